Context: an optimization exercise on an open-source flow, tuned for small area, a short achievable clock period and few clock cycles. The choices shown serve that exercise and are no tape-out recipe. At most, simulation tests tie the RTL to the original design; equivalence was not proved. Runs are listed by start time; runs that overlapped did not see each other's results, and the first one shown may already differ from the original design. The series may have gaps, and a smaller design here may also do less where the tests do not look. No functional check of the RTL was part of runs 2, 3 and 5. Power figures rest on the tool's default switching activity, not on a simulated workload.

--- design.v ---
`timescale 1ns / 1ps
module alu #(parameter DATA_WIDTH = 32)
(
    input  [DATA_WIDTH-1 : 0] a_i,
    input  [DATA_WIDTH-1 : 0] b_i,              
    input  [ 2 : 0]           operation_sel_i,
    input                     shift_sel_i,      
    output [DATA_WIDTH-1 : 0] alu_result_o
);
wire [DATA_WIDTH-1 : 0] ones;
wire [DATA_WIDTH-1 : 0] result_add, result_sll, result_slt, result_sltu;
wire [DATA_WIDTH-1 : 0] result_xor, result_sr, result_or, result_and;
wire operation_add, operation_sll, operation_slt, operation_sltu;
wire operation_xor, operation_sr, operation_or, operation_and;
assign result_add = a_i + b_i;                                     
assign result_sll = a_i << b_i[4:0];                               
assign result_slt = ($signed(a_i) < $signed(b_i)) ? 1 : 0;         
assign result_sltu = (a_i < b_i) ? 1 : 0;                          
assign result_xor = a_i ^ b_i;                                     
assign result_sr = shift_sel_i? ($signed(a_i) >>> b_i[4:0]) : ($signed(a_i) >> b_i[4:0]);  
assign result_or = a_i | b_i;                                      
assign result_and = a_i & b_i;                                     
assign operation_add  = (operation_sel_i == 3'b000);
assign operation_sll  = (operation_sel_i == 3'b001);
assign operation_slt  = (operation_sel_i == 3'b010);
assign operation_sltu = (operation_sel_i == 3'b011);
assign operation_xor  = (operation_sel_i == 3'b100);
assign operation_sr   = (operation_sel_i == 3'b101);
assign operation_or   = (operation_sel_i == 3'b110);
assign operation_and  = (operation_sel_i == 3'b111);
assign alu_result_o =
       (    {DATA_WIDTH{operation_add }} & result_add  )
       | (  {DATA_WIDTH{operation_sll }} & result_sll  )
       | (  {DATA_WIDTH{operation_slt }} & result_slt  )
       | (  {DATA_WIDTH{operation_sltu}} & result_sltu )
       | (  {DATA_WIDTH{operation_xor }} & result_xor  )
       | (  {DATA_WIDTH{operation_sr  }} & result_sr   )
       | (  {DATA_WIDTH{operation_or  }} & result_or   )
       | (  {DATA_WIDTH{operation_and }} & result_and  );
endmodule  
`timescale 1ns / 1ps
module bcu#(parameter DATA_WIDTH = 32)
(
    input  [DATA_WIDTH-1 : 0] a_i,
    input  [DATA_WIDTH-1 : 0] b_i,
    input  [2 : 0]            operation_sel_i,
    output                    compare_result_o
);
wire signed [DATA_WIDTH-1 : 0] signed_a = a_i;
wire signed [DATA_WIDTH-1 : 0] signed_b = b_i;
wire result_beq  = (a_i == b_i) ? 1 : 0;
wire result_bne  = (a_i != b_i) ? 1 : 0;
wire result_blt  = (signed_a < signed_b) ? 1 : 0;
wire result_bge  = (signed_a >= signed_b) ? 1 : 0;
wire result_bltu = (a_i < b_i) ? 1 : 0;
wire result_bgeu = (a_i >= b_i) ? 1 : 0;
wire operation_beq = (operation_sel_i == 3'b000);
wire operation_bne = (operation_sel_i == 3'b001);
wire operation_blt = (operation_sel_i == 3'b100);
wire operation_bge = (operation_sel_i == 3'b101);
wire operation_bltu = (operation_sel_i == 3'b110);
wire operation_bgeu = (operation_sel_i == 3'b111);
assign compare_result_o =
       (operation_beq & result_beq )
       | (operation_bne & result_bne )
       | (operation_blt & result_blt )
       | (operation_bge & result_bge )
       | (operation_bltu & result_bltu)
       | (operation_bgeu & result_bgeu);
endmodule  
`timescale 1ns / 1ps 
module bpu #( parameter ENTRY_NUM = 24, ADDR_WIDTH = 5, DATA_WIDTH = 32 )
(
    input                       clk_i,
    input                       rst_i,
    input                       stall_i,
    input  [DATA_WIDTH - 1 : 0] pc_IF_i,
    input                       is_cond_branch_i,
    input  [DATA_WIDTH - 1 : 0] pc_EXE_i,
    input                       branch_taken_i,
    input  [DATA_WIDTH-1 : 0]   branch_target_addr_i,
    input                       cond_branch_misprediction_i,
    output                      cond_branch_hit_o,
    output                      cond_branch_result_o,
    output [DATA_WIDTH-1 : 0]   cond_branch_target_addr_o
);
wire we;
wire [DATA_WIDTH - 1 : 0] data_out;
wire [ENTRY_NUM - 1  : 0] addr_hit_IF, addr_hit_EXE;
reg  [ADDR_WIDTH - 1 : 0] read_addr, update_addr;
reg  [ADDR_WIDTH - 1 : 0] write_addr;
reg  [DATA_WIDTH - 1 : 0] cond_branch_pc_table[ENTRY_NUM - 1 : 0];
reg  [1: 0]               prediction_table[ENTRY_NUM - 1 : 0];
assign we = ~stall_i & is_cond_branch_i & ~|addr_hit_EXE;  
genvar i;
generate
    for (i = 0; i < ENTRY_NUM; i = i + 1)
    begin
        assign addr_hit_IF[i] = (cond_branch_pc_table[i] == pc_IF_i);
        assign addr_hit_EXE[i] = (cond_branch_pc_table[i] == pc_EXE_i);
    end
endgenerate
always @(posedge clk_i)
begin
    if (rst_i)
    begin
        write_addr <= 0;
    end
    else if (stall_i)
    begin
        write_addr <= write_addr;
    end
    else if (we)
    begin
        write_addr <= (write_addr == (ENTRY_NUM - 1)) ? 0 : write_addr + 1;
    end
end
always @( * )
begin
    case (addr_hit_IF)
        32'h0000_0002: read_addr <= 1 ;
        32'h0000_0004: read_addr <= 2 ;
        32'h0000_0008: read_addr <= 3 ;
        32'h0000_0010: read_addr <= 4 ;
        32'h0000_0020: read_addr <= 5 ;
        32'h0000_0040: read_addr <= 6 ;
        32'h0000_0080: read_addr <= 7 ;
        32'h0000_0100: read_addr <= 8 ;
        32'h0000_0200: read_addr <= 9 ;
        32'h0000_0400: read_addr <= 10;
        32'h0000_0800: read_addr <= 11;
        32'h0000_1000: read_addr <= 12;
        32'h0000_2000: read_addr <= 13;
        32'h0000_4000: read_addr <= 14;
        32'h0000_8000: read_addr <= 15;
        32'h0001_0000: read_addr <= 16;
        32'h0002_0000: read_addr <= 17;
        32'h0004_0000: read_addr <= 18;
        32'h0008_0000: read_addr <= 19;
        32'h0010_0000: read_addr <= 20;
        32'h0020_0000: read_addr <= 21;
        32'h0040_0000: read_addr <= 22;
        32'h0080_0000: read_addr <= 23;
        32'h0100_0000: read_addr <= 24;
        32'h0200_0000: read_addr <= 25;
        32'h0400_0000: read_addr <= 26;
        32'h0800_0000: read_addr <= 27;
        32'h1000_0000: read_addr <= 28;
        32'h2000_0000: read_addr <= 29;
        32'h4000_0000: read_addr <= 30;
        32'h8000_0000: read_addr <= 31;
        default:       read_addr <= 0;   
    endcase
end
always @( * )
begin
    case (addr_hit_EXE)
        32'h0000_0002: update_addr <= 1 ;
        32'h0000_0004: update_addr <= 2 ;
        32'h0000_0008: update_addr <= 3 ;
        32'h0000_0010: update_addr <= 4 ;
        32'h0000_0020: update_addr <= 5 ;
        32'h0000_0040: update_addr <= 6 ;
        32'h0000_0080: update_addr <= 7 ;
        32'h0000_0100: update_addr <= 8 ;
        32'h0000_0200: update_addr <= 9 ;
        32'h0000_0400: update_addr <= 10;
        32'h0000_0800: update_addr <= 11;
        32'h0000_1000: update_addr <= 12;
        32'h0000_2000: update_addr <= 13;
        32'h0000_4000: update_addr <= 14;
        32'h0000_8000: update_addr <= 15;
        32'h0001_0000: update_addr <= 16;
        32'h0002_0000: update_addr <= 17;
        32'h0004_0000: update_addr <= 18;
        32'h0008_0000: update_addr <= 19;
        32'h0010_0000: update_addr <= 20;
        32'h0020_0000: update_addr <= 21;
        32'h0040_0000: update_addr <= 22;
        32'h0080_0000: update_addr <= 23;
        32'h0100_0000: update_addr <= 24;
        32'h0200_0000: update_addr <= 25;
        32'h0400_0000: update_addr <= 26;
        32'h0800_0000: update_addr <= 27;
        32'h1000_0000: update_addr <= 28;
        32'h2000_0000: update_addr <= 29;
        32'h4000_0000: update_addr <= 30;
        32'h8000_0000: update_addr <= 31;
        default:       update_addr <= 0;   
    endcase
end
integer idx;
always @(posedge clk_i)
begin
    if (rst_i)
    begin
        for (idx = 0; idx < ENTRY_NUM; idx = idx + 1)
            cond_branch_pc_table[idx] <= 0;
    end
    else if (stall_i)
    begin
        for (idx = 0; idx < ENTRY_NUM; idx = idx + 1)
            cond_branch_pc_table[idx] <= cond_branch_pc_table[idx];
    end
    else if (we)
    begin
        cond_branch_pc_table[write_addr] <= pc_EXE_i;
    end
end
always @(posedge clk_i)
begin
    if (rst_i)
    begin
        for (idx = 0; idx < ENTRY_NUM; idx = idx + 1)
            prediction_table[idx] <= 2'b0;
    end
    else if (stall_i)
    begin
        for (idx = 0; idx < ENTRY_NUM; idx = idx + 1)
            prediction_table[idx] <= prediction_table[idx];
    end
    else
    begin
        if (we)
        begin
            prediction_table[write_addr] <= {branch_taken_i, branch_taken_i};
        end
        else if (cond_branch_misprediction_i)
        begin
            case (prediction_table[update_addr])
                2'b00:   
                    if (branch_taken_i)
                        prediction_table[update_addr] <= 2'b01;
                    else
                        prediction_table[update_addr] <= 2'b00;
                2'b01:   
                    if (branch_taken_i)
                        prediction_table[update_addr] <= 2'b11;
                    else
                        prediction_table[update_addr] <= 2'b00;
                2'b10:   
                    if (branch_taken_i)
                        prediction_table[update_addr] <= 2'b11;
                    else
                        prediction_table[update_addr] <= 2'b00;
                2'b11:   
                    if (branch_taken_i)
                        prediction_table[update_addr] <= 2'b11;
                    else
                        prediction_table[update_addr] <= 2'b10;
            endcase
        end
    end
end
distri_ram #(.ENTRY_NUM(ENTRY_NUM), .ADDR_WIDTH(ADDR_WIDTH), .DATA_WIDTH(DATA_WIDTH))
           BPU_distri_ram_0(
               .clk_i(clk_i),
               .we_i(we),
               .write_addr_i(write_addr),
               .read_addr_i(read_addr),
               .branch_target_addr_i(branch_target_addr_i),
               .data_o(data_out)
           );
assign cond_branch_hit_o = ( | addr_hit_IF) & ( | pc_IF_i);
assign cond_branch_result_o = ( | prediction_table[read_addr][1]);
assign cond_branch_target_addr_o = {32{( | addr_hit_IF)}} & data_out;
endmodule    
`timescale 1ns / 1ps
module distri_ram
#(parameter ENTRY_NUM = 24, ADDR_WIDTH = 5, DATA_WIDTH = 32)
(
    input  clk_i,
    input  we_i,
    input  [DATA_WIDTH - 1: 0] branch_target_addr_i,
    input  [ADDR_WIDTH - 1: 0] write_addr_i,
    input  [ADDR_WIDTH - 1: 0] read_addr_i,
    output [DATA_WIDTH - 1: 0] data_o
);
reg [DATA_WIDTH - 1: 0] history_table [ENTRY_NUM - 1: 0];
assign data_o = history_table[read_addr_i];
always @(posedge clk_i)
begin
    if (we_i)
    begin
        history_table[write_addr_i] <= branch_target_addr_i;
    end
end
endmodule  
`timescale 1ns / 1ps
module uncond_BHT #( parameter ENTRY_NUM = 24, ADDR_WIDTH = 5, DATA_WIDTH = 32 )
(
    input                     clk_i,
    input                     rst_i,
    input                     stall_i,
    input  [DATA_WIDTH-1 : 0] pc_IF_i,
    input                     is_uncond_branch_i,
    input  [DATA_WIDTH-1 : 0] pc_EXE_i,
    input  [DATA_WIDTH-1 : 0] branch_target_addr_i,
    output                    uncond_branch_hit_o,
    output [DATA_WIDTH-1 : 0] uncond_branch_target_addr_o
);
reg  [DATA_WIDTH-1 : 0] uncond_branch_pc_table[ENTRY_NUM - 1: 0];
wire                    we;
wire [DATA_WIDTH-1 : 0] data_o;
wire [ENTRY_NUM-1  : 0] addr_hit_IF;
wire [ENTRY_NUM-1  : 0] addr_hit_EXE;
reg  [ADDR_WIDTH-1 : 0] read_addr;
reg  [ADDR_WIDTH-1 : 0] write_addr;
assign we = is_uncond_branch_i & ~|addr_hit_EXE;
genvar i;
generate
    for (i = 0; i < ENTRY_NUM; i = i + 1)
    begin
        assign addr_hit_IF[i] = (uncond_branch_pc_table[i] == pc_IF_i);
        assign addr_hit_EXE[i] = (uncond_branch_pc_table[i] == pc_EXE_i);
    end
endgenerate
always @( * )
begin
    case (addr_hit_IF)
        32'h0000_0002: read_addr <= 1 ;
        32'h0000_0004: read_addr <= 2 ;
        32'h0000_0008: read_addr <= 3 ;
        32'h0000_0010: read_addr <= 4 ;
        32'h0000_0020: read_addr <= 5 ;
        32'h0000_0040: read_addr <= 6 ;
        32'h0000_0080: read_addr <= 7 ;
        32'h0000_0100: read_addr <= 8 ;
        32'h0000_0200: read_addr <= 9 ;
        32'h0000_0400: read_addr <= 10;
        32'h0000_0800: read_addr <= 11;
        32'h0000_1000: read_addr <= 12;
        32'h0000_2000: read_addr <= 13;
        32'h0000_4000: read_addr <= 14;
        32'h0000_8000: read_addr <= 15;
        32'h0001_0000: read_addr <= 16;
        32'h0002_0000: read_addr <= 17;
        32'h0004_0000: read_addr <= 18;
        32'h0008_0000: read_addr <= 19;
        32'h0010_0000: read_addr <= 20;
        32'h0020_0000: read_addr <= 21;
        32'h0040_0000: read_addr <= 22;
        32'h0080_0000: read_addr <= 23;
        32'h0100_0000: read_addr <= 24;
        32'h0200_0000: read_addr <= 25;
        32'h0400_0000: read_addr <= 26;
        32'h0800_0000: read_addr <= 27;
        32'h1000_0000: read_addr <= 28;
        32'h2000_0000: read_addr <= 29;
        32'h4000_0000: read_addr <= 30;
        32'h8000_0000: read_addr <= 31;
        default:       read_addr <= 0;   
    endcase
end
always @(posedge clk_i)
begin
    if (rst_i)
    begin
        write_addr <= 0;
    end
    else if (stall_i)
    begin
        write_addr <= write_addr;
    end
    else if (we)
    begin
        write_addr <= (write_addr == (ENTRY_NUM - 1)) ? 0 : write_addr + 1;
    end
end
integer idx;
always @(posedge clk_i)
begin
    if (rst_i)
    begin
        for (idx = 0; idx < ENTRY_NUM; idx = idx + 1)
            uncond_branch_pc_table[idx] <= 0;
    end
    else if (stall_i)
    begin
        for (idx = 0; idx < ENTRY_NUM; idx = idx + 1)
            uncond_branch_pc_table[idx] <= uncond_branch_pc_table[idx];
    end
    else if (we)
    begin
        uncond_branch_pc_table[write_addr] <= pc_EXE_i;
    end
end
distri_ram #(.ENTRY_NUM(ENTRY_NUM), .ADDR_WIDTH(ADDR_WIDTH), .DATA_WIDTH(DATA_WIDTH))
uncond_BHT_distri_ram_0(
    .clk_i(clk_i),
    .we_i(we),
    .write_addr_i(write_addr),
    .read_addr_i(read_addr),
    .branch_target_addr_i(branch_target_addr_i),
    .data_o(data_o)
);
assign uncond_branch_hit_o = ( | addr_hit_IF) & ( | pc_IF_i);
assign uncond_branch_target_addr_o = {32{( | addr_hit_IF)}} & data_o;
endmodule  
`timescale 1ns / 1ps 
module csr_file #(parameter HART_ID = 0, ADDR_WIDTH = 32, DATA_WIDTH = 32)
(
    input  wire                    clk_i,
    input  wire                    rst_i,
    input wire                     stall_i,
    input  wire [11: 0]            csr_rd_addr_i,
    output wire [DATA_WIDTH-1 : 0] csr_data_o,
    input  wire                    csr_we_i,
    input  wire [11: 0]            csr_we_addr_i,
    input  wire [DATA_WIDTH-1 : 0] csr_we_data_i,
    output wire                    irq_taken_o,
    output wire [ADDR_WIDTH-1 : 0] PC_handler_o,
    input  wire [ADDR_WIDTH-1 : 0] nxt_unwb_PC_i,
    input  wire                    sys_jump_i,
    input  wire [ 1: 0]            sys_jump_csr_addr_i,
    output wire                    sys_jump_o,
    output wire [DATA_WIDTH-1 : 0] sys_jump_csr_data_o,
    output wire [ 1: 0]            privilege_lvl_o,
    output wire                    tvm_o,
    output wire                    mmu_enable_o,
    output wire [ 1: 0]            ld_st_privilege_lvl_o,
    output wire [21: 0]            root_ppn_o,
    output wire [ 8: 0]            asid_o,
    output wire                    mxr_o,
    output wire                    sum_o,
    input wire                     exp_vld_i,
    input wire                     exp_isinterrupt_i,
    input wire [ 3: 0]             exp_cause_i,
    input wire [31: 0]             exp_tval_i,
    output wire [ 3: 0]            mstatus_ie_o,  
    output wire [31: 0]            mie_o,
    input  wire [31: 0]            mip_update_i
);
reg  [DATA_WIDTH-1 : 0] mstatus_r;
reg  [DATA_WIDTH-1 : 0] mie_r;
reg  [DATA_WIDTH-1 : 0] mip_r;
reg  [DATA_WIDTH-1 : 0] mtvec_r;
reg  [DATA_WIDTH-1 : 0] mscratch_r;
reg  [DATA_WIDTH-1 : 0] mepc_r;
reg  [DATA_WIDTH-1 : 0] mcause_r, mcause_d;
reg  [DATA_WIDTH-1 : 0] mtval_r;   
reg  [DATA_WIDTH-1 : 0] medeleg_r;   
reg  [DATA_WIDTH-1 : 0] mideleg_r;   
reg  [63           : 0] mcycle_r;
wire [DATA_WIDTH-1 : 0] mvendorid = 0;   
wire [DATA_WIDTH-1 : 0] marchid   = 0;
wire [DATA_WIDTH-1 : 0] mimpid    = 0;
wire [DATA_WIDTH-1 : 0] mhartid   = HART_ID;
wire [DATA_WIDTH-1 : 0] sstatus;
wire [DATA_WIDTH-1 : 0] sip;
wire [DATA_WIDTH-1 : 0] sie;
reg  [DATA_WIDTH-1 : 0] satp_r;
reg  [DATA_WIDTH-1 : 0] stvec_r;
reg  [DATA_WIDTH-1 : 0] sscratch_r;
reg  [DATA_WIDTH-1 : 0] sepc_r;
reg  [DATA_WIDTH-1 : 0] scause_r, scause_d;
reg  [DATA_WIDTH-1 : 0] stval_r;   
reg  [DATA_WIDTH-1 : 0] sedeleg_r;   
reg  [DATA_WIDTH-1 : 0] sideleg_r;   
reg  [63           : 0] cycle_r;
reg  [1            : 0] privilege_lvl_r;
wire [DATA_WIDTH-1 : 0] mtvec_base;
wire [DATA_WIDTH-1 : 0] stvec_base;
wire is_mret = (sys_jump_csr_addr_i == 2'b11);
wire is_sret = (sys_jump_csr_addr_i == 2'b01);
wire is_uret = (sys_jump_csr_addr_i == 2'b00);  
reg  [DATA_WIDTH-1 : 0] csr_data;
reg          trap_to_M;
reg          irq_taken;
reg  [31: 0] PC_handler;
reg stall_delay;
always@(posedge clk_i)
begin
    stall_delay <= stall_i;
end
always @(posedge clk_i)
begin
    if (rst_i)
    begin
        mstatus_r <= {19'b0, 2'b11, 7'b0, 1'b1, 3'b0}; 
    end
    else if(stall_delay)
    begin
        mstatus_r <= mstatus_r;
    end
    else if (irq_taken)
    begin
        if(trap_to_M)
        begin
            mstatus_r <= {mstatus_r[31:13], privilege_lvl_r, mstatus_r[10:8], mstatus_r[3], mstatus_r[6:4], 1'b0, mstatus_r[2:0]}; 
        end
        else
        begin
            mstatus_r <= {mstatus_r[31:9], privilege_lvl_r[0], mstatus_r[7:6], mstatus_r[1], mstatus_r[4:2], 1'b0, mstatus_r[0]}; 
        end
    end
    else if (sys_jump_i)
    begin
        if(is_mret)
        begin
            mstatus_r <= {mstatus_r[31:8], 1'b1, mstatus_r[6:4], mstatus_r[7], mstatus_r[2:0]}; 
        end
        else if(is_sret)
        begin
            mstatus_r <= {mstatus_r[31:6], 1'b1,mstatus_r[4:2], mstatus_r[5],mstatus_r[0]}; 
        end
    end
    else if (csr_we_i)
    begin
        if(csr_we_addr_i == 12'h300)
        begin
            mstatus_r <= csr_we_data_i;
        end
        else if(csr_we_addr_i == 12'h100)
        begin
            mstatus_r <= {csr_we_data_i[31], mstatus_r[30:20], csr_we_data_i[19:18], mstatus_r[17], csr_we_data_i[16:13], mstatus_r[12:9], csr_we_data_i[8], mstatus_r[7:6], csr_we_data_i[5:4], mstatus_r[3:2], csr_we_data_i[1:0]};
        end
    end
end
always @(posedge clk_i)
begin
    if (rst_i)
    begin
        mie_r <= 32'b0;
    end
    else if (csr_we_i && csr_we_addr_i == 12'h304)
    begin
        mie_r <= csr_we_data_i;
    end
end
always @(posedge clk_i)
begin
    if (rst_i)
    begin
        mip_r <= 32'b0;
    end
    else if (csr_we_i && csr_we_addr_i == 12'h304)
    begin
        mip_r <= {22'b0, csr_we_data_i[9:8], 2'b0, csr_we_data_i[5:4], 2'b0, csr_we_data_i[1:0]};
    end
    else
    begin
        mip_r <= mip_update_i;
    end
end
assign mtvec_base = {mtvec_r[DATA_WIDTH-1 : 2], 2'b00};
always @(posedge clk_i)
begin
    if (rst_i)
    begin
        mtvec_r <= 32'h0;  
    end
    else if (csr_we_i && csr_we_addr_i == 12'h305)
    begin
        mtvec_r <= csr_we_data_i;
    end
end
always @(posedge clk_i)
begin
    if (rst_i)
    begin
        mscratch_r <= 32'b0;
    end
    else if (csr_we_i && csr_we_addr_i == 12'h340)
    begin
        mscratch_r <= csr_we_data_i;
    end
end
always @(posedge clk_i)
begin
    if (rst_i)
    begin
        mepc_r <= 32'b0;
    end
    else if (irq_taken && trap_to_M)
    begin
        mepc_r <= nxt_unwb_PC_i;
    end
    else if (csr_we_i && csr_we_addr_i == 12'h341)
    begin
        mepc_r <= csr_we_data_i;
    end
end
always @(posedge clk_i)
begin
    if (rst_i)
    begin
        mcause_r <= 32'b0;
    end
    else if (irq_taken)
    begin
        mcause_r <= mcause_d;
    end
    else if (csr_we_i && csr_we_addr_i == 12'h342)
    begin
        mcause_r <= csr_we_data_i;
    end
end
always @(*)
begin
    mcause_d = mcause_r;
    if(irq_taken && trap_to_M)
    begin
        mcause_d = {exp_isinterrupt_i, 27'b0, exp_cause_i};     
    end
end
always @(posedge clk_i)
begin
    if (rst_i)
    begin
        mtval_r <= 32'b0;
    end
    else if(exp_vld_i && !exp_isinterrupt_i && trap_to_M)
    begin
        if( (exp_cause_i >= 'd0  && exp_cause_i <= 'd1)  ||
            (exp_cause_i >= 'd4  && exp_cause_i <= 'd7)  ||
            (exp_cause_i >= 'd12 && exp_cause_i <= 'd13) ||
            (exp_cause_i == 'd15))
        begin
            mtval_r <= exp_tval_i;
        end
    end
    else if (csr_we_i && csr_we_addr_i == 12'h343)
    begin
        mtval_r <= csr_we_data_i;
    end
end
always @(posedge clk_i)
begin
    if (rst_i)
    begin
        medeleg_r <= 32'b0;
    end
    else if (csr_we_i && csr_we_addr_i == 12'h302)
    begin
        medeleg_r <= csr_we_data_i;
    end
end
always @(posedge clk_i)
begin
    if (rst_i)
    begin
        mideleg_r <= 32'b0;
    end
    else if (csr_we_i && csr_we_addr_i == 12'h303)
    begin
        mideleg_r <= csr_we_data_i;
    end
end
always @(posedge clk_i)
begin
    if (rst_i)
    begin
        mcycle_r    <= 64'b0;
    end
    else if (csr_we_i)
    begin
        case (csr_we_addr_i)
            12'hB00 :
                mcycle_r[31 : 0] <= csr_we_data_i;
            12'hB80 :
                mcycle_r[63: 32] <= csr_we_data_i;
            12'hC00 :
                mcycle_r[31 : 0] <= csr_we_data_i;
            12'hC00 :
                mcycle_r[63: 32] <= csr_we_data_i;
        endcase
    end
    else
    begin
        mcycle_r <= mcycle_r + 1;
    end
end
assign sstatus = {mstatus_r[31], 11'b0, mstatus_r[19:18], 1'b0, mstatus_r[16:13], 4'b0, mstatus_r[ 8], 2'b0, mstatus_r[ 5: 4], 2'b0, mstatus_r[ 1: 0]};
assign sip = {20'b0, mip_r[9:8], 2'b0, mip_r[5:4], 2'b0, mip_r[1:0]};
assign sie = {20'b0, mie_r[9:8], 2'b0, mie_r[5:4], 2'b0, mie_r[1:0]};
always @(posedge clk_i)
begin
    if (rst_i)
    begin
        satp_r <= 32'b0;
    end
    else if (csr_we_i && csr_we_addr_i == 12'h180)
    begin
        satp_r <= csr_we_data_i;
    end
end
assign stvec_base = {stvec_r[DATA_WIDTH-1 : 2], 2'b00};
always @(posedge clk_i)
begin
    if (rst_i)
    begin
        stvec_r <= 32'h0;  
    end
    else if (csr_we_i && csr_we_addr_i == 12'h105)
    begin
        stvec_r <= csr_we_data_i;
    end
end
always @(posedge clk_i)
begin
    if (rst_i)
    begin
        sscratch_r <= 32'b0;
    end
    else if (csr_we_i && csr_we_addr_i == 12'h140)
    begin
        sscratch_r <= csr_we_data_i;
    end
end
always @(posedge clk_i)
begin
    if (rst_i)
    begin
        sepc_r <= 32'b0;
    end
    else if (irq_taken && !trap_to_M)
    begin
        sepc_r <= nxt_unwb_PC_i;
    end
    else if (csr_we_i && csr_we_addr_i == 12'h141)
    begin
        sepc_r <= csr_we_data_i;
    end
end
always @(posedge clk_i)
begin
    if (rst_i)
    begin
        scause_r <= 32'b0;
    end
    else if (irq_taken)
    begin
        scause_r <= scause_d;
    end
    else if (csr_we_i && csr_we_addr_i == 12'h142)
    begin
        scause_r <= csr_we_data_i;
    end
end
always @(*)
begin
    scause_d = scause_r;
    if(irq_taken && !trap_to_M)
    begin
        scause_d = {exp_isinterrupt_i, 27'b0, exp_cause_i};
    end
end
always @(posedge clk_i)
begin
    if (rst_i)
    begin
        stval_r <= 32'b0;
    end
    else if(exp_vld_i && !exp_isinterrupt_i && !trap_to_M)
    begin
        if( (exp_cause_i >= 'd0  && exp_cause_i <= 'd1)  ||
            (exp_cause_i >= 'd4  && exp_cause_i <= 'd7)  ||
            (exp_cause_i >= 'd12 && exp_cause_i <= 'd13) ||
            (exp_cause_i == 'd15))
        begin
            stval_r <= exp_tval_i;
        end
    end
    else if (csr_we_i && csr_we_addr_i == 12'h143)
    begin
        stval_r <= csr_we_data_i;
    end
end
always @(posedge clk_i)
begin
    if (rst_i)
    begin
        sedeleg_r <= 32'b0;
    end
    else if (csr_we_i && csr_we_addr_i == 12'h102)
    begin
        sedeleg_r <= csr_we_data_i;
    end
end
always @(posedge clk_i)
begin
    if (rst_i)
    begin
        sideleg_r <= 32'b0;
    end
    else if (csr_we_i && csr_we_addr_i == 12'h103)
    begin
        sideleg_r <= csr_we_data_i;
    end
end
always @(posedge clk_i)
begin
    if (rst_i)
    begin
        cycle_r <= 64'b0;
    end
    else
    begin
        cycle_r <= cycle_r + 1;
    end
end
always @( * )
begin
    case (csr_rd_addr_i)
        12'h300:
            csr_data = mstatus_r;
        12'h304:
            csr_data = mie_r;
        12'h344:
            csr_data = mip_r;
        12'h305:
            csr_data = mtvec_r;
        12'h340:
            csr_data = mscratch_r;
        12'h341:
            csr_data = mepc_r;
        12'h342:
            csr_data = mcause_r;
        12'h343:       
            csr_data = mtval_r;
        12'hB00:
            csr_data = mcycle_r[31 : 0];
        12'hB80:
            csr_data = mcycle_r[63: 32];
        12'hF11:
            csr_data = mvendorid;
        12'hF12:
            csr_data = marchid;
        12'hF13:
            csr_data = mimpid;
        12'hF14:
            csr_data = mhartid;
        12'h302:
            csr_data = medeleg_r;
        12'h303:
            csr_data = mideleg_r;
        12'h100:
            csr_data = sstatus;
        12'h304:
            csr_data = sie;
        12'h144:
            csr_data = sip;
        12'h180:
            csr_data = satp_r;
        12'h105:
            csr_data = stvec_r;
        12'h140:
            csr_data = sscratch_r;
        12'h141:
            csr_data = sepc_r;
        12'h142:
            csr_data = scause_r;
        12'h143:
            csr_data = stval_r;
        12'h102:
            csr_data = sedeleg_r;
        12'h103:
            csr_data = sideleg_r;
        12'hC00:                        
            csr_data = mcycle_r[31 : 0];   
        12'hC00:                       
            csr_data = mcycle_r[63: 32];   
        default :
            csr_data = 0;
    endcase
end
always@(*) begin
    irq_taken         = 0;
    trap_to_M         = 1;
    if(exp_vld_i)
    begin
        irq_taken = 1;
        if(exp_isinterrupt_i)
        begin
            trap_to_M = (privilege_lvl_r == 2'b11)?1:~mideleg_r[exp_cause_i];
        end
        else
        begin
            trap_to_M = (privilege_lvl_r == 2'b11)?1:~medeleg_r[exp_cause_i];
        end
    end
end
always@(*)
begin
    if(trap_to_M)
    begin
        if(mtvec_r[1: 0] == 2'b00 || !mcause_d[31])
        begin
            PC_handler = mtvec_base;
        end
        else
        begin
            PC_handler = mtvec_base + (mcause_d[30: 0] << 2);
        end
    end
    else
    begin
        if(mtvec_r[1: 0] == 2'b00)
        begin
            PC_handler = stvec_base;
        end
        else
        begin
            PC_handler = stvec_base + (scause_d[30: 0] << 2);
        end
    end
end
always @(posedge clk_i)
begin
    if (rst_i)
    begin 
        privilege_lvl_r <= 2'b11; 
    end
    else
    begin
        if(is_mret)
        begin
            privilege_lvl_r <= mstatus_r[12:11];  
        end
        else if(is_sret)
        begin
            privilege_lvl_r <= {1'b0, mstatus_r[8]};  
        end
        else if(irq_taken)
        begin
            privilege_lvl_r <= (trap_to_M)?2'b11:2'b01;
        end
    end
end
assign csr_data_o          = csr_data;
assign sys_jump_o          = sys_jump_i;
assign sys_jump_csr_data_o = is_mret ? mepc_r :
                             is_sret ? sepc_r :
                             32'b0;
assign irq_taken_o  = irq_taken;
assign PC_handler_o = PC_handler;
assign privilege_lvl_o       = privilege_lvl_r;
assign tvm_o                 = mstatus_r[20]; 
assign mmu_enable_o          = satp_r[31] && privilege_lvl_r != 2'b11; 
assign root_ppn_o            = satp_r[21: 0];
assign asid_o                = satp_r[30:22];
assign ld_st_privilege_lvl_o = (mstatus_r[17])? mstatus_r[12:11] : privilege_lvl_r; 
assign mxr_o                 = mstatus_r[19];
assign sum_o                 = mstatus_r[18];
assign mie_o                 = mie_r;
assign mstatus_ie_o          = mstatus_r[3:0];
endmodule    
`timescale 1ns / 1ps
module decode #(parameter DATA_WIDTH = 32)
(
    input                     clk_i,
    input                     rst_i,
    input                     stall_i,
    input                     flush_i,
    input [DATA_WIDTH-1 : 0]  pc_i,
    input                     pc_vld_i,
    input [DATA_WIDTH-1 : 0]  instruction_i,
    input                     instr_valid_i,
    input                     cond_branch_hit_ID_i,
    input                     cond_branch_result_ID_i,
    input                     uncond_branch_hit_ID_i,
    input  [DATA_WIDTH-1 : 0] rs1_data_i,
    input  [DATA_WIDTH-1 : 0] rs2_data_i,
    output [4: 0]             rs1_addr_o,
    output [4: 0]             rs2_addr_o,
    output                    illegal_instr_o,
    output reg [DATA_WIDTH-1 : 0] pc_o,
    output reg [DATA_WIDTH-1 : 0] imm_o,
    output reg [1: 0]             inputA_sel_o,
    output reg [1: 0]             inputB_sel_o,
    output reg [2: 0]             operation_sel_o,
    output reg                    mem_load_ext_sel_o,
    output reg                    alu_muldiv_sel_o,
    output reg                    shift_sel_o,
    output reg                    is_branch_o,
    output reg                    is_jal_o,
    output reg                    is_jalr_o,
    output reg                    cond_branch_hit_EXE_o,
    output reg                    cond_branch_result_EXE_o,
    output reg                    uncond_branch_hit_EXE_o,
    output reg                    is_csr_instr_o,
    output reg [4: 0]             csr_imm_o,
    output reg                    instr_pc_valid_o,
    output wire [11: 0]            csr_addr_o,
    input  wire [DATA_WIDTH-1 : 0] csr_data_i,
    output reg                    regfile_we_o,
    output reg [2: 0]             regfile_input_sel_o,
    output reg                    mem_we_o,
    output reg                    mem_re_o,
    output reg [1: 0]             mem_input_sel_o,
    output reg [4: 0]             rd_addr_o,
    output reg [4: 0]             rs1_addr2fwd_o,
    output reg [4: 0]             rs2_addr2fwd_o,
    output reg [DATA_WIDTH-1 : 0] rs1_data2fwd_o,
    output reg [DATA_WIDTH-1 : 0] rs2_data2fwd_o,
    output reg [11 :0]            csr_addr2fwd_o,
    output reg [DATA_WIDTH-1 : 0] csr_data2fwd_o,
    input  wire                    tvm_i,
    input  wire [ 1: 0]            privilege_lvl_i,
    output reg                     sys_jump_o,
    output reg  [ 1: 0]            sys_jump_csr_addr_o,
    output reg                     sfence_o,
    output reg                     sfence_type_o, 
    input  wire                    exp_vld_i,
    input  wire [ 3: 0]            exp_cause_i,
    input  wire [31: 0]            exp_tval_i,
    output reg                     exp_vld_o,
    output reg  [ 3: 0]            exp_cause_o,
    output reg  [31: 0]            exp_tval_o
);
wire [DATA_WIDTH-1 : 0] imm;
wire [4: 0]             rd_addr;
wire                    mem_we;
wire                    mem_re;
wire                    regfile_we;
reg  [1: 0]             inputA_sel;
reg  [1: 0]             inputB_sel;
reg  [2: 0]             regfile_input_sel;
wire [2: 0]             operation_sel;
wire [1: 0]             mem_input_sel;
wire                    mem_load_ext_sel;  
wire                    alu_muldiv_sel;    
wire                    shift_sel;         
wire                    is_branch;
wire                    is_jal;
wire                    is_jalr;
wire                    is_csr_instr;
wire [4: 0]             csr_imm;
wire [DATA_WIDTH-1 : 0] rv32_instr = instruction_i;
wire [ 6 : 0]           opcode = rv32_instr[6: 0];
wire [ 4 : 0]           rv32_shamt = rv32_instr[24: 20];
wire [ 2 : 0]           rv32_funct3 = rv32_instr[14: 12];
wire [ 6 : 0]           rv32_funct7 = rv32_instr[DATA_WIDTH-1 : 25];
wire [DATA_WIDTH-1 : 0] immI, immS, immB, immU, immJ;
assign immI = { {21{rv32_instr[31]}}, rv32_instr[30: 25],
                 rv32_instr[24: 21], rv32_instr[20] };
assign immS = { {21{rv32_instr[31]}}, rv32_instr[30: 25], rv32_instr[11: 7] };
assign immB = { {20{rv32_instr[31]}}, rv32_instr[7],
                 rv32_instr[30: 25], rv32_instr[11: 8], 1'b0 };
assign immU = { rv32_instr[31: 12], 12'b0 };
assign immJ = { {12{rv32_instr[31]}}, rv32_instr[19: 12],
                rv32_instr[20], rv32_instr[30: 25], rv32_instr[24: 21], 1'b0 };
wire opcode_1_0_11 = (opcode[1: 0] == 2'b11);  
wire opcode_4_2_000 = (opcode[4: 2] == 3'b000);
wire opcode_4_2_001 = (opcode[4: 2] == 3'b001);
wire opcode_4_2_010 = (opcode[4: 2] == 3'b010);
wire opcode_4_2_011 = (opcode[4: 2] == 3'b011);
wire opcode_4_2_100 = (opcode[4: 2] == 3'b100);
wire opcode_4_2_101 = (opcode[4: 2] == 3'b101);
wire opcode_4_2_110 = (opcode[4: 2] == 3'b110);
wire opcode_4_2_111 = (opcode[4: 2] == 3'b111);
wire opcode_6_5_00 = (opcode[6: 5] == 2'b00);
wire opcode_6_5_01 = (opcode[6: 5] == 2'b01);
wire opcode_6_5_10 = (opcode[6: 5] == 2'b10);
wire opcode_6_5_11 = (opcode[6: 5] == 2'b11);
wire rv32_funct3_000 = (rv32_funct3 == 3'b000);
wire rv32_funct3_001 = (rv32_funct3 == 3'b001);
wire rv32_funct3_010 = (rv32_funct3 == 3'b010);
wire rv32_funct3_011 = (rv32_funct3 == 3'b011);
wire rv32_funct3_100 = (rv32_funct3 == 3'b100);
wire rv32_funct3_101 = (rv32_funct3 == 3'b101);
wire rv32_funct3_110 = (rv32_funct3 == 3'b110);
wire rv32_funct3_111 = (rv32_funct3 == 3'b111);
wire rv32_funct7_0000000 = (rv32_funct7 == 7'b0000000);
wire rv32_funct7_0100000 = (rv32_funct7 == 7'b0100000);
wire rv32_funct7_0000001 = (rv32_funct7 == 7'b0000001);
wire rv32_funct7_0000101 = (rv32_funct7 == 7'b0000101);
wire rv32_funct7_0001001 = (rv32_funct7 == 7'b0001001);
wire rv32_funct7_0001101 = (rv32_funct7 == 7'b0001101);
wire rv32_funct7_0010101 = (rv32_funct7 == 7'b0010101);
wire rv32_funct7_0100001 = (rv32_funct7 == 7'b0100001);
wire rv32_funct7_0010001 = (rv32_funct7 == 7'b0010001);
wire rv32_funct7_0101101 = (rv32_funct7 == 7'b0101101);
wire rv32_funct7_1111111 = (rv32_funct7 == 7'b1111111);
wire rv32_funct7_0000100 = (rv32_funct7 == 7'b0000100);
wire rv32_funct7_0001000 = (rv32_funct7 == 7'b0001000);
wire rv32_funct7_0001100 = (rv32_funct7 == 7'b0001100);
wire rv32_funct7_0101100 = (rv32_funct7 == 7'b0101100);
wire rv32_funct7_0010000 = (rv32_funct7 == 7'b0010000);
wire rv32_funct7_0010100 = (rv32_funct7 == 7'b0010100);
wire rv32_funct7_1100000 = (rv32_funct7 == 7'b1100000);
wire rv32_funct7_1110000 = (rv32_funct7 == 7'b1110000);
wire rv32_funct7_1010000 = (rv32_funct7 == 7'b1010000);
wire rv32_funct7_1101000 = (rv32_funct7 == 7'b1101000);
wire rv32_funct7_1111000 = (rv32_funct7 == 7'b1111000);
wire rv32_funct7_1010001 = (rv32_funct7 == 7'b1010001);
wire rv32_funct7_1110001 = (rv32_funct7 == 7'b1110001);
wire rv32_funct7_1100001 = (rv32_funct7 == 7'b1100001);
wire rv32_funct7_1101001 = (rv32_funct7 == 7'b1101001);
wire rv32_op = opcode_6_5_01 & opcode_4_2_100;       
wire rv32_op_imm = opcode_6_5_00 & opcode_4_2_100;   
wire rv32_jal = opcode_6_5_11 & opcode_4_2_011;      
wire rv32_jalr = opcode_6_5_11 & opcode_4_2_001;     
wire rv32_load = opcode_6_5_00 & opcode_4_2_000 & opcode_1_0_11;     
wire rv32_store = opcode_6_5_01 & opcode_4_2_000 & opcode_1_0_11;    
wire rv32_branch = opcode_6_5_11 & opcode_4_2_000;   
wire rv32_lui = opcode_6_5_01 & opcode_4_2_101;      
wire rv32_auipc = opcode_6_5_00 & opcode_4_2_101;    
wire rv32_miscmem = opcode_6_5_00 & opcode_4_2_011;  
wire rv32_system = opcode_6_5_11 & opcode_4_2_100;   
wire rv32_amo = opcode_6_5_01 & opcode_4_2_011;      
wire rv32m = rv32_op & rv32_funct7_0000001;   
wire rv32_imm_seli = rv32_op_imm | rv32_jalr | rv32_load;
wire rv32_imm_sels = rv32_store;
wire rv32_imm_selb = rv32_branch;
wire rv32_imm_selu = rv32_lui | rv32_auipc;
wire rv32_imm_selj = rv32_jal;
wire rv32_sub = rv32_op & rv32_funct3_000 & rv32_funct7_0100000;
wire rv32_beq = rv32_branch & rv32_funct3_000;
wire rv32_bne = rv32_branch & rv32_funct3_001;
wire rv32_blt = rv32_branch & rv32_funct3_100;
wire rv32_bgt = rv32_branch & rv32_funct3_101;
wire rv32_bltu = rv32_branch & rv32_funct3_110;
wire rv32_bgtu = rv32_branch & rv32_funct3_111;
wire rv32_fence = rv32_miscmem & rv32_funct3_000;
wire rv32_fence_i = rv32_miscmem & rv32_funct3_001;
wire rv32_csrrw = rv32_system & rv32_funct3_001;
wire rv32_csrrs = rv32_system & rv32_funct3_010;
wire rv32_csrrc = rv32_system & rv32_funct3_011;
wire rv32_csrrwi = rv32_system & rv32_funct3_101;
wire rv32_csrrsi = rv32_system & rv32_funct3_110;
wire rv32_csrrci = rv32_system & rv32_funct3_111;
wire rv32_csr = rv32_system & (~rv32_funct3_000);
wire rv32_sys_op = rv32_system & rv32_funct3_000;
wire rv32_ecall = rv32_sys_op & (rv32_instr[31: 20] == 12'b0000_0000_0000);
wire rv32_ebreak = rv32_sys_op & (rv32_instr[31: 20] == 12'b0000_0000_0001);
wire rv32_mret = rv32_sys_op & (rv32_instr[31: 20] == 12'b0011_0000_0010);
wire rv32_sret = rv32_sys_op & (rv32_instr[31: 20] == 12'b0001_0000_0010);
wire rv32_lb = rv32_load & rv32_funct3_000;
wire rv32_lh = rv32_load & rv32_funct3_001;
wire rv32_lw = rv32_load & rv32_funct3_010;
wire rv32_lbu = rv32_load & rv32_funct3_100;
wire rv32_lhu = rv32_load & rv32_funct3_101;
wire rv32_sb = rv32_store & rv32_funct3_000;
wire rv32_sh = rv32_store & rv32_funct3_001;
wire rv32_sw = rv32_store & rv32_funct3_010;
wire rv32_sfence_vma = rv32_funct7_0001001 && rv32_funct3_000 && opcode_6_5_11 && opcode_4_2_100 && opcode_1_0_11;
wire rv32_sfence_type = (rs1_addr_o != 0);
wire         exp_vld   = rv32_ecall;
wire [ 3: 0] exp_cause = (privilege_lvl_i == 2'b11)?'d11:
                         (privilege_lvl_i == 2'b01)?'d9 :'d8;
wire [31: 0] exp_tval  = 0;
assign imm =
       ({32{rv32_imm_seli}} & immI)
       | ({32{rv32_imm_sels}} & immS)
       | ({32{rv32_imm_selb}} & immB)
       | ({32{rv32_imm_selu}} & immU)
       | ({32{rv32_imm_selj}} & immJ)
       ;
assign regfile_we = rv32_lui | rv32_auipc | rv32_load | rv32_op_imm |
                    rv32_op | rv32_csr | rv32_amo | rv32_jal | rv32_jalr;
assign mem_re = rv32_load | rv32_amo;  
assign mem_we = rv32_store;
assign is_jal = rv32_jal;
assign is_jalr = rv32_jalr;
assign is_branch = rv32_branch;
assign rd_addr = rv32_instr[11: 7];
assign rs1_addr_o = rv32_instr[19: 15];
assign rs2_addr_o = rv32_instr[24: 20];
assign csr_addr_o = rv32_instr[31: 20];
assign mem_input_sel = rv32_funct3[1: 0];          
assign mem_load_ext_sel = rv32_funct3[2];          
assign alu_muldiv_sel = rv32m;                     
assign operation_sel = (rv32_lui | rv32_auipc) ?   
       3'b000 : rv32_funct3;                       
assign shift_sel = rv32_funct7_0100000;            
assign is_csr_instr = rv32_csr;
assign csr_imm = rv32_instr[19: 15];
always @(*)
begin
    if (rv32_auipc | rv32_jal | rv32_branch)
        inputA_sel = 1;  
    else if (rv32_lui | rv32_store)
        inputA_sel = 0;  
    else
        inputA_sel = 2;  
end
always @(*)
begin
    if (rv32_sub)
        inputB_sel = 2;  
    else if (rv32_store | rv32_op | rv32_amo)
        inputB_sel = 1;  
    else
        inputB_sel = 0;  
end
always @(*)
begin
    if (rv32_lb | rv32_lbu)
        regfile_input_sel = 0;  
    else if (rv32_lh | rv32_lhu)
        regfile_input_sel = 1;  
    else if (rv32_lw)
        regfile_input_sel = 2;  
    else if (is_jal | is_jalr)
        regfile_input_sel = 3;  
    else if (rv32_csr)
        regfile_input_sel = 5;  
    else
        regfile_input_sel = 4;  
end
wire         sys_jump          = rv32_mret | rv32_sret;  
wire [ 1: 0] sys_jump_csr_addr = ( {2{rv32_mret}} & 2'b11) |
                                 ( {2{rv32_sret}} & 2'b01) ;
assign illegal_instr_o =      
       rv32_fence
       | rv32_fence_i
       | rv32_ebreak;
always @(posedge clk_i)
begin
    if (rst_i)
    begin
        pc_o <= 0;
        rs1_data2fwd_o <= 0;
        rs2_data2fwd_o <= 0;
        imm_o <= 0;
        inputA_sel_o <= 2;
        inputB_sel_o <= 0;
        operation_sel_o <= 0;
        mem_load_ext_sel_o  <= 0;
        mem_input_sel_o <= 0;
        alu_muldiv_sel_o <= 0;
        shift_sel_o <= 0;
        is_branch_o <= 0;
        is_jal_o <= 0;
        is_jalr_o <= 0;
        regfile_we_o <= 1;
        regfile_input_sel_o <= 4;
        mem_we_o <= 0;
        mem_re_o <= 0;
        mem_input_sel_o <= 0;
        rd_addr_o <= 0;
        rs1_addr2fwd_o <= 0;
        rs2_addr2fwd_o <= 0;
        is_csr_instr_o <= 0;
        csr_imm_o <= 0;
        instr_pc_valid_o <= 0;
        cond_branch_hit_EXE_o <= 0;
        cond_branch_result_EXE_o <= 0;
        uncond_branch_hit_EXE_o <= 0;
        sfence_o <= 0;
        sfence_type_o <= 0;
        sys_jump_o <= 0;
        sys_jump_csr_addr_o <= 0;
        exp_vld_o   <= 0;
        exp_cause_o <= 0;
        exp_tval_o <= 0;
        csr_data2fwd_o <= 0;
        csr_addr2fwd_o <= 0;
    end
    else if (stall_i)
    begin
        pc_o <= pc_o;
        rs1_data2fwd_o <= rs1_data2fwd_o;
        rs2_data2fwd_o <= rs2_data2fwd_o;
        imm_o <= imm_o;
        inputA_sel_o <= inputA_sel_o;
        inputB_sel_o <= inputB_sel_o;
        operation_sel_o <= operation_sel_o;
        mem_load_ext_sel_o <= mem_load_ext_sel_o;
        mem_input_sel_o <= mem_input_sel_o;
        alu_muldiv_sel_o <= alu_muldiv_sel_o;
        shift_sel_o <= shift_sel_o;
        is_branch_o <= is_branch_o;
        is_jal_o <= is_jal_o;
        is_jalr_o <= is_jalr_o;
        regfile_we_o <= regfile_we_o;
        regfile_input_sel_o <= regfile_input_sel_o;
        mem_we_o <= mem_we_o;
        mem_re_o <= mem_re_o;
        mem_input_sel_o <= mem_input_sel_o;
        rd_addr_o <= rd_addr_o;
        rs1_addr2fwd_o <= rs1_addr2fwd_o;
        rs2_addr2fwd_o <= rs2_addr2fwd_o;
        is_csr_instr_o <= is_csr_instr_o;
        csr_imm_o <= csr_imm_o;
        instr_pc_valid_o <= instr_pc_valid_o;
        cond_branch_hit_EXE_o <= cond_branch_hit_EXE_o;
        cond_branch_result_EXE_o <= cond_branch_result_EXE_o;
        uncond_branch_hit_EXE_o <= uncond_branch_hit_EXE_o;
        sfence_o <= sfence_o;
        sfence_type_o <= sfence_type_o;
        sys_jump_o <= sys_jump_o;
        sys_jump_csr_addr_o <= sys_jump_csr_addr_o;
        exp_vld_o   <= exp_vld_o;
        exp_cause_o <= exp_cause_o;
        exp_tval_o <= exp_tval_o;
        csr_data2fwd_o <= csr_data2fwd_o;
        csr_addr2fwd_o <= csr_addr2fwd_o;
    end
    else if (flush_i)
    begin  
        pc_o <= pc_i;
        rs1_data2fwd_o <= 0;
        rs2_data2fwd_o <= 0;
        imm_o <= 0;
        inputA_sel_o <= 2;
        inputB_sel_o <= 0;
        operation_sel_o <= 0;
        mem_load_ext_sel_o <= 0;
        mem_input_sel_o <= 0;
        alu_muldiv_sel_o <= 0;
        shift_sel_o <= 0;
        is_branch_o <= 0;
        is_jal_o <= 0;
        is_jalr_o <= 0;
        regfile_we_o <= 1;
        regfile_input_sel_o <= 4;
        mem_we_o <= 0;
        mem_re_o <= 0;
        mem_input_sel_o <= 0;
        rd_addr_o <= 0;
        rs1_addr2fwd_o <= 0;
        rs2_addr2fwd_o <= 0;
        is_csr_instr_o <= 0;
        csr_imm_o <= 0;
        instr_pc_valid_o <= 0;
        cond_branch_hit_EXE_o <= 0;
        cond_branch_result_EXE_o <= 0;
        uncond_branch_hit_EXE_o <= 0;
        sfence_o <= 0;
        sfence_type_o <= 0;
        sys_jump_o <= 0;
        sys_jump_csr_addr_o <= 0;
        exp_vld_o   <= 0;
        exp_cause_o <= 0;
        exp_tval_o <= 0;
        csr_data2fwd_o <= 0;
        csr_addr2fwd_o <= 0;
    end
    else if(exp_vld)
    begin
        pc_o <= pc_i;
        rs1_data2fwd_o <= 0;
        rs2_data2fwd_o <= 0;
        imm_o <= 0;
        inputA_sel_o <= 2;
        inputB_sel_o <= 0;
        operation_sel_o <= 0;
        mem_load_ext_sel_o <= 0;
        mem_input_sel_o <= 0;
        alu_muldiv_sel_o <= 0;
        shift_sel_o <= 0;
        is_branch_o <= 0;
        is_jal_o <= 0;
        is_jalr_o <= 0;
        regfile_we_o <= 1;
        regfile_input_sel_o <= 4;
        mem_we_o <= 0;
        mem_re_o <= 0;
        mem_input_sel_o <= 0;
        rd_addr_o <= 0;
        rs1_addr2fwd_o <= 0;
        rs2_addr2fwd_o <= 0;
        is_csr_instr_o <= 0;
        csr_imm_o <= 0;
        instr_pc_valid_o <= 1;
        cond_branch_hit_EXE_o <= 0;
        cond_branch_result_EXE_o <= 0;
        uncond_branch_hit_EXE_o <= 0;
        sfence_o <= 0;
        sfence_type_o <= 0;
        sys_jump_o <= 0;
        sys_jump_csr_addr_o <= 0;
        exp_vld_o   <= exp_vld;
        exp_cause_o <= exp_cause;
        exp_tval_o <= exp_tval;
        csr_data2fwd_o <= 0;
        csr_addr2fwd_o <= 0;
    end
    else
    begin
        pc_o <= pc_i;
        rs1_data2fwd_o <= rs1_data_i;
        rs2_data2fwd_o <= rs2_data_i;
        imm_o <= imm;
        inputA_sel_o <= inputA_sel;
        inputB_sel_o <= inputB_sel;
        operation_sel_o <= operation_sel;
        mem_load_ext_sel_o <= mem_load_ext_sel;
        mem_input_sel_o <= mem_input_sel;
        alu_muldiv_sel_o <= alu_muldiv_sel;
        shift_sel_o <= shift_sel;
        is_branch_o <= is_branch;
        is_jal_o <= is_jal;
        is_jalr_o <= is_jalr;
        regfile_we_o <= regfile_we;
        regfile_input_sel_o <= regfile_input_sel;
        mem_we_o <= mem_we;
        mem_re_o <= mem_re;
        mem_input_sel_o <= mem_input_sel;
        rd_addr_o <= rd_addr;
        rs1_addr2fwd_o <= rs1_addr_o;
        rs2_addr2fwd_o <= rs2_addr_o;
        is_csr_instr_o <= is_csr_instr;
        csr_imm_o <= csr_imm;
        instr_pc_valid_o <= pc_vld_i;
        cond_branch_hit_EXE_o <= cond_branch_hit_ID_i;
        cond_branch_result_EXE_o <= cond_branch_result_ID_i;
        uncond_branch_hit_EXE_o <= uncond_branch_hit_ID_i;
        sfence_o <= rv32_sfence_vma;
        sfence_type_o <= rv32_sfence_type;
        sys_jump_o <= sys_jump;
        sys_jump_csr_addr_o <= sys_jump_csr_addr;
        exp_vld_o   <= exp_vld_i;
        exp_cause_o <= exp_cause_i;
        exp_tval_o <= exp_tval_i;
        csr_data2fwd_o <= csr_data_i;
        csr_addr2fwd_o <= csr_addr_o;
    end
end
endmodule    
`timescale 1ns / 1ps
module execute #(parameter DATA_WIDTH = 32)
(
    input  wire                    clk_i,
    input  wire                    rst_i,
    input  wire                    flush_i,
    input  wire [DATA_WIDTH-1 : 0] pc_i,
    input  wire                    stall_i,
    input  wire [DATA_WIDTH-1 : 0] imm_i,
    input  wire [ 1: 0]            inputA_sel_i,
    input  wire [ 1: 0]            inputB_sel_i,
    input  wire [ 2: 0]            operation_sel_i,
    input  wire                    alu_muldiv_sel_i,
    input  wire                    shift_sel_i,
    input  wire                    is_branch_i,
    input  wire                    is_jal_i,
    input  wire                    is_jalr_i,
    input  wire                    cond_branch_hit_EXE_i,
    input  wire                    cond_branch_result_EXE_i,
    input  wire                    regfile_we_i,
    input  wire [2: 0]             regfile_input_sel_i,
    input  wire                    mem_we_i,
    input  wire                    mem_re_i,
    input  wire [1: 0]             mem_input_sel_i,
    input  wire                    mem_load_ext_sel_i,
    input  wire [4: 0]             rd_addr_i,
    input  wire [4: 0]             csr_imm_i,
    input  wire                    csr_we_i,
    input  wire [11: 0]            csr_we_addr_i,
    input  wire [DATA_WIDTH-1 : 0] rs1_data_i,
    input  wire [DATA_WIDTH-1 : 0] rs2_data_i,
    input  wire [DATA_WIDTH-1 : 0] csr_data_i,
    output wire [DATA_WIDTH-1 : 0] pc_o,
    output wire [DATA_WIDTH-1 : 0] branch_target_addr_o,
    output wire                    branch_taken_o,
    output wire                    cond_branch_misprediction_o,
    output wire                    stall_from_exe_o,
    output reg                     mem_we_o,
    output reg                     mem_re_o,
    output reg  [DATA_WIDTH-1 : 0] rs2_data_o,
    output reg  [DATA_WIDTH-1 : 0] mem_addr_o,
    output reg  [1: 0]             mem_input_sel_o,
    output reg  [2: 0]             regfile_input_sel_o,
    output reg                     regfile_we_o,
    output reg  [4: 0]             rd_addr_o,
    output reg  [DATA_WIDTH-1 : 0] p_data_o,
    output reg                     csr_we_o,
    output reg  [11: 0]            csr_we_addr_o,
    output reg  [DATA_WIDTH-1 : 0] csr_we_data_o,
    output reg                     mem_load_ext_sel_o,
    input  wire                    sys_jump_i,
    input  wire [ 1: 0]            sys_jump_csr_addr_i,
    output reg                     sys_jump_o,
    output reg  [ 1: 0]            sys_jump_csr_addr_o,
    input  wire                    sfence_i,
    output reg                     sfence_o,
    input  wire                    sfence_type_i,
    output reg                     sfence_type_o, 
    output reg [DATA_WIDTH-1 : 0]  rs1_data_o,
    input  wire                    exp_vld_i,
    input  wire [ 3: 0]            exp_cause_i,
    input  wire [31: 0]            exp_tval_i,
    input  wire                    instruction_pc_vld_i,
    output reg                     exp_vld_o,
    output reg  [ 3: 0]            exp_cause_o,
    output reg  [31: 0]            exp_tval_o,
    output reg  [31: 0]            instruction_pc_o,
    output reg                     instruction_pc_vld_o
);
reg  [DATA_WIDTH-1 : 0]           inputA, inputB;
wire [DATA_WIDTH-1 : 0]           alu_result;
wire [DATA_WIDTH-1 : 0]           muldiv_result;
wire                              compare_result, stall_from_muldiv, muldiv_ready;
wire [DATA_WIDTH-1 : 0]           result;
wire [DATA_WIDTH-1 : 0]           mem_addr;
always @(*)
begin
    case (inputA_sel_i)
        3'd0: inputA = 0;
        3'd1: inputA = pc_i;
        3'd2: inputA = rs1_data_i;
        default: inputA = 0;
    endcase
end
always @(*)
begin
    case (inputB_sel_i)
        3'd0: inputB = imm_i;
        3'd1: inputB = rs2_data_i;
        3'd2: inputB = ~rs2_data_i + 1'b1;
        default: inputB = 0;
    endcase
end
wire [2: 0] alu_operation = (is_branch_i | is_jal_i | is_jalr_i)? 3'b000 : operation_sel_i;
wire [2: 0] muldiv_operation = operation_sel_i;
wire muldiv_req = alu_muldiv_sel_i & !muldiv_ready;
wire [2: 0] branch_operation = operation_sel_i;
alu ALU(
    .a_i(inputA),
    .b_i(inputB),
    .operation_sel_i(alu_operation),
    .shift_sel_i(shift_sel_i),
    .alu_result_o(alu_result)
);
muldiv MulDiv(
    .clk_i(clk_i),
    .rst_i(rst_i),
    .stall_i(stall_i),
    .a_i(inputA),
    .b_i(inputB),
    .req_i(muldiv_req),
    .operation_sel_i(muldiv_operation),
    .muldiv_result_o(muldiv_result),
    .ready_o(muldiv_ready)
);
bcu BCU(
    .a_i(rs1_data_i),
    .b_i(rs2_data_i),
    .operation_sel_i(branch_operation),
    .compare_result_o(compare_result)
);
assign mem_addr = rs1_data_i + imm_i;          
assign branch_target_addr_o = alu_result;  
assign pc_o = pc_i + 'd4;                    
assign branch_taken_o = (is_branch_i & compare_result) | is_jal_i | is_jalr_i;
assign cond_branch_misprediction_o = cond_branch_hit_EXE_i &
                                    (cond_branch_result_EXE_i ^ branch_taken_o);
assign result = alu_muldiv_sel_i ? muldiv_result : alu_result;
assign stall_from_exe_o = alu_muldiv_sel_i & !muldiv_ready;
wire [DATA_WIDTH-1 : 0] csr_inputA = csr_data_i;
wire [DATA_WIDTH-1 : 0] csr_inputB = operation_sel_i[2] ? {27'b0, csr_imm_i} : rs1_data_i;
reg  [DATA_WIDTH-1 : 0] csr_update_data;
always @( * )
begin
    case (operation_sel_i[1: 0])
        2'b01:
            csr_update_data = csr_inputB;
        2'b10:
            csr_update_data = csr_inputA | csr_inputB;
        2'b11:
            csr_update_data = csr_inputA & ~csr_inputB;
        default:
            csr_update_data = csr_inputA;
    endcase
end
always @(posedge clk_i)
begin
    if (rst_i)
    begin
        mem_we_o            <= 0;
        mem_re_o            <= 0;
        rs2_data_o          <= 0;
        mem_addr_o          <= 0;
        mem_input_sel_o     <= 0;
        mem_load_ext_sel_o  <= 0;
        regfile_input_sel_o <= 0;
        regfile_we_o        <= 0;
        rd_addr_o           <= 0;
        sys_jump_o          <= 0;
        sys_jump_csr_addr_o <= 0;
        exp_vld_o           <= 0;
        exp_cause_o         <= 0;
        exp_tval_o          <= 0;
        instruction_pc_o    <= 0;
        instruction_pc_vld_o<= 0;
        csr_we_o            <= 0;
        csr_we_addr_o       <= 0;
        csr_we_data_o       <= 0;
        sfence_o            <= 0;
        sfence_type_o       <= 0;
        rs1_data_o          <= 0;
    end
    else if (stall_i)
    begin
        mem_we_o            <= mem_we_o;
        mem_re_o            <= mem_re_o;
        rs2_data_o          <= rs2_data_o;
        mem_addr_o          <= mem_addr_o;
        mem_input_sel_o     <= mem_input_sel_o;
        mem_load_ext_sel_o  <= mem_load_ext_sel_o;
        regfile_input_sel_o <= regfile_input_sel_o;
        regfile_we_o        <= regfile_we_o;
        rd_addr_o           <= rd_addr_o;
        sys_jump_o          <= sys_jump_o;
        sys_jump_csr_addr_o <= sys_jump_csr_addr_o;
        exp_vld_o           <= exp_vld_o;
        exp_cause_o         <= exp_cause_o;
        exp_tval_o          <= exp_tval_o;
        instruction_pc_o    <= instruction_pc_o;
        instruction_pc_vld_o<= instruction_pc_vld_o;
        csr_we_o            <= csr_we_o;
        csr_we_addr_o       <= csr_we_addr_o;
        csr_we_data_o       <= csr_we_data_o;
        sfence_o            <= sfence_o;
        sfence_type_o       <= sfence_type_o;
        rs1_data_o          <= rs1_data_o;
    end
    else if(flush_i)
    begin
        mem_we_o            <= 0;
        mem_re_o            <= 0;
        rs2_data_o          <= 0;
        mem_addr_o          <= 0;
        mem_input_sel_o     <= 0;
        mem_load_ext_sel_o  <= 0;
        regfile_input_sel_o <= 0;
        regfile_we_o        <= 0;
        rd_addr_o           <= 0;
        sys_jump_o          <= 0;
        sys_jump_csr_addr_o <= 0;
        exp_vld_o           <= 0;
        exp_cause_o         <= 0;
        exp_tval_o          <= 0;
        instruction_pc_o    <= 0;
        instruction_pc_vld_o<= 0;
        csr_we_o            <= 0;
        csr_we_addr_o       <= 0;
        csr_we_data_o       <= 0;
        sfence_o            <= 0;
        sfence_type_o       <= 0;
        rs1_data_o          <= 0;
    end
    else
    begin
        mem_we_o            <= mem_we_i ;
        mem_re_o            <= mem_re_i;
        rs2_data_o          <= rs2_data_i;
        mem_addr_o          <= mem_addr;
        mem_input_sel_o     <= mem_input_sel_i;
        mem_load_ext_sel_o  <= mem_load_ext_sel_i;
        regfile_input_sel_o <= regfile_input_sel_i;
        regfile_we_o        <= regfile_we_i;
        rd_addr_o           <= rd_addr_i;
        sys_jump_o          <= sys_jump_i;
        sys_jump_csr_addr_o <= sys_jump_csr_addr_i;
        exp_vld_o           <= exp_vld_i;
        exp_cause_o         <= exp_cause_i;
        exp_tval_o          <= exp_tval_i;
        instruction_pc_o    <= pc_i;
        instruction_pc_vld_o<= instruction_pc_vld_i;
        csr_we_o            <= csr_we_i;
        csr_we_addr_o       <= csr_we_addr_i;
        csr_we_data_o       <= csr_update_data;
        sfence_o            <= sfence_i;
        sfence_type_o       <= sfence_type_i;
        rs1_data_o          <= rs1_data_i;
    end
end
always @(posedge clk_i)
begin
    if (rst_i)
    begin
        p_data_o <= 0;   
    end
    else if (stall_i)
    begin
        p_data_o <= p_data_o;
    end
    else
    begin
        case (regfile_input_sel_i)
            3'b011: p_data_o <= pc_o;
            3'b100: p_data_o <= result;
            3'b101: p_data_o <= csr_data_i;
            default: p_data_o <= 0;
        endcase
    end
end
endmodule    
`timescale 1ns / 1ps
module fetch #( parameter DATA_WIDTH = 32 )
(
    input                         clk_i,
    input                         rst_i,
    input                         stall_i,
    input                         flush_i,
    input  [DATA_WIDTH-1 : 0]     instruction_i,
    input  [DATA_WIDTH-1 : 0]     pc_i,
    input                         cond_branch_hit_IF_i,
    input                         cond_branch_result_IF_i,
    input                         uncond_branch_hit_IF_i,
    output reg [DATA_WIDTH-1 : 0] instruction_o,
    output reg [DATA_WIDTH-1 : 0] pc_o,
    output reg                    pc_vld_o,
    output reg                    instr_valid_o,
    output reg                    cond_branch_hit_ID_o,
    output reg                    cond_branch_result_ID_o,
    output reg                    uncond_branch_hit_ID_o,
    input  wire                    exp_from_mmu_vld_i,
    input  wire [ 3: 0]            exp_from_mmu_cause_i,
    input  wire [31: 0]            exp_from_mmu_tval_i,
    output reg                     exp_vld_o,
    output reg  [ 3: 0]            exp_cause_o,
    output reg  [31: 0]            exp_tval_o
);
reg [DATA_WIDTH-1 : 0] instruction_tcm;
reg [DATA_WIDTH-1 : 0] instruction_dram;
reg stall_delay;
reg flush_delay;
reg [31: 0] instruction_delay;
always @(posedge clk_i)
begin
    if (rst_i)
        instruction_o <= 32'h00000013;
    else if (stall_i)
        instruction_o <= instruction_o;
    else if (flush_i)
        instruction_o <= 32'h00000013;
    else
        instruction_o <= instruction_i;
end
always @(posedge clk_i)
begin
    if (rst_i)
    begin
        pc_o <= 32'h00000000;
        pc_vld_o <= 0;
        instr_valid_o <= 0;
        cond_branch_hit_ID_o <= 0;
        cond_branch_result_ID_o <= 0;
        uncond_branch_hit_ID_o <= 0;
        exp_vld_o <= 0;
        exp_cause_o <= 0;
        exp_tval_o <= 0;
    end
    else if (stall_i)
    begin
        pc_o <= pc_o;
        pc_vld_o <= pc_vld_o;
        instr_valid_o <= instr_valid_o;
        cond_branch_hit_ID_o <= cond_branch_hit_ID_o;
        cond_branch_result_ID_o <= cond_branch_result_ID_o;
        uncond_branch_hit_ID_o <= uncond_branch_hit_ID_o;
        exp_vld_o <= exp_vld_o;
        exp_cause_o <= exp_cause_o;
        exp_tval_o <= exp_tval_o;
    end
    else if (flush_i)
    begin
        pc_o <= pc_i;
        pc_vld_o <= 0;
        instr_valid_o <= 0;
        cond_branch_hit_ID_o <= 0;
        cond_branch_result_ID_o <= 0;
        uncond_branch_hit_ID_o <= 0;
        exp_vld_o <= 0;
        exp_cause_o <= 0;
        exp_tval_o <= 0;
    end
    else if(exp_from_mmu_vld_i)
    begin
        pc_o <= pc_i;
        pc_vld_o <= 1;
        instr_valid_o <= 0;  
        cond_branch_hit_ID_o <= 0;
        cond_branch_result_ID_o <= 0;
        uncond_branch_hit_ID_o <= 0;
        exp_vld_o <= exp_from_mmu_vld_i;
        exp_cause_o <= exp_from_mmu_cause_i;
        exp_tval_o <= exp_from_mmu_tval_i;
    end
    else
    begin
        pc_o <= pc_i;
        pc_vld_o <= 1;
        instr_valid_o <= 1;  
        cond_branch_hit_ID_o <= cond_branch_hit_IF_i;
        cond_branch_result_ID_o <= cond_branch_result_IF_i;
        uncond_branch_hit_ID_o <= uncond_branch_hit_IF_i;
        exp_vld_o <= exp_from_mmu_vld_i;
        exp_cause_o <= exp_from_mmu_cause_i;
        exp_tval_o <= exp_from_mmu_tval_i;
    end
end
endmodule
`timescale 1ns / 1ps
module forwarding_unit #( parameter DATA_WIDTH = 32 )
(
    input wire  [ 4: 0]            rs1_addr_i,
    input wire  [ 4: 0]            rs2_addr_i,
    input wire  [11: 0]            csr_addr_i,
    input wire  [DATA_WIDTH-1 : 0] rs1_data_i,
    input wire  [DATA_WIDTH-1 : 0] rs2_data_i,
    input wire  [DATA_WIDTH-1 : 0] csr_data_i,
    input wire  [4: 0]             rd_addr_EXE_MEM_i,
    input wire                     regfile_we_EXE_MEM_i,
    input wire  [2: 0]             regfile_input_sel_EXE_MEM_i,
    input wire  [DATA_WIDTH-1 : 0] p_data_EXE_MEM_i,
    input wire  [11: 0]            csr_addr_EXE_MEM_i,
    input wire                     csr_we_EXE_MEM_i,
    input wire  [DATA_WIDTH-1 : 0] csr_data_EXE_MEM_i,
    input wire  [4: 0]             rd_addr_MEM_WB_i,
    input wire                     regfile_we_MEM_WB_i,
    input wire  [DATA_WIDTH-1 : 0] rd_data_MEM_WB_i,
    input wire  [11: 0]            csr_addr_MEM_WB_i,
    input wire                     csr_we_MEM_WB_i,
    input wire  [DATA_WIDTH-1 : 0] csr_data_MEM_WB_i,
    output wire [DATA_WIDTH-1 : 0] rs1_fwd_o,
    output wire [DATA_WIDTH-1 : 0] rs2_fwd_o,
    output wire [DATA_WIDTH-1 : 0] csr_fwd_o
);
wire is_rs1_rd_EXE_MEM_same, is_rs2_rd_EXE_MEM_same, is_csr_addr_EXE_MEM_same;
wire is_rs1_rd_MEM_WB_same, is_rs2_rd_MEM_WB_same, is_csr_addr_MEM_WB_same;
wire is_rd_EXE_MEM_not_zero, is_rd_MEM_WB_not_zero;
wire rs1_EXE_MEM_fwd, rs2_EXE_MEM_fwd, csr_EXE_MEM_fwd;
wire rs1_MEM_WB_fwd, rs2_MEM_WB_fwd, csr_MEM_WB_fwd;
wire [DATA_WIDTH-1 : 0] correct_rs1_data, correct_rs2_data, correct_csr_data;
wire [DATA_WIDTH-1 : 0] correct_fwd_src2;
wire [DATA_WIDTH-1 : 0] correct_fwd_src1;
assign is_rs1_rd_EXE_MEM_same = (rs1_addr_i == rd_addr_EXE_MEM_i);
assign is_rs2_rd_EXE_MEM_same = (rs2_addr_i == rd_addr_EXE_MEM_i);
assign is_csr_addr_EXE_MEM_same = (csr_addr_i == csr_addr_EXE_MEM_i);
assign is_rs1_rd_MEM_WB_same = (rs1_addr_i == rd_addr_MEM_WB_i);
assign is_rs2_rd_MEM_WB_same = (rs2_addr_i == rd_addr_MEM_WB_i);
assign is_csr_addr_MEM_WB_same = (csr_addr_i == csr_addr_MEM_WB_i);
assign is_rd_EXE_MEM_not_zero = ( | rd_addr_EXE_MEM_i);
assign is_rd_MEM_WB_not_zero = ( | rd_addr_MEM_WB_i);
assign rs1_EXE_MEM_fwd = regfile_we_EXE_MEM_i & is_rs1_rd_EXE_MEM_same & is_rd_EXE_MEM_not_zero;
assign rs2_EXE_MEM_fwd = regfile_we_EXE_MEM_i & is_rs2_rd_EXE_MEM_same & is_rd_EXE_MEM_not_zero;
assign csr_EXE_MEM_fwd = csr_we_EXE_MEM_i & is_csr_addr_EXE_MEM_same;
assign rs1_MEM_WB_fwd = regfile_we_MEM_WB_i & is_rs1_rd_MEM_WB_same & is_rd_MEM_WB_not_zero;
assign rs2_MEM_WB_fwd = regfile_we_MEM_WB_i & is_rs2_rd_MEM_WB_same & is_rd_MEM_WB_not_zero;
assign csr_MEM_WB_fwd = csr_we_MEM_WB_i & is_csr_addr_MEM_WB_same;
assign correct_fwd_src2 = rd_data_MEM_WB_i;
assign correct_fwd_src1 = p_data_EXE_MEM_i;     
assign correct_rs1_data =
       rs1_EXE_MEM_fwd ? correct_fwd_src1
       : rs1_MEM_WB_fwd ? correct_fwd_src2
       : rs1_data_i;
assign correct_rs2_data =
       rs2_EXE_MEM_fwd ? correct_fwd_src1
       : rs2_MEM_WB_fwd ? correct_fwd_src2
       : rs2_data_i;
assign correct_csr_data =
       csr_EXE_MEM_fwd ? csr_data_EXE_MEM_i
       : csr_MEM_WB_fwd ? csr_data_MEM_WB_i
       : csr_data_i;
assign rs1_fwd_o = correct_rs1_data;
assign rs2_fwd_o = correct_rs2_data;
assign csr_fwd_o = correct_csr_data;
endmodule    
`timescale 1ns / 1ps
module memory_access #( parameter DATA_WIDTH = 32 )
(
    input  wire                     clk_i,
    input  wire                     rst_i,
    input  wire                    stall_i,
    input  wire                    flush_i,
    output wire                     stall_for_data_fetch_o,
    input  wire [DATA_WIDTH-1 : 0]  unaligned_data_i,        
    input  wire [31: 0]             mem_addr_i,
    input  wire [1 : 0]             mem_input_sel_i,
    input  wire                     exe_we_i,
    input  wire                     exe_re_i,
    output wire [DATA_WIDTH-1 : 0]   data_o,            
    output wire [3: 0]               byte_write_sel_o,
    output wire                      req_vld_o,    
    output wire [DATA_WIDTH-1 : 0]   req_vaddr_o,       
    output wire                      req_rw_o,     
    input  wire                     d_rtrn_vld_i,
    input  wire [DATA_WIDTH-1 : 0]  d_rtrn_data_i,
    input  wire                     sys_jump_i,
    input  wire [ 1: 0]             sys_jump_csr_addr_i,
    output wire                     sys_jump_o,
    output wire [ 1: 0]             sys_jump_csr_addr_o,  
    input  wire                     exp_vld_i,
    input  wire [3 : 0]             exp_cause_i,
    input  wire [31: 0]             exp_tval_i,
    input  wire [31: 0]             instruction_pc_i,
    input  wire                     instruction_pc_vld_i,
    input  wire                     exp_from_mmu_vld_i,
    input  wire [3 : 0]             exp_from_mmu_cause_i,
    input  wire [31: 0]             exp_from_mmu_tval_i,
    output wire                     exp_vld_o,
    output wire                     exp_isinterrupt_o,
    output wire [3 : 0]             exp_cause_o,
    output wire [31: 0]             exp_tval_o,
    output wire [31: 0]             instruction_pc_o,
    output wire                     instruction_pc_vld_o,
    input  wire                    regfile_we_i,
    input  wire [4 : 0]            rd_addr_i,
    input  wire [2 : 0]            regfile_input_sel_i,
    input  wire                    mem_load_ext_sel_i,
    input  wire [1 : 0]            mem_addr_alignment_i,
    input  wire [DATA_WIDTH-1 : 0] p_data_i,
    input  wire                    csr_we_i,
    input  wire [11: 0]            csr_we_addr_i,
    input  wire [DATA_WIDTH-1 : 0] csr_we_data_i,
    input  wire                    sfence_i,
    input  wire                    sfence_type_i,  
    input  wire [DATA_WIDTH-1 : 0] rs1_data_i,  
    input  wire [DATA_WIDTH-1 : 0] rs2_data_i,
    output wire                    sfence_o,
    output wire                    sfence_type_o,  
    output wire [DATA_WIDTH-1 : 0] rs1_data_o,  
    output wire [DATA_WIDTH-1 : 0] rs2_data_o,
    output wire [2: 0]             regfile_input_sel_o,
    output wire                    regfile_we_o,
    output wire [4: 0]             rd_addr_o,
    output wire                    mem_load_ext_sel_o,
    output wire [1: 0]             mem_addr_alignment_o,
    output wire [DATA_WIDTH-1 : 0] p_data_o,
    output wire                    csr_we_o,
    output wire [31: 0]            csr_we_addr_o,
    output wire [31: 0]            csr_we_data_o,
    output wire [DATA_WIDTH-1 : 0] mem_data_o,
    output wire [31: 0]            mip_update_o,
    input  wire                    m_ext_irq_i,  
    input  wire                    m_tmr_irq_i,  
    input  wire                    m_sft_irq_i,  
    input  wire                    s_ext_irq_i,  
    input  wire                    s_tmr_irq_i,  
    input  wire                    s_sft_irq_i,  
    input  wire                    u_ext_irq_i,  
    input  wire                    u_tmr_irq_i,  
    input  wire                    u_sft_irq_i,  
    input  wire [ 3: 0]            mstatus_ie_i,  
    input  wire [31: 0]            mie_i
);
localparam d_IDLE = 0, d_WAIT = 1;
reg                     dS, dS_nxt;
reg  [DATA_WIDTH-1 : 0] data;            
reg  [3: 0]             byte_write_sel;
reg          memory_alignment_exception;
reg          exp_vld;
reg          exp_isinterrupt;
reg  [3 : 0] exp_cause;
reg  [31: 0] exp_tval;
reg                     req_done;
reg                     buffer_exp_vld;
reg [3 : 0]             buffer_exp_cause;
reg [31: 0]             buffer_exp_tval;
reg [DATA_WIDTH-1 : 0]  buffer_data;
reg [2: 0]             regfile_input_sel_r;
reg                    regfile_we_r;
reg [4: 0]             rd_addr_r;
reg                    mem_load_ext_sel_r;
reg [1: 0]             mem_addr_alignment_r;
reg [DATA_WIDTH-1 : 0] p_data_r;
reg                    exp_vld_r;
reg [ 3: 0]            exp_cause_r;
reg [31: 0]            exp_tval_r;
reg                    sys_jump_r;
reg [ 1: 0]            sys_jump_csr_addr_r;
reg [31: 0]            instruction_pc_r;
reg                    instruction_pc_vld_r;
reg                    csr_we_r;
reg [31: 0]            csr_we_addr_r;
reg [31: 0]            csr_we_data_r;
reg [DATA_WIDTH-1 : 0] mem_data_r;
reg [31: 0]            mip_update_r;
reg                    exp_isinterrupt_r;
always @(posedge clk_i)
begin
    if (rst_i)
        dS <= d_IDLE;
    else
        dS <= dS_nxt;
end
always @(*)
begin
    case (dS)
        d_IDLE:
            if ((exe_re_i || exe_we_i) && !memory_alignment_exception && !flush_i && !req_done)
                dS_nxt = d_WAIT;
            else
                dS_nxt = d_IDLE;
        d_WAIT:
            if (d_rtrn_vld_i || exp_from_mmu_vld_i)
                dS_nxt = d_IDLE;
            else
                dS_nxt = d_WAIT;
    endcase
end
always@(posedge clk_i)
begin
    if(rst_i)
    begin
        req_done         <= 'd0;
        buffer_exp_vld   <= 'd0;
        buffer_exp_cause <= 'd0;
        buffer_exp_tval  <= 'd0;
        buffer_data      <= 'd0;
    end
    else if(dS == d_WAIT && (d_rtrn_vld_i || exp_from_mmu_vld_i) && stall_i && !stall_for_data_fetch_o)
    begin
        req_done         <= 'd1;
        buffer_exp_vld   <= exp_from_mmu_vld_i;
        buffer_exp_cause <= exp_from_mmu_cause_i;
        buffer_exp_tval  <= exp_from_mmu_tval_i;
        buffer_data      <= d_rtrn_data_i;
    end
    else if(stall_i)
    begin
        req_done         <= req_done;
        buffer_exp_vld   <= buffer_exp_vld;
        buffer_exp_cause <= buffer_exp_cause;
        buffer_exp_tval  <= buffer_exp_tval;
        buffer_data      <= buffer_data;
    end
    else
    begin
        req_done         <= 'd0;
        buffer_exp_vld   <= 'd0;
        buffer_exp_cause <= 'd0;
        buffer_exp_tval  <= 'd0;
        buffer_data      <= 'd0;
    end
end
always@(*)
begin
    if(m_ext_irq_i && mstatus_ie_i[3] && mie_i[11])
    begin
        exp_vld         = 1'b1;
        exp_isinterrupt = 1'b1;
        exp_cause       = 'd11;
        exp_tval        = 'd0;
    end
    else if(m_tmr_irq_i && mstatus_ie_i[3] && mie_i[7])
    begin
        exp_vld         = 1'b1;
        exp_isinterrupt = 1'b1;
        exp_cause       = 'd7;
        exp_tval        = 'd0;
    end
    else if(m_sft_irq_i && mstatus_ie_i[3] && mie_i[3])
    begin
        exp_vld         = 1'b1;
        exp_isinterrupt = 1'b1;
        exp_cause       = 'd3;
        exp_tval        = 'd0;
    end
    else if(s_ext_irq_i && mstatus_ie_i[1] && mie_i[9])
    begin
        exp_vld         = 1'b1;
        exp_isinterrupt = 1'b1;
        exp_cause       = 'd9;
        exp_tval        = 'd0;
    end
    else if(s_tmr_irq_i && mstatus_ie_i[1] && mie_i[5])
    begin
        exp_vld         = 1'b1;
        exp_isinterrupt = 1'b1;
        exp_cause       = 'd5;
        exp_tval        = 'd0;
    end
    else if(s_sft_irq_i && mstatus_ie_i[1] && mie_i[1])
    begin
        exp_vld         = 1'b1;
        exp_isinterrupt = 1'b1;
        exp_cause       = 'd1;
        exp_tval        = 'd0;
    end
     else if(u_ext_irq_i && mstatus_ie_i[0] && mie_i[8])
    begin
        exp_vld         = 1'b1;
        exp_isinterrupt = 1'b1;
        exp_cause       = 'd8;
        exp_tval        = 'd0;
    end
    else if(u_tmr_irq_i && mstatus_ie_i[0] && mie_i[4])
    begin
        exp_vld         = 1'b1;
        exp_isinterrupt = 1'b1;
        exp_cause       = 'd4;
        exp_tval        = 'd0;
    end
    else if(u_sft_irq_i && mstatus_ie_i[0] && mie_i[0])
    begin
        exp_vld         = 1'b1;
        exp_isinterrupt = 1'b1;
        exp_cause       = 'd0;
        exp_tval        = 'd0;
    end
    else if(memory_alignment_exception && (exe_we_i || exe_re_i))
    begin
        exp_vld         = 1'b1;
        exp_isinterrupt = 1'b0;
        exp_cause       = 'd11;
        exp_tval        = 'd0;
    end
    else if(exp_from_mmu_vld_i)
    begin
        exp_vld         = 1'b1;
        exp_isinterrupt = 1'b0;
        exp_cause       = exp_from_mmu_cause_i;
        exp_tval        = exp_from_mmu_tval_i;
    end
    else if(req_done)
    begin
        exp_vld         = buffer_exp_vld;
        exp_isinterrupt = 1'b0;
        exp_cause       = buffer_exp_cause;
        exp_tval        = buffer_exp_tval;
    end
    else
    begin
        exp_vld         = exp_vld_i;
        exp_isinterrupt = 1'b0;
        exp_cause       = exp_cause_i;
        exp_tval        = exp_tval_i;
    end
end
always @(*)
begin
    case (mem_addr_i[1:0])
        2'b00:
        begin
            case (mem_input_sel_i)
                2'b00:
                begin    
                    data = {24'b0, unaligned_data_i[7: 0]};
                    byte_write_sel = 4'b0001;
                    memory_alignment_exception = 0;
                end
                2'b01:
                begin    
                    data = {16'b0, unaligned_data_i[15: 0]};
                    byte_write_sel = 4'b0011;
                    memory_alignment_exception = 0;
                end
                2'b10:
                begin    
                    data = unaligned_data_i;
                    byte_write_sel = 4'b1111;
                    memory_alignment_exception = 0;
                end
                default:
                begin
                    data = 0;
                    byte_write_sel = 4'b0000;
                    memory_alignment_exception = 1;
                end
            endcase
        end
        2'b01:
        begin
            case (mem_input_sel_i)
                2'b00:
                begin    
                    data = {16'b0, unaligned_data_i[7: 0], 8'b0};
                    byte_write_sel = 4'b0010;
                    memory_alignment_exception = 0;
                end
                default:
                begin
                    data = 0;
                    byte_write_sel = 4'b0000;
                    memory_alignment_exception = 1;
                end
            endcase
        end
        2'b10:
        begin
            case (mem_input_sel_i)
                2'b00:
                begin
                    data = {8'b0, unaligned_data_i[7: 0], 16'b0};
                    byte_write_sel = 4'b0100;
                    memory_alignment_exception = 0;
                end
                2'b01:
                begin
                    data = {unaligned_data_i[15: 0], 16'b0};
                    byte_write_sel = 4'b1100;
                    memory_alignment_exception = 0;
                end
                default:
                begin
                    data = 0;
                    byte_write_sel = 4'b0000;
                    memory_alignment_exception = 1;
                end
            endcase
        end
        2'b11:
        begin
            case (mem_input_sel_i)
                2'b00:
                begin
                    data = {unaligned_data_i[7: 0], 24'b0};
                    byte_write_sel = 4'b1000;
                    memory_alignment_exception = 0;
                end
                default:
                begin
                    data = 0;
                    byte_write_sel = 4'b0000;
                    memory_alignment_exception = 1;
                end
            endcase
        end
        default:
        begin
            data = 0;
            byte_write_sel = 4'b0000;
            memory_alignment_exception = 0;
        end
    endcase
end
always @(posedge clk_i)
begin
    if (rst_i)
    begin
        regfile_we_r         <= 0;
        rd_addr_r            <= 0;
        regfile_input_sel_r  <= 4;
        mem_load_ext_sel_r   <= 0;
        mem_addr_alignment_r <= 0;
        p_data_r             <= 0;
        csr_we_r             <= 0;
        csr_we_addr_r        <= 0;
        csr_we_data_r        <= 0;
        sys_jump_r           <= 0;
        sys_jump_csr_addr_r  <= 0;
        exp_vld_r            <= 0;
        exp_cause_r          <= 0;
        exp_tval_r           <= 0;
        instruction_pc_r     <= 0;
        instruction_pc_vld_r <= 0;
        mem_data_r           <= 32'b0;
        exp_isinterrupt_r    <= 0;
    end
    else if (stall_i)
    begin
        regfile_we_r         <= regfile_we_r;
        rd_addr_r            <= rd_addr_r;
        regfile_input_sel_r  <= regfile_input_sel_r;
        mem_load_ext_sel_r   <= mem_load_ext_sel_r;
        mem_addr_alignment_r <= mem_addr_alignment_r;
        p_data_r             <= p_data_r;
        csr_we_r             <= csr_we_r;
        csr_we_addr_r        <= csr_we_addr_r;
        csr_we_data_r        <= csr_we_data_r;
        sys_jump_r           <= sys_jump_r;
        sys_jump_csr_addr_r  <= sys_jump_csr_addr_r;
        exp_vld_r            <= exp_vld_r;
        exp_cause_r          <= exp_cause_r;
        exp_tval_r           <= exp_tval_r;
        instruction_pc_r     <= instruction_pc_r;
        instruction_pc_vld_r <= instruction_pc_vld_r;
        mem_data_r           <= mem_data_r;
        exp_isinterrupt_r    <= exp_isinterrupt_r;
    end
    else if(flush_i)
    begin
        regfile_we_r         <= 0;
        rd_addr_r            <= 0;
        regfile_input_sel_r  <= 4;
        mem_load_ext_sel_r   <= 0;
        mem_addr_alignment_r <= 0;
        p_data_r             <= 0;
        csr_we_r             <= 0;
        csr_we_addr_r        <= 0;
        csr_we_data_r        <= 0;
        sys_jump_r           <= 0;
        sys_jump_csr_addr_r  <= 0;
        exp_vld_r            <= 0;
        exp_cause_r          <= 0;
        exp_tval_r           <= 0;
        instruction_pc_r     <= 0;
        instruction_pc_vld_r <= 0;
        mem_data_r           <= 32'b0;
        exp_isinterrupt_r    <= 0;
    end
    else if(exp_vld)
    begin
        regfile_we_r         <= 0;
        rd_addr_r            <= 0;
        regfile_input_sel_r  <= 4;
        mem_load_ext_sel_r   <= 0;
        mem_addr_alignment_r <= 0;
        p_data_r             <= 0;
        csr_we_r             <= 0;
        csr_we_addr_r        <= 0;
        csr_we_data_r        <= 0;
        sys_jump_r           <= 0;
        sys_jump_csr_addr_r  <= 0;
        exp_vld_r            <= exp_vld;
        exp_cause_r          <= exp_cause;
        exp_tval_r           <= exp_tval;
        instruction_pc_r     <= instruction_pc_i;
        instruction_pc_vld_r <= instruction_pc_vld_i;
        mem_data_r           <= 32'b0;
        exp_isinterrupt_r    <= exp_isinterrupt;
    end
    else
    begin
        regfile_we_r         <= regfile_we_i;
        rd_addr_r            <= rd_addr_i;
        regfile_input_sel_r  <= regfile_input_sel_i;
        mem_load_ext_sel_r   <= mem_load_ext_sel_i;
        mem_addr_alignment_r <= mem_addr_alignment_i;
        p_data_r             <= p_data_i;
        csr_we_r             <= csr_we_i;
        csr_we_addr_r        <= csr_we_addr_i;
        csr_we_data_r        <= csr_we_data_i;
        sys_jump_r           <= sys_jump_i;
        sys_jump_csr_addr_r  <= sys_jump_csr_addr_i;
        exp_vld_r            <= exp_vld;
        exp_cause_r          <= exp_cause;
        exp_tval_r           <= exp_tval;
        instruction_pc_r     <= instruction_pc_i;
        instruction_pc_vld_r <= instruction_pc_vld_i;
        mem_data_r           <= (req_done)?buffer_data:d_rtrn_data_i;
        exp_isinterrupt_r    <= exp_isinterrupt;
    end
end
always@(posedge clk_i)
begin
    if(rst_i)
    begin
        mip_update_r <= 0;
    end
    else
    begin
        mip_update_r <= {20'b0, {m_ext_irq_i, 1'b0, s_ext_irq_i, u_ext_irq_i}, 
                                {m_tmr_irq_i, 1'b0, s_tmr_irq_i, u_tmr_irq_i}, 
                                {m_sft_irq_i, 1'b0, s_sft_irq_i, u_sft_irq_i}} & mie_i;
    end
end
assign req_vld_o              = (dS == d_IDLE) && ((exe_re_i || exe_we_i) && !memory_alignment_exception && !flush_i && !req_done);      
assign req_vaddr_o            = mem_addr_i;
assign req_rw_o               = exe_we_i;
assign data_o                 = data;
assign byte_write_sel_o       = byte_write_sel;
assign stall_for_data_fetch_o = (dS_nxt == d_WAIT);
assign regfile_input_sel_o  = regfile_input_sel_r;
assign regfile_we_o         = regfile_we_r;
assign rd_addr_o            = rd_addr_r;
assign mem_load_ext_sel_o   = mem_load_ext_sel_r;
assign mem_addr_alignment_o = mem_addr_alignment_r;
assign p_data_o             = p_data_r;
assign exp_vld_o            = exp_vld_r;
assign exp_cause_o          = exp_cause_r;
assign exp_tval_o           = exp_tval_r;
assign sys_jump_o           = sys_jump_r;
assign sys_jump_csr_addr_o  = sys_jump_csr_addr_r;
assign instruction_pc_o     = instruction_pc_r;
assign instruction_pc_vld_o = instruction_pc_vld_r;
assign csr_we_o             = csr_we_r;
assign csr_we_addr_o        = csr_we_addr_r;
assign csr_we_data_o        = csr_we_data_r;
assign mem_data_o           = mem_data_r;
assign mip_update_o         = mip_update_r;
assign exp_isinterrupt_o    = exp_isinterrupt_r;
assign sfence_o             = sfence_i;
assign sfence_type_o        = sfence_type_i;
assign rs1_data_o           = rs1_data_i;
assign rs2_data_o           = rs2_data_i;
endmodule    
`timescale 1 ns / 1 ps
module tlb # (
    parameter TLB_ENTRIES = 4
)(
    input wire          clk_i,
    input wire          rst_i,
    input wire          flush_i,
    input  wire         flush_type_i,
    input  wire [31: 0] fulsh_vaddr_i,
    input  wire [31: 0] fulsh_asid_i,
    input wire          enable_i,
    input wire [ 8: 0]  asid_i,
    input wire          update_vld_i,
    input wire [19: 0]  update_tag_i,
    input wire [31: 0]  update_content_i,
    input wire          update_content_is_4MB_i,
    input  wire [31: 0] vaddr_i,
    output wire         hit_o,
    output wire [31: 0] paddr_o,
    output wire [31: 0] content_o
);
integer i;
genvar  g;
reg  [ 9: 0] tag_vpn_1_r      [0 : TLB_ENTRIES - 1];
reg  [ 9: 0] tag_vpn_0_r      [0 : TLB_ENTRIES - 1];
reg  [31: 0] content_r        [0 : TLB_ENTRIES - 1];
wire [11: 0] content_ppn_1    [0 : TLB_ENTRIES - 1];
wire [ 9: 0] content_ppn_0    [0 : TLB_ENTRIES - 1];
wire [ 1: 0] content_rsw      [0 : TLB_ENTRIES - 1];
wire         content_D        [0 : TLB_ENTRIES - 1];
wire         content_A        [0 : TLB_ENTRIES - 1];
wire         content_G        [0 : TLB_ENTRIES - 1];
wire         content_U        [0 : TLB_ENTRIES - 1];
wire         content_X        [0 : TLB_ENTRIES - 1];
wire         content_W        [0 : TLB_ENTRIES - 1];
wire         content_R        [0 : TLB_ENTRIES - 1];
wire         content_V        [0 : TLB_ENTRIES - 1];        
reg          content_is_4MB_r [0 : TLB_ENTRIES - 1];
reg          content_valid_r  [0 : TLB_ENTRIES - 1];
reg [ 8: 0]  content_asid_r   [0 : TLB_ENTRIES - 1];
wire [ 9: 0] vaddr_i_vpn_1;
wire [ 9: 0] vaddr_i_vpn_0;
reg [0 : TLB_ENTRIES - 1] tlb_sel;
reg [33: 0]               tlb_paddr [0 : TLB_ENTRIES - 1];
reg [$clog2(TLB_ENTRIES) - 1 : 0] FIFO_cnt_r;
assign vaddr_i_vpn_1 = vaddr_i[31:22];
assign vaddr_i_vpn_0 = vaddr_i[21:12];
always@(*) begin
    for(i = 0; i < TLB_ENTRIES; i = i + 1) begin
        if(content_valid_r[i] && (tag_vpn_1_r[i] == vaddr_i_vpn_1)) begin
            if(content_is_4MB_r[i]) begin
                tlb_sel[i]   = 'b1;
                tlb_paddr[i] = {content_ppn_1[i], vaddr_i[21:0]};
            end else begin
                if(tag_vpn_0_r[i] == vaddr_i_vpn_0) begin
                    tlb_sel[i]   = 'b1;
                    tlb_paddr[i] = {content_ppn_1[i], content_ppn_0[i], vaddr_i[11:0]};
                end else begin
                    tlb_sel[i]   = 'b0;
                    tlb_paddr[i] = 'd0;
                end
            end    
        end else begin
            tlb_sel[i]   = 'b0;
            tlb_paddr[i] = 'd0;
        end
    end
end
always@(posedge clk_i) begin
    if(rst_i) begin
        for(i = 0; i < TLB_ENTRIES; i = i +1) begin
            content_valid_r[i]    <= 'b0;
        end
    end else if(flush_i) begin
        for(i = 0; i < TLB_ENTRIES; i = i +1) begin
            if(flush_type_i) begin
                if((content_is_4MB_r[i] && fulsh_vaddr_i[31:22] == {tag_vpn_1_r[i]}) || (fulsh_vaddr_i[31:12] == {tag_vpn_1_r[i],tag_vpn_0_r[i]})) begin
                    if(!fulsh_asid_i) begin
                        content_valid_r[i]    <= (content_asid_r[i] == fulsh_asid_i[8:0])?content_G[i]:content_valid_r[i];
                    end else begin
                        content_valid_r[i]    <= 0;
                    end
                end
            end else begin
                if(!fulsh_asid_i) begin
                    content_valid_r[i]    <= (content_asid_r[i] == fulsh_asid_i[8:0])?content_G[i]:content_valid_r[i];
                end else begin
                    content_valid_r[i]    <= 0;
                end
            end
        end
    end else if(update_vld_i) begin
        content_valid_r[FIFO_cnt_r] <= 'b1;
    end
end
always@(posedge clk_i) begin
    if(update_vld_i) begin
        content_asid_r[FIFO_cnt_r] <= asid_i;
    end
end
always@(posedge clk_i) begin
    if(update_vld_i) begin
        content_r[FIFO_cnt_r] <= update_content_i;
    end
end
generate
    for(g = 0; g < TLB_ENTRIES ; g = g + 1) 
    begin : content_gen
        assign content_ppn_1[g] = content_r[g][31:20];
        assign content_ppn_0[g] = content_r[g][19:10];
        assign content_rsw[g]   = content_r[g][ 9: 8];
        assign content_D[g]     = content_r[g][7];
        assign content_A[g]     = content_r[g][6];
        assign content_G[g]     = content_r[g][5];
        assign content_U[g]     = content_r[g][4];
        assign content_X[g]     = content_r[g][3];
        assign content_W[g]     = content_r[g][2];
        assign content_R[g]     = content_r[g][1];
        assign content_V[g]     = content_r[g][0];
    end
endgenerate
always@(posedge clk_i) begin
    if(update_vld_i) begin
        content_is_4MB_r[FIFO_cnt_r] <= update_content_is_4MB_i;
    end
end
always@(posedge clk_i) begin
    if(rst_i) begin
        for(i = 0; i < TLB_ENTRIES; i = i +1) begin
            tag_vpn_1_r[i] <= 'd0;
            tag_vpn_0_r[i] <= 'd0;
        end
    end else if(update_vld_i) begin
        tag_vpn_1_r[FIFO_cnt_r] <= update_tag_i[19:10];
        tag_vpn_0_r[FIFO_cnt_r] <= update_tag_i[ 9: 0];
    end
end
always @(posedge clk_i) begin
    if (rst_i) begin
        FIFO_cnt_r <= 'd0;
    end else if (update_vld_i) begin
        FIFO_cnt_r <= FIFO_cnt_r + 'd1;
    end
end
assign hit_o = (|tlb_sel);
generate
    for(g = 0; g < TLB_ENTRIES ; g = g + 1) 
    begin : paddr_o_gen
        wire [33:0] paddr_temp;
        if(g == 0)
            assign paddr_temp = {(34){tlb_sel[g]}} & tlb_paddr[g];
        else
            assign paddr_temp = paddr_o_gen[g-1].paddr_temp | ( {(34){tlb_sel[g]}} & tlb_paddr[g] );
    end
    assign paddr_o = paddr_o_gen[TLB_ENTRIES-1].paddr_temp[31:0];
endgenerate
generate
    for(g = 0; g < TLB_ENTRIES ; g = g + 1) 
    begin : content_o_gen
        wire [31:0] content_temp;
        if(g == 0)
            assign content_temp = {(32){tlb_sel[g]}} & content_r[g];
        else
            assign content_temp = content_o_gen[g-1].content_temp | ( {(32){tlb_sel[g]}} & content_r[g] );
    end
    assign content_o = content_o_gen[TLB_ENTRIES-1].content_temp;
endgenerate
endmodule
`timescale 1 ns / 1 ps
module ptw (
    input  wire         clk_i,
    input  wire         rst_i,
    input  wire         flush_i,
    input  wire         itlb_miss_i,
    input  wire [31: 0] i_vaddr_i,
    output wire         itlb_update_vld_o,
    output wire [31: 0] itlb_update_content_o,
    output wire         itlb_update_content_is_4MB_o,
    input  wire         dtlb_miss_i,
    input  wire [31: 0] d_vaddr_i,
    output wire         dtlb_update_vld_o,
    output wire [31: 0] dtlb_update_content_o,
    output wire         dtlb_update_content_is_4MB_o,
    output wire         req_vld_o,          
    output wire         req_rw_o,           
    output wire [3 : 0] req_byte_enable_o,  
    output wire [31: 0] req_addr_o,         
    input  wire         rtrn_vld_i,        
    input  wire [31: 0] rtrn_data_i,       
    input  wire [21: 0] root_ppn_i,
    input  wire [ 8: 0] asid_i,
    input  wire [ 1: 0] privilege_lvl_i,
    output wire         i_exp_vld_o,
    output wire         d_exp_vld_o
);
parameter [1:0] Idle    = 0,
                Look_up = 1,
                Update  = 2;
reg [ 1: 0] S, S_nxt;
reg         work_for_itlb_r;
reg [33: 0] req_addr_r;
reg         pte_lvl_r;
wire [ 9 : 0] d_vaddr_i_vpn_1, d_vaddr_i_vpn_0;
wire [ 9 : 0] i_vaddr_i_vpn_1, i_vaddr_i_vpn_0;
wire [11: 0] rtrn_data_ppn_1;
wire [ 9: 0] rtrn_data_ppn_0;
wire [ 1: 0] rtrn_data_rsw;
wire         rtrn_data_D;
wire         rtrn_data_A;
wire         rtrn_data_G;
wire         rtrn_data_U;
wire         rtrn_data_X;
wire         rtrn_data_W;
wire         rtrn_data_R;
wire         rtrn_data_V;
reg  [31: 0] rtrn_data_r;
reg          content_is_4MB_r;
reg         exception_vld;
assign i_vaddr_i_vpn_1 = i_vaddr_i[31:22];
assign i_vaddr_i_vpn_0 = i_vaddr_i[21:12];
assign d_vaddr_i_vpn_1 = d_vaddr_i[31:22];
assign d_vaddr_i_vpn_0 = d_vaddr_i[21:12];
assign rtrn_data_ppn_1      = rtrn_data_i[31:20];
assign rtrn_data_ppn_0      = rtrn_data_i[19:10];
assign rtrn_data_rsw        = rtrn_data_i[ 9: 8];
assign rtrn_data_D          = rtrn_data_i[7];
assign rtrn_data_A          = rtrn_data_i[6];
assign rtrn_data_G          = rtrn_data_i[5];
assign rtrn_data_U          = rtrn_data_i[4];
assign rtrn_data_X          = rtrn_data_i[3];
assign rtrn_data_W          = rtrn_data_i[2];
assign rtrn_data_R          = rtrn_data_i[1];
assign rtrn_data_V          = rtrn_data_i[0];
assign req_vld_o         = (S == Look_up);
assign req_rw_o          = 'b0;  
assign req_byte_enable_o = 'b1111;
assign req_addr_o        = req_addr_r[31:0];
always@(posedge clk_i) begin
    if(rst_i) begin
        S <= 'd0;
    end else begin
        S <= S_nxt;
    end
end
always @(*) begin
    case(S)
        Idle:
            if(itlb_miss_i || dtlb_miss_i) begin
                S_nxt = Look_up;
            end else begin
                S_nxt = Idle;
            end
        Look_up:
            if(rtrn_vld_i) begin
                if(!rtrn_data_V || 
                    (rtrn_data_W && !rtrn_data_R)) begin
                        S_nxt = Idle;
                end else begin
                    if(rtrn_data_X || rtrn_data_R) begin
                        S_nxt = Update;
                    end else begin
                        if(!pte_lvl_r) begin
                            S_nxt = Look_up;
                        end else begin
                            S_nxt = Idle;
                        end 
                    end
                end
            end else begin
                S_nxt = Look_up;
            end 
        Update:
            S_nxt = Idle;
        default:
            S_nxt = Idle;
    endcase
end
always@(posedge clk_i) begin
    if(S == Idle) begin
        if(itlb_miss_i) begin
            work_for_itlb_r <= 1'b1;  
        end else begin
            work_for_itlb_r <= 1'b0;  
        end
    end
end
always@(posedge clk_i) begin
    if(S == Idle) begin
        if(itlb_miss_i) begin
            req_addr_r <= {root_ppn_i, i_vaddr_i_vpn_1, 2'b0};  
        end else begin
            req_addr_r <= {root_ppn_i, d_vaddr_i_vpn_1, 2'b0};  
        end
    end else if(S == Look_up) begin
        if(rtrn_vld_i) begin
            if(rtrn_data_V
            && !(rtrn_data_W && !rtrn_data_R)  
            && !(rtrn_data_X || rtrn_data_R)  
            && (!pte_lvl_r)) begin  
                if(work_for_itlb_r)
                    req_addr_r <= {rtrn_data_i[31:10], i_vaddr_i_vpn_0, 2'b0};
                else
                    req_addr_r <= {rtrn_data_i[31:10], d_vaddr_i_vpn_0, 2'b0};
            end
        end
    end
end
always@(posedge clk_i) begin
    if(rtrn_vld_i) begin
        if(rtrn_data_V 
        && !(rtrn_data_W && !rtrn_data_R) 
        && (rtrn_data_X || rtrn_data_R)) begin  
            if(!pte_lvl_r) begin
                content_is_4MB_r <= 1'b1;
            end else begin
                content_is_4MB_r <= 1'b0;
            end
        end
    end
end
always@(posedge clk_i) begin
    rtrn_data_r <= rtrn_data_i;
end
always@(posedge clk_i) begin
    if(S == Idle) begin
        pte_lvl_r <= 'b0;
    end else if(S == Look_up && rtrn_vld_i) begin
        pte_lvl_r <= 'b1;
    end
end
assign itlb_update_vld_o     = (S == Update) && work_for_itlb_r;
assign itlb_update_content_o        = rtrn_data_r;
assign itlb_update_content_is_4MB_o = content_is_4MB_r;
assign dtlb_update_vld_o     = (S == Update) && ~work_for_itlb_r;
assign dtlb_update_content_o        = rtrn_data_r;
assign dtlb_update_content_is_4MB_o = content_is_4MB_r;
assign i_exp_vld_o   = exception_vld & work_for_itlb_r;
assign d_exp_vld_o   = exception_vld & (~work_for_itlb_r);
always@(posedge clk_i) begin
    if(rst_i) begin
        exception_vld <= 0;
    end else if(S == Look_up) begin
        if(rtrn_vld_i) begin
            if(~rtrn_data_V || 
                (rtrn_data_W && ~rtrn_data_R)) begin
                    exception_vld <= 1;
            end else begin
                if(rtrn_data_X || rtrn_data_R) begin
                    exception_vld <= 0;
                end else begin
                    if(!pte_lvl_r) begin
                        exception_vld <= 0;
                    end else begin
                        exception_vld <= 1;
                    end 
                end
            end
        end
    end else begin
        exception_vld <= 0;
    end
end
endmodule
`timescale 1 ns / 1 ps
module mmu_arb #(
) (
    input  wire         clk_i,
    input  wire         rst_i,
    input  wire         flush_i,
    input  wire         d_req_vld_i,          
    input  wire [31: 0] d_req_paddr_i,        
    input  wire [31: 0] d_req_data_i,
    input  wire         d_req_rw_i,           
    input  wire [ 3: 0] d_req_byte_enable_i,
    output wire         d_rtrn_vld_o,
    output wire [31: 0] d_rtrn_data_o,
    input  wire         ptw_req_vld_i,          
    input  wire [31: 0] ptw_req_paddr_i,        
    input  wire [31: 0] ptw_req_data_i,
    input  wire         ptw_req_rw_i,           
    input  wire [ 3: 0] ptw_req_byte_enable_i,
    output wire         ptw_rtrn_vld_o,
    output wire [31: 0] ptw_rtrn_data_o,
    output wire         d_req_vld_o,          
    output wire         d_strobe_o,
    output wire [31: 0] d_req_paddr_o,        
    output wire [31: 0] d_req_data_o,
    output wire         d_req_rw_o,           
    output wire [ 3: 0] d_req_byte_enable_o,
    input  wire         d_rtrn_vld_i,
    input  wire [31: 0] d_rtrn_data_i
);
    wire [ 1: 0] req_masked;
    wire [ 1: 0] mask_higher_pri_reqs;
    wire [ 1: 0] grant_masked;
    wire [ 1: 0] unmask_higher_pri_reqs;
    wire [ 1: 0] grant_unmasked;
    wire         no_req_masked;
    wire [ 1: 0] grant;  
    reg  [ 1: 0] pointer_reg, pointer_update_reg;
    reg          wait_for_dcache;
    assign req_masked = {ptw_req_vld_i, d_req_vld_i} & pointer_reg;
    assign mask_higher_pri_reqs[1] = mask_higher_pri_reqs[0] | req_masked[0];
    assign mask_higher_pri_reqs[0] = 1'b0;
    assign grant_masked[ 1: 0] = req_masked[ 1: 0] & ~mask_higher_pri_reqs[ 1: 0];
    assign unmask_higher_pri_reqs[1] = unmask_higher_pri_reqs[0] | d_req_vld_i;
    assign unmask_higher_pri_reqs[0] = 1'b0;
    assign grant_unmasked[ 1: 0] = {ptw_req_vld_i, d_req_vld_i} & ~unmask_higher_pri_reqs[ 1: 0];
    assign no_req_masked = ~(|req_masked);
    assign grant = ({2{no_req_masked}} & grant_unmasked) | grant_masked;
    always @ (posedge clk_i) begin
        if (rst_i) begin
            pointer_update_reg <= 2'b11;
        end else begin
            if (|req_masked) begin  
                pointer_update_reg <= mask_higher_pri_reqs;
            end else begin
                if (d_req_vld_i || ptw_req_vld_i) begin  
                    pointer_update_reg <= unmask_higher_pri_reqs;
                end else begin
                    pointer_update_reg <= pointer_update_reg ;
                end
            end
        end
    end
    always @ (posedge clk_i) begin
        if(rst_i) begin
            pointer_reg <= 2'b11;
        end else begin
            if(d_rtrn_vld_i) begin
                pointer_reg <= pointer_update_reg;
            end
        end 
    end
    reg [31: 0] req_paddr;
    always@(posedge clk_i) begin
        if(rst_i) begin
            req_paddr <= 0;
        end else if(grant[0]) begin
            req_paddr <= d_req_paddr_i;
        end else if(grant[1]) begin
            req_paddr <= ptw_req_paddr_i;
        end
    end 
    reg [31: 0] req_data;
    always@(posedge clk_i) begin
        if(rst_i) begin
            req_data <= 0;
        end else if(grant[0]) begin
            req_data <= d_req_data_i;
        end else if(grant[1]) begin
            req_data <= ptw_req_data_i;
        end
    end 
    reg req_rw;
    always@(posedge clk_i) begin
        if(rst_i) begin
            req_rw <= 0;
        end else if(grant[0]) begin
            req_rw <= d_req_rw_i;
        end else if(grant[1]) begin
            req_rw <= ptw_req_rw_i;
        end
    end 
    reg [3:0] req_byte_enable;
    always@(posedge clk_i) begin
        if(rst_i) begin
            req_byte_enable <= 0;
        end else if(grant[0]) begin
            req_byte_enable <= d_req_byte_enable_i;
        end else if(grant[1]) begin
            req_byte_enable <= ptw_req_byte_enable_i;
        end
    end 
    reg [1:0] req_vld;
    always@(posedge clk_i) begin
        if(rst_i) begin
            req_vld <= 2'b00;
        end else if(d_rtrn_vld_i) begin
            req_vld <= 2'b00;
        end else if(grant[0]) begin
            req_vld <= 2'b01;
        end else if(grant[1]) begin
            req_vld <= 2'b10;
        end else begin
            req_vld <= 2'b00;
        end
    end
    assign d_req_vld_o         = (grant[0] & ~req_vld[0])         |  (grant[1] & ~ req_vld[1]);     
    assign d_req_paddr_o       = (grant[0])?d_req_paddr_i         :((grant[1])?ptw_req_paddr_i:req_paddr);  
    assign d_req_data_o        = (grant[0])?d_req_data_i          :((grant[1])?ptw_req_data_i:req_data);
    assign d_req_rw_o          = (grant[0])?d_req_rw_i            :((grant[1])?ptw_req_rw_i:req_rw);       
    assign d_req_byte_enable_o = (grant[0])?d_req_byte_enable_i   :((grant[1])?ptw_req_byte_enable_i:req_byte_enable);
    assign d_rtrn_vld_o        = pointer_update_reg[1]       & d_rtrn_vld_i;
    assign d_rtrn_data_o       = {32{pointer_update_reg[1]}} & d_rtrn_data_i;
    assign ptw_rtrn_vld_o      = ~pointer_update_reg[1]       & d_rtrn_vld_i;
    assign ptw_rtrn_data_o     = {32{~pointer_update_reg[1]}} & d_rtrn_data_i;
endmodule
`timescale 1 ns / 1 ps
module mmu #(
    parameter INSTR_TLB_ENTRIES     = 4,
    parameter DATA_TLB_ENTRIES      = 4,
    parameter ASID_WIDTH            = 9
) (
    input  wire         clk_i,
    input  wire         rst_i,
    input  wire         flush_i,
    input  wire         flush_type_i,
    input  wire [31: 0] fulsh_vaddr_i,
    input  wire [31: 0] fulsh_asid_i,
    input  wire         enable_i,
    input  wire [21: 0] root_ppn_i,
    input  wire [ 8: 0] asid_i,
    input  wire [ 1: 0] privilege_lvl_i,
    input  wire [ 1: 0] ld_st_privilege_lvl_i,
    input  wire         mxr_i,
    input  wire         sum_i,
    input  wire         i_req_vld_i,          
    input  wire [31: 0] i_req_vaddr_i,        
    output wire         i_req_vld_o,          
    output wire [31: 0] i_req_paddr_o,         
    input  wire         d_req_vld_i,          
    input  wire [31: 0] d_req_vaddr_i,        
    input  wire [31: 0] d_req_data_i,
    input  wire         d_req_rw_i,           
    input  wire [ 3: 0] d_req_byte_enable_i,
    output wire         d_req_vld_o,
    output wire [31: 0] d_req_paddr_o,
    output wire [31: 0] d_req_data_o,
    output wire         d_req_rw_o,           
    output wire [ 3: 0] d_req_byte_enable_o,
    input  wire         i_rtrn_vld_i,
    input  wire [31: 0] i_rtrn_data_i,
    output wire         i_rtrn_vld_o,
    output wire [31: 0] i_rtrn_data_o,
    output wire [31: 0] i_rtrn_vaddr_o,
    input  wire         d_rtrn_vld_i,
    input  wire [31: 0] d_rtrn_data_i,
    output wire         d_rtrn_vld_o,
    output wire [31: 0] d_rtrn_data_o,
    output wire         i_exp_vld_o,
    output wire [ 3: 0] i_exp_cause_o,
    output wire [31: 0] i_exp_tval_o,
    output wire         d_exp_vld_o,
    output wire [ 3: 0] d_exp_cause_o,
    output wire [31: 0] d_exp_tval_o
);
    reg          itlb_req_vld_r;
    reg  [31: 0] itlb_paddr_r;
    reg  [31: 0] itlb_vaddr_r;
    reg          itlb_content_U_r;
    reg          itlb_content_R_r;
    reg          itlb_content_X_r;
    reg          pmp_i_exp_vld;
    reg  [ 3: 0] i_exp_cause;
    reg  [31: 0] i_exp_tval;
    wire         hit_itlb;
    wire [31: 0] paddr_itlb;
    wire [31: 0] itlb_content;
    reg          dtlb_req_vld_r;
    reg  [31: 0] dtlb_paddr_r;
    reg          dtlb_content_U_r;
    reg          dtlb_content_R_r;
    reg          dtlb_content_W_r;
    reg          dtlb_content_D_r;
    reg          dtlb_content_X_r;
    reg          pmp_d_exp_vld;
    reg  [ 3: 0] d_exp_cause;
    reg  [31: 0] d_exp_tval;
    wire         hit_dtlb;
    wire [31: 0] paddr_dtlb;        
    wire [31: 0] dtlb_content;
    wire         itlb_miss_vld = (enable_i && !hit_itlb && i_req_vld_i);
    wire         update_vld_ptw2itlb;
    wire [31: 0] update_content_ptw2itlb;
    wire         update_content_is_4MB_ptw2itlb;
    wire         dtlb_miss_vld = (enable_i && !hit_dtlb && d_req_vld_i);
    wire         update_vld_ptw2dtlb;
    wire [31: 0] update_content_ptw2dtlb;
    wire         update_content_is_4MB_ptw2dtlb;
    wire         req_vld_d2arb;   
    wire [31: 0] req_paddr_d2arb;
    wire [31: 0] req_data_d2arb;
    wire         req_rw_d2arb;
    wire [ 3: 0] req_byte_enable_d2arb;
    wire         req_vld_ptw2arb;
    wire         req_rw_ptw2arb;
    wire [ 3: 0] req_byte_enable_ptw2arb;
    wire [31: 0] req_addr_ptw2arb;
    wire         rtrn_vld_arb2ptw;
    wire         ptw_i_exp_vld;
    wire         ptw_d_exp_vld;
    wire [31: 0] rtrn_data_arb2ptw;
    always@(posedge clk_i) begin
        if(rst_i) begin
            itlb_req_vld_r   <= 0;
            itlb_paddr_r     <= 0;
            itlb_vaddr_r     <= 0;
            itlb_content_U_r <= 0;
            itlb_content_R_r <= 0;
            itlb_content_X_r <= 0;
        end if(enable_i && hit_itlb && i_req_vld_i && !flush_i) begin
            itlb_req_vld_r   <= 1;
            itlb_paddr_r     <= paddr_itlb;
            itlb_vaddr_r     <= i_req_vaddr_i;
            itlb_content_U_r <= itlb_content[4];
            itlb_content_R_r <= itlb_content[1];
            itlb_content_X_r <= itlb_content[3];
        end else if(i_rtrn_vld_i || i_exp_vld_o) begin
            itlb_req_vld_r   <= 0;
            itlb_paddr_r     <= 0;
            itlb_vaddr_r     <= 0;
            itlb_content_U_r <= 0;
            itlb_content_R_r <= 0;
            itlb_content_X_r <= 0;
        end
    end
    always@(*) begin
        if(itlb_req_vld_r && 
            ((!itlb_content_X_r && !itlb_content_R_r)  || 
             (privilege_lvl_i == 'd0 && !itlb_content_U_r) || 
             (privilege_lvl_i == 'd1 &&  itlb_content_U_r)) ) begin
            pmp_i_exp_vld   = 1'b1;
        end else begin
            pmp_i_exp_vld   = 1'b0;
        end
    end
    always@(*) begin
        i_exp_cause = 'd12;
        i_exp_tval  = i_req_vaddr_i;
    end
    reg update_dtlb_done;
    always@(posedge clk_i) begin
        if(rst_i) begin
            update_dtlb_done <= 0;
        end else begin
            update_dtlb_done <= update_vld_ptw2dtlb;
        end
    end
    always@(posedge clk_i) begin
        if(rst_i) begin
            dtlb_req_vld_r   <= 0;
            dtlb_paddr_r     <= 0;
            dtlb_content_U_r <= 0;
            dtlb_content_R_r <= 0;
            dtlb_content_W_r <= 0;
            dtlb_content_D_r <= 0;
            dtlb_content_X_r <= 0;
        end if(enable_i && hit_dtlb && (d_req_vld_i || update_dtlb_done)) begin
            dtlb_req_vld_r   <= 1;
            dtlb_paddr_r     <= paddr_dtlb;
            dtlb_content_U_r <= dtlb_content[4];
            dtlb_content_R_r <= dtlb_content[1];
            dtlb_content_W_r <= dtlb_content[2];
            dtlb_content_D_r <= dtlb_content[7];
            dtlb_content_X_r <= dtlb_content[3];
        end else if(d_rtrn_vld_o || d_exp_vld_o) begin
            dtlb_req_vld_r   <= 0;
            dtlb_paddr_r     <= 0;
            dtlb_content_U_r <= 0;
            dtlb_content_R_r <= 0;
            dtlb_content_W_r <= 0;
            dtlb_content_D_r <= 0;
            dtlb_content_X_r <= 0;
        end
    end
    always@(*) begin
        if(dtlb_req_vld_r && 
            ((!mxr_i && !dtlb_content_R_r) ||
             (mxr_i  && !dtlb_content_R_r && !dtlb_content_X_r) ||
             (d_req_rw_i && (!dtlb_content_W_r || !dtlb_content_D_r)) ||
             (              ld_st_privilege_lvl_i == 0   && !dtlb_content_U_r) || 
             (sum_i == 0 && ld_st_privilege_lvl_i == 'd1 && dtlb_content_U_r)) ) begin
                pmp_d_exp_vld   = 1'b1;
        end else begin
            pmp_d_exp_vld   = 1'b0;
        end
    end
    always@(*) begin
        d_exp_tval = d_req_vaddr_i;
        if(d_req_rw_i) begin
            d_exp_cause = 'd15;
        end else begin
            d_exp_cause = 'd13;
        end
    end
    assign req_vld_d2arb           = (enable_i)?(!d_exp_vld_o && dtlb_req_vld_r):d_req_vld_i;
    assign req_paddr_d2arb         = (enable_i)?dtlb_paddr_r                    :d_req_vaddr_i;
    assign req_data_d2arb          = d_req_data_i;
    assign req_rw_d2arb            = d_req_rw_i;
    assign req_byte_enable_d2arb   = d_req_byte_enable_i;
    assign i_req_vld_o   = (enable_i)?(!i_exp_vld_o && !i_rtrn_vld_o && itlb_req_vld_r):i_req_vld_i;
    assign i_req_paddr_o = (enable_i)?itlb_paddr_r                    :i_req_vaddr_i;
    assign i_rtrn_vld_o   = i_rtrn_vld_i;
    assign i_rtrn_data_o  = i_rtrn_data_i;
    assign i_rtrn_vaddr_o = (enable_i && !ptw_i_exp_vld)?itlb_vaddr_r                    :i_req_vaddr_i;
    assign i_exp_vld_o   = pmp_i_exp_vld || ptw_i_exp_vld;
    assign i_exp_cause_o = i_exp_cause;
    assign i_exp_tval_o  = i_exp_tval; 
    assign d_exp_vld_o   = pmp_d_exp_vld || ptw_d_exp_vld;
    assign d_exp_cause_o = d_exp_cause;
    assign d_exp_tval_o  = d_exp_tval; 
    tlb #(
    ) itlb (
        .clk_i(clk_i),
        .rst_i(rst_i),
        .flush_i(flush_i),
        .flush_type_i(flush_type_i),
        .fulsh_vaddr_i(fulsh_vaddr_i),
        .fulsh_asid_i(fulsh_asid_i),
        .enable_i(enable_i),
        .asid_i(asid_i),
        .update_vld_i(update_vld_ptw2itlb),
        .update_tag_i(i_req_vaddr_i[31:12]),
        .update_content_i(update_content_ptw2itlb),
        .update_content_is_4MB_i(update_content_is_4MB_ptw2itlb),
        .vaddr_i(i_req_vaddr_i),
        .hit_o(hit_itlb),
        .paddr_o(paddr_itlb),
        .content_o(itlb_content)
    );
    tlb #(
    ) dtlb (
        .clk_i(clk_i),
        .rst_i(rst_i),
        .flush_i(flush_i),
        .flush_type_i(flush_type_i),
        .fulsh_vaddr_i(fulsh_vaddr_i),
        .fulsh_asid_i(fulsh_asid_i),
        .enable_i(enable_i),
        .asid_i(asid_i),
        .update_vld_i(update_vld_ptw2dtlb),
        .update_tag_i(d_req_vaddr_i[31:12]),
        .update_content_i(update_content_ptw2dtlb),
        .update_content_is_4MB_i(update_content_is_4MB_ptw2dtlb),
        .vaddr_i(d_req_vaddr_i),
        .hit_o(hit_dtlb),
        .paddr_o(paddr_dtlb),
        .content_o(dtlb_content)
    );
    ptw #(
    ) Ptw (
        .clk_i(clk_i),
        .rst_i(rst_i),
        .flush_i(flush_i),
        .itlb_miss_i(itlb_miss_vld),
        .i_vaddr_i(i_req_vaddr_i),
        .itlb_update_vld_o(update_vld_ptw2itlb),
        .itlb_update_content_o(update_content_ptw2itlb),
        .itlb_update_content_is_4MB_o(update_content_is_4MB_ptw2itlb),
        .dtlb_miss_i(dtlb_miss_vld),
        .d_vaddr_i(d_req_vaddr_i),
        .dtlb_update_vld_o(update_vld_ptw2dtlb),
        .dtlb_update_content_o(update_content_ptw2dtlb),
        .dtlb_update_content_is_4MB_o(update_content_is_4MB_ptw2dtlb),
        .req_vld_o(req_vld_ptw2arb),        
        .req_addr_o(req_addr_ptw2arb),      
        .req_rw_o(req_rw_ptw2arb),          
        .req_byte_enable_o(req_byte_enable_ptw2arb),
        .rtrn_vld_i(rtrn_vld_arb2ptw),
        .rtrn_data_i(rtrn_data_arb2ptw),
        .root_ppn_i(root_ppn_i),
        .asid_i(asid_i),
        .privilege_lvl_i(privilege_lvl_i),
        .i_exp_vld_o(ptw_i_exp_vld),
        .d_exp_vld_o(ptw_d_exp_vld)
    );
    mmu_arb #(
    ) MMU_arb (
        .clk_i(clk_i),
        .rst_i(rst_i),
        .flush_i(flush_i),
        .d_req_vld_i(req_vld_d2arb),   
        .d_req_paddr_i(req_paddr_d2arb),    
        .d_req_data_i(req_data_d2arb),
        .d_req_rw_i(req_rw_d2arb),       
        .d_req_byte_enable_i(req_byte_enable_d2arb),
        .d_rtrn_vld_o(d_rtrn_vld_o),
        .d_rtrn_data_o(d_rtrn_data_o),
        .ptw_req_vld_i(req_vld_ptw2arb),    
        .ptw_req_paddr_i(req_addr_ptw2arb),    
        .ptw_req_data_i('d0),
        .ptw_req_rw_i(req_rw_ptw2arb),      
        .ptw_req_byte_enable_i(req_byte_enable_ptw2arb),
        .ptw_rtrn_vld_o(rtrn_vld_arb2ptw),
        .ptw_rtrn_data_o(rtrn_data_arb2ptw),
        .d_req_vld_o(d_req_vld_o),    
        .d_req_paddr_o(d_req_paddr_o),       
        .d_req_data_o(d_req_data_o),
        .d_req_rw_o(d_req_rw_o),      
        .d_req_byte_enable_o(d_req_byte_enable_o),
        .d_rtrn_vld_i(d_rtrn_vld_i),
        .d_rtrn_data_i(d_rtrn_data_i)
    );
endmodule
`timescale 1ns / 1ps
module muldiv#(parameter DATA_WIDTH = 32)
(
    input                         clk_i,
    input                         rst_i,
    input                         stall_i,
    input  [DATA_WIDTH-1 : 0]     a_i,
    input  [DATA_WIDTH-1 : 0]     b_i,
    input                         req_i,
    input  [ 2 : 0]               operation_sel_i,
    output reg [DATA_WIDTH-1 : 0] muldiv_result_o,
    output reg                    ready_o
);
function [DATA_WIDTH-1 : 0] twos;
    input [DATA_WIDTH-1 : 0] num;
    twos = ~num + 1'b1;
endfunction
function [DATA_WIDTH-1 : 0] abs;
    input [DATA_WIDTH-1 : 0] num;
    abs = num[DATA_WIDTH-1] ? twos(num) : num;
endfunction
wire operation_mul, operation_mulh, operation_mulhsu, operation_mulhu,
     operation_div, operation_divu, operation_rem, operation_remu;
assign operation_mul = (operation_sel_i == 3'b000);
assign operation_mulh = (operation_sel_i == 3'b001);
assign operation_mulhsu = (operation_sel_i == 3'b010);
assign operation_mulhu = (operation_sel_i == 3'b011);
assign operation_div = (operation_sel_i == 3'b100);
assign operation_divu = (operation_sel_i == 3'b101);
assign operation_rem = (operation_sel_i == 3'b110);
assign operation_remu = (operation_sel_i == 3'b111);
wire is_divider, is_a_zero, is_b_zero,
     is_a_neg, is_b_neg, signed_adjust, mul_overflow;
assign is_divider = operation_sel_i[2];
assign is_a_zero = (a_i == 32'b0);
assign is_b_zero = (b_i == 32'b0);
assign is_a_neg  = a_i[31] & (operation_mulh | operation_mulhsu | operation_div | operation_rem);
assign is_b_neg  = b_i[31] & (operation_mulh | operation_div | operation_rem);
assign signed_adjust = is_a_neg ^ is_b_neg;
assign mul_overflow   = (is_a_neg & (a_i[30: 0] == 31'b0));
wire [DATA_WIDTH-1 : 0] op_a, op_b;
assign op_a = ( | is_a_neg) ? abs(a_i) : a_i;
assign op_b = ( | is_b_neg) ? abs(b_i) : b_i;
wire                    is_calc_done;
reg  [DATA_WIDTH-1 : 0] reg32;
reg  [DATA_WIDTH*2 : 0] result;        
reg  [ 5 : 0]           cnt;
assign is_calc_done = ~|cnt;
wire [DATA_WIDTH-1 : 0] mull, mulh, quotient, remainder;
assign mull = result[31: 0];
assign mulh = result[63: 32];
assign quotient = result[31: 0];
assign remainder = result[64: 33];
localparam S_IDLE    = 2'b00,
           S_CALC    = 2'b01,
           S_SIGN_ADJUST = 2'b10,
           S_DONE    = 2'b11;
reg [1 : 0] S, S_nxt;
always @(posedge clk_i)
begin
    if (rst_i)
        S <= S_IDLE;
    else
        S <= S_nxt;
end
always @( * )
begin
    case (S)
        S_IDLE:
            S_nxt = ( | req_i) ?
            (is_a_zero | is_b_zero) ? S_DONE : S_CALC
                : S_IDLE;
        S_CALC:
            S_nxt = ( | is_calc_done) ? S_SIGN_ADJUST : S_CALC;
        S_SIGN_ADJUST:
            S_nxt = S_DONE;
        S_DONE:
            if(stall_i)
                S_nxt = S_DONE;
            else
                S_nxt = S_IDLE;
        default:
            S_nxt = S_IDLE;
    endcase
end
wire mul_add = ( | result[0]);
wire div_sub = (result[63: 32] >= reg32);
wire [32 : 0] adder_opa, adder_opb;
assign adder_opa = is_divider ? twos(reg32) : reg32;
assign adder_opb = result[63: 32];
wire [32 : 0] adder_tmp = adder_opa + adder_opb;
wire [64 : 0] result_tmp = {adder_tmp, result[31: 0]};
always @(posedge clk_i)
begin
    if ( (S == S_IDLE) & req_i)
    begin
        if ( | is_divider)
        begin                    
            if (is_b_zero)
            begin                    
                result[64: 33] <= a_i;
                result[32]  <= 1'b0;
                result[31: 0] <= {32{1'b1}};
            end
            else
            begin
                cnt <= 'd32;
                reg32 <= op_b;
                result <= {1'b0, 32'b0, op_a};   
            end
        end
        else
        begin                                
            if (is_a_zero | is_b_zero)
            begin
                result <= 65'b0;
            end
            else
            begin
                cnt <= 'd31;
                reg32 <= op_a;
                result <= {1'b0, 32'b0, op_b};   
            end
        end
    end
    else if (S == S_CALC)
    begin
        cnt <= cnt - 'd1;
        if ( | is_divider)
        begin
            result <= ( | div_sub) ? {result_tmp[63 : 0], 1'b1} : {result[63 : 0], 1'b0};        
        end
        else
        begin
            result <= ( | mul_add) ? {1'b0, result_tmp[64 : 1]} : {1'b0, result[64 : 1]};        
        end
    end
    else if (S == S_SIGN_ADJUST)
    begin
        if ( | is_divider)
        begin
            result[64: 33] <= ( | is_a_neg) ? twos(remainder) : remainder;
            result[31: 0] <= ( | signed_adjust) ? twos(quotient) : quotient;
        end
        else
        begin
            result <= (operation_mulh | operation_mulhu) ? ( | signed_adjust) ? -result : result
       : ( | operation_mulhsu) ? ( | is_a_neg) ? -result : result
       : result;
        end
    end
end
always @(posedge clk_i)
begin
    if (S == S_DONE)
        ready_o <= 1;
    else
        ready_o <= 0;
end
always @(posedge clk_i)
begin
    if (S == S_DONE)
        muldiv_result_o <= ( {32{operation_mul}} & mull)
                      | ( {32{operation_mulh | operation_mulhsu | operation_mulhu}} & mulh)
                      | ( {32{operation_div | operation_divu}} & quotient)
                      | ( {32{operation_rem | operation_remu}} & remainder)
                      ;
    else
        muldiv_result_o <= muldiv_result_o;
end
endmodule    
`timescale 1ns / 1ps
module pipeline_control(
    input [4: 0] rs1_addr_i,
    input [4: 0] rs2_addr_i,
    input        illegal_instr_i,
    input [4: 0] rd_addr_DEC_EXE_i,
    input        is_load_instr_DEC_EXE_i,
    input        cond_branch_hit_EXE_i,
    input        uncond_branch_hit_EXE_i,
    input        branch_taken_i,
    input        cond_branch_misprediction_i,
    input        sys_jump_i,
    output       flush2fet_o,
    output       flush2dec_o,
    output       flush2exe_o,
    output       flush2mem_o,
    output       stall_from_hazard_o,
    input wire                    sfence_i,
    input wire                    sfence_type_i,  
    input wire [31: 0]            rs1_data_i,  
    input wire [31: 0]            rs2_data_i,
    output wire                    tlb_fulsh_o,
    output wire                    tlb_flush_type_o,
    output wire [31: 0]            tlb_fulsh_vaddr_o,
    output wire [31: 0]            tlb_fulsh_asid_o
);
wire is_rs1_rd_DEC_EXE_same;
wire is_rs2_rd_DEC_EXE_same;
wire is_load_use;
wire branch_flush;
assign is_rs1_rd_DEC_EXE_same = (rs1_addr_i == rd_addr_DEC_EXE_i);
assign is_rs2_rd_DEC_EXE_same = (rs2_addr_i == rd_addr_DEC_EXE_i);
assign is_load_use = (is_rs1_rd_DEC_EXE_same | is_rs2_rd_DEC_EXE_same) & is_load_instr_DEC_EXE_i;
assign branch_flush = (branch_taken_i & !uncond_branch_hit_EXE_i & !cond_branch_hit_EXE_i) | cond_branch_misprediction_i;
assign flush2fet_o = branch_flush | sys_jump_i | sfence_i;
assign flush2dec_o = branch_flush | is_load_use | illegal_instr_i | sys_jump_i | sfence_i;
assign flush2exe_o = sys_jump_i | sfence_i;
assign flush2mem_o = sys_jump_i;
assign stall_from_hazard_o = is_load_use;
assign tlb_fulsh_o       = sfence_i;
assign tlb_flush_type_o  = sfence_type_i;
assign tlb_fulsh_vaddr_o = rs1_data_i;
assign tlb_fulsh_asid_o  = rs2_data_i;
endmodule    
`timescale 1ns / 1ps 
module program_counter #( parameter ADDR_WIDTH = 32, DATA_WIDTH = 32 )
(
    input                     clk_i,
    input                     rst_i,
    input  [ADDR_WIDTH-1 : 0] init_pc_addr_i,
    input                     irq_taken_i,
    input  [ADDR_WIDTH-1 : 0] PC_handler_i,
    input                     stall_i,
    input                     cond_branch_hit_IF_i,
    input                     cond_branch_result_IF_i,
    input  [ADDR_WIDTH-1 : 0] cond_branch_target_addr_i,
    input                     uncond_branch_hit_IF_i,
    input  [ADDR_WIDTH-1 : 0] uncond_branch_target_addr_i,
    input                     sys_jump_i,
    input  [ADDR_WIDTH-1 : 0] sys_jump_csr_data_i,
    input                     cond_branch_hit_EXE_i,
    input                     cond_branch_result_EXE_i,
    input                     uncond_branch_hit_EXE_i,
    input                     cond_branch_misprediction_i,
    input                     branch_taken_i,
    input  [ADDR_WIDTH-1 : 0] branch_target_addr_i,
    input  [ADDR_WIDTH-1 : 0] branch_restore_addr_i,   
    output [ADDR_WIDTH-1 : 0] pc_o,
    input wire         sfence_i,
    input wire [31: 0] dec_pc2exe_i
);
reg  [ADDR_WIDTH-1 : 0] pc_r;
wire                    rv32 = 1;
wire [ 2 : 0]           pc_offset = rv32 ? 4 : 2;
wire [ADDR_WIDTH-1 : 0] pc_increment;
assign pc_increment = pc_r + pc_offset;
reg irq_taken_hold;
reg [31: 0] PC_handler_hold;
always@(posedge clk_i)
begin
    if(rst_i)
    begin
        irq_taken_hold <= 0;
        PC_handler_hold <= 0;
    end
    else if (stall_i)
    begin
        if(!irq_taken_hold)
        begin
            irq_taken_hold <= irq_taken_i;
            PC_handler_hold <= PC_handler_i;
        end
        else
        begin
            irq_taken_hold <= irq_taken_hold;
            PC_handler_hold <= PC_handler_hold;
        end
    end
    else
    begin
        irq_taken_hold <= 0;
        PC_handler_hold <= 0;
    end
end
always @(posedge clk_i)
begin
    if (rst_i)
        pc_r <= init_pc_addr_i;
    else if (stall_i)
        pc_r <= pc_r;
    else if(irq_taken_hold)
        pc_r <= PC_handler_hold;
    else if (irq_taken_i)
        pc_r <= PC_handler_i;
    else if(sfence_i)
        pc_r <= dec_pc2exe_i;
    else
        if (branch_taken_i & !uncond_branch_hit_EXE_i & !cond_branch_hit_EXE_i)
            pc_r <= branch_target_addr_i;
        else if (cond_branch_misprediction_i)
            pc_r <= cond_branch_result_EXE_i ? branch_restore_addr_i : branch_target_addr_i;
        else if (sys_jump_i)
            pc_r <= sys_jump_csr_data_i;
        else if (uncond_branch_hit_IF_i)
            pc_r <= uncond_branch_target_addr_i;
        else if (cond_branch_hit_IF_i & cond_branch_result_IF_i)
            pc_r <= cond_branch_target_addr_i;
        else
            pc_r <= pc_increment;
end
assign pc_o = pc_r;
endmodule    
`timescale 1ns / 1ps
module regfile #( parameter stack_pointer_addr = 32'h0000_4000, DATA_WIDTH = 32 )
(
    input                       clk_i,
    input                       rst_i,
    input  [4: 0]               rs1_addr_i,
    input  [4: 0]               rs2_addr_i,
    input                       regfile_we_i,
    input  [4: 0]               rd_addr_i,
    input  [DATA_WIDTH - 1 : 0] rd_data_i,
    output [DATA_WIDTH - 1 : 0] rs1_data_o,
    output [DATA_WIDTH - 1 : 0] rs2_data_o
);
wire we = regfile_we_i & ( | rd_addr_i);  
reg [31 : 0] rf [0 : 31];
assign rs1_data_o = (we & (rs1_addr_i == rd_addr_i)) ? rd_data_i : rf[rs1_addr_i];
assign rs2_data_o = (we & (rs2_addr_i == rd_addr_i)) ? rd_data_i : rf[rs2_addr_i];
integer i;
always @(posedge clk_i)
begin
    if (rst_i)
    begin
        rf[0 ] <= 32'b0;
        rf[1 ] <= stack_pointer_addr;
        rf[2 ] <= stack_pointer_addr;
        rf[3 ] <= 32'b0;
        rf[4 ] <= 32'b0;
        rf[5 ] <= 32'b0;
        rf[6 ] <= 32'b0;
        rf[7 ] <= 32'b0;
        rf[8 ] <= 32'b0;
        rf[9 ] <= 32'b0;
        rf[10] <= 32'b0;
        rf[11] <= 32'b0;
        rf[12] <= 32'b0;
        rf[13] <= 32'b0;
        rf[14] <= 32'b0;
        rf[15] <= 32'b0;
        rf[16] <= 32'b0;
        rf[17] <= 32'b0;
        rf[18] <= 32'b0;
        rf[19] <= 32'b0;
        rf[20] <= 32'b0;
        rf[21] <= 32'b0;
        rf[22] <= 32'b0;
        rf[23] <= 32'b0;
        rf[24] <= 32'b0;
        rf[25] <= 32'b0;
        rf[26] <= 32'b0;
        rf[27] <= 32'b0;
        rf[28] <= 32'b0;
        rf[29] <= 32'b0;
        rf[30] <= 32'b0;
        rf[31] <= 32'b0;
    end
    else
    begin
        if (we)
        begin
            rf[rd_addr_i] <= rd_data_i;
        end
    end
end
endmodule    
`timescale 1ns / 1ps
module writeback #( parameter DATA_WIDTH = 32 )
(
    input  wire                    clk_i,
    input  wire                    rst_i,
    output wire                    csr_we_o,
    output wire [11: 0]            csr_we_addr_o,
    output wire [DATA_WIDTH-1 : 0] csr_we_data_o,
    output wire                    rd_we_o,
    output wire [4 : 0]            rd_addr_o,
    output wire [DATA_WIDTH-1 : 0] rd_data_o,
    input  wire                    sys_jump_i,
    input  wire [ 1: 0]            sys_jump_csr_addr_i,
    output wire                    sys_jump_o,
    output wire [ 1: 0]            sys_jump_csr_addr_o,
    input  wire                    exp_vld_i,
    input  wire                    exp_isinterrupt_i,
    input  wire [3 : 0]            exp_cause_i,
    input  wire [31: 0]            exp_tval_i,
    input  wire [31: 0]            instruction_pc_i,
    input  wire                    instruction_pc_vld_i,
    output wire                    exp_vld_o,
    output wire                    exp_isinterrupt_o,
    output wire [3 : 0]            exp_cause_o,
    output wire [31: 0]            exp_tval_o,
    output wire [31: 0]            instruction_pc_o,
    output wire                    instruction_pc_vld_o,
    output wire [31: 0]            mip_update_o,
    input wire [2: 0]              regfile_input_sel_i,
    input  wire                    regfile_we_i,
    input  wire [4: 0]             rd_addr_i,
    input  wire                    mem_load_ext_sel_i,
    input  wire [1: 0]             mem_addr_alignment_i,
    input  wire [DATA_WIDTH-1 : 0] p_data_i,
    input  wire                    csr_we_i,
    input  wire [31: 0]            csr_we_addr_i,
    input  wire [31: 0]            csr_we_data_i,
    input  wire [DATA_WIDTH-1 : 0] mem_data_i,
    input  wire [31: 0]            mip_update_i
);
reg [31 : 0] aligned_data, rd_data;
always @(*)
begin
    case (mem_addr_alignment_i)
        2'b00:   aligned_data = mem_data_i;
        2'b01:   aligned_data = {mem_data_i[7: 0], mem_data_i[31: 8]};
        2'b10:   aligned_data = {mem_data_i[15: 0], mem_data_i[31: 16]};
        2'b11:   aligned_data = {mem_data_i[23: 0], mem_data_i[31: 24]};
        default: aligned_data = mem_data_i;
    endcase
end
always @(*)
begin
    case (regfile_input_sel_i)
        3'b000:  rd_data = mem_load_ext_sel_i ?
                          {24'b0, aligned_data[7 : 0]} :
                          {{24{aligned_data[7]}}, aligned_data[7 : 0]};    
        3'b001:  rd_data = mem_load_ext_sel_i ?
                          {16'b0, aligned_data[15 : 0]} :
                          {{16{aligned_data[15]}}, aligned_data[15 : 0]};  
        3'b010:  rd_data = aligned_data;                                    
        default: rd_data = p_data_i;                                       
    endcase
end
assign rd_we_o              = regfile_we_i;
assign rd_addr_o            = rd_addr_i;
assign rd_data_o            = rd_data;
assign sys_jump_o           = sys_jump_i;
assign sys_jump_csr_addr_o  = sys_jump_csr_addr_i;
assign csr_we_o             = csr_we_i;
assign csr_we_addr_o        = csr_we_addr_i;
assign csr_we_data_o        = csr_we_data_i;
assign exp_vld_o            = exp_vld_i;
assign exp_cause_o          = exp_cause_i;
assign exp_tval_o           = exp_tval_i;
assign instruction_pc_o     = instruction_pc_i;
assign instruction_pc_vld_o = instruction_pc_vld_i;
assign mip_update_o         = mip_update_i;
assign exp_isinterrupt_o    = exp_isinterrupt_i;
endmodule  
`timescale 1ns / 1ps
module core_top #(
    parameter ADDR_WIDTH        = 32,
    parameter DATA_WIDTH        = 32,
    parameter HART_ID           = 0,
    parameter COND_ENTRY_NUM    = 8,
    parameter COND_DATA_WIDTH   = 32,
    parameter UNCOND_ENTRY_NUM  = 8,
    parameter UNCOND_DATA_WIDTH = 32
)
(
    input                       clk_i,
    input                       rst_i,
    input                       stall_i,
    input  [ADDR_WIDTH-1 : 0]   init_pc_addr_i,
    input  [DATA_WIDTH-1 : 0]   instruction_i,
    input                       instruction_ready_i,
    output [ADDR_WIDTH-1 : 0]   instruction_addr_o,
    output                      instruction_req_o,
    input  [DATA_WIDTH-1 : 0]   data_read_i,
    input                       data_ready_i,
    output [DATA_WIDTH-1 : 0]   data_write_o,
    output [ADDR_WIDTH-1 : 0]   data_addr_o,
    output                      data_rw_o,       
    output [DATA_WIDTH/8-1 : 0] data_byte_enable_o,
    output                      data_req_o,
    input                       ext_irq_i,
    input                       tmr_irq_i,
    input                       sft_irq_i
);
wire                    sys_jump;
wire [11 : 0]           sys_jump_csr_addr;
wire [DATA_WIDTH-1 : 0] sys_jump_csr_data;
wire flush2fet, flush2dec;
wire flush2exe, flush2mem_wb;
wire pc_vld_fet2dec;
wire stall_from_hazard;
wire [DATA_WIDTH-1 : 0] rs1_fwd, rs2_fwd;
wire [ADDR_WIDTH-1 : 0] pc;
wire [DATA_WIDTH-1 : 0] fet_instr2dec, fet_pc2dec;
wire                    fet_valid2dec;
wire [DATA_WIDTH-1 : 0] rs1_data2dec, rs2_data2dec;
wire [ 4 : 0]           dec_rs1_addr, dec_rs2_addr;
wire                    dec_illegal_instr;
wire [DATA_WIDTH-1 : 0] dec_pc2exe, dec_imm2exe,
                        dec_rs1_data2fwd, dec_rs2_data2fwd;
wire                    dec_regfile_we2exe, dec_we2exe, dec_re2exe,
                        dec_load_ext_sel2exe, instruction_pc_vld_dec2exe;
wire [ 4 : 0]           dec_rd_addr2exe, dec_rs1_addr2fwd, dec_rs2_addr2fwd,
                        dec_csr_imm2csr;
wire [ 1 : 0]           dec_inA_sel2exe, dec_inB_sel2exe, dec_input_sel2exe;
wire [ 2 : 0]           dec_regfile_sel2exe, dec_operation_sel2exe;
wire [11 : 0]           dec_csr_addr2csr;
wire                    alu_muldiv_sel2exe, shift_sel2exe, is_branch2exe,
                        is_jal2exe, is_jalr2exe;
wire                    exe_branch_taken;
wire                    stall_from_exe;
wire [DATA_WIDTH-1 : 0] exe_pc2pc, exe_branch_target_addr;
wire                    exe_we, exe_re;
wire                    exe_regfile_we2mem_wb, exe_load_ext_sel2mem_wb;
wire [DATA_WIDTH-1 : 0] exe_rs2_data2mem, exe_addr2mem, exe_p_data;
wire [ 4 : 0]           exe_rd_addr2mem_wb;
wire [ 1 : 0]           exe_input_sel2mem;
wire [ 2 : 0]           exe_regfile_input_sel2mem_wb;
wire [DATA_WIDTH-1 : 0] data2mem_wb;
wire [ 3 : 0]           byte_write_sel;
wire                    memory_alignment_exception;
wire [DATA_WIDTH-1 : 0] rd_data2wb;
wire                    rd_we2wb;
wire [ 4 : 0]           rd_addr2wb;
localparam COND_ADDR_WIDTH   = $clog2(COND_ENTRY_NUM),
           UNCOND_ADDR_WIDTH = $clog2(UNCOND_ENTRY_NUM);
wire                    cond_branch_hit_IF, cond_branch_hit_ID,
                        cond_branch_hit_EXE,
                        cond_branch_result_IF, cond_branch_result_ID,
                        cond_branch_result_EXE,
                        uncond_branch_hit_IF, uncond_branch_hit_ID,
                        uncond_branch_hit_EXE,
                        cond_branch_misprediction;
wire [DATA_WIDTH-1 : 0] cond_branch_target_addr, uncond_branch_target_addr;
wire irq_taken;
wire [DATA_WIDTH-1 : 0] PC_handler;
wire [ 1: 0] priv_lvl;
wire [11: 0]            csr_addr_dec2fwd;
wire [DATA_WIDTH-1 : 0] csr_data_dec2fwd;
wire [DATA_WIDTH-1 : 0] csr_fwd;
wire [3 : 0] mstatus_ie_csr2mem;
wire [31: 0] mie_csr2mem;
wire         mmu_enable_csr2mmu;
wire [21: 0] root_ppn_csr2mmu;
wire [ 8: 0] asid_csr2mmu;
wire [ 1: 0] ld_st_privilege_lvl_csr2mmu;
wire         mxr_csr2mmu;
wire         sum_csr2mmu;
wire         i_req_vld_fet2mmu;
wire [31: 0] i_req_vaddr_fet2mmu;
wire         i_rtrn_vld_mmu2fet;
wire [31: 0] i_rtrn_data_mmu2fet;
wire [31: 0] i_rtrn_vaddr_mmu2fet;
wire         i_exp_vld_mmu2fet;
wire [ 3: 0] i_exp_cause_mmu2fet;
wire [31: 0] i_exp_tval_mmu2fet;
wire         d_req_vld_mem2mmu;        
wire [31: 0] d_req_vaddr_mem2mmu;      
wire [31: 0] d_req_data_mem2mmu;
wire         d_req_rw_mem2mmu;         
wire [ 3: 0] d_req_byte_enable_mem2mmu;
wire         d_rtrn_vld_mmu2mem;
wire         d_exp_vld_mmu2mem;
wire [ 3: 0] d_exp_cause_mmu2mem;
wire [31: 0] d_exp_tval_mmu2mem;
wire         exp_vld_fet2dec;
wire [ 3: 0] exp_cause_fet2dec;
wire [31: 0] exp_tval_fet2dec;
wire         csr_we_dec2exe;
wire         sys_jump_dec2exe;
wire [ 1: 0] sys_jump_csr_addr_dec2exe;
wire         exp_vld_dec2exe;
wire [ 3: 0] exp_cause_dec2exe;
wire [31: 0] exp_tval_dec2exe;
wire          sfence_dec2exe;
wire          sfence_type_dec2exe;
wire         sys_jump_exe2mem;
wire [ 1: 0] sys_jump_csr_addr_exe2mem;
wire         exp_vld_exe2mem;
wire [ 3: 0] exp_cause_exe2mem;
wire [31: 0] exp_tval_exe2mem;
wire [31: 0] instruction_pc_exe2mem;
wire         instruction_pc_vld_exe2mem;
wire         csr_we_exe2mem_wb;
wire [31: 0] csr_we_addr_exe2mem_wb;
wire [31: 0] csr_we_data_exe2mem_wb;
wire          sfence_exe2mem;
wire          sfence_type_exe2mem;
wire [31: 0]  rs1_data_exe2mem;
wire         sys_jump_mem2mem_wb;
wire [ 1: 0] sys_jump_csr_addr_mem2mem_wb;
wire [31: 0] d_rtrn_data_mmu2mem_wb;
wire         exp_vld_mem2mem_wb;
wire         exp_isinterrupt_mem2wb;
wire [ 3: 0] exp_cause_mem2mem_wb;
wire [31: 0] exp_tval_mem2mem_wb;
wire [31: 0] instruction_pc_mem2mem_wb;
wire         instruction_pc_vld_mem2wb;
wire         sys_jump_mem_wb2csr;
wire [ 1: 0] sys_jump_csr_addr_mem_wb2csr;
wire         exp_vld_mem_wb2csr;
wire         exp_isinterrupt_wb2csr;
wire [ 3: 0] exp_cause_mem_wb2csr;
wire [31: 0] exp_tval_mem_wb2csr;
wire [31: 0] instruction_pc_mem_wb2csr;
wire         instruction_pc_vld_wb2csr;
wire         csr_we_mem_wb2csr;
wire [31: 0] csr_we_addr_mem_wb2csr;
wire [31: 0] csr_we_data_mem_wb2csr;
wire [31: 0] mip_update_wb2csr;
wire         tvm_csr2dec;
wire [31: 0]  csr_data2dec;
wire          flush2mmu;
wire          flush_type2mmu;
wire [31: 0]  fulsh_vaddr2mmu;
wire [31: 0]  fulsh_asid2mmu;
wire          sfence_mem2cont;
wire          sfence_type_mem2cont;
wire [31: 0]  rs1_data_mem2cont;
wire [31: 0]  rs2_data_mem2cont;
localparam i_IDLE = 0, i_NEXT = 1, i_WAIT = 2;
reg[ 1: 0] iS, iS_nxt, dS, dS_nxt;
wire stall_pipeline, stall_for_instr_fetch, stall_for_data_fetch;
assign stall_for_instr_fetch = (iS_nxt == i_WAIT) || (iS == i_IDLE);
 always @(posedge clk_i)
 begin
     if (rst_i)
         iS <= i_IDLE;
     else
         iS <= iS_nxt;
 end
 always @(*)
 begin
     case (iS)
        i_IDLE:
            iS_nxt = i_NEXT;
        i_NEXT:  
            if (i_rtrn_vld_mmu2fet || i_exp_vld_mmu2fet || flush2mmu)
                iS_nxt = i_NEXT;
            else
                iS_nxt = i_WAIT;
        i_WAIT:
            if (i_rtrn_vld_mmu2fet || i_exp_vld_mmu2fet)
                iS_nxt = i_NEXT;  
            else
                iS_nxt = i_WAIT;
        default:
            iS_nxt = i_IDLE;
     endcase
 end
assign i_req_vld_fet2mmu   = (iS == i_NEXT)||(iS == i_WAIT && (!i_rtrn_vld_mmu2fet && !i_exp_vld_mmu2fet));
assign i_req_vaddr_fet2mmu = pc;
pipeline_control Pipeline_Control(
    .rs1_addr_i(dec_rs1_addr),
    .rs2_addr_i(dec_rs2_addr),
    .illegal_instr_i(dec_illegal_instr),
    .rd_addr_DEC_EXE_i(dec_rd_addr2exe),
    .is_load_instr_DEC_EXE_i(dec_re2exe),
    .cond_branch_hit_EXE_i(cond_branch_hit_EXE),
    .uncond_branch_hit_EXE_i(uncond_branch_hit_EXE),
    .branch_taken_i(exe_branch_taken),
    .cond_branch_misprediction_i(cond_branch_misprediction),
    .sys_jump_i(sys_jump),
    .flush2fet_o(flush2fet),
    .flush2dec_o(flush2dec),
    .flush2exe_o(flush2exe),
    .flush2mem_o(flush2mem_wb),
    .stall_from_hazard_o(stall_from_hazard),
    .sfence_i(sfence_mem2cont),
    .sfence_type_i(sfence_type_mem2cont),  
    .rs1_data_i(rs1_data_mem2cont),  
    .rs2_data_i(rs2_data_mem2cont),
    .tlb_fulsh_o(flush2mmu),
    .tlb_flush_type_o(flush_type2mmu),
    .tlb_fulsh_vaddr_o(fulsh_vaddr2mmu),
    .tlb_fulsh_asid_o(fulsh_asid2mmu)
);
forwarding_unit Forwarding_Unit(
    .rs1_addr_i(dec_rs1_addr2fwd),
    .rs2_addr_i(dec_rs2_addr2fwd),
    .csr_addr_i(csr_addr_dec2fwd),
    .rs1_data_i(dec_rs1_data2fwd),
    .rs2_data_i(dec_rs2_data2fwd),
    .csr_data_i(csr_data_dec2fwd),
    .regfile_we_EXE_MEM_i(exe_regfile_we2mem_wb),
    .rd_addr_EXE_MEM_i(exe_rd_addr2mem_wb),
    .regfile_input_sel_EXE_MEM_i(exe_regfile_input_sel2mem_wb),
    .p_data_EXE_MEM_i(exe_p_data),
    .csr_addr_EXE_MEM_i(csr_we_addr_exe2mem_wb),
    .csr_we_EXE_MEM_i(csr_we_exe2mem_wb),
    .csr_data_EXE_MEM_i(csr_we_data_exe2mem_wb),
    .regfile_we_MEM_WB_i(rd_we2wb),
    .rd_addr_MEM_WB_i(rd_addr2wb),
    .rd_data_MEM_WB_i(rd_data2wb),
    .csr_addr_MEM_WB_i(csr_we_addr_mem_wb2csr),
    .csr_we_MEM_WB_i(csr_we_mem_wb2csr),
    .csr_data_MEM_WB_i(csr_we_data_mem_wb2csr),
    .rs1_fwd_o(rs1_fwd),
    .rs2_fwd_o(rs2_fwd),
    .csr_fwd_o(csr_fwd)
);
bpu #(
    .ENTRY_NUM(COND_ENTRY_NUM),
    .ADDR_WIDTH(COND_ADDR_WIDTH),
    .DATA_WIDTH(COND_DATA_WIDTH)
)
Branch_Prediction_Unit(
    .clk_i(clk_i),
    .rst_i(rst_i),
    .stall_i(stall_for_instr_fetch | stall_for_data_fetch | stall_from_exe),
    .pc_IF_i(pc),
    .is_cond_branch_i(is_branch2exe),
    .pc_EXE_i(dec_pc2exe),
    .branch_taken_i(exe_branch_taken),
    .branch_target_addr_i(exe_branch_target_addr),
    .cond_branch_misprediction_i(cond_branch_misprediction),
    .cond_branch_hit_o(cond_branch_hit_IF),
    .cond_branch_result_o(cond_branch_result_IF),
    .cond_branch_target_addr_o(cond_branch_target_addr)
);
uncond_BHT #(
    .ENTRY_NUM(UNCOND_ENTRY_NUM),
    .ADDR_WIDTH(UNCOND_ADDR_WIDTH),
    .DATA_WIDTH(UNCOND_DATA_WIDTH)
)
JAL_BHT(
    .clk_i(clk_i),
    .rst_i(rst_i),
    .stall_i(stall_for_instr_fetch | stall_for_data_fetch | stall_from_exe),
    .pc_IF_i(pc),
    .is_uncond_branch_i(is_jal2exe),
    .pc_EXE_i(dec_pc2exe),
    .branch_target_addr_i(exe_branch_target_addr),
    .uncond_branch_hit_o(uncond_branch_hit_IF),
    .uncond_branch_target_addr_o(uncond_branch_target_addr)
);
regfile Register_File(
    .clk_i(clk_i),
    .rst_i(rst_i),
    .rs1_addr_i(dec_rs1_addr),
    .rs2_addr_i(dec_rs2_addr),
    .regfile_we_i(rd_we2wb),
    .rd_addr_i(rd_addr2wb),
    .rd_data_i(rd_data2wb),
    .rs1_data_o(rs1_data2dec),
    .rs2_data_o(rs2_data2dec)
);
program_counter Program_Counter(
    .clk_i(clk_i),
    .rst_i(rst_i),
    .init_pc_addr_i(init_pc_addr_i),
    .irq_taken_i(irq_taken),
    .PC_handler_i(PC_handler),
    .stall_i((stall_for_instr_fetch | stall_for_data_fetch | stall_from_exe) || stall_from_hazard),
    .cond_branch_hit_IF_i(cond_branch_hit_IF),
    .cond_branch_result_IF_i(cond_branch_result_IF),
    .cond_branch_target_addr_i(cond_branch_target_addr),
    .uncond_branch_hit_IF_i(uncond_branch_hit_IF),
    .uncond_branch_target_addr_i(uncond_branch_target_addr),
    .sys_jump_i(sys_jump),
    .sys_jump_csr_data_i(sys_jump_csr_data),
    .cond_branch_hit_EXE_i(cond_branch_hit_EXE),
    .cond_branch_result_EXE_i(cond_branch_result_EXE),
    .uncond_branch_hit_EXE_i(uncond_branch_hit_EXE),
    .cond_branch_misprediction_i(cond_branch_misprediction),
    .branch_taken_i(exe_branch_taken),
    .branch_target_addr_i(exe_branch_target_addr),
    .branch_restore_addr_i(exe_pc2pc),
    .pc_o(pc),
    .sfence_i(flush2mmu),
    .dec_pc2exe_i(dec_pc2exe)
);
fetch Fetch(
    .clk_i(clk_i),
    .rst_i(rst_i),
    .stall_i((stall_for_instr_fetch | stall_for_data_fetch | stall_from_exe) || stall_from_hazard),
    .flush_i(flush2fet || irq_taken),
    .cond_branch_hit_IF_i(cond_branch_hit_IF),
    .cond_branch_result_IF_i(cond_branch_result_IF),
    .uncond_branch_hit_IF_i(uncond_branch_hit_IF),
    .instruction_i(i_rtrn_data_mmu2fet),
    .pc_i(i_rtrn_vaddr_mmu2fet),
    .instruction_o(fet_instr2dec),
    .cond_branch_hit_ID_o(cond_branch_hit_ID),
    .cond_branch_result_ID_o(cond_branch_result_ID),
    .uncond_branch_hit_ID_o(uncond_branch_hit_ID),
    .pc_o(fet_pc2dec),
    .instr_valid_o(fet_valid2dec),
    .pc_vld_o(pc_vld_fet2dec),
    .exp_from_mmu_vld_i(i_exp_vld_mmu2fet),
    .exp_from_mmu_cause_i(i_exp_cause_mmu2fet),
    .exp_from_mmu_tval_i(i_exp_tval_mmu2fet),
    .exp_vld_o(exp_vld_fet2dec),
    .exp_cause_o(exp_cause_fet2dec),
    .exp_tval_o(exp_tval_fet2dec)
);
decode Decode(
    .clk_i(clk_i),
    .rst_i(rst_i),
    .stall_i(stall_for_instr_fetch | stall_for_data_fetch | stall_from_exe),
    .flush_i(flush2dec || irq_taken),
    .pc_i(fet_pc2dec),
    .pc_vld_i(pc_vld_fet2dec),
    .instruction_i(fet_instr2dec),
    .instr_valid_i(fet_valid2dec),
    .cond_branch_hit_ID_i(cond_branch_hit_ID),
    .cond_branch_result_ID_i(cond_branch_result_ID),
    .uncond_branch_hit_ID_i(uncond_branch_hit_ID),
    .rs1_data_i(rs1_data2dec),
    .rs2_data_i(rs2_data2dec),
    .rs1_addr_o(dec_rs1_addr),
    .rs2_addr_o(dec_rs2_addr),
    .illegal_instr_o(dec_illegal_instr),
    .pc_o(dec_pc2exe),
    .imm_o(dec_imm2exe),
    .inputA_sel_o(dec_inA_sel2exe),
    .inputB_sel_o(dec_inB_sel2exe),
    .operation_sel_o(dec_operation_sel2exe),
    .alu_muldiv_sel_o(alu_muldiv_sel2exe),
    .shift_sel_o(shift_sel2exe),
    .cond_branch_hit_EXE_o(cond_branch_hit_EXE),
    .cond_branch_result_EXE_o(cond_branch_result_EXE),
    .is_jalr_o(is_jalr2exe),
    .is_csr_instr_o(csr_we_dec2exe),
    .csr_imm_o(dec_csr_imm2csr),
    .instr_pc_valid_o(instruction_pc_vld_dec2exe),
    .is_branch_o(is_branch2exe),
    .is_jal_o(is_jal2exe),
    .csr_addr_o(dec_csr_addr2csr),
    .csr_data_i(csr_data2dec),
    .regfile_we_o(dec_regfile_we2exe),
    .regfile_input_sel_o(dec_regfile_sel2exe),
    .mem_we_o(dec_we2exe),
    .mem_re_o(dec_re2exe),
    .mem_input_sel_o(dec_input_sel2exe),
    .mem_load_ext_sel_o(dec_load_ext_sel2exe),
    .uncond_branch_hit_EXE_o(uncond_branch_hit_EXE),
    .rd_addr_o(dec_rd_addr2exe),
    .rs1_addr2fwd_o(dec_rs1_addr2fwd),
    .rs2_addr2fwd_o(dec_rs2_addr2fwd),
    .rs1_data2fwd_o(dec_rs1_data2fwd),
    .rs2_data2fwd_o(dec_rs2_data2fwd),
    .csr_addr2fwd_o(csr_addr_dec2fwd),
    .csr_data2fwd_o(csr_data_dec2fwd),
    .tvm_i(tvm_csr2dec),
    .privilege_lvl_i(priv_lvl),
    .sys_jump_o(sys_jump_dec2exe),
    .sys_jump_csr_addr_o(sys_jump_csr_addr_dec2exe),
    .sfence_o(sfence_dec2exe),
    .sfence_type_o(sfence_type_dec2exe), 
    .exp_vld_i(exp_vld_fet2dec),
    .exp_cause_i(exp_cause_fet2dec),
    .exp_tval_i(exp_tval_fet2dec),
    .exp_vld_o(exp_vld_dec2exe),
    .exp_cause_o(exp_cause_dec2exe),
    .exp_tval_o(exp_tval_dec2exe)
);
execute Execute(
    .clk_i(clk_i),
    .rst_i(rst_i),
    .flush_i(flush2exe || irq_taken),
    .pc_i(dec_pc2exe),
    .stall_i(stall_for_instr_fetch | stall_for_data_fetch | stall_from_exe),
    .imm_i(dec_imm2exe),
    .inputA_sel_i(dec_inA_sel2exe),
    .inputB_sel_i(dec_inB_sel2exe),
    .operation_sel_i(dec_operation_sel2exe),
    .alu_muldiv_sel_i(alu_muldiv_sel2exe),
    .shift_sel_i(shift_sel2exe),
    .is_branch_i(is_branch2exe),
    .is_jal_i(is_jal2exe),
    .is_jalr_i(is_jalr2exe),
    .cond_branch_hit_EXE_i(cond_branch_hit_EXE),
    .cond_branch_result_EXE_i(cond_branch_result_EXE),
    .regfile_we_i(dec_regfile_we2exe),
    .regfile_input_sel_i(dec_regfile_sel2exe),
    .mem_we_i(dec_we2exe),
    .mem_re_i(dec_re2exe),
    .mem_input_sel_i(dec_input_sel2exe),
    .mem_load_ext_sel_i(dec_load_ext_sel2exe),
    .rd_addr_i(dec_rd_addr2exe),
    .csr_imm_i(dec_csr_imm2csr),
    .csr_we_i(csr_we_dec2exe),
    .csr_we_addr_i(csr_addr_dec2fwd),
    .rs1_data_i(rs1_fwd),
    .rs2_data_i(rs2_fwd),
    .csr_data_i(csr_fwd),
    .pc_o(exe_pc2pc),
    .branch_target_addr_o(exe_branch_target_addr),
    .branch_taken_o(exe_branch_taken),
    .cond_branch_misprediction_o(cond_branch_misprediction),
    .stall_from_exe_o(stall_from_exe),
    .mem_we_o(exe_we),
    .mem_re_o(exe_re),
    .rs2_data_o(exe_rs2_data2mem),
    .mem_addr_o(exe_addr2mem),
    .mem_input_sel_o(exe_input_sel2mem),
    .regfile_we_o(exe_regfile_we2mem_wb),
    .regfile_input_sel_o(exe_regfile_input_sel2mem_wb),
    .rd_addr_o(exe_rd_addr2mem_wb),
    .p_data_o(exe_p_data),
    .csr_we_o(csr_we_exe2mem_wb),
    .csr_we_addr_o(csr_we_addr_exe2mem_wb),
    .csr_we_data_o(csr_we_data_exe2mem_wb),
    .mem_load_ext_sel_o(exe_load_ext_sel2mem_wb),
    .sys_jump_i(sys_jump_dec2exe),
    .sys_jump_csr_addr_i(sys_jump_csr_addr_dec2exe),
    .sys_jump_o(sys_jump_exe2mem),
    .sys_jump_csr_addr_o(sys_jump_csr_addr_exe2mem),
    .sfence_i(sfence_dec2exe),
    .sfence_o(sfence_exe2mem),
    .sfence_type_i(sfence_type_dec2exe),
    .sfence_type_o(sfence_type_exe2mem), 
    .rs1_data_o(rs1_data_exe2mem),
    .exp_vld_i(exp_vld_dec2exe),
    .exp_cause_i(exp_cause_dec2exe),
    .exp_tval_i(exp_tval_dec2exe),
    .instruction_pc_vld_i(instruction_pc_vld_dec2exe),
    .exp_vld_o(exp_vld_exe2mem),
    .exp_cause_o(exp_cause_exe2mem),
    .exp_tval_o(exp_tval_exe2mem),
    .instruction_pc_o(instruction_pc_exe2mem),
    .instruction_pc_vld_o(instruction_pc_vld_exe2mem)
);
wire                     req_done_mem2wb;        
wire                     buffer_exp_vld_mem2wb;  
wire [3 : 0]             buffer_exp_cause_mem2wb;
wire [31: 0]             buffer_exp_tval_mem2wb; 
wire [DATA_WIDTH-1 : 0]  buffer_data_mem2wb;
wire [2: 0]             regfile_input_sel_mem2wb;
wire                    regfile_we_mem2wb;
wire [4: 0]             rd_addr_mem2wb;
wire                    mem_load_ext_sel_mem2wb;
wire [1: 0]             mem_addr_alignment_mem2wb;
wire [DATA_WIDTH-1 : 0] p_data_mem2wb;
wire                    exp_vld_mem2wb;
wire [ 3: 0]            exp_cause_mem2wb;
wire [31: 0]            exp_tval_mem2wb;
wire                    sys_jump_mem2wb;
wire [ 1: 0]            sys_jump_csr_addr_mem2wb;
wire [31: 0]            instruction_pc_mem2wb;
wire                    csr_we_mem2wb;
wire [31: 0]            csr_we_addr_mem2wb;
wire [31: 0]            csr_we_data_mem2wb;
wire [DATA_WIDTH-1 : 0] mem_data_mem2wb;
wire [31: 0]            mip_update_mem2wb;
memory_access Memory_Access(
    .clk_i(clk_i),
    .rst_i(rst_i),
    .stall_i(stall_for_instr_fetch | stall_for_data_fetch | stall_from_exe),
    .flush_i(flush2mem_wb || irq_taken),
    .stall_for_data_fetch_o(stall_for_data_fetch),
    .unaligned_data_i(exe_rs2_data2mem),       
    .mem_addr_i(exe_addr2mem),
    .mem_input_sel_i(exe_input_sel2mem),
    .exe_we_i(exe_we),
    .exe_re_i(exe_re),
    .data_o(d_req_data_mem2mmu),                         
    .byte_write_sel_o(d_req_byte_enable_mem2mmu),
    .req_vld_o(d_req_vld_mem2mmu),    
    .req_vaddr_o(d_req_vaddr_mem2mmu),       
    .req_rw_o(d_req_rw_mem2mmu),     
    .d_rtrn_vld_i(d_rtrn_vld_mmu2mem),
    .d_rtrn_data_i(d_rtrn_data_mmu2mem_wb),
    .sys_jump_i(sys_jump_exe2mem),
    .sys_jump_csr_addr_i(sys_jump_csr_addr_exe2mem),
    .sys_jump_o(sys_jump_mem2mem_wb),
    .sys_jump_csr_addr_o(sys_jump_csr_addr_mem2mem_wb),
    .exp_vld_i(exp_vld_exe2mem),
    .exp_cause_i(exp_cause_exe2mem),
    .exp_tval_i(exp_tval_exe2mem),
    .instruction_pc_i(instruction_pc_exe2mem),
    .instruction_pc_vld_i(instruction_pc_vld_exe2mem),
    .exp_from_mmu_vld_i(d_exp_vld_mmu2mem),
    .exp_from_mmu_cause_i(d_exp_cause_mmu2mem),
    .exp_from_mmu_tval_i(d_exp_tval_mmu2mem),
    .exp_vld_o(exp_vld_mem2mem_wb),
    .exp_isinterrupt_o(exp_isinterrupt_mem2wb),
    .exp_cause_o(exp_cause_mem2mem_wb),
    .exp_tval_o(exp_tval_mem2mem_wb),
    .instruction_pc_o(instruction_pc_mem2mem_wb),
    .instruction_pc_vld_o(instruction_pc_vld_mem2wb),
    .regfile_we_i(exe_regfile_we2mem_wb),
    .rd_addr_i(exe_rd_addr2mem_wb),
    .regfile_input_sel_i(exe_regfile_input_sel2mem_wb),
    .mem_load_ext_sel_i(exe_load_ext_sel2mem_wb),
    .mem_addr_alignment_i(exe_addr2mem[1: 0]),
    .p_data_i(exe_p_data),
    .csr_we_i(csr_we_exe2mem_wb),
    .csr_we_addr_i(csr_we_addr_exe2mem_wb),
    .csr_we_data_i(csr_we_data_exe2mem_wb),
    .sfence_i(sfence_exe2mem),
    .sfence_type_i(sfence_type_exe2mem),  
    .rs1_data_i(rs1_data_exe2mem),  
    .rs2_data_i(exe_rs2_data2mem),
    .sfence_o(sfence_mem2cont),
    .sfence_type_o(sfence_type_mem2cont),  
    .rs1_data_o(rs1_data_mem2cont),  
    .rs2_data_o(rs2_data_mem2cont),
    .regfile_input_sel_o(regfile_input_sel_mem2wb),
    .regfile_we_o(regfile_we_mem2wb),
    .rd_addr_o(rd_addr_mem2wb),
    .mem_load_ext_sel_o(mem_load_ext_sel_mem2wb),
    .mem_addr_alignment_o(mem_addr_alignment_mem2wb),
    .p_data_o(p_data_mem2wb),
    .csr_we_o(csr_we_mem2wb),
    .csr_we_addr_o(csr_we_addr_mem2wb),
    .csr_we_data_o(csr_we_data_mem2wb),
    .mem_data_o(mem_data_mem2wb),
    .mip_update_o(mip_update_mem2wb),
    .m_ext_irq_i(ext_irq_i),  
    .m_tmr_irq_i(tmr_irq_i),  
    .m_sft_irq_i(sft_irq_i),  
    .s_ext_irq_i(),  
    .s_tmr_irq_i(),  
    .s_sft_irq_i(),  
    .u_ext_irq_i(),  
    .u_tmr_irq_i(),  
    .u_sft_irq_i(),  
    .mstatus_ie_i(mstatus_ie_csr2mem),  
    .mie_i(mie_csr2mem)
);
writeback Writeback(
    .clk_i(clk_i),
    .rst_i(rst_i),
    .rd_we_o(rd_we2wb),
    .rd_addr_o(rd_addr2wb),
    .rd_data_o(rd_data2wb),
    .sys_jump_i(sys_jump_mem2mem_wb),
    .sys_jump_csr_addr_i(sys_jump_csr_addr_mem2mem_wb),
    .sys_jump_o(sys_jump_mem_wb2csr),
    .sys_jump_csr_addr_o(sys_jump_csr_addr_mem_wb2csr),  
    .exp_vld_i(exp_vld_mem2mem_wb),
    .exp_isinterrupt_i(exp_isinterrupt_mem2wb),
    .exp_cause_i(exp_cause_mem2mem_wb),
    .exp_tval_i(exp_tval_mem2mem_wb),
    .instruction_pc_i(instruction_pc_mem2mem_wb),
    .instruction_pc_vld_i(instruction_pc_vld_mem2wb),
    .csr_we_o(csr_we_mem_wb2csr),
    .csr_we_addr_o(csr_we_addr_mem_wb2csr),
    .csr_we_data_o(csr_we_data_mem_wb2csr),
    .exp_vld_o(exp_vld_mem_wb2csr),
    .exp_isinterrupt_o(exp_isinterrupt_wb2csr),
    .exp_cause_o(exp_cause_mem_wb2csr),
    .exp_tval_o(exp_tval_mem_wb2csr),
    .instruction_pc_o(instruction_pc_mem_wb2csr),
    .instruction_pc_vld_o(instruction_pc_vld_wb2csr),
    .mip_update_o(mip_update_wb2csr),
    .regfile_input_sel_i(regfile_input_sel_mem2wb),
    .regfile_we_i(regfile_we_mem2wb),
    .rd_addr_i(rd_addr_mem2wb),
    .mem_load_ext_sel_i(mem_load_ext_sel_mem2wb),
    .mem_addr_alignment_i(mem_addr_alignment_mem2wb),
    .p_data_i(p_data_mem2wb),
    .csr_we_i(csr_we_mem2wb),
    .csr_we_addr_i(csr_we_addr_mem2wb),
    .csr_we_data_i(csr_we_data_mem2wb),
    .mem_data_i(mem_data_mem2wb),
    .mip_update_i(mip_update_mem2wb)
);
reg [31: 0] nxt_unwb_PC;
always@(*) begin
    if(instruction_pc_vld_wb2csr)
        nxt_unwb_PC = instruction_pc_mem_wb2csr;
    else if(instruction_pc_vld_mem2wb)
        nxt_unwb_PC = instruction_pc_mem2mem_wb;
    else if(instruction_pc_vld_exe2mem)
        nxt_unwb_PC = instruction_pc_exe2mem;
    else if(instruction_pc_vld_dec2exe)
        nxt_unwb_PC = dec_pc2exe;
    else if(fet_valid2dec)
        nxt_unwb_PC = fet_pc2dec;
    else
        nxt_unwb_PC = i_rtrn_vaddr_mmu2fet;
end
csr_file #( .HART_ID(HART_ID) )
CSR(
    .clk_i(clk_i),
    .rst_i(rst_i),
    .stall_i(stall_for_instr_fetch | stall_for_data_fetch | stall_from_exe),
    .csr_rd_addr_i(dec_csr_addr2csr),
    .csr_data_o(csr_data2dec),
    .csr_we_i(csr_we_mem_wb2csr),
    .csr_we_addr_i(csr_we_addr_mem_wb2csr),
    .csr_we_data_i(csr_we_data_mem_wb2csr),
    .irq_taken_o(irq_taken),
    .PC_handler_o(PC_handler),
    .nxt_unwb_PC_i(nxt_unwb_PC),
    .sys_jump_i(sys_jump_mem_wb2csr),
    .sys_jump_csr_addr_i(sys_jump_csr_addr_mem_wb2csr),
    .sys_jump_o(sys_jump),
    .sys_jump_csr_data_o(sys_jump_csr_data),
    .privilege_lvl_o(priv_lvl),
    .tvm_o(tvm_csr2dec),
    .mmu_enable_o(mmu_enable_csr2mmu),
    .ld_st_privilege_lvl_o(ld_st_privilege_lvl_csr2mmu),
    .root_ppn_o(root_ppn_csr2mmu),
    .asid_o(asid_csr2mmu),
    .mxr_o(mxr_csr2mmu),
    .sum_o(sum_csr2mmu),
    .exp_vld_i(exp_vld_mem_wb2csr),
    .exp_isinterrupt_i(exp_isinterrupt_wb2csr),
    .exp_cause_i(exp_cause_mem_wb2csr),
    .exp_tval_i(exp_tval_mem_wb2csr),
    .mstatus_ie_o(mstatus_ie_csr2mem),  
    .mie_o(mie_csr2mem),
    .mip_update_i(mip_update_wb2csr)
);
mmu #(
    .INSTR_TLB_ENTRIES(16),
    .DATA_TLB_ENTRIES(16),
    .ASID_WIDTH(1)
) MMU (
    .clk_i(clk_i),
    .rst_i(rst_i),
    .flush_i(flush2mmu),
    .flush_type_i(flush_type2mmu),
    .fulsh_vaddr_i(fulsh_vaddr2mmu),
    .fulsh_asid_i(fulsh_asid2mmu),
    .enable_i(mmu_enable_csr2mmu),
    .root_ppn_i(root_ppn_csr2mmu),
    .asid_i(asid_csr2mmu),
    .privilege_lvl_i(priv_lvl),
    .ld_st_privilege_lvl_i(ld_st_privilege_lvl_csr2mmu),
    .mxr_i(mxr_csr2mmu),
    .sum_i(sum_csr2mmu),
    .i_req_vld_i(i_req_vld_fet2mmu),          
    .i_req_vaddr_i(i_req_vaddr_fet2mmu),      
    .i_req_vld_o(instruction_req_o),            
    .i_req_paddr_o(instruction_addr_o),         
    .d_req_vld_i(d_req_vld_mem2mmu),          
    .d_req_vaddr_i(d_req_vaddr_mem2mmu),        
    .d_req_data_i(d_req_data_mem2mmu),
    .d_req_rw_i(d_req_rw_mem2mmu),           
    .d_req_byte_enable_i(d_req_byte_enable_mem2mmu),
    .d_req_vld_o(data_req_o),
    .d_req_paddr_o(data_addr_o),
    .d_req_data_o(data_write_o),
    .d_req_rw_o(data_rw_o),           
    .d_req_byte_enable_o(data_byte_enable_o),    
    .i_rtrn_vld_i(instruction_ready_i),
    .i_rtrn_data_i(instruction_i),
    .i_rtrn_vld_o(i_rtrn_vld_mmu2fet),
    .i_rtrn_vaddr_o(i_rtrn_vaddr_mmu2fet),
    .i_rtrn_data_o(i_rtrn_data_mmu2fet),
    .d_rtrn_vld_i(data_ready_i),
    .d_rtrn_data_i(data_read_i),
    .d_rtrn_vld_o(d_rtrn_vld_mmu2mem),
    .d_rtrn_data_o(d_rtrn_data_mmu2mem_wb),
    .i_exp_vld_o(i_exp_vld_mmu2fet),
    .i_exp_cause_o(i_exp_cause_mmu2fet),
    .i_exp_tval_o(i_exp_tval_mmu2fet),
    .d_exp_vld_o(d_exp_vld_mmu2mem),
    .d_exp_cause_o(d_exp_cause_mmu2mem),
    .d_exp_tval_o(d_exp_tval_mmu2mem)
);
endmodule  
--- run.sh ---
#!/bin/bash
# synth_recipe.tcl (not shown) runs the flow's synth.tcl, then flattens the netlist and writes it again
# the make line also repeats each setting of config.mk as NAME=value (left out here)
make -C /OpenROAD-flow-scripts/flow DESIGN_CONFIG=/design/flow/config.mk WORK_HOME=/design/flow/orfs CLKGATE_MAP_FILE= SYNTH_SCRIPT=/design/flow/synth_recipe.tcl finish
--- config.mk ---
export PLATFORM = sky130hd
export DESIGN_NAME = core_top
export DESIGN_NICKNAME = core_top
export VERILOG_FILES = /design/flow/design.v
export SDC_FILE = /design/flow/constraint.sdc
export NUM_CORES = 8
export LEC_CHECK = 0
export CAP_MARGIN = 20
export CORE_MARGIN = 2
export CORE_UTILIZATION = 40
export SLEW_MARGIN = 20
--- constraint.sdc ---
create_clock -name core_clock -period 20.0 [get_ports {clk_i}]
set_input_delay 4.0000 -clock core_clock [delete_from_list [all_inputs] [get_ports {clk_i}]]
set_output_delay 4.0000 -clock core_clock [all_outputs]
set_load 0.01 [all_outputs]
==> parameters.txt, run 1 <==
Parameter                              Value

Cells and area
  Share of post-route cells with drive strength above 1 ... 12.8%
  Final net count ... 22200
  Final design area excluding fillers ... 264000 um^2
  Final core utilization ... 44.8%
  Layout-stage area growth over the synthesis result ... 11.8%
  Number of flip-flops in the largest register ... 1024
  Area taken by multi-input logic gates ... 111000 um^2
  Area taken by flip-flops and latches ... 118000 um^2
  Largest register by flop count ... Register_File.rf
  Layout fillers ... 54600

Yosys
  EDFF count, synth ... 2806
  Share of synthesized flip-flops with an asynchronous set or reset ... 0%
  Avg Inst Size Synth ... 10.6 um^2
  Unique masters post-synth ... 102
  YS warnings ... 30
  Fraction of the yosys area taken by sequential cells ... 49.7%
  Cell count after synthesis ... 22300
  Biggest area contributors in the synthesized netlist ... sky130_fd_sc_hd__edfxtp_1 36%, sky130_fd_sc_hd__dfxtp_1 14%, sky130_fd_sc_hd__mux4_2 6.5%
  Most frequent cell after synthesis ... sky130_fd_sc_hd__edfxtp_1
  Post-synth top area cell ... sky130_fd_sc_hd__edfxtp_1
  Post-synthesis cell area ... 236000 um^2
  Predominant post-synthesis flop cell ... sky130_fd_sc_hd__edfxtp_1
  Post-synthesis sequential element count ... 4462
  Most numerous cell types in the synthesized netlist ... 2806 x sky130_fd_sc_hd__edfxtp_1, 2474 x sky130_fd_sc_hd__nand2_1, 1977 x sky130_fd_sc_hd__nor2_1
  Proportion of netlist area held by the largest area contributor ... 35.7%

Worst setup path
  Crit path required time ... 20.98 ns
  Largest stage delay on the critical path ... 0.97 ns
  Maximum fanout count along the critical path ... 75
  Type of element launching the critical path ... flop
  Cell with the largest stage delay on the worst path ... sky130_fd_sc_hd__and3_4
  Reg-to-reg critical path startpoint ... Memory_Access.rd_addr_r[2]
  Kind of critical path ... reg2reg
  CP Data Arrival Time ... 12.09 ns
  Worst setup EP type ... flop
  Worst setup startpoint ... Memory_Access.rd_addr_r[2]
  Cell chain of the critical path ... nor3_2 -> a211oi_2 -> buf_4 -> and2_1 -> nand2_1 -> o221ai_1 -> clkinv_1 -> ha_1 -> nand4_1 -> nor2_1 -> a21oi_1 -> o211ai_1 -> a21oi_1 -> o311ai_0 -> mux2i_1 -> o21ai_0 -> o21ai_1 -> and4_4 -> and3_4 -> buf_4 -> a32o_1

Min path
  Start point of the worst min-delay path ... Memory_Access.mip_update_r[11]
  Tightest Hold Check Type ... reg2reg

Detailed routing
  Antenna-violating nets left ... 0
  Average wire per cell in the routed design ... 35.5 um
  Number of vias per cell ... 6.45
  DRC violations left ... 0
  DR iter-0 viols ... 30900
  Routed wire length ... 1070 mm
  DRT Pass-1 Iters ... 14
  Via Count ... 194000

Clock network
  Post_cts resized ... 0
  CTS sink count ... 4462
  Clock slew seen by the registers of the worst setup and hold paths ... 0.06 ns
  Clock latency reported for the late side of the worst-skew pair ... 1.13 ns
  Number of buffers inserted to repair setup after CTS ... 0
  Number of CTS-inserted buffers ... 477
  Depth of the CTS H-tree ... 5
  Clock tree from TritonCTS ... yes
  Deepest clock path buffer count ... 4
  Clk Tree Root Cell ... sky130_fd_sc_hd__clkbuf_16
  Hold Buf Count CTS ... 0

Floorplanning
  Row count ... 282
  Initial Util ... 40.1%
  Y dimension of the die ... 772 um
  Total Die Area ... 597000 um^2
  Floorplan die width ... 772 um
  Core Box Area ... 589000 um^2
  I/O Pins ... 207

Global route
  Wire length of the first global-routing pass ... 1450 mm
  Overall fraction of global-route tracks in use ... 34.4%
  Maximum number of pins on one net before global-route repair ... 159
  Vias in the first global route ... 178000
  Number of antenna violations at the first check in global routing ... 112
  Grt ovf ... 0

Place
  Count of buffers from port buffering ... 205
  HPWL after detailed placement ... 724 mm
  Weighted congestion reported at the end of routability-driven placement ... 1.07
  Placed inst area ... 248000 um^2

Timing
  Number of hold-slack violations in the final timing report ... 0
  Top achievable clock speed ... 90.0 MHz
  RSZ-0062 raised after global routing ... false
  Share of the clock period used by the worst path after layout ... 55.5%
  Final clock skew ... 0.0908 ns
  Normalized max-slew margin ... 4.89%
  Fin Setup TNS ... 0 ns
  Worst-margin pin slew ... 1.42 ns
  Count of final setup violators ... 0
  Time the worst path needs with I/O delays and setup ... 11.11 ns
  Max-slew violation count ... 0

Flow run
  Max-cap violation count ... 0

Power and ir drop
  Switching part of the total ... 27.0%
  Share of total power in combinational logic ... 11.0%
  Total power per unit cell area ... 82.7 nW/um^2
  Maximum resistive drop on vdd ... 0.0821 mV
  Seq pwr share ... 46.6%
  Net switching component of the power ... 5900 uW
  P_leak ... 0.0922 uW
  Cell internal pwr ... 16000 uW
  Clock Power Share ... 42.4%

Status
  Outcome ... complete, no violations
==> through the flow <==
| stage | hold WS, ns | setup slack, ns | power [uW] | instances |
|---|---|---|---|---|
| floorplan | 0.422 | 9.96 | 11600 | 22300 |
| global placement | 0.434 | 9.60 | 12700 | 29100 |
| detailed placement | 0.441 | 9.59 | 12700 | 29100 |
| CTS | 0.444 | 9.47 | 21700 | 30000 |
| global route | 0.457 | 8.89 | 22200 | 30000 |
| finish | 0.441 | 8.89 | 21900 | 30100 |
==> layer usage <==
layer / global-route usage, % / routed length (um)
met2: 49.9 / 446000
met5: 0.0563 / 327
met1: 43.3 / 386000
met4: 27.5 / 106000
met3: 9.18 / 130000
==> cell type report <==
cell class,count,area share (%)
clock inverter,249,1.03
antenna,76,0.0720
timing repair buffer,983,3.05
tap,7810,3.70
clock buffer,646,5.06
multi-input combinational,15500,42.2
inverter,289,0.415
sequential,4462,44.5
==> final timing paths <==
| path | end | depth (start not counted) | slack (ns) |
|---|---|---|---|
| max | Decode.rs1_data2fwd_o[24] | 21 | 8.89 |
| min | CSR.mip_r[11] | 1 | 0.44 |
| max reg2reg | Decode.rs1_data2fwd_o[24] | 21 | 8.89 |
| min reg2reg | CSR.mip_r[11] | 1 | 0.44 |
==> placed cells by master, fill, tap and decap left out, types with 91 or more instances in the layout <==
cell and instances:
sky130_fd_sc_hd__mux2_2 210, sky130_fd_sc_hd__o31ai_1 98, sky130_fd_sc_hd__a21o_1 91, sky130_fd_sc_hd__a22oi_1 319, sky130_fd_sc_hd__a31oi_1 113, sky130_fd_sc_hd__edfxtp_1 2806, sky130_fd_sc_hd__o22ai_1 133, sky130_fd_sc_hd__o21ai_0 774
sky130_fd_sc_hd__a22o_1 481, sky130_fd_sc_hd__o211ai_1 102, sky130_fd_sc_hd__ha_1 316, sky130_fd_sc_hd__and2_1 685, sky130_fd_sc_hd__and3_1 303, sky130_fd_sc_hd__xnor2_1 820, sky130_fd_sc_hd__nor2_1 1925, sky130_fd_sc_hd__buf_4 761
sky130_fd_sc_hd__nand4_1 283, sky130_fd_sc_hd__clkbuf_1 102, sky130_fd_sc_hd__nand3_1 350, sky130_fd_sc_hd__nor2b_1 182, sky130_fd_sc_hd__a21oi_1 1146, sky130_fd_sc_hd__nor3_1 183, sky130_fd_sc_hd__dfxtp_1 1589, sky130_fd_sc_hd__mux2i_1 854
sky130_fd_sc_hd__clkdlybuf4s50_1 204, sky130_fd_sc_hd__nand2_1 2399, sky130_fd_sc_hd__clkinv_2 94, sky130_fd_sc_hd__a221oi_1 96, sky130_fd_sc_hd__inv_1 270, sky130_fd_sc_hd__xor2_1 1053, sky130_fd_sc_hd__a211oi_1 361, sky130_fd_sc_hd__nor4_1 318
sky130_fd_sc_hd__mux4_2 686, sky130_fd_sc_hd__clkbuf_16 487
==> power groups by stage <==
stage	registers (uW)	clock network (uW)	logic [uW]
after floorplan	10300	0	1330
after global placement	10400	0	2300
after detailed placement	10400	0	2310
after CTS	10200	9250	2320
after global routing	10200	9600	2450
final	10200	9260	2410
==> critical path, delay by kind of cell (launching register included) <==
family | cells | cell delay (ns)
buffers and inverters | 3 | 1.76
muxes | 1 | 0.96
adders and majority gates | 1 | 0.48
AOI/OAI and AO/OA | 9 | 3.78
DFF | 1 | 0.69
and+or+nand+nor | 7 | 3.08
==> logic make-up (layout without fill, tap and decap cells) <==
| logic type | Yosys count | in the layout | synth area share, % |
|---|---|---|---|
| DFF | 4462 | 4462 | 49.7 |
| xor gates and xnor gates | 1877 | 1877 | 6.96 |
| and+or+nand+nor | 7110 | 7110 | 14.0 |
| AOI/OAI and AO/OA | 4443 | 4443 | 12.7 |
| other | 1 | 108 | 0.00159 |
| buffers and inverters | 2327 | 2167 | 3.74 |
| muxes | 1759 | 1759 | 11.2 |
| adders and majority gates | 322 | 322 | 1.72 |
Testbench counts, summed over its fixed seeds: cycles 84,421.
==> run 2, diff against run 1 <==
--- a/design.v
+++ b/design.v
@@ -2407,5 +2407,6 @@
 reg [0 : TLB_ENTRIES - 1] tlb_sel;
 reg [33: 0]               tlb_paddr [0 : TLB_ENTRIES - 1];
-reg [$clog2(TLB_ENTRIES) - 1 : 0] FIFO_cnt_r;
+localparam IW = (TLB_ENTRIES > 1) ? $clog2(TLB_ENTRIES) : 1;
+reg [IW - 1 : 0] FIFO_cnt_r;
 assign vaddr_i_vpn_1 = vaddr_i[31:22];
 assign vaddr_i_vpn_0 = vaddr_i[21:12];
@@ -2504,5 +2505,5 @@
         FIFO_cnt_r <= 'd0;
     end else if (update_vld_i) begin
-        FIFO_cnt_r <= FIFO_cnt_r + 'd1;
+        FIFO_cnt_r <= (FIFO_cnt_r == TLB_ENTRIES - 1) ? 'd0 : FIFO_cnt_r + 'd1;
     end
 end
@@ -3066,4 +3067,5 @@
     assign d_exp_tval_o  = d_exp_tval; 
     tlb #(
+        .TLB_ENTRIES(1)
     ) itlb (
         .clk_i(clk_i),
@@ -3085,4 +3087,5 @@
     );
     tlb #(
+        .TLB_ENTRIES(1)
     ) dtlb (
         .clk_i(clk_i),
@@ -3171,49 +3174,50 @@
     output reg                    ready_o
 );
-function [DATA_WIDTH-1 : 0] twos;
-    input [DATA_WIDTH-1 : 0] num;
-    twos = ~num + 1'b1;
-endfunction
-function [DATA_WIDTH-1 : 0] abs;
-    input [DATA_WIDTH-1 : 0] num;
-    abs = num[DATA_WIDTH-1] ? twos(num) : num;
+localparam S_IDLE  = 2'b00,
+           S_CALC  = 2'b01,
+           S_SETUP = 2'b10,
+           S_DONE  = 2'b11;
+reg [1 : 0] S;
+wire op_div    = operation_sel_i[2];
+wire signed_a  = (operation_sel_i == 3'b001) | (operation_sel_i == 3'b010) |
+                 (operation_sel_i == 3'b100) | (operation_sel_i == 3'b110);
+wire signed_b  = (operation_sel_i == 3'b001) |
+                 (operation_sel_i == 3'b100) | (operation_sel_i == 3'b110);
+wire neg_a     = a_i[31] & signed_a;
+wire neg_b     = b_i[31] & signed_b;
+wire a_zero    = (a_i == 32'b0);
+wire b_zero    = (b_i == 32'b0);
+wire [31:0] abs_a = neg_a ? (~a_i + 32'd1) : a_i;
+wire [31:0] abs_b = neg_b ? (~b_i + 32'd1) : b_i;
+reg  [2:0]  op_r;
+reg         neg_a_r, neg_b_r;
+reg  [32:0] X;
+reg  [31:0] Y;
+reg  [32:0] Z;
+reg  [3:0]  cnt;               
+wire [39:0] pp   = Z[31:0] * Y[7:0];
+wire [39:0] msum = {8'b0, X[31:0]} + pp;
+function [5:0] clz32;
+    input [31:0] v;
+    integer k;
+    begin
+        clz32 = 6'd32;
+        for (k = 0; k < 32; k = k + 1)
+            if (v[k]) clz32 = 6'd31 - k;
+    end
 endfunction
-wire operation_mul, operation_mulh, operation_mulhsu, operation_mulhu,
-     operation_div, operation_divu, operation_rem, operation_remu;
-assign operation_mul = (operation_sel_i == 3'b000);
-assign operation_mulh = (operation_sel_i == 3'b001);
-assign operation_mulhsu = (operation_sel_i == 3'b010);
-assign operation_mulhu = (operation_sel_i == 3'b011);
-assign operation_div = (operation_sel_i == 3'b100);
-assign operation_divu = (operation_sel_i == 3'b101);
-assign operation_rem = (operation_sel_i == 3'b110);
-assign operation_remu = (operation_sel_i == 3'b111);
-wire is_divider, is_a_zero, is_b_zero,
-     is_a_neg, is_b_neg, signed_adjust, mul_overflow;
-assign is_divider = operation_sel_i[2];
-assign is_a_zero = (a_i == 32'b0);
-assign is_b_zero = (b_i == 32'b0);
-assign is_a_neg  = a_i[31] & (operation_mulh | operation_mulhsu | operation_div | operation_rem);
-assign is_b_neg  = b_i[31] & (operation_mulh | operation_div | operation_rem);
-assign signed_adjust = is_a_neg ^ is_b_neg;
-assign mul_overflow   = (is_a_neg & (a_i[30: 0] == 31'b0));
-wire [DATA_WIDTH-1 : 0] op_a, op_b;
-assign op_a = ( | is_a_neg) ? abs(a_i) : a_i;
-assign op_b = ( | is_b_neg) ? abs(b_i) : b_i;
-wire                    is_calc_done;
-reg  [DATA_WIDTH-1 : 0] reg32;
-reg  [DATA_WIDTH*2 : 0] result;        
-reg  [ 5 : 0]           cnt;
-assign is_calc_done = ~|cnt;
-wire [DATA_WIDTH-1 : 0] mull, mulh, quotient, remainder;
-assign mull = result[31: 0];
-assign mulh = result[63: 32];
-assign quotient = result[31: 0];
-assign remainder = result[64: 33];
-localparam S_IDLE    = 2'b00,
-           S_CALC    = 2'b01,
-           S_SIGN_ADJUST = 2'b10,
-           S_DONE    = 2'b11;
-reg [1 : 0] S, S_nxt;
+wire [5:0]  clz_a   = clz32(X[31:0]);
+wire [5:0]  clz_b   = clz32(Z[31:0]);
+wire        a_lt_b  = (X[31:0] < Z[31:0]);
+wire [4:0]  sh      = clz_b[4:0] - clz_a[4:0];    
+wire [4:0]  sh_even = sh | 5'd1;
+wire [32:0] d_init  = {1'b0, Z[31:0]} << (sh + {4'b0, ~sh[0]});
+wire [33:0] t1   = {1'b0, X} - {1'b0, Z};
+wire        q1   = ~t1[33];
+wire [32:0] r1   = q1 ? t1[32:0] : X;
+wire [32:0] d1   = {1'b0, Z[32:1]};
+wire [33:0] t2   = {1'b0, r1} - {1'b0, d1};
+wire        q2   = ~t2[33];
+wire [32:0] r2   = q2 ? t2[32:0] : r1;
 always @(posedge clk_i)
 begin
@@ -3221,110 +3225,71 @@
         S <= S_IDLE;
     else
-        S <= S_nxt;
+        case (S)
+            S_IDLE:  if (req_i) S <= (a_zero | b_zero) ? S_DONE : (op_div ? S_SETUP : S_CALC);
+            S_SETUP: S <= a_lt_b ? S_DONE : S_CALC;
+            S_CALC:  if (cnt == 4'd0) S <= S_DONE;
+            S_DONE:  if (!stall_i) S <= S_IDLE;
+        endcase
 end
-always @( * )
+always @(posedge clk_i)
 begin
     case (S)
         S_IDLE:
-            S_nxt = ( | req_i) ?
-            (is_a_zero | is_b_zero) ? S_DONE : S_CALC
-                : S_IDLE;
-        S_CALC:
-            S_nxt = ( | is_calc_done) ? S_SIGN_ADJUST : S_CALC;
-        S_SIGN_ADJUST:
-            S_nxt = S_DONE;
-        S_DONE:
-            if(stall_i)
-                S_nxt = S_DONE;
-            else
-                S_nxt = S_IDLE;
-        default:
-            S_nxt = S_IDLE;
-    endcase
-end
-wire mul_add = ( | result[0]);
-wire div_sub = (result[63: 32] >= reg32);
-wire [32 : 0] adder_opa, adder_opb;
-assign adder_opa = is_divider ? twos(reg32) : reg32;
-assign adder_opb = result[63: 32];
-wire [32 : 0] adder_tmp = adder_opa + adder_opb;
-wire [64 : 0] result_tmp = {adder_tmp, result[31: 0]};
-always @(posedge clk_i)
-begin
-    if ( (S == S_IDLE) & req_i)
-    begin
-        if ( | is_divider)
-        begin                    
-            if (is_b_zero)
-            begin                    
-                result[64: 33] <= a_i;
-                result[32]  <= 1'b0;
-                result[31: 0] <= {32{1'b1}};
-            end
-            else
-            begin
-                cnt <= 'd32;
-                reg32 <= op_b;
-                result <= {1'b0, 32'b0, op_a};   
-            end
-        end
-        else
-        begin                                
-            if (is_a_zero | is_b_zero)
-            begin
-                result <= 65'b0;
+            if (req_i) begin
+                op_r    <= operation_sel_i;
+                neg_a_r <= neg_a & ~b_zero;
+                neg_b_r <= neg_b & ~b_zero;
+                cnt     <= 4'd3;
+                if (a_zero | b_zero) begin
+                    X <= {1'b0, (b_zero & op_div) ? a_i : 32'b0};
+                    Y <= (b_zero & op_div) ? 32'hFFFF_FFFF : 32'b0;
+                end else if (op_div) begin
+                    X <= {1'b0, abs_a};
+                    Y <= 32'b0;
+                    Z <= {1'b0, abs_b};
+                end else begin
+                    X <= 33'b0;
+                    Y <= abs_b;
+                    Z <= {1'b0, abs_a};
+                end
             end
-            else
-            begin
-                cnt <= 'd31;
-                reg32 <= op_a;
-                result <= {1'b0, 32'b0, op_b};   
+        S_SETUP: begin
+            Z   <= d_init;
+            cnt <= sh_even[4:1];
+        end
+        S_CALC: begin
+            cnt <= cnt - 4'd1;
+            if (op_r[2]) begin
+                X <= r2;
+                Z <= {2'b0, Z[32:2]};
+                Y <= {Y[29:0], q1, q2};
+            end else begin
+                X <= {1'b0, msum[39:8]};
+                Y <= {msum[7:0], Y[31:8]};
             end
         end
-    end
-    else if (S == S_CALC)
-    begin
-        cnt <= cnt - 'd1;
-        if ( | is_divider)
-        begin
-            result <= ( | div_sub) ? {result_tmp[63 : 0], 1'b1} : {result[63 : 0], 1'b0};        
-        end
-        else
-        begin
-            result <= ( | mul_add) ? {1'b0, result_tmp[64 : 1]} : {1'b0, result[64 : 1]};        
-        end
-    end
-    else if (S == S_SIGN_ADJUST)
-    begin
-        if ( | is_divider)
-        begin
-            result[64: 33] <= ( | is_a_neg) ? twos(remainder) : remainder;
-            result[31: 0] <= ( | signed_adjust) ? twos(quotient) : quotient;
-        end
-        else
-        begin
-            result <= (operation_mulh | operation_mulhu) ? ( | signed_adjust) ? -result : result
-       : ( | operation_mulhsu) ? ( | is_a_neg) ? -result : result
-       : result;
-        end
-    end
+        default: ;
+    endcase
 end
-always @(posedge clk_i)
+wire        y_zero = (Y == 32'b0);
+wire [31:0] x_neg  = ~X[31:0] + {31'b0, (op_r[2] | y_zero)};
+wire [31:0] y_neg  = ~Y + 32'd1;
+wire        neg_ab = neg_a_r ^ neg_b_r;
+always @(*)
 begin
-    if (S == S_DONE)
-        ready_o <= 1;
-    else
-        ready_o <= 0;
+    case (op_r)
+        3'b000:         muldiv_result_o = Y;
+        3'b001, 3'b010,
+        3'b011:         muldiv_result_o = neg_ab ? x_neg : X[31:0];
+        3'b100, 3'b101: muldiv_result_o = neg_ab ? y_neg : Y;
+        default:        muldiv_result_o = neg_a_r ? x_neg : X[31:0];
+    endcase
 end
 always @(posedge clk_i)
 begin
     if (S == S_DONE)
-        muldiv_result_o <= ( {32{operation_mul}} & mull)
-                      | ( {32{operation_mulh | operation_mulhsu | operation_mulhu}} & mulh)
-                      | ( {32{operation_div | operation_divu}} & quotient)
-                      | ( {32{operation_rem | operation_remu}} & remainder)
-                      ;
+        ready_o <= 1;
     else
-        muldiv_result_o <= muldiv_result_o;
+        ready_o <= 0;
 end
 endmodule    
@@ -3475,53 +3440,22 @@
 );
 wire we = regfile_we_i & ( | rd_addr_i);  
-reg [31 : 0] rf [0 : 31];
-assign rs1_data_o = (we & (rs1_addr_i == rd_addr_i)) ? rd_data_i : rf[rs1_addr_i];
-assign rs2_data_o = (we & (rs2_addr_i == rd_addr_i)) ? rd_data_i : rf[rs2_addr_i];
-integer i;
-always @(posedge clk_i)
-begin
-    if (rst_i)
-    begin
-        rf[0 ] <= 32'b0;
-        rf[1 ] <= stack_pointer_addr;
-        rf[2 ] <= stack_pointer_addr;
-        rf[3 ] <= 32'b0;
-        rf[4 ] <= 32'b0;
-        rf[5 ] <= 32'b0;
-        rf[6 ] <= 32'b0;
-        rf[7 ] <= 32'b0;
-        rf[8 ] <= 32'b0;
-        rf[9 ] <= 32'b0;
-        rf[10] <= 32'b0;
-        rf[11] <= 32'b0;
-        rf[12] <= 32'b0;
-        rf[13] <= 32'b0;
-        rf[14] <= 32'b0;
-        rf[15] <= 32'b0;
-        rf[16] <= 32'b0;
-        rf[17] <= 32'b0;
-        rf[18] <= 32'b0;
-        rf[19] <= 32'b0;
-        rf[20] <= 32'b0;
-        rf[21] <= 32'b0;
-        rf[22] <= 32'b0;
-        rf[23] <= 32'b0;
-        rf[24] <= 32'b0;
-        rf[25] <= 32'b0;
-        rf[26] <= 32'b0;
-        rf[27] <= 32'b0;
-        rf[28] <= 32'b0;
-        rf[29] <= 32'b0;
-        rf[30] <= 32'b0;
-        rf[31] <= 32'b0;
-    end
-    else
-    begin
-        if (we)
+reg  [31 : 0] rf [1 : 31];
+wire [31 : 0] wd_zero = rst_i ? 32'b0 : rd_data_i;
+wire [31 : 0] wd_sp   = rst_i ? stack_pointer_addr : rd_data_i;
+wire [31 : 0] rf_rs1 = (rs1_addr_i == 5'd0) ? 32'b0 : rf[rs1_addr_i];
+wire [31 : 0] rf_rs2 = (rs2_addr_i == 5'd0) ? 32'b0 : rf[rs2_addr_i];
+assign rs1_data_o = (we & (rs1_addr_i == rd_addr_i)) ? rd_data_i : rf_rs1;
+assign rs2_data_o = (we & (rs2_addr_i == rd_addr_i)) ? rd_data_i : rf_rs2;
+genvar g;
+generate
+    for (g = 1; g < 32; g = g + 1)
+    begin : regs
+        always @(posedge clk_i)
         begin
-            rf[rd_addr_i] <= rd_data_i;
+            if (rst_i | (we & (rd_addr_i == g)))
+                rf[g] <= (g == 1 || g == 2) ? wd_sp : wd_zero;
         end
     end
-end
+endgenerate
 endmodule    
 `timescale 1ns / 1ps
==> run 2 against run 1 <==
  * Largest power group unchanged
  * Synthesized area fell by 6.5%
  * Global-route usage up 1.7 points
  * Flip-flop and latch count decreased by 410
  * Critical endpoint is now Decode.imm_o[17]
  * Power increased by 7.2%
  * Clock skew decreased by 0.031 ns
==> parameters.txt, run 2 <==
Parameter                              Value

Cells and area
  Top library cells by usage in the layout, fill and taps aside ... 2792 x sky130_fd_sc_hd__nand2_1, 2419 x sky130_fd_sc_hd__edfxtp_1, 1581 x sky130_fd_sc_hd__dfxtp_1, 1252 x sky130_fd_sc_hd__a21oi_1, 1108 x sky130_fd_sc_hd__nor2_1
  Layout-stage area growth over the synthesis result ... 12.1%
  Number of flip-flops in the largest register ... 992 (-3.1%)
  Leading cell type in the layout, fill and taps excluded ... sky130_fd_sc_hd__nand2_1
  Share of post-route cells with drive strength above 1 ... 9.60% (-3.2 points)
  Largest register by flop count ... Register_File.rf
  Final net count ... 22600 (+1.9%)
  Final design area excluding fillers ... 247000 um^2 (-6.3%)

Detailed routing
  Number of vias per cell ... 6.61 (+2.6%)
  Average wire per cell in the routed design ... 35.7 um (+0.58%)
  DR iter-0 viols ... 31600 (+2.5%)
  Antenna-violating nets left ... 0 (unchanged)
  Routed wire length ... 1060 mm (-0.92%)
  Via Count ... 196000 (+1.1%)
  DRT Pass-1 Iters ... 17 (+3)
  DRC violations left ... 0 (unchanged)

Worst setup path
  Crit path required time ... 20.99 ns (about the same)
  Type of element launching the critical path ... flop
  Capturing point of the worst reg2reg path ... Decode.imm_o[17]
  Endpoint of the most critical setup path ... Decode.imm_o[17]
  CP Data Arrival Time ... 12.25 ns (+0.16 ns)
  Cell chain of the critical path ... buf_4 -> mux4_2 -> a22o_1 -> a211oi_1 -> a21oi_1 -> mux2i_1 -> inv_1 -> ha_1 -> a21o_1 -> a21o_1 -> a21o_1 -> a31oi_1 -> nand2_1 -> o211a_1 -> a2111oi_2 -> buf_4 -> mux2_2 -> nand3_1 -> or4_1 -> or3_2 -> buf_4 -> nor2_1 -> a221o_1
  Minimum setup slack among reg-to-reg paths ... 8.73 ns (-0.16 ns)
  Maximum fanout count along the critical path ... 69 (-8.0%)
  Worst setup startpoint ... Memory_Access.mem_addr_alignment_r[0]
  Kind of critical path ... reg2reg
  Worst setup EP type ... flop
  Largest stage delay on the critical path ... 0.94 ns (-0.03 ns)
  Cells on worst reg2reg path ... 23 (+9.5%)
  Cell with the largest stage delay on the worst path ... sky130_fd_sc_hd__or4_1
  Reg-to-reg critical path startpoint ... Memory_Access.mem_addr_alignment_r[0]

Timing
  Number of hold-slack violations in the final timing report ... 0 (unchanged)
  Normalized max-slew margin ... 7.10% (+2.2 points)
  Fin Setup TNS ... 0 ns (unchanged)
  Time the worst path needs with I/O delays and setup ... 11.27 ns (+0.159 ns)
  Count of final setup violators ... 0 (unchanged)
  Worst-margin pin slew ... 1.38 ns (-0.0357 ns)
  Final clock skew ... 0.0600 ns (-0.0308 ns)
  Hold_ws ... 0.425 ns (-0.0156 ns)
  Max-slew violation count ... 0 (unchanged)
  RSZ-0062 raised after global routing ... false
  Top achievable clock speed ... 88.7 MHz (-1.4%)
  Share of the clock period used by the worst path after layout ... 56.3% (+0.79 points)

Yosys
  Predominant post-synthesis flop cell ... sky130_fd_sc_hd__edfxtp_1
  EDFF count, synth ... 2419 (-14%)
  Cell count after synthesis ... 22300 (+0.15%)
  YS warnings ... 63 (+110%)
  Post-synthesis cell area ... 221000 um^2 (-6.5%)
  Post-synthesis sequential element count ... 4052 (-9.2%)
  Unique masters post-synth ... 117 (+15%)
  Fraction of the yosys area taken by sequential cells ... 47.7% (-2.0 points)
  Biggest area contributors in the synthesized netlist ... sky130_fd_sc_hd__edfxtp_1 33%, sky130_fd_sc_hd__dfxtp_1 15%, sky130_fd_sc_hd__nand2_1 4.8%
  Proportion of netlist area held by the largest area contributor ... 32.9% (-2.8 points)
  Most numerous cell types in the synthesized netlist ... 2810 x sky130_fd_sc_hd__nand2_1, 2419 x sky130_fd_sc_hd__edfxtp_1, 1633 x sky130_fd_sc_hd__dfxtp_1
  Avg Inst Size Synth ... 9.89 um^2 (-6.6%)
  Post-synth top area cell ... sky130_fd_sc_hd__edfxtp_1
  Share of synthesized flip-flops with an asynchronous set or reset ... 0% (unchanged)
  Most frequent cell after synthesis ... sky130_fd_sc_hd__nand2_1

Global route
  Overall fraction of global-route tracks in use ... 36.2% (+1.7 points)
  Number of antenna violations at the first check in global routing ... 99 (-12%)
  Wire length of the first global-routing pass ... 1440 mm (-0.21%)
  Vias in the first global route ... 180000 (+1.2%)
  Grt ovf ... 0 (unchanged)
  Maximum number of pins on one net before global-route repair ... 190 (+19%)

Place
  HPWL after detailed placement ... 709 mm (-2.2%)
  Placed inst area ... 233000 um^2 (-6.0%)
  Count of buffers from port buffering ... 205 (unchanged)
  Weighted congestion reported at the end of routability-driven placement ... 1.03 (-4.2%)

Floorplanning
  Row count ... 272 (-3.5%)
  Core Box Area ... 549000 um^2 (-6.7%)
  Y dimension of the die ... 747 um (-3.3%)
  Total Die Area ... 558000 um^2 (-6.5%)
  Initial Util ... 40.2% (+0.099 points)
  Floorplan die width ... 747 um (-3.3%)
  I/O Pins ... 207 (unchanged)

Clock network
  Clock slew seen by the registers of the worst setup and hold paths ... 0.07 ns (about the same)
  CTS sink count ... 4052 (-9.2%)
  Depth of the CTS H-tree ... 5 (unchanged)
  Post_cts resized ... 0 (unchanged)
  Clock latency reported for the late side of the worst-skew pair ... 1.08 ns (-0.05 ns)
  Deepest clock path buffer count ... 4 (unchanged)
  Number of CTS-inserted buffers ... 428 (-10%)
  Number of buffers inserted to repair setup after CTS ... 0 (unchanged)
  Clk Tree Root Cell ... sky130_fd_sc_hd__clkbuf_16
  Clock tree from TritonCTS ... yes
  Hold Buf Count CTS ... 0 (unchanged)

Power and ir drop
  Total power per unit cell area ... 94.7 nW/um^2 (+14%)
  Maximum resistive drop on vdd ... 0.168 mV (+100%)
  P_leak ... 0.0888 uW (-3.7%)

Status
  Outcome ... complete, no violations

Flow run
  Max-cap violation count ... 0 (unchanged)

Min path
  Tightest Hold Check Type ... reg2reg
==> run 2: changes by cell type after synthesis, moves of 184 or more <==
cell                       before   now
sky130_fd_sc_hd__a221oi_1      97   315
sky130_fd_sc_hd__inv_1        276   523
sky130_fd_sc_hd__fa_1           5   219
sky130_fd_sc_hd__o21ai_0      796  1014
sky130_fd_sc_hd__edfxtp_1    2806  2419
sky130_fd_sc_hd__nor2_1      1977  1225
sky130_fd_sc_hd__clkbuf_1    1727  1543
sky130_fd_sc_hd__xor2_1      1055   676
sky130_fd_sc_hd__mux4_2       686    37
sky130_fd_sc_hd__a22oi_1      319   711
sky130_fd_sc_hd__nand2_1     2474  2810
==> run 2: cell families after synthesis <==
family / synth area share (%)
buffers and inverters: 4.14
muxes: 5.12
DFF: 47.7
AOI/OAI and AO/OA: 17.4
adders and majority gates: 4.10
and+or+nand+nor: 15.1
xor gates and xnor gates: 6.42
==> run 2: worst min-delay path by stage <==
stage,startpoint,end,slack (ns),cells past startpoint
floorplan,MMU.Ptw.rtrn_data_r[2],MMU.dtlb.content_r[0][2],0.39,0
CTS,MMU.Ptw.rtrn_data_r[2],MMU.dtlb.content_r[0][2],0.42,0
detailed placement,MMU.Ptw.rtrn_data_r[2],MMU.dtlb.content_r[0][2],0.39,0
global placement,MMU.Ptw.rtrn_data_r[2],MMU.dtlb.content_r[0][2],0.39,0
finish,MMU.Ptw.rtrn_data_r[2],MMU.dtlb.content_r[0][2],0.42,0
global route,MMU.Ptw.rtrn_data_r[2],MMU.dtlb.content_r[0][2],0.44,0
==> run 2: routing by layer <==
metal,wire (um),vias up,GRT usage (%)
li1,-,81100,-
met1,376000,95800,44.4
met2,436000,14800,52.5
met3,141000,4084,11.5
met4,104000,58,28.4
met5,397,-,0
==> run 2: critical path, delay by kind of cell (launching register included) <==
family | cells | cell delay (ns)
compound gates | 10 | 4.23
fa+ha+maj | 1 | 0.35
buf+inv | 4 | 1.60
flops | 1 | 0.31
mux | 3 | 1.99
simple gates | 5 | 2.66
==> run 2: report_power, final <==
group / internal [uW] / switching (uW) / total (uW) / leakage, uW
clock: 4740 / 3670 / 8410 / 0.00704
combinational: 2040 / 3640 / 5680 / 0.0443
sequential: 9070 / 278 / 9350 / 0.0376
==> run 2: area by class of cell <==
class	instances	area [um^2]
Fill cell	51900	302000
Multi-Input combinational cell	15900	108000
Sequential cell	4052	105000
Clock buffer	568	11900
Tap cell	7261	9080
Timing Repair Buffer	993	8050
Clock inverter	228	2530
Inverter	541	2040
Antenna cell	72	180
==> run 2: through the flow <==
step | std cells | power [uW] | setup slack (ns) | utilization (%)
final | 29600 | 23400 | 8.73 | 45.1
after global routing | 29600 | 24200 | 8.85 | 45.0
after CTS | 29500 | 23300 | 9.19 | 45.0
after detailed placement | 28700 | 15000 | 9.30 | 42.4
after global placement | 28700 | 15000 | 9.37 | 42.4
after floorplan | 22300 | 13200 | 10.66 | -
==> run 3, diff against run 2 <==
--- a/design.v
+++ b/design.v
@@ -1008,5 +1008,13 @@
     output reg                     exp_vld_o,
     output reg  [ 3: 0]            exp_cause_o,
-    output reg  [31: 0]            exp_tval_o
+    output reg  [31: 0]            exp_tval_o,
+    input  wire [ 4: 0]            ex_mem_rd_i,
+    input  wire [11: 0]            ex_mem_csr_addr_i,
+    output reg                     fwd_m1_rs1_o,
+    output reg                     fwd_m1_rs2_o,
+    output reg                     fwd_m2_rs1_o,
+    output reg                     fwd_m2_rs2_o,
+    output reg                     fwd_m1_csr_o,
+    output reg                     fwd_m2_csr_o
 );
 wire [DATA_WIDTH-1 : 0] imm;
@@ -1208,4 +1216,10 @@
        | rv32_fence_i
        | rv32_ebreak;
+wire fwd_m1_rs1 = (rs1_addr_o == rd_addr_o) & (|rd_addr_o);
+wire fwd_m1_rs2 = (rs2_addr_o == rd_addr_o) & (|rd_addr_o);
+wire fwd_m2_rs1 = (rs1_addr_o == ex_mem_rd_i) & (|ex_mem_rd_i);
+wire fwd_m2_rs2 = (rs2_addr_o == ex_mem_rd_i) & (|ex_mem_rd_i);
+wire fwd_m1_csr = (csr_addr_o == csr_addr2fwd_o);
+wire fwd_m2_csr = (csr_addr_o == ex_mem_csr_addr_i);
 always @(posedge clk_i)
 begin
@@ -1221,126 +1235,33 @@
         mem_load_ext_sel_o  <= 0;
         mem_input_sel_o <= 0;
-        alu_muldiv_sel_o <= 0;
         shift_sel_o <= 0;
-        is_branch_o <= 0;
-        is_jal_o <= 0;
-        is_jalr_o <= 0;
-        regfile_we_o <= 1;
-        regfile_input_sel_o <= 4;
-        mem_we_o <= 0;
-        mem_re_o <= 0;
-        mem_input_sel_o <= 0;
-        rd_addr_o <= 0;
-        rs1_addr2fwd_o <= 0;
-        rs2_addr2fwd_o <= 0;
-        is_csr_instr_o <= 0;
         csr_imm_o <= 0;
-        instr_pc_valid_o <= 0;
-        cond_branch_hit_EXE_o <= 0;
-        cond_branch_result_EXE_o <= 0;
-        uncond_branch_hit_EXE_o <= 0;
-        sfence_o <= 0;
-        sfence_type_o <= 0;
-        sys_jump_o <= 0;
-        sys_jump_csr_addr_o <= 0;
-        exp_vld_o   <= 0;
         exp_cause_o <= 0;
         exp_tval_o <= 0;
         csr_data2fwd_o <= 0;
-        csr_addr2fwd_o <= 0;
     end
-    else if (stall_i)
+    else if (!stall_i)
     begin
-        pc_o <= pc_o;
-        rs1_data2fwd_o <= rs1_data2fwd_o;
-        rs2_data2fwd_o <= rs2_data2fwd_o;
-        imm_o <= imm_o;
-        inputA_sel_o <= inputA_sel_o;
-        inputB_sel_o <= inputB_sel_o;
-        operation_sel_o <= operation_sel_o;
-        mem_load_ext_sel_o <= mem_load_ext_sel_o;
-        mem_input_sel_o <= mem_input_sel_o;
-        alu_muldiv_sel_o <= alu_muldiv_sel_o;
-        shift_sel_o <= shift_sel_o;
-        is_branch_o <= is_branch_o;
-        is_jal_o <= is_jal_o;
-        is_jalr_o <= is_jalr_o;
-        regfile_we_o <= regfile_we_o;
-        regfile_input_sel_o <= regfile_input_sel_o;
-        mem_we_o <= mem_we_o;
-        mem_re_o <= mem_re_o;
-        mem_input_sel_o <= mem_input_sel_o;
-        rd_addr_o <= rd_addr_o;
-        rs1_addr2fwd_o <= rs1_addr2fwd_o;
-        rs2_addr2fwd_o <= rs2_addr2fwd_o;
-        is_csr_instr_o <= is_csr_instr_o;
-        csr_imm_o <= csr_imm_o;
-        instr_pc_valid_o <= instr_pc_valid_o;
-        cond_branch_hit_EXE_o <= cond_branch_hit_EXE_o;
-        cond_branch_result_EXE_o <= cond_branch_result_EXE_o;
-        uncond_branch_hit_EXE_o <= uncond_branch_hit_EXE_o;
-        sfence_o <= sfence_o;
-        sfence_type_o <= sfence_type_o;
-        sys_jump_o <= sys_jump_o;
-        sys_jump_csr_addr_o <= sys_jump_csr_addr_o;
-        exp_vld_o   <= exp_vld_o;
-        exp_cause_o <= exp_cause_o;
-        exp_tval_o <= exp_tval_o;
-        csr_data2fwd_o <= csr_data2fwd_o;
-        csr_addr2fwd_o <= csr_addr2fwd_o;
-    end
-    else if (flush_i)
-    begin  
         pc_o <= pc_i;
-        rs1_data2fwd_o <= 0;
-        rs2_data2fwd_o <= 0;
-        imm_o <= 0;
-        inputA_sel_o <= 2;
-        inputB_sel_o <= 0;
-        operation_sel_o <= 0;
-        mem_load_ext_sel_o <= 0;
-        mem_input_sel_o <= 0;
-        alu_muldiv_sel_o <= 0;
-        shift_sel_o <= 0;
-        is_branch_o <= 0;
-        is_jal_o <= 0;
-        is_jalr_o <= 0;
-        regfile_we_o <= 1;
-        regfile_input_sel_o <= 4;
-        mem_we_o <= 0;
-        mem_re_o <= 0;
-        mem_input_sel_o <= 0;
-        rd_addr_o <= 0;
-        rs1_addr2fwd_o <= 0;
-        rs2_addr2fwd_o <= 0;
-        is_csr_instr_o <= 0;
-        csr_imm_o <= 0;
-        instr_pc_valid_o <= 0;
-        cond_branch_hit_EXE_o <= 0;
-        cond_branch_result_EXE_o <= 0;
-        uncond_branch_hit_EXE_o <= 0;
-        sfence_o <= 0;
-        sfence_type_o <= 0;
-        sys_jump_o <= 0;
-        sys_jump_csr_addr_o <= 0;
-        exp_vld_o   <= 0;
-        exp_cause_o <= 0;
-        exp_tval_o <= 0;
-        csr_data2fwd_o <= 0;
-        csr_addr2fwd_o <= 0;
+        rs1_data2fwd_o <= rs1_data_i;
+        rs2_data2fwd_o <= rs2_data_i;
+        imm_o <= imm;
+        inputA_sel_o <= inputA_sel;
+        inputB_sel_o <= inputB_sel;
+        operation_sel_o <= operation_sel;
+        mem_load_ext_sel_o <= mem_load_ext_sel;
+        mem_input_sel_o <= mem_input_sel;
+        shift_sel_o <= shift_sel;
+        csr_imm_o <= csr_imm;
+        exp_cause_o <= exp_vld ? exp_cause : exp_cause_i;
+        exp_tval_o <= exp_vld ? exp_tval : exp_tval_i;
+        csr_data2fwd_o <= csr_data_i;
     end
-    else if(exp_vld)
-    begin
-        pc_o <= pc_i;
-        rs1_data2fwd_o <= 0;
-        rs2_data2fwd_o <= 0;
-        imm_o <= 0;
-        inputA_sel_o <= 2;
-        inputB_sel_o <= 0;
-        operation_sel_o <= 0;
-        mem_load_ext_sel_o <= 0;
-        mem_input_sel_o <= 0;
+end
+always @(posedge clk_i)
+begin
+    if (rst_i || (!stall_i && (flush_i || exp_vld)))
+    begin  
         alu_muldiv_sel_o <= 0;
-        shift_sel_o <= 0;
         is_branch_o <= 0;
         is_jal_o <= 0;
@@ -1350,11 +1271,9 @@
         mem_we_o <= 0;
         mem_re_o <= 0;
-        mem_input_sel_o <= 0;
         rd_addr_o <= 0;
         rs1_addr2fwd_o <= 0;
         rs2_addr2fwd_o <= 0;
         is_csr_instr_o <= 0;
-        csr_imm_o <= 0;
-        instr_pc_valid_o <= 1;
+        instr_pc_valid_o <= !rst_i && !flush_i;
         cond_branch_hit_EXE_o <= 0;
         cond_branch_result_EXE_o <= 0;
@@ -1364,23 +1283,16 @@
         sys_jump_o <= 0;
         sys_jump_csr_addr_o <= 0;
-        exp_vld_o   <= exp_vld;
-        exp_cause_o <= exp_cause;
-        exp_tval_o <= exp_tval;
-        csr_data2fwd_o <= 0;
+        exp_vld_o   <= !rst_i && !flush_i;
         csr_addr2fwd_o <= 0;
+        fwd_m1_rs1_o <= 0;
+        fwd_m1_rs2_o <= 0;
+        fwd_m2_rs1_o <= 0;
+        fwd_m2_rs2_o <= 0;
+        fwd_m1_csr_o <= 0;
+        fwd_m2_csr_o <= 0;
     end
-    else
+    else if (!stall_i)
     begin
-        pc_o <= pc_i;
-        rs1_data2fwd_o <= rs1_data_i;
-        rs2_data2fwd_o <= rs2_data_i;
-        imm_o <= imm;
-        inputA_sel_o <= inputA_sel;
-        inputB_sel_o <= inputB_sel;
-        operation_sel_o <= operation_sel;
-        mem_load_ext_sel_o <= mem_load_ext_sel;
-        mem_input_sel_o <= mem_input_sel;
         alu_muldiv_sel_o <= alu_muldiv_sel;
-        shift_sel_o <= shift_sel;
         is_branch_o <= is_branch;
         is_jal_o <= is_jal;
@@ -1390,10 +1302,8 @@
         mem_we_o <= mem_we;
         mem_re_o <= mem_re;
-        mem_input_sel_o <= mem_input_sel;
         rd_addr_o <= rd_addr;
         rs1_addr2fwd_o <= rs1_addr_o;
         rs2_addr2fwd_o <= rs2_addr_o;
         is_csr_instr_o <= is_csr_instr;
-        csr_imm_o <= csr_imm;
         instr_pc_valid_o <= pc_vld_i;
         cond_branch_hit_EXE_o <= cond_branch_hit_ID_i;
@@ -1405,8 +1315,11 @@
         sys_jump_csr_addr_o <= sys_jump_csr_addr;
         exp_vld_o   <= exp_vld_i;
-        exp_cause_o <= exp_cause_i;
-        exp_tval_o <= exp_tval_i;
-        csr_data2fwd_o <= csr_data_i;
         csr_addr2fwd_o <= csr_addr_o;
+        fwd_m1_rs1_o <= fwd_m1_rs1;
+        fwd_m1_rs2_o <= fwd_m1_rs2;
+        fwd_m2_rs1_o <= fwd_m2_rs1;
+        fwd_m2_rs2_o <= fwd_m2_rs2;
+        fwd_m1_csr_o <= fwd_m1_csr;
+        fwd_m2_csr_o <= fwd_m2_csr;
     end
 end
@@ -1693,5 +1606,5 @@
     input                         cond_branch_result_IF_i,
     input                         uncond_branch_hit_IF_i,
-    output reg [DATA_WIDTH-1 : 0] instruction_o,
+    output reg [DATA_WIDTH-1 : 0] instruction_o,    
     output reg [DATA_WIDTH-1 : 0] pc_o,
     output reg                    pc_vld_o,
@@ -1712,15 +1625,20 @@
 reg flush_delay;
 reg [31: 0] instruction_delay;
+reg [DATA_WIDTH-1 : 0] instruction_r;
+reg                    instr_nop;
+always @(posedge clk_i)
+begin
+    if (!stall_i)
+        instruction_r <= instruction_i;
+end
 always @(posedge clk_i)
 begin
     if (rst_i)
-        instruction_o <= 32'h00000013;
-    else if (stall_i)
-        instruction_o <= instruction_o;
-    else if (flush_i)
-        instruction_o <= 32'h00000013;
-    else
-        instruction_o <= instruction_i;
+        instr_nop <= 1'b1;
+    else if (!stall_i)
+        instr_nop <= flush_i;
 end
+always @(*)
+    instruction_o = instr_nop ? 32'h00000013 : instruction_r;
 always @(posedge clk_i)
 begin
@@ -1728,4 +1646,18 @@
     begin
         pc_o <= 32'h00000000;
+        exp_cause_o <= 0;
+        exp_tval_o <= 0;
+    end
+    else if (!stall_i)
+    begin
+        pc_o <= pc_i;
+        exp_cause_o <= exp_from_mmu_cause_i;
+        exp_tval_o <= exp_from_mmu_tval_i;
+    end
+end
+always @(posedge clk_i)
+begin
+    if (rst_i)
+    begin
         pc_vld_o <= 0;
         instr_valid_o <= 0;
@@ -1734,10 +1666,7 @@
         uncond_branch_hit_ID_o <= 0;
         exp_vld_o <= 0;
-        exp_cause_o <= 0;
-        exp_tval_o <= 0;
     end
     else if (stall_i)
     begin
-        pc_o <= pc_o;
         pc_vld_o <= pc_vld_o;
         instr_valid_o <= instr_valid_o;
@@ -1746,10 +1675,7 @@
         uncond_branch_hit_ID_o <= uncond_branch_hit_ID_o;
         exp_vld_o <= exp_vld_o;
-        exp_cause_o <= exp_cause_o;
-        exp_tval_o <= exp_tval_o;
     end
     else if (flush_i)
     begin
-        pc_o <= pc_i;
         pc_vld_o <= 0;
         instr_valid_o <= 0;
@@ -1758,10 +1684,7 @@
         uncond_branch_hit_ID_o <= 0;
         exp_vld_o <= 0;
-        exp_cause_o <= 0;
-        exp_tval_o <= 0;
     end
     else if(exp_from_mmu_vld_i)
     begin
-        pc_o <= pc_i;
         pc_vld_o <= 1;
         instr_valid_o <= 0;  
@@ -1770,10 +1693,7 @@
         uncond_branch_hit_ID_o <= 0;
         exp_vld_o <= exp_from_mmu_vld_i;
-        exp_cause_o <= exp_from_mmu_cause_i;
-        exp_tval_o <= exp_from_mmu_tval_i;
     end
     else
     begin
-        pc_o <= pc_i;
         pc_vld_o <= 1;
         instr_valid_o <= 1;  
@@ -1782,6 +1702,4 @@
         uncond_branch_hit_ID_o <= uncond_branch_hit_IF_i;
         exp_vld_o <= exp_from_mmu_vld_i;
-        exp_cause_o <= exp_from_mmu_cause_i;
-        exp_tval_o <= exp_from_mmu_tval_i;
     end
 end
@@ -1809,4 +1727,10 @@
     input wire                     csr_we_MEM_WB_i,
     input wire  [DATA_WIDTH-1 : 0] csr_data_MEM_WB_i,
+    input wire                     fwd_m1_rs1_i,
+    input wire                     fwd_m1_rs2_i,
+    input wire                     fwd_m2_rs1_i,
+    input wire                     fwd_m2_rs2_i,
+    input wire                     fwd_m1_csr_i,
+    input wire                     fwd_m2_csr_i,
     output wire [DATA_WIDTH-1 : 0] rs1_fwd_o,
     output wire [DATA_WIDTH-1 : 0] rs2_fwd_o,
@@ -1829,10 +1753,10 @@
 assign is_rd_EXE_MEM_not_zero = ( | rd_addr_EXE_MEM_i);
 assign is_rd_MEM_WB_not_zero = ( | rd_addr_MEM_WB_i);
-assign rs1_EXE_MEM_fwd = regfile_we_EXE_MEM_i & is_rs1_rd_EXE_MEM_same & is_rd_EXE_MEM_not_zero;
-assign rs2_EXE_MEM_fwd = regfile_we_EXE_MEM_i & is_rs2_rd_EXE_MEM_same & is_rd_EXE_MEM_not_zero;
-assign csr_EXE_MEM_fwd = csr_we_EXE_MEM_i & is_csr_addr_EXE_MEM_same;
-assign rs1_MEM_WB_fwd = regfile_we_MEM_WB_i & is_rs1_rd_MEM_WB_same & is_rd_MEM_WB_not_zero;
-assign rs2_MEM_WB_fwd = regfile_we_MEM_WB_i & is_rs2_rd_MEM_WB_same & is_rd_MEM_WB_not_zero;
-assign csr_MEM_WB_fwd = csr_we_MEM_WB_i & is_csr_addr_MEM_WB_same;
+assign rs1_EXE_MEM_fwd = regfile_we_EXE_MEM_i & fwd_m1_rs1_i;
+assign rs2_EXE_MEM_fwd = regfile_we_EXE_MEM_i & fwd_m1_rs2_i;
+assign csr_EXE_MEM_fwd = csr_we_EXE_MEM_i & fwd_m1_csr_i;
+assign rs1_MEM_WB_fwd = regfile_we_MEM_WB_i & fwd_m2_rs1_i;
+assign rs2_MEM_WB_fwd = regfile_we_MEM_WB_i & fwd_m2_rs2_i;
+assign csr_MEM_WB_fwd = csr_we_MEM_WB_i & fwd_m2_csr_i;
 assign correct_fwd_src2 = rd_data_MEM_WB_i;
 assign correct_fwd_src1 = p_data_EXE_MEM_i;     
@@ -2212,4 +2136,28 @@
     endcase
 end
+wire [DATA_WIDTH-1 : 0] load_raw = (req_done)?buffer_data:d_rtrn_data_i;
+reg  [DATA_WIDTH-1 : 0] load_aligned, wb_data;
+always @(*)
+begin
+    case (mem_addr_alignment_i)
+        2'b00:   load_aligned = load_raw;
+        2'b01:   load_aligned = {load_raw[7: 0], load_raw[31: 8]};
+        2'b10:   load_aligned = {load_raw[15: 0], load_raw[31: 16]};
+        default: load_aligned = {load_raw[23: 0], load_raw[31: 24]};
+    endcase
+end
+always @(*)
+begin
+    case (regfile_input_sel_i)
+        3'b000:  wb_data = mem_load_ext_sel_i ?
+                          {24'b0, load_aligned[7 : 0]} :
+                          {{24{load_aligned[7]}}, load_aligned[7 : 0]};
+        3'b001:  wb_data = mem_load_ext_sel_i ?
+                          {16'b0, load_aligned[15 : 0]} :
+                          {{16{load_aligned[15]}}, load_aligned[15 : 0]};
+        3'b010:  wb_data = load_aligned;
+        default: wb_data = p_data_i;
+    endcase
+end
 always @(posedge clk_i)
 begin
@@ -2305,5 +2253,5 @@
         mem_load_ext_sel_r   <= mem_load_ext_sel_i;
         mem_addr_alignment_r <= mem_addr_alignment_i;
-        p_data_r             <= p_data_i;
+        p_data_r             <= wb_data;
         csr_we_r             <= csr_we_i;
         csr_we_addr_r        <= csr_we_addr_i;
@@ -2972,5 +2920,5 @@
             itlb_content_R_r <= itlb_content[1];
             itlb_content_X_r <= itlb_content[3];
-        end else if(i_rtrn_vld_i || i_exp_vld_o) begin
+        end else if(i_req_vld_o || i_exp_vld_o) begin
             itlb_req_vld_r   <= 0;
             itlb_paddr_r     <= 0;
@@ -3055,7 +3003,7 @@
     assign req_rw_d2arb            = d_req_rw_i;
     assign req_byte_enable_d2arb   = d_req_byte_enable_i;
-    assign i_req_vld_o   = (enable_i)?(!i_exp_vld_o && !i_rtrn_vld_o && itlb_req_vld_r):i_req_vld_i;
+    assign i_req_vld_o   = (enable_i)?(!i_exp_vld_o && itlb_req_vld_r):i_req_vld_i;
     assign i_req_paddr_o = (enable_i)?itlb_paddr_r                    :i_req_vaddr_i;
-    assign i_rtrn_vld_o   = i_rtrn_vld_i;
+    assign i_rtrn_vld_o   = i_req_vld_o;
     assign i_rtrn_data_o  = i_rtrn_data_i;
     assign i_rtrn_vaddr_o = (enable_i && !ptw_i_exp_vld)?itlb_vaddr_r                    :i_req_vaddr_i;
@@ -3133,4 +3081,14 @@
         .d_exp_vld_o(ptw_d_exp_vld)
     );
+    wire         arb_req_vld;
+    wire [31: 0] arb_req_paddr;
+    wire [31: 0] arb_req_data;
+    wire         arb_req_rw;
+    wire [ 3: 0] arb_req_byte_enable;
+    assign d_req_vld_o         = enable_i ? arb_req_vld         : d_req_vld_i;
+    assign d_req_paddr_o       = enable_i ? arb_req_paddr       : d_req_vaddr_i;
+    assign d_req_data_o        = enable_i ? arb_req_data        : d_req_data_i;
+    assign d_req_rw_o          = enable_i ? arb_req_rw          : d_req_rw_i;
+    assign d_req_byte_enable_o = enable_i ? arb_req_byte_enable : d_req_byte_enable_i;
     mmu_arb #(
     ) MMU_arb (
@@ -3152,9 +3110,9 @@
         .ptw_rtrn_vld_o(rtrn_vld_arb2ptw),
         .ptw_rtrn_data_o(rtrn_data_arb2ptw),
-        .d_req_vld_o(d_req_vld_o),    
-        .d_req_paddr_o(d_req_paddr_o),       
-        .d_req_data_o(d_req_data_o),
-        .d_req_rw_o(d_req_rw_o),      
-        .d_req_byte_enable_o(d_req_byte_enable_o),
+        .d_req_vld_o(arb_req_vld),
+        .d_req_paddr_o(arb_req_paddr),
+        .d_req_data_o(arb_req_data),
+        .d_req_rw_o(arb_req_rw),
+        .d_req_byte_enable_o(arb_req_byte_enable),
         .d_rtrn_vld_i(d_rtrn_vld_i),
         .d_rtrn_data_i(d_rtrn_data_i)
@@ -3225,10 +3183,5 @@
         S <= S_IDLE;
     else
-        case (S)
-            S_IDLE:  if (req_i) S <= (a_zero | b_zero) ? S_DONE : (op_div ? S_SETUP : S_CALC);
-            S_SETUP: S <= a_lt_b ? S_DONE : S_CALC;
-            S_CALC:  if (cnt == 4'd0) S <= S_DONE;
-            S_DONE:  if (!stall_i) S <= S_IDLE;
-        endcase
+        S <= S_nxt;
 end
 always @(posedge clk_i)
@@ -3286,10 +3239,21 @@
     endcase
 end
+reg [1:0] S_nxt;
+always @(*)
+begin
+    S_nxt = S;
+    case (S)
+        S_IDLE:  if (req_i) S_nxt = (a_zero | b_zero) ? S_DONE : (op_div ? S_SETUP : S_CALC);
+        S_SETUP: S_nxt = a_lt_b ? S_DONE : S_CALC;
+        S_CALC:  if (cnt == 4'd0) S_nxt = S_DONE;
+        S_DONE:  if (!stall_i) S_nxt = S_IDLE;
+    endcase
+end
 always @(posedge clk_i)
 begin
-    if (S == S_DONE)
-        ready_o <= 1;
-    else
+    if (rst_i)
         ready_o <= 0;
+    else
+        ready_o <= (S == S_DONE) | (S_nxt == S_DONE);
 end
 endmodule    
@@ -3512,14 +3476,5 @@
 always @(*)
 begin
-    case (regfile_input_sel_i)
-        3'b000:  rd_data = mem_load_ext_sel_i ?
-                          {24'b0, aligned_data[7 : 0]} :
-                          {{24{aligned_data[7]}}, aligned_data[7 : 0]};    
-        3'b001:  rd_data = mem_load_ext_sel_i ?
-                          {16'b0, aligned_data[15 : 0]} :
-                          {{16{aligned_data[15]}}, aligned_data[15 : 0]};  
-        3'b010:  rd_data = aligned_data;                                    
-        default: rd_data = p_data_i;                                       
-    endcase
+    rd_data = p_data_i;
 end
 assign rd_we_o              = regfile_we_i;
@@ -3577,4 +3532,5 @@
 wire stall_from_hazard;
 wire [DATA_WIDTH-1 : 0] rs1_fwd, rs2_fwd;
+wire fwd_m1_rs1, fwd_m1_rs2, fwd_m2_rs1, fwd_m2_rs2, fwd_m1_csr, fwd_m2_csr;
 wire [ADDR_WIDTH-1 : 0] pc;
 wire [DATA_WIDTH-1 : 0] fet_instr2dec, fet_pc2dec;
@@ -3735,5 +3691,5 @@
      endcase
  end
-assign i_req_vld_fet2mmu   = (iS == i_NEXT)||(iS == i_WAIT && (!i_rtrn_vld_mmu2fet && !i_exp_vld_mmu2fet));
+assign i_req_vld_fet2mmu   = (iS == i_NEXT)||(iS == i_WAIT && !i_exp_vld_mmu2fet);
 assign i_req_vaddr_fet2mmu = pc;
 pipeline_control Pipeline_Control(
@@ -3782,4 +3738,10 @@
     .csr_we_MEM_WB_i(csr_we_mem_wb2csr),
     .csr_data_MEM_WB_i(csr_we_data_mem_wb2csr),
+    .fwd_m1_rs1_i(fwd_m1_rs1),
+    .fwd_m1_rs2_i(fwd_m1_rs2),
+    .fwd_m2_rs1_i(fwd_m2_rs1),
+    .fwd_m2_rs2_i(fwd_m2_rs2),
+    .fwd_m1_csr_i(fwd_m1_csr),
+    .fwd_m2_csr_i(fwd_m2_csr),
     .rs1_fwd_o(rs1_fwd),
     .rs2_fwd_o(rs2_fwd),
@@ -3940,5 +3902,13 @@
     .exp_vld_o(exp_vld_dec2exe),
     .exp_cause_o(exp_cause_dec2exe),
-    .exp_tval_o(exp_tval_dec2exe)
+    .exp_tval_o(exp_tval_dec2exe),
+    .ex_mem_rd_i(exe_rd_addr2mem_wb),
+    .ex_mem_csr_addr_i(csr_we_addr_exe2mem_wb[11:0]),
+    .fwd_m1_rs1_o(fwd_m1_rs1),
+    .fwd_m1_rs2_o(fwd_m1_rs2),
+    .fwd_m2_rs1_o(fwd_m2_rs1),
+    .fwd_m2_rs2_o(fwd_m2_rs2),
+    .fwd_m1_csr_o(fwd_m1_csr),
+    .fwd_m2_csr_o(fwd_m2_csr)
 );
 execute Execute(
==> run 3 against run 2 <==
  * Still clean on timing, DRC and antenna
  * Flip-flop and latch count fell by 28
  * Worst setup slack improved by 0.97 ns
  * Die area fell by 0.19%
  * Non-clock buffer count did not move
  * Global-route usage rose by 0.34 points
  * Power rose by 44%
  * Sequential share of layout area fell by 0.075 points
  * Clock skew rose by 0.076 ns
  * Combinational power rose to 2.6 times the previous value
  * Hold slack got worse by 0.018 ns
  * Highest routed layer unchanged
==> parameters.txt, run 3 <==
Parameter                              Value

Status
  Outcome ... complete, no violations

Yosys
  Proportion of netlist area held by the largest area contributor ... 33.4% (+0.53 points)
  Unique masters post-synth ... 113 (-3.4%)
  YS warnings ... 63 (unchanged)
  EDFF count, synth ... 2453 (+1.4%)
  Share of synthesized flip-flops with an asynchronous set or reset ... 0% (unchanged)
  Most numerous cell types in the synthesized netlist ... 2850 x sky130_fd_sc_hd__nand2_1, 2453 x sky130_fd_sc_hd__edfxtp_1, 1573 x sky130_fd_sc_hd__a21oi_1
  Predominant post-synthesis flop cell ... sky130_fd_sc_hd__edfxtp_1
  Fraction of the yosys area taken by sequential cells ... 47.7% (about the same)
  Cell count after synthesis ... 22600 (+1.0%)
  Most frequent cell after synthesis ... sky130_fd_sc_hd__nand2_1
  Biggest area contributors in the synthesized netlist ... sky130_fd_sc_hd__edfxtp_1 33%, sky130_fd_sc_hd__dfxtp_1 14%, sky130_fd_sc_hd__nand2_1 4.9%
  Post-synthesis cell area ... 220000 um^2 (-0.19%)
  Post-synth top area cell ... sky130_fd_sc_hd__edfxtp_1
  Post-synthesis sequential element count ... 4024 (-0.69%)
  Avg Inst Size Synth ... 9.77 um^2 (-1.2%)

Place
  HPWL after detailed placement ... 711 mm (+0.37%)
  Placed inst area ... 232000 um^2 (-0.15%)
  Weighted congestion reported at the end of routability-driven placement ... 1.02 (-0.73%)
  Number of placed instances, taps included ... 29000 (+0.76%)
  Count of buffers from port buffering ... 204 (-0.49%)

Timing
  Fin Setup TNS ... 0 ns (unchanged)
  Hold_ws ... 0.406 ns (-0.0184 ns)
  Final clock skew ... 0.136 ns (+0.0760 ns)
  Worst-margin pin slew ... 1.36 ns (-0.0224 ns)
  Time the worst path needs with I/O delays and setup ... 10.30 ns (-0.968 ns)
  Normalized max-slew margin ... 8.48% (+1.4 points)
  Top achievable clock speed ... 97.1 MHz (+9.4%)
  RSZ-0062 raised after global routing ... false
  Share of the clock period used by the worst path after layout ... 51.5% (-4.8 points)
  Number of hold-slack violations in the final timing report ... 0 (unchanged)
  Max-slew violation count ... 0 (unchanged)
  Count of final setup violators ... 0 (unchanged)

Worst setup path
  Crit path required time ... 16.00 ns (-4.99 ns)
  Minimum setup slack among reg-to-reg paths ... 9.89 ns (+1.16 ns)
  Most used cell, CP ... sky130_fd_sc_hd__nand2_1
  Type of element launching the critical path ... flop
  Largest stage delay on the critical path ... 0.66 ns (-0.28 ns)
  Cell chain of the critical path ... buf_4 -> nor2_1 -> nand2_1 -> o21ai_0 -> nor4_1 -> nand2_1 -> and2_1 -> a31oi_4 -> buf_4 -> nor3_1 -> o21ai_0 -> nand2_1 -> clkdlybuf4s50_1
  CP Data Arrival Time ... 6.30 ns (-5.95 ns)
  Worst setup EP type ... primary output
  Kind of critical path ... reg2out
  Maximum fanout count along the critical path ... 46 (-33%)
  Cell with the largest stage delay on the worst path ... sky130_fd_sc_hd__nor4_1

Cells and area
  Finished Layout Cells ... 29800 (+0.79%)
  Top library cells by usage in the layout, fill and taps aside ... 2830 x sky130_fd_sc_hd__nand2_1, 2453 x sky130_fd_sc_hd__edfxtp_1, 1565 x sky130_fd_sc_hd__a21oi_1, 1522 x sky130_fd_sc_hd__dfxtp_1, 1185 x sky130_fd_sc_hd__nor2_1
  Leading cell type in the layout, fill and taps excluded ... sky130_fd_sc_hd__nand2_1
  Final net count ... 22800 (+0.99%)
  Number of flip-flops in the largest register ... 992 (unchanged)
  Share of post-route cells with drive strength above 1 ... 9.11% (-0.49 points)
  Largest register by flop count ... Register_File.rf
  Layout-stage area growth over the synthesis result ... 12.2% (about the same)
  Layout fillers ... 52200 (+0.43%)
  Final design area excluding fillers ... 247000 um^2 (about the same)

Floorplanning
  Initial Util ... 40.2% (about the same)
  Total Die Area ... 557000 um^2 (-0.19%)
  Y dimension of the die ... 746 um (about the same)
  I/O Pins ... 207 (unchanged)
  Row count ... 272 (unchanged)
  Core Box Area ... 549000 um^2 (-0.12%)
  Floorplan die width ... 746 um (about the same)

Power and ir drop
  P_leak ... 0.0886 uW (-0.25%)
  Total power per unit cell area ... 136 nW/um^2 (+44%)
  Maximum resistive drop on vdd ... 0.443 mV (+160%)
  Overall power ... 33700 uW (+44%)

Global route
  Number of antenna violations at the first check in global routing ... 105 (+6.1%)
  Met3 Usage GRT ... 13.8% (+2.3 points)
  Vias in the first global route ... 182000 (+1.2%)
  Wire length of the first global-routing pass ... 1450 mm (+0.62%)
  Most used routing layer ... met2
  Maximum number of pins on one net before global-route repair ... 202 (+6.3%)
  Overall fraction of global-route tracks in use ... 36.5% (+0.34 points)
  Grt ovf ... 0 (unchanged)
  Fraction of met1 tracks used by global routing ... 47.0% (+2.7 points)
  Fraction of met2 tracks used by global routing ... 51.9% (-0.55 points)

Clock network
  Post_cts resized ... 0 (unchanged)
  Clk Tree Root Cell ... sky130_fd_sc_hd__clkbuf_16
  Clock latency reported for the late side of the worst-skew pair ... 1.12 ns (+0.04 ns)
  Clock tree from TritonCTS ... yes
  Deepest clock path buffer count ... 4 (unchanged)
  Hold Buf Count CTS ... 0 (unchanged)
  Number of buffers inserted to repair setup after CTS ... 0 (unchanged)
  Number of CTS-inserted buffers ... 434 (+1.4%)
  Depth of the CTS H-tree ... 5 (unchanged)
  Clock slew seen by the registers of the worst setup and hold paths ... 0.06 ns (about the same)
  CTS sink count ... 4024 (-0.69%)

Flow run
  Max-cap violation count ... 0 (unchanged)

Detailed routing
  Antenna-violating nets left ... 0 (unchanged)
  Routed wire length ... 1070 mm (+0.90%)
  Average wire per cell in the routed design ... 35.8 um (+0.11%)
  Number of vias per cell ... 6.62 (+0.11%)
  DRT Pass-1 Iters ... 13 (-4)
  DR iter-0 viols ... 32700 (+3.5%)
  Via Count ... 198000 (+0.90%)
  DRC violations left ... 0 (unchanged)

Min path
  Tightest Hold Check Type ... reg2reg
run 3: critical path, delay by kind of cell, from the launching register on:
kind	cells	cell delay [ns]
buf+inv	3	1.72
simple gates	7	1.83
flops	1	0.31
compound gates	3	1.40
run 3: worst paths after layout:
check / startpoint / end / cells after the start
worst min-delay path: MMU.Ptw.rtrn_data_r[2] / MMU.dtlb.content_r[0][2] / 0
worst min register to register: MMU.Ptw.rtrn_data_r[2] / MMU.dtlb.content_r[0][2] / 0
worst max register to register: Execute.MulDiv.Z[2] / Execute.MulDiv.X[3] / 27
worst max-delay path: Execute.mem_addr_o[0] / data_req_o / 13
run 3: stage by stage:
stage | utilization, % | worst slack, ns
2_1_floorplan | - | 11.22
3_3_place_gp | 42.4 | 10.25
3_5_place_dp | 42.4 | 10.25
4_1_cts | 45.0 | 9.79
5_1_grt | 45.0 | 9.47
6_report | 45.1 | 9.70
run 3: report_power, final:
part,leakage (uW),switching (uW),internal [uW]
sequential,0.0372,759,9700
combinational,0.0443,9730,5150
clock,0.00703,3690,4650
total,0.0886,14200,19500
run 3: layout make-up:
type,instances,area (um^2),share of cell area [%]
clock buffer,589,11900,4.82
antenna,69,173,0.0698
clock inverter,223,2540,1.03
tap,7261,9080,3.67
timing repair buffer,993,8170,3.30
inverter,523,1980,0.803
multi-input combinational,16200,108000,43.7
sequential,4024,105000,42.6
run 3: kinds of logic after synthesis:
kind of cell / Yosys count / synth area share [%]
compound gates: 5876 / 17.9
mux: 1008 / 4.72
buf+inv: 2382 / 4.15
fa+ha+maj: 592 / 4.10
flops: 4024 / 47.7
simple gates: 7186 / 15.4
xor+xnor: 1498 / 5.95
run 3: metal layers:
layer,up-vias,routed length [um]
li1,82000,-
met1,97200,398000
met2,14800,433000
met3,3498,157000
met4,94,78500
met5,-,644
==> run 4, diff against run 3 <==
--- a/design.v
+++ b/design.v
@@ -1008,13 +1008,5 @@
     output reg                     exp_vld_o,
     output reg  [ 3: 0]            exp_cause_o,
-    output reg  [31: 0]            exp_tval_o,
-    input  wire [ 4: 0]            ex_mem_rd_i,
-    input  wire [11: 0]            ex_mem_csr_addr_i,
-    output reg                     fwd_m1_rs1_o,
-    output reg                     fwd_m1_rs2_o,
-    output reg                     fwd_m2_rs1_o,
-    output reg                     fwd_m2_rs2_o,
-    output reg                     fwd_m1_csr_o,
-    output reg                     fwd_m2_csr_o
+    output reg  [31: 0]            exp_tval_o
 );
 wire [DATA_WIDTH-1 : 0] imm;
@@ -1216,10 +1208,4 @@
        | rv32_fence_i
        | rv32_ebreak;
-wire fwd_m1_rs1 = (rs1_addr_o == rd_addr_o) & (|rd_addr_o);
-wire fwd_m1_rs2 = (rs2_addr_o == rd_addr_o) & (|rd_addr_o);
-wire fwd_m2_rs1 = (rs1_addr_o == ex_mem_rd_i) & (|ex_mem_rd_i);
-wire fwd_m2_rs2 = (rs2_addr_o == ex_mem_rd_i) & (|ex_mem_rd_i);
-wire fwd_m1_csr = (csr_addr_o == csr_addr2fwd_o);
-wire fwd_m2_csr = (csr_addr_o == ex_mem_csr_addr_i);
 always @(posedge clk_i)
 begin
@@ -1235,33 +1221,126 @@
         mem_load_ext_sel_o  <= 0;
         mem_input_sel_o <= 0;
+        alu_muldiv_sel_o <= 0;
         shift_sel_o <= 0;
+        is_branch_o <= 0;
+        is_jal_o <= 0;
+        is_jalr_o <= 0;
+        regfile_we_o <= 1;
+        regfile_input_sel_o <= 4;
+        mem_we_o <= 0;
+        mem_re_o <= 0;
+        mem_input_sel_o <= 0;
+        rd_addr_o <= 0;
+        rs1_addr2fwd_o <= 0;
+        rs2_addr2fwd_o <= 0;
+        is_csr_instr_o <= 0;
         csr_imm_o <= 0;
+        instr_pc_valid_o <= 0;
+        cond_branch_hit_EXE_o <= 0;
+        cond_branch_result_EXE_o <= 0;
+        uncond_branch_hit_EXE_o <= 0;
+        sfence_o <= 0;
+        sfence_type_o <= 0;
+        sys_jump_o <= 0;
+        sys_jump_csr_addr_o <= 0;
+        exp_vld_o   <= 0;
         exp_cause_o <= 0;
         exp_tval_o <= 0;
         csr_data2fwd_o <= 0;
+        csr_addr2fwd_o <= 0;
     end
-    else if (!stall_i)
+    else if (stall_i)
     begin
-        pc_o <= pc_i;
-        rs1_data2fwd_o <= rs1_data_i;
-        rs2_data2fwd_o <= rs2_data_i;
-        imm_o <= imm;
-        inputA_sel_o <= inputA_sel;
-        inputB_sel_o <= inputB_sel;
-        operation_sel_o <= operation_sel;
-        mem_load_ext_sel_o <= mem_load_ext_sel;
-        mem_input_sel_o <= mem_input_sel;
-        shift_sel_o <= shift_sel;
-        csr_imm_o <= csr_imm;
-        exp_cause_o <= exp_vld ? exp_cause : exp_cause_i;
-        exp_tval_o <= exp_vld ? exp_tval : exp_tval_i;
-        csr_data2fwd_o <= csr_data_i;
+        pc_o <= pc_o;
+        rs1_data2fwd_o <= rs1_data2fwd_o;
+        rs2_data2fwd_o <= rs2_data2fwd_o;
+        imm_o <= imm_o;
+        inputA_sel_o <= inputA_sel_o;
+        inputB_sel_o <= inputB_sel_o;
+        operation_sel_o <= operation_sel_o;
+        mem_load_ext_sel_o <= mem_load_ext_sel_o;
+        mem_input_sel_o <= mem_input_sel_o;
+        alu_muldiv_sel_o <= alu_muldiv_sel_o;
+        shift_sel_o <= shift_sel_o;
+        is_branch_o <= is_branch_o;
+        is_jal_o <= is_jal_o;
+        is_jalr_o <= is_jalr_o;
+        regfile_we_o <= regfile_we_o;
+        regfile_input_sel_o <= regfile_input_sel_o;
+        mem_we_o <= mem_we_o;
+        mem_re_o <= mem_re_o;
+        mem_input_sel_o <= mem_input_sel_o;
+        rd_addr_o <= rd_addr_o;
+        rs1_addr2fwd_o <= rs1_addr2fwd_o;
+        rs2_addr2fwd_o <= rs2_addr2fwd_o;
+        is_csr_instr_o <= is_csr_instr_o;
+        csr_imm_o <= csr_imm_o;
+        instr_pc_valid_o <= instr_pc_valid_o;
+        cond_branch_hit_EXE_o <= cond_branch_hit_EXE_o;
+        cond_branch_result_EXE_o <= cond_branch_result_EXE_o;
+        uncond_branch_hit_EXE_o <= uncond_branch_hit_EXE_o;
+        sfence_o <= sfence_o;
+        sfence_type_o <= sfence_type_o;
+        sys_jump_o <= sys_jump_o;
+        sys_jump_csr_addr_o <= sys_jump_csr_addr_o;
+        exp_vld_o   <= exp_vld_o;
+        exp_cause_o <= exp_cause_o;
+        exp_tval_o <= exp_tval_o;
+        csr_data2fwd_o <= csr_data2fwd_o;
+        csr_addr2fwd_o <= csr_addr2fwd_o;
     end
-end
-always @(posedge clk_i)
-begin
-    if (rst_i || (!stall_i && (flush_i || exp_vld)))
+    else if (flush_i)
     begin  
+        pc_o <= pc_i;
+        rs1_data2fwd_o <= 0;
+        rs2_data2fwd_o <= 0;
+        imm_o <= 0;
+        inputA_sel_o <= 2;
+        inputB_sel_o <= 0;
+        operation_sel_o <= 0;
+        mem_load_ext_sel_o <= 0;
+        mem_input_sel_o <= 0;
+        alu_muldiv_sel_o <= 0;
+        shift_sel_o <= 0;
+        is_branch_o <= 0;
+        is_jal_o <= 0;
+        is_jalr_o <= 0;
+        regfile_we_o <= 1;
+        regfile_input_sel_o <= 4;
+        mem_we_o <= 0;
+        mem_re_o <= 0;
+        mem_input_sel_o <= 0;
+        rd_addr_o <= 0;
+        rs1_addr2fwd_o <= 0;
+        rs2_addr2fwd_o <= 0;
+        is_csr_instr_o <= 0;
+        csr_imm_o <= 0;
+        instr_pc_valid_o <= 0;
+        cond_branch_hit_EXE_o <= 0;
+        cond_branch_result_EXE_o <= 0;
+        uncond_branch_hit_EXE_o <= 0;
+        sfence_o <= 0;
+        sfence_type_o <= 0;
+        sys_jump_o <= 0;
+        sys_jump_csr_addr_o <= 0;
+        exp_vld_o   <= 0;
+        exp_cause_o <= 0;
+        exp_tval_o <= 0;
+        csr_data2fwd_o <= 0;
+        csr_addr2fwd_o <= 0;
+    end
+    else if(exp_vld)
+    begin
+        pc_o <= pc_i;
+        rs1_data2fwd_o <= 0;
+        rs2_data2fwd_o <= 0;
+        imm_o <= 0;
+        inputA_sel_o <= 2;
+        inputB_sel_o <= 0;
+        operation_sel_o <= 0;
+        mem_load_ext_sel_o <= 0;
+        mem_input_sel_o <= 0;
         alu_muldiv_sel_o <= 0;
+        shift_sel_o <= 0;
         is_branch_o <= 0;
         is_jal_o <= 0;
@@ -1271,9 +1350,11 @@
         mem_we_o <= 0;
         mem_re_o <= 0;
+        mem_input_sel_o <= 0;
         rd_addr_o <= 0;
         rs1_addr2fwd_o <= 0;
         rs2_addr2fwd_o <= 0;
         is_csr_instr_o <= 0;
-        instr_pc_valid_o <= !rst_i && !flush_i;
+        csr_imm_o <= 0;
+        instr_pc_valid_o <= 1;
         cond_branch_hit_EXE_o <= 0;
         cond_branch_result_EXE_o <= 0;
@@ -1283,16 +1364,23 @@
         sys_jump_o <= 0;
         sys_jump_csr_addr_o <= 0;
-        exp_vld_o   <= !rst_i && !flush_i;
+        exp_vld_o   <= exp_vld;
+        exp_cause_o <= exp_cause;
+        exp_tval_o <= exp_tval;
+        csr_data2fwd_o <= 0;
         csr_addr2fwd_o <= 0;
-        fwd_m1_rs1_o <= 0;
-        fwd_m1_rs2_o <= 0;
-        fwd_m2_rs1_o <= 0;
-        fwd_m2_rs2_o <= 0;
-        fwd_m1_csr_o <= 0;
-        fwd_m2_csr_o <= 0;
     end
-    else if (!stall_i)
+    else
     begin
+        pc_o <= pc_i;
+        rs1_data2fwd_o <= rs1_data_i;
+        rs2_data2fwd_o <= rs2_data_i;
+        imm_o <= imm;
+        inputA_sel_o <= inputA_sel;
+        inputB_sel_o <= inputB_sel;
+        operation_sel_o <= operation_sel;
+        mem_load_ext_sel_o <= mem_load_ext_sel;
+        mem_input_sel_o <= mem_input_sel;
         alu_muldiv_sel_o <= alu_muldiv_sel;
+        shift_sel_o <= shift_sel;
         is_branch_o <= is_branch;
         is_jal_o <= is_jal;
@@ -1302,8 +1390,10 @@
         mem_we_o <= mem_we;
         mem_re_o <= mem_re;
+        mem_input_sel_o <= mem_input_sel;
         rd_addr_o <= rd_addr;
         rs1_addr2fwd_o <= rs1_addr_o;
         rs2_addr2fwd_o <= rs2_addr_o;
         is_csr_instr_o <= is_csr_instr;
+        csr_imm_o <= csr_imm;
         instr_pc_valid_o <= pc_vld_i;
         cond_branch_hit_EXE_o <= cond_branch_hit_ID_i;
@@ -1315,11 +1405,8 @@
         sys_jump_csr_addr_o <= sys_jump_csr_addr;
         exp_vld_o   <= exp_vld_i;
+        exp_cause_o <= exp_cause_i;
+        exp_tval_o <= exp_tval_i;
+        csr_data2fwd_o <= csr_data_i;
         csr_addr2fwd_o <= csr_addr_o;
-        fwd_m1_rs1_o <= fwd_m1_rs1;
-        fwd_m1_rs2_o <= fwd_m1_rs2;
-        fwd_m2_rs1_o <= fwd_m2_rs1;
-        fwd_m2_rs2_o <= fwd_m2_rs2;
-        fwd_m1_csr_o <= fwd_m1_csr;
-        fwd_m2_csr_o <= fwd_m2_csr;
     end
 end
@@ -1606,5 +1693,5 @@
     input                         cond_branch_result_IF_i,
     input                         uncond_branch_hit_IF_i,
-    output reg [DATA_WIDTH-1 : 0] instruction_o,    
+    output reg [DATA_WIDTH-1 : 0] instruction_o,
     output reg [DATA_WIDTH-1 : 0] pc_o,
     output reg                    pc_vld_o,
@@ -1625,20 +1712,15 @@
 reg flush_delay;
 reg [31: 0] instruction_delay;
-reg [DATA_WIDTH-1 : 0] instruction_r;
-reg                    instr_nop;
-always @(posedge clk_i)
-begin
-    if (!stall_i)
-        instruction_r <= instruction_i;
-end
 always @(posedge clk_i)
 begin
     if (rst_i)
-        instr_nop <= 1'b1;
-    else if (!stall_i)
-        instr_nop <= flush_i;
+        instruction_o <= 32'h00000013;
+    else if (stall_i)
+        instruction_o <= instruction_o;
+    else if (flush_i)
+        instruction_o <= 32'h00000013;
+    else
+        instruction_o <= instruction_i;
 end
-always @(*)
-    instruction_o = instr_nop ? 32'h00000013 : instruction_r;
 always @(posedge clk_i)
 begin
@@ -1646,18 +1728,4 @@
     begin
         pc_o <= 32'h00000000;
-        exp_cause_o <= 0;
-        exp_tval_o <= 0;
-    end
-    else if (!stall_i)
-    begin
-        pc_o <= pc_i;
-        exp_cause_o <= exp_from_mmu_cause_i;
-        exp_tval_o <= exp_from_mmu_tval_i;
-    end
-end
-always @(posedge clk_i)
-begin
-    if (rst_i)
-    begin
         pc_vld_o <= 0;
         instr_valid_o <= 0;
@@ -1666,7 +1734,10 @@
         uncond_branch_hit_ID_o <= 0;
         exp_vld_o <= 0;
+        exp_cause_o <= 0;
+        exp_tval_o <= 0;
     end
     else if (stall_i)
     begin
+        pc_o <= pc_o;
         pc_vld_o <= pc_vld_o;
         instr_valid_o <= instr_valid_o;
@@ -1675,7 +1746,10 @@
         uncond_branch_hit_ID_o <= uncond_branch_hit_ID_o;
         exp_vld_o <= exp_vld_o;
+        exp_cause_o <= exp_cause_o;
+        exp_tval_o <= exp_tval_o;
     end
     else if (flush_i)
     begin
+        pc_o <= pc_i;
         pc_vld_o <= 0;
         instr_valid_o <= 0;
@@ -1684,7 +1758,10 @@
         uncond_branch_hit_ID_o <= 0;
         exp_vld_o <= 0;
+        exp_cause_o <= 0;
+        exp_tval_o <= 0;
     end
     else if(exp_from_mmu_vld_i)
     begin
+        pc_o <= pc_i;
         pc_vld_o <= 1;
         instr_valid_o <= 0;  
@@ -1693,7 +1770,10 @@
         uncond_branch_hit_ID_o <= 0;
         exp_vld_o <= exp_from_mmu_vld_i;
+        exp_cause_o <= exp_from_mmu_cause_i;
+        exp_tval_o <= exp_from_mmu_tval_i;
     end
     else
     begin
+        pc_o <= pc_i;
         pc_vld_o <= 1;
         instr_valid_o <= 1;  
@@ -1702,4 +1782,6 @@
         uncond_branch_hit_ID_o <= uncond_branch_hit_IF_i;
         exp_vld_o <= exp_from_mmu_vld_i;
+        exp_cause_o <= exp_from_mmu_cause_i;
+        exp_tval_o <= exp_from_mmu_tval_i;
     end
 end
@@ -1727,10 +1809,4 @@
     input wire                     csr_we_MEM_WB_i,
     input wire  [DATA_WIDTH-1 : 0] csr_data_MEM_WB_i,
-    input wire                     fwd_m1_rs1_i,
-    input wire                     fwd_m1_rs2_i,
-    input wire                     fwd_m2_rs1_i,
-    input wire                     fwd_m2_rs2_i,
-    input wire                     fwd_m1_csr_i,
-    input wire                     fwd_m2_csr_i,
     output wire [DATA_WIDTH-1 : 0] rs1_fwd_o,
     output wire [DATA_WIDTH-1 : 0] rs2_fwd_o,
@@ -1753,10 +1829,10 @@
 assign is_rd_EXE_MEM_not_zero = ( | rd_addr_EXE_MEM_i);
 assign is_rd_MEM_WB_not_zero = ( | rd_addr_MEM_WB_i);
-assign rs1_EXE_MEM_fwd = regfile_we_EXE_MEM_i & fwd_m1_rs1_i;
-assign rs2_EXE_MEM_fwd = regfile_we_EXE_MEM_i & fwd_m1_rs2_i;
-assign csr_EXE_MEM_fwd = csr_we_EXE_MEM_i & fwd_m1_csr_i;
-assign rs1_MEM_WB_fwd = regfile_we_MEM_WB_i & fwd_m2_rs1_i;
-assign rs2_MEM_WB_fwd = regfile_we_MEM_WB_i & fwd_m2_rs2_i;
-assign csr_MEM_WB_fwd = csr_we_MEM_WB_i & fwd_m2_csr_i;
+assign rs1_EXE_MEM_fwd = regfile_we_EXE_MEM_i & is_rs1_rd_EXE_MEM_same & is_rd_EXE_MEM_not_zero;
+assign rs2_EXE_MEM_fwd = regfile_we_EXE_MEM_i & is_rs2_rd_EXE_MEM_same & is_rd_EXE_MEM_not_zero;
+assign csr_EXE_MEM_fwd = csr_we_EXE_MEM_i & is_csr_addr_EXE_MEM_same;
+assign rs1_MEM_WB_fwd = regfile_we_MEM_WB_i & is_rs1_rd_MEM_WB_same & is_rd_MEM_WB_not_zero;
+assign rs2_MEM_WB_fwd = regfile_we_MEM_WB_i & is_rs2_rd_MEM_WB_same & is_rd_MEM_WB_not_zero;
+assign csr_MEM_WB_fwd = csr_we_MEM_WB_i & is_csr_addr_MEM_WB_same;
 assign correct_fwd_src2 = rd_data_MEM_WB_i;
 assign correct_fwd_src1 = p_data_EXE_MEM_i;     
@@ -2136,28 +2212,4 @@
     endcase
 end
-wire [DATA_WIDTH-1 : 0] load_raw = (req_done)?buffer_data:d_rtrn_data_i;
-reg  [DATA_WIDTH-1 : 0] load_aligned, wb_data;
-always @(*)
-begin
-    case (mem_addr_alignment_i)
-        2'b00:   load_aligned = load_raw;
-        2'b01:   load_aligned = {load_raw[7: 0], load_raw[31: 8]};
-        2'b10:   load_aligned = {load_raw[15: 0], load_raw[31: 16]};
-        default: load_aligned = {load_raw[23: 0], load_raw[31: 24]};
-    endcase
-end
-always @(*)
-begin
-    case (regfile_input_sel_i)
-        3'b000:  wb_data = mem_load_ext_sel_i ?
-                          {24'b0, load_aligned[7 : 0]} :
-                          {{24{load_aligned[7]}}, load_aligned[7 : 0]};
-        3'b001:  wb_data = mem_load_ext_sel_i ?
-                          {16'b0, load_aligned[15 : 0]} :
-                          {{16{load_aligned[15]}}, load_aligned[15 : 0]};
-        3'b010:  wb_data = load_aligned;
-        default: wb_data = p_data_i;
-    endcase
-end
 always @(posedge clk_i)
 begin
@@ -2253,5 +2305,5 @@
         mem_load_ext_sel_r   <= mem_load_ext_sel_i;
         mem_addr_alignment_r <= mem_addr_alignment_i;
-        p_data_r             <= wb_data;
+        p_data_r             <= p_data_i;
         csr_we_r             <= csr_we_i;
         csr_we_addr_r        <= csr_we_addr_i;
@@ -2920,5 +2972,5 @@
             itlb_content_R_r <= itlb_content[1];
             itlb_content_X_r <= itlb_content[3];
-        end else if(i_req_vld_o || i_exp_vld_o) begin
+        end else if(i_rtrn_vld_i || i_exp_vld_o) begin
             itlb_req_vld_r   <= 0;
             itlb_paddr_r     <= 0;
@@ -3003,7 +3055,7 @@
     assign req_rw_d2arb            = d_req_rw_i;
     assign req_byte_enable_d2arb   = d_req_byte_enable_i;
-    assign i_req_vld_o   = (enable_i)?(!i_exp_vld_o && itlb_req_vld_r):i_req_vld_i;
+    assign i_req_vld_o   = (enable_i)?(!i_exp_vld_o && !i_rtrn_vld_o && itlb_req_vld_r):i_req_vld_i;
     assign i_req_paddr_o = (enable_i)?itlb_paddr_r                    :i_req_vaddr_i;
-    assign i_rtrn_vld_o   = i_req_vld_o;
+    assign i_rtrn_vld_o   = i_rtrn_vld_i;
     assign i_rtrn_data_o  = i_rtrn_data_i;
     assign i_rtrn_vaddr_o = (enable_i && !ptw_i_exp_vld)?itlb_vaddr_r                    :i_req_vaddr_i;
@@ -3081,14 +3133,4 @@
         .d_exp_vld_o(ptw_d_exp_vld)
     );
-    wire         arb_req_vld;
-    wire [31: 0] arb_req_paddr;
-    wire [31: 0] arb_req_data;
-    wire         arb_req_rw;
-    wire [ 3: 0] arb_req_byte_enable;
-    assign d_req_vld_o         = enable_i ? arb_req_vld         : d_req_vld_i;
-    assign d_req_paddr_o       = enable_i ? arb_req_paddr       : d_req_vaddr_i;
-    assign d_req_data_o        = enable_i ? arb_req_data        : d_req_data_i;
-    assign d_req_rw_o          = enable_i ? arb_req_rw          : d_req_rw_i;
-    assign d_req_byte_enable_o = enable_i ? arb_req_byte_enable : d_req_byte_enable_i;
     mmu_arb #(
     ) MMU_arb (
@@ -3110,9 +3152,9 @@
         .ptw_rtrn_vld_o(rtrn_vld_arb2ptw),
         .ptw_rtrn_data_o(rtrn_data_arb2ptw),
-        .d_req_vld_o(arb_req_vld),
-        .d_req_paddr_o(arb_req_paddr),
-        .d_req_data_o(arb_req_data),
-        .d_req_rw_o(arb_req_rw),
-        .d_req_byte_enable_o(arb_req_byte_enable),
+        .d_req_vld_o(d_req_vld_o),    
+        .d_req_paddr_o(d_req_paddr_o),       
+        .d_req_data_o(d_req_data_o),
+        .d_req_rw_o(d_req_rw_o),      
+        .d_req_byte_enable_o(d_req_byte_enable_o),
         .d_rtrn_vld_i(d_rtrn_vld_i),
         .d_rtrn_data_i(d_rtrn_data_i)
@@ -3476,5 +3518,14 @@
 always @(*)
 begin
-    rd_data = p_data_i;
+    case (regfile_input_sel_i)
+        3'b000:  rd_data = mem_load_ext_sel_i ?
+                          {24'b0, aligned_data[7 : 0]} :
+                          {{24{aligned_data[7]}}, aligned_data[7 : 0]};    
+        3'b001:  rd_data = mem_load_ext_sel_i ?
+                          {16'b0, aligned_data[15 : 0]} :
+                          {{16{aligned_data[15]}}, aligned_data[15 : 0]};  
+        3'b010:  rd_data = aligned_data;                                    
+        default: rd_data = p_data_i;                                       
+    endcase
 end
 assign rd_we_o              = regfile_we_i;
@@ -3532,5 +3583,4 @@
 wire stall_from_hazard;
 wire [DATA_WIDTH-1 : 0] rs1_fwd, rs2_fwd;
-wire fwd_m1_rs1, fwd_m1_rs2, fwd_m2_rs1, fwd_m2_rs2, fwd_m1_csr, fwd_m2_csr;
 wire [ADDR_WIDTH-1 : 0] pc;
 wire [DATA_WIDTH-1 : 0] fet_instr2dec, fet_pc2dec;
@@ -3691,5 +3741,5 @@
      endcase
  end
-assign i_req_vld_fet2mmu   = (iS == i_NEXT)||(iS == i_WAIT && !i_exp_vld_mmu2fet);
+assign i_req_vld_fet2mmu   = (iS == i_NEXT)||(iS == i_WAIT && (!i_rtrn_vld_mmu2fet && !i_exp_vld_mmu2fet));
 assign i_req_vaddr_fet2mmu = pc;
 pipeline_control Pipeline_Control(
@@ -3738,10 +3788,4 @@
     .csr_we_MEM_WB_i(csr_we_mem_wb2csr),
     .csr_data_MEM_WB_i(csr_we_data_mem_wb2csr),
-    .fwd_m1_rs1_i(fwd_m1_rs1),
-    .fwd_m1_rs2_i(fwd_m1_rs2),
-    .fwd_m2_rs1_i(fwd_m2_rs1),
-    .fwd_m2_rs2_i(fwd_m2_rs2),
-    .fwd_m1_csr_i(fwd_m1_csr),
-    .fwd_m2_csr_i(fwd_m2_csr),
     .rs1_fwd_o(rs1_fwd),
     .rs2_fwd_o(rs2_fwd),
@@ -3902,13 +3946,5 @@
     .exp_vld_o(exp_vld_dec2exe),
     .exp_cause_o(exp_cause_dec2exe),
-    .exp_tval_o(exp_tval_dec2exe),
-    .ex_mem_rd_i(exe_rd_addr2mem_wb),
-    .ex_mem_csr_addr_i(csr_we_addr_exe2mem_wb[11:0]),
-    .fwd_m1_rs1_o(fwd_m1_rs1),
-    .fwd_m1_rs2_o(fwd_m1_rs2),
-    .fwd_m2_rs1_o(fwd_m2_rs1),
-    .fwd_m2_rs2_o(fwd_m2_rs2),
-    .fwd_m1_csr_o(fwd_m1_csr),
-    .fwd_m2_csr_o(fwd_m2_csr)
+    .exp_tval_o(exp_tval_dec2exe)
 );
 execute Execute(
==> run 4 against run 3 <==
  * Still clean
  * Clock-buffer cell count fell by 17
  * Sequential power fell by about 10%
  * Via count fell by 1.4%
  * Fmax fell by 6.6%
  * Global-route usage fell by 0.98 points
  * Cell count fell by 1.4%
  * Critical path type is now reg2reg
  * Largest power group is now sequential cells
==> parameters.txt, run 4 <==
Parameter                              Value

Cells and area
  Final design area excluding fillers ... 247000 um^2 (about the same)
  Number of flip-flops in the largest register ... 992 (unchanged)
  Largest register by flop count ... Register_File.rf
  Finished Layout Cells ... 29400 (-1.4%)
  Final net count ... 22400 (-1.8%)
  Leading cell type in the layout, fill and taps excluded ... sky130_fd_sc_hd__nand2_1
  Top library cells by usage in the layout, fill and taps aside ... 2510 x sky130_fd_sc_hd__nand2_1, 2419 x sky130_fd_sc_hd__edfxtp_1, 1582 x sky130_fd_sc_hd__dfxtp_1, 1290 x sky130_fd_sc_hd__a21oi_1, 1120 x sky130_fd_sc_hd__nor2_1
  Share of post-route cells with drive strength above 1 ... 9.68% (+0.58 points)
  Layout-stage area growth over the synthesis result ... 11.9%

Power and ir drop
  Maximum resistive drop on vdd ... 0.227 mV (-49%)
  Total power per unit cell area ... 105 nW/um^2 (-23%)
  Overall power ... 25900 uW (-23%)
  P_leak ... 0.0884 uW (-0.24%)

Timing
  Time the worst path needs with I/O delays and setup ... 11.03 ns (+0.725 ns)
  Count of final setup violators ... 0 (unchanged)
  Final clock skew ... 0.118 ns (-0.0178 ns)
  Worst-margin pin slew ... 1.33 ns (-0.0289 ns)
  Share of the clock period used by the worst path after layout ... 55.1% (+3.6 points)
  RSZ-0062 raised after global routing ... false
  Fin Setup TNS ... 0 ns (unchanged)
  Top achievable clock speed ... 90.7 MHz (-6.6%)
  Max-slew violation count ... 0 (unchanged)
  Number of hold-slack violations in the final timing report ... 0 (unchanged)
  Normalized max-slew margin ... 10.7% (+2.2 points)

Flow run
  Max-cap violation count ... 0 (unchanged)

Global route
  Vias in the first global route ... 178000 (-2.2%)
  Grt ovf ... 0 (unchanged)
  Wire length of the first global-routing pass ... 1420 mm (-2.2%)
  Number of antenna violations at the first check in global routing ... 80 (-24%)
  Maximum number of pins on one net before global-route repair ... 208 (+3.0%)
  Overall fraction of global-route tracks in use ... 35.5% (-0.98 points)

Yosys
  EDFF count, synth ... 2419 (-1.4%)
  Proportion of netlist area held by the largest area contributor ... 32.9% (-0.57 points)
  Fraction of the yosys area taken by sequential cells ... 47.6% (-0.058 points)
  Most numerous cell types in the synthesized netlist ... 2528 x sky130_fd_sc_hd__nand2_1, 2419 x sky130_fd_sc_hd__edfxtp_1, 1633 x sky130_fd_sc_hd__dfxtp_1
  Post-synthesis sequential element count ... 4052 (+0.70%)
  Unique masters post-synth ... 116 (+2.7%)
  Predominant post-synthesis flop cell ... sky130_fd_sc_hd__edfxtp_1
  Cell count after synthesis ... 22200 (-1.6%)
  Share of synthesized flip-flops with an asynchronous set or reset ... 0% (unchanged)
  Post-synthesis cell area ... 221000 um^2 (+0.33%)
  Avg Inst Size Synth ... 9.96 um^2 (+1.9%)
  Post-synth top area cell ... sky130_fd_sc_hd__edfxtp_1
  Most frequent cell after synthesis ... sky130_fd_sc_hd__nand2_1
  YS warnings ... 63 (unchanged)
  Biggest area contributors in the synthesized netlist ... sky130_fd_sc_hd__edfxtp_1 33%, sky130_fd_sc_hd__dfxtp_1 15%, sky130_fd_sc_hd__nand2_1 4.3%

Detailed routing
  DRC violations left ... 0 (unchanged)
  Number of vias per cell ... 6.62 (about the same)
  DR iter-0 viols ... 31700 (-3.1%)
  Average wire per cell in the routed design ... 35.5 um (-0.81%)
  Routed wire length ... 1040 mm (-2.2%)
  DRT Pass-1 Iters ... 11 (-2)
  Via Count ... 195000 (-1.4%)
  Antenna-violating nets left ... 0 (unchanged)

Place
  Placed inst area ... 233000 um^2 (+0.12%)
  Weighted congestion reported at the end of routability-driven placement ... 1.02 (+0.38%)
  Number of placed instances, taps included ... 28600 (-1.3%)
  HPWL after detailed placement ... 694 mm (-2.4%)
  Count of buffers from port buffering ... 205 (+0.49%)

Worst setup path
  Cell with the largest stage delay on the worst path ... sky130_fd_sc_hd__dfxtp_2
  Worst setup EP type ... flop
  Crit path required time ... 20.86 ns (+4.86 ns)
  Number of logic stages on the critical path including buffering ... 21 (+8)
  CP Data Arrival Time ... 11.89 ns (+5.59 ns)
  Type of element launching the critical path ... flop
  Most used cell, CP ... sky130_fd_sc_hd__buf_4
  Largest stage delay on the critical path ... 1.01 ns (+0.35 ns)
  Dominant delay contributor by cell family on the critical path ... compound AO/OA/AOI/OAI gates
  Kind of critical path ... reg2reg
  Maximum fanout count along the critical path ... 51 (+11%)
  Worst path bufs/invs ... 4 (+1)
  Cell chain of the critical path ... mux4_2 -> a22oi_2 -> nand2_1 -> mux2i_1 -> nor2_1 -> a21oi_1 -> inv_1 -> ha_1 -> nand4_1 -> nor4_1 -> nand3_1 -> o211ai_1 -> mux2i_1 -> a21oi_1 -> a211oi_2 -> buf_4 -> a2111oi_4 -> buf_4 -> and3_4 -> buf_4 -> a22oi_1
  Cells on worst reg2reg path ... 21 (-22%)

Status
  Outcome ... complete, no violations

Clock network
  CTS sink count ... 4052 (+0.70%)
  Number of buffers inserted to repair setup after CTS ... 0 (unchanged)
  Deepest clock path buffer count ... 4 (unchanged)
  Clock tree from TritonCTS ... yes
  Clock latency reported for the late side of the worst-skew pair ... 1.14 ns (+0.02 ns)
  Clock slew seen by the registers of the worst setup and hold paths ... 0.06 ns (about the same)
  Post_cts resized ... 0 (unchanged)
  Hold Buf Count CTS ... 0 (unchanged)
  Depth of the CTS H-tree ... 5 (unchanged)
  Number of CTS-inserted buffers ... 430 (-0.92%)
  Clk Tree Root Cell ... sky130_fd_sc_hd__clkbuf_16

Floorplanning
  Core Box Area ... 552000 um^2 (+0.55%)
  Initial Util ... 40.1% (-0.089 points)
  Row count ... 273 (+0.37%)
  Floorplan die width ... 748 um (+0.16%)
  Y dimension of the die ... 748 um (+0.16%)
  I/O Pins ... 207 (unchanged)
  Total Die Area ... 559000 um^2 (+0.33%)

Min path
  Hold depth ... 1 (+1)
  Tightest Hold Check Type ... reg2reg
-- run 4: kinds of logic after synthesis --
logic type / count (synthesis) / share of synthesized area, %
AOI/OAI and AO/OA: 5673 / 17.6
xor gates and xnor gates: 1606 / 6.36
adders and majority gates: 594 / 4.10
buffers and inverters: 2388 / 4.14
DFF: 4052 / 47.6
muxes: 1122 / 5.53
and+or+nand+nor: 6776 / 14.7
-- run 4: power breakdown --
part	switching [uW]	leakage [uW]	internal, uW
Clock	3640	0.00703	4740
Sequential	313	0.0373	9120
Combinational	5010	0.0441	3100
Total	8960	0.0884	17000
-- run 4: per-layer routing --
metal / track usage [%] / vias up / part of all wire [%]
met5: 0.0340 / - / 0.030
met4: 24.9 / 50 / 8.8
met3: 10.2 / 3733 / 13
met2: 51.5 / 14700 / 41
met1: 45.5 / 95500 / 37
li1: - / 80800 / -
-- run 4: metrics by stage --
stage,util (%),setup WS (ns),hold slack [ns]
floorplan,-,11.15,0.386
global placement,42.2,9.12,0.388
detailed placement,42.2,9.10,0.403
CTS,44.8,9.47,0.410
global route,44.8,8.97,0.431
finish,44.8,8.97,0.398
-- run 4: worst register-to-register path: stages, from the launching register on --
cell	delay [ns]
sky130_fd_sc_hd__dfxtp_2	1.01
sky130_fd_sc_hd__mux4_2	0.77
sky130_fd_sc_hd__a22oi_2	0.81
sky130_fd_sc_hd__nand2_1	0.22
sky130_fd_sc_hd__mux2i_1	0.79
sky130_fd_sc_hd__nor2_1	0.08
sky130_fd_sc_hd__a21oi_1	0.61
sky130_fd_sc_hd__inv_1	0.20
sky130_fd_sc_hd__ha_1	0.35
sky130_fd_sc_hd__nand4_1	0.14
sky130_fd_sc_hd__nor4_1	0.57
sky130_fd_sc_hd__nand3_1	0.14
sky130_fd_sc_hd__o211ai_1	0.57
sky130_fd_sc_hd__mux2i_1	0.16
sky130_fd_sc_hd__a21oi_1	0.87
sky130_fd_sc_hd__a211oi_2	0.16
sky130_fd_sc_hd__buf_4	0.26
sky130_fd_sc_hd__a2111oi_4	0.71
sky130_fd_sc_hd__buf_4	0.60
sky130_fd_sc_hd__and3_4	0.69
sky130_fd_sc_hd__buf_4	0.81
sky130_fd_sc_hd__a22oi_1	0.25
-- run 4: final timing paths --
path,endpoint,startpoint,slack [ns]
max reg2reg,Decode.inputA_sel_o[1],Memory_Access.mem_addr_alignment_r[0],8.97
min,Memory_Access.csr_we_data_r[5],Execute.csr_we_data_o[5],0.40
min reg2reg,Memory_Access.csr_we_data_r[5],Execute.csr_we_data_o[5],0.40
max,Decode.inputA_sel_o[1],Memory_Access.mem_addr_alignment_r[0],8.97
-- run 4: cell type report --
class / instances / area, um^2
fillers: 52200 / 304000
multi-input cells: 15800 / 108000
flip-flops and latches: 4052 / 105000
clock buffers: 572 / 11900
well taps: 7287 / 9120
repair buffers: 968 / 8010
clock inverters: 225 / 2480
inverters: 509 / 1920
diodes: 51 / 128
Testbench counts for the RTL of run 4, summed over its fixed seeds: cycles 52,429.
==> run 5, diff against run 4 <==
--- a/design.v
+++ b/design.v
@@ -1008,5 +1008,13 @@
     output reg                     exp_vld_o,
     output reg  [ 3: 0]            exp_cause_o,
-    output reg  [31: 0]            exp_tval_o
+    output reg  [31: 0]            exp_tval_o,
+    input  wire [ 4: 0]            ex_mem_rd_i,
+    input  wire [11: 0]            ex_mem_csr_addr_i,
+    output reg                     fwd_m1_rs1_o,
+    output reg                     fwd_m1_rs2_o,
+    output reg                     fwd_m2_rs1_o,
+    output reg                     fwd_m2_rs2_o,
+    output reg                     fwd_m1_csr_o,
+    output reg                     fwd_m2_csr_o
 );
 wire [DATA_WIDTH-1 : 0] imm;
@@ -1208,4 +1216,10 @@
        | rv32_fence_i
        | rv32_ebreak;
+wire fwd_m1_rs1 = (rs1_addr_o == rd_addr_o) & (|rd_addr_o);
+wire fwd_m1_rs2 = (rs2_addr_o == rd_addr_o) & (|rd_addr_o);
+wire fwd_m2_rs1 = (rs1_addr_o == ex_mem_rd_i) & (|ex_mem_rd_i);
+wire fwd_m2_rs2 = (rs2_addr_o == ex_mem_rd_i) & (|ex_mem_rd_i);
+wire fwd_m1_csr = (csr_addr_o == csr_addr2fwd_o);
+wire fwd_m2_csr = (csr_addr_o == ex_mem_csr_addr_i);
 always @(posedge clk_i)
 begin
@@ -1221,126 +1235,33 @@
         mem_load_ext_sel_o  <= 0;
         mem_input_sel_o <= 0;
-        alu_muldiv_sel_o <= 0;
         shift_sel_o <= 0;
-        is_branch_o <= 0;
-        is_jal_o <= 0;
-        is_jalr_o <= 0;
-        regfile_we_o <= 1;
-        regfile_input_sel_o <= 4;
-        mem_we_o <= 0;
-        mem_re_o <= 0;
-        mem_input_sel_o <= 0;
-        rd_addr_o <= 0;
-        rs1_addr2fwd_o <= 0;
-        rs2_addr2fwd_o <= 0;
-        is_csr_instr_o <= 0;
         csr_imm_o <= 0;
-        instr_pc_valid_o <= 0;
-        cond_branch_hit_EXE_o <= 0;
-        cond_branch_result_EXE_o <= 0;
-        uncond_branch_hit_EXE_o <= 0;
-        sfence_o <= 0;
-        sfence_type_o <= 0;
-        sys_jump_o <= 0;
-        sys_jump_csr_addr_o <= 0;
-        exp_vld_o   <= 0;
         exp_cause_o <= 0;
         exp_tval_o <= 0;
         csr_data2fwd_o <= 0;
-        csr_addr2fwd_o <= 0;
     end
-    else if (stall_i)
+    else if (!stall_i)
     begin
-        pc_o <= pc_o;
-        rs1_data2fwd_o <= rs1_data2fwd_o;
-        rs2_data2fwd_o <= rs2_data2fwd_o;
-        imm_o <= imm_o;
-        inputA_sel_o <= inputA_sel_o;
-        inputB_sel_o <= inputB_sel_o;
-        operation_sel_o <= operation_sel_o;
-        mem_load_ext_sel_o <= mem_load_ext_sel_o;
-        mem_input_sel_o <= mem_input_sel_o;
-        alu_muldiv_sel_o <= alu_muldiv_sel_o;
-        shift_sel_o <= shift_sel_o;
-        is_branch_o <= is_branch_o;
-        is_jal_o <= is_jal_o;
-        is_jalr_o <= is_jalr_o;
-        regfile_we_o <= regfile_we_o;
-        regfile_input_sel_o <= regfile_input_sel_o;
-        mem_we_o <= mem_we_o;
-        mem_re_o <= mem_re_o;
-        mem_input_sel_o <= mem_input_sel_o;
-        rd_addr_o <= rd_addr_o;
-        rs1_addr2fwd_o <= rs1_addr2fwd_o;
-        rs2_addr2fwd_o <= rs2_addr2fwd_o;
-        is_csr_instr_o <= is_csr_instr_o;
-        csr_imm_o <= csr_imm_o;
-        instr_pc_valid_o <= instr_pc_valid_o;
-        cond_branch_hit_EXE_o <= cond_branch_hit_EXE_o;
-        cond_branch_result_EXE_o <= cond_branch_result_EXE_o;
-        uncond_branch_hit_EXE_o <= uncond_branch_hit_EXE_o;
-        sfence_o <= sfence_o;
-        sfence_type_o <= sfence_type_o;
-        sys_jump_o <= sys_jump_o;
-        sys_jump_csr_addr_o <= sys_jump_csr_addr_o;
-        exp_vld_o   <= exp_vld_o;
-        exp_cause_o <= exp_cause_o;
-        exp_tval_o <= exp_tval_o;
-        csr_data2fwd_o <= csr_data2fwd_o;
-        csr_addr2fwd_o <= csr_addr2fwd_o;
-    end
-    else if (flush_i)
-    begin  
         pc_o <= pc_i;
-        rs1_data2fwd_o <= 0;
-        rs2_data2fwd_o <= 0;
-        imm_o <= 0;
-        inputA_sel_o <= 2;
-        inputB_sel_o <= 0;
-        operation_sel_o <= 0;
-        mem_load_ext_sel_o <= 0;
-        mem_input_sel_o <= 0;
-        alu_muldiv_sel_o <= 0;
-        shift_sel_o <= 0;
-        is_branch_o <= 0;
-        is_jal_o <= 0;
-        is_jalr_o <= 0;
-        regfile_we_o <= 1;
-        regfile_input_sel_o <= 4;
-        mem_we_o <= 0;
-        mem_re_o <= 0;
-        mem_input_sel_o <= 0;
-        rd_addr_o <= 0;
-        rs1_addr2fwd_o <= 0;
-        rs2_addr2fwd_o <= 0;
-        is_csr_instr_o <= 0;
-        csr_imm_o <= 0;
-        instr_pc_valid_o <= 0;
-        cond_branch_hit_EXE_o <= 0;
-        cond_branch_result_EXE_o <= 0;
-        uncond_branch_hit_EXE_o <= 0;
-        sfence_o <= 0;
-        sfence_type_o <= 0;
-        sys_jump_o <= 0;
-        sys_jump_csr_addr_o <= 0;
-        exp_vld_o   <= 0;
-        exp_cause_o <= 0;
-        exp_tval_o <= 0;
-        csr_data2fwd_o <= 0;
-        csr_addr2fwd_o <= 0;
+        rs1_data2fwd_o <= rs1_data_i;
+        rs2_data2fwd_o <= rs2_data_i;
+        imm_o <= imm;
+        inputA_sel_o <= inputA_sel;
+        inputB_sel_o <= inputB_sel;
+        operation_sel_o <= operation_sel;
+        mem_load_ext_sel_o <= mem_load_ext_sel;
+        mem_input_sel_o <= mem_input_sel;
+        shift_sel_o <= shift_sel;
+        csr_imm_o <= csr_imm;
+        exp_cause_o <= exp_vld ? exp_cause : exp_cause_i;
+        exp_tval_o <= exp_vld ? exp_tval : exp_tval_i;
+        csr_data2fwd_o <= csr_data_i;
     end
-    else if(exp_vld)
-    begin
-        pc_o <= pc_i;
-        rs1_data2fwd_o <= 0;
-        rs2_data2fwd_o <= 0;
-        imm_o <= 0;
-        inputA_sel_o <= 2;
-        inputB_sel_o <= 0;
-        operation_sel_o <= 0;
-        mem_load_ext_sel_o <= 0;
-        mem_input_sel_o <= 0;
+end
+always @(posedge clk_i)
+begin
+    if (rst_i || (!stall_i && (flush_i || exp_vld)))
+    begin  
         alu_muldiv_sel_o <= 0;
-        shift_sel_o <= 0;
         is_branch_o <= 0;
         is_jal_o <= 0;
@@ -1350,11 +1271,9 @@
         mem_we_o <= 0;
         mem_re_o <= 0;
-        mem_input_sel_o <= 0;
         rd_addr_o <= 0;
         rs1_addr2fwd_o <= 0;
         rs2_addr2fwd_o <= 0;
         is_csr_instr_o <= 0;
-        csr_imm_o <= 0;
-        instr_pc_valid_o <= 1;
+        instr_pc_valid_o <= !rst_i && !flush_i;
         cond_branch_hit_EXE_o <= 0;
         cond_branch_result_EXE_o <= 0;
@@ -1364,23 +1283,16 @@
         sys_jump_o <= 0;
         sys_jump_csr_addr_o <= 0;
-        exp_vld_o   <= exp_vld;
-        exp_cause_o <= exp_cause;
-        exp_tval_o <= exp_tval;
-        csr_data2fwd_o <= 0;
+        exp_vld_o   <= !rst_i && !flush_i;
         csr_addr2fwd_o <= 0;
+        fwd_m1_rs1_o <= 0;
+        fwd_m1_rs2_o <= 0;
+        fwd_m2_rs1_o <= 0;
+        fwd_m2_rs2_o <= 0;
+        fwd_m1_csr_o <= 0;
+        fwd_m2_csr_o <= 0;
     end
-    else
+    else if (!stall_i)
     begin
-        pc_o <= pc_i;
-        rs1_data2fwd_o <= rs1_data_i;
-        rs2_data2fwd_o <= rs2_data_i;
-        imm_o <= imm;
-        inputA_sel_o <= inputA_sel;
-        inputB_sel_o <= inputB_sel;
-        operation_sel_o <= operation_sel;
-        mem_load_ext_sel_o <= mem_load_ext_sel;
-        mem_input_sel_o <= mem_input_sel;
         alu_muldiv_sel_o <= alu_muldiv_sel;
-        shift_sel_o <= shift_sel;
         is_branch_o <= is_branch;
         is_jal_o <= is_jal;
@@ -1390,10 +1302,8 @@
         mem_we_o <= mem_we;
         mem_re_o <= mem_re;
-        mem_input_sel_o <= mem_input_sel;
         rd_addr_o <= rd_addr;
         rs1_addr2fwd_o <= rs1_addr_o;
         rs2_addr2fwd_o <= rs2_addr_o;
         is_csr_instr_o <= is_csr_instr;
-        csr_imm_o <= csr_imm;
         instr_pc_valid_o <= pc_vld_i;
         cond_branch_hit_EXE_o <= cond_branch_hit_ID_i;
@@ -1405,8 +1315,11 @@
         sys_jump_csr_addr_o <= sys_jump_csr_addr;
         exp_vld_o   <= exp_vld_i;
-        exp_cause_o <= exp_cause_i;
-        exp_tval_o <= exp_tval_i;
-        csr_data2fwd_o <= csr_data_i;
         csr_addr2fwd_o <= csr_addr_o;
+        fwd_m1_rs1_o <= fwd_m1_rs1;
+        fwd_m1_rs2_o <= fwd_m1_rs2;
+        fwd_m2_rs1_o <= fwd_m2_rs1;
+        fwd_m2_rs2_o <= fwd_m2_rs2;
+        fwd_m1_csr_o <= fwd_m1_csr;
+        fwd_m2_csr_o <= fwd_m2_csr;
     end
 end
@@ -1453,4 +1366,7 @@
     output reg  [DATA_WIDTH-1 : 0] rs2_data_o,
     output reg  [DATA_WIDTH-1 : 0] mem_addr_o,
+    output reg  [DATA_WIDTH-1 : 0] st_data_o,
+    output reg  [3: 0]             st_be_o,
+    output reg                     st_misalign_o,
     output reg  [1: 0]             mem_input_sel_o,
     output reg  [2: 0]             regfile_input_sel_o,
@@ -1557,4 +1473,104 @@
     endcase
 end
+reg [DATA_WIDTH-1 : 0] st_data;
+reg [3: 0] st_be;
+reg st_misalign;
+always @(*)
+begin
+    case (mem_addr[1:0])
+        2'b00:
+        begin
+            case (mem_input_sel_i)
+                2'b00:
+                begin    
+                    st_data = {24'b0, rs2_data_i[7: 0]};
+                    st_be = 4'b0001;
+                    st_misalign = 0;
+                end
+                2'b01:
+                begin    
+                    st_data = {16'b0, rs2_data_i[15: 0]};
+                    st_be = 4'b0011;
+                    st_misalign = 0;
+                end
+                2'b10:
+                begin    
+                    st_data = rs2_data_i;
+                    st_be = 4'b1111;
+                    st_misalign = 0;
+                end
+                default:
+                begin
+                    st_data = 0;
+                    st_be = 4'b0000;
+                    st_misalign = 1;
+                end
+            endcase
+        end
+        2'b01:
+        begin
+            case (mem_input_sel_i)
+                2'b00:
+                begin    
+                    st_data = {16'b0, rs2_data_i[7: 0], 8'b0};
+                    st_be = 4'b0010;
+                    st_misalign = 0;
+                end
+                default:
+                begin
+                    st_data = 0;
+                    st_be = 4'b0000;
+                    st_misalign = 1;
+                end
+            endcase
+        end
+        2'b10:
+        begin
+            case (mem_input_sel_i)
+                2'b00:
+                begin
+                    st_data = {8'b0, rs2_data_i[7: 0], 16'b0};
+                    st_be = 4'b0100;
+                    st_misalign = 0;
+                end
+                2'b01:
+                begin
+                    st_data = {rs2_data_i[15: 0], 16'b0};
+                    st_be = 4'b1100;
+                    st_misalign = 0;
+                end
+                default:
+                begin
+                    st_data = 0;
+                    st_be = 4'b0000;
+                    st_misalign = 1;
+                end
+            endcase
+        end
+        2'b11:
+        begin
+            case (mem_input_sel_i)
+                2'b00:
+                begin
+                    st_data = {rs2_data_i[7: 0], 24'b0};
+                    st_be = 4'b1000;
+                    st_misalign = 0;
+                end
+                default:
+                begin
+                    st_data = 0;
+                    st_be = 4'b0000;
+                    st_misalign = 1;
+                end
+            endcase
+        end
+        default:
+        begin
+            st_data = 0;
+            st_be = 4'b0000;
+            st_misalign = 0;
+        end
+    endcase
+end
 always @(posedge clk_i)
 begin
@@ -1565,4 +1581,7 @@
         rs2_data_o          <= 0;
         mem_addr_o          <= 0;
+        st_data_o           <= 0;
+        st_be_o             <= 4'b0001;
+        st_misalign_o       <= 0;
         mem_input_sel_o     <= 0;
         mem_load_ext_sel_o  <= 0;
@@ -1590,4 +1609,7 @@
         rs2_data_o          <= rs2_data_o;
         mem_addr_o          <= mem_addr_o;
+        st_data_o           <= st_data_o;
+        st_be_o             <= st_be_o;
+        st_misalign_o       <= st_misalign_o;
         mem_input_sel_o     <= mem_input_sel_o;
         mem_load_ext_sel_o  <= mem_load_ext_sel_o;
@@ -1615,4 +1637,7 @@
         rs2_data_o          <= 0;
         mem_addr_o          <= 0;
+        st_data_o           <= 0;
+        st_be_o             <= 4'b0001;
+        st_misalign_o       <= 0;
         mem_input_sel_o     <= 0;
         mem_load_ext_sel_o  <= 0;
@@ -1640,4 +1665,7 @@
         rs2_data_o          <= rs2_data_i;
         mem_addr_o          <= mem_addr;
+        st_data_o           <= st_data;
+        st_be_o             <= st_be;
+        st_misalign_o       <= st_misalign;
         mem_input_sel_o     <= mem_input_sel_i;
         mem_load_ext_sel_o  <= mem_load_ext_sel_i;
@@ -1693,5 +1721,5 @@
     input                         cond_branch_result_IF_i,
     input                         uncond_branch_hit_IF_i,
-    output reg [DATA_WIDTH-1 : 0] instruction_o,
+    output reg [DATA_WIDTH-1 : 0] instruction_o,    
     output reg [DATA_WIDTH-1 : 0] pc_o,
     output reg                    pc_vld_o,
@@ -1712,15 +1740,20 @@
 reg flush_delay;
 reg [31: 0] instruction_delay;
+reg [DATA_WIDTH-1 : 0] instruction_r;
+reg                    instr_nop;
+always @(posedge clk_i)
+begin
+    if (!stall_i)
+        instruction_r <= instruction_i;
+end
 always @(posedge clk_i)
 begin
     if (rst_i)
-        instruction_o <= 32'h00000013;
-    else if (stall_i)
-        instruction_o <= instruction_o;
-    else if (flush_i)
-        instruction_o <= 32'h00000013;
-    else
-        instruction_o <= instruction_i;
+        instr_nop <= 1'b1;
+    else if (!stall_i)
+        instr_nop <= flush_i;
 end
+always @(*)
+    instruction_o = instr_nop ? 32'h00000013 : instruction_r;
 always @(posedge clk_i)
 begin
@@ -1728,4 +1761,18 @@
     begin
         pc_o <= 32'h00000000;
+        exp_cause_o <= 0;
+        exp_tval_o <= 0;
+    end
+    else if (!stall_i)
+    begin
+        pc_o <= pc_i;
+        exp_cause_o <= exp_from_mmu_cause_i;
+        exp_tval_o <= exp_from_mmu_tval_i;
+    end
+end
+always @(posedge clk_i)
+begin
+    if (rst_i)
+    begin
         pc_vld_o <= 0;
         instr_valid_o <= 0;
@@ -1734,10 +1781,7 @@
         uncond_branch_hit_ID_o <= 0;
         exp_vld_o <= 0;
-        exp_cause_o <= 0;
-        exp_tval_o <= 0;
     end
     else if (stall_i)
     begin
-        pc_o <= pc_o;
         pc_vld_o <= pc_vld_o;
         instr_valid_o <= instr_valid_o;
@@ -1746,10 +1790,7 @@
         uncond_branch_hit_ID_o <= uncond_branch_hit_ID_o;
         exp_vld_o <= exp_vld_o;
-        exp_cause_o <= exp_cause_o;
-        exp_tval_o <= exp_tval_o;
     end
     else if (flush_i)
     begin
-        pc_o <= pc_i;
         pc_vld_o <= 0;
         instr_valid_o <= 0;
@@ -1758,10 +1799,7 @@
         uncond_branch_hit_ID_o <= 0;
         exp_vld_o <= 0;
-        exp_cause_o <= 0;
-        exp_tval_o <= 0;
     end
     else if(exp_from_mmu_vld_i)
     begin
-        pc_o <= pc_i;
         pc_vld_o <= 1;
         instr_valid_o <= 0;  
@@ -1770,10 +1808,7 @@
         uncond_branch_hit_ID_o <= 0;
         exp_vld_o <= exp_from_mmu_vld_i;
-        exp_cause_o <= exp_from_mmu_cause_i;
-        exp_tval_o <= exp_from_mmu_tval_i;
     end
     else
     begin
-        pc_o <= pc_i;
         pc_vld_o <= 1;
         instr_valid_o <= 1;  
@@ -1782,6 +1817,4 @@
         uncond_branch_hit_ID_o <= uncond_branch_hit_IF_i;
         exp_vld_o <= exp_from_mmu_vld_i;
-        exp_cause_o <= exp_from_mmu_cause_i;
-        exp_tval_o <= exp_from_mmu_tval_i;
     end
 end
@@ -1809,4 +1842,10 @@
     input wire                     csr_we_MEM_WB_i,
     input wire  [DATA_WIDTH-1 : 0] csr_data_MEM_WB_i,
+    input wire                     fwd_m1_rs1_i,
+    input wire                     fwd_m1_rs2_i,
+    input wire                     fwd_m2_rs1_i,
+    input wire                     fwd_m2_rs2_i,
+    input wire                     fwd_m1_csr_i,
+    input wire                     fwd_m2_csr_i,
     output wire [DATA_WIDTH-1 : 0] rs1_fwd_o,
     output wire [DATA_WIDTH-1 : 0] rs2_fwd_o,
@@ -1829,10 +1868,10 @@
 assign is_rd_EXE_MEM_not_zero = ( | rd_addr_EXE_MEM_i);
 assign is_rd_MEM_WB_not_zero = ( | rd_addr_MEM_WB_i);
-assign rs1_EXE_MEM_fwd = regfile_we_EXE_MEM_i & is_rs1_rd_EXE_MEM_same & is_rd_EXE_MEM_not_zero;
-assign rs2_EXE_MEM_fwd = regfile_we_EXE_MEM_i & is_rs2_rd_EXE_MEM_same & is_rd_EXE_MEM_not_zero;
-assign csr_EXE_MEM_fwd = csr_we_EXE_MEM_i & is_csr_addr_EXE_MEM_same;
-assign rs1_MEM_WB_fwd = regfile_we_MEM_WB_i & is_rs1_rd_MEM_WB_same & is_rd_MEM_WB_not_zero;
-assign rs2_MEM_WB_fwd = regfile_we_MEM_WB_i & is_rs2_rd_MEM_WB_same & is_rd_MEM_WB_not_zero;
-assign csr_MEM_WB_fwd = csr_we_MEM_WB_i & is_csr_addr_MEM_WB_same;
+assign rs1_EXE_MEM_fwd = regfile_we_EXE_MEM_i & fwd_m1_rs1_i;
+assign rs2_EXE_MEM_fwd = regfile_we_EXE_MEM_i & fwd_m1_rs2_i;
+assign csr_EXE_MEM_fwd = csr_we_EXE_MEM_i & fwd_m1_csr_i;
+assign rs1_MEM_WB_fwd = regfile_we_MEM_WB_i & fwd_m2_rs1_i;
+assign rs2_MEM_WB_fwd = regfile_we_MEM_WB_i & fwd_m2_rs2_i;
+assign csr_MEM_WB_fwd = csr_we_MEM_WB_i & fwd_m2_csr_i;
 assign correct_fwd_src2 = rd_data_MEM_WB_i;
 assign correct_fwd_src1 = p_data_EXE_MEM_i;     
@@ -1866,4 +1905,7 @@
     input  wire                     exe_we_i,
     input  wire                     exe_re_i,
+    input  wire [DATA_WIDTH-1 : 0]  st_data_i,
+    input  wire [3 : 0]             st_be_i,
+    input  wire                     st_misalign_i,
     output wire [DATA_WIDTH-1 : 0]   data_o,            
     output wire [3: 0]               byte_write_sel_o,
@@ -2117,97 +2159,30 @@
 always @(*)
 begin
-    case (mem_addr_i[1:0])
-        2'b00:
-        begin
-            case (mem_input_sel_i)
-                2'b00:
-                begin    
-                    data = {24'b0, unaligned_data_i[7: 0]};
-                    byte_write_sel = 4'b0001;
-                    memory_alignment_exception = 0;
-                end
-                2'b01:
-                begin    
-                    data = {16'b0, unaligned_data_i[15: 0]};
-                    byte_write_sel = 4'b0011;
-                    memory_alignment_exception = 0;
-                end
-                2'b10:
-                begin    
-                    data = unaligned_data_i;
-                    byte_write_sel = 4'b1111;
-                    memory_alignment_exception = 0;
-                end
-                default:
-                begin
-                    data = 0;
-                    byte_write_sel = 4'b0000;
-                    memory_alignment_exception = 1;
-                end
-            endcase
-        end
-        2'b01:
-        begin
-            case (mem_input_sel_i)
-                2'b00:
-                begin    
-                    data = {16'b0, unaligned_data_i[7: 0], 8'b0};
-                    byte_write_sel = 4'b0010;
-                    memory_alignment_exception = 0;
-                end
-                default:
-                begin
-                    data = 0;
-                    byte_write_sel = 4'b0000;
-                    memory_alignment_exception = 1;
-                end
-            endcase
-        end
-        2'b10:
-        begin
-            case (mem_input_sel_i)
-                2'b00:
-                begin
-                    data = {8'b0, unaligned_data_i[7: 0], 16'b0};
-                    byte_write_sel = 4'b0100;
-                    memory_alignment_exception = 0;
-                end
-                2'b01:
-                begin
-                    data = {unaligned_data_i[15: 0], 16'b0};
-                    byte_write_sel = 4'b1100;
-                    memory_alignment_exception = 0;
-                end
-                default:
-                begin
-                    data = 0;
-                    byte_write_sel = 4'b0000;
-                    memory_alignment_exception = 1;
-                end
-            endcase
-        end
-        2'b11:
-        begin
-            case (mem_input_sel_i)
-                2'b00:
-                begin
-                    data = {unaligned_data_i[7: 0], 24'b0};
-                    byte_write_sel = 4'b1000;
-                    memory_alignment_exception = 0;
-                end
-                default:
-                begin
-                    data = 0;
-                    byte_write_sel = 4'b0000;
-                    memory_alignment_exception = 1;
-                end
-            endcase
-        end
-        default:
-        begin
-            data = 0;
-            byte_write_sel = 4'b0000;
-            memory_alignment_exception = 0;
-        end
+    data = st_data_i;
+    byte_write_sel = st_be_i;
+    memory_alignment_exception = st_misalign_i;
+end
+wire [DATA_WIDTH-1 : 0] load_raw = (req_done)?buffer_data:d_rtrn_data_i;
+reg  [DATA_WIDTH-1 : 0] load_aligned, wb_data;
+always @(*)
+begin
+    case (mem_addr_alignment_i)
+        2'b00:   load_aligned = load_raw;
+        2'b01:   load_aligned = {load_raw[7: 0], load_raw[31: 8]};
+        2'b10:   load_aligned = {load_raw[15: 0], load_raw[31: 16]};
+        default: load_aligned = {load_raw[23: 0], load_raw[31: 24]};
+    endcase
+end
+always @(*)
+begin
+    case (regfile_input_sel_i)
+        3'b000:  wb_data = mem_load_ext_sel_i ?
+                          {24'b0, load_aligned[7 : 0]} :
+                          {{24{load_aligned[7]}}, load_aligned[7 : 0]};
+        3'b001:  wb_data = mem_load_ext_sel_i ?
+                          {16'b0, load_aligned[15 : 0]} :
+                          {{16{load_aligned[15]}}, load_aligned[15 : 0]};
+        3'b010:  wb_data = load_aligned;
+        default: wb_data = p_data_i;
     endcase
 end
@@ -2305,5 +2280,5 @@
         mem_load_ext_sel_r   <= mem_load_ext_sel_i;
         mem_addr_alignment_r <= mem_addr_alignment_i;
-        p_data_r             <= p_data_i;
+        p_data_r             <= wb_data;
         csr_we_r             <= csr_we_i;
         csr_we_addr_r        <= csr_we_addr_i;
@@ -2972,5 +2947,5 @@
             itlb_content_R_r <= itlb_content[1];
             itlb_content_X_r <= itlb_content[3];
-        end else if(i_rtrn_vld_i || i_exp_vld_o) begin
+        end else if(i_req_vld_o || i_exp_vld_o) begin
             itlb_req_vld_r   <= 0;
             itlb_paddr_r     <= 0;
@@ -3055,7 +3030,7 @@
     assign req_rw_d2arb            = d_req_rw_i;
     assign req_byte_enable_d2arb   = d_req_byte_enable_i;
-    assign i_req_vld_o   = (enable_i)?(!i_exp_vld_o && !i_rtrn_vld_o && itlb_req_vld_r):i_req_vld_i;
+    assign i_req_vld_o   = (enable_i)?(!i_exp_vld_o && itlb_req_vld_r):i_req_vld_i;
     assign i_req_paddr_o = (enable_i)?itlb_paddr_r                    :i_req_vaddr_i;
-    assign i_rtrn_vld_o   = i_rtrn_vld_i;
+    assign i_rtrn_vld_o   = i_req_vld_o;
     assign i_rtrn_data_o  = i_rtrn_data_i;
     assign i_rtrn_vaddr_o = (enable_i && !ptw_i_exp_vld)?itlb_vaddr_r                    :i_req_vaddr_i;
@@ -3133,4 +3108,30 @@
         .d_exp_vld_o(ptw_d_exp_vld)
     );
+    wire         arb_req_vld;
+    wire [31: 0] arb_req_paddr;
+    wire [31: 0] arb_req_data;
+    wire         arb_req_rw;
+    wire [ 3: 0] arb_req_byte_enable;
+    reg          arb_req_vld_q;
+    reg  [31: 0] arb_req_paddr_q;
+    reg  [31: 0] arb_req_data_q;
+    reg          arb_req_rw_q;
+    reg  [ 3: 0] arb_req_byte_enable_q;
+    always @(posedge clk_i) begin
+        if (rst_i) begin
+            arb_req_vld_q <= 1'b0;
+        end else begin
+            arb_req_vld_q <= arb_req_vld & enable_i;
+        end
+        arb_req_paddr_q       <= arb_req_paddr;
+        arb_req_data_q        <= arb_req_data;
+        arb_req_rw_q          <= arb_req_rw;
+        arb_req_byte_enable_q <= arb_req_byte_enable;
+    end
+    assign d_req_vld_o         = enable_i ? arb_req_vld_q         : d_req_vld_i;
+    assign d_req_paddr_o       = enable_i ? arb_req_paddr_q       : d_req_vaddr_i;
+    assign d_req_data_o        = enable_i ? arb_req_data_q        : d_req_data_i;
+    assign d_req_rw_o          = enable_i ? arb_req_rw_q          : d_req_rw_i;
+    assign d_req_byte_enable_o = enable_i ? arb_req_byte_enable_q : d_req_byte_enable_i;
     mmu_arb #(
     ) MMU_arb (
@@ -3152,9 +3153,9 @@
         .ptw_rtrn_vld_o(rtrn_vld_arb2ptw),
         .ptw_rtrn_data_o(rtrn_data_arb2ptw),
-        .d_req_vld_o(d_req_vld_o),    
-        .d_req_paddr_o(d_req_paddr_o),       
-        .d_req_data_o(d_req_data_o),
-        .d_req_rw_o(d_req_rw_o),      
-        .d_req_byte_enable_o(d_req_byte_enable_o),
+        .d_req_vld_o(arb_req_vld),
+        .d_req_paddr_o(arb_req_paddr),
+        .d_req_data_o(arb_req_data),
+        .d_req_rw_o(arb_req_rw),
+        .d_req_byte_enable_o(arb_req_byte_enable),
         .d_rtrn_vld_i(d_rtrn_vld_i),
         .d_rtrn_data_i(d_rtrn_data_i)
@@ -3518,14 +3519,5 @@
 always @(*)
 begin
-    case (regfile_input_sel_i)
-        3'b000:  rd_data = mem_load_ext_sel_i ?
-                          {24'b0, aligned_data[7 : 0]} :
-                          {{24{aligned_data[7]}}, aligned_data[7 : 0]};    
-        3'b001:  rd_data = mem_load_ext_sel_i ?
-                          {16'b0, aligned_data[15 : 0]} :
-                          {{16{aligned_data[15]}}, aligned_data[15 : 0]};  
-        3'b010:  rd_data = aligned_data;                                    
-        default: rd_data = p_data_i;                                       
-    endcase
+    rd_data = p_data_i;
 end
 assign rd_we_o              = regfile_we_i;
@@ -3583,4 +3575,5 @@
 wire stall_from_hazard;
 wire [DATA_WIDTH-1 : 0] rs1_fwd, rs2_fwd;
+wire fwd_m1_rs1, fwd_m1_rs2, fwd_m2_rs1, fwd_m2_rs2, fwd_m1_csr, fwd_m2_csr;
 wire [ADDR_WIDTH-1 : 0] pc;
 wire [DATA_WIDTH-1 : 0] fet_instr2dec, fet_pc2dec;
@@ -3609,4 +3602,7 @@
 wire [ 1 : 0]           exe_input_sel2mem;
 wire [ 2 : 0]           exe_regfile_input_sel2mem_wb;
+wire [DATA_WIDTH-1 : 0] exe_st_data;
+wire [ 3 : 0]           exe_st_be;
+wire                    exe_st_misalign;
 wire [DATA_WIDTH-1 : 0] data2mem_wb;
 wire [ 3 : 0]           byte_write_sel;
@@ -3711,4 +3707,13 @@
 wire [31: 0]  rs1_data_mem2cont;
 wire [31: 0]  rs2_data_mem2cont;
+reg rst_q;
+always @(posedge clk_i)
+    rst_q <= rst_i;
+reg mmu_en_r;
+always @(posedge clk_i)
+    if (rst_q)
+        mmu_en_r <= 1'b0;
+    else
+        mmu_en_r <= mmu_enable_csr2mmu;
 localparam i_IDLE = 0, i_NEXT = 1, i_WAIT = 2;
 reg[ 1: 0] iS, iS_nxt, dS, dS_nxt;
@@ -3717,5 +3722,5 @@
  always @(posedge clk_i)
  begin
-     if (rst_i)
+     if (rst_q)
          iS <= i_IDLE;
      else
@@ -3741,5 +3746,5 @@
      endcase
  end
-assign i_req_vld_fet2mmu   = (iS == i_NEXT)||(iS == i_WAIT && (!i_rtrn_vld_mmu2fet && !i_exp_vld_mmu2fet));
+assign i_req_vld_fet2mmu   = (iS == i_NEXT)||(iS == i_WAIT && !i_exp_vld_mmu2fet);
 assign i_req_vaddr_fet2mmu = pc;
 pipeline_control Pipeline_Control(
@@ -3788,4 +3793,10 @@
     .csr_we_MEM_WB_i(csr_we_mem_wb2csr),
     .csr_data_MEM_WB_i(csr_we_data_mem_wb2csr),
+    .fwd_m1_rs1_i(fwd_m1_rs1),
+    .fwd_m1_rs2_i(fwd_m1_rs2),
+    .fwd_m2_rs1_i(fwd_m2_rs1),
+    .fwd_m2_rs2_i(fwd_m2_rs2),
+    .fwd_m1_csr_i(fwd_m1_csr),
+    .fwd_m2_csr_i(fwd_m2_csr),
     .rs1_fwd_o(rs1_fwd),
     .rs2_fwd_o(rs2_fwd),
@@ -3799,5 +3810,5 @@
 Branch_Prediction_Unit(
     .clk_i(clk_i),
-    .rst_i(rst_i),
+    .rst_i(rst_q),
     .stall_i(stall_for_instr_fetch | stall_for_data_fetch | stall_from_exe),
     .pc_IF_i(pc),
@@ -3818,5 +3829,5 @@
 JAL_BHT(
     .clk_i(clk_i),
-    .rst_i(rst_i),
+    .rst_i(rst_q),
     .stall_i(stall_for_instr_fetch | stall_for_data_fetch | stall_from_exe),
     .pc_IF_i(pc),
@@ -3829,5 +3840,5 @@
 regfile Register_File(
     .clk_i(clk_i),
-    .rst_i(rst_i),
+    .rst_i(rst_q),
     .rs1_addr_i(dec_rs1_addr),
     .rs2_addr_i(dec_rs2_addr),
@@ -3840,5 +3851,5 @@
 program_counter Program_Counter(
     .clk_i(clk_i),
-    .rst_i(rst_i),
+    .rst_i(rst_q),
     .init_pc_addr_i(init_pc_addr_i),
     .irq_taken_i(irq_taken),
@@ -3865,5 +3876,5 @@
 fetch Fetch(
     .clk_i(clk_i),
-    .rst_i(rst_i),
+    .rst_i(rst_q),
     .stall_i((stall_for_instr_fetch | stall_for_data_fetch | stall_from_exe) || stall_from_hazard),
     .flush_i(flush2fet || irq_taken),
@@ -3889,5 +3900,5 @@
 decode Decode(
     .clk_i(clk_i),
-    .rst_i(rst_i),
+    .rst_i(rst_q),
     .stall_i(stall_for_instr_fetch | stall_for_data_fetch | stall_from_exe),
     .flush_i(flush2dec || irq_taken),
@@ -3946,9 +3957,17 @@
     .exp_vld_o(exp_vld_dec2exe),
     .exp_cause_o(exp_cause_dec2exe),
-    .exp_tval_o(exp_tval_dec2exe)
+    .exp_tval_o(exp_tval_dec2exe),
+    .ex_mem_rd_i(exe_rd_addr2mem_wb),
+    .ex_mem_csr_addr_i(csr_we_addr_exe2mem_wb[11:0]),
+    .fwd_m1_rs1_o(fwd_m1_rs1),
+    .fwd_m1_rs2_o(fwd_m1_rs2),
+    .fwd_m2_rs1_o(fwd_m2_rs1),
+    .fwd_m2_rs2_o(fwd_m2_rs2),
+    .fwd_m1_csr_o(fwd_m1_csr),
+    .fwd_m2_csr_o(fwd_m2_csr)
 );
 execute Execute(
     .clk_i(clk_i),
-    .rst_i(rst_i),
+    .rst_i(rst_q),
     .flush_i(flush2exe || irq_taken),
     .pc_i(dec_pc2exe),
@@ -3987,4 +4006,7 @@
     .rs2_data_o(exe_rs2_data2mem),
     .mem_addr_o(exe_addr2mem),
+    .st_data_o(exe_st_data),
+    .st_be_o(exe_st_be),
+    .st_misalign_o(exe_st_misalign),
     .mem_input_sel_o(exe_input_sel2mem),
     .regfile_we_o(exe_regfile_we2mem_wb),
@@ -4039,5 +4061,5 @@
 memory_access Memory_Access(
     .clk_i(clk_i),
-    .rst_i(rst_i),
+    .rst_i(rst_q),
     .stall_i(stall_for_instr_fetch | stall_for_data_fetch | stall_from_exe),
     .flush_i(flush2mem_wb || irq_taken),
@@ -4048,4 +4070,7 @@
     .exe_we_i(exe_we),
     .exe_re_i(exe_re),
+    .st_data_i(exe_st_data),
+    .st_be_i(exe_st_be),
+    .st_misalign_i(exe_st_misalign),
     .data_o(d_req_data_mem2mmu),                         
     .byte_write_sel_o(d_req_byte_enable_mem2mmu),
@@ -4115,5 +4140,5 @@
 writeback Writeback(
     .clk_i(clk_i),
-    .rst_i(rst_i),
+    .rst_i(rst_q),
     .rd_we_o(rd_we2wb),
     .rd_addr_o(rd_addr2wb),
@@ -4169,5 +4194,5 @@
 CSR(
     .clk_i(clk_i),
-    .rst_i(rst_i),
+    .rst_i(rst_q),
     .stall_i(stall_for_instr_fetch | stall_for_data_fetch | stall_from_exe),
     .csr_rd_addr_i(dec_csr_addr2csr),
@@ -4205,10 +4230,10 @@
 ) MMU (
     .clk_i(clk_i),
-    .rst_i(rst_i),
+    .rst_i(rst_q),
     .flush_i(flush2mmu),
     .flush_type_i(flush_type2mmu),
     .fulsh_vaddr_i(fulsh_vaddr2mmu),
     .fulsh_asid_i(fulsh_asid2mmu),
-    .enable_i(mmu_enable_csr2mmu),
+    .enable_i(mmu_en_r),
     .root_ppn_i(root_ppn_csr2mmu),
     .asid_i(asid_csr2mmu),
==> flow/run.sh (new file) <==
#!/bin/bash
# Standard ORFS layout (standard.sh, unchanged synthesis) with timing
# repair asked to aim for more setup slack than the 20 ns constraint needs.
# make's full output goes to flow.log in this folder.
set -euo pipefail
bash standard.sh SETUP_SLACK_MARGIN=15 TNS_END_PERCENT=10 finish > flow.log 2>&1
==> standard.sh (new file) <==
#!/bin/bash
# synth_recipe.tcl (not shown) runs the flow's synth.tcl, then flattens the netlist and writes it again
# the make line also repeats each setting of config.mk as NAME=value (left out here)
make -C /OpenROAD-flow-scripts/flow DESIGN_CONFIG=/design/flow/config.mk WORK_HOME=/design/flow/orfs CLKGATE_MAP_FILE= SYNTH_SCRIPT=/design/flow/synth_recipe.tcl "${@:-finish}"
removed: run.sh
==> run 5 against run 4 <==
  * Power grew 5.1%
  * Cell count up 4.5%
  * Design area is 7.6% higher
  * Clock-buffer cell count grew 1
  * Synthesized cell count grew 1.5%
  * Global-route usage increased by 2.5 points
  * Still clean
==> parameters.txt, run 5 <==
Parameter                              Value

Floorplanning
  Row count ... 274 (+0.37%)
  Core Box Area ... 557000 um^2 (+0.99%)
  Total Die Area ... 565000 um^2 (+1.2%)
  Floorplan die width ... 752 um (+0.59%)
  Y dimension of the die ... 752 um (+0.59%)
  Initial Util ... 40.2% (+0.081 points)
  I/O Pins ... 207 (unchanged)

Worst setup path
  Crit path required time ... 20.80 ns (-0.06 ns)
  Most used cell, CP ... sky130_fd_sc_hd__buf_12
  Maximum fanout count along the critical path ... 7 (-86%)
  Reg-to-reg critical path startpoint ... Execute.MulDiv.X[4]
  Kind of critical path ... reg2reg
  Capturing point of the worst reg2reg path ... Execute.MulDiv.X[14]
  Type of element launching the critical path ... flop
  CP Data Arrival Time ... 7.97 ns (-3.92 ns)
  Minimum setup slack among reg-to-reg paths ... 12.83 ns (+3.85 ns)
  Cell with the largest stage delay on the worst path ... sky130_fd_sc_hd__or4_1
  Cells on worst reg2reg path ... 31 (+48%)
  Worst setup EP type ... flop
  Largest stage delay on the critical path ... 0.53 ns (-0.48 ns)

Detailed routing
  DRT Pass-1 Iters ... 10 (-1)
  Via Count ... 205000 (+5.4%)
  Average wire per cell in the routed design ... 36.9 um (+4.1%)
  Routed wire length ... 1140 mm (+8.7%)
  Antenna-violating nets left ... 0 (unchanged)
  Number of vias per cell ... 6.68 (+0.93%)
  DRC violations left ... 0 (unchanged)
  DR iter-0 viols ... 34100 (+7.5%)

Timing
  RSZ-0062 raised after global routing ... true
  Top achievable clock speed ... 139 MHz (+54%)
  Normalized max-slew margin ... 5.88% (-4.8 points)
  Number of hold-slack violations in the final timing report ... 0 (unchanged)
  Final clock skew ... 0.109 ns (-0.00958 ns)
  Worst-margin pin slew ... 1.41 ns (+0.0757 ns)
  Fin Setup TNS ... 0 ns (unchanged)
  Max-slew violation count ... 0 (unchanged)
  Count of final setup violators ... 0 (unchanged)
  Time the worst path needs with I/O delays and setup ... 7.17 ns (-3.85 ns)
  Share of the clock period used by the worst path after layout ... 35.9% (-19 points)

Cells and area
  Area taken by multi-input logic gates ... 114000 um^2 (+5.5%)
  Area taken by flip-flops and latches ... 107000 um^2 (+1.9%)
  Number of flip-flops in the largest register ... 992 (unchanged)
  Share of post-route cells with drive strength above 1 ... 16.1% (+6.4 points)
  Layout-stage area growth over the synthesis result ... 18.9%
  Final core utilization ... 47.8% (+2.9 points)
  Finished Layout Cells ... 30800 (+4.5%)
  Layout fillers ... 51300 (-1.6%)
  Top library cells by usage in the layout, fill and taps aside ... 2653 x sky130_fd_sc_hd__nand2_1, 2453 x sky130_fd_sc_hd__edfxtp_1, 1607 x sky130_fd_sc_hd__dfxtp_1, 1498 x sky130_fd_sc_hd__a21oi_1, 1169 x sky130_fd_sc_hd__nor2_1
  Leading cell type in the layout, fill and taps excluded ... sky130_fd_sc_hd__nand2_1
  Final net count ... 23500 (+4.9%)
  Largest register by flop count ... Register_File.rf

Global route
  Wire length of the first global-routing pass ... 1520 mm (+6.6%)
  Number of antenna violations at the first check in global routing ... 99 (+24%)
  Maximum number of pins on one net before global-route repair ... 160 (-23%)
  Grt ovf ... 0 (unchanged)
  Vias in the first global route ... 186000 (+4.4%)
  Overall fraction of global-route tracks in use ... 38.0% (+2.5 points)

Yosys
  Biggest area contributors in the synthesized netlist ... sky130_fd_sc_hd__edfxtp_1 33%, sky130_fd_sc_hd__dfxtp_1 15%, sky130_fd_sc_hd__nand2_1 4.5%
  Most frequent cell after synthesis ... sky130_fd_sc_hd__nand2_1
  Post-synthesis cell area ... 224000 um^2 (+1.2%)
  Share of synthesized flip-flops with an asynchronous set or reset ... 0% (unchanged)
  Predominant post-synthesis flop cell ... sky130_fd_sc_hd__edfxtp_1
  YS warnings ... 63 (unchanged)
  Proportion of netlist area held by the largest area contributor ... 32.9% (+0.069 points)
  Most numerous cell types in the synthesized netlist ... 2711 x sky130_fd_sc_hd__nand2_1, 2453 x sky130_fd_sc_hd__edfxtp_1, 1678 x sky130_fd_sc_hd__dfxtp_1
  Unique masters post-synth ... 123 (+6.0%)
  Post-synthesis sequential element count ... 4131 (+1.9%)
  Cell count after synthesis ... 22600 (+1.5%)
  Fraction of the yosys area taken by sequential cells ... 47.9% (+0.30 points)
  Post-synth top area cell ... sky130_fd_sc_hd__edfxtp_1
  EDFF count, synth ... 2453 (+1.4%)
  Avg Inst Size Synth ... 9.92 um^2 (-0.35%)

Power and ir drop
  Maximum resistive drop on vdd ... 0.135 mV (-41%)
  Switching part of the total ... 35.9% (+1.3 points)
  Clock Power Share ... 32.3% (about the same)
  Total power per unit cell area ... 102 nW/um^2 (-2.3%)
  Net switching component of the power ... 9780 uW (+9.1%)
  Share of total power in combinational logic ... 30.5% (-0.8 points)
  Cell internal pwr ... 17500 uW (+3.0%)
  Seq pwr share ... 37.2% (+0.8 points)
  P_leak ... 0.0964 uW (+9.0%)

Clock network
  CTS sink count ... 4131 (+1.9%)
  Clock slew seen by the registers of the worst setup and hold paths ... 0.06 ns (about the same)
  Hold Buf Count CTS ... 0 (unchanged)
  Clk Tree Root Cell ... sky130_fd_sc_hd__clkbuf_16
  Clock latency reported for the late side of the worst-skew pair ... 1.13 ns (about the same)
  Depth of the CTS H-tree ... 5 (unchanged)
  Deepest clock path buffer count ... 4 (unchanged)
  Clock tree from TritonCTS ... yes
  Number of CTS-inserted buffers ... 440 (+2.3%)

Place
  Number of placed instances, taps included ... 29100 (+1.7%)
  Weighted congestion reported at the end of routability-driven placement ... 1.03 (+0.30%)
  HPWL after detailed placement ... 729 mm (+5.0%)
  Count of buffers from port buffering ... 204 (-0.49%)

Min path
  Worst hold path endpoint ... MMU.dtlb.content_r[0][7]
  Start point of the worst min-delay path ... MMU.Ptw.rtrn_data_r[7]
  Tightest Hold Check Type ... reg2reg
  Hold depth ... 0 (-1)

Status
  Outcome ... complete, no violations

Flow run
  Max-cap violation count ... 0 (unchanged)
run 5: logic make-up (layout without fill, tap and decap cells):
group / Yosys count / after routing / synth area share (%)
other cells: 0 / 88 / 0
simple gates: 6958 / 6969 / 14.8
buf+inv: 2374 / 3017 / 4.26
flops: 4131 / 4131 / 47.9
mux: 1111 / 1111 / 5.33
compound gates: 5869 / 5870 / 17.7
xor+xnor: 1521 / 1521 / 5.95
fa+ha+maj: 591 / 591 / 4.04
run 5: layer usage:
metal	GRT usage [%]	vias up	wire (um)	share of wire [%]
met4	31.0	62	119000	10
met5	0	-	478	0.042
li1	-	83500	-	-
met1	45.8	100000	394000	35
met3	13.9	4789	163000	14
met2	54.3	16800	460000	40
run 5: cell type report:
cell class                 instances  share of cell area (%)
multi-input combinational      16100                    43.0
sequential                      4131                    40.4
timing repair buffer            1686                    6.60
clock buffer                     573                    4.54
tap                             7452                    3.50
clock inverter                   249                    1.17
inverter                         509                   0.763
antenna                           88                  0.0828
run 5: metrics by stage:
step | hold slack, ns | worst slack (ns) | instance area, um^2 | total power [uW]
final | 0.402 | 12.83 | 266000 | 27200
after global routing | 0.415 | 12.60 | 266000 | 27800
after CTS | 0.409 | 13.10 | 263000 | 26600
after detailed placement | 0.393 | 10.96 | 235000 | 17000
after global placement | 0.390 | 11.07 | 235000 | 17000
after floorplan | 0.386 | 13.42 | 224000 | 14200
run 5: how the worst max path moves through the flow:
| stage | startpoint | endpoint | slack, ns |
|---|---|---|---|
| after CTS | Execute.MulDiv.Z[14] | Execute.MulDiv.X[18] | 13.10 |
| after detailed placement | Execute.MulDiv.Z[2] | Execute.MulDiv.X[25] | 10.96 |
| final | Execute.MulDiv.X[4] | Execute.MulDiv.X[14] | 12.83 |
| after floorplan | data_ready_i | flop | 13.42 |
| after global routing | Execute.MulDiv.X[0] | Execute.MulDiv.X[21] | 12.60 |
| after global placement | Decode.fwd_m1_rs2_o | Program_Counter.pc_r[28] | 11.07 |
run 5: power by group through the flow:
stage          Clock [uW]  Sequential (uW)  Combinational, uW
2_1_floorplan           0            10000               4180
3_3_place_gp            0            10300               6680
3_5_place_dp            0            10300               6720
4_1_cts              8750            10100               7720
5_1_grt              9100            10100               8600
6_report             8800            10100               8320
run 5: timing repair:
action | CTS | global route
pin swaps | 338 | 105
setup endpoints to repair | 3288 | 2978
buffers inserted | 531 | 131
resized for setup | 1808 | 430
cloned | 58 | 40
run 5: critical path: cells and delay by family, from the launching register on:
| family | cells | cell delay, ns |
|---|---|---|
| AOI/OAI and AO/OA | 18 | 3.45 |
| adders and majority gates | 2 | 0.61 |
| buffers and inverters | 5 | 0.82 |
| DFF | 1 | 0.44 |
| muxes | 1 | 0.27 |
| and+or+nand+nor | 5 | 1.28 |
==> run 6, diff against run 5 <==
--- a/design.v
+++ b/design.v
@@ -80,4 +80,5 @@
     input                       branch_taken_i,
     input  [DATA_WIDTH-1 : 0]   branch_target_addr_i,
+    input  [DATA_WIDTH-1 : 0]   imm_EXE_i,
     input                       cond_branch_misprediction_i,
     output                      cond_branch_hit_o,
@@ -86,9 +87,8 @@
 );
 wire we;
-wire [DATA_WIDTH - 1 : 0] data_out;
 wire [ENTRY_NUM - 1  : 0] addr_hit_IF, addr_hit_EXE;
 reg  [ADDR_WIDTH - 1 : 0] read_addr, update_addr;
 reg  [ADDR_WIDTH - 1 : 0] write_addr;
-reg  [DATA_WIDTH - 1 : 0] cond_branch_pc_table[ENTRY_NUM - 1 : 0];
+reg  [15 : 0] cond_branch_pc_table[ENTRY_NUM - 1 : 0];
 reg  [1: 0]               prediction_table[ENTRY_NUM - 1 : 0];
 assign we = ~stall_i & is_cond_branch_i & ~|addr_hit_EXE;  
@@ -97,6 +97,6 @@
     for (i = 0; i < ENTRY_NUM; i = i + 1)
     begin
-        assign addr_hit_IF[i] = (cond_branch_pc_table[i] == pc_IF_i);
-        assign addr_hit_EXE[i] = (cond_branch_pc_table[i] == pc_EXE_i);
+        assign addr_hit_IF[i] = (cond_branch_pc_table[i] == pc_IF_i[15:0]);
+        assign addr_hit_EXE[i] = (cond_branch_pc_table[i] == pc_EXE_i[15:0]);
     end
 endgenerate
@@ -205,5 +205,5 @@
     else if (we)
     begin
-        cond_branch_pc_table[write_addr] <= pc_EXE_i;
+        cond_branch_pc_table[write_addr] <= pc_EXE_i[15:0];
     end
 end
@@ -253,16 +253,35 @@
     end
 end
-distri_ram #(.ENTRY_NUM(ENTRY_NUM), .ADDR_WIDTH(ADDR_WIDTH), .DATA_WIDTH(DATA_WIDTH))
-           BPU_distri_ram_0(
-               .clk_i(clk_i),
-               .we_i(we),
-               .write_addr_i(write_addr),
-               .read_addr_i(read_addr),
-               .branch_target_addr_i(branch_target_addr_i),
-               .data_o(data_out)
-           );
+reg  [11:0] offset_table [0 : ENTRY_NUM - 1];
+always @(posedge clk_i)
+begin
+    if (we)
+        offset_table[write_addr] <= imm_EXE_i[12:1];
+end
+reg  [11:0] data_out;
+integer oi;
+always @(*)
+begin
+    data_out = 12'b0;
+    for (oi = 0; oi < ENTRY_NUM; oi = oi + 1)
+        if (addr_hit_IF[oi])
+            data_out = data_out | offset_table[oi];
+end
+wire [13:0]  tgt_lo = {1'b0, pc_IF_i[12:0]} + {1'b0, data_out, 1'b0};
+wire [18:0] pc_hi  = pc_IF_i[31:13];
+wire          off_neg = data_out[11];
+wire [18:0] tgt_hi = (tgt_lo[13] & ~off_neg) ? pc_hi + 1'b1 :
+                       (~tgt_lo[13] & off_neg) ? pc_hi - 1'b1 : pc_hi;
 assign cond_branch_hit_o = ( | addr_hit_IF) & ( | pc_IF_i);
-assign cond_branch_result_o = ( | prediction_table[read_addr][1]);
-assign cond_branch_target_addr_o = {32{( | addr_hit_IF)}} & data_out;
+reg pred_sel;
+always @(*)
+begin
+    pred_sel = 1'b0;
+    for (oi = 0; oi < ENTRY_NUM; oi = oi + 1)
+        if (addr_hit_IF[oi])
+            pred_sel = pred_sel | prediction_table[oi][1];
+end
+assign cond_branch_result_o = pred_sel;
+assign cond_branch_target_addr_o = {32{( | addr_hit_IF)}} & {tgt_hi, tgt_lo[12:0]};
 endmodule    
 `timescale 1ns / 1ps
@@ -297,10 +316,10 @@
     input  [DATA_WIDTH-1 : 0] pc_EXE_i,
     input  [DATA_WIDTH-1 : 0] branch_target_addr_i,
+    input  [DATA_WIDTH-1 : 0] imm_EXE_i,
     output                    uncond_branch_hit_o,
     output [DATA_WIDTH-1 : 0] uncond_branch_target_addr_o
 );
-reg  [DATA_WIDTH-1 : 0] uncond_branch_pc_table[ENTRY_NUM - 1: 0];
+reg  [15 : 0] uncond_branch_pc_table[ENTRY_NUM - 1: 0];
 wire                    we;
-wire [DATA_WIDTH-1 : 0] data_o;
 wire [ENTRY_NUM-1  : 0] addr_hit_IF;
 wire [ENTRY_NUM-1  : 0] addr_hit_EXE;
@@ -312,6 +331,6 @@
     for (i = 0; i < ENTRY_NUM; i = i + 1)
     begin
-        assign addr_hit_IF[i] = (uncond_branch_pc_table[i] == pc_IF_i);
-        assign addr_hit_EXE[i] = (uncond_branch_pc_table[i] == pc_EXE_i);
+        assign addr_hit_IF[i] = (uncond_branch_pc_table[i] == pc_IF_i[15:0]);
+        assign addr_hit_EXE[i] = (uncond_branch_pc_table[i] == pc_EXE_i[15:0]);
     end
 endgenerate
@@ -383,18 +402,29 @@
     else if (we)
     begin
-        uncond_branch_pc_table[write_addr] <= pc_EXE_i;
+        uncond_branch_pc_table[write_addr] <= pc_EXE_i[15:0];
     end
 end
-distri_ram #(.ENTRY_NUM(ENTRY_NUM), .ADDR_WIDTH(ADDR_WIDTH), .DATA_WIDTH(DATA_WIDTH))
-uncond_BHT_distri_ram_0(
-    .clk_i(clk_i),
-    .we_i(we),
-    .write_addr_i(write_addr),
-    .read_addr_i(read_addr),
-    .branch_target_addr_i(branch_target_addr_i),
-    .data_o(data_o)
-);
+reg  [19:0] offset_table [0 : ENTRY_NUM - 1];
+always @(posedge clk_i)
+begin
+    if (we)
+        offset_table[write_addr] <= imm_EXE_i[20:1];
+end
+reg  [19:0] data_o;
+integer oi;
+always @(*)
+begin
+    data_o = 20'b0;
+    for (oi = 0; oi < ENTRY_NUM; oi = oi + 1)
+        if (addr_hit_IF[oi])
+            data_o = data_o | offset_table[oi];
+end
+wire [21:0]  tgt_lo = {1'b0, pc_IF_i[20:0]} + {1'b0, data_o, 1'b0};
+wire [10:0] pc_hi  = pc_IF_i[31:21];
+wire          off_neg = data_o[19];
+wire [10:0] tgt_hi = (tgt_lo[21] & ~off_neg) ? pc_hi + 1'b1 :
+                       (~tgt_lo[21] & off_neg) ? pc_hi - 1'b1 : pc_hi;
 assign uncond_branch_hit_o = ( | addr_hit_IF) & ( | pc_IF_i);
-assign uncond_branch_target_addr_o = {32{( | addr_hit_IF)}} & data_o;
+assign uncond_branch_target_addr_o = {32{( | addr_hit_IF)}} & {tgt_hi, tgt_lo[20:0]};
 endmodule  
 `timescale 1ns / 1ps 
@@ -1016,5 +1046,6 @@
     output reg                     fwd_m2_rs2_o,
     output reg                     fwd_m1_csr_o,
-    output reg                     fwd_m2_csr_o
+    output reg                     fwd_m2_csr_o,
+    output wire                    is_csr_id_o
 );
 wire [DATA_WIDTH-1 : 0] imm;
@@ -1175,4 +1206,5 @@
 assign shift_sel = rv32_funct7_0100000;            
 assign is_csr_instr = rv32_csr;
+assign is_csr_id_o = rv32_csr;
 assign csr_imm = rv32_instr[19: 15];
 always @(*)
@@ -1333,4 +1365,5 @@
     input  wire [DATA_WIDTH-1 : 0] pc_i,
     input  wire                    stall_i,
+    input  wire                    operand_wait_i,
     input  wire [DATA_WIDTH-1 : 0] imm_i,
     input  wire [ 1: 0]            inputA_sel_i,
@@ -1423,5 +1456,5 @@
 wire [2: 0] alu_operation = (is_branch_i | is_jal_i | is_jalr_i)? 3'b000 : operation_sel_i;
 wire [2: 0] muldiv_operation = operation_sel_i;
-wire muldiv_req = alu_muldiv_sel_i & !muldiv_ready;
+wire muldiv_req = alu_muldiv_sel_i & !muldiv_ready & !operand_wait_i;
 wire [2: 0] branch_operation = operation_sel_i;
 alu ALU(
@@ -1900,4 +1933,8 @@
     input  wire                    flush_i,
     output wire                     stall_for_data_fetch_o,
+    input  wire                     blocking_i,
+    input  wire                     fwd_m2_any_i,
+    output wire [DATA_WIDTH-1 : 0]  wb_rd_data_o,
+    output wire                     operand_wait_o,
     input  wire [DATA_WIDTH-1 : 0]  unaligned_data_i,        
     input  wire [31: 0]             mem_addr_i,
@@ -1987,4 +2024,8 @@
 reg [31: 0]             buffer_exp_tval;
 reg [DATA_WIDTH-1 : 0]  buffer_data;
+reg                     busy_r;        
+reg                     issued_r;      
+reg                     ans_r;         
+reg                     ld_pending_r;  
 reg [2: 0]             regfile_input_sel_r;
 reg                    regfile_we_r;
@@ -2017,5 +2058,5 @@
     case (dS)
         d_IDLE:
-            if ((exe_re_i || exe_we_i) && !memory_alignment_exception && !flush_i && !req_done)
+            if (blocking_i && (exe_re_i || exe_we_i) && !memory_alignment_exception && !flush_i && !req_done)
                 dS_nxt = d_WAIT;
             else
@@ -2038,4 +2079,8 @@
         buffer_data      <= 'd0;
     end
+    else if(!blocking_i && issued_r && d_rtrn_vld_i)
+    begin
+        buffer_data      <= d_rtrn_data_i;
+    end
     else if(dS == d_WAIT && (d_rtrn_vld_i || exp_from_mmu_vld_i) && stall_i && !stall_for_data_fetch_o)
     begin
@@ -2154,5 +2199,5 @@
         exp_isinterrupt = 1'b0;
         exp_cause       = exp_cause_i;
-        exp_tval        = exp_tval_i;
+        exp_tval        = instruction_pc_i;    
     end
 end
@@ -2163,5 +2208,60 @@
     memory_alignment_exception = st_misalign_i;
 end
-wire [DATA_WIDTH-1 : 0] load_raw = (req_done)?buffer_data:d_rtrn_data_i;
+wire memop_b     = !blocking_i && (exe_re_i || exe_we_i) && !memory_alignment_exception && !flush_i;
+wire issue_b     = memop_b && !busy_r && !issued_r;
+wire stall_mem_b = memop_b && !issued_r && busy_r;
+wire stall_wb_b  = ld_pending_r && !d_rtrn_vld_i;
+wire stall_fwd_b = ld_pending_r && regfile_we_r && fwd_m2_any_i;
+wire have_data_b = ans_r || (issued_r && d_rtrn_vld_i);
+wire [DATA_WIDTH-1 : 0] raw_b = ans_r ? buffer_data : d_rtrn_data_i;
+wire needs_data  = (regfile_input_sel_i == 3'd0) || (regfile_input_sel_i == 3'd1) || (regfile_input_sel_i == 3'd2);
+always @(posedge clk_i)
+begin
+    if (rst_i)
+        busy_r <= 1'b0;
+    else if (issue_b)
+        busy_r <= 1'b1;
+    else if (d_rtrn_vld_i)
+        busy_r <= 1'b0;
+end
+always @(posedge clk_i)
+begin
+    if (rst_i || !stall_i)
+        issued_r <= 1'b0;
+    else if (issue_b)
+        issued_r <= 1'b1;
+end
+always @(posedge clk_i)
+begin
+    if (rst_i || !stall_i)
+        ans_r <= 1'b0;
+    else if (issued_r && d_rtrn_vld_i)
+        ans_r <= 1'b1;
+end
+function [DATA_WIDTH-1 : 0] load_align;
+    input [DATA_WIDTH-1 : 0] raw;
+    input [1 : 0]            ofs;
+    input [2 : 0]            sel;
+    input                    uns;
+    reg   [DATA_WIDTH-1 : 0] al;
+    begin
+        case (ofs)
+            2'b00:   al = raw;
+            2'b01:   al = {raw[7: 0], raw[31: 8]};
+            2'b10:   al = {raw[15: 0], raw[31: 16]};
+            default: al = {raw[23: 0], raw[31: 24]};
+        endcase
+        case (sel)
+            3'b000:  load_align = uns ? {24'b0, al[7 : 0]} : {{24{al[7]}}, al[7 : 0]};
+            3'b001:  load_align = uns ? {16'b0, al[15 : 0]} : {{16{al[15]}}, al[15 : 0]};
+            default: load_align = al;
+        endcase
+    end
+endfunction
+wire [DATA_WIDTH-1 : 0] wb_load_data = load_align(d_rtrn_data_i, mem_addr_alignment_r,
+                                                  regfile_input_sel_r, mem_load_ext_sel_r);
+assign wb_rd_data_o = ld_pending_r ? wb_load_data : p_data_r;
+assign operand_wait_o = stall_fwd_b;
+wire [DATA_WIDTH-1 : 0] load_raw = blocking_i ? ((req_done)?buffer_data:d_rtrn_data_i) : raw_b;
 reg  [DATA_WIDTH-1 : 0] load_aligned, wb_data;
 always @(*)
@@ -2217,5 +2317,5 @@
         mem_load_ext_sel_r   <= mem_load_ext_sel_r;
         mem_addr_alignment_r <= mem_addr_alignment_r;
-        p_data_r             <= p_data_r;
+        p_data_r             <= (ld_pending_r && d_rtrn_vld_i) ? wb_load_data : p_data_r;
         csr_we_r             <= csr_we_r;
         csr_we_addr_r        <= csr_we_addr_r;
@@ -2295,4 +2395,13 @@
     end
 end
+always @(posedge clk_i)
+begin
+    if (rst_i)
+        ld_pending_r <= 1'b0;
+    else if (stall_i)
+        ld_pending_r <= ld_pending_r && !d_rtrn_vld_i;
+    else
+        ld_pending_r <= memop_b && needs_data && !have_data_b && !exp_vld;
+end
 always@(posedge clk_i)
 begin
@@ -2308,10 +2417,11 @@
     end
 end
-assign req_vld_o              = (dS == d_IDLE) && ((exe_re_i || exe_we_i) && !memory_alignment_exception && !flush_i && !req_done);      
+assign req_vld_o              = blocking_i ? ((dS == d_IDLE) && ((exe_re_i || exe_we_i) && !memory_alignment_exception && !flush_i && !req_done))
+                                           : issue_b;
 assign req_vaddr_o            = mem_addr_i;
 assign req_rw_o               = exe_we_i;
 assign data_o                 = data;
 assign byte_write_sel_o       = byte_write_sel;
-assign stall_for_data_fetch_o = (dS_nxt == d_WAIT);
+assign stall_for_data_fetch_o = blocking_i ? (dS_nxt == d_WAIT) : (stall_mem_b | stall_wb_b | stall_fwd_b);
 assign regfile_input_sel_o  = regfile_input_sel_r;
 assign regfile_we_o         = regfile_we_r;
@@ -3129,7 +3239,7 @@
         arb_req_byte_enable_q <= arb_req_byte_enable;
     end
-    assign d_req_vld_o         = enable_i ? arb_req_vld_q         : d_req_vld_i;
+    assign d_req_vld_o         = (enable_i ? arb_req_vld_q : d_req_vld_i) & !rst_i;
     assign d_req_paddr_o       = enable_i ? arb_req_paddr_q       : d_req_vaddr_i;
-    assign d_req_data_o        = enable_i ? arb_req_data_q        : d_req_data_i;
+    assign d_req_data_o        = d_req_data_i;
     assign d_req_rw_o          = enable_i ? arb_req_rw_q          : d_req_rw_i;
     assign d_req_byte_enable_o = enable_i ? arb_req_byte_enable_q : d_req_byte_enable_i;
@@ -3214,11 +3324,13 @@
 wire [4:0]  sh_even = sh | 5'd1;
 wire [32:0] d_init  = {1'b0, Z[31:0]} << (sh + {4'b0, ~sh[0]});
-wire [33:0] t1   = {1'b0, X} - {1'b0, Z};
-wire        q1   = ~t1[33];
-wire [32:0] r1   = q1 ? t1[32:0] : X;
-wire [32:0] d1   = {1'b0, Z[32:1]};
-wire [33:0] t2   = {1'b0, r1} - {1'b0, d1};
-wire        q2   = ~t2[33];
-wire [32:0] r2   = q2 ? t2[32:0] : r1;
+reg  [33:0] T;
+wire [34:0] t_d  = {2'b0, X} - {2'b0, Z};
+wire [34:0] t_t  = {2'b0, X} - {1'b0, T};
+wire [34:0] t_h  = {2'b0, X} - {3'b0, Z[32:1]};
+wire        q1   = ~t_d[34];
+wire        q2   = q1 ? ~t_t[34] : ~t_h[34];
+wire [32:0] r2   = q1 ? (q2 ? t_t[32:0] : t_d[32:0]) : (q2 ? t_h[32:0] : X);
+wire [33:0] ub3    = {2'b0, Z[31:0]} + {1'b0, Z[31:0], 1'b0};
+wire [33:0] t_init = ub3 << (sh + {4'b0, ~sh[0]} - 5'd1);
 always @(posedge clk_i)
 begin
@@ -3252,4 +3364,5 @@
         S_SETUP: begin
             Z   <= d_init;
+            T   <= t_init;
             cnt <= sh_even[4:1];
         end
@@ -3259,4 +3372,5 @@
                 X <= r2;
                 Z <= {2'b0, Z[32:2]};
+                T <= {2'b0, T[33:2]};
                 Y <= {Y[29:0], q1, q2};
             end else begin
@@ -3298,5 +3412,5 @@
         ready_o <= 0;
     else
-        ready_o <= (S == S_DONE) | (S_nxt == S_DONE);
+        ready_o <= (S == S_DONE) | (S_nxt == S_DONE) | (ready_o & stall_i & (S == S_IDLE));
 end
 endmodule    
@@ -3719,4 +3833,19 @@
 reg[ 1: 0] iS, iS_nxt, dS, dS_nxt;
 wire stall_pipeline, stall_for_instr_fetch, stall_for_data_fetch;
+wire stall_for_data_mem;
+wire [DATA_WIDTH-1 : 0] wb_rd_data;
+wire operand_wait;
+wire dec_is_csr;
+reg  csr_stall_done_r;
+wire stall_csr = dec_is_csr & csr_we_mem_wb2csr & (exe_re | exe_we) & !exe_st_misalign
+                 & !csr_stall_done_r;
+assign stall_for_data_fetch = stall_for_data_mem | stall_csr;
+always @(posedge clk_i)
+begin
+    if (rst_q || !(stall_for_instr_fetch | stall_for_data_fetch | stall_from_exe))
+        csr_stall_done_r <= 1'b0;
+    else if (stall_csr)
+        csr_stall_done_r <= 1'b1;
+end
 assign stall_for_instr_fetch = (iS_nxt == i_WAIT) || (iS == i_IDLE);
  always @(posedge clk_i)
@@ -3789,5 +3918,5 @@
     .regfile_we_MEM_WB_i(rd_we2wb),
     .rd_addr_MEM_WB_i(rd_addr2wb),
-    .rd_data_MEM_WB_i(rd_data2wb),
+    .rd_data_MEM_WB_i(p_data_mem2wb),
     .csr_addr_MEM_WB_i(csr_we_addr_mem_wb2csr),
     .csr_we_MEM_WB_i(csr_we_mem_wb2csr),
@@ -3817,4 +3946,5 @@
     .branch_taken_i(exe_branch_taken),
     .branch_target_addr_i(exe_branch_target_addr),
+    .imm_EXE_i(dec_imm2exe),
     .cond_branch_misprediction_i(cond_branch_misprediction),
     .cond_branch_hit_o(cond_branch_hit_IF),
@@ -3835,4 +3965,5 @@
     .pc_EXE_i(dec_pc2exe),
     .branch_target_addr_i(exe_branch_target_addr),
+    .imm_EXE_i(dec_imm2exe),
     .uncond_branch_hit_o(uncond_branch_hit_IF),
     .uncond_branch_target_addr_o(uncond_branch_target_addr)
@@ -3965,5 +4096,6 @@
     .fwd_m2_rs2_o(fwd_m2_rs2),
     .fwd_m1_csr_o(fwd_m1_csr),
-    .fwd_m2_csr_o(fwd_m2_csr)
+    .fwd_m2_csr_o(fwd_m2_csr),
+    .is_csr_id_o(dec_is_csr)
 );
 execute Execute(
@@ -3973,4 +4105,5 @@
     .pc_i(dec_pc2exe),
     .stall_i(stall_for_instr_fetch | stall_for_data_fetch | stall_from_exe),
+    .operand_wait_i(operand_wait),
     .imm_i(dec_imm2exe),
     .inputA_sel_i(dec_inA_sel2exe),
@@ -4064,5 +4197,9 @@
     .stall_i(stall_for_instr_fetch | stall_for_data_fetch | stall_from_exe),
     .flush_i(flush2mem_wb || irq_taken),
-    .stall_for_data_fetch_o(stall_for_data_fetch),
+    .stall_for_data_fetch_o(stall_for_data_mem),
+    .blocking_i(mmu_en_r),
+    .fwd_m2_any_i(fwd_m2_rs1 | fwd_m2_rs2),
+    .wb_rd_data_o(wb_rd_data),
+    .operand_wait_o(operand_wait),
     .unaligned_data_i(exe_rs2_data2mem),       
     .mem_addr_i(exe_addr2mem),
@@ -4169,5 +4306,5 @@
     .mem_load_ext_sel_i(mem_load_ext_sel_mem2wb),
     .mem_addr_alignment_i(mem_addr_alignment_mem2wb),
-    .p_data_i(p_data_mem2wb),
+    .p_data_i(wb_rd_data),
     .csr_we_i(csr_we_mem2wb),
     .csr_we_addr_i(csr_we_addr_mem2wb),
==> flow/run.sh (replaced) <==
#!/bin/bash
# Standard ORFS layout (standard.sh, unchanged synthesis) with timing
# repair asked to aim for more setup slack than the 20 ns constraint needs,
# without removing buffers (which can leave max-slew violations), and larger
# clock-tree sink clusters.  make's full output goes to flow.log.
set -euo pipefail
bash standard.sh SETUP_SLACK_MARGIN=15 TNS_END_PERCENT=10 SKIP_BUFFER_REMOVAL=1 CAP_MARGIN=30 SLEW_MARGIN=30 CTS_CLUSTER_SIZE=30 CTS_CLUSTER_DIAMETER=60 finish > flow.log 2>&1
==> run 6 against run 5 <==
  * Now fails the layout checks on antenna violations
  * Synthesized cell count decreased by 4.1%
  * Critical path depth decreased by 23
  * Clock skew increased by 0.011 ns
  * Via count decreased by 3.0%
  * Design area decreased by 9.2%
  * Register-to-register slack improved by 0.58 ns
  * Routed wire length decreased by 3.2%
  * Synthesized area decreased by 9.4%
  * Non-clock buffer count decreased by 69
  * Critical path type is now reg2out
  * Highest routed layer unchanged
==> parameters.txt, run 6 <==
Parameter                              Value

Cells and area
  Top library cells by usage in the layout, fill and taps aside ... 2550 x sky130_fd_sc_hd__nand2_1, 1975 x sky130_fd_sc_hd__edfxtp_1, 1496 x sky130_fd_sc_hd__a21oi_1, 1470 x sky130_fd_sc_hd__dfxtp_1, 1359 x sky130_fd_sc_hd__nor2_1
  Final design area excluding fillers ... 242000 um^2 (-9.2%)
  Registers with the most flip-flops ... Register_File.rf: 992 flops, JAL_BHT.offset_table: 160 flops
  Layout-stage area growth over the synthesis result ... 19.2%
  Share of post-route cells with drive strength above 1 ... 15.8% (-0.32 points)
  Number of flip-flops in the largest register ... 992 (unchanged)
  Leading cell type in the layout, fill and taps excluded ... sky130_fd_sc_hd__nand2_1
  Final net count ... 22700 (-3.5%)
  Largest register by flop count ... Register_File.rf

Power and ir drop
  Maximum resistive drop on vdd ... 0.318 mV (+140%)
  Total power per unit cell area ... 155 nW/um^2 (+51%)
  P_leak ... 0.0874 uW (-9.3%)

Worst setup path
  Worst path bufs/invs ... 3 (-2)
  Number of logic stages on the critical path including buffering ... 8 (-74%)
  Worst setup EP type ... primary output
  Largest stage delay on the critical path ... 0.40 ns (-0.13 ns)
  Worst setup startpoint ... CSR.privilege_lvl_r[0]
  Maximum fanout count along the critical path ... 3 (-4)
  Capturing point of the worst reg2reg path ... Execute.MulDiv.X[24]
  Cells on worst reg2reg path ... 21 (-32%)
  Minimum setup slack among reg-to-reg paths ... 13.41 ns (+0.58 ns)
  Most used cell, CP ... sky130_fd_sc_hd__buf_6
  CP Data Arrival Time ... 2.65 ns (-5.32 ns)
  Cell with the largest stage delay on the worst path ... sky130_fd_sc_hd__dfxtp_4
  Crit path required time ... 16.00 ns (-4.80 ns)
  Dominant delay contributor by cell family on the critical path ... compound AO/OA/AOI/OAI gates
  Kind of critical path ... reg2out
  Type of element launching the critical path ... flop
  Cell chain of the critical path ... xor2_1 -> o22ai_1 -> a22oi_1 -> buf_4 -> a21oi_4 -> o21ai_2 -> buf_6 -> buf_6
  Endpoint of the most critical setup path ... instruction_req_o
  Reg-to-reg critical path startpoint ... Execute.MulDiv.X[23]

Yosys
  EDFF count, synth ... 1975 (-19%)
  Most frequent cell after synthesis ... sky130_fd_sc_hd__nand2_1
  Predominant post-synthesis flop cell ... sky130_fd_sc_hd__edfxtp_1
  Post-synthesis sequential element count ... 3504 (-15%)
  Biggest area contributors in the synthesized netlist ... sky130_fd_sc_hd__edfxtp_1 29%, sky130_fd_sc_hd__dfxtp_1 15%, sky130_fd_sc_hd__nand2_1 4.9%
  Avg Inst Size Synth ... 9.37 um^2 (-5.6%)
  YS warnings ... 62 (-1.6%)
  Post-synth top area cell ... sky130_fd_sc_hd__edfxtp_1
  Fraction of the yosys area taken by sequential cells ... 44.4% (-3.6 points)
  Cell count after synthesis ... 21600 (-4.1%)
  Proportion of netlist area held by the largest area contributor ... 29.3% (-3.7 points)
  Most numerous cell types in the synthesized netlist ... 2642 x sky130_fd_sc_hd__nand2_1, 1975 x sky130_fd_sc_hd__edfxtp_1, 1596 x sky130_fd_sc_hd__a21oi_1
  Post-synthesis cell area ... 203000 um^2 (-9.4%)
  Share of synthesized flip-flops with an asynchronous set or reset ... 0% (unchanged)
  Unique masters post-synth ... 119 (-3.3%)

Global route
  Overall fraction of global-route tracks in use ... 40.9% (+2.9 points)
  Maximum number of pins on one net before global-route repair ... 201 (+26%)
  Number of antenna violations at the first check in global routing ... 121 (+22%)
  Wire length of the first global-routing pass ... 1470 mm (-2.7%)
  Vias in the first global route ... 179000 (-3.6%)
  Grt ovf ... 0 (unchanged)

Clock network
  Depth of the CTS H-tree ... 5 (unchanged)
  Clock tree from TritonCTS ... yes
  Deepest clock path buffer count ... 4 (unchanged)
  Clock latency reported for the late side of the worst-skew pair ... 1.09 ns (-0.04 ns)
  Hold Buf Count CTS ... 0 (unchanged)
  CTS sink count ... 3504 (-15%)
  Clk Tree Root Cell ... sky130_fd_sc_hd__clkbuf_16
  Clock slew seen by the registers of the worst setup and hold paths ... 0.09 ns (+0.03 ns)
  Number of CTS-inserted buffers ... 335 (-24%)

Timing
  RSZ-0062 raised after global routing ... true
  Number of hold-slack violations in the final timing report ... 0 (unchanged)
  Max-slew violation count ... 0 (unchanged)
  Time the worst path needs with I/O delays and setup ... 6.65 ns (-0.524 ns)
  Final clock skew ... 0.120 ns (+0.0113 ns)
  Normalized max-slew margin ... 14.9% (+9.0 points)
  Share of the clock period used by the worst path after layout ... 33.2% (-2.6 points)
  Top achievable clock speed ... 150 MHz (+7.9%)
  Count of final setup violators ... 0 (unchanged)
  Fin Setup TNS ... 0 ns (unchanged)
  Worst-margin pin slew ... 1.27 ns (-0.134 ns)

Floorplanning
  Floorplan die width ... 716 um (-4.8%)
  I/O Pins ... 207 (unchanged)
  Y dimension of the die ... 716 um (-4.8%)
  Initial Util ... 40.2% (about the same)
  Core Box Area ... 505000 um^2 (-9.4%)
  Row count ... 261 (-4.7%)
  Total Die Area ... 512000 um^2 (-9.4%)

Detailed routing
  Average wire per cell in the routed design ... 37.9 um (+2.7%)
  Number of vias per cell ... 6.88 (+3.0%)
  Via Count ... 199000 (-3.0%)
  DR iter-0 viols ... 36300 (+6.4%)
  Antenna-violating nets left ... 1 (+1)
  DRT Pass-1 Iters ... 13 (+3)
  DRC violations left ... 0 (unchanged)
  Routed wire length ... 1100 mm (-3.2%)

Flow run
  Max-cap violation count ... 0 (unchanged)

Place
  Count of buffers from port buffering ... 204 (unchanged)
  HPWL after detailed placement ... 717 mm (-1.6%)
  Weighted congestion reported at the end of routability-driven placement ... 1.04 (+1.5%)
  Placed inst area ... 214000 um^2 (-8.9%)

Min path
  Hold depth ... 0 (unchanged)
  Tightest Hold Check Type ... reg2reg

Status
  Failed layout checks ..... antenna violations
  Outcome ... finished with violations
run 6: cell count changes after synthesis, sizes merged, moves of 149 or more:
cell / previous run / this run
a211oi: 309 / 462
and2: 843 / 587
edfxtp: 2453 / 1975
nor2: 1321 / 1493
dfxtp: 1678 / 1529
xor2: 873 / 375
run 6: per-stage QoR:
stage | cells | total power [uW] | util (%) | hold WS, ns | setup slack (ns)
3_5_place_dp | 27600 | 27000 | 42.4 | 0.392 | 11.26
3_3_place_gp | 27500 | 26900 | 42.4 | 0.391 | 11.07
2_1_floorplan | 21600 | 20400 | - | 0.386 | 13.72
5_1_grt | 28900 | 38600 | 47.8 | 0.415 | 13.34
4_1_cts | 28800 | 36100 | 47.5 | 0.410 | 13.39
6_report | 29000 | 37400 | 47.9 | 0.412 | 13.35
run 6: worst min-delay path by stage:
stage,start,to,slack (ns)
6_report,MMU.Ptw.rtrn_data_r[7],MMU.dtlb.content_r[0][7],0.41
3_5_place_dp,MMU.Ptw.rtrn_data_r[7],MMU.dtlb.content_r[0][7],0.39
4_1_cts,MMU.Ptw.rtrn_data_r[7],MMU.dtlb.content_r[0][7],0.41
5_1_grt,MMU.Ptw.rtrn_data_r[18],MMU.dtlb.content_r[0][18],0.42
3_3_place_gp,MMU.Ptw.rtrn_data_r[7],MMU.dtlb.content_r[0][7],0.39
2_1_floorplan,MMU.Ptw.rtrn_data_r[2],MMU.dtlb.content_r[0][2],0.39
run 6: kinds of logic (layout without fill, tap and decap cells):
family / count (synthesis) / in the layout / share of synthesized area (%)
other: 0 / 78 / 0
buffers and inverters: 2332 / 2845 / 4.44
multiplexers: 915 / 915 / 4.73
flip-flops: 3504 / 3504 / 44.4
AND/OR/NAND/NOR: 6911 / 6938 / 15.9
XOR/XNOR: 1105 / 1106 / 4.77
AO/OA/AOI/OAI: 6167 / 6168 / 20.6
adder cells (fa/ha/maj): 706 / 706 / 5.18
run 6: final cells by class:
class	count	area, um^2
Antenna cell	78	195
Fill cell	47000	263000
Timing Repair inverter	2	15.0
Multi-Input combinational cell	15800	111000
Clock inverter	263	3280
Clock buffer	362	8720
Inverter	601	2390
Tap cell	6706	8390
Sequential cell	3504	90000
Timing Repair Buffer	1617	17300
run 6: timing repair:
item | CTS | global route
setup buffers | 513 | 50
setup endpoints to repair | 2936 | 2897
resized for setup | 1646 | 215
pin swaps | 312 | 29
cloned | 101 | 32
run 6: report_power, final:
part	leakage, uW	switching, uW	internal [uW]
clock	0.00581	3540	3600
sequential	0.0323	830	8590
combinational	0.0494	13400	7400
total	0.0874	17800	19600
run 6: routing by layer:
| metal | global-route usage (%) | share of wire (%) |
|---|---|---|
| met5 | 0.179 | 0.069 |
| met4 | 29.1 | 9.3 |
| met3 | 17.5 | 16 |
| met2 | 55.8 | 39 |
| met1 | 51.3 | 36 |
Testbench counts for the RTL of run 6, summed over its fixed seeds: cycles 48,105.
==> run 7, diff against run 6 <==
--- a/flow/run.sh
+++ b/flow/run.sh
@@ -5,3 +5,3 @@
 # clock-tree sink clusters.  make's full output goes to flow.log.
 set -euo pipefail
-bash standard.sh SETUP_SLACK_MARGIN=15 TNS_END_PERCENT=10 SKIP_BUFFER_REMOVAL=1 CAP_MARGIN=30 SLEW_MARGIN=30 CTS_CLUSTER_SIZE=30 CTS_CLUSTER_DIAMETER=60 finish > flow.log 2>&1
+bash standard.sh SETUP_SLACK_MARGIN=15 TNS_END_PERCENT=10 SKIP_BUFFER_REMOVAL=1 CTS_CLUSTER_SIZE=30 CTS_CLUSTER_DIAMETER=60 finish > flow.log 2>&1
==> run 7 against run 6 <==
  * Largest power group unchanged
  * Worst setup slack got worse by 0.012 ns
  * Core utilization rose by 0.22 points
  * The run now finishes clean
  * Fmax fell by 0.19%
  * Via count rose by 0.60%
==> parameters.txt, run 7 <==
Parameter                              Value

Status
  Outcome ... complete, no violations

Global route
  Vias in the first global route ... 180000 (+0.24%)
  Maximum number of pins on one net before global-route repair ... 201 (unchanged)
  Wire length of the first global-routing pass ... 1480 mm (+0.37%)
  Overall fraction of global-route tracks in use ... 41.0% (+0.14 points)
  Number of antenna violations at the first check in global routing ... 107 (-12%)
  Grt ovf ... 0 (unchanged)

Clock network
  CTS sink count ... 3504 (unchanged)
  Deepest clock path buffer count ... 4 (unchanged)
  Number of CTS-inserted buffers ... 336 (+0.30%)
  Clk Tree Root Cell ... sky130_fd_sc_hd__clkbuf_16
  Depth of the CTS H-tree ... 5 (unchanged)
  Clock slew seen by the registers of the worst setup and hold paths ... 0.08 ns (about the same)
  Clock tree from TritonCTS ... yes
  Clock latency reported for the late side of the worst-skew pair ... 1.09 ns (about the same)

Detailed routing
  Number of vias per cell ... 6.91 (+0.45%)
  DR iter-0 viols ... 36200 (-0.058%)
  DRT Pass-1 Iters ... 13 (unchanged)
  Via Count ... 200000 (+0.60%)
  Antenna-violating nets left ... 0 (-1)
  Routed wire length ... 1100 mm (+0.21%)
  DRC violations left ... 0 (unchanged)
  Average wire per cell in the routed design ... 38.0 um (about the same)

Yosys
  Predominant post-synthesis flop cell ... sky130_fd_sc_hd__edfxtp_1
  Post-synthesis sequential element count ... 3504 (unchanged)
  Share of synthesized flip-flops with an asynchronous set or reset ... 0% (unchanged)
  Most frequent cell after synthesis ... sky130_fd_sc_hd__nand2_1
  Fraction of the yosys area taken by sequential cells ... 44.4% (unchanged)
  Post-synthesis cell area ... 203000 um^2 (unchanged)
  Proportion of netlist area held by the largest area contributor ... 29.3% (unchanged)
  Unique masters post-synth ... 119 (unchanged)
  Biggest area contributors in the synthesized netlist ... sky130_fd_sc_hd__edfxtp_1 29%, sky130_fd_sc_hd__dfxtp_1 15%, sky130_fd_sc_hd__nand2_1 4.9%
  Avg Inst Size Synth ... 9.37 um^2 (unchanged)
  Post-synth top area cell ... sky130_fd_sc_hd__edfxtp_1
  YS warnings ... 62 (unchanged)
  Cell count after synthesis ... 21600 (unchanged)
  EDFF count, synth ... 1975 (unchanged)
  Most numerous cell types in the synthesized netlist ... 2642 x sky130_fd_sc_hd__nand2_1, 1975 x sky130_fd_sc_hd__edfxtp_1, 1596 x sky130_fd_sc_hd__a21oi_1

Floorplanning
  Floorplan die width ... 716 um (unchanged)
  I/O Pins ... 207 (unchanged)
  Y dimension of the die ... 716 um (unchanged)
  Row count ... 261 (unchanged)
  Total Die Area ... 512000 um^2 (unchanged)
  Initial Util ... 40.2% (unchanged)
  Core Box Area ... 505000 um^2 (unchanged)

Worst setup path
  Most used cell, CP ... sky130_fd_sc_hd__buf_6
  Worst path bufs/invs ... 3 (unchanged)
  Crit path required time ... 16.00 ns (about the same)
  Dominant delay contributor by cell family on the critical path ... compound AO/OA/AOI/OAI gates
  Cell with the largest stage delay on the worst path ... sky130_fd_sc_hd__dfxtp_4
  Type of element launching the critical path ... flop
  Worst setup EP type ... primary output
  Largest stage delay on the critical path ... 0.45 ns (+0.05 ns)
  Maximum fanout count along the critical path ... 3 (unchanged)
  Cell chain of the critical path ... xor2_1 -> o22ai_1 -> a22oi_1 -> buf_4 -> a21oi_4 -> o21ai_2 -> buf_6 -> buf_6
  CP Data Arrival Time ... 2.66 ns (about the same)
  Kind of critical path ... reg2out

Power and ir drop
  Maximum resistive drop on vdd ... 0.336 mV (+5.8%)
  P_leak ... 0.0879 uW (+0.52%)
  Total power per unit cell area ... 155 nW/um^2 (+0.47%)

Timing
  Final clock skew ... 0.116 ns (-0.00413 ns)
  Fin Setup TNS ... 0 ns (unchanged)
  Normalized max-slew margin ... 8.09% (-6.8 points)
  RSZ-0062 raised after global routing ... true
  Time the worst path needs with I/O delays and setup ... 6.66 ns (+0.0124 ns)
  Top achievable clock speed ... 150 MHz (-0.19%)
  Share of the clock period used by the worst path after layout ... 33.3% (+0.062 points)
  Max-slew violation count ... 0 (unchanged)
  Worst-margin pin slew ... 1.37 ns (+0.0970 ns)
  Count of final setup violators ... 0 (unchanged)
  Number of hold-slack violations in the final timing report ... 0 (unchanged)
  Hold_ws ... 0.406 ns (-0.00597 ns)

Cells and area
  Share of post-route cells with drive strength above 1 ... 16.0% (+0.24 points)
  Registers with the most flip-flops ... Register_File.rf: 992 flops, JAL_BHT.offset_table: 160 flops
  Layout-stage area growth over the synthesis result ... 19.7%
  Leading cell type in the layout, fill and taps excluded ... sky130_fd_sc_hd__nand2_1
  Top library cells by usage in the layout, fill and taps aside ... 2556 x sky130_fd_sc_hd__nand2_1, 1975 x sky130_fd_sc_hd__edfxtp_1, 1489 x sky130_fd_sc_hd__a21oi_1, 1475 x sky130_fd_sc_hd__dfxtp_1, 1366 x sky130_fd_sc_hd__nor2_1
  Number of flip-flops in the largest register ... 992 (unchanged)
  Final core utilization ... 48.1% (+0.22 points)
  Final design area excluding fillers ... 243000 um^2 (+0.46%)
  Layout fillers ... 47000 (-0.21%)
  Largest register by flop count ... Register_File.rf
  Final net count ... 22800 (+0.22%)

Place
  Weighted congestion reported at the end of routability-driven placement ... 1.04 (unchanged)
  Placed inst area ... 214000 um^2 (-0.12%)
  HPWL after detailed placement ... 716 mm (-0.15%)
  Count of buffers from port buffering ... 204 (unchanged)

Flow run
  Max-cap violation count ... 0 (unchanged)

Min path
  Tightest Hold Check Type ... reg2reg
-- run 7: cell counts after synthesis --
Identical to the previous run, type by type.
-- run 7: final timing paths --
| kind | from | to | slack [ns] | cells after the start |
|---|---|---|---|---|
| max | CSR.privilege_lvl_r[0] | instruction_req_o | 13.34 | 8 |
| max reg2reg | Execute.MulDiv.Y[0] | Execute.MulDiv.X[24] | 13.57 | 22 |
| min | Decode.regfile_we_o | Execute.regfile_we_o | 0.41 | 1 |
| min reg2reg | Decode.regfile_we_o | Execute.regfile_we_o | 0.41 | 1 |
-- run 7: logic make-up after synthesis --
kind of cell	count (synthesis)	share of synthesized area [%]
and+or+nand+nor	6911	15.9
buffers and inverters	2332	4.44
DFF	3504	44.4
xor gates and xnor gates	1105	4.77
adders and majority gates	706	5.18
muxes	915	4.73
AOI/OAI and AO/OA	6167	20.6
-- run 7: cell type report --
class                   count  area [um^2]  area share, %
diodes                     72          180         0.0742
flip-flops and latches   3504        90000           37.1
inverters                 601         2390          0.985
repair inverters            3         21.3        0.00876
well taps                6706         8390           3.46
multi-input cells       15800       112000           46.1
clock buffers             368         8780           3.62
repair buffers           1658        17800           7.34
clock inverters           256         3270           1.35
-- run 7: per-stage QoR --
step | power, uW | cells | setup WS (ns)
2_1_floorplan | 20400 | 21600 | 13.72
3_3_place_gp | 26900 | 27500 | 11.07
3_5_place_dp | 27000 | 27500 | 11.03
4_1_cts | 36300 | 28800 | 13.39
5_1_grt | 38900 | 28900 | 13.36
6_report | 37700 | 29000 | 13.34
-- run 7: per-layer routing --
layer  track usage, %  vias up  wire length [um]
met5            0.434        -               937
met4             29.0       71            102000
met3             17.0     4543            177000
met2             56.2    17700            427000
met1             51.7    97300            394000
li1                 -    80800                 -
-- run 7: worst register-to-register path, stage by stage (launching register included) --
cell and delay [ns]:
sky130_fd_sc_hd__edfxtp_1 0.40, sky130_fd_sc_hd__buf_4 0.20, sky130_fd_sc_hd__bufbuf_16 0.37, sky130_fd_sc_hd__nand2_1 0.12, sky130_fd_sc_hd__fa_1 0.50, sky130_fd_sc_hd__inv_1 0.05, sky130_fd_sc_hd__fa_1 0.49, sky130_fd_sc_hd__inv_1 0.05
sky130_fd_sc_hd__fa_1 0.56, sky130_fd_sc_hd__inv_1 0.06, sky130_fd_sc_hd__fa_1 0.45, sky130_fd_sc_hd__ha_1 0.41, sky130_fd_sc_hd__nor2b_1 0.18, sky130_fd_sc_hd__o21ai_0 0.14, sky130_fd_sc_hd__nand2b_1 0.13, sky130_fd_sc_hd__a21oi_1 0.48
sky130_fd_sc_hd__a21oi_1 0.17, sky130_fd_sc_hd__nand2b_1 0.23, sky130_fd_sc_hd__a31oi_1 0.24, sky130_fd_sc_hd__xor2_1 0.24, sky130_fd_sc_hd__o22ai_1 0.22, sky130_fd_sc_hd__a32oi_1 0.24, sky130_fd_sc_hd__o311ai_1 0.14
-- run 7: report_power, final --
part | internal (uW) | leakage, uW | switching (uW)
Clock | 3600 | 0.00582 | 3560
Sequential | 8590 | 0.0323 | 828
Combinational | 7550 | 0.0498 | 13600
-- run 7: timing repair --
action / CTS / global route
setup endpoints to repair: 2966 / 2902
gates resized for setup: 1785 / 260
pin swaps: 375 / 34
cloned: 113 / 35
hold buffers: 0 / 0
setup buffers: 547 / 67
==> run 8, diff against run 7 <==
--- a/design.v
+++ b/design.v
@@ -1696,5 +1696,5 @@
         mem_we_o            <= mem_we_i ;
         mem_re_o            <= mem_re_i;
-        rs2_data_o          <= rs2_data_i;
+        rs2_data_o          <= {31'b0, |rs2_data_i};
         mem_addr_o          <= mem_addr;
         st_data_o           <= st_data;
@@ -2191,6 +2191,6 @@
         exp_vld         = buffer_exp_vld;
         exp_isinterrupt = 1'b0;
-        exp_cause       = buffer_exp_cause;
-        exp_tval        = buffer_exp_tval;
+        exp_cause       = exp_from_mmu_cause_i;    
+        exp_tval        = exp_from_mmu_tval_i;     
     end
     else
--- a/flow/run.sh
+++ b/flow/run.sh
@@ -5,3 +5,3 @@
 # clock-tree sink clusters.  make's full output goes to flow.log.
 set -euo pipefail
-bash standard.sh SETUP_SLACK_MARGIN=15 TNS_END_PERCENT=10 SKIP_BUFFER_REMOVAL=1 CTS_CLUSTER_SIZE=30 CTS_CLUSTER_DIAMETER=60 finish > flow.log 2>&1
+bash standard.sh SETUP_SLACK_MARGIN=14 TNS_END_PERCENT=10 SKIP_BUFFER_REMOVAL=1 CTS_CLUSTER_SIZE=30 CTS_CLUSTER_DIAMETER=60 CORE_UTILIZATION=80 finish > flow.log 2>&1
==> run 8 against run 7 <==
  * The run now fails in global routing (5_1_grt)
  * Synthesized cell count is 3.3% lower
  * Synthesized area is 1.7% lower
==> parameters.txt, run 8 <==
Parameter                              Value

Place
  Placed inst area ... 205000 um^2 (-4.2%)
  Number of placed instances, taps included ... 23400 (-15%)
  Count of buffers from port buffering ... 204 (unchanged)
  HPWL after detailed placement ... 617 mm (-14%)
  Weighted congestion reported at the end of routability-driven placement ... 1.23 (+18%)

Status
  Stage where the flow stopped ... global routing (5_1_grt)
  Stop err ... [ERROR GRT-0116] Global routing finished with congestion. Check the congestion regions in the DRC Viewer.
  Outcome ... stopped before the end

Yosys
  Share of synthesized flip-flops with an asynchronous set or reset ... 0% (unchanged)
  Post-synth top area cell ... sky130_fd_sc_hd__edfxtp_1
  EDFF count, synth ... 1975 (unchanged)
  Proportion of netlist area held by the largest area contributor ... 29.8% (+0.51 points)
  Post-synthesis sequential element count ... 3440 (-1.8%)
  Avg Inst Size Synth ... 9.52 um^2 (+1.6%)
  Cell count after synthesis ... 20900 (-3.3%)
  YS warnings ... 62 (unchanged)
  Unique masters post-synth ... 129 (+8.4%)
  Most numerous cell types in the synthesized netlist ... 2430 x sky130_fd_sc_hd__nand2_1, 1975 x sky130_fd_sc_hd__edfxtp_1, 1476 x sky130_fd_sc_hd__a21oi_1
  Most frequent cell after synthesis ... sky130_fd_sc_hd__nand2_1
  Post-synthesis cell area ... 199000 um^2 (-1.7%)
  Biggest area contributors in the synthesized netlist ... sky130_fd_sc_hd__edfxtp_1 30%, sky130_fd_sc_hd__dfxtp_1 15%, sky130_fd_sc_hd__nand2_1 4.6%
  Fraction of the yosys area taken by sequential cells ... 44.5% (+0.12 points)
  Predominant post-synthesis flop cell ... sky130_fd_sc_hd__edfxtp_1

Floorplanning
  Floorplan die width ... 503 um (-30%)
  Y dimension of the die ... 503 um (-30%)
  I/O Pins ... 207 (unchanged)
  Row count ... 183 (-30%)
  Initial Util ... 80.3% (+40 points)

Global route
  Maximum number of pins on one net before global-route repair ... 230

Clock network
  CTS sink count ... 3440 (-1.8%)
  Hold Buf Count CTS ... 0 (unchanged)
  Number of CTS-inserted buffers ... 196 (-42%)
  Clk Tree Root Cell ... sky130_fd_sc_hd__clkbuf_16
  Depth of the CTS H-tree ... 4 (-1)
  Deepest clock path buffer count ... 3 (-1)
## run 8: cell types whose count changed after synthesis, moves of 83 or more
cell	previous run	this run
sky130_fd_sc_hd__a21oi_1	1596	1476
sky130_fd_sc_hd__a221oi_1	334	417
sky130_fd_sc_hd__a22o_1	442	627
sky130_fd_sc_hd__a22oi_1	725	561
sky130_fd_sc_hd__and3_1	143	232
sky130_fd_sc_hd__nand2_1	2642	2430
sky130_fd_sc_hd__o21ai_0	1004	871
## run 8: cell families after synthesis
| family | Yosys count | share of synthesized area [%] |
|---|---|---|
| XOR/XNOR | 1124 | 4.94 |
| flip-flops | 3440 | 44.5 |
| AO/OA/AOI/OAI | 5931 | 20.5 |
| adder cells (fa/ha/maj) | 705 | 5.27 |
| multiplexers | 931 | 5.01 |
| buffers and inverters | 2270 | 4.41 |
| AND/OR/NAND/NOR | 6530 | 15.4 |
## run 8: worst min path at each step
stage / to / slack [ns]
after detailed placement: MMU.dtlb.content_r[0][2] / 0.40
after floorplan: MMU.dtlb.content_r[0][2] / 0.39
after CTS: MMU.dtlb.content_r[0][2] / 0.42
after global placement: MMU.dtlb.content_r[0][7] / 0.39
## run 8: power groups by stage
stage          combinational [uW]  sequential [uW]  clock (uW)
2_1_floorplan                6440             8770           0
3_5_place_dp                10000             9160           0
4_1_cts                     10700             9010        4970
3_3_place_gp                 9670             9100           0
## run 8: per-stage QoR
step	power (uW)	worst slack (ns)
after floorplan	15200	13.26
after global placement	18800	9.72
after detailed placement	19200	9.60
after CTS	24600	13.37
## run 8: what timing repair did
action	CTS
pin swaps	29
resized for setup	422
endpoints found under the setup margin	2710
buffers inserted	126
endpoints found under the hold margin	0
cloned	35
Testbench counts for the RTL of run 8, summed over its fixed seeds: cycles 48,105.
==> run 9, diff against run 8 <==
--- a/flow/run.sh
+++ b/flow/run.sh
@@ -5,3 +5,3 @@
 # clock-tree sink clusters.  make's full output goes to flow.log.
 set -euo pipefail
-bash standard.sh SETUP_SLACK_MARGIN=14 TNS_END_PERCENT=10 SKIP_BUFFER_REMOVAL=1 CTS_CLUSTER_SIZE=30 CTS_CLUSTER_DIAMETER=60 CORE_UTILIZATION=80 finish > flow.log 2>&1
+bash standard.sh SETUP_SLACK_MARGIN=14 TNS_END_PERCENT=10 SKIP_BUFFER_REMOVAL=1 CTS_CLUSTER_SIZE=30 CTS_CLUSTER_DIAMETER=60 CORE_UTILIZATION=60 finish > flow.log 2>&1
==> run 9 against run 8 <==
  * Now fails the layout checks on max-capacitance violations, max-slew violations
  * Synthesized cell count did not move
  * Synthesized area is the same
==> parameters.txt, run 9 <==
Parameter                              Value

Worst setup path
  Crit path required time ... 16.00 ns
  Type of element launching the critical path ... flop
  Minimum setup slack among reg-to-reg paths ... 13.56 ns
  Kind of critical path ... reg2out
  CP Data Arrival Time ... 2.57 ns
  Worst setup EP type ... primary output
  Maximum fanout count along the critical path ... 9

Cells and area
  Top library cells by usage in the layout, fill and taps aside ... 2391 x sky130_fd_sc_hd__nand2_1, 1975 x sky130_fd_sc_hd__edfxtp_1, 1415 x sky130_fd_sc_hd__dfxtp_1, 1405 x sky130_fd_sc_hd__a21oi_1, 1311 x sky130_fd_sc_hd__nor2_1
  Final design area excluding fillers ... 226000 um^2
  Largest register by flop count ... Register_File.rf
  Number of flip-flops in the largest register ... 992
  Registers with the most flip-flops ... Register_File.rf: 992 flops, JAL_BHT.offset_table: 160 flops
  Share of post-route cells with drive strength above 1 ... 12.9%
  Final net count ... 21600
  Leading cell type in the layout, fill and taps excluded ... sky130_fd_sc_hd__nand2_1
  Layout fillers ... 25500
  Area taken by flip-flops and latches ... 88700 um^2
  Layout-stage area growth over the synthesis result ... 13.5%
  Area taken by multi-input logic gates ... 107000 um^2

Yosys
  Proportion of netlist area held by the largest area contributor ... 29.8% (unchanged)
  Fraction of the yosys area taken by sequential cells ... 44.5% (unchanged)
  Unique masters post-synth ... 129 (unchanged)
  Cell count after synthesis ... 20900 (unchanged)
  Avg Inst Size Synth ... 9.52 um^2 (unchanged)
  Most frequent cell after synthesis ... sky130_fd_sc_hd__nand2_1
  Most numerous cell types in the synthesized netlist ... 2430 x sky130_fd_sc_hd__nand2_1, 1975 x sky130_fd_sc_hd__edfxtp_1, 1476 x sky130_fd_sc_hd__a21oi_1
  Share of synthesized flip-flops with an asynchronous set or reset ... 0% (unchanged)
  EDFF count, synth ... 1975 (unchanged)
  Post-synth top area cell ... sky130_fd_sc_hd__edfxtp_1
  Biggest area contributors in the synthesized netlist ... sky130_fd_sc_hd__edfxtp_1 30%, sky130_fd_sc_hd__dfxtp_1 15%, sky130_fd_sc_hd__nand2_1 4.6%
  YS warnings ... 62 (unchanged)
  Post-synthesis sequential element count ... 3440 (unchanged)
  Post-synthesis cell area ... 199000 um^2 (unchanged)
  Predominant post-synthesis flop cell ... sky130_fd_sc_hd__edfxtp_1

Floorplanning
  Core Box Area ... 331000 um^2
  Row count ... 211 (+15%)
  Total Die Area ... 337000 um^2
  I/O Pins ... 207 (unchanged)
  Floorplan die width ... 580 um (+15%)
  Y dimension of the die ... 580 um (+15%)
  Initial Util ... 60.3% (-20 points)

Global route
  Maximum number of pins on one net before global-route repair ... 206
  Grt ovf ... 0
  Wire length of the first global-routing pass ... 1340 mm
  Vias in the first global route ... 175000
  Number of antenna violations at the first check in global routing ... 110
  Overall fraction of global-route tracks in use ... 55.7%

Timing
  Share of the clock period used by the worst path after layout ... 32.9%
  Normalized max-slew margin ... -0.788%
  Final clock skew ... 0.145 ns
  Fin Setup TNS ... 0 ns
  Max-slew violation count ... 3
  Worst-margin pin slew ... 1.50 ns
  RSZ-0062 raised after global routing ... true
  Number of hold-slack violations in the final timing report ... 0
  Count of final setup violators ... 0
  Top achievable clock speed ... 152 MHz
  Time the worst path needs with I/O delays and setup ... 6.57 ns

Place
  HPWL after detailed placement ... 652 mm (+5.7%)
  Weighted congestion reported at the end of routability-driven placement ... 1.09 (-11%)
  Count of buffers from port buffering ... 204 (unchanged)
  Placed inst area ... 207000 um^2 (+1.1%)

Flow run
  Max-cap violation count ... 1

Power and ir drop
  P_leak ... 0.0840 uW
  Total power per unit cell area ... 123 nW/um^2
  Maximum resistive drop on vdd ... 0.189 mV

Detailed routing
  Antenna-violating nets left ... 0
  Routed wire length ... 993 mm
  Average wire per cell in the routed design ... 38.9 um
  DRT Pass-1 Iters ... 17
  DR iter-0 viols ... 40400
  DRC violations left ... 0
  Via Count ... 196000
  Number of vias per cell ... 7.68

Clock network
  CTS sink count ... 3440 (unchanged)
  Clock latency reported for the late side of the worst-skew pair ... 1.09 ns
  Clock tree from TritonCTS ... yes
  Hold Buf Count CTS ... 0 (unchanged)
  Depth of the CTS H-tree ... 5 (+1)
  Clock slew seen by the registers of the worst setup and hold paths ... 0.10 ns
  Clk Tree Root Cell ... sky130_fd_sc_hd__clkbuf_16
  Deepest clock path buffer count ... 4 (+1)
  Number of CTS-inserted buffers ... 279 (+42%)

Min path
  Tightest Hold Check Type ... reg2reg

Status
  Failed layout checks ..... max-capacitance violations, max-slew violations
  Outcome ... finished with violations
run 9: layout make-up:
cell class,instances,area share (%)
clock buffers,302,3.24
diodes,80,0.0885
flip-flops and latches,3440,39.2
multi-input cells,15200,47.2
clock inverters,210,1.23
well taps,4366,2.42
inverters,584,1.02
repair buffers,1300,5.60
run 9: routing by layer:
metal | up-vias | global-route usage [%] | routed length [um] | share of wire (%)
met2 | 20100 | 73.9 | 375000 | 38
met3 | 5691 | 28.9 | 190000 | 19
met4 | 113 | 39.6 | 98900 | 10
met1 | 92600 | 68.7 | 326000 | 33
met5 | - | 2.18 | 2250 | 0.23
li1 | 77500 | - | - | -
run 9: cells by family after synthesis:
group,after synthesis,share of synthesized area [%]
AND/OR/NAND/NOR,6530,15.4
AO/OA/AOI/OAI,5931,20.5
flip-flops,3440,44.5
buffers and inverters,2270,4.41
XOR/XNOR,1124,4.94
multiplexers,931,5.01
adder cells (fa/ha/maj),705,5.27
run 9: worst paths after layout:
| path | startpoint | to | cells after the start |
|---|---|---|---|
| max | mmu_en_r | instruction_addr_o[21] | 6 |
| min | MMU.Ptw.rtrn_data_r[2] | MMU.dtlb.content_r[0][2] | 0 |
| max reg2reg | Memory_Access.exp_cause_r[0] | Program_Counter.pc_r[29] | 26 |
| min reg2reg | MMU.Ptw.rtrn_data_r[2] | MMU.dtlb.content_r[0][2] | 0 |
run 9: report_power, final:
part           internal [uW]  switching (uW)
clock network           2990            3270
logic                   4100            8450
registers               8300             719
total                  15400           12400
run 9: per-stage QoR:
step / std cells / hold slack, ns / util, % / setup WS (ns) / total power (uW)
floorplan: 20900 / 0.386 / - / 13.26 / 15200
global placement: 24500 / 0.387 / 62.7 / 10.45 / 19400
detailed placement: 24500 / 0.393 / 62.7 / 10.43 / 19500
CTS: 25200 / 0.415 / 67.1 / 13.41 / 26100
global route: 25400 / 0.417 / 68.3 / 13.47 / 28200
finish: 25500 / 0.415 / 68.4 / 13.43 / 27800
run 9: worst max-delay path: stages, from the launching register on:
cell	delay (ns)
sky130_fd_sc_hd__dfxtp_4	0.38
sky130_fd_sc_hd__buf_16	0.17
sky130_fd_sc_hd__buf_4	0.16
sky130_fd_sc_hd__clkbuf_16	0.15
sky130_fd_sc_hd__buf_4	0.13
sky130_fd_sc_hd__o21ai_1	0.26
sky130_fd_sc_hd__dlygate4sd2_1	0.32
run 9: what timing repair did:
item / CTS / global route
pin swaps: 55 / 102
cloned: 36 / 27
gates resized for setup: 605 / 463
setup endpoints to repair: 2733 / 1945
setup buffers: 149 / 186
==> run 10, diff against run 9 <==
--- a/flow/run.sh
+++ b/flow/run.sh
@@ -5,3 +5,3 @@
 # clock-tree sink clusters.  make's full output goes to flow.log.
 set -euo pipefail
-bash standard.sh SETUP_SLACK_MARGIN=14 TNS_END_PERCENT=10 SKIP_BUFFER_REMOVAL=1 CTS_CLUSTER_SIZE=30 CTS_CLUSTER_DIAMETER=60 CORE_UTILIZATION=60 finish > flow.log 2>&1
+bash standard.sh SETUP_SLACK_MARGIN=14 TNS_END_PERCENT=10 SKIP_BUFFER_REMOVAL=1 CTS_CLUSTER_SIZE=30 CTS_CLUSTER_DIAMETER=60 finish > flow.log 2>&1
==> run 10 against run 9 <==
  * Now clean on timing, DRC and antenna
  * Design area increased by 0.92%
  * Power rose by 2.3%
  * Synthesized area unchanged
  * Critical endpoint is now data_addr_o[22]
  * Largest cell class unchanged
==> parameters.txt, run 10 <==
Parameter                              Value

Status
  Outcome ... complete, no violations

Timing
  Number of hold-slack violations in the final timing report ... 0 (unchanged)
  RSZ-0062 raised after global routing ... true
  Share of the clock period used by the worst path after layout ... 34.3% (+1.4 points)
  Fin Setup TNS ... 0 ns (unchanged)
  Normalized max-slew margin ... 6.17% (+7.0 points)
  Final clock skew ... 0.128 ns (-0.0161 ns)
  Top achievable clock speed ... 146 MHz (-4.1%)
  Count of final setup violators ... 0 (unchanged)
  Time the worst path needs with I/O delays and setup ... 6.85 ns (+0.280 ns)
  Worst-margin pin slew ... 1.40 ns (-0.0957 ns)
  Max-slew violation count ... 0 (-3)

Clock network
  Clock slew seen by the registers of the worst setup and hold paths ... 0.09 ns (about the same)
  Clock tree from TritonCTS ... yes
  Number of CTS-inserted buffers ... 332 (+19%)
  Depth of the CTS H-tree ... 5 (unchanged)
  Clock latency reported for the late side of the worst-skew pair ... 1.08 ns (about the same)
  CTS sink count ... 3440 (unchanged)
  Clk Tree Root Cell ... sky130_fd_sc_hd__clkbuf_16
  Deepest clock path buffer count ... 4 (unchanged)

Floorplanning
  Floorplan die width ... 710 um (+22%)
  Total Die Area ... 504000 um^2 (+50%)
  I/O Pins ... 207 (unchanged)
  Y dimension of the die ... 710 um (+22%)
  Row count ... 259 (+23%)
  Initial Util ... 40.1% (-20 points)
  Core Box Area ... 497000 um^2 (+50%)

Yosys
  EDFF count, synth ... 1975 (unchanged)
  Share of synthesized flip-flops with an asynchronous set or reset ... 0% (unchanged)
  Most numerous cell types in the synthesized netlist ... 2430 x sky130_fd_sc_hd__nand2_1, 1975 x sky130_fd_sc_hd__edfxtp_1, 1476 x sky130_fd_sc_hd__a21oi_1
  Unique masters post-synth ... 129 (unchanged)
  Post-synth top area cell ... sky130_fd_sc_hd__edfxtp_1
  Most frequent cell after synthesis ... sky130_fd_sc_hd__nand2_1
  Predominant post-synthesis flop cell ... sky130_fd_sc_hd__edfxtp_1
  Fraction of the yosys area taken by sequential cells ... 44.5% (unchanged)
  Proportion of netlist area held by the largest area contributor ... 29.8% (unchanged)
  Cell count after synthesis ... 20900 (unchanged)
  Post-synthesis cell area ... 199000 um^2 (unchanged)
  Biggest area contributors in the synthesized netlist ... sky130_fd_sc_hd__edfxtp_1 30%, sky130_fd_sc_hd__dfxtp_1 15%, sky130_fd_sc_hd__nand2_1 4.6%
  Avg Inst Size Synth ... 9.52 um^2 (unchanged)
  Post-synthesis sequential element count ... 3440 (unchanged)
  YS warnings ... 62 (unchanged)

Worst setup path
  Reg-to-reg critical path startpoint ... Memory_Access.exp_cause_r[0]
  Minimum setup slack among reg-to-reg paths ... 13.23 ns (-0.33 ns)
  Crit path required time ... 16.00 ns (about the same)
  Kind of critical path ... reg2out
  Type of element launching the critical path ... flop
  CP Data Arrival Time ... 2.85 ns (+0.28 ns)
  Worst setup startpoint ... Execute.mem_addr_o[22]
  Worst setup EP type ... primary output
  Maximum fanout count along the critical path ... 6 (-3)

Detailed routing
  Antenna-violating nets left ... 0 (unchanged)
  Via Count ... 189000 (-3.5%)
  DRT Pass-1 Iters ... 14 (-3)
  DRC violations left ... 0 (unchanged)
  Routed wire length ... 1060 mm (+7.0%)
  Average wire per cell in the routed design ... 38.3 um (-1.7%)
  DR iter-0 viols ... 32800 (-19%)
  Number of vias per cell ... 6.81 (-11%)

Global route
  Vias in the first global route ... 170000 (-2.4%)
  Overall fraction of global-route tracks in use ... 40.1% (-16 points)
  Wire length of the first global-routing pass ... 1420 mm (+6.2%)
  Number of antenna violations at the first check in global routing ... 96 (-13%)
  Grt ovf ... 0 (unchanged)
  Maximum number of pins on one net before global-route repair ... 153 (-26%)

Cells and area
  Layout-stage area growth over the synthesis result ... 14.5%
  Layout fillers ... 47200 (+86%)
  Top library cells by usage in the layout, fill and taps aside ... 2394 x sky130_fd_sc_hd__nand2_1, 1975 x sky130_fd_sc_hd__edfxtp_1, 1417 x sky130_fd_sc_hd__a21oi_1, 1415 x sky130_fd_sc_hd__dfxtp_1, 1318 x sky130_fd_sc_hd__nor2_1
  Registers with the most flip-flops ... Register_File.rf: 992 flops, JAL_BHT.offset_table: 160 flops
  Number of flip-flops in the largest register ... 992 (unchanged)
  Largest register by flop count ... Register_File.rf
  Final net count ... 21600 (-0.42%)
  Leading cell type in the layout, fill and taps excluded ... sky130_fd_sc_hd__nand2_1
  Share of post-route cells with drive strength above 1 ... 12.2% (-0.70 points)

Min path
  Tightest Hold Check Type ... reg2reg
  Start point of the worst min-delay path ... MMU.Ptw.rtrn_data_r[2]

Place
  Count of buffers from port buffering ... 204 (unchanged)
  HPWL after detailed placement ... 719 mm (+10%)
  Weighted congestion reported at the end of routability-driven placement ... 1.06 (-2.8%)

Power and ir drop
  Total power per unit cell area ... 125 nW/um^2 (+1.4%)
  P_leak ... 0.0839 uW (-0.21%)
  Maximum resistive drop on vdd ... 0.209 mV (+10%)
  Overall power ... 28500 uW (+2.3%)

Flow run
  Max-cap violation count ... 0 (-1)
==> run 10: cell counts after synthesis <==
No cell type changed its count.
==> run 10: per-stage QoR <==
step / worst slack, ns / std cells / cell area, um^2 / utilization, % / hold slack, ns
floorplan: 13.26 / 20900 / 200000 / - / 0.386
global placement: 10.36 / 26800 / 210000 / 42.4 / 0.386
detailed placement: 10.30 / 26800 / 211000 / 42.4 / 0.389
CTS: 13.17 / 27600 / 226000 / 45.5 / 0.383
global route: 13.20 / 27700 / 228000 / 45.9 / 0.405
finish: 13.15 / 27800 / 228000 / 45.9 / 0.403
==> run 10: report_power, final <==
group / switching, uW / total (uW) / leakage [uW] / internal (uW)
sequential: 707 / 9010 / 0.0317 / 8310
combinational: 8470 / 12400 / 0.0463 / 3950
clock: 3510 / 7040 / 0.00579 / 3540
==> run 10: timing repair <==
action                      CTS  global route
hold buffers                  0             0
setup buffers               112            71
setup endpoints to repair  2773          2145
pin swaps                    62            49
cloned                       24            13
gates resized for setup     522           204
==> run 10: routing by layer <==
metal	vias up	track usage [%]	share of wire (%)
met3	3932	14.9	15
met4	58	27.8	8.8
met2	15300	56.2	40
met5	-	0.0286	0.040
met1	92500	50.9	37
li1	77300	-	-
==> run 10: worst paths after layout <==
path | end | cells after the start
setup / recovery | data_addr_o[22] | 3
hold / removal | MMU.dtlb.content_r[0][2] | 0
setup reg to reg | Program_Counter.pc_r[22] | 24
hold reg to reg | MMU.dtlb.content_r[0][2] | 0
==> run 10: layout make-up <==
| class | instances | area, um^2 | share of cell area (%) |
|---|---|---|---|
| inverters | 584 | 2250 | 0.987 |
| diodes | 71 | 178 | 0.0779 |
| repair inverters | 2 | 17.5 | 0.00768 |
| clock inverters | 257 | 3390 | 1.49 |
| clock buffers | 360 | 8580 | 3.76 |
| flip-flops and latches | 3440 | 88700 | 38.9 |
| repair buffers | 1154 | 10900 | 4.79 |
| well taps | 6655 | 8330 | 3.65 |
| multi-input cells | 15200 | 106000 | 46.4 |
==> run 10: critical path, stage by stage, from the launching register on <==
cell and delay, ns:
sky130_fd_sc_hd__dfxtp_1 0.87, sky130_fd_sc_hd__nor2b_1 0.28, sky130_fd_sc_hd__a21o_1 0.12, sky130_fd_sc_hd__clkdlybuf4s50_1 0.54
==> run 10: kinds of logic (layout without fill, tap and decap cells) <==
logic type | count (synthesis) | after routing | synth area share, %
AND/OR/NAND/NOR | 6530 | 6537 | 15.4
AO/OA/AOI/OAI | 5931 | 5931 | 20.5
flip-flops | 3440 | 3440 | 44.5
buffers and inverters | 2270 | 2357 | 4.41
XOR/XNOR | 1124 | 1124 | 4.94
multiplexers | 931 | 931 | 5.01
adder cells (fa/ha/maj) | 705 | 705 | 5.27
other | 0 | 71 | 0
==> run 11, diff against run 10 <==
--- a/flow/run.sh
+++ b/flow/run.sh
@@ -5,3 +5,3 @@
 # clock-tree sink clusters.  make's full output goes to flow.log.
 set -euo pipefail
-bash standard.sh SETUP_SLACK_MARGIN=14 TNS_END_PERCENT=10 SKIP_BUFFER_REMOVAL=1 CTS_CLUSTER_SIZE=30 CTS_CLUSTER_DIAMETER=60 finish > flow.log 2>&1
+bash standard.sh SETUP_SLACK_MARGIN=14 TNS_END_PERCENT=10 SKIP_BUFFER_REMOVAL=1 CTS_CLUSTER_SIZE=30 CTS_CLUSTER_DIAMETER=60 CORE_UTILIZATION=55 CAP_MARGIN=30 SLEW_MARGIN=30 finish > flow.log 2>&1
==> run 11 against run 10 <==
  * Worst setup slack improved by 0.16 ns
  * Non-clock buffer count increased by 222
  * Cell count decreased by 6.0%
  * Power increased by 0.25%
  * Flip-flop and latch count unchanged
  * Critical path type is now in2reg
  * Design area increased by 0.54%
  * Clock power decreased by 4.1%
  * Sequential share of layout area decreased by 0.20 points
  * Die area decreased by 27%
==> parameters.txt, run 11 <==
Parameter                              Value

Place
  Weighted congestion reported at the end of routability-driven placement ... 1.11 (+4.3%)
  Count of buffers from port buffering ... 204 (unchanged)
  Placement-stage worst setup slack ... 10.10 ns (-0.203 ns)
  HPWL after detailed placement ... 662 mm (-7.9%)
  Number of placed instances, taps included ... 25000 (-7.0%)

Timing
  Time the worst path needs with I/O delays and setup ... 6.69 ns (-0.158 ns)
  Normalized max-slew margin ... 6.39% (+0.22 points)
  Worst-margin pin slew ... 1.39 ns (-0.0112 ns)
  Max-slew violation count ... 0 (unchanged)
  Fin Setup TNS ... 0 ns (unchanged)
  Final WS setup ... 13.31 ns (+0.158 ns)
  Final clock skew ... 0.0985 ns (-0.0300 ns)
  RSZ-0062 raised after global routing ... true
  Top achievable clock speed ... 149 MHz (+2.4%)
  Number of hold-slack violations in the final timing report ... 0 (unchanged)
  Count of final setup violators ... 0 (unchanged)
  Share of the clock period used by the worst path after layout ... 33.5% (-0.79 points)

Cells and area
  Largest register by flop count ... Register_File.rf
  Final net count ... 21700 (+0.89%)
  Share of post-route cells with drive strength above 1 ... 13.7% (+1.5 points)
  Registers with the most flip-flops ... Register_File.rf: 992 flops, JAL_BHT.offset_table: 160 flops
  Leading cell type in the layout, fill and taps excluded ... sky130_fd_sc_hd__nand2_1
  Finished Layout Cells ... 26100 (-6.0%)
  Number of flip-flops in the largest register ... 992 (unchanged)
  Final core utilization ... 63.5% (+18 points)
  Layout-stage area growth over the synthesis result ... 15.1%
  Top library cells by usage in the layout, fill and taps aside ... 2380 x sky130_fd_sc_hd__nand2_1, 1975 x sky130_fd_sc_hd__edfxtp_1, 1414 x sky130_fd_sc_hd__dfxtp_1, 1401 x sky130_fd_sc_hd__a21oi_1, 1293 x sky130_fd_sc_hd__nor2_1

Clock network
  Clock latency reported for the late side of the worst-skew pair ... 1.04 ns (-0.04 ns)
  Number of CTS-inserted buffers ... 306 (-7.8%)
  Clock tree from TritonCTS ... yes
  Clk Tree Root Cell ... sky130_fd_sc_hd__clkbuf_16
  Depth of the CTS H-tree ... 5 (unchanged)
  Clock slew seen by the registers of the worst setup and hold paths ... 0.08 ns (about the same)
  Hold Buf Count CTS ... 0 (unchanged)
  Deepest clock path buffer count ... 4 (unchanged)
  CTS sink count ... 3440 (unchanged)

Worst setup path
  Maximum fanout count along the critical path ... 31 (+25)
  Type of element launching the critical path ... input pin
  Capturing point of the worst reg2reg path ... Execute.MulDiv.X[32]
  Cells on worst reg2reg path ... 16 (-33%)
  Dominant delay contributor by cell family on the critical path ... compound AO/OA/AOI/OAI gates
  Worst path bufs/invs ... 2 (+1)
  Reg-to-reg critical path startpoint ... Execute.MulDiv.X[0]
  Largest stage delay on the critical path ... 0.90 ns (+0.03 ns)
  Minimum setup slack among reg-to-reg paths ... 13.59 ns (+0.36 ns)
  Crit path required time ... 20.69 ns (+4.69 ns)
  Cell chain of the critical path ... clkdlybuf4s50_1 -> inv_1 -> o21ai_0 -> a31oi_1 -> a21oi_2 -> and2_2
  Kind of critical path ... in2reg
  Worst setup EP type ... flop
  CP Data Arrival Time ... 7.38 ns (+4.53 ns)
  Cell with the largest stage delay on the worst path ... sky130_fd_sc_hd__clkdlybuf4s50_1

Yosys
  Predominant post-synthesis flop cell ... sky130_fd_sc_hd__edfxtp_1
  Fraction of the yosys area taken by sequential cells ... 44.5% (unchanged)
  Most frequent cell after synthesis ... sky130_fd_sc_hd__nand2_1
  Proportion of netlist area held by the largest area contributor ... 29.8% (unchanged)
  YS warnings ... 62 (unchanged)
  Post-synthesis cell area ... 199000 um^2 (unchanged)
  Most numerous cell types in the synthesized netlist ... 2430 x sky130_fd_sc_hd__nand2_1, 1975 x sky130_fd_sc_hd__edfxtp_1, 1476 x sky130_fd_sc_hd__a21oi_1
  Biggest area contributors in the synthesized netlist ... sky130_fd_sc_hd__edfxtp_1 30%, sky130_fd_sc_hd__dfxtp_1 15%, sky130_fd_sc_hd__nand2_1 4.6%
  Share of synthesized flip-flops with an asynchronous set or reset ... 0% (unchanged)
  EDFF count, synth ... 1975 (unchanged)
  Avg Inst Size Synth ... 9.52 um^2 (unchanged)
  Post-synthesis sequential element count ... 3440 (unchanged)
  Post-synth top area cell ... sky130_fd_sc_hd__edfxtp_1
  Cell count after synthesis ... 20900 (unchanged)
  Unique masters post-synth ... 129 (unchanged)

Global route
  Overall fraction of global-route tracks in use ... 51.8% (+12 points)
  Grt ovf ... 0 (unchanged)
  Vias in the first global route ... 169000 (-0.99%)
  Maximum number of pins on one net before global-route repair ... 157 (+2.6%)
  Wire length of the first global-routing pass ... 1340 mm (-5.5%)
  Number of antenna violations at the first check in global routing ... 94 (-2.1%)

Floorplanning
  Core Box Area ... 361000 um^2 (-27%)
  Total Die Area ... 367000 um^2 (-27%)
  Floorplan die width ... 606 um (-15%)
  I/O Pins ... 207 (unchanged)
  Y dimension of the die ... 606 um (-15%)
  Row count ... 221 (-15%)
  Initial Util ... 55.1% (+15 points)

Detailed routing
  DRC violations left ... 0 (unchanged)
  Antenna-violating nets left ... 0 (unchanged)
  DRT Pass-1 Iters ... 15 (+1)
  Average wire per cell in the routed design ... 38.5 um (+0.49%)
  Routed wire length ... 1000 mm (-5.6%)
  Via Count ... 192000 (+1.6%)
  Number of vias per cell ... 7.37 (+8.1%)
  DR iter-0 viols ... 36100 (+10%)

Power and ir drop
  P_leak ... 0.0853 uW (+1.7%)
  Total power per unit cell area ... 124 nW/um^2 (-0.29%)
  Overall power ... 28600 uW (+0.25%)
  Maximum resistive drop on vdd ... 0.228 mV (+9.4%)

Min path
  Worst hold path endpoint ... MMU.dtlb.content_r[0][7]
  Hold depth ... 0 (unchanged)
  Start point of the worst min-delay path ... MMU.Ptw.rtrn_data_r[7]
  Tightest Hold Check Type ... reg2reg

Status
  Outcome ... complete, no violations

Flow run
  Max-cap violation count ... 0 (unchanged)
## run 11: layer usage
metal / wire length, um / GRT usage, % / share of wire [%]
met3: 172000 / 22.5 / 17
met2: 387000 / 70.0 / 39
met5: 1300 / 0.666 / 0.13
met4: 91000 / 35.3 / 9.1
met1: 351000 / 66.4 / 35
## run 11: kinds of logic after synthesis
kind of cell	Yosys count	share of synthesized area, %
simple gates	6530	15.4
compound gates	5931	20.5
flops	3440	44.5
buf+inv	2270	4.41
xor+xnor	1124	4.94
mux	931	5.01
fa+ha+maj	705	5.27
## run 11: worst max path at each step
stage,cells past startpoint,to,from
3_3_place_gp,15,Execute.st_data_o[19],data_ready_i
3_5_place_dp,15,Execute.instruction_pc_o[24],data_ready_i
6_report,6,Register_File.rf[1][2],data_read_i[2]
5_1_grt,4,instruction_addr_o[27],mmu_en_r
4_1_cts,7,instruction_req_o,MMU.itlb_content_U_r
2_1_floorplan,14,Branch_Prediction_Unit.prediction_table[2][0],data_ready_i
## run 11: timing repair
item	4_1_cts	5_1_grt
setup endpoints to repair	2712	2254
cloned	43	30
pin swaps	25	158
buffers inserted	137	248
resized for setup	487	597
## run 11: through the flow
step | cell area, um^2 | hold WS [ns]
6_report | 229000 | 0.415
3_5_place_dp | 208000 | 0.396
5_1_grt | 229000 | 0.417
3_3_place_gp | 208000 | 0.390
2_1_floorplan | 200000 | 0.386
4_1_cts | 224000 | 0.414
## run 11: power breakdown
group,switching (uW),internal [uW]
logic,8450,4330
clock network,3410,3340
registers,714,8300
## run 11: final cells by class
type / instances / area, um^2
repair inverters: 1 / 11.3
inverters: 584 / 2280
flip-flops and latches: 3440 / 88700
well taps: 4794 / 6000
multi-input cells: 15200 / 107000
clock inverters: 237 / 3360
clock buffers: 332 / 7880
fillers: 30100 / 132000
diodes: 86 / 215
repair buffers: 1376 / 14000
==> run 12, diff against run 11 <==
==> flow/run.sh (replaced) <==
#!/bin/bash
# Standard ORFS layout (standard.sh, unchanged synthesis) with:
#  - timing repair asked to aim for more setup slack than the 20 ns
#    constraint needs (SETUP_SLACK_MARGIN), on the worst 10% of endpoints;
#  - no buffer removal during timing repair (it can leave max-slew faults);
#  - larger clock-tree sink clusters;
#  - a denser core.
# make's full output goes to flow.log in this folder.
set -euo pipefail
bash standard.sh SETUP_SLACK_MARGIN=14 TNS_END_PERCENT=10 SKIP_BUFFER_REMOVAL=1 CTS_CLUSTER_SIZE=30 CTS_CLUSTER_DIAMETER=60 CORE_UTILIZATION=50 finish > flow.log 2>&1
==> run 12 against run 11 <==
  * Critical path depth decreased by 3
  * Synthesized area unchanged
  * Critical path type is now reg2out
  * Global-route usage decreased by 2.9 points
  * Fmax increased by 0.13%
  * Clock power increased by 4.6%
  * Clock-buffer cell count increased by 19
==> parameters.txt, run 12 <==
Parameter                              Value

Cells and area
  Leading cell type in the layout, fill and taps excluded ... sky130_fd_sc_hd__nand2_1
  Top library cells by usage in the layout, fill and taps aside ... 2393 x sky130_fd_sc_hd__nand2_1, 1975 x sky130_fd_sc_hd__edfxtp_1, 1414 x sky130_fd_sc_hd__dfxtp_1, 1413 x sky130_fd_sc_hd__a21oi_1, 1311 x sky130_fd_sc_hd__nor2_1
  Area taken by flip-flops and latches ... 88700 um^2 (about the same)
  Registers with the most flip-flops ... Register_File.rf: 992 flops, JAL_BHT.offset_table: 160 flops
  Layout-stage area growth over the synthesis result ... 14.5%
  Largest register by flop count ... Register_File.rf
  Area taken by multi-input logic gates ... 106000 um^2 (-0.60%)
  Final design area excluding fillers ... 228000 um^2 (-0.54%)
  Number of flip-flops in the largest register ... 992 (unchanged)
  Layout fillers ... 34900 (+16%)
  Finished Layout Cells ... 26400 (+1.4%)
  Final net count ... 21700 (-0.42%)
  Share of post-route cells with drive strength above 1 ... 13.0% (-0.74 points)

Clock network
  Clock tree from TritonCTS ... yes
  Clock latency reported for the late side of the worst-skew pair ... 1.05 ns (about the same)
  Number of CTS-inserted buffers ... 329 (+7.5%)
  Deepest clock path buffer count ... 4 (unchanged)
  Clock slew seen by the registers of the worst setup and hold paths ... 0.08 ns (about the same)
  Hold Buf Count CTS ... 0 (unchanged)
  Depth of the CTS H-tree ... 5 (unchanged)
  CTS sink count ... 3440 (unchanged)
  Clk Tree Root Cell ... sky130_fd_sc_hd__clkbuf_16

Worst setup path
  Capturing point of the worst reg2reg path ... Program_Counter.pc_r[18]
  Maximum fanout count along the critical path ... 10 (-68%)
  Worst setup startpoint ... Program_Counter.pc_r[23]
  Cells on worst reg2reg path ... 18 (+2)
  Number of logic stages on the critical path including buffering ... 3 (-3)
  Minimum setup slack among reg-to-reg paths ... 13.33 ns (-0.26 ns)
  Largest stage delay on the critical path ... 0.62 ns (-0.28 ns)
  Dominant delay contributor by cell family on the critical path ... buffers and inverters
  Worst path bufs/invs ... 2 (unchanged)
  Kind of critical path ... reg2out
  Crit path required time ... 16.00 ns (-4.69 ns)
  CP Data Arrival Time ... 2.68 ns (-4.70 ns)
  Reg-to-reg critical path startpoint ... Execute.regfile_we_o
  Cell chain of the critical path ... buf_4 -> mux2_2 -> clkdlybuf4s50_1
  Cell with the largest stage delay on the worst path ... sky130_fd_sc_hd__edfxtp_1
  Type of element launching the critical path ... flop
  Endpoint of the most critical setup path ... instruction_addr_o[23]
  Worst setup EP type ... primary output

Yosys
  Avg Inst Size Synth ... 9.52 um^2 (unchanged)
  Most frequent cell after synthesis ... sky130_fd_sc_hd__nand2_1
  Proportion of netlist area held by the largest area contributor ... 29.8% (unchanged)
  Predominant post-synthesis flop cell ... sky130_fd_sc_hd__edfxtp_1
  Fraction of the yosys area taken by sequential cells ... 44.5% (unchanged)
  EDFF count, synth ... 1975 (unchanged)
  Share of synthesized flip-flops with an asynchronous set or reset ... 0% (unchanged)
  YS warnings ... 62 (unchanged)
  Post-synthesis sequential element count ... 3440 (unchanged)
  Post-synth top area cell ... sky130_fd_sc_hd__edfxtp_1
  Cell count after synthesis ... 20900 (unchanged)
  Most numerous cell types in the synthesized netlist ... 2430 x sky130_fd_sc_hd__nand2_1, 1975 x sky130_fd_sc_hd__edfxtp_1, 1476 x sky130_fd_sc_hd__a21oi_1
  Unique masters post-synth ... 129 (unchanged)
  Biggest area contributors in the synthesized netlist ... sky130_fd_sc_hd__edfxtp_1 30%, sky130_fd_sc_hd__dfxtp_1 15%, sky130_fd_sc_hd__nand2_1 4.6%
  Post-synthesis cell area ... 199000 um^2 (unchanged)

Global route
  Overall fraction of global-route tracks in use ... 48.9% (-2.9 points)
  Vias in the first global route ... 169000 (+0.35%)
  Grt ovf ... 0 (unchanged)
  Number of antenna violations at the first check in global routing ... 98 (+4.3%)
  Maximum number of pins on one net before global-route repair ... 189 (+20%)
  Wire length of the first global-routing pass ... 1390 mm (+3.9%)

Timing
  Count of final setup violators ... 0 (unchanged)
  Final clock skew ... 0.0931 ns (-0.00539 ns)
  Worst-margin pin slew ... 1.39 ns (-0.00144 ns)
  Hold_ws ... 0.410 ns (-0.00407 ns)
  Top achievable clock speed ... 150 MHz (+0.13%)
  RSZ-0062 raised after global routing ... true
  Fin Setup TNS ... 0 ns (unchanged)
  Time the worst path needs with I/O delays and setup ... 6.68 ns (-0.00870 ns)
  Max-slew violation count ... 0 (unchanged)
  Number of hold-slack violations in the final timing report ... 0 (unchanged)
  Share of the clock period used by the worst path after layout ... 33.4% (-0.044 points)
  Normalized max-slew margin ... 6.49% (+0.097 points)

Detailed routing
  DRC violations left ... 0 (unchanged)
  DRT Pass-1 Iters ... 13 (-2)
  DR iter-0 viols ... 33100 (-8.2%)
  Antenna-violating nets left ... 0 (unchanged)
  Average wire per cell in the routed design ... 39.3 um (+2.2%)
  Number of vias per cell ... 7.21 (-2.2%)
  Via Count ... 191000 (-0.83%)
  Routed wire length ... 1040 mm (+3.6%)

Place
  Weighted congestion reported at the end of routability-driven placement ... 1.06 (-4.1%)
  HPWL after detailed placement ... 697 mm (+5.3%)
  Count of buffers from port buffering ... 204 (unchanged)
  Placed inst area ... 209000 um^2 (+0.17%)
  Number of placed instances, taps included ... 25400 (+1.9%)

Floorplanning
  Total Die Area ... 404000 um^2 (+9.9%)
  I/O Pins ... 207 (unchanged)
  Y dimension of the die ... 635 um (+4.8%)
  Row count ... 231 (+4.5%)
  Core Box Area ... 396000 um^2 (+9.6%)
  Floorplan die width ... 635 um (+4.8%)
  Initial Util ... 50.3% (-4.8 points)

Min path
  Start point of the worst min-delay path ... MMU.Ptw.rtrn_data_r[7]
  Tightest Hold Check Type ... reg2reg

Power and ir drop
  Total power per unit cell area ... 125 nW/um^2 (+0.28%)
  Maximum resistive drop on vdd ... 0.163 mV (-29%)
  P_leak ... 0.0847 uW (-0.73%)

Status
  Outcome ... complete, no violations

Flow run
  Max-cap violation count ... 0 (unchanged)
run 12: kinds of logic after synthesis:
| logic type | share of synthesized area (%) |
|---|---|
| fa+ha+maj | 5.27 |
| flops | 44.5 |
| simple gates | 15.4 |
| xor+xnor | 4.94 |
| buf+inv | 4.41 |
| compound gates | 20.5 |
| mux | 5.01 |
run 12: power by group:
part / leakage [uW] / switching [uW] / internal [uW]
logic: 0.0471 / 8350 / 4040
clock network: 0.00582 / 3540 / 3520
registers: 0.0317 / 722 / 8310
run 12: layout make-up:
| class | instances | area share [%] |
|---|---|---|
| Multi-Input combinational cell | 15200 | 46.6 |
| Timing Repair Buffer | 1255 | 5.32 |
| Clock buffer | 351 | 3.76 |
| Tap cell | 5242 | 2.87 |
| Inverter | 584 | 1.00 |
| Sequential cell | 3440 | 38.9 |
| Timing Repair inverter | 2 | 0.00768 |
| Clock inverter | 263 | 1.49 |
| Antenna cell | 64 | 0.0702 |
run 12: worst min path at each step:
stage	depth (start not counted)	end	slack, ns
CTS	0	MMU.dtlb.content_r[0][7]	0.40
floorplan	0	MMU.dtlb.content_r[0][2]	0.39
global route	0	MMU.dtlb.content_r[0][7]	0.41
detailed placement	0	MMU.dtlb.content_r[0][2]	0.41
global placement	0	MMU.dtlb.content_r[0][7]	0.39
finish	0	MMU.dtlb.content_r[0][7]	0.41
run 12: per-layer routing:
layer | routed length [um] | vias up | track usage, %
li1 | - | 77500 | -
met1 | 382000 | 92900 | 64.1
met2 | 408000 | 16100 | 67.0
met3 | 164000 | 3898 | 19.2
met4 | 84700 | 70 | 30.8
met5 | 623 | - | 0.177
run 12: worst reg2reg max path, cell delays in order, from the launching register on:
cell,delay [ns]
sky130_fd_sc_hd__dfxtp_4,0.41
sky130_fd_sc_hd__buf_6,0.20
sky130_fd_sc_hd__nand2_8,0.25
sky130_fd_sc_hd__buf_6,0.32
sky130_fd_sc_hd__nand3b_1,0.16
sky130_fd_sc_hd__buf_8,0.21
sky130_fd_sc_hd__o21ai_1,0.83
sky130_fd_sc_hd__inv_1,0.53
sky130_fd_sc_hd__mux2i_1,0.39
sky130_fd_sc_hd__mux2i_1,0.16
sky130_fd_sc_hd__mux2_2,0.29
sky130_fd_sc_hd__a21boi_0,0.49
sky130_fd_sc_hd__nand2_1,0.10
sky130_fd_sc_hd__a21oi_1,0.35
sky130_fd_sc_hd__a2111oi_1,0.14
sky130_fd_sc_hd__buf_4,0.22
sky130_fd_sc_hd__mux2i_1,0.99
sky130_fd_sc_hd__a21oi_1,0.19
sky130_fd_sc_hd__a211oi_1,0.28
run 12: timing repair:
action	in CTS	in global routing
endpoints found under the setup margin	2791	1856
cloned	38	13
endpoints found under the hold margin	0	0
pin swaps	89	61
buffers inserted	190	87
resized for setup	680	208
run 12: metrics by stage:
| stage | utilization [%] | total power [uW] | setup WS (ns) |
|---|---|---|---|
| 2_1_floorplan | - | 15200 | 13.26 |
| 3_3_place_gp | 52.7 | 19700 | 10.43 |
| 6_report | 57.6 | 28500 | 13.32 |
| 5_1_grt | 57.5 | 29100 | 13.35 |
| 4_1_cts | 57.1 | 27200 | 13.30 |
| 3_5_place_dp | 52.7 | 19800 | 10.37 |

==> afterwards: timing with drivers on the ports <==
The flow's constraints put no driver on any port. The routed layouts listed below were extracted and timed again, unchanged, in two steps.
Step 1, drivers: a clkbuf_16 drives clk_i and a buf_2 each remaining input, both assumed.
Step 2, shift: input delay + t, output delay - t, t = (earliest + latest rising clock arrival at the registers) / 2. This alone moves slack from input paths to output paths.
a / b / c = ideal / step 1 / step 2; a / b = the first two.
| run | t, ns | setup WS [ns] | clock arrival spread, ns | worst data-port slew with drivers (ns) |
|---|---|---|---|---|
| run 1 | 1.223 | 8.890 / 8.890 / 8.890 | 0.094 / 0.094 | 0.42 |
| run 2 | 1.181 | 8.732 / 8.732 / 8.732 | 0.062 / 0.063 | 0.11 |
| run 3 | 1.183 | 9.700 / 9.573 / 9.891 | 0.189 / 0.189 | 0.09 |
| run 4 | 1.178 | 8.975 / 8.975 / 8.694 | 0.125 / 0.126 | 0.11 |
| run 5 | 1.221 | 12.830 / 12.830 / 12.727 | 0.128 / 0.128 | 0.11 |
| run 6 | 1.144 | 13.354 / 13.231 / 12.353 | 0.128 / 0.128 | 0.27 |
| run 7 | 1.182 | 13.341 / 13.197 / 12.397 | 0.128 / 0.128 | 0.25 |
| run 9 | 1.126 | 13.429 / 13.311 / 12.443 | 0.159 / 0.159 | 0.07 |
| run 10 | 1.151 | 13.149 / 13.006 / 12.351 | 0.142 / 0.142 | 0.29 |
| run 11 | 1.105 | 13.307 / 13.232 / 12.300 | 0.115 / 0.116 | 0.27 |
| run 12 | 1.125 | 13.316 / 13.197 / 12.288 | 0.094 / 0.094 | 0.07 |
The setup slack of run 12, which loses most, moves by -0.119 ns with the drivers and by -1.028 ns with both steps.
